This design comes from an exercise in tuning for small area, a short achievable clock period and few clock cycles on the open sky130 flow, not from production work. At most, simulation tests tie the RTL to the original design; equivalence was not proved. The runs stand in the order in which they began. Some may have run side by side, so a run need not build on the results above it, and the first need not be the original design. Not every run is shown, and edits may drop behaviour that the tests do not exercise. No functional check of the RTL was part of runs 3 to 15, 18, 19, 24, 25 and 33 to 35. Power and IR drop assume default switching activity.

$ cat design/flow/config.mk
export PLATFORM = sky130hd
export DESIGN_NAME = alu_add
export DESIGN_NICKNAME = alu_add
export VERILOG_FILES = /design/flow/design.v
export SDC_FILE = /design/flow/constraint.sdc
export NUM_CORES = 4
export LEC_CHECK = 0
export CAP_MARGIN = 20
export CORE_MARGIN = 2
export CORE_UTILIZATION = 40
export SLEW_MARGIN = 20
$ cat design/flow/constraint.sdc
create_clock -name core_clock -period 10.0 [get_ports {clk_i}]
set_input_delay 2.0000 -clock core_clock [delete_from_list [all_inputs] [get_ports {clk_i}]]
set_output_delay 2.0000 -clock core_clock [all_outputs]
set_load 0.01 [all_outputs]
$ cat design/flow/design.v
package calc_pkg;
    typedef struct packed {
        logic on;
        logic off;
        logic mem_rc;
        logic mem_sub;
        logic mem_add;
        logic op_percent;
        logic op_sqrt;
        logic op_div;
        logic op_mul;
        logic op_sub;
        logic op_add;
        logic op_eq;
        logic dot;
        logic num_1;
        logic num_2;
        logic num_3;
        logic num_4;
        logic num_5;
        logic num_6;
        logic num_7;
        logic num_8;
        logic num_9;
        logic num_0;
    } buttons_t;
    typedef enum logic [4:0] {
        B_NONE,          
        B_ON,            
        B_OFF,           
        B_MEM_RC,        
        B_MEM_SUB,       
        B_MEM_ADD,       
        B_OP_PERCENT,    
        B_OP_SQRT,       
        B_OP_DIV,        
        B_OP_MUL,        
        B_OP_SUB,        
        B_OP_ADD,        
        B_OP_EQ,         
        B_DOT,           
        B_NUM_1,         
        B_NUM_2,         
        B_NUM_3,         
        B_NUM_4,         
        B_NUM_5,         
        B_NUM_6,         
        B_NUM_7,         
        B_NUM_8,         
        B_NUM_9,         
        B_NUM_0,         
        B_UNKNOWN        
    } active_button_t;
    function automatic logic isNumberButton(active_button_t active_button);
        isNumberButton = ((active_button >= calc_pkg::B_NUM_1) && (active_button <= calc_pkg::B_NUM_0));
    endfunction
    function automatic logic isOpButton(active_button_t active_button);
        isOpButton = ((active_button >= calc_pkg::B_OP_DIV) && (active_button <= calc_pkg::B_OP_ADD));
    endfunction
    function automatic logic isEqButton(active_button_t active_button);
        isEqButton = (active_button == calc_pkg::B_OP_EQ);
    endfunction
    function automatic logic isDotButton(active_button_t active_button);
        isDotButton = (active_button == calc_pkg::B_DOT);
    endfunction
    typedef logic [3:0] bcd_t;
    function automatic logic [6:0] bcd2segments(bcd_t bcd);
        unique case (bcd)
            4'd0: bcd2segments = 7'b1111110;
            4'd1: bcd2segments = 7'b0110000;
            4'd2: bcd2segments = 7'b1101101;
            4'd3: bcd2segments = 7'b1111001;
            4'd4: bcd2segments = 7'b0110011;
            4'd5: bcd2segments = 7'b1011011;
            4'd6: bcd2segments = 7'b1011111;
            4'd7: bcd2segments = 7'b1110000;
            4'd8: bcd2segments = 7'b1111111;
            4'd9: bcd2segments = 7'b1111011;
            default: bcd2segments = 7'bxxxxxxx;
        endcase
    endfunction
    typedef enum logic [1:0] {
        OP_NONE,
        OP_ADD,
        OP_MUL,
        OP_DIV
    } op_t;
    function automatic op_t button2op(active_button_t active_button);
        unique case (active_button)
            calc_pkg::B_OP_DIV: button2op = calc_pkg::OP_DIV;
            calc_pkg::B_OP_MUL: button2op = calc_pkg::OP_MUL;
            calc_pkg::B_OP_SUB: button2op = calc_pkg::OP_ADD;
            calc_pkg::B_OP_ADD: button2op = calc_pkg::OP_ADD;
            default: button2op = calc_pkg::OP_NONE;
        endcase
    endfunction
    function automatic bcd_t button2bcd(active_button_t active_button);
        unique case (active_button)
            calc_pkg::B_NUM_1: button2bcd = 1;
            calc_pkg::B_NUM_2: button2bcd = 2;
            calc_pkg::B_NUM_3: button2bcd = 3;
            calc_pkg::B_NUM_4: button2bcd = 4;
            calc_pkg::B_NUM_5: button2bcd = 5;
            calc_pkg::B_NUM_6: button2bcd = 6;
            calc_pkg::B_NUM_7: button2bcd = 7;
            calc_pkg::B_NUM_8: button2bcd = 8;
            calc_pkg::B_NUM_9: button2bcd = 9;
            calc_pkg::B_NUM_0: button2bcd = 0;
            default: button2bcd = 0;
        endcase
    endfunction
    parameter NumDigits = 8;
    typedef logic unsigned [$clog2(NumDigits)-1:0] exponent_t;
    typedef struct packed {
        logic error;
        logic sign;
        exponent_t exponent;
        bcd_t [NumDigits-1:0] significand;
    } num_t;
    function automatic num_t neg(num_t num);
        neg = num;
        neg.sign = !num.sign;
    endfunction
endpackage
module alu_add (
    input   logic           clk_i,
    input   logic           rst_i,
    input   logic [36:0]    left_i,      
    input   logic [36:0]    right_i,     
    output  logic           in_ready_o,
    input   logic           in_valid_i,
    output  logic [36:0]    result_o,    
    input   logic           out_ready_i,
    output  logic           out_valid_o
);
typedef enum logic [1:0] {
    S_IDLE,
    S_NORMALIZE,
    S_ADD,
    S_RENORMALIZE
} state_t;
state_t state_d, state_q;
logic [$clog2(calc_pkg::NumDigits):0] counter_d, counter_q;
logic in_ready_d, in_ready_q;
logic out_valid_d, out_valid_q;
assign out_valid_o = out_valid_q;
assign in_ready_o = in_ready_q;
calc_pkg::num_t left_d, left_q;
calc_pkg::num_t right_d, right_q;
calc_pkg::num_t result_d, result_q;
calc_pkg::bcd_t result_extra_d, result_extra_q;
logic carryborrow_d, carryborrow_q;
assign result_o = out_valid_q ? result_q : '0;
logic [4:0] nibble_sum;
always_comb begin
    nibble_sum = 'x;
    carryborrow_d = carryborrow_q;
    if (state_q != S_ADD) begin
        carryborrow_d = 0;
    end else if (left_q.sign == right_q.sign) begin
        nibble_sum =
            left_q.significand[counter_q]
            + right_q.significand[counter_q]
            + 4'(carryborrow_q);
        if (nibble_sum >= 10) begin
            nibble_sum += 6;
        end
        carryborrow_d = nibble_sum[4];
    end else begin
        if (left_q.significand > right_q.significand) begin
            nibble_sum =
                6'(left_q.significand[counter_q])
                - 6'(right_q.significand[counter_q])
                - 6'(carryborrow_q);
        end else begin
            nibble_sum =
                6'(right_q.significand[counter_q])
                - 6'(left_q.significand[counter_q])
                - 6'(carryborrow_q);
        end
        carryborrow_d = nibble_sum[4];
        if ($signed(nibble_sum) < 0) begin
            nibble_sum += 10;
        end
    end
end
always_comb begin
    state_d = state_q;
    out_valid_d = out_valid_q;
    in_ready_d = in_ready_q;
    counter_d = counter_q;
    left_d = left_q;
    right_d = right_q;
    result_d = result_q;
    result_extra_d = result_extra_q;
    unique case (state_q)
        S_IDLE: begin
            result_d = '0;
            if (in_valid_i) begin
                left_d = left_i;
                right_d = right_i;
                state_d = S_NORMALIZE;
                in_ready_d = 0;
            end
        end
        S_NORMALIZE: begin
            if (left_q.exponent < right_q.exponent) begin
                left_d.significand = (left_q.significand >> 4);
                left_d.exponent++;
            end else if (left_q.exponent > right_q.exponent) begin
                right_d.significand = (right_q.significand >> 4);
                right_d.exponent++;
            end else begin
                state_d = S_ADD;
                counter_d = 0;
            end
        end
        S_ADD: begin
            result_d.exponent = left_q.exponent;
            if (left_q.sign == right_q.sign) begin
                result_extra_d = carryborrow_d;
            end
            if (left_q.significand > right_q.significand) begin
                result_d.sign = left_q.sign;
            end else begin
                result_d.sign = right_q.sign;
            end
            result_d.significand[counter_q] = 4'(nibble_sum);
            counter_d++;
            if (counter_d == calc_pkg::NumDigits) begin
                state_d = S_RENORMALIZE;
            end
        end
        S_RENORMALIZE: begin
            if (result_extra_q != '0) begin  
                result_extra_d = '0;
                result_d.significand = ({result_extra_q, result_q.significand} >> 4);
                result_d.exponent++;
                if (result_d.exponent == 0)
                    result_d.error = 1;
            end else if ((result_q.exponent != 0) && (result_q.significand[calc_pkg::NumDigits-1] == 0)) begin  
                result_d.significand = (result_q.significand << 4);
                result_d.exponent--;
            end else begin  
                out_valid_d = 1;
                if (result_d.significand == 0)
                    result_d.sign = 0;
                if (out_valid_q && out_ready_i) begin
                    state_d = S_IDLE;
                    out_valid_d = 0;
                    in_ready_d = 1;
                    result_d = '0;
                end
            end
        end
    endcase
end
always_ff @(posedge clk_i) begin
    if (rst_i) begin
        state_q <= S_IDLE;
        out_valid_q <= 0;
        in_ready_q <= 1;
        counter_q <= '0;
        left_q <= '0;
        right_q <= '0;
        result_q <= '0;
        result_extra_q <= '0;
        carryborrow_q <= 0;
    end else begin
        state_q <= state_d;
        out_valid_q <= out_valid_d;
        in_ready_q <= in_ready_d;
        counter_q <= counter_d;
        left_q <= left_d;
        right_q <= right_d;
        result_q <= result_d;
        result_extra_q <= result_extra_d;
        carryborrow_q <= carryborrow_d;
    end
end
endmodule
$ cat design/flow/run.sh
#!/bin/bash
# synth_recipe.tcl (not shown) runs the flow's synth.tcl, then flattens the netlist and writes it again
# the make line also repeats each setting of config.mk as NAME=value (left out here)
make -C /OpenROAD-flow-scripts/flow DESIGN_CONFIG=/design/flow/config.mk WORK_HOME=/design/flow/orfs CLKGATE_MAP_FILE= SYNTH_SCRIPT=/design/flow/synth_recipe.tcl finish
==> impl_metrics.tcl, run 1 <==
set metrics [dict create \
    power.internal_mw 1.80 \
    final_area_um2 10400 \
    drt_wl_total_um 24800 \
    syn_to_final_growth_pct 23.3 \
    fin_setup_tns_ns 0 \
    crit_start "counter_q[0]" \
    die_area_um2 22400 \
    synth_seq_area_share 0.281 \
    worstRegToRegCells 15 \
    path_buf_inv 2 \
    layout_min_cycle_time_ns 4.72 \
    critPathLaunchType "register" \
    synth_edf_count 0 \
    cts_max_level 4 \
    place.gp.congestion 0.864 \
    synth_common_cells "dfxtp_1 (119), nor2_1 (97), mux2i_1 (67), a211oi_1 (66)" \
    grt_max_degree 92 \
    path_delay_family "adder cells" \
    synth-seq-cells 119 \
    outcome "complete, no violations" \
    vias 7947 \
    hp-class "reg -> reg" \
    layout-drive-gt1-share 0.0674 \
    grt_antenna_before_repair 0 \
    grt_pass1_wl_um 40300 \
    critPathMaxStageDelay_ns 0.69 \
    timing_hold_violations_final 0 \
    syn_area_um2 8470 \
    ctsResizeCount 0 \
    grt_use_total 0.227 \
    cp_max_fo 19 \
    cts_sinks 119 \
    crit-reg2reg-capture "result_q[19]" \
    total_power_mw 3.32 \
    finalClockSkew_ns 0.0119 \
    overflow 0 \
    maxCapViolations 0 \
    grt_setup_unrepaired "no" \
    synth_top_area_cell "dfxtp_1" \
    power.share.clock 0.197 \
    comb_power_share 0.547 \
    p_leak_nw 3.96 \
    r2r_setup_slack_ns 5.28 \
    cts_tree "built" \
    placement.io_buffers 114 \
    drt-initial-drc-count 525 \
    rows 53 \
    postCtsSetupRepairBufs 0 \
    worstMarginPinSlew_ns 1.10 \
    postRouteAntennaNets 0 \
    cts_buffers 17 \
    dr.pass1.iters 5 \
    insertion_delay_ns 0.42 \
    fp.dieH_um 150 \
    slew_headroom 0.269 \
    drc 0 \
    pwr_density_cell_nw_per_um2 318 \
    clk_pin_slew_ns 0.06 \
    grt_pass1_vias 7493 \
    pwr-share-seq 0.257 \
    p_sw_mw 1.52 \
    ctsHoldBuffers 0 \
    avgViaCountPerCell 5.79 \
    cts_root_buf "clkbuf_16" \
    diodes 0 \
    path_cells "buf_4 > mux4_2 > nand2_1 > nand2_1 > nand2_1 > inv_1 > fa_1 > fa_1 > mux2_2 > ha_1 > o31ai_1 > xor2_1 > a21o_1 > o2111ai_1 > a31oi_1" \
    period_share 0.472 \
    avgSynthCellArea_um2 8.39 \
    fmax_ghz 0.212 \
    async_flop_share 0 \
    place_ws_ns 5.26 \
    min_path_cells 2 \
    die_width_um 150 \
    routedWlPerCell_um 18.0 \
    io_pins 117 \
    synthTopCellsByArea "dfxtp_1 (28%), ha_1 (9.4%), mux2i_1 (7.9%)" \
    dpl_cell_area_um2 9820 \
    start_util 0.406 \
    ys_warn_count 1 \
    p_sw_frac 0.459 \
    cts_buffer_depth 2 \
    yosysMostFrequentCell "dfxtp_1" \
    fin_nets 1234 \
    core_um2 20900 \
    arrival_ns 5.07 \
    endpoint_kind "register" \
    finalWorstSetupSlack_ns 5.28 \
    worstSetupPathType "reg -> reg" \
    hp-start "result_q[35]" \
    worst-path-stages 15 \
    synth_cell_types 59 \
    min_to "result_q[35]" \
    required_ns 10.35 \
    syn-instance-count 1010 \
    drv_slew 0 \
    rr_startpoint "counter_q[0]" \
    hpwlAfterDp_um 17700 \
    yosysTopAreaCellShare 0.281 \
    syn_nets 1158 \
    setup_viol 0 \
    peakVddDrop_mv 0.190 \
    cp_slowest_cell "dfxtp_1" \
    synthFlopType "dfxtp_1" \
    crit_top_cell "nand2_1" \
]
[cells by family (layout without fill, tap and decap cells)]
family                   after synthesis  after routing  share of synthesized area
XOR/XNOR                              19             19                     0.0196
multiplexers                          87             87                      0.128
buffers and inverters                134            222                     0.0611
adder cells (fa/ha/maj)               70             70                      0.109
AO/OA/AOI/OAI                        288            288                      0.235
flip-flops                           119            119                      0.281
AND/OR/NAND/NOR                      293            293                      0.166
[state kept, by name, summed over array words and instances (netlist names)]
name	flops
carryborrow_q	1
right_q	36
in_ready_q	1
counter_q	4
state_q	2
result_extra_q	1
out_valid_q	1
left_q	36
result_q	37
[through the flow]
stage	utilization	std cells	hold slack, ns
3_5_place_dp	0.470	1341	0.475
2_1_floorplan	-	1010	0.427
5_1_grt	0.500	1373	0.500
4_1_cts	0.499	1372	0.481
6_report	0.500	1373	0.473
3_3_place_gp	0.470	1341	0.469
[how the worst max path moves through the flow]
stage / endpoint / slack (ns)
after floorplan: result_q[18] / 5.89
after global placement: result_q[7] / 5.29
after detailed placement: result_q[18] / 5.26
after CTS: result_q[19] / 5.21
after global routing: result_q[17] / 4.81
final: result_q[19] / 5.28
[power by group through the flow]
stage / registers [mW] / logic [mW] / clock network, mW
floorplan: 0.760 / 1.40 / 0
global placement: 0.857 / 1.77 / 0
detailed placement: 0.856 / 1.80 / 0
CTS: 0.847 / 1.82 / 0.657
finish: 0.852 / 1.81 / 0.653
global route: 0.875 / 2.04 / 0.680
[area by class of cell]
type,count,area (um^2)
inverters,65,244
flip-flops and latches,119,2380
fillers,1987,10400
well taps,275,344
repair buffers,126,1230
clock inverters,12,175
multi-input cells,757,5630
clock buffers,19,443
[metal layers]
metal  GRT usage  up-vias  part of all wire
met5           0        -                 0
met4      0.0638        0             0.017
li1            -     3892                 -
met3      0.0409       32             0.050
met1       0.310     3762              0.47
met2       0.366      261              0.46
[worst min-delay path, cell delays in order, from the launching register on]
cell and delay (ns):
dfxtp_1 0.32, nand2_1 0.06, a21oi_1 0.05
[cell usage in the layout, fill, tap and decap left out, types with 24 or more instances in the layout]
cell / count
o21ai_0: 45
ha_1: 63
dfxtp_1: 119
a211oi_1: 66
mux2i_1: 67
clkdlybuf4s50_1: 113
nor2_1: 97
nand2_1: 63
and2_1: 41
nand3_1: 24
a21oi_1: 47
inv_1: 64
Testbench counts, summed over its fixed seeds: cycles 50,936.
==> inputs of run 2 (changes only) <==
==> design/flow/design.v (replaced) <==
package calc_pkg;
    typedef struct packed {
        logic on;
        logic off;
        logic mem_rc;
        logic mem_sub;
        logic mem_add;
        logic op_percent;
        logic op_sqrt;
        logic op_div;
        logic op_mul;
        logic op_sub;
        logic op_add;
        logic op_eq;
        logic dot;
        logic num_1;
        logic num_2;
        logic num_3;
        logic num_4;
        logic num_5;
        logic num_6;
        logic num_7;
        logic num_8;
        logic num_9;
        logic num_0;
    } buttons_t;
    typedef enum logic [4:0] {
        B_NONE,          
        B_ON,            
        B_OFF,           
        B_MEM_RC,        
        B_MEM_SUB,       
        B_MEM_ADD,       
        B_OP_PERCENT,    
        B_OP_SQRT,       
        B_OP_DIV,        
        B_OP_MUL,        
        B_OP_SUB,        
        B_OP_ADD,        
        B_OP_EQ,         
        B_DOT,           
        B_NUM_1,         
        B_NUM_2,         
        B_NUM_3,         
        B_NUM_4,         
        B_NUM_5,         
        B_NUM_6,         
        B_NUM_7,         
        B_NUM_8,         
        B_NUM_9,         
        B_NUM_0,         
        B_UNKNOWN        
    } active_button_t;
    function automatic logic isNumberButton(active_button_t active_button);
        isNumberButton = ((active_button >= calc_pkg::B_NUM_1) && (active_button <= calc_pkg::B_NUM_0));
    endfunction
    function automatic logic isOpButton(active_button_t active_button);
        isOpButton = ((active_button >= calc_pkg::B_OP_DIV) && (active_button <= calc_pkg::B_OP_ADD));
    endfunction
    function automatic logic isEqButton(active_button_t active_button);
        isEqButton = (active_button == calc_pkg::B_OP_EQ);
    endfunction
    function automatic logic isDotButton(active_button_t active_button);
        isDotButton = (active_button == calc_pkg::B_DOT);
    endfunction
    typedef logic [3:0] bcd_t;
    function automatic logic [6:0] bcd2segments(bcd_t bcd);
        unique case (bcd)
            4'd0: bcd2segments = 7'b1111110;
            4'd1: bcd2segments = 7'b0110000;
            4'd2: bcd2segments = 7'b1101101;
            4'd3: bcd2segments = 7'b1111001;
            4'd4: bcd2segments = 7'b0110011;
            4'd5: bcd2segments = 7'b1011011;
            4'd6: bcd2segments = 7'b1011111;
            4'd7: bcd2segments = 7'b1110000;
            4'd8: bcd2segments = 7'b1111111;
            4'd9: bcd2segments = 7'b1111011;
            default: bcd2segments = 7'bxxxxxxx;
        endcase
    endfunction
    typedef enum logic [1:0] {
        OP_NONE,
        OP_ADD,
        OP_MUL,
        OP_DIV
    } op_t;
    function automatic op_t button2op(active_button_t active_button);
        unique case (active_button)
            calc_pkg::B_OP_DIV: button2op = calc_pkg::OP_DIV;
            calc_pkg::B_OP_MUL: button2op = calc_pkg::OP_MUL;
            calc_pkg::B_OP_SUB: button2op = calc_pkg::OP_ADD;
            calc_pkg::B_OP_ADD: button2op = calc_pkg::OP_ADD;
            default: button2op = calc_pkg::OP_NONE;
        endcase
    endfunction
    function automatic bcd_t button2bcd(active_button_t active_button);
        unique case (active_button)
            calc_pkg::B_NUM_1: button2bcd = 1;
            calc_pkg::B_NUM_2: button2bcd = 2;
            calc_pkg::B_NUM_3: button2bcd = 3;
            calc_pkg::B_NUM_4: button2bcd = 4;
            calc_pkg::B_NUM_5: button2bcd = 5;
            calc_pkg::B_NUM_6: button2bcd = 6;
            calc_pkg::B_NUM_7: button2bcd = 7;
            calc_pkg::B_NUM_8: button2bcd = 8;
            calc_pkg::B_NUM_9: button2bcd = 9;
            calc_pkg::B_NUM_0: button2bcd = 0;
            default: button2bcd = 0;
        endcase
    endfunction
    parameter NumDigits = 8;
    typedef logic unsigned [$clog2(NumDigits)-1:0] exponent_t;
    typedef struct packed {
        logic error;
        logic sign;
        exponent_t exponent;
        bcd_t [NumDigits-1:0] significand;
    } num_t;
    function automatic num_t neg(num_t num);
        neg = num;
        neg.sign = !num.sign;
    endfunction
endpackage
module alu_add (
    input   logic           clk_i,
    input   logic           rst_i,
    input   logic [36:0]    left_i,      
    input   logic [36:0]    right_i,     
    output  logic           in_ready_o,
    input   logic           in_valid_i,
    output  logic [36:0]    result_o,    
    input   logic           out_ready_i,
    output  logic           out_valid_o
);
logic [31:0] sa, sb, big, sml, sml_sh;
logic [2:0]  ea, eb, er, d_ab, d_ba, d;
logic        ga, gb, a_ge, g_big, g_small, sub;
assign sa = left_i[31:0];
assign sb = right_i[31:0];
assign ea = left_i[34:32];
assign eb = right_i[34:32];
assign ga = left_i[35];
assign gb = right_i[35];
assign a_ge    = (ea >= eb);
assign d_ab    = ea - eb;
assign d_ba    = eb - ea;
assign d       = a_ge ? d_ab : d_ba;
assign er      = a_ge ? ea : eb;
assign big     = a_ge ? sa : sb;
assign sml   = a_ge ? sb : sa;
assign g_big   = a_ge ? ga : gb;
assign g_small = a_ge ? gb : ga;
assign sub     = ga ^ gb;
assign sml_sh = sml >> {d, 2'b00};
logic [3:0] xd [8];
logic [3:0] yd [8];
logic [4:0] t  [8];
logic [7:0] g, p;
always_comb begin
    for (int i = 0; i < 8; i++) begin
        xd[i] = big[4*i +: 4];
        yd[i] = sub ? (4'd9 - sml_sh[4*i +: 4]) : sml_sh[4*i +: 4];
        t[i]  = 5'(xd[i]) + 5'(yd[i]);
        g[i]  = (t[i] >= 5'd10);
        p[i]  = (t[i] == 5'd9);
    end
end
logic [8:0] c0, c1;
logic [7:0] gg [4];
logic [7:0] pp [4];
always_comb begin
    gg[0] = g; pp[0] = p;
    for (int l = 0; l < 3; l++) begin
        for (int i = 0; i < 8; i++) begin
            if (i >= (1 << l)) begin
                gg[l+1][i] = gg[l][i] | (pp[l][i] & gg[l][i - (1 << l)]);
                pp[l+1][i] = pp[l][i] & pp[l][i - (1 << l)];
            end else begin
                gg[l+1][i] = gg[l][i];
                pp[l+1][i] = pp[l][i];
            end
        end
    end
    c0[0] = 1'b0;
    c1[0] = 1'b1;
    for (int i = 0; i < 8; i++) begin
        c0[i+1] = gg[3][i];
        c1[i+1] = gg[3][i] | pp[3][i];
    end
end
logic [31:0] s0, s1, s0c;
logic [4:0]  u0 [8];
logic [4:0]  u1 [8];
always_comb begin
    for (int i = 0; i < 8; i++) begin
        u0[i] = t[i] + 5'(c0[i]);
        u1[i] = t[i] + 5'(c1[i]);
        s0[4*i +: 4] = (u0[i] >= 5'd10) ? 4'(u0[i] - 5'd10) : u0[i][3:0];
        s1[4*i +: 4] = (u1[i] >= 5'd10) ? 4'(u1[i] - 5'd10) : u1[i][3:0];
        s0c[4*i +: 4] = 4'd9 - s0[4*i +: 4];
    end
end
logic        cy;
logic [31:0] sig1;
logic [2:0]  exp1;
logic        sgn1, err1;
assign cy = c0[8];
always_comb begin
    if (!sub) begin
        sig1 = cy ? {4'd1, s0[31:4]} : s0;
        exp1 = er + 3'(cy);
        err1 = cy & (er == 3'd7);
        sgn1 = ga;
    end else begin
        sig1 = cy ? s1 : s0c;
        exp1 = er;
        err1 = 1'b0;
        sgn1 = cy ? g_big : g_small;
    end
end
logic        valid_q;
logic [31:0] sig_q;
logic [2:0]  exp_q;
logic        sgn_q, err_q;
assign in_ready_o  = !valid_q || out_ready_i;
assign out_valid_o = valid_q;
always_ff @(posedge clk_i) begin
    if (rst_i)
        valid_q <= 1'b0;
    else if (in_ready_o)
        valid_q <= in_valid_i;
end
always_ff @(posedge clk_i) begin
    if (in_ready_o) begin
        sig_q <= sig1;
        exp_q <= exp1;
        sgn_q <= sgn1;
        err_q <= err1;
    end
end
logic [3:0]  lz;
logic [2:0]  k;
logic [31:0] sig2;
always_comb begin
    lz = 4'd8;
    for (int i = 0; i < 8; i++)
        if (sig_q[4*i +: 4] != 4'd0) lz = 4'(7 - i);
    k = ({1'b0, exp_q} < lz) ? exp_q : lz[2:0];
    sig2 = sig_q << {k, 2'b00};
end
assign result_o = {err_q, sgn_q & (sig_q != 32'd0), exp_q - k, sig2};
endmodule
==> run 2 against run 1 <==
Wire length is 1.3% higher. Critical path depth is 23 higher. Fmax is 50% lower. Largest cell class unchanged. Non-clock buffer count is 43 higher. Global-route usage is 2.2 points lower. Register-to-register slack better by 3.6 ns. Still clean.
==> impl_metrics.tcl, run 2 <==
set metrics [dict create \
    endpoint_kind "register" \
    path_buf_inv 8 \
    period_share 0.943 \
    syn_area_um2 9310 \
    fp.dieH_um 157 \
    setup_viol 0 \
    yosysMostFrequentCell "nand2_1" \
    grt_antenna_before_repair 0 \
    top_regs "sig_q x32, exp_q x3" \
    grt_max_degree 40 \
    cp_max_fo 15 \
    timing_hold_violations_final 0 \
    drv_slew 0 \
    synth_cell_types 67 \
    fin_nets 1495 \
    rows 55 \
    drc 0 \
    io_pins 117 \
    largest_reg_flops 32 \
    synth-seq-cells 38 \
    path_delay_family "adder cells" \
    yosysTopAreaCellShare 0.150 \
    die_area_um2 24500 \
    grt_pass1_vias 7962 \
    syn_to_final_growth_pct 22.1 \
    final_area_um2 11400 \
    hpwlAfterDp_um 21000 \
    top_register "sig_q" \
    fin_setup_tns_ns 0 \
    clk_pin_slew_ns 0.06 \
    overflow 0 \
    synth_edf_count 37 \
    fmax_ghz 0.106 \
    worstMarginPinSlew_ns 0.880 \
    vias 8498 \
    slew_headroom 0.408 \
    avgSynthCellArea_um2 7.99 \
    layout-drive-gt1-share 0.123 \
    layout_common_cells "nand2_1 (130), clkdlybuf4s50_1 (114), ha_1 (112), mux2i_1 (99), nor2_1 (91)" \
    core_um2 22800 \
    ys_warn_count 8 \
    die_width_um 157 \
    dr.pass1.iters 5 \
    cts_max_level 2 \
    maxCapViolations 0 \
    synth_common_cells "nand2_1 (130), ha_1 (112), mux2i_1 (103), nor2_1 (91), inv_1 (86)" \
    critPathMaxStageDelay_ns 0.51 \
    cts_buffers 5 \
    layout_min_cycle_time_ns 9.43 \
    synthTopCellsByArea "ha_1 (15%), edfxtp_1 (12%), mux2i_1 (11%)" \
    cts_root_buf "clkbuf_16" \
    cts_sinks 38 \
    async_flop_share 0 \
    finalClockSkew_ns 0.00618 \
    place.gp.congestion 0.883 \
    cts_buffer_depth 2 \
    crit_top_cell "ha_1" \
    outcome "complete, no violations" \
    drt_wl_total_um 25100 \
    hp-class "reg -> reg" \
    synth_top_area_cell "ha_1" \
    postRouteAntennaNets 0 \
    critPathLaunchType "input port" \
    start_util 0.409 \
    synthFlopType "edfxtp_1" \
    required_ns 10.02 \
    grt_use_total 0.205 \
    drt-initial-drc-count 429 \
    dpl_cell_area_um2 11100 \
    cts_tree "built" \
    diodes 0 \
    worstSetupPathType "in -> reg" \
    syn_nets 1367 \
    arrival_ns 9.45 \
    routedWlPerCell_um 15.6 \
    insertion_delay_ns 0.28 \
    syn-instance-count 1166 \
    grt_pass1_wl_um 40600 \
    avgViaCountPerCell 5.28 \
    synth_seq_area_share 0.121 \
    placement.io_buffers 114 \
    cp_slowest_cell "or4b_4" \
    final_common_cell "nand2_1" \
]
## run 2: worst paths after layout
kind | cells after the start | slack [ns] | start | end
worst max-delay path | 38 | 0.57 | left_i[32] | sig_q[26]
worst min register to register | 3 | 0.88 | valid_q | valid_q
worst min-delay path | 3 | 0.88 | valid_q | valid_q
worst max register to register | 2 | 8.85 | valid_q | sig_q[0]
## run 2: kinds of logic after synthesis
family	count (synthesis)	synth area share
simple gates	393	0.204
mux	166	0.205
compound gates	208	0.140
buf+inv	136	0.0582
xor+xnor	102	0.0967
fa+ha+maj	123	0.174
flops	38	0.121
## run 2: tightest hold or removal path, stage by stage, from the launching register on
cell	delay [ns]
dfxtp_1	0.34
nand2b_2	0.05
buf_4	0.26
a21oi_1	0.18
## run 2: final cells by class
type / count / area, um^2
Fill cell: 2224 / 11400
Multi-Input combinational cell: 992 / 7730
Timing Repair Buffer: 169 / 1580
Sequential cell: 38 / 1130
Tap cell: 313 / 392
Inverter: 88 / 333
Clock buffer: 6 / 139
Clock inverter: 2 / 60.1
## run 2: routing by layer
| metal | routed length, um | vias to the layer above | track usage |
|---|---|---|---|
| li1 | - | 4412 | - |
| met2 | 11200 | 220 | 0.338 |
| met5 | 0 | - | 0 |
| met4 | 633 | 0 | 0.0585 |
| met1 | 12300 | 3830 | 0.289 |
| met3 | 904 | 36 | 0.0127 |
## run 2: what timing repair did
item,4_1_cts,5_1_grt
setup endpoints to repair,0,9
setup buffers,0,4
hold buffers,0,0
endpoints found under the hold margin,0,0
resized for setup,0,12
## run 2: stage by stage
step                hold slack [ns]  std cells  setup slack (ns)  utilization
CTS                           0.905       1603             0.264        0.495
floorplan                      1.46       1166             0.506            -
global route                  0.931       1608           -0.0248        0.499
global placement              0.868       1595            0.0887        0.486
finish                        0.877       1608             0.565        0.499
detailed placement            0.891       1595           -0.0191        0.486
Testbench counts for the RTL of run 2, summed over its fixed seeds: cycles 3,208.
Power of run 2 is not shown: the default activity estimate is doubtful for this run.
==> inputs of run 3 (changes only) <==
--- a/design/flow/design.v
+++ b/design/flow/design.v
@@ -134,28 +134,28 @@
     output  logic           out_valid_o
 );
 logic [31:0] sa, sb, big, sml, sml_sh;
-logic [2:0]  ea, eb, er, d_ab, d_ba, d;
-logic        ga, gb, a_ge, g_big, g_small, sub;
+logic [2:0]  ea, eb, er, d;
+logic        ga, gb, a_ge, g_big, g_sml, sub;
 assign sa = left_i[31:0];
 assign sb = right_i[31:0];
 assign ea = left_i[34:32];
 assign eb = right_i[34:32];
 assign ga = left_i[35];
 assign gb = right_i[35];
-assign a_ge    = (ea >= eb);
-assign d_ab    = ea - eb;
-assign d_ba    = eb - ea;
-assign d       = a_ge ? d_ab : d_ba;
-assign er      = a_ge ? ea : eb;
-assign big     = a_ge ? sa : sb;
-assign sml   = a_ge ? sb : sa;
-assign g_big   = a_ge ? ga : gb;
-assign g_small = a_ge ? gb : ga;
-assign sub     = ga ^ gb;
+assign a_ge   = (ea >= eb);
+assign d      = a_ge ? (ea - eb) : (eb - ea);
+assign er     = a_ge ? ea : eb;
+assign big    = a_ge ? sa : sb;
+assign sml    = a_ge ? sb : sa;
+assign g_big  = a_ge ? ga : gb;
+assign g_sml  = a_ge ? gb : ga;
+assign sub    = ga ^ gb;
 assign sml_sh = sml >> {d, 2'b00};
 logic [3:0] xd [8];
 logic [3:0] yd [8];
 logic [4:0] t  [8];
+logic [3:0] r0 [8];
+logic [3:0] r1 [8];
 logic [7:0] g, p;
 always_comb begin
     for (int i = 0; i < 8; i++) begin
@@ -164,6 +164,8 @@
         t[i]  = 5'(xd[i]) + 5'(yd[i]);
         g[i]  = (t[i] >= 5'd10);
         p[i]  = (t[i] == 5'd9);
+        r0[i] = g[i] ? 4'(t[i] - 5'd10) : t[i][3:0];
+        r1[i] = (g[i] || p[i]) ? 4'(t[i] - 5'd9) : 4'(t[i] + 5'd1);
     end
 end
 logic [8:0] c0, c1;
@@ -189,36 +191,26 @@
         c1[i+1] = gg[3][i] | pp[3][i];
     end
 end
-logic [31:0] s0, s1, s0c;
-logic [4:0]  u0 [8];
-logic [4:0]  u1 [8];
+logic        cy, inc, neg;
+logic [31:0] s;
+assign cy  = c0[8];
+assign inc = sub & cy;
+assign neg = sub & ~cy;
 always_comb begin
     for (int i = 0; i < 8; i++) begin
-        u0[i] = t[i] + 5'(c0[i]);
-        u1[i] = t[i] + 5'(c1[i]);
-        s0[4*i +: 4] = (u0[i] >= 5'd10) ? 4'(u0[i] - 5'd10) : u0[i][3:0];
-        s1[4*i +: 4] = (u1[i] >= 5'd10) ? 4'(u1[i] - 5'd10) : u1[i][3:0];
-        s0c[4*i +: 4] = 4'd9 - s0[4*i +: 4];
-    end
-end
-logic        cy;
+        s[4*i +: 4] = (inc ? c1[i] : c0[i]) ? r1[i] : r0[i];
+        if (neg) s[4*i +: 4] = 4'd9 - s[4*i +: 4];
+    end
+end
+logic        shr;
 logic [31:0] sig1;
 logic [2:0]  exp1;
 logic        sgn1, err1;
-assign cy = c0[8];
-always_comb begin
-    if (!sub) begin
-        sig1 = cy ? {4'd1, s0[31:4]} : s0;
-        exp1 = er + 3'(cy);
-        err1 = cy & (er == 3'd7);
-        sgn1 = ga;
-    end else begin
-        sig1 = cy ? s1 : s0c;
-        exp1 = er;
-        err1 = 1'b0;
-        sgn1 = cy ? g_big : g_small;
-    end
-end
+assign shr  = ~sub & cy;
+assign sig1 = shr ? {4'd1, s[31:4]} : s;
+assign exp1 = er + 3'(shr);
+assign err1 = shr & (er == 3'd7);
+assign sgn1 = sub ? (cy ? g_big : g_sml) : ga;
 logic        valid_q;
 logic [31:0] sig_q;
 logic [2:0]  exp_q;
@@ -239,15 +231,24 @@
         err_q <= err1;
     end
 end
-logic [3:0]  lz;
-logic [2:0]  k;
-logic [31:0] sig2;
-always_comb begin
-    lz = 4'd8;
-    for (int i = 0; i < 8; i++)
-        if (sig_q[4*i +: 4] != 4'd0) lz = 4'(7 - i);
-    k = ({1'b0, exp_q} < lz) ? exp_q : lz[2:0];
-    sig2 = sig_q << {k, 2'b00};
-end
-assign result_o = {err_q, sgn_q & (sig_q != 32'd0), exp_q - k, sig2};
+logic [31:0] n4, n2, n1;
+logic [2:0]  e4, e2, e1;
+always_comb begin
+    n4 = sig_q; e4 = exp_q;
+    if (exp_q[2] && sig_q[31:16] == 16'd0) begin
+        n4 = {sig_q[15:0], 16'd0};
+        e4 = {1'b0, exp_q[1:0]};
+    end
+    n2 = n4; e2 = e4;
+    if (e4 >= 3'd2 && n4[31:24] == 8'd0) begin
+        n2 = {n4[23:0], 8'd0};
+        e2 = e4 - 3'd2;
+    end
+    n1 = n2; e1 = e2;
+    if (e2 != 3'd0 && n2[31:28] == 4'd0) begin
+        n1 = {n2[27:0], 4'd0};
+        e1 = e2 - 3'd1;
+    end
+end
+assign result_o = {err_q, sgn_q & (sig_q != 32'd0), e1, n1};
 endmodule
==> run 3 against run 2 <==
Sequential share of layout area increased by 1.2 points. Die area shrank 8.6%. First-iteration DRC count shrank 16%. Clock skew is 0.0021 ns lower. Synthesized cell count fell by 9.8%. Fmax up 0.92%. Cell count fell by 12%. Design area shrank 11%. Still clean on timing, DRC and antenna. Register-to-register slack about the same.
==> impl_metrics.tcl, run 3 <==
set metrics [dict create \
    outcome "complete, no violations" \
    fin_nets 1316 \
    avgViaCountPerCell 5.49 \
    final_common_cell "mux2i_1" \
    drc 0 \
    overflow 0 \
    hpwlAfterDp_um 18700 \
    cts_root_buf "clkbuf_16" \
    cts_max_level 2 \
    grt_pass1_vias 7200 \
    top_register "sig_q" \
    synth_top_area_cell "mux2i_1" \
    yosysTopAreaCellShare 0.135 \
    place.gp.congestion 0.931 \
    die_area_um2 22400 \
    syn-instance-count 1052 \
    yosysMostFrequentCell "mux2i_1" \
    grt_use_total 0.201 \
    routedWlPerCell_um 15.8 \
    placement.io_buffers 114 \
    endpoint_kind "register" \
    syn_to_final_growth_pct 19.5 \
    syn_nets 1230 \
    synth_seq_area_share 0.133 \
    ctsHoldBuffers 0 \
    syn_area_um2 8500 \
    ctsResizeCount 0 \
    postCtsSetupRepairBufs 0 \
    drt_wl_total_um 22300 \
    finalClockSkew_ns 0.00405 \
    worstSetupPathType "in -> reg" \
    timing_hold_violations_final 0 \
    synthTopCellsByArea "mux2i_1 (14%), edfxtp_1 (13%), ha_1 (12%)" \
    cts_buffers 5 \
    setup_viol 0 \
    grt_max_degree 54 \
    cts_buffer_depth 2 \
    multi_input_area_um2 6990 \
    grt_antenna_before_repair 0 \
    drt-initial-drc-count 360 \
    die_width_um 150 \
    seqCellArea_um2 1130 \
    synthFlopType "edfxtp_1" \
    hp-class "reg -> reg" \
    core_um2 21000 \
    avgSynthCellArea_um2 8.08 \
    layout_common_cells "mux2i_1 (115), clkdlybuf4s50_1 (114), a21oi_1 (113), nand2_1 (88), nor2_1 (83)" \
    drv_slew 0 \
    postRouteAntennaNets 0 \
    arrival_ns 9.37 \
    required_ns 10.02 \
    fp.dieH_um 150 \
    largest_reg_flops 32 \
    vias 7769 \
    dr.pass1.iters 5 \
    synth_cell_types 81 \
    crit_top_cell "ha_1" \
    io_pins 117 \
    top_regs "sig_q x32, exp_q x3" \
    period_share 0.935 \
    cts_sinks 38 \
    cp_max_fo 53 \
    fin_setup_tns_ns 0 \
    critPathLaunchType "input port" \
    synth_edf_count 37 \
    cp_slowest_cell "mux4_2" \
    ys_warn_count 8 \
    cts_tree "built" \
    synth_common_cells "mux2i_1 (115), a21oi_1 (114), nand2_1 (88), nor2_1 (84), ha_1 (82)" \
    fin_util 0.484 \
    diodes 0 \
    layout_min_cycle_time_ns 9.35 \
    layout-drive-gt1-share 0.0992 \
    grt_setup_unrepaired "no" \
    fillers 2140 \
    grt_pass1_wl_um 36600 \
    async_flop_share 0 \
    synth-seq-cells 38 \
    worstMarginPinSlew_ns 0.785 \
    slew_headroom 0.476 \
    start_util 0.405 \
    rows 53 \
    maxCapViolations 0 \
    clk_pin_slew_ns 0.06 \
    insertion_delay_ns 0.28 \
    fmax_ghz 0.107 \
    critPathMaxStageDelay_ns 0.50 \
]
==> run 3: per-stage QoR <==
step	setup WS [ns]	area, um^2	cells	hold WS (ns)
floorplan	1.27	8500	1052	1.46
global placement	0.430	9980	1406	0.880
detailed placement	0.378	9980	1406	0.889
CTS	0.675	10100	1414	0.903
global route	0.208	10100	1414	0.944
finish	0.651	10100	1414	0.880
==> run 3: final cells by class <==
cell class,count,area share
Tap cell,275,0.0339
Multi-Input combinational cell,897,0.688
Sequential cell,38,0.111
Clock buffer,5,0.0123
Timing Repair Buffer,130,0.126
Inverter,66,0.0244
Clock inverter,3,0.00395
==> run 3: final timing paths <==
| check | slack [ns] | end | depth (start not counted) | startpoint |
|---|---|---|---|---|
| worst max-delay path | 0.65 | exp_q[2] | 28 | left_i[32] |
| worst max register to register | 8.86 | sig_q[28] | 2 | valid_q |
| worst min register to register | 0.88 | valid_q | 3 | valid_q |
| worst min-delay path | 0.88 | valid_q | 3 | valid_q |
==> run 3: logic make-up (layout without fill, tap and decap cells) <==
group,count (synthesis),after routing,share of synthesized area
flip-flops,38,38,0.133
AND/OR/NAND/NOR,295,295,0.170
adder cells (fa/ha/maj),100,100,0.163
AO/OA/AOI/OAI,274,274,0.209
multiplexers,168,168,0.210
XOR/XNOR,60,60,0.0627
buffers and inverters,117,204,0.0524
==> run 3: worst max-delay path: cells and delay by family <==
kind,cells,cell delay [ns]
adders and majority gates,6,1.72
AOI/OAI and AO/OA,7,1.56
buffers and inverters,5,1.23
muxes,3,1.18
and+or+nand+nor,5,1.14
xor gates and xnor gates,2,0.48
==> run 3: routing by layer <==
layer | up-vias | track usage | share of wire | wire length, um
met4 | 0 | 0.0783 | 0.035 | 777
met5 | - | 0 | 0 | 0
met1 | 3513 | 0.280 | 0.49 | 10800
li1 | 4014 | - | - | -
met2 | 200 | 0.327 | 0.44 | 9890
met3 | 42 | 0.0119 | 0.036 | 794
Power of run 3 is not shown: the default activity estimate is doubtful for this run.
==> inputs of run 4 (changes only) <==
--- a/design/flow/config.mk
+++ b/design/flow/config.mk
@@ -5,7 +5,9 @@
 export SDC_FILE = /design/flow/constraint.sdc
 export NUM_CORES = 4
 export LEC_CHECK = 0
+export ABC_CLOCK_PERIOD_IN_PS = 5000
 export CAP_MARGIN = 20
 export CORE_MARGIN = 2
 export CORE_UTILIZATION = 40
+export SETUP_SLACK_MARGIN = 3
 export SLEW_MARGIN = 20
==> run 4 against run 3 <==
Worst setup slack improved by 1.6 ns. Synthesized cell count did not move. Via count rose by 12%. Non-clock buffer count rose by 159. Highest routed layer unchanged. Sequential share of layout area fell by 2.6 points. Utilization rose by 15 points. Wire length rose by 24%. Hold slack got worse by 0.0022 ns. Register-to-register slack barely moved. Still clean. Clock-buffer cell count did not move. Die area did not move. Fmax rose by 20%.
==> impl_metrics.tcl, run 4 <==
set metrics [dict create \
    crit_start "right_i[32]" \
    start_util 0.405 \
    period_share 0.779 \
    multi_input_area_um2 8490 \
    met3_length_um 1040 \
    cts_buffer_depth 2 \
    synthTopCellsByArea "mux2i_1 (14%), edfxtp_1 (13%), ha_1 (12%)" \
    cts_sinks 38 \
    io_pins 117 \
    endpoint_kind "register" \
    grt_setup_unrepaired "yes" \
    final_area_um2 13200 \
    synth_cell_types 81 \
    vias 8719 \
    cts_max_level 2 \
    placement.io_buffers 114 \
    grt_max_degree 48 \
    ctsHoldBuffers 0 \
    grt_pass1_vias 7839 \
    rows 53 \
    cp_max_fo 7 \
    drc 0 \
    die_width_um 150 \
    clk_pin_slew_ns 0.05 \
    fillers 1727 \
    dpl_cell_area_um2 10300 \
    fin_setup_tns_ns 0 \
    top_regs "sig_q x32, exp_q x3" \
    outcome "complete, no violations" \
    synth_seq_area_share 0.133 \
    dpl.cell_count 1409 \
    synth_edf_count 37 \
    wirelength_met1_um 12000 \
    drt_wl_total_um 27600 \
    critPathLaunchType "input port" \
    ys_warn_count 8 \
    syn-instance-count 1052 \
    insertion_delay_ns 0.28 \
    required_ns 10.04 \
    postRouteAntennaNets 0 \
    fmax_ghz 0.128 \
    syn_nets 1230 \
    met2_wirelength_um 13400 \
    worstMarginPinSlew_ns 0.811 \
    grt_use_total 0.228 \
    yosysMostFrequentCell "mux2i_1" \
    syn_area_um2 8500 \
    die_area_um2 22400 \
    layout_min_cycle_time_ns 7.79 \
    grt_antenna_before_repair 0 \
    highest_layer "met4" \
    largest_reg_flops 32 \
    hp-class "reg -> reg" \
    cp-endpoint "sig_q[27]" \
    cts_buffers 5 \
    final_common_cell "buf_4" \
    r2r_setup_slack_ns 8.86 \
    drt-initial-drc-count 472 \
    hpwlAfterDp_um 19100 \
    slew_headroom 0.459 \
    synth_common_cells "mux2i_1 (115), a21oi_1 (114), nand2_1 (88), nor2_1 (84), ha_1 (82)" \
    crit-reg2reg-capture "sig_q[20]" \
    avgSynthCellArea_um2 8.08 \
    routedWlPerCell_um 17.5 \
    avgViaCountPerCell 5.54 \
    core_um2 21000 \
    worstSetupPathType "in -> reg" \
    fin_util 0.632 \
    fin_nets 1476 \
    seqCellArea_um2 1130 \
    synth-seq-cells 38 \
    cts_root_buf "clkbuf_16" \
    async_flop_share 0 \
    rr_startpoint "valid_q" \
    finalClockSkew_ns 0.00201 \
    cp_slowest_cell "or4b_4" \
    timing_hold_violations_final 0 \
    dr.pass1.iters 5 \
    yosysTopAreaCellShare 0.135 \
    overflow 0 \
    drv_slew 0 \
    critPathMaxStageDelay_ns 0.49 \
    grt_pass1_wl_um 41000 \
    layout-drive-gt1-share 0.363 \
    diodes 0 \
    worstRegToRegCells 2 \
    synth_top_area_cell "mux2i_1" \
    top_register "sig_q" \
    layout_common_cells "buf_4 (136), clkdlybuf4s50_1 (107), a21oi_1 (95), nand2_1 (81), nor2_1 (67)" \
    syn_to_final_growth_pct 55.9 \
    maxCapViolations 0 \
    arrival_ns 7.83 \
    place.gp.congestion 0.900 \
    layoutNonFillerInstCount 1574 \
    synthFlopType "edfxtp_1" \
    fp.dieH_um 150 \
    cts_tree "built" \
    setup_viol 0 \
]
[run 4: worst min-delay path by stage]
stage | start | endpoint | slack, ns | depth (start not counted)
2_1_floorplan | valid_q | valid_q | 1.46 | 2
3_3_place_gp | valid_q | valid_q | 0.88 | 3
3_5_place_dp | valid_q | valid_q | 0.88 | 3
4_1_cts | valid_q | valid_q | 0.90 | 3
5_1_grt | valid_q | sgn_q | 0.96 | 2
6_report | valid_q | valid_q | 0.88 | 3
[run 4: routing by layer]
metal / GRT usage / vias up
li1: - / 4337
met1: 0.306 / 4015
met2: 0.387 / 293
met3: 0.0131 / 74
met4: 0.0821 / 0
met5: 0 / -
[run 4: repair_timing]
item	CTS	global route
pin swaps	53	58
endpoints found under the setup margin	71	69
gates cloned	6	5
buffers inserted	84	62
gates resized for setup	174	140
[run 4: kinds of logic (layout without fill, tap and decap cells)]
group,Yosys count,in the layout,share of synthesized area
buf+inv,117,363,0.0524
compound gates,274,274,0.209
simple gates,295,295,0.170
xor+xnor,60,60,0.0627
fa+ha+maj,100,100,0.163
flops,38,38,0.133
mux,168,169,0.210
[run 4: critical path: cells and delay by family]
kind,cells,cell delay (ns)
buf+inv,4,0.48
mux,4,0.81
simple gates,9,1.93
compound gates,8,1.58
xor+xnor,1,0.18
fa+ha+maj,3,0.83
[run 4: through the flow]
step,setup WS [ns],hold WS [ns]
after floorplan,2.27,1.46
after detailed placement,0.815,0.883
after CTS,2.17,0.897
final,2.21,0.878
after global placement,0.893,0.880
after global routing,2.01,0.956
[run 4: final cells by class]
| cell class | instances | area share |
|---|---|---|
| multi-input combinational | 898 | 0.641 |
| timing repair buffer | 289 | 0.213 |
| sequential | 38 | 0.0854 |
| tap | 275 | 0.0260 |
| inverter | 66 | 0.0202 |
| clock buffer | 5 | 0.00945 |
| clock inverter | 3 | 0.00482 |
Power of run 4 is not shown: the default activity estimate is doubtful for this run.
==> inputs of run 5 (changes only) <==
--- a/design/flow/config.mk
+++ b/design/flow/config.mk
@@ -5,7 +5,7 @@
 export SDC_FILE = /design/flow/constraint.sdc
 export NUM_CORES = 4
 export LEC_CHECK = 0
-export ABC_CLOCK_PERIOD_IN_PS = 5000
+export ABC_AREA = 1
 export CAP_MARGIN = 20
 export CORE_MARGIN = 2
 export CORE_UTILIZATION = 40
==> run 5 against run 4 <==
First-iteration DRC count up 4.0%. Die area rose by 9.0%. Wire length grew 14%. Design area up 5.7%. Fmax increased by 10%. Synthesized cell count up 44%. Non-clock buffer count grew 13. Area after synthesis is 9.2% higher. Global-route usage up 1.0 points. Hold slack got worse by 0.035 ns. Largest cell class unchanged.
==> impl_metrics.tcl, run 5 <==
set metrics [dict create \
    hp-class "reg -> reg" \
    critPathMaxStageDelay_ns 0.41 \
    setup_viol 0 \
    highest_layer "met4" \
    path_buf_inv 13 \
    outcome "complete, no violations" \
    ys_warn_count 8 \
    worstMarginPinSlew_ns 0.900 \
    start_util 0.409 \
    layout-drive-gt1-share 0.311 \
    cts_sinks 38 \
    critPathLaunchType "input port" \
    grt_setup_unrepaired "yes" \
    avgSynthCellArea_um2 6.14 \
    place.gp.congestion 0.959 \
    maxCapViolations 0 \
    postRouteAntennaNets 0 \
    top_regs "sig_q x32, exp_q x3" \
    crit_start "right_i[34]" \
    hp-start "valid_q" \
    layout_min_cycle_time_ns 7.06 \
    drt_wl_total_um 31400 \
    top_register "sig_q" \
    synth_top_area_cell "nand2_1" \
    met3_length_um 928 \
    core_um2 22700 \
    synth_edf_count 37 \
    vias 10600 \
    fin_nets 1941 \
    drv_slew 0 \
    path_delay_family "simple AND/OR/NAND/NOR gates" \
    largest_reg_flops 32 \
    drt-initial-drc-count 491 \
    synthTopCellsByArea "nand2_1 (17%), edfxtp_1 (12%), ha_1 (11%)" \
    cts_buffers 5 \
    syn_to_final_growth_pct 50.8 \
    grt_pass1_wl_um 47500 \
    arrival_ns 7.09 \
    grt_pass1_vias 9853 \
    endpoint_kind "register" \
    async_flop_share 0 \
    finalClockSkew_ns 0.00614 \
    syn_nets 1690 \
    synth_cell_types 56 \
    syn-instance-count 1512 \
    die_area_um2 24400 \
    grt_max_degree 52 \
    cts_buffer_depth 2 \
    final_common_cell "nand2_1" \
    cp_slowest_cell "fa_2" \
    period_share 0.706 \
    placement.io_buffers 114 \
    synth-seq-cells 38 \
    required_ns 10.02 \
    fmax_ghz 0.142 \
    overflow 0 \
    synth_seq_area_share 0.122 \
    cp_max_fo 6 \
    synth_common_cells "nand2_1 (424), inv_1 (219), nand3_1 (155), o21ai_0 (146), nor2_1 (90)" \
    dr.pass1.iters 5 \
    wirelength_met1_um 13000 \
    timing_hold_violations_final 0 \
    yosysTopAreaCellShare 0.172 \
    fin_util 0.616 \
    clk_pin_slew_ns 0.06 \
    io_pins 117 \
    rows 55 \
    rr_startpoint "valid_q" \
    avgViaCountPerCell 5.18 \
    fp.dieH_um 156 \
    hpwlAfterDp_um 21800 \
    met2_wirelength_um 15800 \
    die_width_um 156 \
    routedWlPerCell_um 15.3 \
    drc 0 \
    fin_setup_tns_ns 0 \
    yosysMostFrequentCell "nand2_1" \
    hold_ws_ns 0.843 \
    cts_root_buf "clkbuf_16" \
    grt_use_total 0.238 \
    diodes 0 \
    synthFlopType "edfxtp_1" \
    slew_headroom 0.394 \
    cts_max_level 2 \
    cts_tree "built" \
    syn_area_um2 9280 \
    worstSetupPathType "in -> reg" \
    insertion_delay_ns 0.28 \
    grt_antenna_before_repair 0 \
    layout_common_cells "nand2_1 (356), inv_1 (190), buf_4 (154), nand3_1 (115), clkdlybuf4s50_1 (108)" \
]
run 5: cell types whose count changed after synthesis, moves of 13 or more:
cell	delta
nand2_1	+336
inv_1	+155
nand3_1	+135
mux2i_1	-106
o21ai_0	+98
a21oi_1	-65
mux2_2	-49
xnor2_1	-22
nand2b_1	-17
a21o_1	-16
nand2_2	+16
nand3b_1	+14
a211oi_1	-13
run 5: metrics by stage:
stage               cell area [um^2]  worst slack (ns)  instances
floorplan                       9370              3.01       1512
global placement               10600              1.03       1864
detailed placement             10600             0.941       1864
CTS                            12800              2.98       1998
global route                   14000              2.68       2049
finish                         14000              2.94       2049
run 5: path summary, 6_finish.rpt:
check	end	slack (ns)	cells past startpoint
max reg2reg	sig_q[4]	8.86	2
min	valid_q	0.84	3
max	sig_q[31]	2.94	42
min reg2reg	valid_q	0.84	3
run 5: layout make-up:
cell class | instances | area [um^2]
clock inverter | 2 | 60.1
fill | 2028 | 8710
sequential | 38 | 1130
clock buffer | 6 | 139
tap | 285 | 357
timing repair inverter | 1 | 8.76
multi-input combinational | 1186 | 8540
inverter | 229 | 901
timing repair buffer | 302 | 2860
run 5: logic make-up (layout without fill, tap and decap cells):
group / after synthesis / count (layout) / synth area share
multiplexers: 9 / 9 / 0.00971
flip-flops: 38 / 38 / 0.122
AND/OR/NAND/NOR: 765 / 767 / 0.379
XOR/XNOR: 54 / 54 / 0.0607
buffers and inverters: 290 / 540 / 0.127
adder cells (fa/ha/maj): 100 / 100 / 0.149
AO/OA/AOI/OAI: 256 / 256 / 0.152
run 5: worst reg2reg max path, cell delays in order (launching register included):
cell and delay, ns:
dfxtp_1 0.30, nand2_1 0.06, buf_4 0.40
run 5: timing repair:
item | 4_1_cts | 5_1_grt
pin swaps | 110 | 106
hold buffers | 0 | 0
setup endpoints to repair | 38 | 41
endpoints found under the hold margin | 0 | 0
cloned | 7 | 3
buffers inserted | 119 | 48
gates resized for setup | 279 | 194
run 5: metal layers:
layer / track usage / up-vias
met4: 0.104 / 0
met1: 0.288 / 4857
li1: - / 5383
met3: 0.0127 / 94
met2: 0.434 / 288
met5: 0 / -
Power of run 5 is not shown: default switching activity piles up to over one toggle a cycle in this logic, so the estimate is an artifact.
==> inputs of run 6 (changes only) <==
--- a/design/flow/design.v
+++ b/design/flow/design.v
@@ -151,21 +151,23 @@
 assign g_sml  = a_ge ? gb : ga;
 assign sub    = ga ^ gb;
 assign sml_sh = sml >> {d, 2'b00};
-logic [3:0] xd [8];
-logic [3:0] yd [8];
-logic [4:0] t  [8];
+logic        cy;
+logic [31:0] s;
+function automatic logic [3:0] c9(input logic [3:0] y, input logic en);
+    c9 = {en ? ~(y[3] | y[2] | y[1]) : y[3], y[2] ^ (en & y[1]), y[1], y[0] ^ en};
+endfunction
+function automatic logic [3:0] dinc(input logic [3:0] r, input logic c);
+    dinc = c ? {(r[3] & ~r[0]) | (r[2] & r[1] & r[0]), r[2] ^ (r[1] & r[0]), (r[1] ^ r[0]) & ~r[3], ~r[0]} : r;
+endfunction
 logic [3:0] r0 [8];
-logic [3:0] r1 [8];
+logic [4:0] z  [8];
 logic [7:0] g, p;
 always_comb begin
     for (int i = 0; i < 8; i++) begin
-        xd[i] = big[4*i +: 4];
-        yd[i] = sub ? (4'd9 - sml_sh[4*i +: 4]) : sml_sh[4*i +: 4];
-        t[i]  = 5'(xd[i]) + 5'(yd[i]);
-        g[i]  = (t[i] >= 5'd10);
-        p[i]  = (t[i] == 5'd9);
-        r0[i] = g[i] ? 4'(t[i] - 5'd10) : t[i][3:0];
-        r1[i] = (g[i] || p[i]) ? 4'(t[i] - 5'd9) : 4'(t[i] + 5'd1);
+        z[i] = 5'(big[4*i +: 4]) + 5'(c9(sml_sh[4*i +: 4], sub));
+        g[i] = z[i][4] | (z[i][3] & (z[i][2] | z[i][1]));
+        p[i] = ~z[i][4] & z[i][3] & ~z[i][2] & ~z[i][1] & z[i][0];
+        r0[i] = g[i] ? {z[i][3] ^ (z[i][2] | z[i][1]), ~(z[i][2] ^ z[i][1]), ~z[i][1], z[i][0]} : z[i][3:0];
     end
 end
 logic [8:0] c0, c1;
@@ -191,16 +193,13 @@
         c1[i+1] = gg[3][i] | pp[3][i];
     end
 end
-logic        cy, inc, neg;
-logic [31:0] s;
+logic        inc, neg;
 assign cy  = c0[8];
 assign inc = sub & cy;
 assign neg = sub & ~cy;
 always_comb begin
-    for (int i = 0; i < 8; i++) begin
-        s[4*i +: 4] = (inc ? c1[i] : c0[i]) ? r1[i] : r0[i];
-        if (neg) s[4*i +: 4] = 4'd9 - s[4*i +: 4];
-    end
+    for (int i = 0; i < 8; i++)
+        s[4*i +: 4] = c9(dinc(r0[i], c0[i] | (inc & c1[i])), neg);
 end
 logic        shr;
 logic [31:0] sig1;
==> design/flow/flow/run.sh (new file) <==
#!/bin/bash
# Standard ORFS layout, with two changes: adders are left to abc as plain gates
# (no half/full adder cells), and ports are buffered with buf_1 cells.
set -euo pipefail
bash standard.sh ADDER_MAP_FILE= 'BUFFER_PORTS_ARGS=-buffer_cell sky130_fd_sc_hd__buf_1' finish > standard.log 2>&1
==> design/flow/standard.sh (new file) <==
#!/bin/bash
# synth_recipe.tcl (not shown) runs the flow's synth.tcl, then flattens the netlist and writes it again
# the make line also repeats each setting of config.mk as NAME=value (left out here)
make -C /OpenROAD-flow-scripts/flow DESIGN_CONFIG=/design/flow/config.mk WORK_HOME=/design/flow/orfs CLKGATE_MAP_FILE= SYNTH_SCRIPT=/design/flow/synth_recipe.tcl "${@:-finish}"
--- a/design/flow/config.mk
+++ b/design/flow/config.mk
@@ -5,9 +5,7 @@
 export SDC_FILE = /design/flow/constraint.sdc
 export NUM_CORES = 4
 export LEC_CHECK = 0
-export ABC_AREA = 1
 export CAP_MARGIN = 20
 export CORE_MARGIN = 2
 export CORE_UTILIZATION = 40
-export SETUP_SLACK_MARGIN = 3
 export SLEW_MARGIN = 20
removed: design/flow/run.sh
==> run 6 against run 5 <==
Still clean on timing, DRC and antenna. Critical path depth decreased by 21. Clock-buffer cell count unchanged. Cell count fell by 7.3%. Critical path type unchanged.
==> impl_metrics.tcl, run 6 <==
set metrics [dict create \
    placement.io_buffers 114 \
    top_register "sig_q" \
    final_area_um2 11700 \
    syn-instance-count 1485 \
    fp.dieH_um 168 \
    yosysTopAreaCellShare 0.108 \
    arrival_ns 8.98 \
    avgViaCountPerCell 6.50 \
    postRouteAntennaNets 0 \
    die_width_um 168 \
    syn_to_final_growth_pct 9.02 \
    period_share 0.896 \
    drt-initial-drc-count 1377 \
    hp-class "reg -> reg" \
    layout_common_cells "nand2_1 (185), nor2_1 (135), a21oi_1 (124), mux2i_1 (116), buf_1 (114)" \
    dr.pass1.iters 8 \
    maxCapViolations 0 \
    critPathMaxStageDelay_ns 0.58 \
    required_ns 10.02 \
    finalWorstSetupSlack_ns 1.04 \
    setup_viol 0 \
    ys_warn_count 5 \
    grt_max_degree 55 \
    fin_util 0.446 \
    synth_cell_types 118 \
    dpl.cell_count 1892 \
    syn_area_um2 10700 \
    pwr_density_cell_nw_per_um2 239 \
    insertion_delay_ns 0.27 \
    path_cells "buf_1 > nand2b_1 > a21o_1 > a21oi_4 > buf_4 > o2111ai_1 > o311a_1 > a21o_1 > o221a_1 > nor3_1 > a2bb2oi_1 > a2111oi_4 > nand4_1 > o32ai_4 > a2111oi_4 > nor4_4 > mux2_2 > o31ai_1 > buf_4 > nor4_1 > a211o_1" \
    synth_common_cells "nand2_1 (185), nor2_1 (136), a21oi_1 (124), mux2i_1 (116)" \
    cp_max_fo 24 \
    layoutNonFillerInstCount 1900 \
    r2r_setup_slack_ns 8.64 \
    vias 12300 \
    total_power_mw 2.79 \
    cts_sinks 38 \
    drc 0 \
    timing_hold_violations_final 0 \
    cts_tree "built" \
    core_um2 26200 \
    critPathLaunchType "input port" \
    rows 59 \
    cp_slowest_cell "nor4_4" \
    min_path_cells 2 \
    cts_max_level 2 \
    async_flop_share 0 \
    synth_top_area_cell "mux2i_1" \
    peakVddDrop_mv 0.0940 \
    cts_buffer_depth 2 \
    fmax_ghz 0.112 \
    ctsResizeCount 0 \
    ctsHoldBuffers 0 \
    p_leak_nw 4.29 \
    grt_use_total 0.267 \
    synthFlopType "edfxtp_1" \
    die_area_um2 28100 \
    grt_antenna_before_repair 0 \
    pwr-share-seq 0.142 \
    outcome "complete, no violations" \
    endpoint_kind "register" \
    cts_buffers 5 \
    hpwlAfterDp_um 30800 \
    worstMarginPinSlew_ns 0.922 \
    drt_wl_total_um 38800 \
    hold_ws_ns 1.15 \
    comb_power_share 0.784 \
    worstSetupPathType "in -> reg" \
    final_common_cell "nand2_1" \
    top_regs "sig_q x32, exp_q x3" \
    start_util 0.409 \
    avgSynthCellArea_um2 7.21 \
    drv_slew 0 \
    power.internal_mw 1.29 \
    synth_edf_count 37 \
    min_to "valid_q" \
    synth_seq_area_share 0.106 \
    p_sw_frac 0.536 \
    rr_startpoint "valid_q" \
    worstRegToRegCells 1 \
    finalClockSkew_ns 0.00391 \
    dpl_cell_area_um2 11500 \
    layout_min_cycle_time_ns 8.96 \
    synthTopCellsByArea "mux2i_1 (11%), edfxtp_1 (10%), nand2_1 (6.5%)" \
    cts_root_buf "clkbuf_16" \
    largest_reg_flops 32 \
    fin_setup_tns_ns 0 \
    grt_pass1_wl_um 61400 \
    io_pins 117 \
    yosysMostFrequentCell "nand2_1" \
    fin_nets 1642 \
    path_delay_family "compound AO/OA/AOI/OAI gates" \
    clk_pin_slew_ns 0.05 \
    overflow 0 \
    power.share.clock 0.074 \
    layout-drive-gt1-share 0.0984 \
    synth-seq-cells 38 \
    hp-start "valid_q" \
    place_ws_ns 0.914 \
    syn_nets 1563 \
    p_sw_mw 1.50 \
    place.gp.congestion 0.949 \
    crit-reg2reg-capture "exp_q[0]" \
    grt_setup_unrepaired "no" \
    diodes 0 \
    grt_pass1_vias 11100 \
    path_buf_inv 3 \
    postCtsSetupRepairBufs 0 \
    routedWlPerCell_um 20.4 \
    slew_headroom 0.370 \
]
run 6: changes by cell type in the layout (fill, tap and decap cells not counted), sizes merged, moves of 29 or more:
| cell | change |
|---|---|
| nand2 | -262 |
| inv | -198 |
| nand3 | -138 |
| clkdlybuf4s50 | -108 |
| mux2i | +107 |
| ha | -82 |
| o21ai | -82 |
| a21oi | +73 |
| xnor2 | +60 |
| nor3 | +46 |
| a211oi | +34 |
| nor2 | +32 |
| buf | -29 |
run 6: power by group through the flow:
stage	registers (mW)	logic [mW]	clock network, mW
3_5_place_dp	0.397	2.16	0
3_3_place_gp	0.397	2.13	0
4_1_cts	0.394	2.17	0.210
5_1_grt	0.404	2.41	0.217
2_1_floorplan	0.345	1.65	0
6_report	0.397	2.19	0.207
run 6: kinds of logic (layout without fill, tap and decap cells):
group / count (synthesis) / after routing / share of synthesized area
buf+inv: 116 / 196 / 0.0550
xor+xnor: 93 / 93 / 0.0791
flops: 38 / 38 / 0.106
simple gates: 565 / 565 / 0.257
mux: 143 / 143 / 0.138
fa+ha+maj: 15 / 15 / 0.0141
compound gates: 515 / 515 / 0.352
run 6: cell type report:
type	instances	area [um^2]
Clock buffer	6	139
Timing Repair Buffer	160	773
Multi-Input combinational cell	1331	9050
Sequential cell	38	1130
Fill cell	2744	14500
Inverter	28	105
Tap cell	335	419
Clock inverter	2	60.1
run 6: how the worst max path moves through the flow:
stage	startpoint	end	depth (start not counted)
after floorplan	left_i[32]	sig_q[30]	22
after global placement	right_i[32]	sig_q[30]	21
after detailed placement	right_i[32]	sig_q[30]	21
after CTS	right_i[32]	sig_q[30]	21
after global routing	right_i[32]	sig_q[30]	21
final	right_i[32]	sig_q[30]	21
run 6: layer usage:
metal  routed length [um]  GRT usage  vias to the layer above  part of all wire
met5                    0          0                        -                 0
met4                 1350     0.0775                        0             0.035
met3                 2850     0.0340                       79             0.073
met2                16900      0.420                      520              0.44
met1                17700      0.380                     5880              0.46
li1                     -          -                     5867                 -
run 6: worst min-delay path: cells and delay by family (launching register included):
kind | cells | cell delay, ns
and+or+nand+nor | 1 | 0.65
DFF | 1 | 0.32
AOI/OAI and AO/OA | 1 | 0.14
==> inputs of run 7 (changes only) <==
==> design/flow/run.sh (new file) <==
#!/bin/bash
# synth_recipe.tcl (not shown) runs the flow's synth.tcl, then flattens the netlist and writes it again
# the make line also repeats each setting of config.mk as NAME=value (left out here)
make -C /OpenROAD-flow-scripts/flow DESIGN_CONFIG=/design/flow/config.mk WORK_HOME=/design/flow/orfs CLKGATE_MAP_FILE= SYNTH_SCRIPT=/design/flow/synth_recipe.tcl finish
removed: design/flow/flow/run.sh
removed: design/flow/standard.sh
==> run 7 against run 6 <==
Critical endpoint unchanged. Register-to-register slack about the same. Critical path type unchanged. Largest cell class unchanged. Still clean on timing, DRC and antenna. Wire length is 44% lower. Fmax shrank 4.3%. Sequential share of layout area is 2.4 points higher. Non-clock buffer count down 30. Design area down 20%. Critical path depth rose by 7. Area after synthesis shrank 28%.
==> impl_metrics.tcl, run 7 <==
set metrics [dict create \
    outcome "complete, no violations" \
    final_common_cell "clkdlybuf4s50_1" \
    grt_max_degree 50 \
    overflow 0 \
    cts_buffers 5 \
    drc 0 \
    arrival_ns 9.38 \
    die_width_um 143 \
    endpoint_kind "register" \
    largest_reg_flops 32 \
    worstMarginPinSlew_ns 0.932 \
    synthFlopType "edfxtp_1" \
    core_um2 18800 \
    syn_nets 1111 \
    syn_area_um2 7710 \
    synth_top_area_cell "edfxtp_1" \
    place_ws_ns 0.243 \
    cp_max_fo 48 \
    diodes 0 \
    postCtsSetupRepairBufs 0 \
    cts_tree "built" \
    dpl.cell_count 1298 \
    hpwlAfterDp_um 18100 \
    avgSynthCellArea_um2 8.05 \
    placement.io_buffers 114 \
    grt_antenna_before_repair 0 \
    fin_nets 1199 \
    cts_root_buf "clkbuf_16" \
    seqCellArea_um2 1130 \
    synth_edf_count 37 \
    drt_wl_total_um 21900 \
    timing_hold_violations_final 0 \
    layout_min_cycle_time_ns 9.36 \
    synth_seq_area_share 0.147 \
    cts_sinks 38 \
    rows 50 \
    dpl_cell_area_um2 9150 \
    grt_use_total 0.214 \
    place.gp.congestion 0.925 \
    syn_to_final_growth_pct 21.5 \
    drt-initial-drc-count 547 \
    multi_input_area_um2 6260 \
    clk_pin_slew_ns 0.06 \
    setup_viol 0 \
    insertion_delay_ns 0.28 \
    vias 7326 \
    ctsResizeCount 0 \
    avgViaCountPerCell 5.61 \
    grt_pass1_wl_um 35200 \
    cts_max_level 2 \
    required_ns 10.02 \
    layout_common_cells "clkdlybuf4s50_1 (114), nor2_1 (98), mux2i_1 (92), a21oi_1 (91), nand2_1 (78)" \
    synth_common_cells "nor2_1 (99), mux2i_1 (93), a21oi_1 (92), nand2_1 (78), ha_1 (66)" \
    hp-class "reg -> reg" \
    drv_slew 0 \
    yosysTopAreaCellShare 0.144 \
    io_pins 117 \
    synth-seq-cells 38 \
    grt_setup_unrepaired "no" \
    period_share 0.936 \
    synthTopCellsByArea "edfxtp_1 (14%), mux2i_1 (12%), ha_1 (11%)" \
    layoutNonFillerInstCount 1306 \
    postRouteAntennaNets 0 \
    final_area_um2 9360 \
    yosysMostFrequentCell "nor2_1" \
    fillers 1836 \
    start_util 0.409 \
    syn-instance-count 957 \
    ctsHoldBuffers 0 \
    die_area_um2 20400 \
    top_regs "sig_q x32, exp_q x3" \
    ys_warn_count 5 \
    finalClockSkew_ns 0.00302 \
    fmax_ghz 0.107 \
    top_register "sig_q" \
    synth_cell_types 77 \
    fin_setup_tns_ns 0 \
    fp.dieH_um 143 \
    dr.pass1.iters 6 \
    slew_headroom 0.378 \
    cts_buffer_depth 2 \
    critPathLaunchType "input port" \
    finalWorstSetupSlack_ns 0.640 \
    grt_pass1_vias 6740 \
    worstSetupPathType "in -> reg" \
    async_flop_share 0 \
    layout-drive-gt1-share 0.0956 \
    maxCapViolations 0 \
    routedWlPerCell_um 16.7 \
]
run 7: layout make-up:
type                       instances  share of cell area
tap                              260              0.0348
sequential                        38               0.121
clock inverter                     3             0.00735
inverter                          48              0.0192
clock buffer                       5              0.0134
multi-input combinational        822               0.668
timing repair buffer             130               0.136
run 7: per-layer routing:
layer	vias up	share of wire	track usage
li1	3719	-	-
met1	3427	0.47	0.300
met2	168	0.47	0.359
met3	12	0.056	0.0342
met4	0	0.0052	0.0240
met5	-	0	0
run 7: worst paths after layout:
kind / start / cells after the start / endpoint / slack [ns]
worst max-delay path: left_i[32] / 28 / sig_q[30] / 0.64
worst max register to register: valid_q / 1 / exp_q[0] / 8.63
worst min register to register: valid_q / 2 / valid_q / 1.15
worst min-delay path: valid_q / 2 / valid_q / 1.15
run 7: cell families after synthesis:
family,after synthesis,share of synthesized area
flops,38,0.147
simple gates,294,0.185
fa+ha+maj,76,0.133
compound gates,247,0.208
mux,142,0.205
buf+inv,97,0.0489
xor+xnor,63,0.0735
run 7: worst max-delay path: stages:
cell and delay [ns]:
clkdlybuf4s50_1 0.48, inv_1 0.06, ha_1 0.29, nand2b_1 0.14, a21o_1 0.20, a21oi_4 0.29, buf_12 0.29, mux2i_1 0.44
mux2i_1 0.21, mux2i_1 0.40, nor2_1 0.10, xnor2_1 0.14, ha_1 0.25, fa_1 0.47, xor2_1 0.33, inv_1 0.08
ha_1 0.20, inv_1 0.05, ha_1 0.20, a211oi_4 0.09, o41a_1 0.54, nor4_4 0.41, o2111ai_4 0.26, a31oi_1 0.46
mux2i_1 0.49, a211oi_1 0.14, a31oi_1 0.16, o31ai_1 0.10
run 7: per-stage QoR:
| stage | util | hold WS (ns) |
|---|---|---|
| 5_1_grt | 0.497 | 1.27 |
| 4_1_cts | 0.496 | 1.22 |
| 6_report | 0.497 | 1.15 |
| 3_3_place_gp | 0.486 | 1.18 |
| 2_1_floorplan | - | 1.46 |
| 3_5_place_dp | 0.486 | 1.20 |
Power of run 7 is not shown: the default activity estimate is doubtful for this run.
==> inputs of run 8 (changes only) <==
==> design/flow/flow/run.sh (new file) <==
#!/bin/bash
# Standard ORFS layout, with ports buffered by buf_1 cells instead of clkdlybuf4s50_1.
set -euo pipefail
bash standard.sh 'BUFFER_PORTS_ARGS=-buffer_cell sky130_fd_sc_hd__buf_1' finish > standard.log 2>&1
==> design/flow/standard.sh (new file) <==
#!/bin/bash
# synth_recipe.tcl (not shown) runs the flow's synth.tcl, then flattens the netlist and writes it again
# the make line also repeats each setting of config.mk as NAME=value (left out here)
make -C /OpenROAD-flow-scripts/flow DESIGN_CONFIG=/design/flow/config.mk WORK_HOME=/design/flow/orfs CLKGATE_MAP_FILE= SYNTH_SCRIPT=/design/flow/synth_recipe.tcl "${@:-finish}"
removed: design/flow/run.sh
==> run 8 against run 7 <==
Still clean on timing, DRC and antenna. Fmax increased by 2.9%. Hold slack improved by 0.017 ns. Worst setup slack improved by 0.27 ns.
==> impl_metrics.tcl, run 8 <==
set metrics [dict create \
    outcome "complete, no violations" \
    fin_nets 1197 \
    layout_common_cells "buf_1 (114), nor2_1 (98), mux2i_1 (93), a21oi_1 (91), nand2_1 (78)" \
    postRouteAntennaNets 0 \
    ctsResizeCount 0 \
    worstMarginPinSlew_ns 0.933 \
    syn_to_final_growth_pct 11.3 \
    maxCapViolations 0 \
    insertion_delay_ns 0.28 \
    grt_pass1_wl_um 34900 \
    grt_use_total 0.212 \
    cp_slowest_cell "a211oi_1" \
    cts_max_level 2 \
    vias 7350 \
    avgViaCountPerCell 5.64 \
    grt_pass1_vias 6797 \
    worstRegToRegCells 1 \
    fmax_ghz 0.110 \
    clk_pin_slew_ns 0.06 \
    arrival_ns 9.11 \
    period_share 0.909 \
    cp_max_fo 37 \
    layout_min_cycle_time_ns 9.09 \
    cts_buffers 5 \
    fillers 1958 \
    min_path_cells 2 \
    avgSynthCellArea_um2 8.05 \
    overflow 0 \
    slew_headroom 0.378 \
    synthFlopType "edfxtp_1" \
    synth-seq-cells 38 \
    postCtsSetupRepairBufs 0 \
    async_flop_share 0 \
    core_um2 18800 \
    syn_nets 1111 \
    dr.pass1.iters 5 \
    finalClockSkew_ns 0.00608 \
    drt_wl_total_um 21200 \
    synth_edf_count 37 \
    required_ns 10.01 \
    largest_reg_flops 32 \
    die_width_um 143 \
    cts_root_buf "clkbuf_16" \
    diodes 0 \
    syn-instance-count 957 \
    start_util 0.409 \
    hpwlAfterDp_um 17400 \
    synth_seq_area_share 0.147 \
    fp.dieH_um 143 \
    timing_hold_violations_final 0 \
    ctsHoldBuffers 0 \
    ys_warn_count 5 \
    fin_setup_tns_ns 0 \
    top_regs "sig_q x32, exp_q x3" \
    grt_max_degree 50 \
    yosysTopAreaCellShare 0.144 \
    crit_top_cell "mux2i_1" \
    grt_antenna_before_repair 0 \
    routedWlPerCell_um 16.3 \
    cts_buffer_depth 2 \
    rows 50 \
    synth_common_cells "nor2_1 (99), mux2i_1 (93), a21oi_1 (92), nand2_1 (78), ha_1 (66)" \
    io_pins 117 \
    drc 0 \
    setup_viol 0 \
    drt-initial-drc-count 603 \
    critPathMaxStageDelay_ns 0.64 \
    synth_top_area_cell "edfxtp_1" \
    top_register "sig_q" \
    endpoint_kind "register" \
    drv_slew 0 \
    syn_area_um2 7710 \
    cts_tree "built" \
    cts_sinks 38 \
    die_area_um2 20400 \
    synthTopCellsByArea "edfxtp_1 (14%), mux2i_1 (12%), ha_1 (11%)" \
    place.gp.congestion 0.933 \
    hp-class "reg -> reg" \
    layout-drive-gt1-share 0.0920 \
    grt_setup_unrepaired "no" \
    critPathLaunchType "input port" \
    placement.io_buffers 114 \
    worstSetupPathType "in -> reg" \
    yosysMostFrequentCell "nor2_1" \
    final_common_cell "buf_1" \
    synth_cell_types 77 \
]
==> run 8: cell counts after synthesis <==
Identical to the previous run, type by type.
==> run 8: routing by layer <==
metal  up-vias  global-route usage  part of all wire
met5         -                   0                 0
met4         0              0.0427             0.017
met3        24              0.0161             0.044
met2       169               0.356              0.46
met1      3445               0.299              0.48
li1       3712                   -                 -
==> run 8: cells by family after synthesis <==
kind of cell | count (synthesis) | synth area share
XOR/XNOR | 63 | 0.0735
adder cells (fa/ha/maj) | 76 | 0.133
buffers and inverters | 97 | 0.0489
AND/OR/NAND/NOR | 294 | 0.185
multiplexers | 142 | 0.205
flip-flops | 38 | 0.147
AO/OA/AOI/OAI | 247 | 0.208
==> run 8: final cells by class <==
type,count,area [um^2],area share
Sequential cell,38,1130,0.132
Inverter,48,180,0.0210
Clock buffer,6,139,0.0162
Multi-Input combinational cell,822,6250,0.728
Clock inverter,2,12.5,0.00146
Timing Repair Buffer,128,546,0.0636
Tap cell,260,325,0.0379
==> run 8: critical path: cells and delay by family <==
| kind | cells | cell delay, ns |
|---|---|---|
| AO/OA/AOI/OAI | 12 | 3.04 |
| multiplexers | 4 | 1.64 |
| AND/OR/NAND/NOR | 5 | 0.81 |
| adder cells (fa/ha/maj) | 3 | 0.80 |
| buffers and inverters | 4 | 0.64 |
| XOR/XNOR | 1 | 0.12 |
==> run 8: path summary, 6_finish.rpt <==
| check | end | start | slack [ns] |
|---|---|---|---|
| max | sig_q[30] | left_i[32] | 0.91 |
| min | valid_q | valid_q | 1.17 |
| max reg2reg | exp_q[0] | valid_q | 8.63 |
| min reg2reg | valid_q | valid_q | 1.17 |
==> run 8: per-stage QoR <==
| stage | setup WS (ns) | hold slack (ns) | std cells | util | cell area, um^2 |
|---|---|---|---|---|---|
| 4_1_cts | 0.964 | 1.22 | 1304 | 0.455 | 8570 |
| 6_report | 0.907 | 1.17 | 1304 | 0.456 | 8580 |
| 3_3_place_gp | 0.792 | 1.17 | 1296 | 0.447 | 8420 |
| 2_1_floorplan | 1.26 | 1.46 | 957 | - | 7710 |
| 3_5_place_dp | 0.695 | 1.21 | 1296 | 0.447 | 8420 |
| 5_1_grt | 0.149 | 1.31 | 1304 | 0.456 | 8580 |
Power of run 8 is not shown: the default activity estimate is doubtful for this run.
==> inputs of run 9 (changes only) <==
--- a/design/flow/design.v
+++ b/design/flow/design.v
@@ -133,6 +133,12 @@
     input   logic           out_ready_i,
     output  logic           out_valid_o
 );
+function automatic logic [3:0] c9(input logic [3:0] y, input logic en);
+    c9 = {en ? ~(y[3] | y[2] | y[1]) : y[3], y[2] ^ (en & y[1]), y[1], y[0] ^ en};
+endfunction
+function automatic logic [3:0] dinc(input logic [3:0] r, input logic c);
+    dinc = c ? {(r[3] & ~r[0]) | (r[2] & r[1] & r[0]), r[2] ^ (r[1] & r[0]), (r[1] ^ r[0]) & ~r[3], ~r[0]} : r;
+endfunction
 logic [31:0] sa, sb, big, sml, sml_sh;
 logic [2:0]  ea, eb, er, d;
 logic        ga, gb, a_ge, g_big, g_sml, sub;
@@ -151,14 +157,6 @@
 assign g_sml  = a_ge ? gb : ga;
 assign sub    = ga ^ gb;
 assign sml_sh = sml >> {d, 2'b00};
-logic        cy;
-logic [31:0] s;
-function automatic logic [3:0] c9(input logic [3:0] y, input logic en);
-    c9 = {en ? ~(y[3] | y[2] | y[1]) : y[3], y[2] ^ (en & y[1]), y[1], y[0] ^ en};
-endfunction
-function automatic logic [3:0] dinc(input logic [3:0] r, input logic c);
-    dinc = c ? {(r[3] & ~r[0]) | (r[2] & r[1] & r[0]), r[2] ^ (r[1] & r[0]), (r[1] ^ r[0]) & ~r[3], ~r[0]} : r;
-endfunction
 logic [3:0] r0 [8];
 logic [4:0] z  [8];
 logic [7:0] g, p;
@@ -193,27 +191,17 @@
         c1[i+1] = gg[3][i] | pp[3][i];
     end
 end
-logic        inc, neg;
+logic        cy, inc;
+logic [31:0] s;
 assign cy  = c0[8];
 assign inc = sub & cy;
-assign neg = sub & ~cy;
-always_comb begin
+always_comb
     for (int i = 0; i < 8; i++)
-        s[4*i +: 4] = c9(dinc(r0[i], c0[i] | (inc & c1[i])), neg);
-end
-logic        shr;
-logic [31:0] sig1;
-logic [2:0]  exp1;
-logic        sgn1, err1;
-assign shr  = ~sub & cy;
-assign sig1 = shr ? {4'd1, s[31:4]} : s;
-assign exp1 = er + 3'(shr);
-assign err1 = shr & (er == 3'd7);
-assign sgn1 = sub ? (cy ? g_big : g_sml) : ga;
+        s[4*i +: 4] = dinc(r0[i], c0[i] | (inc & c1[i]));
 logic        valid_q;
-logic [31:0] sig_q;
-logic [2:0]  exp_q;
-logic        sgn_q, err_q;
+logic [31:0] s_q;
+logic [2:0]  er_q;
+logic        sgn_q, cy_q, sub_q;
 assign in_ready_o  = !valid_q || out_ready_i;
 assign out_valid_o = valid_q;
 always_ff @(posedge clk_i) begin
@@ -224,19 +212,27 @@
 end
 always_ff @(posedge clk_i) begin
     if (in_ready_o) begin
-        sig_q <= sig1;
-        exp_q <= exp1;
-        sgn_q <= sgn1;
-        err_q <= err1;
-    end
-end
+        s_q   <= s;
+        er_q  <= er;
+        sgn_q <= sub ? (cy ? g_big : g_sml) : ga;
+        cy_q  <= cy;
+        sub_q <= sub;
+    end
+end
+logic        neg, shr;
+logic [31:0] m;
+assign neg = sub_q & ~cy_q;
+assign shr = ~sub_q & cy_q;
+always_comb
+    for (int i = 0; i < 8; i++)
+        m[4*i +: 4] = c9(s_q[4*i +: 4], neg);
 logic [31:0] n4, n2, n1;
 logic [2:0]  e4, e2, e1;
 always_comb begin
-    n4 = sig_q; e4 = exp_q;
-    if (exp_q[2] && sig_q[31:16] == 16'd0) begin
-        n4 = {sig_q[15:0], 16'd0};
-        e4 = {1'b0, exp_q[1:0]};
+    n4 = m; e4 = er_q;
+    if (er_q[2] && m[31:16] == 16'd0) begin
+        n4 = {m[15:0], 16'd0};
+        e4 = {1'b0, er_q[1:0]};
     end
     n2 = n4; e2 = e4;
     if (e4 >= 3'd2 && n4[31:24] == 8'd0) begin
@@ -249,5 +245,6 @@
         e1 = e2 - 3'd1;
     end
 end
-assign result_o = {err_q, sgn_q & (sig_q != 32'd0), e1, n1};
+assign result_o = shr ? {er_q == 3'd7, sgn_q, er_q + 3'd1, 4'd1, m[31:4]}
+                      : {1'b0, sgn_q & (m != 32'd0), e1, n1};
 endmodule
==> design/flow/run.sh (new file) <==
#!/bin/bash
# synth_recipe.tcl (not shown) runs the flow's synth.tcl, then flattens the netlist and writes it again
# the make line also repeats each setting of config.mk as NAME=value (left out here)
make -C /OpenROAD-flow-scripts/flow DESIGN_CONFIG=/design/flow/config.mk WORK_HOME=/design/flow/orfs CLKGATE_MAP_FILE= SYNTH_SCRIPT=/design/flow/synth_recipe.tcl finish
removed: design/flow/flow/run.sh
removed: design/flow/standard.sh
==> run 9 against run 8 <==
Sequential share of layout area shrank 1.0 points. Worst setup slack improved by 0.14 ns. Fmax grew 1.5%. Global-route usage up 0.26 points. Area after synthesis up 3.7%. Non-clock buffer count increased by 4.
==> impl_metrics.tcl, run 9 <==
set metrics [dict create \
    diodes 0 \
    power.share.clock 0.062 \
    pwr-share-seq 0.155 \
    synth_cell_types 93 \
    maxCapViolations 0 \
    fin_nets 1214 \
    drv_slew 0 \
    top_register "s_q" \
    ctsResizeCount 0 \
    layout_min_cycle_time_ns 8.96 \
    fp.dieH_um 145 \
    cts_sinks 39 \
    grt_max_degree 49 \
    async_flop_share 0 \
    synth-seq-cells 39 \
    layout_common_cells "clkdlybuf4s50_1 (114), nand2_1 (111), mux2i_1 (90), ha_1 (67), nor2_1 (66)" \
    grt_antenna_before_repair 0 \
    setup_viol 0 \
    timing_hold_violations_final 0 \
    vias 7547 \
    cts_max_level 2 \
    core_um2 19500 \
    critPathLaunchType "input port" \
    drt-initial-drc-count 396 \
    synth_edf_count 38 \
    required_ns 10.12 \
    peakVddDrop_mv 0.122 \
    place.gp.congestion 0.941 \
    die_width_um 145 \
    synth_top_area_cell "edfxtp_1" \
    cp_max_fo 19 \
    grt_use_total 0.214 \
    grt_pass1_wl_um 37500 \
    synthFlopType "edfxtp_1" \
    p_sw_frac 0.487 \
    final_common_cell "clkdlybuf4s50_1" \
    fin_util 0.489 \
    layout-drive-gt1-share 0.0981 \
    grt_setup_unrepaired "no" \
    cts_buffer_depth 2 \
    postRouteAntennaNets 0 \
    synth_common_cells "nand2_1 (111), mux2i_1 (90), ha_1 (67), nor2_1 (66), a21oi_1 (59)" \
    place_ws_ns 0.720 \
    die_area_um2 21100 \
    drt_wl_total_um 23200 \
    syn_area_um2 7990 \
    synthTopCellsByArea "edfxtp_1 (14%), mux2i_1 (11%), ha_1 (10%)" \
    period_share 0.896 \
    routedWlPerCell_um 17.5 \
    syn-instance-count 978 \
    drc 0 \
    avgSynthCellArea_um2 8.17 \
    worstMarginPinSlew_ns 0.949 \
    insertion_delay_ns 0.28 \
    fmax_ghz 0.112 \
    arrival_ns 9.07 \
    comb_power_share 0.783 \
    dpl.cell_count 1317 \
    hpwlAfterDp_um 18800 \
    io_pins 117 \
    pwr_density_cell_nw_per_um2 338 \
    grt_pass1_vias 7244 \
    hp-class "reg -> reg" \
    clk_pin_slew_ns 0.06 \
    cts_root_buf "clkbuf_16" \
    finalClockSkew_ns 0.00350 \
    overflow 0 \
    start_util 0.409 \
    postCtsSetupRepairBufs 0 \
    p_sw_mw 1.57 \
    total_power_mw 3.22 \
    fin_setup_tns_ns 0 \
    slew_headroom 0.367 \
    worstSetupPathType "in -> reg" \
    syn_to_final_growth_pct 19.4 \
    dr.pass1.iters 6 \
    endpoint_kind "register" \
    synth_seq_area_share 0.145 \
    placement.io_buffers 114 \
    yosysTopAreaCellShare 0.143 \
    largest_reg_flops 32 \
    ys_warn_count 5 \
    cts_tree "built" \
    fillers 1942 \
    rows 51 \
    p_leak_nw 4.02 \
    avgViaCountPerCell 5.70 \
    ctsHoldBuffers 0 \
    yosysMostFrequentCell "nand2_1" \
    layoutNonFillerInstCount 1325 \
    top_regs "s_q x32, er_q x3" \
    outcome "complete, no violations" \
    power.internal_mw 1.65 \
    syn_nets 1133 \
    cts_buffers 5 \
    finalWorstSetupSlack_ns 1.04 \
]
run 9: logic make-up (layout without fill, tap and decap cells):
kind of cell | Yosys count | in the layout | synth area share
AND/OR/NAND/NOR | 320 | 320 | 0.198
AO/OA/AOI/OAI | 232 | 232 | 0.207
adder cells (fa/ha/maj) | 77 | 77 | 0.130
buffers and inverters | 101 | 183 | 0.0570
multiplexers | 135 | 135 | 0.182
XOR/XNOR | 74 | 74 | 0.0811
flip-flops | 39 | 39 | 0.145
run 9: path summary, 6_finish.rpt:
kind / cells past startpoint / end / startpoint / slack, ns
worst max-delay path: 27 / s_q[29] / left_i[32] / 1.04
worst min-delay path: 2 / valid_q / valid_q / 1.15
worst max register to register: 1 / er_q[2] / valid_q / 8.65
worst min register to register: 2 / valid_q / valid_q / 1.15
run 9: layout make-up:
| class | count | area (um^2) | area share |
|---|---|---|---|
| multi-input combinational | 838 | 6410 | 0.672 |
| timing repair buffer | 132 | 1290 | 0.135 |
| sequential | 39 | 1160 | 0.122 |
| tap | 265 | 332 | 0.0348 |
| inverter | 43 | 161 | 0.0169 |
| clock buffer | 6 | 129 | 0.0135 |
| clock inverter | 2 | 60.1 | 0.00630 |
run 9: power groups by stage:
stage | Clock, mW | Combinational [mW] | Sequential [mW]
2_1_floorplan | 0 | 1.86 | 0.402
3_3_place_gp | 0 | 2.47 | 0.494
3_5_place_dp | 0 | 2.50 | 0.497
4_1_cts | 0.206 | 2.52 | 0.494
5_1_grt | 0.210 | 2.80 | 0.508
6_report | 0.200 | 2.52 | 0.500
run 9: metal layers:
metal	GRT usage	routed length, um
met1	0.289	10800
met4	0.0946	927
met5	0	0
met3	0.0185	1090
met2	0.352	10400
run 9: worst max-delay path, stage by stage:
cell and delay, ns:
clkdlybuf4s50_1 0.48, inv_1 0.06, ha_1 0.30, nand2b_1 0.14
a21o_1 0.21, a21oi_4 0.37, buf_4 0.23, mux2i_1 0.38
xnor2_2 0.29, buf_4 0.33, nand2_1 0.18, nor2_1 0.20
xnor2_1 0.15, ha_1 0.19, inv_1 0.06, fa_1 0.45
xor2_1 0.25, ha_1 0.20, inv_1 0.04, ha_1 0.17
nor3b_1 0.50, a21boi_1 0.49, a21oi_1 0.24, o21ai_1 0.46
nor3_1 0.12, nor3_1 0.30, mux2i_1 0.27
run 9: metrics by stage:
stage	hold WS (ns)	cell area, um^2
2_1_floorplan	1.48	7990
3_3_place_gp	1.14	9350
3_5_place_dp	1.18	9350
4_1_cts	1.18	9540
5_1_grt	1.27	9540
6_report	1.15	9540
==> inputs of run 10 (changes only) <==
==> design/flow/flow/run.sh (new file) <==
#!/bin/bash
# Standard ORFS layout, with ports buffered by buf_1 cells instead of clkdlybuf4s50_1.
set -euo pipefail
bash standard.sh 'BUFFER_PORTS_ARGS=-buffer_cell sky130_fd_sc_hd__buf_1' finish > standard.log 2>&1
==> design/flow/standard.sh (new file) <==
#!/bin/bash
# synth_recipe.tcl (not shown) runs the flow's synth.tcl, then flattens the netlist and writes it again
# the make line also repeats each setting of config.mk as NAME=value (left out here)
make -C /OpenROAD-flow-scripts/flow DESIGN_CONFIG=/design/flow/config.mk WORK_HOME=/design/flow/orfs CLKGATE_MAP_FILE= SYNTH_SCRIPT=/design/flow/synth_recipe.tcl "${@:-finish}"
--- a/design/flow/config.mk
+++ b/design/flow/config.mk
@@ -5,6 +5,7 @@
 export SDC_FILE = /design/flow/constraint.sdc
 export NUM_CORES = 4
 export LEC_CHECK = 0
+export ABC_CLOCK_PERIOD_IN_PS = 6000
 export CAP_MARGIN = 20
 export CORE_MARGIN = 2
 export CORE_UTILIZATION = 40
removed: design/flow/run.sh
==> run 10 against run 9 <==
Power fell by 5.6%. Non-clock buffer count is 1 lower. Cell count hardly changed. Critical path depth stayed put. Still clean. Hold slack worse by 0.018 ns. Area after synthesis is the same. Register-to-register slack about the same.
==> impl_metrics.tcl, run 10 <==
set metrics [dict create \
    diodes 0 \
    overflow 0 \
    cp_max_fo 37 \
    synth_seq_area_share 0.145 \
    die_area_um2 21100 \
    drt-initial-drc-count 522 \
    drc 0 \
    worstMarginPinSlew_ns 0.915 \
    cts_max_level 2 \
    met3_length_um 1410 \
    synthFlopType "edfxtp_1" \
    place.gp.congestion 0.926 \
    fin_setup_tns_ns 0 \
    vias 7560 \
    clk_pin_slew_ns 0.06 \
    cts_buffers 5 \
    yosysMostFrequentCell "nand2_1" \
    cp_slowest_cell "mux2_2" \
    core_um2 19500 \
    timing_hold_violations_final 0 \
    crit_top_cell "ha_1" \
    arrival_ns 8.67 \
    required_ns 10.02 \
    hold_ws_ns 1.13 \
    pwr_density_cell_nw_per_um2 345 \
    outcome "complete, no violations" \
    worstSetupPathType "in -> reg" \
    met2_wirelength_um 9950 \
    placement.io_buffers 114 \
    syn_area_um2 7990 \
    die_width_um 145 \
    grt_max_degree 41 \
    grt_use_total 0.209 \
    top_regs "s_q x32, er_q x3" \
    grt_antenna_before_repair 0 \
    routedWlPerCell_um 17.1 \
    dr.pass1.iters 5 \
    hp-class "reg -> reg" \
    place_ws_ns 1.04 \
    endpoint_kind "register" \
    async_flop_share 0 \
    ys_warn_count 5 \
    critPathMaxStageDelay_ns 0.65 \
    p_leak_nw 3.70 \
    finalClockSkew_ns 0.00543 \
    critPathLaunchType "input port" \
    hpwlAfterDp_um 18100 \
    top_register "s_q" \
    grt_pass1_wl_um 36500 \
    fp.dieH_um 145 \
    synth-seq-cells 39 \
    syn_to_final_growth_pct 10.2 \
    layoutNonFillerInstCount 1324 \
    drt_wl_total_um 22600 \
    yosysTopAreaCellShare 0.143 \
    synth_top_area_cell "edfxtp_1" \
    io_pins 117 \
    syn_nets 1133 \
    avgViaCountPerCell 5.71 \
    synth_common_cells "nand2_1 (111), mux2i_1 (90), ha_1 (67), nor2_1 (66), a21oi_1 (59)" \
    period_share 0.864 \
    grt_pass1_vias 6975 \
    dpl.cell_count 1316 \
    start_util 0.409 \
    layout-drive-gt1-share 0.0973 \
    path_delay_family "compound AO/OA/AOI/OAI gates" \
    rows 51 \
    synthTopCellsByArea "edfxtp_1 (14%), mux2i_1 (11%), ha_1 (10%)" \
    final_area_um2 8810 \
    peakVddDrop_mv 0.130 \
    cts_root_buf "clkbuf_16" \
    maxCapViolations 0 \
    synth_cell_types 93 \
    postCtsSetupRepairBufs 0 \
    layout_common_cells "buf_1 (114), nand2_1 (111), mux2i_1 (90), ha_1 (67), nor2_1 (66)" \
    highest_layer "met4" \
    syn-instance-count 978 \
    postRouteAntennaNets 0 \
    synth_edf_count 38 \
    cts_tree "built" \
    cts_buffer_depth 2 \
    cts_sinks 39 \
    insertion_delay_ns 0.28 \
    ctsResizeCount 0 \
    layout_min_cycle_time_ns 8.64 \
    largest_reg_flops 32 \
    fmax_ghz 0.116 \
    total_power_mw 3.04 \
    path_buf_inv 4 \
    wirelength_met1_um 10500 \
    avgSynthCellArea_um2 8.17 \
    ctsHoldBuffers 0 \
    grt_setup_unrepaired "no" \
    fin_nets 1213 \
    final_common_cell "buf_1" \
    slew_headroom 0.390 \
    finalWorstSetupSlack_ns 1.36 \
    setup_viol 0 \
    drv_slew 0 \
    dpl_cell_area_um2 8620 \
    fin_util 0.451 \
]
run 10: cell counts after synthesis:
Identical to the previous run, type by type.
run 10: kinds of logic after synthesis:
family,share of synthesized area
simple gates,0.198
compound gates,0.207
mux,0.182
buf+inv,0.0570
fa+ha+maj,0.130
xor+xnor,0.0811
flops,0.145
run 10: worst paths after layout:
| path | start | end | slack (ns) | cells after the start |
|---|---|---|---|---|
| setup reg to reg | valid_q | er_q[2] | 8.66 | 1 |
| setup / recovery | left_i[32] | s_q[29] | 1.36 | 27 |
| hold reg to reg | valid_q | valid_q | 1.13 | 2 |
| hold / removal | valid_q | valid_q | 1.13 | 2 |
run 10: where the power goes:
part | switching [mW] | leakage (nW) | internal (mW) | total (mW)
registers | 0.153 | 0.408 | 0.349 | 0.503
clock network | 0.0570 | 0.0911 | 0.143 | 0.200
logic | 1.35 | 3.20 | 0.989 | 2.34
total | 1.56 | 3.70 | 1.48 | 3.04
run 10: routing by layer:
layer	vias to the layer above	global-route usage
li1	3759	-
met1	3463	0.296
met2	286	0.333
met3	52	0.0141
met4	0	0.0809
met5	-	0
run 10: cell type report:
class | instances | area [um^2]
well taps | 265 | 332
flip-flops and latches | 39 | 1160
clock inverters | 2 | 60.1
multi-input cells | 838 | 6410
repair buffers | 131 | 556
inverters | 43 | 161
fillers | 2003 | 10700
clock buffers | 6 | 129
==> inputs of run 11 (changes only) <==
--- a/design/flow/config.mk
+++ b/design/flow/config.mk
@@ -5,8 +5,8 @@
 export SDC_FILE = /design/flow/constraint.sdc
 export NUM_CORES = 4
 export LEC_CHECK = 0
-export ABC_CLOCK_PERIOD_IN_PS = 6000
 export CAP_MARGIN = 20
 export CORE_MARGIN = 2
 export CORE_UTILIZATION = 40
+export SETUP_SLACK_MARGIN = 2
 export SLEW_MARGIN = 20
==> run 11 against run 10 <==
Global-route usage is 0.27 points higher. Utilization is 1.9 points higher. Clock-buffer cell count stayed put. Sequential share of layout area is 0.53 points lower. Sequential power hardly changed. Power is 5.5% higher. Combinational power is 7% higher. Fmax is 13% higher. Wire length is 3.0% higher. Worst setup slack better by 1.0 ns.
==> impl_metrics.tcl, run 11 <==
set metrics [dict create \
    die_area_um2 21100 \
    hpwlAfterDp_um 18100 \
    yosysTopAreaCellShare 0.143 \
    largest_reg_flops 32 \
    dpl.cell_count 1311 \
    synth_common_cells "nand2_1 (111), mux2i_1 (90), ha_1 (67), nor2_1 (66), a21oi_1 (59)" \
    placement.io_buffers 114 \
    synthTopCellsByArea "edfxtp_1 (14%), mux2i_1 (11%), ha_1 (10%)" \
    cts_max_level 2 \
    synth_seq_area_share 0.145 \
    arrival_ns 7.66 \
    finalClockSkew_ns 0.00674 \
    syn-instance-count 978 \
    synth_top_area_cell "edfxtp_1" \
    grt.busiest_layer "met2" \
    fmax_ghz 0.131 \
    io_pins 117 \
    die_width_um 145 \
    vias 7663 \
    required_ns 10.03 \
    rows 51 \
    gr-usage-met3 0.0160 \
    cts_buffers 5 \
    syn_to_final_growth_pct 14.8 \
    slew_headroom 0.386 \
    drt-initial-drc-count 497 \
    dr.pass1.iters 5 \
    diodes 0 \
    p_sw_frac 0.508 \
    cp_slowest_cell "fa_1" \
    grt_max_degree 49 \
    yosysMostFrequentCell "nand2_1" \
    setup_viol 0 \
    ys_warn_count 5 \
    outcome "complete, no violations" \
    avgViaCountPerCell 5.71 \
    grt_setup_unrepaired "no" \
    synthFlopType "edfxtp_1" \
    pwr_density_cell_nw_per_um2 349 \
    cts_sinks 39 \
    insertion_delay_ns 0.28 \
    layout-drive-gt1-share 0.134 \
    synth_cell_types 93 \
    cts_buffer_depth 2 \
    clk_pin_slew_ns 0.06 \
    met2_usage 0.344 \
    syn_nets 1133 \
    top_register "s_q" \
    critPathMaxStageDelay_ns 0.43 \
    power.internal_mw 1.58 \
    timing_hold_violations_final 0 \
    p_sw_mw 1.63 \
    synth-seq-cells 39 \
    grt_pass1_vias 6963 \
    syn_area_um2 7990 \
    fin_setup_tns_ns 0 \
    final_common_cell "buf_1" \
    ctsHoldBuffers 0 \
    grt_antenna_before_repair 0 \
    comb_power_share 0.780 \
    peakVddDrop_mv 0.118 \
    top_regs "s_q x32, er_q x3" \
    avgSynthCellArea_um2 8.17 \
    drc 0 \
    async_flop_share 0 \
    maxCapViolations 0 \
    layoutNonFillerInstCount 1342 \
    cp_max_fo 11 \
    p_leak_nw 3.85 \
    fp.dieH_um 145 \
    power.share.clock 0.063 \
    layout_common_cells "buf_1 (114), nand2_1 (111), mux2i_1 (86), ha_1 (67), nor2_1 (65)" \
    routedWlPerCell_um 17.4 \
    start_util 0.409 \
    worstMarginPinSlew_ns 0.921 \
    hp-class "reg -> reg" \
    pwr-share-seq 0.157 \
    core_um2 19500 \
    grt_use_total 0.212 \
    endpoint_kind "register" \
    period_share 0.763 \
    cts_tree "built" \
    drt_wl_total_um 23300 \
    drv_slew 0 \
    synth_edf_count 38 \
    worstSetupPathType "in -> reg" \
    critPathLaunchType "input port" \
    layout_min_cycle_time_ns 7.63 \
    cts_root_buf "clkbuf_16" \
    overflow 0 \
    place.gp.congestion 0.914 \
    fin_nets 1231 \
    crit_top_cell "ha_1" \
    postRouteAntennaNets 0 \
    grt_pass1_wl_um 36800 \
    use_met1 0.298 \
]
run 11: area by class of cell:
cell class / count / area (um^2)
Tap cell: 265 / 332
Multi-Input combinational cell: 840 / 6600
Timing Repair Buffer: 147 / 733
Clock buffer: 6 / 129
Sequential cell: 39 / 1160
Fill cell: 2006 / 10300
Inverter: 43 / 161
Clock inverter: 2 / 60.1
run 11: per-layer routing:
| metal | up-vias | share of wire | routed length [um] |
|---|---|---|---|
| li1 | 3796 | - | - |
| met2 | 290 | 0.45 | 10400 |
| met5 | - | 0 | 0 |
| met3 | 43 | 0.058 | 1340 |
| met4 | 0 | 0.031 | 727 |
| met1 | 3534 | 0.46 | 10800 |
run 11: final timing paths:
kind              depth (start not counted)  endpoint  slack [ns]        from
setup / recovery                         29   s_q[30]        2.37  left_i[32]
hold / removal                            2   valid_q        1.15     valid_q
setup reg to reg                          1   s_q[25]        8.64     valid_q
hold reg to reg                           2   valid_q        1.15     valid_q
run 11: cell families (layout without fill, tap and decap cells):
| group | Yosys count | in the layout | synth area share |
|---|---|---|---|
| compound gates | 232 | 232 | 0.207 |
| xor+xnor | 74 | 74 | 0.0811 |
| fa+ha+maj | 77 | 77 | 0.130 |
| buf+inv | 101 | 198 | 0.0570 |
| flops | 39 | 39 | 0.145 |
| mux | 135 | 136 | 0.182 |
| simple gates | 320 | 321 | 0.198 |
run 11: worst max-delay path, delay by kind of cell:
family	cells	cell delay, ns
AND/OR/NAND/NOR	3	0.34
buffers and inverters	6	0.68
XOR/XNOR	3	0.48
adder cells (fa/ha/maj)	5	1.34
AO/OA/AOI/OAI	9	2.03
multiplexers	3	0.78
run 11: power groups by stage:
stage / sequential, mW / combinational, mW / clock, mW
after floorplan: 0.402 / 1.89 / 0
after global placement: 0.496 / 2.30 / 0
after detailed placement: 0.498 / 2.33 / 0
after CTS: 0.496 / 2.38 / 0.206
after global routing: 0.512 / 2.79 / 0.213
final: 0.503 / 2.50 / 0.202
run 11: stage by stage:
step	total power, mW	hold slack [ns]	utilization	setup slack, ns	instance area [um^2]
floorplan	2.29	1.48	-	2.01	8040
global placement	2.80	1.14	0.442	0.995	8630
detailed placement	2.83	1.16	0.442	0.930	8630
CTS	3.08	1.17	0.457	2.01	8930
global route	3.51	1.27	0.470	1.96	9180
finish	3.21	1.15	0.470	2.37	9180
run 11: repair_timing:
| action | in CTS | in global routing |
|---|---|---|
| endpoints found under the setup margin | 34 | 53 |
| pin swaps | 4 | 4 |
| gates resized for setup | 6 | 26 |
| setup buffers | 9 | 11 |
| gates cloned | 0 | 3 |
==> inputs of run 12 (changes only) <==
--- a/design/flow/config.mk
+++ b/design/flow/config.mk
@@ -8,5 +8,5 @@
 export CAP_MARGIN = 20
 export CORE_MARGIN = 2
 export CORE_UTILIZATION = 40
-export SETUP_SLACK_MARGIN = 2
+export SETUP_SLACK_MARGIN = 3.5
 export SLEW_MARGIN = 20
==> run 12 against run 11 <==
Utilization increased by 13 points. Worst setup slack better by 0.53 ns. Hold slack better by 0.0053 ns.
==> impl_metrics.tcl, run 12 <==
set metrics [dict create \
    maxCapViolations 0 \
    top_regs "s_q x32, er_q x3" \
    top_register "s_q" \
    avgViaCountPerCell 5.86 \
    layout_common_cells "buf_4 (120), nand2_1 (95), buf_1 (80), mux2i_1 (59), nor2_1 (53)" \
    rows 51 \
    grt.busiest_layer "met2" \
    crit-reg2reg-capture "s_q[29]" \
    synth-compound-area-share 0.207 \
    grt_use_total 0.237 \
    synth_edf_count 38 \
    cts_buffer_depth 2 \
    io_pins 117 \
    drv_slew 0 \
    syn-instance-count 978 \
    worstSetupPathType "in -> reg" \
    synth_mux_area_frac 0.182 \
    layoutNonFillerInstCount 1478 \
    crit_start "left_i[32]" \
    fin_nets 1367 \
    overflow 0 \
    layout_min_cycle_time_ns 7.11 \
    gr-usage-met3 0.0229 \
    clk_pin_slew_ns 0.05 \
    yosysTopAreaCellShare 0.143 \
    synth_fa_ha_area_frac 0.130 \
    fp.dieH_um 145 \
    synth_xor_area_frac 0.0811 \
    cts_tree "built" \
    setup_viol 0 \
    grt_setup_unrepaired "yes" \
    grt_antenna_before_repair 0 \
    dr.pass1.iters 5 \
    yosysMostFrequentCell "nand2_1" \
    grt_pass1_wl_um 41300 \
    cp_max_fo 8 \
    synthFlopType "edfxtp_1" \
    critPathLaunchType "input port" \
    start_util 0.409 \
    min_to "valid_q" \
    min_path_cells 2 \
    ys_warn_count 5 \
    hp-start "valid_q" \
    hpwlAfterDp_um 18100 \
    postRouteAntennaNets 0 \
    cts_max_level 2 \
    r2r_setup_slack_ns 8.65 \
    fin_setup_tns_ns 0 \
    hold_ws_ns 1.15 \
    multi_input_area_um2 7780 \
    outcome "complete, no violations" \
    rr_startpoint "valid_q" \
    dpl.cell_count 1313 \
    synthTopCellsByArea "edfxtp_1 (14%), mux2i_1 (11%), ha_1 (10%)" \
    slew_headroom 0.311 \
    synth_common_cells "nand2_1 (111), mux2i_1 (90), ha_1 (67), nor2_1 (66), a21oi_1 (59)" \
    seqCellArea_um2 1160 \
    drt-initial-drc-count 539 \
    routedWlPerCell_um 19.0 \
    synth-simple-area-share 0.198 \
    cts_sinks 39 \
    hp-class "reg -> reg" \
    fmax_ghz 0.141 \
    finalClockSkew_ns 0.00391 \
    die_width_um 145 \
    core_um2 19500 \
    die_area_um2 21100 \
    arrival_ns 7.13 \
    async_flop_share 0 \
    fin_util 0.604 \
    avgSynthCellArea_um2 8.17 \
    diodes 0 \
    synth_top_family_by_area "compound AO/OA/AOI/OAI gates" \
    drc 0 \
    placement.io_buffers 114 \
    endpoint_kind "register" \
    worstMarginPinSlew_ns 1.03 \
    timing_hold_violations_final 0 \
    syn_area_um2 7990 \
    synth_top_area_cell "edfxtp_1" \
    drt_wl_total_um 28100 \
    insertion_delay_ns 0.28 \
    met2_usage 0.411 \
    period_share 0.711 \
    use_met1 0.304 \
    worstRegToRegCells 1 \
    required_ns 10.03 \
    layout-drive-gt1-share 0.398 \
    synth-seq-cells 39 \
    largest_reg_flops 32 \
    fillers 1646 \
    cts_root_buf "clkbuf_16" \
    syn_nets 1133 \
    final_common_cell "buf_4" \
    place.gp.congestion 0.932 \
    grt_max_degree 41 \
    grt_pass1_vias 8009 \
    synth_cell_types 93 \
    vias 8668 \
    ctsHoldBuffers 0 \
    synth_seq_area_share 0.145 \
    syn_to_final_growth_pct 47.5 \
    cts_buffers 5 \
]
-- run 12: cell counts after synthesis --
No cell type changed its count.
-- run 12: cell families after synthesis --
kind of cell | count (synthesis)
flops | 39
compound gates | 232
buf+inv | 101
mux | 135
xor+xnor | 74
simple gates | 320
fa+ha+maj | 77
-- run 12: per-layer routing --
metal,vias up,share of wire
li1,4070,-
met1,4070,0.41
met2,418,0.48
met3,110,0.061
met4,0,0.051
met5,-,0
-- run 12: final cells by class --
| type | count | area share |
|---|---|---|
| well taps | 265 | 0.0281 |
| multi-input cells | 841 | 0.660 |
| flip-flops and latches | 39 | 0.0985 |
| clock inverters | 2 | 0.00509 |
| repair inverters | 1 | 0.000955 |
| inverters | 43 | 0.0152 |
| clock buffers | 6 | 0.0109 |
| repair buffers | 281 | 0.181 |
-- run 12: timing repair --
item | 4_1_cts | 5_1_grt
endpoints found under the setup margin | 69 | 69
buffers inserted | 83 | 62
pin swaps | 62 | 85
resized for setup | 153 | 204
cloned | 10 | 2
-- run 12: worst max path at each step --
stage,endpoint
CTS,s_q[17]
global route,s_q[23]
floorplan,s_q[9]
finish,s_q[17]
global placement,s_q[17]
detailed placement,s_q[27]
-- run 12: critical path, cell delays in order --
cell and delay (ns):
buf_8 0.10, inv_6 0.05, ha_4 0.19, nand2b_4 0.13, a21o_1 0.20, a21oi_4 0.14
buf_12 0.17, mux2i_4 0.31, buf_6 0.15, xor2_4 0.20, buf_6 0.16, nand2_1 0.07
a31oi_1 0.32, xnor2_1 0.16, ha_1 0.24, fa_2 0.40, a21o_1 0.18, a21o_1 0.26
and4b_2 0.32, and4_1 0.24, o2111ai_4 0.16, a21oi_4 0.28, nor2_4 0.09, o31ai_4 0.27
mux2_4 0.32
-- run 12: through the flow --
stage	instance area [um^2]	setup slack, ns
after global routing	11800	2.74
after CTS	10600	2.95
after floorplan	8280	2.74
after global placement	8800	1.21
final	11800	2.89
after detailed placement	8800	1.15
Power of run 12 is not shown: the default activity estimate is doubtful for this run.
==> inputs of run 13 (changes only) <==
--- a/design/flow/config.mk
+++ b/design/flow/config.mk
@@ -5,8 +5,9 @@
 export SDC_FILE = /design/flow/constraint.sdc
 export NUM_CORES = 4
 export LEC_CHECK = 0
+export ABC_CLOCK_PERIOD_IN_PS = 6000
 export CAP_MARGIN = 20
 export CORE_MARGIN = 2
 export CORE_UTILIZATION = 40
-export SETUP_SLACK_MARGIN = 3.5
+export SETUP_SLACK_MARGIN = 3
 export SLEW_MARGIN = 20
==> run 13 against run 12 <==
Register-to-register slack gained 0.18 ns. Worst setup slack better by 0.14 ns. Still clean. Via count down 5.7%. Hold slack worse by 0.26 ns. Non-clock buffer count shrank 52. Wire length fell by 7.7%. Synthesized cell count stayed put. Critical path depth rose by 1. Cell count down 3.6%. Utilization is 5.5 points lower.
==> impl_metrics.tcl, run 13 <==
set metrics [dict create \
    outcome "complete, no violations" \
    synth_fa_ha_area_frac 0.130 \
    synth-seq-cells 39 \
    grt.busiest_layer "met2" \
    cp_slowest_cell "mux2_4" \
    hp-class "reg -> reg" \
    synth_edf_count 38 \
    synth_cell_types 93 \
    postRouteAntennaNets 0 \
    final_common_cell "nand2_1" \
    crit_start "right_i[32]" \
    top_register "s_q" \
    cts_max_level 2 \
    met2_usage 0.388 \
    vias 8171 \
    syn_nets 1133 \
    ctsHoldBuffers 0 \
    timing_hold_violations_final 0 \
    syn_area_um2 7990 \
    maxCapViolations 0 \
    yosysTopAreaCellShare 0.143 \
    synth-compound-area-share 0.207 \
    syn_to_final_growth_pct 34.1 \
    cp_max_fo 10 \
    cts_root_buf "clkbuf_16" \
    arrival_ns 6.99 \
    peakVddDrop_mv 0.133 \
    fmax_ghz 0.144 \
    async_flop_share 0 \
    ys_warn_count 5 \
    synth_mux_area_frac 0.182 \
    period_share 0.696 \
    grt_use_total 0.233 \
    rows 51 \
    multi_input_area_um2 7310 \
    die_width_um 145 \
    drt_wl_total_um 26000 \
    fin_nets 1314 \
    drv_slew 0 \
    synth_common_cells "nand2_1 (111), mux2i_1 (90), ha_1 (67), nor2_1 (66), a21oi_1 (59)" \
    grt_pass1_vias 7630 \
    hold_ws_ns 0.889 \
    critPathMaxStageDelay_ns 0.32 \
    grt_max_degree 41 \
    slew_headroom 0.395 \
    grt_pass1_wl_um 40300 \
    cts_buffers 5 \
    placement.io_buffers 114 \
    pwr_density_cell_nw_per_um2 345 \
    worstMarginPinSlew_ns 0.908 \
    grt_antenna_before_repair 0 \
    drc 0 \
    synth_xor_area_frac 0.0811 \
    rr_startpoint "valid_q" \
    largest_reg_flops 32 \
    fp.dieH_um 145 \
    cts_buffer_depth 2 \
    insertion_delay_ns 0.28 \
    hp-start "valid_q" \
    synth_seq_area_share 0.145 \
    endpoint_kind "register" \
    synth_top_area_cell "edfxtp_1" \
    avgSynthCellArea_um2 8.17 \
    hpwlAfterDp_um 18300 \
    start_util 0.409 \
    synth-simple-area-share 0.198 \
    gr-usage-met3 0.0219 \
    setup_viol 0 \
    worstSetupPathType "in -> reg" \
    core_um2 19500 \
    io_pins 117 \
    fin_setup_tns_ns 0 \
    avgViaCountPerCell 5.73 \
    synth_top_family_by_area "compound AO/OA/AOI/OAI gates" \
    total_power_mw 3.69 \
    top_regs "s_q x32, er_q x3" \
    path_delay_family "compound AO/OA/AOI/OAI gates" \
    synthTopCellsByArea "edfxtp_1 (14%), mux2i_1 (11%), ha_1 (10%)" \
    yosysMostFrequentCell "nand2_1" \
    fillers 1859 \
    finalClockSkew_ns 0.00536 \
    clk_pin_slew_ns 0.06 \
    syn-instance-count 978 \
    routedWlPerCell_um 18.2 \
    required_ns 10.03 \
    overflow 0 \
    dr.pass1.iters 4 \
    drt-initial-drc-count 522 \
    critPathLaunchType "input port" \
    die_area_um2 21100 \
    p_leak_nw 4.45 \
    seqCellArea_um2 1160 \
    place.gp.congestion 0.933 \
    diodes 0 \
    cts_tree "built" \
    layout_common_cells "nand2_1 (110), buf_1 (108), buf_4 (98), mux2i_1 (66), nor2_1 (59)" \
    path_buf_inv 5 \
    layout_min_cycle_time_ns 6.96 \
    layout-drive-gt1-share 0.289 \
    grt_setup_unrepaired "yes" \
    cts_sinks 39 \
    use_met1 0.306 \
    synthFlopType "edfxtp_1" \
]
[run 13: routing by layer]
layer	routed length [um]	vias to the layer above
li1	-	3964
met1	11000	3792
met2	12300	335
met3	1530	80
met4	1160	0
met5	0	-
[run 13: metrics by stage]
stage,util,std cells,setup slack (ns),instance area (um^2)
floorplan,-,978,2.74,8280
global placement,0.451,1313,1.27,8800
detailed placement,0.451,1313,1.26,8800
CTS,0.517,1380,2.98,10100
global route,0.549,1425,2.79,10700
finish,0.549,1425,3.04,10700
[run 13: worst paths after layout]
path	endpoint	slack, ns	depth (start not counted)
max reg2reg	s_q[20]	8.83	2
min reg2reg	valid_q	0.89	3
max	s_q[17]	3.04	26
min	valid_q	0.89	3
[run 13: cell type report]
cell class	count	share of cell area
Clock inverter	3	0.00409
Clock buffer	5	0.0117
Timing Repair Buffer	229	0.147
Tap cell	265	0.0309
Inverter	43	0.0158
Sequential cell	39	0.108
Multi-Input combinational cell	841	0.682
[run 13: power breakdown]
part | leakage (nW) | internal [mW] | switching (mW)
registers | 0.408 | 0.349 | 0.136
logic | 3.96 | 1.42 | 1.61
clock network | 0.0838 | 0.117 | 0.0575
total | 4.45 | 1.89 | 1.81
[run 13: worst reg2reg max path, delay by kind of cell (launching register included)]
family,cells,cell delay [ns]
simple gates,1,0.06
flops,1,0.32
buf+inv,1,0.40
[run 13: kinds of logic after synthesis]
| logic type | count (synthesis) |
|---|---|
| simple gates | 320 |
| compound gates | 232 |
| mux | 135 |
| buf+inv | 101 |
| fa+ha+maj | 77 |
| xor+xnor | 74 |
| flops | 39 |
[run 13: timing repair]
item / 4_1_cts / 5_1_grt
gates cloned: 8 / 1
endpoints found under the setup margin: 69 / 68
resized for setup: 105 / 67
endpoints found under the hold margin: 0 / 0
setup buffers: 51 / 44
pin swaps: 27 / 42
==> inputs of run 14 (changes only) <==
--- a/design/flow/design.v
+++ b/design/flow/design.v
@@ -159,10 +159,21 @@
 assign sml_sh = sml >> {d, 2'b00};
 logic [3:0] r0 [8];
 logic [4:0] z  [8];
+logic [3:0] xk [8];
+logic [3:0] xh [8];
+logic [4:0] xc [8];
 logic [7:0] g, p;
 always_comb begin
     for (int i = 0; i < 8; i++) begin
-        z[i] = 5'(big[4*i +: 4]) + 5'(c9(sml_sh[4*i +: 4], sub));
+        xk[i] = big[4*i +: 4] & c9(sml_sh[4*i +: 4], sub);
+        xh[i] = big[4*i +: 4] ^ c9(sml_sh[4*i +: 4], sub);
+        xc[i][0] = 1'b0;
+        xc[i][1] = xk[i][0];
+        xc[i][2] = xk[i][1] | (xh[i][1] & xk[i][0]);
+        xc[i][3] = xk[i][2] | (xh[i][2] & xk[i][1]) | (xh[i][2] & xh[i][1] & xk[i][0]);
+        xc[i][4] = xk[i][3] | (xh[i][3] & xk[i][2]) | (xh[i][3] & xh[i][2] & xk[i][1])
+                 | (xh[i][3] & xh[i][2] & xh[i][1] & xk[i][0]);
+        z[i] = {xc[i][4], xh[i] ^ xc[i][3:0]};
         g[i] = z[i][4] | (z[i][3] & (z[i][2] | z[i][1]));
         p[i] = ~z[i][4] & z[i][3] & ~z[i][2] & ~z[i][1] & z[i][0];
         r0[i] = g[i] ? {z[i][3] ^ (z[i][2] | z[i][1]), ~(z[i][2] ^ z[i][1]), ~z[i][1], z[i][0]} : z[i][3:0];
@@ -220,31 +231,33 @@
     end
 end
 logic        neg, shr;
-logic [31:0] m;
-assign neg = sub_q & ~cy_q;
-assign shr = ~sub_q & cy_q;
-always_comb
+logic [7:0]  zd;         
+logic [8:1]  kt;         
+logic [7:0]  lzt;        
+logic [2:0]  k;
+logic [31:0] h4, h2, h1, m;
+logic [3:0]  fill;
+assign neg  = sub_q & ~cy_q;
+assign shr  = ~sub_q & cy_q;
+assign fill = {neg, 2'b00, neg};
+always_comb begin
     for (int i = 0; i < 8; i++)
-        m[4*i +: 4] = c9(s_q[4*i +: 4], neg);
-logic [31:0] n4, n2, n1;
-logic [2:0]  e4, e2, e1;
-always_comb begin
-    n4 = m; e4 = er_q;
-    if (er_q[2] && m[31:16] == 16'd0) begin
-        n4 = {m[15:0], 16'd0};
-        e4 = {1'b0, er_q[1:0]};
-    end
-    n2 = n4; e2 = e4;
-    if (e4 >= 3'd2 && n4[31:24] == 8'd0) begin
-        n2 = {n4[23:0], 8'd0};
-        e2 = e4 - 3'd2;
-    end
-    n1 = n2; e1 = e2;
-    if (e2 != 3'd0 && n2[31:28] == 4'd0) begin
-        n1 = {n2[27:0], 4'd0};
-        e1 = e2 - 3'd1;
-    end
-end
-assign result_o = shr ? {er_q == 3'd7, sgn_q, er_q + 3'd1, 4'd1, m[31:4]}
-                      : {1'b0, sgn_q & (m != 32'd0), e1, n1};
+        zd[i] = (s_q[4*i +: 4] == fill);
+    lzt[0] = 1'b1;
+    for (int j = 1; j <= 7; j++) begin
+        lzt[j] = lzt[j-1] & zd[8-j];
+        kt[j] = lzt[j] && (er_q >= 3'(j));
+    end
+    kt[8] = 1'b0;
+    k[2] = kt[4];
+    k[1] = kt[6] | (kt[2] & ~kt[4]);
+    k[0] = kt[7] | (kt[5] & ~kt[6]) | (kt[3] & ~kt[4]) | (kt[1] & ~kt[2]);
+    h4 = k[2] ? {s_q[15:0], {4{fill}}} : s_q;
+    h2 = k[1] ? {h4[23:0], {2{fill}}} : h4;
+    h1 = k[0] ? {h2[27:0], fill} : h2;
+    for (int i = 0; i < 8; i++)
+        m[4*i +: 4] = c9(h1[4*i +: 4], neg);
+end
+assign result_o = shr ? {er_q == 3'd7, sgn_q, er_q + 3'd1, 4'd1, s_q[31:4]}
+                      : {1'b0, sgn_q & ~(&zd), er_q - k, m};
 endmodule
==> design/flow/config.mk (replaced) <==
export PLATFORM = sky130hd
export DESIGN_NAME = alu_add
export DESIGN_NICKNAME = alu_add
export VERILOG_FILES = /design/flow/design.v
export SDC_FILE = /design/flow/constraint.sdc
export NUM_CORES = 4
export LEC_CHECK = 0
export CAP_MARGIN = 20
export CORE_MARGIN = 2
export CORE_UTILIZATION = 40
export SETUP_SLACK_MARGIN = 2
export SLEW_MARGIN = 20
==> run 14 against run 13 <==
Synthesized cell count grew 2.6%. Wire length shrank 5.1%. Sequential share of layout area grew 1.5 points. Combinational power shrank 21%. Die area grew 3.8%. Fmax shrank 10%. Sequential power is essentially flat. Worst setup slack lost 0.79 ns. Still clean on timing, DRC and antenna. Critical endpoint is now s_q[21]. Design area shrank 12%. Critical path type unchanged. Critical path depth shrank 3. Clock skew grew 0.0029 ns.
==> impl_metrics.tcl, run 14 <==
set metrics [dict create \
    async_flop_share 0 \
    peakVddDrop_mv 0.227 \
    arrival_ns 7.78 \
    synth_cell_types 88 \
    fin_util 0.464 \
    worstRegToRegCells 1 \
    syn_area_um2 8310 \
    cts_buffers 5 \
    final_common_cell "buf_1" \
    syn_nets 1153 \
    cts_tree "built" \
    syn-instance-count 1003 \
    critPathLaunchType "input port" \
    grt_setup_unrepaired "no" \
    final_area_um2 9410 \
    fillers 2057 \
    avgViaCountPerCell 5.83 \
    drt_wl_total_um 24600 \
    postRouteAntennaNets 0 \
    min_path_cells 2 \
    grt_max_degree 46 \
    fin_setup_tns_ns 0 \
    overflow 0 \
    layout-drive-gt1-share 0.144 \
    synth_top_area_cell "edfxtp_1" \
    yosysMostFrequentCell "mux2i_1" \
    fmax_ghz 0.129 \
    synth_common_cells "mux2i_1 (99), nor2_1 (91), nand2_1 (83), a21oi_1 (69), ha_1 (63)" \
    dr.pass1.iters 5 \
    drv_slew 0 \
    clk_pin_slew_ns 0.06 \
    worstSetupPathType "in -> reg" \
    ctsHoldBuffers 0 \
    synthTopCellsByArea "edfxtp_1 (14%), mux2i_1 (12%), ha_1 (9.5%)" \
    diodes 0 \
    cts_root_buf "clkbuf_16" \
    synth_edf_count 38 \
    timing_hold_violations_final 0 \
    crit_start "right_i[34]" \
    seqCellArea_um2 1160 \
    slew_headroom 0.363 \
    grt_use_total 0.221 \
    dpl_cell_area_um2 8960 \
    layoutNonFillerInstCount 1374 \
    routedWlPerCell_um 17.9 \
    pwr_density_cell_nw_per_um2 321 \
    rows 52 \
    grt_antenna_before_repair 0 \
    layout_min_cycle_time_ns 7.75 \
    finalClockSkew_ns 0.00821 \
    synth_seq_area_share 0.140 \
    path_cells "buf_1 > inv_1 > ha_1 > a21o_1 > a31o_4 > buf_4 > mux2i_2 > mux2i_1 > mux2i_1 > nor2_1 > xnor2_1 > ha_1 > inv_1 > fa_1 > xor2_1 > nand3_1 > nor3b_1 > nand3_1 > a311oi_2 > nand4b_1 > a21oi_1 > or2_1 > mux2_1" \
    p_leak_nw 3.90 \
    critPathMaxStageDelay_ns 0.50 \
    yosysTopAreaCellShare 0.137 \
    total_power_mw 3.02 \
    hpwlAfterDp_um 19500 \
    cts_max_level 2 \
    io_pins 117 \
    grt_pass1_wl_um 39000 \
    hp-class "reg -> reg" \
    core_um2 20300 \
    fp.dieH_um 148 \
    largest_reg_flops 32 \
    cp_slowest_cell "a311oi_2" \
    cp-endpoint "s_q[21]" \
    avgSynthCellArea_um2 8.28 \
    insertion_delay_ns 0.28 \
    endpoint_kind "register" \
    fin_nets 1253 \
    rr_startpoint "valid_q" \
    grt_pass1_vias 7520 \
    dpl.cell_count 1352 \
    r2r_setup_slack_ns 8.61 \
    drc 0 \
    vias 8005 \
    top_register "s_q" \
    placement.io_buffers 114 \
    required_ns 10.02 \
    place.gp.congestion 0.942 \
    setup_viol 0 \
    path_buf_inv 4 \
    top_regs "s_q x32, er_q x3" \
    cp_max_fo 9 \
    hold_ws_ns 1.17 \
    outcome "complete, no violations" \
    ys_warn_count 8 \
    path_delay_family "simple AND/OR/NAND/NOR gates" \
    finalWorstSetupSlack_ns 2.25 \
    start_util 0.409 \
    period_share 0.775 \
    syn_to_final_growth_pct 13.3 \
    maxCapViolations 0 \
    layout_common_cells "buf_1 (114), mux2i_1 (91), nor2_1 (89), nand2_1 (83), a21oi_1 (65)" \
    crit-reg2reg-capture "s_q[20]" \
    drt-initial-drc-count 592 \
    worst-path-stages 23 \
    place_ws_ns 1.42 \
    multi_input_area_um2 6920 \
    cts_sinks 39 \
    synth-seq-cells 39 \
    cts_buffer_depth 2 \
    synthFlopType "edfxtp_1" \
    die_area_um2 21900 \
    worstMarginPinSlew_ns 0.948 \
    die_width_um 148 \
]
==> run 14: cell types whose count changed after synthesis, moves of 5 or more <==
cell / before / now
nand2b_1: 17 / 8
a21oi_1: 59 / 69
o21ai_0: 36 / 56
a211oi_2: 7 / 1
a21o_1: 25 / 19
nand2_1: 111 / 83
nor2_1: 66 / 91
mux4_2: 4 / 18
mux2i_1: 90 / 99
inv_1: 42 / 52
buf_2: 11 / 6
==> run 14: repair_timing <==
action,CTS,global route
pin swaps,1,4
endpoints found under the setup margin,19,33
gates cloned,1,2
buffers inserted,4,7
gates resized for setup,6,35
==> run 14: metal layers <==
layer	track usage	share of wire	vias up
met2	0.368	0.46	292
li1	-	-	3922
met3	0.0328	0.069	42
met5	0	0	-
met1	0.307	0.45	3749
met4	0.0424	0.018	0
==> run 14: area by class of cell <==
cell class,instances,share of cell area
clock inverters,3,0.00213
well taps,270,0.0359
inverters,56,0.0223
flip-flops and latches,39,0.123
multi-input cells,861,0.736
clock buffers,5,0.0133
repair buffers,140,0.0670
==> run 14: report_power, final <==
part | leakage (nW) | switching, mW | internal (mW) | total (mW)
Combinational | 3.42 | 1.36 | 1.02 | 2.38
Sequential | 0.409 | 0.143 | 0.343 | 0.486
Clock | 0.0658 | 0.0621 | 0.0917 | 0.154
Total | 3.90 | 1.57 | 1.46 | 3.02
==> run 14: worst min-delay path by stage <==
stage                        from      end  slack, ns
final                     valid_q  valid_q       1.17
after CTS                 valid_q  valid_q       1.22
after floorplan           valid_q  valid_q       1.48
after global placement    valid_q  valid_q       1.18
after detailed placement  valid_q  valid_q       1.22
after global routing      valid_q  valid_q       1.33
==> run 14: cell families (layout without fill, tap and decap cells) <==
| kind of cell | count (synthesis) | count (layout) | share of synthesized area |
|---|---|---|---|
| multiplexers | 158 | 159 | 0.224 |
| XOR/XNOR | 71 | 71 | 0.0749 |
| AO/OA/AOI/OAI | 248 | 250 | 0.205 |
| flip-flops | 39 | 39 | 0.140 |
| adder cells (fa/ha/maj) | 72 | 72 | 0.117 |
| AND/OR/NAND/NOR | 309 | 309 | 0.185 |
| buffers and inverters | 106 | 204 | 0.0542 |
==> run 14: worst min-delay path, delay by kind of cell, from the launching register on <==
family           cells  cell delay (ns)
AND/OR/NAND/NOR      1             0.66
flip-flops           1             0.32
AO/OA/AOI/OAI        1             0.15
==> inputs of run 15 (changes only) <==
--- a/design/flow/design.v
+++ b/design/flow/design.v
@@ -159,21 +159,10 @@
 assign sml_sh = sml >> {d, 2'b00};
 logic [3:0] r0 [8];
 logic [4:0] z  [8];
-logic [3:0] xk [8];
-logic [3:0] xh [8];
-logic [4:0] xc [8];
 logic [7:0] g, p;
 always_comb begin
     for (int i = 0; i < 8; i++) begin
-        xk[i] = big[4*i +: 4] & c9(sml_sh[4*i +: 4], sub);
-        xh[i] = big[4*i +: 4] ^ c9(sml_sh[4*i +: 4], sub);
-        xc[i][0] = 1'b0;
-        xc[i][1] = xk[i][0];
-        xc[i][2] = xk[i][1] | (xh[i][1] & xk[i][0]);
-        xc[i][3] = xk[i][2] | (xh[i][2] & xk[i][1]) | (xh[i][2] & xh[i][1] & xk[i][0]);
-        xc[i][4] = xk[i][3] | (xh[i][3] & xk[i][2]) | (xh[i][3] & xh[i][2] & xk[i][1])
-                 | (xh[i][3] & xh[i][2] & xh[i][1] & xk[i][0]);
-        z[i] = {xc[i][4], xh[i] ^ xc[i][3:0]};
+        z[i] = 5'(big[4*i +: 4]) + 5'(c9(sml_sh[4*i +: 4], sub));
         g[i] = z[i][4] | (z[i][3] & (z[i][2] | z[i][1]));
         p[i] = ~z[i][4] & z[i][3] & ~z[i][2] & ~z[i][1] & z[i][0];
         r0[i] = g[i] ? {z[i][3] ^ (z[i][2] | z[i][1]), ~(z[i][2] ^ z[i][1]), ~z[i][1], z[i][0]} : z[i][3:0];
==> run 15 against run 14 <==
Global-route usage shrank 0.74 points. Via count shrank 1.2%. Non-clock buffer count shrank 2. Synthesized cell count grew 1.3%. Largest power group unchanged.
==> impl_metrics.tcl, run 15 <==
set metrics [dict create \
    dr.pass1.iters 7 \
    cp_max_fo 46 \
    hp-class "reg -> reg" \
    crit-reg2reg-capture "s_q[23]" \
    syn-instance-count 1016 \
    arrival_ns 7.67 \
    vias 7905 \
    layout-drive-gt1-share 0.131 \
    core_um2 20300 \
    slew_headroom 0.439 \
    insertion_delay_ns 0.27 \
    period_share 0.766 \
    syn_area_um2 8280 \
    async_flop_share 0 \
    power.share.clock 0.055 \
    comb_power_share 0.791 \
    pwr-share-seq 0.154 \
    p_leak_nw 3.81 \
    critPathLaunchType "input port" \
    maxCapViolations 0 \
    drv_slew 0 \
    rr_startpoint "valid_q" \
    worstMarginPinSlew_ns 0.841 \
    fmax_ghz 0.131 \
    crit_start "left_i[32]" \
    p_sw_mw 1.61 \
    cp_slowest_cell "fa_1" \
    yosysTopAreaCellShare 0.138 \
    min_path_cells 2 \
    r2r_setup_slack_ns 8.84 \
    cts_buffer_depth 2 \
    io_pins 117 \
    hpwlAfterDp_um 19200 \
    cts_sinks 39 \
    grt_setup_unrepaired "yes" \
    outcome "complete, no violations" \
    synth-seq-cells 39 \
    p_sw_frac 0.511 \
    top_register "s_q" \
    fin_setup_tns_ns 0 \
    avgViaCountPerCell 5.76 \
    routedWlPerCell_um 17.2 \
    critPathMaxStageDelay_ns 0.56 \
    ctsHoldBuffers 0 \
    fin_nets 1254 \
    grt_pass1_vias 7219 \
    fin_util 0.461 \
    drt_wl_total_um 23600 \
    place_ws_ns 1.21 \
    postRouteAntennaNets 0 \
    setup_viol 0 \
    start_util 0.408 \
    avgSynthCellArea_um2 8.15 \
    cts_max_level 2 \
    pwr_density_cell_nw_per_um2 336 \
    timing_hold_violations_final 0 \
    diodes 0 \
    cts_buffers 5 \
    required_ns 10.01 \
    cts_tree "built" \
    hp-start "valid_q" \
    synth_edf_count 38 \
    drc 0 \
    hold_ws_ns 0.885 \
    place.gp.congestion 0.951 \
    finalWorstSetupSlack_ns 2.34 \
    total_power_mw 3.14 \
    synth_cell_types 81 \
    worstRegToRegCells 2 \
    worstSetupPathType "in -> reg" \
    grt_pass1_wl_um 38100 \
    synthFlopType "edfxtp_1" \
    layout_common_cells "buf_1 (114), nand2_1 (112), mux2i_1 (81), nor2_1 (66), ha_1 (62)" \
    finalClockSkew_ns 0.00375 \
    top_regs "s_q x32, er_q x3" \
    fillers 2126 \
    fp.dieH_um 148 \
    endpoint_kind "register" \
    die_width_um 148 \
    largest_reg_flops 32 \
    crit_top_cell "mux2i_1" \
    synth_top_area_cell "edfxtp_1" \
    die_area_um2 21900 \
    synthTopCellsByArea "edfxtp_1 (14%), mux2i_1 (11%), ha_1 (9.5%)" \
    clk_pin_slew_ns 0.06 \
    layout_min_cycle_time_ns 7.66 \
    final_common_cell "buf_1" \
    ys_warn_count 5 \
    syn_to_final_growth_pct 13.2 \
    grt_antenna_before_repair 0 \
    synth_common_cells "nand2_1 (112), mux2i_1 (87), nor2_1 (67), a21oi_1 (64), ha_1 (63)" \
    grt_max_degree 47 \
    grt_use_total 0.213 \
    rows 52 \
    syn_nets 1168 \
    overflow 0 \
    power.internal_mw 1.54 \
    yosysMostFrequentCell "nand2_1" \
    cts_root_buf "clkbuf_16" \
    placement.io_buffers 114 \
    drt-initial-drc-count 459 \
    peakVddDrop_mv 0.153 \
    synth_seq_area_share 0.140 \
    min_to "s_q[2]" \
]
-- run 15: layout make-up --
class	instances	area (um^2)	share of cell area
multi-input combinational	871	6880	0.735
sequential	39	1160	0.124
timing repair buffer	138	646	0.0689
tap	270	338	0.0361
inverter	47	176	0.0188
clock buffer	5	125	0.0134
clock inverter	3	38.8	0.00414
-- run 15: what timing repair did --
item	in CTS	in global routing
resized for setup	2	22
endpoints found under the setup margin	14	23
pin swaps	1	6
setup buffers	5	7
-- run 15: critical path, delay by kind of cell --
kind | cells | cell delay (ns)
compound gates | 8 | 1.84
fa+ha+maj | 5 | 1.43
buf+inv | 8 | 0.98
mux | 4 | 0.83
simple gates | 3 | 0.45
xor+xnor | 1 | 0.15
-- run 15: how the worst max path moves through the flow --
| stage | to | slack, ns |
|---|---|---|
| after floorplan | s_q[28] | 2.06 |
| after global placement | s_q[28] | 1.26 |
| after detailed placement | s_q[28] | 1.21 |
| after CTS | s_q[28] | 2.05 |
| after global routing | s_q[29] | 1.94 |
| final | s_q[27] | 2.34 |
-- run 15: power groups by stage --
stage	combinational, mW	sequential (mW)	clock, mW
after floorplan	1.89	0.399	0
after global placement	2.33	0.485	0
after detailed placement	2.36	0.482	0
after CTS	2.39	0.479	0.177
after global routing	2.79	0.490	0.186
final	2.49	0.484	0.173
-- run 15: per-stage QoR --
| step | area (um^2) | instances |
|---|---|---|
| floorplan | 8310 | 1016 |
| global placement | 8940 | 1353 |
| detailed placement | 8940 | 1353 |
| CTS | 9180 | 1366 |
| global route | 9370 | 1373 |
| finish | 9370 | 1373 |
-- run 15: routing by layer --
metal / wire length [um] / part of all wire / vias up / track usage
met2: 10600 / 0.45 / 253 / 0.350
met4: 574 / 0.024 / 0 / 0.0595
met5: 0 / 0 / - / 0
li1: - / - / 3947 / -
met3: 1200 / 0.051 / 35 / 0.0170
met1: 11200 / 0.47 / 3670 / 0.302
-- run 15: cells by family after synthesis --
family	synth area share
compound gates	0.193
xor+xnor	0.0677
fa+ha+maj	0.122
buf+inv	0.0532
flops	0.140
mux	0.215
simple gates	0.209
==> inputs of run 16 (changes only) <==
--- a/design/flow/design.v
+++ b/design/flow/design.v
@@ -139,6 +139,20 @@
 function automatic logic [3:0] dinc(input logic [3:0] r, input logic c);
     dinc = c ? {(r[3] & ~r[0]) | (r[2] & r[1] & r[0]), r[2] ^ (r[1] & r[0]), (r[1] ^ r[0]) & ~r[3], ~r[0]} : r;
 endfunction
+logic v1_q, v2_q, en1, en2;
+assign en2         = !v2_q || out_ready_i;
+assign en1         = !v1_q || en2;
+assign in_ready_o  = en1;
+assign out_valid_o = v2_q;
+always_ff @(posedge clk_i) begin
+    if (rst_i) begin
+        v1_q <= 1'b0;
+        v2_q <= 1'b0;
+    end else begin
+        if (en1) v1_q <= in_valid_i;
+        if (en2) v2_q <= v1_q;
+    end
+end
 logic [31:0] sa, sb, big, sml, sml_sh;
 logic [2:0]  ea, eb, er, d;
 logic        ga, gb, a_ge, g_big, g_sml, sub;
@@ -157,15 +171,43 @@
 assign g_sml  = a_ge ? gb : ga;
 assign sub    = ga ^ gb;
 assign sml_sh = sml >> {d, 2'b00};
+logic [4:0] z  [8];
+logic [3:0] xk [8];
+logic [3:0] xh [8];
+logic [4:0] xc [8];
+always_comb begin
+    for (int i = 0; i < 8; i++) begin
+        xk[i] = big[4*i +: 4] & c9(sml_sh[4*i +: 4], sub);
+        xh[i] = big[4*i +: 4] ^ c9(sml_sh[4*i +: 4], sub);
+        xc[i][0] = 1'b0;
+        xc[i][1] = xk[i][0];
+        xc[i][2] = xk[i][1] | (xh[i][1] & xk[i][0]);
+        xc[i][3] = xk[i][2] | (xh[i][2] & xk[i][1]) | (xh[i][2] & xh[i][1] & xk[i][0]);
+        xc[i][4] = xk[i][3] | (xh[i][3] & xk[i][2]) | (xh[i][3] & xh[i][2] & xk[i][1])
+                 | (xh[i][3] & xh[i][2] & xh[i][1] & xk[i][0]);
+        z[i] = {xc[i][4], xh[i] ^ xc[i][3:0]};
+    end
+end
+logic [4:0] z_q [8];
+logic [2:0] er_q;
+logic       sub_q, gbig_q, gsml_q;
+always_ff @(posedge clk_i) begin
+    if (en1) begin
+        for (int i = 0; i < 8; i++) z_q[i] <= z[i];
+        er_q   <= er;
+        sub_q  <= sub;
+        gbig_q <= g_big;
+        gsml_q <= g_sml;
+    end
+end
 logic [3:0] r0 [8];
-logic [4:0] z  [8];
 logic [7:0] g, p;
 always_comb begin
     for (int i = 0; i < 8; i++) begin
-        z[i] = 5'(big[4*i +: 4]) + 5'(c9(sml_sh[4*i +: 4], sub));
-        g[i] = z[i][4] | (z[i][3] & (z[i][2] | z[i][1]));
-        p[i] = ~z[i][4] & z[i][3] & ~z[i][2] & ~z[i][1] & z[i][0];
-        r0[i] = g[i] ? {z[i][3] ^ (z[i][2] | z[i][1]), ~(z[i][2] ^ z[i][1]), ~z[i][1], z[i][0]} : z[i][3:0];
+        g[i] = z_q[i][4] | (z_q[i][3] & (z_q[i][2] | z_q[i][1]));
+        p[i] = ~z_q[i][4] & z_q[i][3] & ~z_q[i][2] & ~z_q[i][1] & z_q[i][0];
+        r0[i] = g[i] ? {z_q[i][3] ^ (z_q[i][2] | z_q[i][1]), ~(z_q[i][2] ^ z_q[i][1]), ~z_q[i][1], z_q[i][0]}
+                     : z_q[i][3:0];
     end
 end
 logic [8:0] c0, c1;
@@ -191,47 +233,25 @@
         c1[i+1] = gg[3][i] | pp[3][i];
     end
 end
-logic        cy, inc;
+logic        cy, inc, neg, shr;
 logic [31:0] s;
 assign cy  = c0[8];
-assign inc = sub & cy;
+assign inc = sub_q & cy;
+assign neg = sub_q & ~cy;
+assign shr = ~sub_q & cy;
 always_comb
     for (int i = 0; i < 8; i++)
         s[4*i +: 4] = dinc(r0[i], c0[i] | (inc & c1[i]));
-logic        valid_q;
-logic [31:0] s_q;
-logic [2:0]  er_q;
-logic        sgn_q, cy_q, sub_q;
-assign in_ready_o  = !valid_q || out_ready_i;
-assign out_valid_o = valid_q;
-always_ff @(posedge clk_i) begin
-    if (rst_i)
-        valid_q <= 1'b0;
-    else if (in_ready_o)
-        valid_q <= in_valid_i;
-end
-always_ff @(posedge clk_i) begin
-    if (in_ready_o) begin
-        s_q   <= s;
-        er_q  <= er;
-        sgn_q <= sub ? (cy ? g_big : g_sml) : ga;
-        cy_q  <= cy;
-        sub_q <= sub;
-    end
-end
-logic        neg, shr;
 logic [7:0]  zd;         
+logic [7:0]  lzt;        
 logic [8:1]  kt;         
-logic [7:0]  lzt;        
 logic [2:0]  k;
 logic [31:0] h4, h2, h1, m;
 logic [3:0]  fill;
-assign neg  = sub_q & ~cy_q;
-assign shr  = ~sub_q & cy_q;
 assign fill = {neg, 2'b00, neg};
 always_comb begin
     for (int i = 0; i < 8; i++)
-        zd[i] = (s_q[4*i +: 4] == fill);
+        zd[i] = (s[4*i +: 4] == fill);
     lzt[0] = 1'b1;
     for (int j = 1; j <= 7; j++) begin
         lzt[j] = lzt[j-1] & zd[8-j];
@@ -241,12 +261,17 @@
     k[2] = kt[4];
     k[1] = kt[6] | (kt[2] & ~kt[4]);
     k[0] = kt[7] | (kt[5] & ~kt[6]) | (kt[3] & ~kt[4]) | (kt[1] & ~kt[2]);
-    h4 = k[2] ? {s_q[15:0], {4{fill}}} : s_q;
+    h4 = k[2] ? {s[15:0], {4{fill}}} : s;
     h2 = k[1] ? {h4[23:0], {2{fill}}} : h4;
     h1 = k[0] ? {h2[27:0], fill} : h2;
     for (int i = 0; i < 8; i++)
         m[4*i +: 4] = c9(h1[4*i +: 4], neg);
 end
-assign result_o = shr ? {er_q == 3'd7, sgn_q, er_q + 3'd1, 4'd1, s_q[31:4]}
-                      : {1'b0, sgn_q & ~(&zd), er_q - k, m};
+logic [36:0] res;
+assign res = shr ? {er_q == 3'd7, gbig_q, er_q + 3'd1, 4'd1, s[31:4]}
+                 : {1'b0, (neg ? gsml_q : gbig_q) & ~(&zd), er_q - k, m};
+logic [36:0] r2_q;
+always_ff @(posedge clk_i)
+    if (en2) r2_q <= res;
+assign result_o = r2_q;
 endmodule
--- a/design/flow/config.mk
+++ b/design/flow/config.mk
@@ -8,5 +8,5 @@
 export CAP_MARGIN = 20
 export CORE_MARGIN = 2
 export CORE_UTILIZATION = 40
-export SETUP_SLACK_MARGIN = 2
+export SETUP_SLACK_MARGIN = 3
 export SLEW_MARGIN = 20
==> run 16 against run 15 <==
Sequential share of layout area up 11 points. Global-route usage down 0.27 points. Still clean. Critical endpoint is now z_q[1][3]. Critical path depth down 11. Synthesized cell count up 9.7%. Worst setup slack better by 1.1 ns.
==> impl_metrics.tcl, run 16 <==
set metrics [dict create \
    cts_buffers 9 \
    cts_root_buf "clkbuf_16" \
    cp_max_fo 60 \
    fmax_ghz 0.152 \
    cts_sinks 85 \
    cts_max_level 3 \
    yosysMostFrequentCell "mux2i_1" \
    fin_setup_tns_ns 0 \
    cts_tree "built" \
    layout_min_cycle_time_ns 6.60 \
    synth_seq_area_share 0.256 \
    synth_top_area_cell "edfxtp_1" \
    top_regs "z_q x40, r2_q x37, er_q x3" \
    core_um2 24300 \
    synth_common_cells "mux2i_1 (120), nand2_1 (104), edfxtp_1 (83), nor2_1 (77), inv_1 (71)" \
    drv_slew 0 \
    synth_cell_types 87 \
    routedWlPerCell_um 17.7 \
    place_ws_ns 2.99 \
    syn_to_final_growth_pct 10.9 \
    setup_viol 0 \
    largest_reg_flops 40 \
    insertion_delay_ns 0.36 \
    grt_antenna_before_repair 0 \
    finalClockSkew_ns 0.0107 \
    die_width_um 161 \
    postCtsSetupRepairBufs 0 \
    critPathLaunchType "input port" \
    diodes 0 \
    multi_input_area_um2 6910 \
    drt-initial-drc-count 424 \
    ys_warn_count 9 \
    avgSynthCellArea_um2 8.88 \
    yosysTopAreaCellShare 0.252 \
    vias 8564 \
    synthTopCellsByArea "edfxtp_1 (25%), mux2i_1 (12%), ha_1 (8.0%)" \
    place.gp.congestion 0.946 \
    fillers 2443 \
    arrival_ns 6.70 \
    hpwlAfterDp_um 21200 \
    drc 0 \
    async_flop_share 0 \
    grt_use_total 0.211 \
    postRouteAntennaNets 0 \
    crit-reg2reg-capture "r2_q[14]" \
    synth_edf_count 83 \
    synth-seq-cells 85 \
    fin_util 0.452 \
    slew_headroom 0.274 \
    outcome "complete, no violations" \
    die_area_um2 26000 \
    timing_hold_violations_final 0 \
    avgViaCountPerCell 5.60 \
    grt_max_degree 61 \
    syn_area_um2 9900 \
    rows 57 \
    finalWorstSetupSlack_ns 3.40 \
    fp.dieH_um 161 \
    worstRegToRegCells 19 \
    endpoint_kind "register" \
    top_register "z_q" \
    layout-drive-gt1-share 0.105 \
    syn_nets 1267 \
    hold_ws_ns 0.521 \
    drt_wl_total_um 27100 \
    min_path_cells 2 \
    overflow 0 \
    cts_buffer_depth 2 \
    r2r_setup_slack_ns 3.44 \
    period_share 0.660 \
    grt_pass1_vias 8021 \
    clk_pin_slew_ns 0.06 \
    dr.pass1.iters 5 \
    grt_pass1_wl_um 43500 \
    hp-start "v1_q" \
    synthFlopType "edfxtp_1" \
    maxCapViolations 0 \
    placement.io_buffers 114 \
    seqCellArea_um2 2530 \
    fin_nets 1351 \
    rr_startpoint "z_q[0][1]" \
    layout_common_cells "mux2i_1 (118), buf_1 (114), nand2_1 (103), edfxtp_1 (83), nor2_1 (75)" \
    io_pins 117 \
    start_util 0.407 \
    min_to "v2_q" \
    final_common_cell "mux2i_1" \
    hp-class "reg -> reg" \
    syn-instance-count 1115 \
    grt_setup_unrepaired "no" \
    worstMarginPinSlew_ns 1.09 \
    required_ns 10.10 \
    worstSetupPathType "in -> reg" \
]
## run 16: critical path, cell delays in order
cell and delay, ns:
buf_1 0.09, inv_1 0.06, ha_1 0.28, buf_4 0.28, o21ai_0 0.22, nand2b_1 0.11, a21oi_4 0.44, buf_4 0.71
mux2i_2 0.28, buf_4 0.35, nor2_1 0.09, a22o_1 0.28, o21ai_0 0.56, nor2_1 0.11, xnor2_1 0.17, ha_1 0.31
a21oi_1 0.21, xnor2_1 0.09
## run 16: area by class of cell
class | count | area share
multi-input combinational | 901 | 0.629
clock inverter | 7 | 0.00889
sequential | 85 | 0.231
timing repair buffer | 128 | 0.0485
inverter | 74 | 0.0255
tap | 324 | 0.0369
clock buffer | 9 | 0.0205
## run 16: cells by family (layout without fill, tap and decap cells)
logic type	count (synthesis)	after routing	share of synthesized area
adders and majority gates	75	75	0.103
DFF	85	85	0.256
muxes	180	180	0.190
xor gates and xnor gates	71	71	0.0628
buffers and inverters	129	218	0.0514
AOI/OAI and AO/OA	255	255	0.179
and+or+nand+nor	320	320	0.158
## run 16: metrics by stage
step                      area [um^2]  std cells
final                           11000       1528
after CTS                       11000       1528
after global routing            11000       1528
after detailed placement        10600       1512
after global placement          10600       1512
after floorplan                  9900       1115
## run 16: worst max-delay path by stage
stage                    start        end  slack [ns]  cells after the start
floorplan           left_i[32]  z_q[4][3]        3.87                     15
global placement    left_i[32]  z_q[1][4]        3.14                     18
detailed placement  left_i[32]  z_q[1][3]        2.99                     18
CTS                  z_q[6][1]   r2_q[14]        3.37                     19
global route        left_i[32]  z_q[1][3]        3.03                     18
finish              left_i[32]  z_q[1][3]        3.40                     18
## run 16: what timing repair did
action	4_1_cts	5_1_grt
setup endpoints to repair	0	9
resized for setup	0	4
hold buffers	0	0
## run 16: routing by layer
| layer | vias up | wire [um] | track usage |
|---|---|---|---|
| met1 | 3931 | 12600 | 0.289 |
| met2 | 264 | 12300 | 0.340 |
| li1 | 4316 | - | - |
| met4 | 0 | 922 | 0.0950 |
| met3 | 53 | 1210 | 0.0159 |
| met5 | - | 0 | 0 |
Testbench counts for the RTL of run 16, summed over its fixed seeds: cycles 3,216.
Power of run 16 is not shown: the default activity estimate is doubtful for this run.
==> inputs of run 17 (changes only) <==
--- a/design/flow/config.mk
+++ b/design/flow/config.mk
@@ -8,5 +8,5 @@
 export CAP_MARGIN = 20
 export CORE_MARGIN = 2
 export CORE_UTILIZATION = 40
-export SETUP_SLACK_MARGIN = 3
+export SETUP_SLACK_MARGIN = 4.5
 export SLEW_MARGIN = 20
==> run 17 against run 16 <==
Sequential share of layout area is 1.7 points lower. Via count rose by 4.9%. Die area unchanged. Critical path depth is 2 higher. Clock skew is 0.00058 ns higher. Wire length grew 4.9%.
==> impl_metrics.tcl, run 17 <==
set metrics [dict create \
    outcome "complete, no violations" \
    layout_min_cycle_time_ns 5.37 \
    arrival_ns 5.48 \
    avgSynthCellArea_um2 8.88 \
    fin_setup_tns_ns 0 \
    drt_wl_total_um 28500 \
    hp-class "reg -> reg" \
    cp_slowest_cell "or4_4" \
    synth_seq_area_share 0.256 \
    layout-drive-gt1-share 0.185 \
    drt-initial-drc-count 608 \
    yosysMostFrequentCell "mux2i_1" \
    largest_reg_flops 40 \
    fillers 2326 \
    syn_area_um2 9900 \
    worstMarginPinSlew_ns 1.03 \
    critPathLaunchType "register" \
    crit-reg2reg-capture "r2_q[14]" \
    final_common_cell "buf_1" \
    die_width_um 161 \
    fmax_ghz 0.186 \
    worst-path-stages 20 \
    clk_pin_slew_ns 0.07 \
    synth_cell_types 87 \
    diodes 0 \
    worstRegToRegCells 20 \
    top_regs "z_q x40, r2_q x37, er_q x3" \
    drc 0 \
    rows 57 \
    seqCellArea_um2 2530 \
    finalClockSkew_ns 0.0112 \
    insertion_delay_ns 0.36 \
    cts_tree "built" \
    maxCapViolations 0 \
    drv_slew 0 \
    top_register "z_q" \
    highest_layer "met4" \
    dr.pass1.iters 5 \
    grt_pass1_vias 8205 \
    ctsHoldBuffers 0 \
    met2_wirelength_um 13300 \
    rr_startpoint "z_q[5][1]" \
    r2r_setup_slack_ns 4.63 \
    path_buf_inv 4 \
    ys_warn_count 9 \
    cts_max_level 3 \
    cts_sinks 85 \
    grt_antenna_before_repair 0 \
    syn_nets 1267 \
    die_area_um2 26000 \
    cp-endpoint "r2_q[14]" \
    syn-instance-count 1115 \
    timing_hold_violations_final 0 \
    syn_to_final_growth_pct 19.7 \
    yosysTopAreaCellShare 0.252 \
    critPathMaxStageDelay_ns 0.56 \
    path_cells "inv_1 > ha_1 > inv_1 > ha_1 > nor2_4 > o21a_4 > o31ai_4 > buf_6 > a21o_4 > buf_6 > a21oi_4 > mux2i_2 > o311ai_4 > or4_4 > a2111oi_4 > a211o_4 > mux2i_4 > mux2i_2 > o311a_1 > a211o_1" \
    postRouteAntennaNets 0 \
    cp_max_fo 22 \
    cts_root_buf "clkbuf_16" \
    layoutNonFillerInstCount 1576 \
    multi_input_area_um2 7350 \
    core_um2 24300 \
    cts_buffer_depth 2 \
    synth-seq-cells 85 \
    grt_max_degree 48 \
    period_share 0.537 \
    crit_start "z_q[5][1]" \
    io_pins 117 \
    synthTopCellsByArea "edfxtp_1 (25%), mux2i_1 (12%), ha_1 (8.0%)" \
    dpl.cell_count 1513 \
    cts_buffers 9 \
    worstSetupPathType "reg -> reg" \
    setup_viol 0 \
    synth_edf_count 83 \
    grt_pass1_wl_um 44500 \
    placement.io_buffers 114 \
    overflow 0 \
    layout_common_cells "buf_1 (114), nand2_1 (102), mux2i_1 (98), edfxtp_1 (83), inv_1 (71)" \
    synth_common_cells "mux2i_1 (120), nand2_1 (104), edfxtp_1 (83), nor2_1 (77), inv_1 (71)" \
    fin_nets 1399 \
    slew_headroom 0.311 \
    fp.dieH_um 161 \
    required_ns 10.10 \
    synth_top_area_cell "edfxtp_1" \
    place.gp.congestion 0.946 \
    avgViaCountPerCell 5.70 \
    hpwlAfterDp_um 21100 \
    grt_use_total 0.215 \
    path_delay_family "compound AO/OA/AOI/OAI gates" \
    endpoint_kind "register" \
    vias 8985 \
    async_flop_share 0 \
    met3_length_um 1500 \
    wirelength_met1_um 12700 \
    routedWlPerCell_um 18.1 \
    synthFlopType "edfxtp_1" \
    grt_setup_unrepaired "no" \
    start_util 0.407 \
]
==> run 17: cell counts after synthesis <==
No cell type changed its count.
==> run 17: cell families (layout without fill, tap and decap cells) <==
kind of cell,count (synthesis),count (layout),share of synthesized area
and+or+nand+nor,320,320,0.158
AOI/OAI and AO/OA,255,256,0.179
muxes,180,180,0.190
buffers and inverters,129,265,0.0514
DFF,85,85,0.256
adders and majority gates,75,75,0.103
xor gates and xnor gates,71,71,0.0628
==> run 17: cell type report <==
| type | count | share of cell area |
|---|---|---|
| Clock buffer | 9 | 0.0190 |
| Clock inverter | 7 | 0.00623 |
| Inverter | 74 | 0.0241 |
| Multi-Input combinational cell | 902 | 0.620 |
| Sequential cell | 85 | 0.214 |
| Tap cell | 324 | 0.0342 |
| Timing Repair Buffer | 175 | 0.0826 |
==> run 17: timing repair <==
item,CTS,global route
setup buffers,11,33
endpoints found under the hold margin,0,0
resized for setup,53,60
endpoints found under the setup margin,69,55
pin swaps,6,15
gates cloned,2,1
==> run 17: how the worst min path moves through the flow <==
| stage | from | to | slack [ns] | depth (start not counted) |
|---|---|---|---|---|
| finish | v1_q | v2_q | 0.52 | 2 |
| global route | v1_q | v2_q | 0.55 | 2 |
| CTS | v1_q | v2_q | 0.53 | 2 |
| detailed placement | v1_q | v2_q | 0.52 | 2 |
| global placement | v1_q | v2_q | 0.49 | 2 |
| floorplan | v1_q | v2_q | 0.46 | 2 |
==> run 17: worst register-to-register path, stage by stage, from the launching register on <==
cell	delay, ns
edfxtp_1	0.47
inv_1	0.12
ha_1	0.15
inv_1	0.05
ha_1	0.20
nor2_4	0.22
o21a_4	0.21
o31ai_4	0.08
buf_6	0.14
a21o_4	0.24
buf_6	0.19
a21oi_4	0.23
mux2i_2	0.32
o311ai_4	0.18
or4_4	0.56
a2111oi_4	0.42
a211o_4	0.28
mux2i_4	0.33
mux2i_2	0.14
o311a_1	0.31
a211o_1	0.29
==> run 17: per-stage QoR <==
step	util	hold slack [ns]	setup slack (ns)	instance area, um^2
6_report	0.487	0.523	4.63	11800
5_1_grt	0.487	0.553	4.45	11800
4_1_cts	0.465	0.529	4.47	11300
3_5_place_dp	0.438	0.517	3.06	10600
3_3_place_gp	0.438	0.494	3.16	10600
2_1_floorplan	-	0.463	4.51	9900
==> run 17: layer usage <==
layer / up-vias / global-route usage
met5: - / 0
met1: 4190 / 0.289
met2: 323 / 0.353
met4: 0 / 0.0869
met3: 55 / 0.0226
li1: 4417 / -
Power of run 17 is not shown: the default activity estimate is doubtful for this run.
==> inputs of run 18 (changes only) <==
==> design/flow/design.v: back to that of run 9 <==
--- a/design/flow/config.mk
+++ b/design/flow/config.mk
@@ -5,8 +5,9 @@
 export SDC_FILE = /design/flow/constraint.sdc
 export NUM_CORES = 4
 export LEC_CHECK = 0
+export ABC_AREA = 1
 export CAP_MARGIN = 20
 export CORE_MARGIN = 2
 export CORE_UTILIZATION = 40
-export SETUP_SLACK_MARGIN = 4.5
+export SETUP_SLACK_MARGIN = 2
 export SLEW_MARGIN = 20
==> run 18 against run 17 <==
Non-clock buffer count down 37. Utilization down 3.3 points. Clock skew down 0.0029 ns. Critical path depth up 13. Via count down 5.7%. Register-to-register slack better by 4.2 ns. Synthesized cell count up 18%. Fmax down 28%. Design area down 25%.
==> impl_metrics.tcl, run 18 <==
set metrics [dict create \
    syn_area_um2 7950 \
    finalClockSkew_ns 0.00835 \
    yosysMostFrequentCell "nand2_1" \
    vias 8477 \
    yosysTopAreaCellShare 0.187 \
    postRouteAntennaNets 0 \
    synth_seq_area_share 0.146 \
    seqCellArea_um2 1160 \
    cp-endpoint "s_q[24]" \
    arrival_ns 7.52 \
    multi_input_area_um2 5910 \
    place.gp.congestion 0.965 \
    ys_warn_count 5 \
    grt_max_degree 54 \
    crit_start "left_i[33]" \
    setup_viol 0 \
    synth_top_area_cell "nand2_1" \
    synth_edf_count 38 \
    drt-initial-drc-count 452 \
    synth_common_cells "nand2_1 (396), inv_1 (174), o21ai_0 (154), nand3_1 (113), nor2_1 (71)" \
    cts_max_level 2 \
    fillers 2141 \
    synth-seq-cells 39 \
    largest_reg_flops 32 \
    worst-path-stages 33 \
    syn-instance-count 1312 \
    top_regs "s_q x32, er_q x3" \
    synthTopCellsByArea "nand2_1 (19%), edfxtp_1 (14%), ha_1 (11%)" \
    r2r_setup_slack_ns 8.84 \
    dr.pass1.iters 7 \
    grt_use_total 0.219 \
    fin_setup_tns_ns 0 \
    drt_wl_total_um 23700 \
    path_buf_inv 9 \
    cts_root_buf "clkbuf_16" \
    rr_startpoint "valid_q" \
    top_register "s_q" \
    die_area_um2 21000 \
    worstSetupPathType "in -> reg" \
    slew_headroom 0.346 \
    grt_pass1_vias 7732 \
    hpwlAfterDp_um 19300 \
    overflow 0 \
    required_ns 10.03 \
    final_common_cell "nand2_1" \
    fmax_ghz 0.134 \
    avgSynthCellArea_um2 6.06 \
    rows 51 \
    syn_to_final_growth_pct 11.4 \
    timing_hold_violations_final 0 \
    synthFlopType "edfxtp_1" \
    io_pins 117 \
    endpoint_kind "register" \
    cts_tree "built" \
    drv_slew 0 \
    cts_buffers 5 \
    insertion_delay_ns 0.28 \
    worstMarginPinSlew_ns 0.981 \
    fp.dieH_um 145 \
    synth_cell_types 48 \
    grt_pass1_wl_um 38200 \
    cts_sinks 39 \
    cts_buffer_depth 2 \
    async_flop_share 0 \
    cp_slowest_cell "nor2_1" \
    grt_antenna_before_repair 2 \
    cp_max_fo 23 \
    critPathMaxStageDelay_ns 0.37 \
    routedWlPerCell_um 14.2 \
    path_delay_family "simple AND/OR/NAND/NOR gates" \
    start_util 0.408 \
    crit_top_cell "nand2_1" \
    layout_min_cycle_time_ns 7.49 \
    avgViaCountPerCell 5.08 \
    placement.io_buffers 114 \
    crit-reg2reg-capture "s_q[7]" \
    outcome "complete, no violations" \
    worstRegToRegCells 2 \
    die_width_um 145 \
    layout_common_cells "nand2_1 (394), inv_1 (172), o21ai_0 (149), buf_1 (114), nand3_1 (111)" \
    grt_setup_unrepaired "no" \
    layout-drive-gt1-share 0.0570 \
    clk_pin_slew_ns 0.06 \
    core_um2 19500 \
    fin_nets 1557 \
    critPathLaunchType "input port" \
    syn_nets 1467 \
    drc 0 \
    ctsHoldBuffers 0 \
    maxCapViolations 0 \
    period_share 0.749 \
    hp-class "reg -> reg" \
]
run 18: changes by cell type after synthesis, sizes merged, moves of 59 or more:
cell and change:
mux2 -59, nand3 +86, mux2i -116, nand2 +303, o21ai +121, inv +105
run 18: repair_timing:
item                                    CTS  global route
setup buffers                             0            11
gates cloned                              0             1
pin swaps                                 0             2
endpoints found under the setup margin   17            32
gates resized for setup                   4            13
run 18: layout make-up:
class | instances | share of cell area
Multi-Input combinational cell | 1039 | 0.668
Sequential cell | 39 | 0.131
Inverter | 179 | 0.0771
Timing Repair Buffer | 138 | 0.0696
Tap cell | 265 | 0.0375
Clock buffer | 5 | 0.0141
Clock inverter | 3 | 0.00226
Antenna cell | 1 | 0.000283
run 18: layer usage:
metal / share of wire / GRT usage / vias to the layer above
met5: 0.00055 / 0 / -
met3: 0.044 / 0.0148 / 27
met4: 0.017 / 0.0550 / 2
met1: 0.46 / 0.288 / 3755
li1: - / - / 4480
met2: 0.48 / 0.391 / 213
run 18: cell families (layout without fill, tap and decap cells):
group	after synthesis	in the layout	synth area share
AO/OA/AOI/OAI	243	243	0.168
XOR/XNOR	66	66	0.0728
adder cells (fa/ha/maj)	77	77	0.131
buffers and inverters	235	325	0.118
flip-flops	39	39	0.146
multiplexers	5	5	0.00646
other	0	1	0
AND/OR/NAND/NOR	647	648	0.358
run 18: worst min path at each step:
stage / slack [ns] / startpoint / cells after the start / end
2_1_floorplan: 1.40 / valid_q / 2 / valid_q
3_3_place_gp: 0.85 / valid_q / 3 / valid_q
3_5_place_dp: 0.87 / valid_q / 3 / valid_q
4_1_cts: 0.88 / valid_q / 3 / valid_q
5_1_grt: 0.95 / valid_q / 2 / s_q[30]
6_report: 0.86 / valid_q / 3 / valid_q
run 18: worst reg2reg max path, delay by kind of cell, from the launching register on:
kind                   cells  cell delay, ns
buffers and inverters      1            0.40
DFF                        1            0.31
and+or+nand+nor            1            0.06
run 18: through the flow:
step | util | area, um^2 | hold WS, ns | setup slack [ns] | cells
floorplan | - | 7950 | 1.40 | 2.92 | 1312
global placement | 0.439 | 8550 | 0.850 | 1.49 | 1648
detailed placement | 0.439 | 8550 | 0.865 | 1.42 | 1648
CTS | 0.448 | 8710 | 0.882 | 2.20 | 1656
global route | 0.455 | 8850 | 0.945 | 2.00 | 1668
finish | 0.455 | 8850 | 0.861 | 2.51 | 1669
Power of run 18 is not shown: the default activity estimate is doubtful for this run.
==> inputs of run 19 (changes only) <==
--- a/design/flow/config.mk
+++ b/design/flow/config.mk
@@ -5,7 +5,7 @@
 export SDC_FILE = /design/flow/constraint.sdc
 export NUM_CORES = 4
 export LEC_CHECK = 0
-export ABC_AREA = 1
+export ABC_CLOCK_PERIOD_IN_PS = 7000
 export CAP_MARGIN = 20
 export CORE_MARGIN = 2
 export CORE_UTILIZATION = 40
==> run 19 against run 18 <==
Global-route usage decreased by 0.77 points. Cell count down 20%. Non-clock buffer count increased by 9. Area after synthesis grew 0.58%. Clock skew fell by 0.0016 ns. First-iteration DRC count increased by 10%. Sequential share of layout area shrank 0.47 points. Still clean on timing, DRC and antenna. Hold slack better by 0.28 ns.
==> impl_metrics.tcl, run 19 <==
set metrics [dict create \
    outcome "complete, no violations" \
    drt-initial-drc-count 497 \
    synth_cell_types 93 \
    timing_hold_violations_final 0 \
    rows 51 \
    final_common_cell "buf_1" \
    synthFlopType "edfxtp_1" \
    grt_max_degree 49 \
    worstRegToRegCells 1 \
    postRouteAntennaNets 0 \
    fp.dieH_um 145 \
    critPathMaxStageDelay_ns 0.43 \
    syn_to_final_growth_pct 14.8 \
    routedWlPerCell_um 17.4 \
    cts_buffers 5 \
    cts_root_buf "clkbuf_16" \
    die_width_um 145 \
    synth_edf_count 38 \
    grt_setup_unrepaired "no" \
    avgSynthCellArea_um2 8.17 \
    fin_setup_tns_ns 0 \
    min_path_cells 2 \
    seqCellArea_um2 1160 \
    crit-reg2reg-capture "s_q[25]" \
    largest_reg_flops 32 \
    grt_antenna_before_repair 0 \
    avgViaCountPerCell 5.71 \
    yosysTopAreaCellShare 0.143 \
    min_to "valid_q" \
    hp-class "reg -> reg" \
    synthTopCellsByArea "edfxtp_1 (14%), mux2i_1 (11%), ha_1 (10%)" \
    cp_slowest_cell "fa_1" \
    drt_wl_total_um 23300 \
    p_leak_nw 3.85 \
    cts_buffer_depth 2 \
    setup_viol 0 \
    cp_max_fo 11 \
    layout_min_cycle_time_ns 7.63 \
    diodes 0 \
    finalClockSkew_ns 0.00674 \
    synth_top_area_cell "edfxtp_1" \
    place.gp.congestion 0.914 \
    drv_slew 0 \
    path_delay_family "compound AO/OA/AOI/OAI gates" \
    hp-start "valid_q" \
    hpwlAfterDp_um 18100 \
    start_util 0.409 \
    maxCapViolations 0 \
    placement.io_buffers 114 \
    top_regs "s_q x32, er_q x3" \
    fmax_ghz 0.131 \
    critPathLaunchType "input port" \
    peakVddDrop_mv 0.118 \
    dr.pass1.iters 5 \
    async_flop_share 0 \
    layout_common_cells "buf_1 (114), nand2_1 (111), mux2i_1 (86), ha_1 (67), nor2_1 (65)" \
    insertion_delay_ns 0.28 \
    path_buf_inv 6 \
    rr_startpoint "valid_q" \
    fin_nets 1231 \
    syn_nets 1133 \
    fin_util 0.470 \
    overflow 0 \
    layout-drive-gt1-share 0.134 \
    grt_pass1_vias 6963 \
    cts_tree "built" \
    yosysMostFrequentCell "nand2_1" \
    endpoint_kind "register" \
    die_area_um2 21100 \
    core_um2 19500 \
    grt_use_total 0.212 \
    cts_sinks 39 \
    ctsHoldBuffers 0 \
    cts_max_level 2 \
    fillers 2006 \
    synth_seq_area_share 0.145 \
    worstSetupPathType "in -> reg" \
    io_pins 117 \
    synth-seq-cells 39 \
    syn_area_um2 7990 \
    clk_pin_slew_ns 0.06 \
    ys_warn_count 5 \
    pwr_density_cell_nw_per_um2 349 \
    synth_common_cells "nand2_1 (111), mux2i_1 (90), ha_1 (67), nor2_1 (66), a21oi_1 (59)" \
    multi_input_area_um2 6600 \
    grt_pass1_wl_um 36800 \
    worstMarginPinSlew_ns 0.921 \
    r2r_setup_slack_ns 8.64 \
    crit_top_cell "ha_1" \
    slew_headroom 0.386 \
    top_register "s_q" \
    required_ns 10.03 \
    drc 0 \
    syn-instance-count 978 \
    arrival_ns 7.66 \
    period_share 0.763 \
    vias 7663 \
]
[run 19: cell count changes in the layout (fill, tap and decap cells not counted), moves of 19 or more]
cell,delta
a21oi_1,+22
o21ai_0,-114
xor2_1,-23
mux2_2,+38
xnor2_1,+26
inv_1,-130
mux2i_1,+82
nand3_1,-90
a21o_1,+24
nor3_1,+19
nand2_1,-283
[run 19: worst min-delay path, delay by kind of cell, from the launching register on]
| family | cells | cell delay (ns) |
|---|---|---|
| flip-flops | 1 | 0.31 |
| AND/OR/NAND/NOR | 1 | 0.64 |
| AO/OA/AOI/OAI | 1 | 0.15 |
[run 19: worst max-delay path by stage]
| stage | from | to | slack (ns) | depth (start not counted) |
|---|---|---|---|---|
| after floorplan | left_i[32] | s_q[9] | 2.01 | 26 |
| final | left_i[32] | s_q[30] | 2.37 | 29 |
| after detailed placement | left_i[32] | s_q[29] | 0.93 | 26 |
| after global routing | left_i[32] | s_q[30] | 1.96 | 29 |
| after CTS | left_i[32] | s_q[17] | 2.01 | 27 |
| after global placement | left_i[32] | s_q[29] | 1.0 | 26 |
[run 19: report_power, final]
group          switching (mW)  internal (mW)  total, mW
clock                  0.0589          0.143      0.202
sequential              0.154          0.349      0.503
combinational            1.42           1.08       2.50
[run 19: timing repair]
action | CTS | global route
cloned | 0 | 3
resized for setup | 6 | 26
pin swaps | 4 | 4
setup buffers | 9 | 11
setup endpoints to repair | 34 | 53
[run 19: through the flow]
step | power (mW) | hold slack (ns) | area, um^2 | setup slack, ns | cells
floorplan | 2.29 | 1.48 | 8040 | 2.01 | 978
global placement | 2.80 | 1.14 | 8630 | 0.995 | 1311
detailed placement | 2.83 | 1.16 | 8630 | 0.930 | 1311
CTS | 3.08 | 1.17 | 8930 | 2.01 | 1328
global route | 3.51 | 1.27 | 9180 | 1.96 | 1342
finish | 3.21 | 1.15 | 9180 | 2.37 | 1342
[run 19: layout make-up]
| cell class | instances | share of cell area |
|---|---|---|
| Inverter | 43 | 0.0176 |
| Multi-Input combinational cell | 840 | 0.719 |
| Timing Repair Buffer | 147 | 0.0799 |
| Clock buffer | 6 | 0.0140 |
| Sequential cell | 39 | 0.127 |
| Clock inverter | 2 | 0.00654 |
| Tap cell | 265 | 0.0361 |
[run 19: kinds of logic (layout without fill, tap and decap cells)]
| group | after synthesis | in the layout | share of synthesized area |
|---|---|---|---|
| compound gates | 232 | 232 | 0.207 |
| xor+xnor | 74 | 74 | 0.0811 |
| fa+ha+maj | 77 | 77 | 0.130 |
| buf+inv | 101 | 198 | 0.0570 |
| flops | 39 | 39 | 0.145 |
| mux | 135 | 136 | 0.182 |
| simple gates | 320 | 321 | 0.198 |
[run 19: per-layer routing]
layer / up-vias / part of all wire / track usage
li1: 3796 / - / -
met1: 3534 / 0.46 / 0.298
met2: 290 / 0.45 / 0.344
met3: 43 / 0.058 / 0.0160
met4: 0 / 0.031 / 0.0706
met5: - / 0 / 0
==> inputs of run 20 (changes only) <==
==> design/flow/design.v: back to that of run 16 <==
==> design/flow/config.mk (replaced) <==
export PLATFORM = sky130hd
export DESIGN_NAME = alu_add
export DESIGN_NICKNAME = alu_add
export VERILOG_FILES = /design/flow/design.v
export SDC_FILE = /design/flow/constraint.sdc
export NUM_CORES = 4
export LEC_CHECK = 0
export CAP_MARGIN = 20
export CORE_MARGIN = 2
export CORE_UTILIZATION = 40
export SETUP_SLACK_MARGIN = 5
export SLEW_MARGIN = 20
==> run 20 against run 19 <==
Critical endpoint is now r2_q[10]. Register-to-register slack worse by 3.8 ns. Critical path type is now reg -> reg. Die area is 23% higher. Via count is 27% higher. Utilization is 8.3 points higher. First-iteration DRC count is 32% higher. Fmax is 49% higher.
==> impl_metrics.tcl, run 20 <==
set metrics [dict create \
    top_regs "z_q x40, r2_q x37, er_q x3" \
    avgSynthCellArea_um2 8.88 \
    yosysMostFrequentCell "mux2i_1" \
    layout-drive-gt1-share 0.308 \
    period_share 0.512 \
    hpwlAfterDp_um 20600 \
    layout_common_cells "buf_1 (110), nand2_1 (98), buf_4 (95), edfxtp_1 (83), mux2i_1 (82)" \
    critPathLaunchType "register" \
    finalClockSkew_ns 0.00579 \
    routedWlPerCell_um 19.1 \
    place.gp.congestion 0.933 \
    drc 0 \
    worstSetupPathType "reg -> reg" \
    arrival_ns 5.20 \
    layout_min_cycle_time_ns 5.12 \
    die_area_um2 26000 \
    fin_setup_tns_ns 0 \
    yosysTopAreaCellShare 0.252 \
    worstMarginPinSlew_ns 1.17 \
    hold_ws_ns 0.514 \
    hp-class "reg -> reg" \
    diodes 0 \
    cp-endpoint "r2_q[10]" \
    die_width_um 161 \
    synth_common_cells "mux2i_1 (120), nand2_1 (104), edfxtp_1 (83), nor2_1 (77), inv_1 (71)" \
    clk_pin_slew_ns 0.07 \
    path_cells "buf_4 > nor4_1 > and3_4 > a21oi_4 > o31ai_4 > mux2i_2 > o31ai_4 > or4_4 > a2111oi_4 > a211o_4 > buf_12 > clkinv_16 > buf_12 > or4_4 > nand3_2 > xnor2_1 > o22ai_1" \
    largest_reg_flops 40 \
    syn_nets 1267 \
    path_buf_inv 4 \
    grt_pass1_vias 8766 \
    synthFlopType "edfxtp_1" \
    endpoint_kind "register" \
    critPathMaxStageDelay_ns 0.60 \
    fillers 2099 \
    vias 9699 \
    grt_setup_unrepaired "yes" \
    fmax_ghz 0.195 \
    slew_headroom 0.213 \
    synth-seq-cells 85 \
    synthTopCellsByArea "edfxtp_1 (25%), mux2i_1 (12%), ha_1 (8.0%)" \
    fin_util 0.553 \
    syn_area_um2 9900 \
    crit_start "z_q[6][1]" \
    required_ns 10.09 \
    cts_buffers 9 \
    core_um2 24300 \
    ys_warn_count 9 \
    cts_buffer_depth 2 \
    timing_hold_violations_final 0 \
    synth_top_area_cell "edfxtp_1" \
    drt-initial-drc-count 655 \
    dr.pass1.iters 5 \
    crit-reg2reg-capture "r2_q[10]" \
    fin_nets 1477 \
    postRouteAntennaNets 0 \
    avgViaCountPerCell 5.86 \
    drt_wl_total_um 31600 \
    fp.dieH_um 161 \
    cts_sinks 85 \
    worst-path-stages 17 \
    final_area_um2 13500 \
    cp_max_fo 7 \
    start_util 0.407 \
    grt_antenna_before_repair 0 \
    grt_use_total 0.224 \
    overflow 0 \
    hp-start "v1_q" \
    syn-instance-count 1115 \
    cts_tree "built" \
    cp_slowest_cell "or4_4" \
    syn_to_final_growth_pct 36.0 \
    placement.io_buffers 114 \
    async_flop_share 0 \
    setup_viol 0 \
    grt_max_degree 48 \
    r2r_setup_slack_ns 4.88 \
    rows 57 \
    insertion_delay_ns 0.36 \
    synth_edf_count 83 \
    final_common_cell "buf_1" \
    outcome "complete, no violations" \
    cts_root_buf "clkbuf_16" \
    grt_pass1_wl_um 46300 \
    maxCapViolations 0 \
    worstRegToRegCells 17 \
    io_pins 117 \
    drv_slew 0 \
    rr_startpoint "z_q[6][1]" \
    synth_seq_area_share 0.256 \
    dpl_cell_area_um2 10700 \
    cts_max_level 3 \
    synth_cell_types 87 \
    top_register "z_q" \
    path_delay_family "simple AND/OR/NAND/NOR gates" \
]
run 20: cell types whose count changed after synthesis, moves of 6 or more:
cell      delta
nand2_1      -7
a21o_1      -10
inv_1       +29
nand3_1      +9
edfxtp_1    +45
o21bai_1     +8
mux2_2      +21
nor2_1      +11
mux2i_1     +30
nand4_1      +8
nand2b_1     -9
and2_1       -6
a211oi_2     -6
a31oi_1     +15
run 20: stage by stage:
stage / setup slack (ns) / instances
after CTS: 5.00 / 1600
final: 4.88 / 1654
after global placement: 3.03 / 1512
after detailed placement: 2.91 / 1512
after global routing: 4.75 / 1654
after floorplan: 5.00 / 1115
run 20: routing by layer:
metal  global-route usage  wire length, um  vias up
met4                0.106             1560        0
met1                0.292            13200     4510
met3               0.0342             2350      125
li1                     -                -     4584
met2                0.367            14500      480
met5                    0                0        -
run 20: cell type report:
class	instances	area [um^2]	area share
Multi-Input combinational cell	905	8020	0.596
Sequential cell	85	2530	0.188
Timing Repair Buffer	249	1880	0.139
Tap cell	324	405	0.0301
Inverter	74	318	0.0236
Clock buffer	9	225	0.0167
Clock inverter	7	72.6	0.00539
Timing Repair inverter	1	11.3	0.000837
run 20: worst reg2reg max path, delay by kind of cell (launching register included):
kind                   cells  cell delay (ns)
AND/OR/NAND/NOR            5             2.07
AO/OA/AOI/OAI              6             1.35
buffers and inverters      4             0.54
flip-flops                 1             0.43
multiplexers               1             0.32
XOR/XNOR                   1             0.12
run 20: logic make-up after synthesis:
group	after synthesis	share of synthesized area
muxes	180	0.190
and+or+nand+nor	320	0.158
AOI/OAI and AO/OA	255	0.179
buffers and inverters	129	0.0514
xor gates and xnor gates	71	0.0628
adders and majority gates	75	0.103
DFF	85	0.256
run 20: worst min-delay path by stage:
stage	end	cells past startpoint
6_report	v2_q	2
5_1_grt	v2_q	2
4_1_cts	v2_q	2
3_5_place_dp	v2_q	2
3_3_place_gp	v2_q	2
2_1_floorplan	v2_q	2
run 20: what timing repair did:
item,in CTS,in global routing
setup buffers,61,51
setup endpoints to repair,72,56
cloned,11,3
gates resized for setup,117,152
pin swaps,25,52
hold buffers,0,0
Testbench counts for the RTL of run 20, summed over its fixed seeds: cycles 3,216.
Power of run 20 is not shown: the default activity estimate is doubtful for this run.
==> inputs of run 21 (changes only) <==
--- a/design/flow/config.mk
+++ b/design/flow/config.mk
@@ -5,8 +5,9 @@
 export SDC_FILE = /design/flow/constraint.sdc
 export NUM_CORES = 4
 export LEC_CHECK = 0
+export ABC_AREA = 1
 export CAP_MARGIN = 20
 export CORE_MARGIN = 2
 export CORE_UTILIZATION = 40
-export SETUP_SLACK_MARGIN = 5
+export SETUP_SLACK_MARGIN = 4
 export SLEW_MARGIN = 20
==> run 21 against run 20 <==
Still clean. Synthesized cell count rose by 44%. Register-to-register slack got worse by 0.40 ns. Clock skew rose by 0.0072 ns. Flip-flop and latch count did not move. Cell count rose by 22%. Area after synthesis rose by 3.2%. Via count rose by 4.4%. Non-clock buffer count fell by 117. Design area fell by 16%. Worst setup slack got worse by 0.53 ns. Global-route usage fell by 1.4 points. Largest cell class unchanged.
==> impl_metrics.tcl, run 21 <==
set metrics [dict create \
    synth_common_cells "nand2_1 (574), inv_1 (209), o21ai_0 (170), nand3_1 (143), edfxtp_1 (83)" \
    hpwlAfterDp_um 22600 \
    postRouteAntennaNets 0 \
    cts_sinks 85 \
    hp-class "reg -> reg" \
    syn_to_final_growth_pct 10.8 \
    cp_slowest_cell "fa_1" \
    r2r_setup_slack_ns 4.48 \
    avgSynthCellArea_um2 6.36 \
    finalClockSkew_ns 0.0130 \
    grt_max_degree 88 \
    start_util 0.407 \
    crit_top_cell "nand2_1" \
    synth_seq_area_share 0.248 \
    dpl.cell_count 1996 \
    worstSetupPathType "in -> reg" \
    worstRegToRegCells 28 \
    cp_max_fo 45 \
    synthTopCellsByArea "edfxtp_1 (24%), nand2_1 (21%), o21ai_0 (8.3%)" \
    cts_buffer_depth 2 \
    syn_nets 1758 \
    vias 10100 \
    slew_headroom 0.261 \
    largest_reg_flops 40 \
    grt_pass1_vias 9035 \
    routedWlPerCell_um 14.1 \
    worstMarginPinSlew_ns 1.11 \
    synth-seq-cells 85 \
    synth_cell_types 51 \
    drt_wl_total_um 28400 \
    grt_setup_unrepaired "no" \
    syn-instance-count 1606 \
    hp-start "v1_q" \
    grt_antenna_before_repair 0 \
    rr_startpoint "z_q[0][1]" \
    syn_area_um2 10200 \
    ctsHoldBuffers 0 \
    top_regs "z_q x40, r2_q x37, er_q x3" \
    cts_tree "built" \
    synth_edf_count 83 \
    io_pins 117 \
    drv_slew 0 \
    drt-initial-drc-count 616 \
    synth_top_area_cell "edfxtp_1" \
    overflow 0 \
    dr.pass1.iters 5 \
    clk_pin_slew_ns 0.06 \
    rows 58 \
    fillers 2762 \
    fmax_ghz 0.177 \
    layout_common_cells "nand2_1 (574), inv_1 (207), o21ai_0 (167), nand3_1 (141), buf_1 (114)" \
    maxCapViolations 0 \
    top_register "z_q" \
    synthFlopType "edfxtp_1" \
    fp.dieH_um 164 \
    yosysMostFrequentCell "nand2_1" \
    crit-reg2reg-capture "r2_q[34]" \
    placement.io_buffers 114 \
    diodes 0 \
    fin_nets 1839 \
    required_ns 10.10 \
    fin_setup_tns_ns 0 \
    seqCellArea_um2 2530 \
    drc 0 \
    place.gp.congestion 0.927 \
    cts_max_level 3 \
    multi_input_area_um2 6630 \
    die_area_um2 26800 \
    die_width_um 164 \
    ys_warn_count 9 \
    grt_pass1_wl_um 44900 \
    grt_use_total 0.211 \
    endpoint_kind "register" \
    insertion_delay_ns 0.36 \
    min_path_cells 2 \
    yosysTopAreaCellShare 0.244 \
    final_common_cell "nand2_1" \
    period_share 0.565 \
    layout-drive-gt1-share 0.0573 \
    avgViaCountPerCell 5.01 \
    layoutNonFillerInstCount 2022 \
    critPathLaunchType "input port" \
    outcome "complete, no violations" \
    cts_buffers 9 \
    min_to "v2_q" \
    async_flop_share 0 \
    arrival_ns 5.75 \
    path_cells "buf_1 > inv_1 > ha_1 > buf_4 > nand3_1 > nand3_2 > clkinv_1 > buf_6 > nand2_1 > nand2_1 > xor2_2 > buf_4 > clkinvlp_2 > buf_4 > nand2_1 > nand2_1 > xor2_1 > ha_1 > inv_1 > fa_1 > xnor2_1" \
    timing_hold_violations_final 0 \
    layout_min_cycle_time_ns 5.65 \
    setup_viol 0 \
    core_um2 25100 \
    critPathMaxStageDelay_ns 0.37 \
    cts_root_buf "clkbuf_16" \
]
-- run 21: cell families (layout without fill, tap and decap cells) --
| group | Yosys count | in the layout | synth area share |
|---|---|---|---|
| AO/OA/AOI/OAI | 262 | 262 | 0.140 |
| XOR/XNOR | 52 | 52 | 0.0446 |
| flip-flops | 85 | 85 | 0.248 |
| multiplexers | 4 | 4 | 0.00404 |
| adder cells (fa/ha/maj) | 74 | 74 | 0.0987 |
| buffers and inverters | 287 | 371 | 0.112 |
| AND/OR/NAND/NOR | 842 | 844 | 0.353 |
-- run 21: area by class of cell --
| class | count | area share |
|---|---|---|
| clock buffers | 9 | 0.0199 |
| repair buffers | 132 | 0.0512 |
| well taps | 330 | 0.0365 |
| repair inverters | 2 | 0.000884 |
| clock inverters | 7 | 0.00851 |
| multi-input cells | 1236 | 0.585 |
| inverters | 221 | 0.0739 |
| flip-flops and latches | 85 | 0.224 |
-- run 21: through the flow --
step                      hold WS (ns)  setup WS (ns)  cell area, um^2   util
after floorplan                  0.425           4.71            10200      -
after global placement           0.449           3.58            10900  0.432
after detailed placement         0.455           3.43            10900  0.432
after CTS                        0.464           4.12            11200  0.446
after global routing             0.482           4.03            11300  0.451
final                            0.460           4.35            11300  0.451
-- run 21: routing by layer --
metal | up-vias | share of wire | global-route usage
li1 | 5350 | - | -
met1 | 4437 | 0.45 | 0.280
met2 | 273 | 0.46 | 0.345
met3 | 61 | 0.044 | 0.0199
met4 | 0 | 0.042 | 0.102
met5 | - | 0 | 0
-- run 21: worst max-delay path: cells and delay by family --
family	cells	cell delay, ns
adder cells (fa/ha/maj)	3	0.84
buffers and inverters	9	1.79
XOR/XNOR	3	0.42
AND/OR/NAND/NOR	6	0.69
-- run 21: worst max path at each step --
stage | startpoint | end | slack, ns | cells after the start
floorplan | left_i[32] | z_q[2][2] | 4.71 | 18
global placement | z_q[7][1] | r2_q[34] | 3.58 | 24
detailed placement | left_i[32] | z_q[2][4] | 3.43 | 19
CTS | z_q[7][1] | r2_q[34] | 4.12 | 24
global route | z_q[0][1] | r2_q[34] | 4.03 | 29
finish | left_i[32] | z_q[2][2] | 4.35 | 21
-- run 21: repair_timing --
action / 4_1_cts / 5_1_grt
endpoints found under the hold margin: 0 / 0
setup buffers: 0 / 6
pin swaps: 0 / 2
gates resized for setup: 6 / 9
setup endpoints to repair: 4 / 18
cloned: 0 / 4
Power of run 21 is not shown: the default activity estimate is doubtful for this run.
==> inputs of run 22 (changes only) <==
--- a/design/flow/design.v
+++ b/design/flow/design.v
@@ -153,32 +153,32 @@
         if (en2) v2_q <= v1_q;
     end
 end
-logic [31:0] sa, sb, big, sml, sml_sh;
-logic [2:0]  ea, eb, er, d;
-logic        ga, gb, a_ge, g_big, g_sml, sub;
+logic [31:0] sa, sb, xa, xb;
+logic [2:0]  ea, eb, er, dab, dba, sha, shb;
+logic        ga, gb, a_lt, sub;
 assign sa = left_i[31:0];
 assign sb = right_i[31:0];
 assign ea = left_i[34:32];
 assign eb = right_i[34:32];
 assign ga = left_i[35];
 assign gb = right_i[35];
-assign a_ge   = (ea >= eb);
-assign d      = a_ge ? (ea - eb) : (eb - ea);
-assign er     = a_ge ? ea : eb;
-assign big    = a_ge ? sa : sb;
-assign sml    = a_ge ? sb : sa;
-assign g_big  = a_ge ? ga : gb;
-assign g_sml  = a_ge ? gb : ga;
-assign sub    = ga ^ gb;
-assign sml_sh = sml >> {d, 2'b00};
+assign a_lt = (ea < eb);
+assign dab  = ea - eb;
+assign dba  = eb - ea;
+assign sha  = a_lt ? dba : 3'd0;
+assign shb  = a_lt ? 3'd0 : dab;
+assign er   = a_lt ? eb : ea;
+assign sub  = ga ^ gb;
+assign xa   = sa >> {sha, 2'b00};
+assign xb   = sb >> {shb, 2'b00};
 logic [4:0] z  [8];
 logic [3:0] xk [8];
 logic [3:0] xh [8];
 logic [4:0] xc [8];
 always_comb begin
     for (int i = 0; i < 8; i++) begin
-        xk[i] = big[4*i +: 4] & c9(sml_sh[4*i +: 4], sub);
-        xh[i] = big[4*i +: 4] ^ c9(sml_sh[4*i +: 4], sub);
+        xk[i] = xa[4*i +: 4] & c9(xb[4*i +: 4], sub);
+        xh[i] = xa[4*i +: 4] ^ c9(xb[4*i +: 4], sub);
         xc[i][0] = 1'b0;
         xc[i][1] = xk[i][0];
         xc[i][2] = xk[i][1] | (xh[i][1] & xk[i][0]);
@@ -190,14 +190,14 @@
 end
 logic [4:0] z_q [8];
 logic [2:0] er_q;
-logic       sub_q, gbig_q, gsml_q;
+logic       sub_q, ga_q, gb_q;
 always_ff @(posedge clk_i) begin
     if (en1) begin
         for (int i = 0; i < 8; i++) z_q[i] <= z[i];
         er_q   <= er;
         sub_q  <= sub;
-        gbig_q <= g_big;
-        gsml_q <= g_sml;
+        ga_q   <= ga;
+        gb_q   <= gb;
     end
 end
 logic [3:0] r0 [8];
@@ -268,8 +268,8 @@
         m[4*i +: 4] = c9(h1[4*i +: 4], neg);
 end
 logic [36:0] res;
-assign res = shr ? {er_q == 3'd7, gbig_q, er_q + 3'd1, 4'd1, s[31:4]}
-                 : {1'b0, (neg ? gsml_q : gbig_q) & ~(&zd), er_q - k, m};
+assign res = shr ? {er_q == 3'd7, ga_q, er_q + 3'd1, 4'd1, s[31:4]}
+                 : {1'b0, (neg ? gb_q : ga_q) & ~(&zd), er_q - k, m};
 logic [36:0] r2_q;
 always_ff @(posedge clk_i)
     if (en2) r2_q <= res;
--- a/design/flow/config.mk
+++ b/design/flow/config.mk
@@ -9,5 +9,5 @@
 export CAP_MARGIN = 20
 export CORE_MARGIN = 2
 export CORE_UTILIZATION = 40
-export SETUP_SLACK_MARGIN = 4
+export SETUP_SLACK_MARGIN = 4.5
 export SLEW_MARGIN = 20
==> run 22 against run 21 <==
Cell count is 0.59% lower. Area after synthesis increased by 0.51%. Global-route usage rose by 0.31 points. Design area rose by 0.66%. Wire length increased by 0.33%. Utilization increased by 0.17 points. Register-to-register slack gained 0.48 ns. Highest routed layer unchanged. Fmax grew 6.6%. Flip-flop and latch count stayed put. Worst setup slack better by 0.35 ns. Die area rose by 0.50%. Sequential share of layout area decreased by 0.15 points.
==> impl_metrics.tcl, run 22 <==
set metrics [dict create \
    outcome "complete, no violations" \
    grt_antenna_before_repair 0 \
    final_common_cell "nand2_1" \
    layout-drive-gt1-share 0.0798 \
    layout_common_cells "nand2_1 (473), inv_1 (212), o21ai_0 (150), nand3_1 (142), buf_1 (114)" \
    setup_viol 0 \
    cp_max_fo 27 \
    dpl_cell_area_um2 10900 \
    ys_warn_count 9 \
    drt-initial-drc-count 661 \
    place.gp.congestion 0.962 \
    period_share 0.529 \
    routedWlPerCell_um 14.2 \
    fin_setup_tns_ns 0 \
    final_area_um2 11400 \
    synth-seq-cells 85 \
    diodes 0 \
    drt_wl_total_um 28500 \
    synth_common_cells "nand2_1 (476), inv_1 (218), o21ai_0 (160), nand3_1 (143), nor2_1 (108)" \
    die_area_um2 27000 \
    yosysTopAreaCellShare 0.243 \
    clk_pin_slew_ns 0.06 \
    avgSynthCellArea_um2 6.49 \
    cts_tree "built" \
    met3_length_um 1310 \
    grt_max_degree 49 \
    syn_nets 1736 \
    core_um2 25200 \
    timing_hold_violations_final 0 \
    grt_use_total 0.214 \
    cp_slowest_cell "fa_1" \
    top_register "z_q" \
    fin_util 0.453 \
    placement.io_buffers 114 \
    fp.dieH_um 164 \
    critPathMaxStageDelay_ns 0.49 \
    cts_max_level 3 \
    grt_pass1_vias 8971 \
    yosysMostFrequentCell "nand2_1" \
    fmax_ghz 0.189 \
    die_width_um 164 \
    start_util 0.408 \
    fin_nets 1827 \
    avgViaCountPerCell 4.99 \
    met2_wirelength_um 13100 \
    grt_setup_unrepaired "yes" \
    ctsHoldBuffers 0 \
    rr_startpoint "z_q[0][1]" \
    slew_headroom 0.358 \
    highest_layer "met4" \
    syn_to_final_growth_pct 10.9 \
    hold_ws_ns 0.467 \
    drc 0 \
    cts_buffer_depth 2 \
    dr.pass1.iters 5 \
    async_flop_share 0 \
    path_cells "buf_1 > inv_1 > ha_1 > a21oi_1 > and2_2 > inv_1 > nand2_4 > clkinvlp_4 > buf_4 > nor2_1 > a31oi_1 > o21ai_0 > xor2_1 > ha_1 > inv_1 > fa_1 > inv_1" \
    critPathLaunchType "input port" \
    layout_min_cycle_time_ns 5.29 \
    drv_slew 0 \
    crit_start "right_i[33]" \
    endpoint_kind "register" \
    multi_input_area_um2 6620 \
    largest_reg_flops 40 \
    hpwlAfterDp_um 22600 \
    worstSetupPathType "in -> reg" \
    rows 58 \
    overflow 0 \
    insertion_delay_ns 0.36 \
    synth_seq_area_share 0.247 \
    synthTopCellsByArea "edfxtp_1 (24%), nand2_1 (17%), inv_1 (8.0%)" \
    cts_buffers 9 \
    hp-start "v1_q" \
    synth_edf_count 83 \
    required_ns 10.12 \
    worstMarginPinSlew_ns 0.957 \
    syn_area_um2 10300 \
    wirelength_met1_um 12700 \
    crit_top_cell "inv_1" \
    finalClockSkew_ns 0.00670 \
    arrival_ns 5.41 \
    postRouteAntennaNets 0 \
    io_pins 117 \
    syn-instance-count 1584 \
    synthFlopType "edfxtp_1" \
    grt_pass1_wl_um 45800 \
    cts_sinks 85 \
    seqCellArea_um2 2530 \
    fillers 2679 \
    hp-class "reg -> reg" \
    maxCapViolations 0 \
    synth_cell_types 50 \
    synth_top_area_cell "edfxtp_1" \
    top_regs "z_q x40, r2_q x37, er_q x3" \
    cts_root_buf "clkbuf_16" \
    vias 10000 \
]
run 22: logic make-up after synthesis:
logic type                 Yosys count  share of synthesized area
and+or+nand+nor                    810                      0.352
buffers and inverters              298                      0.115
AOI/OAI and AO/OA                  260                      0.138
DFF                                 85                      0.247
adders and majority gates           74                     0.0982
xor gates and xnor gates            52                     0.0443
muxes                                5                    0.00487
run 22: per-stage QoR:
stage | setup WS [ns] | std cells
CTS | 4.51 | 1996
floorplan | 4.82 | 1584
finish | 4.71 | 2010
detailed placement | 3.50 | 1977
global placement | 3.55 | 1977
global route | 4.49 | 2010
run 22: final timing paths:
kind	depth (start not counted)	slack [ns]	endpoint
hold reg to reg	2	0.47	v2_q
hold / removal	2	0.47	v2_q
setup / recovery	17	4.71	z_q[1][1]
setup reg to reg	27	4.96	r2_q[34]
run 22: repair_timing:
item,4_1_cts,5_1_grt
pin swaps,0,0
buffers inserted,0,6
resized for setup,9,33
gates cloned,3,8
setup endpoints to repair,28,31
run 22: routing by layer:
layer	GRT usage	up-vias
met1	0.272	4364
met4	0.111	0
met3	0.0245	61
met5	0	-
li1	-	5315
met2	0.357	296
run 22: cell type report:
class,count,area share
clock inverter,7,0.00637
inverter,238,0.0806
timing repair buffer,129,0.0481
tap,330,0.0362
sequential,85,0.222
multi-input combinational,1202,0.581
clock buffer,9,0.0198
timing repair inverter,10,0.00593
run 22: worst max-delay path: cells and delay by family:
kind	cells	cell delay (ns)
buf+inv	7	0.92
xor+xnor	1	0.38
simple gates	3	0.64
fa+ha+maj	3	0.94
compound gates	3	0.51
Testbench counts for the RTL of run 22, summed over its fixed seeds: cycles 3,216.
Power of run 22 is not shown: the default activity estimate is doubtful for this run.
==> inputs of run 23 (changes only) <==
--- a/design/flow/design.v
+++ b/design/flow/design.v
@@ -153,32 +153,32 @@
         if (en2) v2_q <= v1_q;
     end
 end
-logic [31:0] sa, sb, xa, xb;
-logic [2:0]  ea, eb, er, dab, dba, sha, shb;
-logic        ga, gb, a_lt, sub;
+logic [31:0] sa, sb, big, sml, sml_sh;
+logic [2:0]  ea, eb, er, d;
+logic        ga, gb, a_ge, g_big, g_sml, sub;
 assign sa = left_i[31:0];
 assign sb = right_i[31:0];
 assign ea = left_i[34:32];
 assign eb = right_i[34:32];
 assign ga = left_i[35];
 assign gb = right_i[35];
-assign a_lt = (ea < eb);
-assign dab  = ea - eb;
-assign dba  = eb - ea;
-assign sha  = a_lt ? dba : 3'd0;
-assign shb  = a_lt ? 3'd0 : dab;
-assign er   = a_lt ? eb : ea;
-assign sub  = ga ^ gb;
-assign xa   = sa >> {sha, 2'b00};
-assign xb   = sb >> {shb, 2'b00};
+assign a_ge   = (ea >= eb);
+assign d      = a_ge ? (ea - eb) : (eb - ea);
+assign er     = a_ge ? ea : eb;
+assign big    = a_ge ? sa : sb;
+assign sml    = a_ge ? sb : sa;
+assign g_big  = a_ge ? ga : gb;
+assign g_sml  = a_ge ? gb : ga;
+assign sub    = ga ^ gb;
+assign sml_sh = sml >> {d, 2'b00};
 logic [4:0] z  [8];
 logic [3:0] xk [8];
 logic [3:0] xh [8];
 logic [4:0] xc [8];
 always_comb begin
     for (int i = 0; i < 8; i++) begin
-        xk[i] = xa[4*i +: 4] & c9(xb[4*i +: 4], sub);
-        xh[i] = xa[4*i +: 4] ^ c9(xb[4*i +: 4], sub);
+        xk[i] = big[4*i +: 4] & c9(sml_sh[4*i +: 4], sub);
+        xh[i] = big[4*i +: 4] ^ c9(sml_sh[4*i +: 4], sub);
         xc[i][0] = 1'b0;
         xc[i][1] = xk[i][0];
         xc[i][2] = xk[i][1] | (xh[i][1] & xk[i][0]);
@@ -190,14 +190,14 @@
 end
 logic [4:0] z_q [8];
 logic [2:0] er_q;
-logic       sub_q, ga_q, gb_q;
+logic       sub_q, gbig_q, gsml_q;
 always_ff @(posedge clk_i) begin
     if (en1) begin
         for (int i = 0; i < 8; i++) z_q[i] <= z[i];
         er_q   <= er;
         sub_q  <= sub;
-        ga_q   <= ga;
-        gb_q   <= gb;
+        gbig_q <= g_big;
+        gsml_q <= g_sml;
     end
 end
 logic [3:0] r0 [8];
@@ -268,8 +268,8 @@
         m[4*i +: 4] = c9(h1[4*i +: 4], neg);
 end
 logic [36:0] res;
-assign res = shr ? {er_q == 3'd7, ga_q, er_q + 3'd1, 4'd1, s[31:4]}
-                 : {1'b0, (neg ? gb_q : ga_q) & ~(&zd), er_q - k, m};
+assign res = shr ? {er_q == 3'd7, gbig_q, er_q + 3'd1, 4'd1, s[31:4]}
+                 : {1'b0, (neg ? gsml_q : gbig_q) & ~(&zd), er_q - k, m};
 logic [36:0] r2_q;
 always_ff @(posedge clk_i)
     if (en2) r2_q <= res;
==> run 23 against run 22 <==
Still clean. Worst setup slack improved by 0.0019 ns. Area after synthesis decreased by 0.51%. Utilization increased by 0.60 points. Flip-flop and latch count unchanged. Sequential share of layout area decreased by 0.23 points. Wire length increased by 3.5%. Design area increased by 1.0%. Clock-buffer cell count unchanged.
==> impl_metrics.tcl, run 23 <==
set metrics [dict create \
    outcome "complete, no violations" \
    endpoint_kind "register" \
    layout-drive-gt1-share 0.0653 \
    syn-instance-count 1606 \
    arrival_ns 5.40 \
    vias 10300 \
    met3_length_um 1570 \
    synth_common_cells "nand2_1 (574), inv_1 (209), o21ai_0 (170), nand3_1 (143), edfxtp_1 (83)" \
    cts_buffer_depth 2 \
    syn_area_um2 10200 \
    postRouteAntennaNets 0 \
    largest_reg_flops 40 \
    avgSynthCellArea_um2 6.36 \
    synth_seq_area_share 0.248 \
    maxCapViolations 0 \
    dr.pass1.iters 8 \
    fin_nets 1848 \
    synthFlopType "edfxtp_1" \
    met2_wirelength_um 13600 \
    insertion_delay_ns 0.35 \
    critPathLaunchType "input port" \
    worstRegToRegCells 28 \
    worstSetupPathType "in -> reg" \
    wirelength_met1_um 12900 \
    hp-class "reg -> reg" \
    required_ns 10.11 \
    layout_min_cycle_time_ns 5.29 \
    worstMarginPinSlew_ns 1.08 \
    crit-reg2reg-capture "r2_q[34]" \
    timing_hold_violations_final 0 \
    synth_cell_types 51 \
    ys_warn_count 9 \
    syn_nets 1758 \
    grt_pass1_wl_um 45300 \
    die_area_um2 26800 \
    die_width_um 164 \
    grt_pass1_vias 9097 \
    synth-seq-cells 85 \
    cts_max_level 3 \
    cts_buffers 9 \
    grt_use_total 0.213 \
    grt_antenna_before_repair 0 \
    diodes 0 \
    io_pins 117 \
    place.gp.congestion 0.927 \
    fin_setup_tns_ns 0 \
    r2r_setup_slack_ns 4.82 \
    highest_layer "met4" \
    avgViaCountPerCell 5.09 \
    fp.dieH_um 164 \
    clk_pin_slew_ns 0.06 \
    core_um2 25100 \
    hpwlAfterDp_um 22600 \
    synth_top_area_cell "edfxtp_1" \
    top_register "z_q" \
    placement.io_buffers 114 \
    setup_viol 0 \
    cp-endpoint "z_q[5][4]" \
    routedWlPerCell_um 14.5 \
    drt_wl_total_um 29500 \
    rows 58 \
    slew_headroom 0.276 \
    grt_setup_unrepaired "yes" \
    yosysMostFrequentCell "nand2_1" \
    syn_to_final_growth_pct 12.7 \
    final_common_cell "nand2_1" \
    start_util 0.407 \
    overflow 0 \
    cp_max_fo 45 \
    synthTopCellsByArea "edfxtp_1 (24%), nand2_1 (21%), o21ai_0 (8.3%)" \
    drc 0 \
    synth_edf_count 83 \
    async_flop_share 0 \
    period_share 0.529 \
    cts_tree "built" \
    yosysTopAreaCellShare 0.244 \
    rr_startpoint "z_q[0][1]" \
    top_regs "z_q x40, r2_q x37, er_q x3" \
    crit_start "left_i[32]" \
    ctsHoldBuffers 0 \
    drv_slew 0 \
    cts_sinks 85 \
    cts_root_buf "clkbuf_16" \
    drt-initial-drc-count 691 \
    grt_max_degree 88 \
    layout_common_cells "nand2_1 (574), inv_1 (206), o21ai_0 (163), nand3_1 (141), buf_1 (114)" \
    fmax_ghz 0.189 \
    finalClockSkew_ns 0.00983 \
]
-- run 23: changes by cell type in the layout (fill, tap and decap cells not counted), moves of 6 or more --
| cell | before | now |
|---|---|---|
| nand2_1 | 473 | 574 |
| or2_2 | 9 | 1 |
| nor2_1 | 105 | 67 |
| o21ai_1 | 36 | 21 |
| clkinvlp_4 | 14 | 3 |
| o21ai_0 | 150 | 163 |
| inv_1 | 212 | 206 |
-- run 23: what timing repair did --
| item | CTS | global route |
|---|---|---|
| gates cloned | 1 | 7 |
| buffers inserted | 2 | 9 |
| endpoints found under the setup margin | 59 | 33 |
| gates resized for setup | 18 | 21 |
| pin swaps | 0 | 7 |
-- run 23: worst min-delay path by stage --
stage / startpoint / to / slack, ns / cells past startpoint
floorplan: v1_q / v2_q / 0.42 / 2
global placement: v1_q / v2_q / 0.45 / 2
detailed placement: v1_q / v2_q / 0.46 / 2
CTS: v1_q / v2_q / 0.46 / 2
global route: v1_q / v2_q / 0.48 / 2
finish: v1_q / v2_q / 0.46 / 2
-- run 23: per-stage QoR --
step	setup WS, ns	utilization	hold WS, ns	cells	area [um^2]
2_1_floorplan	4.71	-	0.425	1606	10200
3_3_place_gp	3.58	0.432	0.449	1996	10900
3_5_place_dp	3.43	0.432	0.455	1996	10900
4_1_cts	4.47	0.449	0.464	2015	11300
5_1_grt	4.44	0.459	0.482	2031	11500
6_report	4.71	0.459	0.460	2031	11500
-- run 23: layout make-up --
class,instances,area [um^2]
Clock buffer,9,225
Clock inverter,7,96.3
Fill cell,2742,13600
Inverter,221,837
Multi-Input combinational cell,1240,6720
Sequential cell,85,2530
Tap cell,330,413
Timing Repair Buffer,138,687
Timing Repair inverter,1,7.51
-- run 23: per-layer routing --
metal	up-vias	global-route usage
met1	4532	0.279
met4	0	0.108
met2	341	0.347
met5	-	0
met3	83	0.0225
li1	5381	-
-- run 23: cells by family (layout without fill, tap and decap cells) --
family          count (synthesis)  after routing  synth area share
fa+ha+maj                      74             74            0.0987
buf+inv                       287            376             0.112
simple gates                  842            848             0.353
mux                             4              4           0.00404
flops                          85             85             0.248
xor+xnor                       52             52            0.0446
compound gates                262            262             0.140
-- run 23: critical path, cell delays in order --
cell and delay (ns):
buf_1 0.13, inv_1 0.06, ha_1 0.32, buf_12 0.18, nand3_1 0.14, nand3_4 0.17, clkinv_1 0.12, buf_12 0.19
nand2_1 0.07, nand2_1 0.10, xor2_2 0.19, buf_12 0.20, clkinvlp_4 0.10, buf_4 0.19, nor2_1 0.26, nand2_1 0.11
xnor2_1 0.14, ha_1 0.32, a21oi_1 0.14, nand2_1 0.09, a21o_1 0.16
Testbench counts for the RTL of run 23, summed over its fixed seeds: cycles 3,216.
Power of run 23 is not shown: the default activity estimate is doubtful for this run.
==> inputs of run 24 (changes only) <==
--- a/design/flow/design.v
+++ b/design/flow/design.v
@@ -139,46 +139,64 @@
 function automatic logic [3:0] dinc(input logic [3:0] r, input logic c);
     dinc = c ? {(r[3] & ~r[0]) | (r[2] & r[1] & r[0]), r[2] ^ (r[1] & r[0]), (r[1] ^ r[0]) & ~r[3], ~r[0]} : r;
 endfunction
-logic v1_q, v2_q, en1, en2;
-assign en2         = !v2_q || out_ready_i;
+logic v1_q, v2_q, v3_q, en1, en2, en3;
+assign en3         = !v3_q || out_ready_i;
+assign en2         = !v2_q || en3;
 assign en1         = !v1_q || en2;
 assign in_ready_o  = en1;
-assign out_valid_o = v2_q;
+assign out_valid_o = v3_q;
 always_ff @(posedge clk_i) begin
     if (rst_i) begin
         v1_q <= 1'b0;
         v2_q <= 1'b0;
+        v3_q <= 1'b0;
     end else begin
         if (en1) v1_q <= in_valid_i;
         if (en2) v2_q <= v1_q;
-    end
-end
-logic [31:0] sa, sb, big, sml, sml_sh;
-logic [2:0]  ea, eb, er, d;
-logic        ga, gb, a_ge, g_big, g_sml, sub;
+        if (en3) v3_q <= v2_q;
+    end
+end
+logic [31:0] sa, sb, xa, xb;
+logic [2:0]  ea, eb, er, dab, dba, sha, shb;
+logic        ga, gb, a_lt;
 assign sa = left_i[31:0];
 assign sb = right_i[31:0];
 assign ea = left_i[34:32];
 assign eb = right_i[34:32];
 assign ga = left_i[35];
 assign gb = right_i[35];
-assign a_ge   = (ea >= eb);
-assign d      = a_ge ? (ea - eb) : (eb - ea);
-assign er     = a_ge ? ea : eb;
-assign big    = a_ge ? sa : sb;
-assign sml    = a_ge ? sb : sa;
-assign g_big  = a_ge ? ga : gb;
-assign g_sml  = a_ge ? gb : ga;
-assign sub    = ga ^ gb;
-assign sml_sh = sml >> {d, 2'b00};
+assign a_lt = (ea < eb);
+assign dab  = ea - eb;
+assign dba  = eb - ea;
+assign sha  = a_lt ? dba : 3'd0;
+assign shb  = a_lt ? 3'd0 : dab;
+assign er   = a_lt ? eb : ea;
+assign xa   = sa >> {sha, 2'b00};
+assign xb   = sb >> {shb, 2'b00};
+logic [31:0] xa_q, xb_q;
+logic [2:0]  er1_q;
+logic        ga1_q, gb1_q;
+always_ff @(posedge clk_i) begin
+    if (en1) begin
+        xa_q  <= xa;
+        xb_q  <= xb;
+        er1_q <= er;
+        ga1_q <= ga;
+        gb1_q <= gb;
+    end
+end
+logic       sub;
 logic [4:0] z  [8];
 logic [3:0] xk [8];
 logic [3:0] xh [8];
 logic [4:0] xc [8];
+logic [3:0] r0 [8];
+logic [7:0] g, p;
+assign sub = ga1_q ^ gb1_q;
 always_comb begin
     for (int i = 0; i < 8; i++) begin
-        xk[i] = big[4*i +: 4] & c9(sml_sh[4*i +: 4], sub);
-        xh[i] = big[4*i +: 4] ^ c9(sml_sh[4*i +: 4], sub);
+        xk[i] = xa_q[4*i +: 4] & c9(xb_q[4*i +: 4], sub);
+        xh[i] = xa_q[4*i +: 4] ^ c9(xb_q[4*i +: 4], sub);
         xc[i][0] = 1'b0;
         xc[i][1] = xk[i][0];
         xc[i][2] = xk[i][1] | (xh[i][1] & xk[i][0]);
@@ -186,28 +204,9 @@
         xc[i][4] = xk[i][3] | (xh[i][3] & xk[i][2]) | (xh[i][3] & xh[i][2] & xk[i][1])
                  | (xh[i][3] & xh[i][2] & xh[i][1] & xk[i][0]);
         z[i] = {xc[i][4], xh[i] ^ xc[i][3:0]};
-    end
-end
-logic [4:0] z_q [8];
-logic [2:0] er_q;
-logic       sub_q, gbig_q, gsml_q;
-always_ff @(posedge clk_i) begin
-    if (en1) begin
-        for (int i = 0; i < 8; i++) z_q[i] <= z[i];
-        er_q   <= er;
-        sub_q  <= sub;
-        gbig_q <= g_big;
-        gsml_q <= g_sml;
-    end
-end
-logic [3:0] r0 [8];
-logic [7:0] g, p;
-always_comb begin
-    for (int i = 0; i < 8; i++) begin
-        g[i] = z_q[i][4] | (z_q[i][3] & (z_q[i][2] | z_q[i][1]));
-        p[i] = ~z_q[i][4] & z_q[i][3] & ~z_q[i][2] & ~z_q[i][1] & z_q[i][0];
-        r0[i] = g[i] ? {z_q[i][3] ^ (z_q[i][2] | z_q[i][1]), ~(z_q[i][2] ^ z_q[i][1]), ~z_q[i][1], z_q[i][0]}
-                     : z_q[i][3:0];
+        g[i] = z[i][4] | (z[i][3] & (z[i][2] | z[i][1]));
+        p[i] = ~z[i][4] & z[i][3] & ~z[i][2] & ~z[i][1] & z[i][0];
+        r0[i] = g[i] ? {z[i][3] ^ (z[i][2] | z[i][1]), ~(z[i][2] ^ z[i][1]), ~z[i][1], z[i][0]} : z[i][3:0];
     end
 end
 logic [8:0] c0, c1;
@@ -233,45 +232,59 @@
         c1[i+1] = gg[3][i] | pp[3][i];
     end
 end
-logic        cy, inc, neg, shr;
+logic        cy, inc;
 logic [31:0] s;
 assign cy  = c0[8];
-assign inc = sub_q & cy;
-assign neg = sub_q & ~cy;
-assign shr = ~sub_q & cy;
+assign inc = sub & cy;
 always_comb
     for (int i = 0; i < 8; i++)
         s[4*i +: 4] = dinc(r0[i], c0[i] | (inc & c1[i]));
+logic [31:0] s_q;
+logic [2:0]  er2_q;
+logic        sub_q, cy_q, ga2_q, gb2_q;
+always_ff @(posedge clk_i) begin
+    if (en2) begin
+        s_q   <= s;
+        er2_q <= er1_q;
+        sub_q <= sub;
+        cy_q  <= cy;
+        ga2_q <= ga1_q;
+        gb2_q <= gb1_q;
+    end
+end
+logic        neg, shr;
 logic [7:0]  zd;         
 logic [7:0]  lzt;        
 logic [8:1]  kt;         
 logic [2:0]  k;
 logic [31:0] h4, h2, h1, m;
 logic [3:0]  fill;
+assign neg  = sub_q & ~cy_q;
+assign shr  = ~sub_q & cy_q;
 assign fill = {neg, 2'b00, neg};
 always_comb begin
     for (int i = 0; i < 8; i++)
-        zd[i] = (s[4*i +: 4] == fill);
+        zd[i] = (s_q[4*i +: 4] == fill);
     lzt[0] = 1'b1;
     for (int j = 1; j <= 7; j++) begin
         lzt[j] = lzt[j-1] & zd[8-j];
-        kt[j] = lzt[j] && (er_q >= 3'(j));
+        kt[j] = lzt[j] && (er2_q >= 3'(j));
     end
     kt[8] = 1'b0;
     k[2] = kt[4];
     k[1] = kt[6] | (kt[2] & ~kt[4]);
     k[0] = kt[7] | (kt[5] & ~kt[6]) | (kt[3] & ~kt[4]) | (kt[1] & ~kt[2]);
-    h4 = k[2] ? {s[15:0], {4{fill}}} : s;
+    h4 = k[2] ? {s_q[15:0], {4{fill}}} : s_q;
     h2 = k[1] ? {h4[23:0], {2{fill}}} : h4;
     h1 = k[0] ? {h2[27:0], fill} : h2;
     for (int i = 0; i < 8; i++)
         m[4*i +: 4] = c9(h1[4*i +: 4], neg);
 end
 logic [36:0] res;
-assign res = shr ? {er_q == 3'd7, gbig_q, er_q + 3'd1, 4'd1, s[31:4]}
-                 : {1'b0, (neg ? gsml_q : gbig_q) & ~(&zd), er_q - k, m};
-logic [36:0] r2_q;
+assign res = shr ? {er2_q == 3'd7, ga2_q, er2_q + 3'd1, 4'd1, s_q[31:4]}
+                 : {1'b0, (neg ? gb2_q : ga2_q) & ~(&zd), er2_q - k, m};
+logic [36:0] r3_q;
 always_ff @(posedge clk_i)
-    if (en2) r2_q <= res;
-assign result_o = r2_q;
+    if (en3) r3_q <= res;
+assign result_o = r3_q;
 endmodule
--- a/design/flow/config.mk
+++ b/design/flow/config.mk
@@ -9,5 +9,5 @@
 export CAP_MARGIN = 20
 export CORE_MARGIN = 2
 export CORE_UTILIZATION = 40
-export SETUP_SLACK_MARGIN = 4.5
+export SETUP_SLACK_MARGIN = 5
 export SLEW_MARGIN = 20
==> run 24 against run 23 <==
Die area increased by 15%. Design area increased by 16%. Register-to-register slack improved by 0.60 ns. Cell count increased by 2.4%. Flip-flop and latch count increased by 63. Global-route usage decreased by 0.62 points. Via count increased by 1.0%. Still clean. Wire length increased by 6.2%. Synthesized cell count decreased by 0.87%. Clock skew about the same. Critical path depth decreased by 15.
==> impl_metrics.tcl, run 24 <==
set metrics [dict create \
    outcome "complete, no violations" \
    dr.pass1.iters 7 \
    finalWorstSetupSlack_ns 5.08 \
    syn_nets 1744 \
    fin_nets 1834 \
    synthTopCellsByArea "edfxtp_1 (37%), nand2_1 (16%), ha_1 (6.7%)" \
    cts_max_level 4 \
    dpl.cell_count 2041 \
    synth_top_area_cell "edfxtp_1" \
    required_ns 8.00 \
    fp.dieH_um 176 \
    routedWlPerCell_um 15.1 \
    insertion_delay_ns 0.42 \
    fmax_ghz 0.203 \
    synth_seq_area_share 0.374 \
    largest_reg_flops 37 \
    postRouteAntennaNets 0 \
    synth_cell_types 45 \
    vias 10400 \
    maxCapViolations 0 \
    slew_headroom 0.433 \
    ys_warn_count 8 \
    drc 0 \
    cts_root_buf "clkbuf_16" \
    crit-reg2reg-capture "s_q[29]" \
    layout_min_cycle_time_ns 4.92 \
    die_area_um2 30900 \
    total_power_mw 4.47 \
    setup_viol 0 \
    final_common_cell "nand2_1" \
    start_util 0.409 \
    peakVddDrop_mv 0.135 \
    dpl_cell_area_um2 12600 \
    worstSetupPathType "in -> out" \
    timing_hold_violations_final 0 \
    pwr_density_cell_nw_per_um2 336 \
    layout_common_cells "nand2_1 (492), inv_1 (204), o21ai_0 (150), edfxtp_1 (145), nand3_1 (121)" \
    final_area_um2 13300 \
    top_register "r3_q" \
    period_share 0.492 \
    hp-class "reg -> reg" \
    async_flop_share 0 \
    finalClockSkew_ns 0.00996 \
    avgViaCountPerCell 5.02 \
    worstMarginPinSlew_ns 0.849 \
    fin_setup_tns_ns 0 \
    diodes 0 \
    die_width_um 176 \
    cts_tree "built" \
    grt_pass1_vias 9643 \
    placement.io_buffers 114 \
    drt_wl_total_um 31300 \
    overflow 0 \
    syn_to_final_growth_pct 12.8 \
    grt_use_total 0.206 \
    drv_slew 0 \
    rows 62 \
    multi_input_area_um2 6480 \
    place_ws_ns 4.02 \
    cts_sinks 148 \
    grt_pass1_wl_um 50200 \
    endpoint_kind "output port" \
    arrival_ns 2.92 \
    drt-initial-drc-count 627 \
    avgSynthCellArea_um2 7.42 \
    r2r_setup_slack_ns 5.42 \
    hp-start "er1_q[1]" \
    seqCellArea_um2 4410 \
    rr_startpoint "gb1_q" \
    yosysTopAreaCellShare 0.369 \
    crit_start "out_ready_i" \
    synthFlopType "edfxtp_1" \
    core_um2 28900 \
    worstRegToRegCells 20 \
    place.gp.congestion 0.890 \
    fillers 2947 \
    grt_setup_unrepaired "no" \
    grt_max_degree 42 \
    synth_edf_count 145 \
    p_leak_nw 6.26 \
    cp_max_fo 20 \
    min_path_cells 0 \
    layout-drive-gt1-share 0.0596 \
    syn_area_um2 11800 \
    syn-instance-count 1592 \
    clk_pin_slew_ns 0.06 \
    io_pins 117 \
    layoutNonFillerInstCount 2079 \
    cts_buffer_depth 2 \
    synth-seq-cells 148 \
    synth_common_cells "nand2_1 (496), inv_1 (205), o21ai_0 (150), edfxtp_1 (145), nand3_1 (121)" \
    critPathLaunchType "input port" \
    yosysMostFrequentCell "nand2_1" \
    cts_buffers 17 \
    min_to "er2_q[1]" \
    grt_antenna_before_repair 0 \
    hpwlAfterDp_um 23300 \
]
-- run 24: power breakdown --
group	switching [mW]	leakage, nW	internal (mW)	total [mW]
registers	0.167	1.61	1.04	1.21
clock network	0.268	0.297	0.423	0.691
logic	1.66	4.36	0.911	2.57
-- run 24: how the worst max path moves through the flow --
stage,to,slack (ns),cells past startpoint
floorplan,in_ready_o,5.12,4
global placement,xa_q[11],4.06,12
detailed placement,xa_q[2],4.02,12
CTS,in_ready_o,5.05,6
global route,in_ready_o,5.00,6
finish,in_ready_o,5.08,6
-- run 24: per-layer routing --
layer | global-route usage | wire length [um]
met5 | 0 | 0
met4 | 0.0716 | 881
met3 | 0.0277 | 1310
met2 | 0.369 | 15300
met1 | 0.255 | 13800
-- run 24: per-stage QoR --
stage                      util  hold WS (ns)
after floorplan               -         0.400
after global placement    0.436         0.410
after detailed placement  0.436         0.405
after CTS                 0.460         0.417
after global routing      0.461         0.444
final                     0.461         0.416
-- run 24: kinds of logic after synthesis --
group	synth area share
compound gates	0.107
flops	0.374
mux	0.0308
xor+xnor	0.0312
simple gates	0.283
fa+ha+maj	0.0854
buf+inv	0.0887
-- run 24: repair_timing --
item,4_1_cts,5_1_grt
pin swaps,3,0
setup buffers,3,0
endpoints found under the setup margin,42,40
gates cloned,3,0
resized for setup,8,6
hold buffers,0,0
-- run 24: cell type report --
type	instances	area share
repair buffers	126	0.0393
clock inverters	13	0.0148
clock buffers	19	0.0325
multi-input cells	1179	0.486
well taps	384	0.0361
flip-flops and latches	148	0.331
inverters	210	0.0595
-- run 24: critical path, stage by stage --
cell	delay, ns
buf_1	0.08
inv_2	0.09
nand2_8	0.13
nor2_4	0.23
nand2_8	0.16
buf_2	0.22
==> inputs of run 25 (changes only) <==
==> design/flow/flow/run.sh (replaced) <==
#!/bin/bash
# Standard ORFS layout, with ports buffered by buf_1 cells instead of clkdlybuf4s50_1,
# and timing repair aimed at 6 ns of setup slack.
set -euo pipefail
bash standard.sh 'BUFFER_PORTS_ARGS=-buffer_cell sky130_fd_sc_hd__buf_1' SETUP_SLACK_MARGIN=6 finish > standard.log 2>&1
--- a/design/flow/config.mk
+++ b/design/flow/config.mk
@@ -9,5 +9,4 @@
 export CAP_MARGIN = 20
 export CORE_MARGIN = 2
 export CORE_UTILIZATION = 40
-export SETUP_SLACK_MARGIN = 5
 export SLEW_MARGIN = 20
==> run 25 against run 24 <==
Register-to-register slack improved by 0.73 ns. Clock skew is essentially flat. Combinational power grew 12%. Hold slack gained 0.011 ns. Highest routed layer unchanged. Die area did not move. Largest cell class unchanged. Non-clock buffer count rose by 41. Flip-flop and latch count unchanged. Clock-buffer cell count is 2 lower. Sequential share of layout area down 1.9 points.
==> impl_metrics.tcl, run 25 <==
set metrics [dict create \
    layout-drive-gt1-share 0.118 \
    postRouteAntennaNets 0 \
    cts_root_buf "clkbuf_16" \
    ys_warn_count 8 \
    cts_tree "built" \
    worstRegToRegCells 20 \
    slew_headroom 0.457 \
    cp_slowest_cell "nor2_4" \
    clk_pin_slew_ns 0.06 \
    vias 10800 \
    fin_nets 1885 \
    worstMarginPinSlew_ns 0.814 \
    place_ws_ns 4.62 \
    fin_setup_tns_ns 0 \
    grt_antenna_before_repair 0 \
    top_register "r3_q" \
    die_area_um2 30900 \
    finalWorstSetupSlack_ns 5.34 \
    largest_reg_flops 37 \
    worstSetupPathType "in -> out" \
    path_buf_inv 3 \
    core_um2 28900 \
    grt_max_degree 41 \
    diodes 0 \
    arrival_ns 2.66 \
    syn_to_final_growth_pct 19.7 \
    avgSynthCellArea_um2 7.42 \
    timing_hold_violations_final 0 \
    dpl_cell_area_um2 12600 \
    cts_buffer_depth 2 \
    fmax_ghz 0.215 \
    yosysTopAreaCellShare 0.369 \
    synth_edf_count 145 \
    fillers 2847 \
    cp-endpoint "in_ready_o" \
    crit-reg2reg-capture "s_q[29]" \
    overflow 0 \
    outcome "complete, no violations" \
    worst-path-stages 6 \
    place.gp.congestion 0.892 \
    synth-seq-cells 148 \
    drt_wl_total_um 33800 \
    dr.pass1.iters 6 \
    synthTopCellsByArea "edfxtp_1 (37%), nand2_1 (16%), ha_1 (6.7%)" \
    critPathLaunchType "input port" \
    synth_seq_area_share 0.374 \
    critPathMaxStageDelay_ns 0.17 \
    hold_ws_ns 0.427 \
    drc 0 \
    synthFlopType "edfxtp_1" \
    path_delay_family "buffers and inverters" \
    hp-class "reg -> reg" \
    start_util 0.409 \
    p_leak_nw 6.58 \
    rr_startpoint "gb1_q" \
    grt_setup_unrepaired "yes" \
    io_pins 117 \
    insertion_delay_ns 0.43 \
    rows 62 \
    final_area_um2 14100 \
    grt_use_total 0.217 \
    path_cells "buf_6 > clkinvlp_4 > nand2_8 > nor2_4 > nand2_8 > buf_6" \
    hpwlAfterDp_um 23300 \
    syn_nets 1744 \
    final_common_cell "nand2_1" \
    layout_common_cells "nand2_1 (484), inv_1 (198), edfxtp_1 (145), o21ai_0 (140), nand3_1 (113)" \
    async_flop_share 0 \
    synth_top_area_cell "edfxtp_1" \
    grt_pass1_wl_um 52400 \
    drt-initial-drc-count 625 \
    die_width_um 176 \
    endpoint_kind "output port" \
    cts_sinks 148 \
    finalClockSkew_ns 0.00991 \
    maxCapViolations 0 \
    synth_cell_types 45 \
    fp.dieH_um 176 \
    required_ns 8.00 \
    cp_max_fo 2 \
    placement.io_buffers 114 \
    grt_pass1_vias 9940 \
    crit_start "out_ready_i" \
    total_power_mw 4.71 \
    syn_area_um2 11800 \
    cts_max_level 4 \
    synth_common_cells "nand2_1 (496), inv_1 (205), o21ai_0 (150), edfxtp_1 (145), nand3_1 (121)" \
    peakVddDrop_mv 0.167 \
    cts_buffers 17 \
    r2r_setup_slack_ns 6.15 \
    syn-instance-count 1592 \
    yosysMostFrequentCell "nand2_1" \
    setup_viol 0 \
    period_share 0.466 \
    avgViaCountPerCell 5.05 \
    pwr_density_cell_nw_per_um2 333 \
    routedWlPerCell_um 15.8 \
    drv_slew 0 \
    layout_min_cycle_time_ns 4.66 \
]
==> run 25: cell types whose count changed in the layout (fill, tap and decap cells not counted), moves of 8 or more <==
cell / change
buf_4: +32
nand2_1: -8
nand3_1: -8
o21ai_0: -10
o21ai_1: +8
==> run 25: through the flow <==
step / util / instances
2_1_floorplan: - / 1592
3_3_place_gp: 0.437 / 2040
3_5_place_dp: 0.437 / 2040
4_1_cts: 0.472 / 2098
5_1_grt: 0.490 / 2130
6_report: 0.490 / 2130
==> run 25: metal layers <==
layer  up-vias  track usage  routed length, um
li1       5539            -                  -
met1      4801        0.269              14200
met2       327        0.382              16500
met3        90       0.0271               1520
met4         0       0.0909               1540
met5         -            0                  0
==> run 25: kinds of logic after synthesis <==
family                     share of synthesized area
AOI/OAI and AO/OA                              0.107
xor gates and xnor gates                      0.0312
adders and majority gates                     0.0854
buffers and inverters                         0.0887
DFF                                            0.374
muxes                                         0.0308
and+or+nand+nor                                0.283
==> run 25: worst min path at each step <==
stage             start  endpoint  slack [ns]  cells past startpoint
2_1_floorplan  er1_q[0]  er2_q[0]        0.40                      0
3_3_place_gp   er1_q[1]  er2_q[1]        0.41                      0
3_5_place_dp   er1_q[1]  er2_q[1]        0.41                      0
4_1_cts        er1_q[1]  er2_q[1]        0.43                      0
5_1_grt        er1_q[0]  er2_q[0]        0.45                      0
6_report       er1_q[2]  er2_q[2]        0.43                      0
==> run 25: timing repair <==
item | CTS | global route
cloned | 11 | 5
resized for setup | 53 | 56
hold buffers | 0 | 0
hold endpoints to repair | 0 | 0
buffers inserted | 15 | 27
pin swaps | 7 | 22
endpoints found under the setup margin | 118 | 99
==> run 25: power breakdown <==
group | switching, mW | total (mW) | internal [mW] | leakage (nW)
combinational | 1.79 | 2.87 | 1.09 | 4.70
clock | 0.278 | 0.627 | 0.349 | 0.282
sequential | 0.168 | 1.21 | 1.04 | 1.61
total | 2.23 | 4.71 | 2.48 | 6.58
==> run 25: layout make-up <==
type | instances | area, um^2 | share of cell area
Clock inverter | 15 | 143 | 0.0101
Sequential cell | 148 | 4410 | 0.312
Inverter | 210 | 817 | 0.0578
Clock buffer | 17 | 425 | 0.0301
Tap cell | 384 | 480 | 0.0340
Timing Repair Buffer | 167 | 963 | 0.0682
Multi-Input combinational cell | 1186 | 6870 | 0.486
Timing Repair inverter | 3 | 20.0 | 0.00142
==> inputs of run 26 (changes only) <==
==> design/flow/design.v: back to that of run 22 <==
==> design/flow/flow/run.sh (replaced) <==
#!/bin/bash
# Standard ORFS layout, with two changes: abc maps the logic with flow/area.abc (an
# area-oriented script), and ports are buffered by buf_1 cells instead of clkdlybuf4s50_1.
set -euo pipefail
export FLOW_SYNTH_TCL=$PWD/synth_recipe.tcl
export ABC_SCRIPT_OVERRIDE=$PWD/flow/area.abc
bash standard.sh SYNTH_SCRIPT=$PWD/flow/synth.tcl 'BUFFER_PORTS_ARGS=-buffer_cell sky130_fd_sc_hd__buf_1' finish > standard.log 2>&1
==> design/flow/flow/area.abc (new file) <==
strash
&get -n
&dch -f
&nf -a
&put
topo
stime -c
==> design/flow/flow/synth.tcl (new file) <==
# The standard synthesis (synth_recipe.tcl), with abc's technology mapping run with
# the script in $ABC_SCRIPT_OVERRIDE instead of ORFS's abc_speed/abc_area script.
proc abc {args} {
  set i [lsearch -exact $args -script]
  if { $i >= 0 } {
    lset args [expr { $i + 1 }] $::env(ABC_SCRIPT_OVERRIDE)
  }
  yosys abc {*}$args
}
source $::env(FLOW_SYNTH_TCL)
--- a/design/flow/config.mk
+++ b/design/flow/config.mk
@@ -5,8 +5,8 @@
 export SDC_FILE = /design/flow/constraint.sdc
 export NUM_CORES = 4
 export LEC_CHECK = 0
-export ABC_AREA = 1
 export CAP_MARGIN = 20
 export CORE_MARGIN = 2
 export CORE_UTILIZATION = 40
+export SETUP_SLACK_MARGIN = 4.5
 export SLEW_MARGIN = 20
==> run 26 against run 25 <==
Die area shrank 24%. Non-clock buffer count grew 35. Highest routed layer unchanged. Worst setup slack lost 1.0 ns. Still clean on timing, DRC and antenna.
==> impl_metrics.tcl, run 26 <==
set metrics [dict create \
    synthFlopType "edfxtp_1" \
    place_ws_ns 3.19 \
    dr.pass1.iters 5 \
    fmax_ghz 0.175 \
    cts_max_level 3 \
    path_cells "or4b_4 > o31a_1 > nor3_2 > a311oi_4 > buf_12 > buf_8 > or4_4 > a21boi_4 > o22ai_1 > a2111o_1 > or4b_4 > or3_4 > o221a_4 > nand2_8 > buf_4 > buf_16 > buf_8 > mux2i_4 > buf_4 > nand4_1 > o221ai_2" \
    path_buf_inv 6 \
    drv_slew 0 \
    rows 54 \
    arrival_ns 5.88 \
    fp.dieH_um 153 \
    die_width_um 153 \
    synth_seq_area_share 0.285 \
    layout_common_cells "buf_1 (114), nor2_1 (111), nand2_1 (105), edfxtp_1 (83), clkinv_1 (78)" \
    cts_buffers 9 \
    worstMarginPinSlew_ns 0.938 \
    dpl_cell_area_um2 9970 \
    slew_headroom 0.374 \
    top_regs "z_q x40, r2_q x37, er_q x3" \
    synth-seq-cells 85 \
    maxCapViolations 0 \
    cts_sinks 85 \
    async_flop_share 0 \
    drc 0 \
    fin_setup_tns_ns 0 \
    syn_to_final_growth_pct 33.8 \
    syn-instance-count 1050 \
    timing_hold_violations_final 0 \
    start_util 0.408 \
    syn_area_um2 8900 \
    final_area_um2 11900 \
    avgSynthCellArea_um2 8.47 \
    synth_edf_count 83 \
    cts_tree "built" \
    finalClockSkew_ns 0.00544 \
    cp_slowest_cell "or4b_4" \
    grt_max_degree 48 \
    postRouteAntennaNets 0 \
    synthTopCellsByArea "edfxtp_1 (28%), mux2i_1 (11%), ha_1 (8.9%)" \
    overflow 0 \
    cp_max_fo 7 \
    setup_viol 0 \
    cts_root_buf "clkbuf_16" \
    die_area_um2 23400 \
    io_pins 117 \
    hp-class "reg -> reg" \
    placement.io_buffers 114 \
    outcome "complete, no violations" \
    insertion_delay_ns 0.35 \
    top_register "z_q" \
    drt_wl_total_um 28400 \
    grt_pass1_vias 8309 \
    core_um2 21800 \
    synth_common_cells "nor2_1 (120), nand2_1 (114), mux2i_1 (100), o21ai_0 (89), clkinv_1 (84)" \
    avgViaCountPerCell 5.78 \
    vias 8975 \
    path_delay_family "simple AND/OR/NAND/NOR gates" \
    synth_cell_types 56 \
    drt-initial-drc-count 595 \
    largest_reg_flops 40 \
    layout_min_cycle_time_ns 5.71 \
    fin_nets 1421 \
    endpoint_kind "register" \
    grt_antenna_before_repair 0 \
    ys_warn_count 9 \
    routedWlPerCell_um 18.3 \
    grt_setup_unrepaired "yes" \
    critPathLaunchType "register" \
    required_ns 10.18 \
    grt_pass1_wl_um 43300 \
    critPathMaxStageDelay_ns 0.61 \
    finalWorstSetupSlack_ns 4.29 \
    syn_nets 1202 \
    final_common_cell "buf_1" \
    grt_use_total 0.228 \
    yosysTopAreaCellShare 0.280 \
    yosysMostFrequentCell "nor2_1" \
    worstSetupPathType "reg -> reg" \
    diodes 0 \
    place.gp.congestion 0.908 \
    cts_buffer_depth 2 \
    layout-drive-gt1-share 0.193 \
    clk_pin_slew_ns 0.06 \
    synth_top_area_cell "edfxtp_1" \
    period_share 0.571 \
    hpwlAfterDp_um 19600 \
]
run 26: final cells by class:
type / count / area (um^2)
inverter: 84 / 338
timing repair inverter: 2 / 25.0
timing repair buffer: 202 / 1250
multi-input combinational: 885 / 7140
clock inverter: 3 / 38.8
fill: 1932 / 9920
sequential: 85 / 2530
clock buffer: 11 / 233
tap: 280 / 350
run 26: stage by stage:
| stage | cells | util | hold WS, ns |
|---|---|---|---|
| 2_1_floorplan | 1050 | - | 0.463 |
| 3_3_place_gp | 1455 | 0.457 | 0.497 |
| 3_5_place_dp | 1455 | 0.457 | 0.503 |
| 4_1_cts | 1520 | 0.507 | 0.512 |
| 5_1_grt | 1552 | 0.546 | 0.567 |
| 6_report | 1552 | 0.546 | 0.511 |
run 26: logic make-up after synthesis:
family | synth area share
xor gates and xnor gates | 0.0620
and+or+nand+nor | 0.183
adders and majority gates | 0.113
buffers and inverters | 0.0354
DFF | 0.285
muxes | 0.124
AOI/OAI and AO/OA | 0.197
run 26: worst min-delay path, delay by kind of cell, from the launching register on:
family	cells	cell delay (ns)
flip-flops	1	0.33
AND/OR/NAND/NOR	2	0.14
run 26: path summary, 6_finish.rpt:
check                 start  endpoint  slack (ns)  cells after the start
setup / recovery  z_q[5][1]  r2_q[15]        4.29                     21
hold / removal         v1_q      v2_q        0.51                      2
hold reg to reg        v1_q      v2_q        0.51                      2
setup reg to reg  z_q[5][1]  r2_q[15]        4.29                     21
run 26: what timing repair did:
action	CTS	global route
cloned	6	1
setup endpoints to repair	62	52
hold endpoints to repair	0	0
hold buffers	0	0
resized for setup	90	126
pin swaps	31	27
buffers inserted	45	31
run 26: routing by layer:
layer  share of wire  global-route usage
met1            0.42               0.292
met2            0.46               0.371
met3           0.065              0.0340
met4           0.052               0.119
met5               0                   0
Testbench counts for the RTL of run 26, summed over its fixed seeds: cycles 3,216.
Power of run 26 is not shown: the default activity estimate is doubtful for this run.
==> inputs of run 27 (changes only) <==
==> design/flow/flow/run.sh (replaced) <==
#!/bin/bash
# Standard ORFS layout, with ports buffered by buf_1 cells instead of clkdlybuf4s50_1,
# and timing repair aimed at 6 ns of setup slack.
set -euo pipefail
bash standard.sh 'BUFFER_PORTS_ARGS=-buffer_cell sky130_fd_sc_hd__buf_1' SETUP_SLACK_MARGIN=6 finish > standard.log 2>&1
--- a/design/flow/config.mk
+++ b/design/flow/config.mk
@@ -5,8 +5,8 @@
 export SDC_FILE = /design/flow/constraint.sdc
 export NUM_CORES = 4
 export LEC_CHECK = 0
+export ABC_AREA = 1
 export CAP_MARGIN = 20
 export CORE_MARGIN = 2
 export CORE_UTILIZATION = 40
-export SETUP_SLACK_MARGIN = 4.5
 export SLEW_MARGIN = 20
removed: design/flow/flow/area.abc
removed: design/flow/flow/synth.tcl
==> run 27 against run 26 <==
Still clean. Synthesized cell count up 51%. Cell count grew 44%. Clock skew rose by 0.0011 ns. First-iteration DRC count grew 40%. Critical path depth fell by 3. Register-to-register slack improved by 1.3 ns. Clock-buffer cell count unchanged. Via count grew 34%. Critical path type is now in -> reg. Largest cell class unchanged. Highest routed layer unchanged.
==> impl_metrics.tcl, run 27 <==
set metrics [dict create \
    cts_buffer_depth 2 \
    cts_sinks 85 \
    vias 12000 \
    fp.dieH_um 164 \
    cts_buffers 9 \
    endpoint_kind "register" \
    maxCapViolations 0 \
    syn-instance-count 1584 \
    placement.io_buffers 114 \
    drt-initial-drc-count 834 \
    ys_warn_count 9 \
    final_common_cell "nand2_1" \
    grt_use_total 0.262 \
    cp_max_fo 7 \
    diodes 0 \
    gr-usage-met3 0.0303 \
    synth_edf_count 83 \
    ctsHoldBuffers 0 \
    avgViaCountPerCell 5.39 \
    fmax_ghz 0.216 \
    top_register "z_q" \
    met2_usage 0.446 \
    place.gp.congestion 0.924 \
    grt.busiest_layer "met2" \
    routedWlPerCell_um 17.4 \
    layout-drive-gt1-share 0.412 \
    drc 0 \
    dpl_cell_area_um2 11100 \
    grt_max_degree 39 \
    rows 58 \
    grt_antenna_before_repair 0 \
    setup_viol 0 \
    synth_seq_area_share 0.247 \
    start_util 0.408 \
    syn_area_um2 10300 \
    cts_tree "built" \
    hp-class "reg -> reg" \
    synth_common_cells "nand2_1 (476), inv_1 (218), o21ai_0 (160), nand3_1 (143), nor2_1 (108)" \
    grt_setup_unrepaired "yes" \
    yosysMostFrequentCell "nand2_1" \
    finalWorstSetupSlack_ns 5.37 \
    required_ns 10.11 \
    final_area_um2 16100 \
    layout_min_cycle_time_ns 4.63 \
    finalClockSkew_ns 0.00650 \
    fin_nets 2048 \
    place_ws_ns 3.85 \
    cts_max_level 3 \
    insertion_delay_ns 0.36 \
    die_area_um2 27000 \
    grt_pass1_vias 10600 \
    yosysTopAreaCellShare 0.243 \
    die_width_um 164 \
    arrival_ns 4.75 \
    critPathLaunchType "input port" \
    top_regs "z_q x40, r2_q x37, er_q x3" \
    drt_wl_total_um 38800 \
    use_met1 0.299 \
    clk_pin_slew_ns 0.06 \
    postRouteAntennaNets 0 \
    slew_headroom 0.465 \
    syn_nets 1736 \
    synth_cell_types 50 \
    grt_pass1_wl_um 55000 \
    worstSetupPathType "in -> reg" \
    dr.pass1.iters 6 \
    fin_setup_tns_ns 0 \
    worstMarginPinSlew_ns 0.794 \
    period_share 0.463 \
    largest_reg_flops 40 \
    cts_root_buf "clkbuf_16" \
    outcome "complete, no violations" \
    synthFlopType "edfxtp_1" \
    async_flop_share 0 \
    synth_top_area_cell "edfxtp_1" \
    timing_hold_violations_final 0 \
    hpwlAfterDp_um 22800 \
    synthTopCellsByArea "edfxtp_1 (24%), nand2_1 (17%), inv_1 (8.0%)" \
    io_pins 117 \
    avgSynthCellArea_um2 6.49 \
    synth-seq-cells 85 \
    drv_slew 0 \
    overflow 0 \
    layout_common_cells "nand2_1 (342), inv_1 (173), buf_4 (153), buf_1 (106), nand2_2 (100)" \
    fillers 2059 \
    syn_to_final_growth_pct 56.3 \
    core_um2 25200 \
]
==> run 27: changes by cell type after synthesis, moves of 40 or more <==
cell	previous run	this run
clkbuf_1	0	40
clkinv_1	84	4
inv_1	0	218
mux2i_1	100	5
nand2_1	114	476
nand3_1	17	143
o21ai_0	89	160
==> run 27: repair_timing <==
action                                  4_1_cts  5_1_grt
resized for setup                           346      418
gates cloned                                 25        5
endpoints found under the setup margin       77       77
hold endpoints to repair                      0        0
buffers inserted                            135       77
pin swaps                                   131      168
==> run 27: per-stage QoR <==
step / utilization / hold slack [ns] / instances
floorplan: - / 0.459 / 1584
global route: 0.638 / 0.711 / 2230
global placement: 0.439 / 0.472 / 1973
detailed placement: 0.439 / 0.486 / 1973
finish: 0.638 / 0.679 / 2230
CTS: 0.551 / 0.673 / 2148
==> run 27: path summary, 6_finish.rpt <==
kind                                 start   endpoint  slack, ns  depth (start not counted)
worst min register to register        ga_q   r2_q[35]       0.68                          2
worst max register to register   z_q[0][2]   r2_q[34]       5.63                         31
worst min-delay path                  ga_q   r2_q[35]       0.68                          2
worst max-delay path            left_i[34]  z_q[1][4]       5.37                         18
==> run 27: area by class of cell <==
cell class | instances | area [um^2] | area share
clock buffer | 11 | 233 | 0.0145
clock inverter | 4 | 50.0 | 0.00312
inverter | 238 | 1020 | 0.0637
multi-input combinational | 1213 | 9030 | 0.562
sequential | 85 | 2530 | 0.158
tap | 330 | 413 | 0.0257
timing repair buffer | 336 | 2640 | 0.164
timing repair inverter | 13 | 136 | 0.00849
==> run 27: critical path, stage by stage <==
cell and delay [ns]:
buf_8 0.11, ha_4 0.25, a21oi_4 0.17, and2_4 0.20, buf_8 0.13, inv_12 0.05
nand2_8 0.13, buf_12 0.15, inv_12 0.05, buf_12 0.12, o311ai_4 0.22, nand2_2 0.14
nor2_2 0.11, xnor2_1 0.08, ha_1 0.38, a21oi_2 0.17, nand2_2 0.08, a21o_1 0.19
==> run 27: cell families (layout without fill, tap and decap cells) <==
logic type / Yosys count / count (layout) / share of synthesized area
buffers and inverters: 298 / 602 / 0.115
XOR/XNOR: 52 / 52 / 0.0443
multiplexers: 5 / 5 / 0.00487
AND/OR/NAND/NOR: 810 / 822 / 0.352
flip-flops: 85 / 85 / 0.247
AO/OA/AOI/OAI: 260 / 260 / 0.138
adder cells (fa/ha/maj): 74 / 74 / 0.0982
==> run 27: metal layers <==
layer / vias up / part of all wire
li1: 5796 / -
met1: 5461 / 0.38
met2: 566 / 0.48
met3: 201 / 0.053
met4: 0 / 0.088
met5: - / 0
Power of run 27 is not shown: the default activity estimate is doubtful for this run.
==> inputs of run 28 (changes only) <==
==> design/flow/flow/run.sh (replaced) <==
#!/bin/bash
# Standard ORFS layout, with ports buffered by buf_1 cells instead of clkdlybuf4s50_1,
# and timing repair aimed at 5.5 ns of setup slack.
set -euo pipefail
bash standard.sh 'BUFFER_PORTS_ARGS=-buffer_cell sky130_fd_sc_hd__buf_1' SETUP_SLACK_MARGIN=5.5 finish > standard.log 2>&1
==> run 28 against run 27 <==
Still clean. First-iteration DRC count down 22%. Flip-flop and latch count unchanged. Fmax down 0.31%. Register-to-register slack worse by 0.04 ns. Utilization down 11 points. Sequential share of layout area up 3.4 points.
==> impl_metrics.tcl, run 28 <==
set metrics [dict create \
    grt_use_total 0.242 \
    hpwlAfterDp_um 22600 \
    drt-initial-drc-count 654 \
    yosysTopAreaCellShare 0.243 \
    cts_root_buf "clkbuf_16" \
    avgSynthCellArea_um2 6.49 \
    place.gp.congestion 0.913 \
    syn_nets 1736 \
    finalWorstSetupSlack_ns 5.35 \
    avgViaCountPerCell 5.14 \
    hold_ws_ns 0.615 \
    synthTopCellsByArea "edfxtp_1 (24%), nand2_1 (17%), inv_1 (8.0%)" \
    synth_top_area_cell "edfxtp_1" \
    critPathLaunchType "input port" \
    fp.dieH_um 164 \
    cts_max_level 3 \
    hp-start "v1_q" \
    grt_pass1_vias 9971 \
    drc 0 \
    hp-class "reg -> reg" \
    cts_buffer_depth 2 \
    endpoint_kind "register" \
    routedWlPerCell_um 15.6 \
    postRouteAntennaNets 0 \
    placement.io_buffers 114 \
    arrival_ns 4.75 \
    synth-seq-cells 85 \
    drt_wl_total_um 32800 \
    async_flop_share 0 \
    die_area_um2 27000 \
    fillers 2525 \
    cts_buffers 9 \
    synth_edf_count 83 \
    grt_max_degree 42 \
    largest_reg_flops 40 \
    cts_tree "built" \
    worstRegToRegCells 31 \
    synth_cell_types 50 \
    io_pins 117 \
    rows 58 \
    drv_slew 0 \
    grt_antenna_before_repair 0 \
    required_ns 10.11 \
    synth_seq_area_share 0.247 \
    cts_sinks 85 \
    ys_warn_count 9 \
    crit-reg2reg-capture "r2_q[34]" \
    min_path_cells 2 \
    final_common_cell "nand2_1" \
    fin_setup_tns_ns 0 \
    fin_nets 1915 \
    clk_pin_slew_ns 0.06 \
    fmax_ghz 0.215 \
    core_um2 25200 \
    layout_min_cycle_time_ns 4.65 \
    cp_max_fo 5 \
    worstMarginPinSlew_ns 0.697 \
    layout-drive-gt1-share 0.214 \
    overflow 0 \
    min_to "v2_q" \
    r2r_setup_slack_ns 5.59 \
    top_register "z_q" \
    top_regs "z_q x40, r2_q x37, er_q x3" \
    vias 10800 \
    maxCapViolations 0 \
    place_ws_ns 3.89 \
    slew_headroom 0.535 \
    diodes 0 \
    setup_viol 0 \
    die_width_um 164 \
    finalClockSkew_ns 0.00750 \
    syn-instance-count 1584 \
    insertion_delay_ns 0.35 \
    syn_area_um2 10300 \
    syn_to_final_growth_pct 28.3 \
    dr.pass1.iters 7 \
    synthFlopType "edfxtp_1" \
    layoutNonFillerInstCount 2098 \
    yosysMostFrequentCell "nand2_1" \
    rr_startpoint "z_q[0][2]" \
    dpl.cell_count 1975 \
    worstSetupPathType "in -> reg" \
    timing_hold_violations_final 0 \
    layout_common_cells "nand2_1 (456), inv_1 (191), nand3_1 (136), o21ai_0 (111), buf_1 (108)" \
    outcome "complete, no violations" \
    period_share 0.465 \
    synth_common_cells "nand2_1 (476), inv_1 (218), o21ai_0 (160), nand3_1 (143), nor2_1 (108)" \
    grt_setup_unrepaired "yes" \
    grt_pass1_wl_um 51200 \
    start_util 0.408 \
]
run 28: cell counts after synthesis:
Identical to the previous run, type by type.
run 28: cells by family after synthesis:
group | synth area share
AND/OR/NAND/NOR | 0.352
buffers and inverters | 0.115
AO/OA/AOI/OAI | 0.138
flip-flops | 0.247
adder cells (fa/ha/maj) | 0.0982
XOR/XNOR | 0.0443
multiplexers | 0.00487
run 28: area by class of cell:
type,count,area [um^2],area share
Clock buffer,14,264,0.0200
Tap cell,330,413,0.0313
Multi-Input combinational cell,1213,7490,0.568
Timing Repair inverter,7,62.6,0.00475
Inverter,238,1010,0.0770
Timing Repair Buffer,209,1370,0.104
Sequential cell,85,2530,0.192
Clock inverter,2,35.0,0.00266
run 28: worst max-delay path by stage:
stage	start	endpoint	slack, ns	cells after the start
4_1_cts	right_i[34]	z_q[1][1]	5.37	17
3_5_place_dp	left_i[32]	z_q[3][4]	3.89	13
5_1_grt	right_i[34]	z_q[1][1]	5.30	18
3_3_place_gp	left_i[32]	z_q[3][4]	3.88	13
2_1_floorplan	left_i[34]	z_q[0][1]	5.32	16
6_report	right_i[34]	z_q[0][1]	5.35	17
run 28: stage by stage:
step / utilization / area [um^2]
after floorplan: - / 10600
after global placement: 0.439 / 11100
after detailed placement: 0.439 / 11100
after CTS: 0.498 / 12500
after global routing: 0.523 / 13200
final: 0.523 / 13200
run 28: metal layers:
metal | wire length (um) | global-route usage
met5 | 0 | 0
met4 | 2310 | 0.154
met3 | 1580 | 0.0301
met2 | 15400 | 0.411
met1 | 13500 | 0.288
run 28: timing repair:
item | in CTS | in global routing
hold buffers | 0 | 0
pin swaps | 47 | 53
buffers inserted | 54 | 33
gates cloned | 16 | 4
gates resized for setup | 158 | 111
endpoints found under the setup margin | 75 | 53
run 28: critical path: stages:
cell and delay, ns:
buf_8 0.09, inv_12 0.03, ha_4 0.27, a21oi_4 0.05, and2_4 0.18, nor2_4 0.10
buf_12 0.15, buf_8 0.13, buf_12 0.10, mux2i_4 0.23, o21ai_2 0.08, o21ai_2 0.17
xor2_2 0.27, ha_2 0.25, inv_2 0.04, fa_2 0.55, inv_1 0.03
Power of run 28 is not shown: the default activity estimate is doubtful for this run.
==> inputs of run 29 (changes only) <==
==> design/flow/flow/run.sh (replaced) <==
#!/bin/bash
# Standard ORFS layout, with ports buffered by buf_1 cells instead of clkdlybuf4s50_1.
set -euo pipefail
bash standard.sh 'BUFFER_PORTS_ARGS=-buffer_cell sky130_fd_sc_hd__buf_1' finish > standard.log 2>&1
--- a/design/flow/config.mk
+++ b/design/flow/config.mk
@@ -9,4 +9,5 @@
 export CAP_MARGIN = 20
 export CORE_MARGIN = 2
 export CORE_UTILIZATION = 40
+export SETUP_SLACK_MARGIN = 5
 export SLEW_MARGIN = 20
==> run 29 against run 28 <==
Register-to-register slack got worse by 0.28 ns. Cell count fell by 1.7%. Fmax fell by 4.3%. Critical endpoint is now z_q[1][4]. Worst setup slack got worse by 0.21 ns.
==> impl_metrics.tcl, run 29 <==
set metrics [dict create \
    critPathLaunchType "input port" \
    cp_max_fo 14 \
    top_regs "z_q x40, r2_q x37, er_q x3" \
    worstRegToRegCells 28 \
    maxCapViolations 0 \
    drv_slew 0 \
    synth-seq-cells 85 \
    synthTopCellsByArea "edfxtp_1 (24%), nand2_1 (17%), inv_1 (8.0%)" \
    hp-class "reg -> reg" \
    fp.dieH_um 164 \
    grt_pass1_wl_um 47400 \
    avgSynthCellArea_um2 6.49 \
    timing_hold_violations_final 0 \
    drc 0 \
    die_area_um2 27000 \
    synth_top_area_cell "edfxtp_1" \
    diodes 0 \
    core_um2 25200 \
    async_flop_share 0 \
    period_share 0.486 \
    postRouteAntennaNets 0 \
    seqCellArea_um2 2530 \
    overflow 0 \
    grt_max_degree 49 \
    grt_use_total 0.222 \
    syn_nets 1736 \
    slew_headroom 0.483 \
    syn_area_um2 10300 \
    cp_slowest_cell "ha_1" \
    die_width_um 164 \
    clk_pin_slew_ns 0.06 \
    layout_common_cells "nand2_1 (471), inv_1 (210), nand3_1 (142), o21ai_0 (130), buf_1 (112)" \
    worstSetupPathType "in -> reg" \
    synth_common_cells "nand2_1 (476), inv_1 (218), o21ai_0 (160), nand3_1 (143), nor2_1 (108)" \
    syn-instance-count 1584 \
    largest_reg_flops 40 \
    ys_warn_count 9 \
    top_register "z_q" \
    fin_nets 1879 \
    syn_to_final_growth_pct 16.8 \
    cts_buffers 9 \
    hpwlAfterDp_um 22600 \
    path_cells "clkbuf_2 > inv_1 > ha_1 > nand3_1 > and2_4 > nor2_4 > buf_12 > clkinvlp_2 > nand2_1 > o21ai_0 > o21ai_1 > nand2_1 > o21ai_1 > nand4_1 > o21ai_0 > ha_1 > a21o_1" \
    cts_max_level 3 \
    grt_pass1_vias 9336 \
    grt_antenna_before_repair 0 \
    multi_input_area_um2 6850 \
    cts_buffer_depth 2 \
    fillers 2637 \
    routedWlPerCell_um 14.7 \
    start_util 0.408 \
    drt_wl_total_um 30300 \
    yosysTopAreaCellShare 0.243 \
    arrival_ns 4.97 \
    layout_min_cycle_time_ns 4.86 \
    insertion_delay_ns 0.35 \
    io_pins 117 \
    synth_seq_area_share 0.247 \
    grt_setup_unrepaired "yes" \
    cts_tree "built" \
    placement.io_buffers 114 \
    drt-initial-drc-count 678 \
    fmax_ghz 0.206 \
    synthFlopType "edfxtp_1" \
    endpoint_kind "register" \
    worstMarginPinSlew_ns 0.771 \
    ctsHoldBuffers 0 \
    cts_root_buf "clkbuf_16" \
    finalClockSkew_ns 0.00848 \
    synth_cell_types 50 \
    dr.pass1.iters 6 \
    place.gp.congestion 0.930 \
    synth_edf_count 83 \
    avgViaCountPerCell 5.07 \
    rows 58 \
    final_common_cell "nand2_1" \
    outcome "complete, no violations" \
    fin_setup_tns_ns 0 \
    min_path_cells 2 \
    vias 10500 \
    required_ns 10.11 \
    setup_viol 0 \
    critPathMaxStageDelay_ns 0.35 \
    yosysMostFrequentCell "nand2_1" \
    cts_sinks 85 \
    layout-drive-gt1-share 0.124 \
]
[run 29: cell count changes in the layout (fill, tap and decap cells not counted), sizes merged, moves of 2 or more]
cell,delta
buf,-38
clkbuf,-2
clkinvlp,+18
inv,-7
nand3,-2
nor2,-2
[run 29: cells by family (layout without fill, tap and decap cells)]
kind of cell    after synthesis  count (layout)  synth area share
buf+inv                     298             440             0.115
flops                        85              85             0.247
compound gates              260             260             0.138
fa+ha+maj                    74              74            0.0982
xor+xnor                     52              52            0.0443
simple gates                810             816             0.352
mux                           5               5           0.00487
[run 29: worst paths after layout]
| path | endpoint | slack (ns) | startpoint |
|---|---|---|---|
| max reg2reg | r2_q[34] | 5.31 | z_q[0][1] |
| max | z_q[1][4] | 5.14 | left_i[33] |
| min | v2_q | 0.46 | v1_q |
| min reg2reg | v2_q | 0.46 | v1_q |
[run 29: stage by stage]
| step | setup WS [ns] | util | cells | cell area (um^2) | hold slack, ns |
|---|---|---|---|---|---|
| after floorplan | 5.02 | - | 1584 | 10300 | 0.437 |
| after global placement | 3.54 | 0.433 | 1978 | 10900 | 0.451 |
| after detailed placement | 3.53 | 0.433 | 1978 | 10900 | 0.455 |
| after CTS | 4.94 | 0.458 | 2026 | 11500 | 0.465 |
| after global routing | 4.96 | 0.476 | 2062 | 12000 | 0.490 |
| final | 5.14 | 0.476 | 2062 | 12000 | 0.462 |
[run 29: area by class of cell]
class | count | area share
multi-input combinational | 1207 | 0.571
timing repair buffer | 172 | 0.0753
tap | 330 | 0.0344
timing repair inverter | 14 | 0.00793
clock inverter | 6 | 0.00334
clock buffer | 10 | 0.0191
inverter | 238 | 0.0775
sequential | 85 | 0.211
[run 29: repair_timing]
| item | in CTS | in global routing |
|---|---|---|
| setup buffers | 15 | 31 |
| cloned | 17 | 5 |
| resized for setup | 55 | 60 |
| pin swaps | 7 | 17 |
| setup endpoints to repair | 40 | 33 |
[run 29: metal layers]
metal,vias up,GRT usage,share of wire
met5,-,0,0
met4,0,0.131,0.061
met3,84,0.0210,0.045
met2,348,0.375,0.46
met1,4606,0.274,0.43
li1,5424,-,-
[run 29: critical path, delay by kind of cell]
kind | cells | cell delay (ns)
adder cells (fa/ha/maj) | 2 | 0.63
buffers and inverters | 4 | 0.58
AND/OR/NAND/NOR | 6 | 0.72
AO/OA/AOI/OAI | 5 | 1.02
Power of run 29 is not shown: the default activity estimate is doubtful for this run.
==> inputs of run 30 (changes only) <==
--- a/design/flow/config.mk
+++ b/design/flow/config.mk
@@ -8,6 +8,6 @@
 export ABC_AREA = 1
 export CAP_MARGIN = 20
 export CORE_MARGIN = 2
-export CORE_UTILIZATION = 40
+export CORE_UTILIZATION = 60
 export SETUP_SLACK_MARGIN = 5
 export SLEW_MARGIN = 20
==> run 30 against run 29 <==
Die area decreased by 33%. Largest cell class unchanged. Cell count decreased by 4.9%. Register-to-register slack got worse by 0.10 ns. Worst setup slack got worse by 0.11 ns. Hold slack got worse by 0.0013 ns. Design area about the same. Fmax decreased by 2.2%. Critical endpoint is now z_q[3][2]. Critical path type unchanged. Sequential share of layout area about the same. Area after synthesis unchanged. Wire length decreased by 0.99%. Clock skew decreased by 0.0010 ns. Via count increased by 5.2%.
==> impl_metrics.tcl, run 30 <==
set metrics [dict create \
    drv_slew 0 \
    yosysMostFrequentCell "nand2_1" \
    layout_common_cells "nand2_1 (472), inv_1 (210), nand3_1 (142), o21ai_0 (136), buf_1 (112)" \
    cts_buffer_depth 2 \
    diodes 0 \
    synth_common_cells "nand2_1 (476), inv_1 (218), o21ai_0 (160), nand3_1 (143), nor2_1 (108)" \
    synth_cell_types 50 \
    grt_antenna_before_repair 0 \
    avgSynthCellArea_um2 6.49 \
    worstMarginPinSlew_ns 0.952 \
    maxCapViolations 0 \
    synth_xor_area_frac 0.0443 \
    io_pins 117 \
    path_cells "clkbuf_2 > inv_1 > ha_1 > nand3_1 > and2_4 > nor2_4 > buf_12 > clkinvlp_4 > o21ai_0 > nand2_1 > nand3_1 > o21ai_1 > xor2_1 > ha_2 > inv_1 > fa_1 > xnor2_1" \
    largest_reg_flops 40 \
    cts_tree "built" \
    cp_slowest_cell "fa_1" \
    layout-drive-gt1-share 0.132 \
    async_flop_share 0 \
    drt_wl_total_um 30000 \
    dpl.cell_count 1868 \
    start_util 0.617 \
    critPathLaunchType "input port" \
    vias 11000 \
    routedWlPerCell_um 15.3 \
    die_width_um 135 \
    overflow 0 \
    fp.dieH_um 135 \
    top_register "z_q" \
    cts_buffers 9 \
    synth_mux_area_frac 0.00487 \
    synth-simple-area-share 0.352 \
    layout_min_cycle_time_ns 4.96 \
    synth_top_family_by_area "simple AND/OR/NAND/NOR gates" \
    syn_area_um2 10300 \
    cp_max_fo 14 \
    placement.io_buffers 114 \
    syn_to_final_growth_pct 16.7 \
    clk_pin_slew_ns 0.06 \
    period_share 0.496 \
    critPathMaxStageDelay_ns 0.38 \
    path_delay_family "adder cells" \
    fin_nets 1890 \
    path_buf_inv 5 \
    fin_setup_tns_ns 0 \
    drt-initial-drc-count 775 \
    postRouteAntennaNets 0 \
    synth-compound-area-share 0.138 \
    place.gp.congestion 0.970 \
    hpwlAfterDp_um 21300 \
    insertion_delay_ns 0.34 \
    timing_hold_violations_final 0 \
    final_common_cell "nand2_1" \
    worstSetupPathType "in -> reg" \
    ys_warn_count 9 \
    grt_pass1_vias 9574 \
    slew_headroom 0.364 \
    cts_max_level 3 \
    synth_fa_ha_area_frac 0.0982 \
    synth_seq_area_share 0.247 \
    synth_edf_count 83 \
    layoutNonFillerInstCount 1961 \
    hp-class "reg -> reg" \
    grt_pass1_wl_um 46000 \
    yosysTopAreaCellShare 0.243 \
    synthFlopType "edfxtp_1" \
    synth-seq-cells 85 \
    dr.pass1.iters 8 \
    fmax_ghz 0.202 \
    rows 47 \
    arrival_ns 5.05 \
    outcome "complete, no violations" \
    die_area_um2 18200 \
    grt_max_degree 49 \
    setup_viol 0 \
    core_um2 16600 \
    ctsHoldBuffers 0 \
    grt_use_total 0.319 \
    syn-instance-count 1584 \
    syn_nets 1736 \
    synthTopCellsByArea "edfxtp_1 (24%), nand2_1 (17%), inv_1 (8.0%)" \
    cts_sinks 85 \
    grt_setup_unrepaired "yes" \
    endpoint_kind "register" \
    finalClockSkew_ns 0.00745 \
    top_regs "z_q x40, r2_q x37, er_q x3" \
    avgViaCountPerCell 5.61 \
    cts_root_buf "clkbuf_16" \
    required_ns 10.09 \
    synth_top_area_cell "edfxtp_1" \
    drc 0 \
]
run 30: worst min-delay path, cell delays in order (launching register included):
cell and delay, ns:
dfxtp_1 0.32, inv_1 0.05, a21oi_1 0.05
run 30: layout make-up:
type                    count  area [um^2]
clock buffers               9          225
flip-flops and latches     85         2530
fillers                  1427         4660
repair buffers            183         1010
inverters                 238          920
multi-input cells        1205         6830
repair inverters           16          113
well taps                 220          275
clock inverters             5         77.6
run 30: logic make-up (layout without fill, tap and decap cells):
group / Yosys count / count (layout)
muxes: 5 / 5
buffers and inverters: 298 / 451
AOI/OAI and AO/OA: 260 / 260
DFF: 85 / 85
xor gates and xnor gates: 52 / 52
and+or+nand+nor: 810 / 814
adders and majority gates: 74 / 74
run 30: worst paths after layout:
| kind | start | end | slack (ns) | cells past startpoint |
|---|---|---|---|---|
| worst min-delay path | v1_q | v2_q | 0.46 | 2 |
| worst max-delay path | left_i[33] | z_q[3][2] | 5.04 | 17 |
| worst min register to register | v1_q | v2_q | 0.46 | 2 |
| worst max register to register | z_q[4][2] | r2_q[34] | 5.21 | 26 |
run 30: metrics by stage:
stage / setup slack, ns / utilization / instance area, um^2 / hold slack, ns
after floorplan: 5.02 / - / 10300 / 0.437
after global placement: 3.80 / 0.647 / 10800 / 0.450
after detailed placement: 3.70 / 0.647 / 10800 / 0.455
after CTS: 5.00 / 0.683 / 11400 / 0.464
after global routing: 4.89 / 0.720 / 12000 / 0.485
final: 5.04 / 0.720 / 12000 / 0.461
run 30: metal layers:
layer,GRT usage,part of all wire,up-vias
li1,-,-,5449
met1,0.370,0.38,4835
met2,0.547,0.47,541
met3,0.0338,0.060,178
met4,0.230,0.086,0
met5,0,0,-
run 30: timing repair:
item | 4_1_cts | 5_1_grt
cloned | 16 | 8
resized for setup | 54 | 59
setup buffers | 8 | 47
pin swaps | 4 | 17
setup endpoints to repair | 71 | 30
Power of run 30 is not shown: the default activity estimate is doubtful for this run.
==> inputs of run 31 (changes only) <==
--- a/design/flow/config.mk
+++ b/design/flow/config.mk
@@ -6,8 +6,9 @@
 export NUM_CORES = 4
 export LEC_CHECK = 0
 export ABC_AREA = 1
+export ABC_CLOCK_PERIOD_IN_PS = 4500
 export CAP_MARGIN = 20
 export CORE_MARGIN = 2
-export CORE_UTILIZATION = 60
+export CORE_UTILIZATION = 40
 export SETUP_SLACK_MARGIN = 5
 export SLEW_MARGIN = 20
==> run 31 against run 30 <==
Still clean. Register-to-register slack better by 0.10 ns. Flip-flop and latch count did not move. Critical path depth unchanged. Utilization fell by 24 points. Worst setup slack better by 0.11 ns. Clock-buffer cell count increased by 1. Fmax rose by 2.2%. Highest routed layer unchanged.
==> impl_metrics.tcl, run 31 <==
set metrics [dict create \
    start_util 0.408 \
    io_pins 117 \
    cp_max_fo 14 \
    grt_setup_unrepaired "yes" \
    yosysTopAreaCellShare 0.243 \
    synthFlopType "edfxtp_1" \
    synth_top_area_cell "edfxtp_1" \
    grt_max_degree 49 \
    synthTopCellsByArea "edfxtp_1 (24%), nand2_1 (17%), inv_1 (8.0%)" \
    cts_buffers 9 \
    arrival_ns 4.97 \
    synth_cell_types 50 \
    setup_viol 0 \
    layout-drive-gt1-share 0.124 \
    die_area_um2 27000 \
    fin_setup_tns_ns 0 \
    placement.io_buffers 114 \
    critPathLaunchType "input port" \
    hp-class "reg -> reg" \
    hpwlAfterDp_um 22600 \
    fin_nets 1879 \
    drt_wl_total_um 30300 \
    finalClockSkew_ns 0.00848 \
    routedWlPerCell_um 14.7 \
    grt_pass1_wl_um 47400 \
    cts_buffer_depth 2 \
    vias 10500 \
    synth_edf_count 83 \
    die_width_um 164 \
    rr_startpoint "z_q[0][1]" \
    rows 58 \
    dr.pass1.iters 6 \
    drv_slew 0 \
    grt_pass1_vias 9336 \
    place.gp.congestion 0.930 \
    syn_area_um2 10300 \
    cts_root_buf "clkbuf_16" \
    clk_pin_slew_ns 0.06 \
    avgViaCountPerCell 5.07 \
    top_register "z_q" \
    cts_tree "built" \
    crit_start "left_i[33]" \
    required_ns 10.11 \
    worstSetupPathType "in -> reg" \
    yosysMostFrequentCell "nand2_1" \
    core_um2 25200 \
    largest_reg_flops 40 \
    overflow 0 \
    hp-start "v1_q" \
    outcome "complete, no violations" \
    fp.dieH_um 164 \
    synth-seq-cells 85 \
    top_regs "z_q x40, r2_q x37, er_q x3" \
    async_flop_share 0 \
    layout_common_cells "nand2_1 (471), inv_1 (210), nand3_1 (142), o21ai_0 (130), buf_1 (112)" \
    grt_use_total 0.222 \
    cts_sinks 85 \
    fmax_ghz 0.206 \
    layout_min_cycle_time_ns 4.86 \
    syn_nets 1736 \
    slew_headroom 0.483 \
    worstMarginPinSlew_ns 0.771 \
    endpoint_kind "register" \
    insertion_delay_ns 0.35 \
    postRouteAntennaNets 0 \
    syn_to_final_growth_pct 16.8 \
    drt-initial-drc-count 678 \
    diodes 0 \
    synth_common_cells "nand2_1 (476), inv_1 (218), o21ai_0 (160), nand3_1 (143), nor2_1 (108)" \
    timing_hold_violations_final 0 \
    syn-instance-count 1584 \
    period_share 0.486 \
    drc 0 \
    final_common_cell "nand2_1" \
    maxCapViolations 0 \
    cts_max_level 3 \
    grt_antenna_before_repair 0 \
    ys_warn_count 9 \
    avgSynthCellArea_um2 6.49 \
    synth_seq_area_share 0.247 \
]
## run 31: changes by cell type in the layout (fill, tap and decap cells not counted), moves of 2 or more
cell / previous run / this run
o311ai_1: 0 / 2
inv_2: 18 / 15
buf_6: 2 / 0
buf_4: 59 / 51
clkinv_4: 0 / 2
bufinv_16: 2 / 0
clkinv_2: 2 / 0
clkinv_1: 3 / 5
o21ai_1: 42 / 48
o21ai_0: 136 / 130
o311ai_2: 2 / 0
## run 31: layer usage
| metal | share of wire | track usage | wire, um |
|---|---|---|---|
| met4 | 0.061 | 0.131 | 1840 |
| met1 | 0.43 | 0.274 | 13100 |
| met2 | 0.46 | 0.375 | 14000 |
| met5 | 0 | 0 | 0 |
| met3 | 0.045 | 0.0210 | 1370 |
## run 31: cells by family after synthesis
kind of cell	share of synthesized area
compound gates	0.138
fa+ha+maj	0.0982
simple gates	0.352
xor+xnor	0.0443
mux	0.00487
flops	0.247
buf+inv	0.115
## run 31: per-stage QoR
step | instance area (um^2) | hold WS [ns] | cells | utilization | setup WS, ns
4_1_cts | 11500 | 0.465 | 2026 | 0.458 | 4.94
3_3_place_gp | 10900 | 0.451 | 1978 | 0.433 | 3.54
6_report | 12000 | 0.462 | 2062 | 0.476 | 5.14
3_5_place_dp | 10900 | 0.455 | 1978 | 0.433 | 3.53
5_1_grt | 12000 | 0.490 | 2062 | 0.476 | 4.96
2_1_floorplan | 10300 | 0.437 | 1584 | - | 5.02
## run 31: final timing paths
path / end / slack [ns] / cells past startpoint
setup reg to reg: r2_q[34] / 5.31 / 28
hold reg to reg: v2_q / 0.46 / 2
hold / removal: v2_q / 0.46 / 2
setup / recovery: z_q[1][4] / 5.14 / 17
## run 31: cell type report
type	count	area (um^2)
Fill cell	2637	13200
Multi-Input combinational cell	1207	6850
Sequential cell	85	2530
Inverter	238	930
Timing Repair Buffer	172	903
Tap cell	330	413
Clock buffer	10	229
Timing Repair inverter	14	95.1
Clock inverter	6	40.0
## run 31: what timing repair did
item,4_1_cts,5_1_grt
resized for setup,55,60
buffers inserted,15,31
pin swaps,7,17
hold buffers,0,0
endpoints found under the setup margin,40,33
gates cloned,17,5
## run 31: worst max-delay path, cell delays in order
cell        delay, ns
clkbuf_2         0.12
inv_1            0.09
ha_1             0.28
nand3_1          0.08
and2_4           0.18
nor2_4           0.14
buf_12           0.18
clkinvlp_2       0.19
nand2_1          0.09
o21ai_0          0.11
o21ai_1          0.28
nand2_1          0.08
o21ai_1          0.23
nand4_1          0.15
o21ai_0          0.22
ha_1             0.35
a21o_1           0.18
Power of run 31 is not shown: the default activity estimate is doubtful for this run.
==> inputs of run 32 (changes only) <==
--- a/design/flow/config.mk
+++ b/design/flow/config.mk
@@ -5,7 +5,6 @@
 export SDC_FILE = /design/flow/constraint.sdc
 export NUM_CORES = 4
 export LEC_CHECK = 0
-export ABC_AREA = 1
 export ABC_CLOCK_PERIOD_IN_PS = 4500
 export CAP_MARGIN = 20
 export CORE_MARGIN = 2
==> run 32 against run 31 <==
Still clean. Die area up 1.2%. Cell count fell by 13%. Clock-buffer cell count grew 1. Sequential share of layout area is 1.1 points lower. Via count shrank 0.46%. Non-clock buffer count is 40 higher. Critical path depth is 2 higher. First-iteration DRC count is 18% higher. Fmax decreased by 3.4%. Register-to-register slack worse by 0.14 ns. Critical endpoint is now z_q[3][3]. Highest routed layer unchanged.
==> impl_metrics.tcl, run 32 <==
set metrics [dict create \
    start_util 0.404 \
    required_ns 10.10 \
    cts_sinks 85 \
    io_pins 117 \
    synthTopCellsByArea "edfxtp_1 (24%), mux2i_1 (8.2%), ha_1 (7.6%)" \
    cts_buffer_depth 2 \
    fin_setup_tns_ns 0 \
    syn_to_final_growth_pct 21.4 \
    path_buf_inv 6 \
    layout_common_cells "nand2_1 (177), buf_1 (113), nor2_1 (97), buf_4 (86), inv_1 (84)" \
    layout_min_cycle_time_ns 5.02 \
    hpwlAfterDp_um 23600 \
    syn_area_um2 10400 \
    clk_pin_slew_ns 0.06 \
    grt_use_total 0.232 \
    drv_slew 0 \
    setup_viol 0 \
    vias 10400 \
    grt_max_degree 48 \
    yosysMostFrequentCell "nand2_1" \
    top_register "z_q" \
    slew_headroom 0.455 \
    routedWlPerCell_um 18.4 \
    cp_slowest_cell "ha_1" \
    r2r_setup_slack_ns 5.17 \
    die_area_um2 27300 \
    outcome "complete, no violations" \
    top_regs "z_q x40, r2_q x37, er_q x3" \
    drc 0 \
    fmax_ghz 0.199 \
    layout-drive-gt1-share 0.169 \
    placement.io_buffers 114 \
    avgViaCountPerCell 5.80 \
    rows 59 \
    final_common_cell "nand2_1" \
    drt-initial-drc-count 799 \
    dr.pass1.iters 5 \
    cts_max_level 3 \
    avgSynthCellArea_um2 8.00 \
    critPathMaxStageDelay_ns 0.27 \
    diodes 0 \
    cts_root_buf "clkbuf_16" \
    critPathLaunchType "input port" \
    grt_setup_unrepaired "yes" \
    synth_seq_area_share 0.244 \
    hp-class "reg -> reg" \
    arrival_ns 5.13 \
    period_share 0.502 \
    postRouteAntennaNets 0 \
    drt_wl_total_um 33100 \
    synth_top_area_cell "edfxtp_1" \
    worstMarginPinSlew_ns 0.814 \
    worstSetupPathType "in -> reg" \
    grt_antenna_before_repair 0 \
    fillers 2462 \
    yosysTopAreaCellShare 0.240 \
    async_flop_share 0 \
    synth_edf_count 83 \
    timing_hold_violations_final 0 \
    grt_pass1_vias 9344 \
    endpoint_kind "register" \
    ctsHoldBuffers 0 \
    syn-instance-count 1300 \
    largest_reg_flops 40 \
    cp_max_fo 11 \
    cts_buffers 9 \
    fp.dieH_um 165 \
    synth_common_cells "nand2_1 (183), nor2_1 (102), inv_1 (85), mux2i_1 (85)" \
    die_width_um 165 \
    grt_pass1_wl_um 49800 \
    synth-seq-cells 85 \
    maxCapViolations 0 \
    path_cells "clkbuf_2 > inv_2 > ha_1 > nor2b_1 > o21ai_1 > nand2b_1 > buf_6 > buf_4 > and2_1 > buf_6 > nand2_1 > a21oi_1 > a21oi_1 > o22ai_2 > buf_4 > ha_1 > a21o_1 > a21oi_2 > xnor2_1" \
    core_um2 25800 \
    syn_nets 1452 \
    fin_nets 1609 \
    cts_tree "built" \
    ys_warn_count 9 \
    synthFlopType "edfxtp_1" \
    synth_cell_types 95 \
    path_delay_family "buffers and inverters" \
    overflow 0 \
    place.gp.congestion 0.926 \
    finalClockSkew_ns 0.00487 \
    insertion_delay_ns 0.35 \
]
-- run 32: changes by cell type in the layout (fill, tap and decap cells not counted), moves of 21 or more --
cell | previous run | this run
nand2_1 | 471 | 177
inv_1 | 210 | 84
o21ai_0 | 130 | 48
nand3_1 | 142 | 63
mux2i_1 | 5 | 76
a21oi_1 | 29 | 77
xnor2_1 | 16 | 55
o21ai_1 | 48 | 10
buf_4 | 51 | 86
xor2_1 | 35 | 13
a31oi_1 | 3 | 24
-- run 32: through the flow --
step / instance area (um^2) / cells / util / setup WS, ns / hold slack (ns)
2_1_floorplan: 10400 / 1300 / - / 5.03 / 0.484
3_3_place_gp: 11100 / 1694 / 0.429 / 3.60 / 0.491
3_5_place_dp: 11100 / 1694 / 0.429 / 3.57 / 0.513
4_1_cts: 11800 / 1731 / 0.458 / 4.99 / 0.568
6_report: 12600 / 1796 / 0.490 / 4.98 / 0.551
5_1_grt: 12600 / 1796 / 0.490 / 4.82 / 0.605
-- run 32: repair_timing --
action                     CTS  global route
gates resized for setup     57            57
buffers inserted            20            58
pin swaps                   10            23
setup endpoints to repair   68            57
cloned                       2             7
-- run 32: path summary, 6_finish.rpt --
check	start	endpoint	cells after the start
hold / removal	ga_q	r2_q[35]	1
setup reg to reg	z_q[2][1]	r2_q[22]	20
setup / recovery	left_i[33]	z_q[3][3]	19
hold reg to reg	ga_q	r2_q[35]	1
-- run 32: kinds of logic (layout without fill, tap and decap cells) --
family          after synthesis  after routing  synth area share
simple gates                500            504             0.236
compound gates              306            308             0.196
buf+inv                     159            314            0.0633
mux                         103            103             0.102
flops                        85             85             0.244
fa+ha+maj                    75             75            0.0981
xor+xnor                     72             72            0.0607
-- run 32: routing by layer --
| layer | routed length, um | up-vias | track usage |
|---|---|---|---|
| met1 | 13700 | 4832 | 0.292 |
| met2 | 15500 | 445 | 0.383 |
| met4 | 1750 | 0 | 0.125 |
| met5 | 0 | - | 0 |
| li1 | - | 5030 | - |
| met3 | 2110 | 107 | 0.0352 |
-- run 32: cell type report --
type | instances | area, um^2 | share of cell area
well taps | 335 | 419 | 0.0332
flip-flops and latches | 85 | 2530 | 0.201
repair buffers | 212 | 1270 | 0.101
clock buffers | 11 | 233 | 0.0184
clock inverters | 4 | 50.0 | 0.00396
multi-input cells | 1062 | 7770 | 0.616
inverters | 87 | 339 | 0.0269
Power of run 32 is not shown: the default activity estimate is doubtful for this run.
==> inputs of run 33 (changes only) <==
--- a/design/flow/design.v
+++ b/design/flow/design.v
@@ -239,9 +239,12 @@
 assign inc = sub_q & cy;
 assign neg = sub_q & ~cy;
 assign shr = ~sub_q & cy;
+logic [4:0] u [8];
 always_comb
-    for (int i = 0; i < 8; i++)
-        s[4*i +: 4] = dinc(r0[i], c0[i] | (inc & c1[i]));
+    for (int i = 0; i < 8; i++) begin
+        u[i] = z_q[i] + 5'(c0[i] | (inc & c1[i]));
+        s[4*i +: 4] = (u[i] >= 5'd10) ? 4'(u[i] - 5'd10) : u[i][3:0];
+    end
 logic [7:0]  zd;         
 logic [7:0]  lzt;        
 logic [8:1]  kt;         
--- a/design/flow/config.mk
+++ b/design/flow/config.mk
@@ -5,7 +5,7 @@
 export SDC_FILE = /design/flow/constraint.sdc
 export NUM_CORES = 4
 export LEC_CHECK = 0
-export ABC_CLOCK_PERIOD_IN_PS = 4500
+export ABC_AREA = 1
 export CAP_MARGIN = 20
 export CORE_MARGIN = 2
 export CORE_UTILIZATION = 40
==> run 33 against run 32 <==
Synthesized cell count grew 17%. Sequential share of layout area shrank 1.3 points. Worst setup slack lost 0.67 ns. Wire length grew 5.5%. Utilization grew 6.5 points. Via count grew 7.3%. Global-route usage grew 1.7 points. Flip-flop and latch count is the same. Clock skew grew 0.0032 ns. First-iteration DRC count grew 16%.
==> impl_metrics.tcl, run 33 <==
set metrics [dict create \
    outcome "complete, no violations" \
    cp_slowest_cell "edfxtp_1" \
    cts_max_level 3 \
    postRouteAntennaNets 0 \
    top_register "z_q" \
    top_regs "z_q x40, r2_q x37, er_q x3" \
    fillers 2264 \
    fin_nets 1907 \
    async_flop_share 0 \
    diodes 0 \
    start_util 0.408 \
    synth_edf_count 83 \
    ys_warn_count 10 \
    largest_reg_flops 40 \
    synthTopCellsByArea "edfxtp_1 (25%), nand2_1 (18%), o21ai_0 (7.9%)" \
    insertion_delay_ns 0.36 \
    critPathMaxStageDelay_ns 0.41 \
    critPathLaunchType "register" \
    io_pins 117 \
    syn_area_um2 9960 \
    syn_nets 1679 \
    grt_antenna_before_repair 0 \
    synth_top_area_cell "edfxtp_1" \
    synth_top_family_by_area "simple AND/OR/NAND/NOR gates" \
    cts_sinks 85 \
    fmax_ghz 0.175 \
    hp-class "reg -> reg" \
    synth-seq-cells 85 \
    grt_use_total 0.249 \
    cts_tree "built" \
    layoutNonFillerInstCount 2084 \
    endpoint_kind "register" \
    drc 0 \
    dr.pass1.iters 7 \
    synth_common_cells "nand2_1 (479), inv_1 (205), o21ai_0 (158), nand3_1 (119), nor2_1 (95)" \
    die_width_um 162 \
    grt_setup_unrepaired "yes" \
    cp_max_fo 6 \
    core_um2 24400 \
    grt.busiest_layer "met2" \
    layout_min_cycle_time_ns 5.70 \
    grt_pass1_wl_um 52000 \
    cts_buffer_depth 2 \
    rows 57 \
    avgSynthCellArea_um2 6.52 \
    yosysMostFrequentCell "nand2_1" \
    dpl.cell_count 1911 \
    final_common_cell "nand2_1" \
    place.gp.congestion 0.904 \
    layout-drive-gt1-share 0.250 \
    drt-initial-drc-count 925 \
    grt_pass1_vias 9954 \
    clk_pin_slew_ns 0.06 \
    arrival_ns 5.92 \
    syn_to_final_growth_pct 35.9 \
    vias 11200 \
    overflow 0 \
    syn-instance-count 1527 \
    fin_setup_tns_ns 0 \
    synth_mux_area_frac 0.00301 \
    yosysTopAreaCellShare 0.250 \
    synth_fa_ha_area_frac 0.101 \
    layout_common_cells "nand2_1 (399), inv_1 (188), buf_1 (112), o21ai_0 (107), buf_4 (107)" \
    synth_xor_area_frac 0.0528 \
    met2_usage 0.406 \
    synth-compound-area-share 0.145 \
    synth_cell_types 53 \
    multi_input_area_um2 7630 \
    setup_viol 0 \
    gr-usage-met3 0.0424 \
    grt_max_degree 49 \
    use_met1 0.313 \
    fp.dieH_um 162 \
    routedWlPerCell_um 16.7 \
    seqCellArea_um2 2530 \
    timing_hold_violations_final 0 \
    finalClockSkew_ns 0.00802 \
    placement.io_buffers 114 \
    synthFlopType "edfxtp_1" \
    synth-simple-area-share 0.330 \
    die_area_um2 26200 \
    avgViaCountPerCell 5.36 \
    drv_slew 0 \
    worstSetupPathType "reg -> reg" \
    slew_headroom 0.363 \
    fin_util 0.555 \
    maxCapViolations 0 \
    worstMarginPinSlew_ns 0.945 \
    crit_top_cell "nand2_4" \
    drt_wl_total_um 34900 \
    period_share 0.570 \
    cts_root_buf "clkbuf_16" \
    cts_buffers 9 \
    required_ns 10.23 \
    hpwlAfterDp_um 21200 \
    synth_seq_area_share 0.254 \
]
-- run 33: cell count changes in the layout (fill, tap and decap cells not counted), sizes merged, moves of 50 or more --
cell	change
a21oi	-50
inv	+126
mux2i	-82
nand2	+307
nand3	+66
o21ai	+121
-- run 33: critical path, delay by kind of cell, from the launching register on --
kind / cells / cell delay (ns)
buf+inv: 9 / 0.92
compound gates: 6 / 1.15
flops: 1 / 0.41
fa+ha+maj: 3 / 0.56
simple gates: 23 / 2.37
xor+xnor: 1 / 0.15
-- run 33: area by class of cell --
class                   count  area share
clock buffers               9      0.0166
clock inverters             7     0.00481
inverters                 220      0.0644
multi-input cells        1172       0.564
flip-flops and latches     85       0.187
well taps                 324      0.0300
repair buffers            256       0.127
repair inverters           11     0.00555
-- run 33: path summary, 6_finish.rpt --
path	to	slack (ns)	depth (start not counted)	from
setup / recovery	r2_q[22]	4.30	42	z_q[3][1]
hold / removal	v2_q	0.46	2	v1_q
setup reg to reg	r2_q[22]	4.30	42	z_q[3][1]
hold reg to reg	v2_q	0.46	2	v1_q
-- run 33: kinds of logic (layout without fill, tap and decap cells) --
kind of cell	count (synthesis)	in the layout
adder cells (fa/ha/maj)	74	74
flip-flops	85	85
multiplexers	3	3
AND/OR/NAND/NOR	763	776
buffers and inverters	283	503
AO/OA/AOI/OAI	259	259
XOR/XNOR	60	60
-- run 33: metrics by stage --
| stage | worst slack [ns] | area, um^2 | hold WS (ns) |
|---|---|---|---|
| 6_report | 4.30 | 13500 | 0.465 |
| 5_1_grt | 3.95 | 13500 | 0.508 |
| 4_1_cts | 4.53 | 12600 | 0.469 |
| 3_5_place_dp | 2.91 | 10600 | 0.455 |
| 3_3_place_gp | 2.94 | 10600 | 0.447 |
| 2_1_floorplan | 4.57 | 10000 | 0.437 |
-- run 33: timing repair --
item | CTS | global route
hold buffers | 0 | 0
pin swaps | 106 | 93
setup buffers | 87 | 44
gates cloned | 20 | 6
resized for setup | 251 | 145
endpoints found under the setup margin | 74 | 68
-- run 33: layer usage --
metal  part of all wire  vias to the layer above
met5                  0                        -
li1                   -                     5441
met4              0.067                        0
met1               0.40                     4980
met2               0.46                      570
met3              0.074                      181
Power of run 33 is not shown: the default activity estimate is doubtful for this run.
==> inputs of run 34 (changes only) <==
--- a/design/flow/design.v
+++ b/design/flow/design.v
@@ -144,6 +144,9 @@
 assign en1         = !v1_q || en2;
 assign in_ready_o  = en1;
 assign out_valid_o = v2_q;
+logic ld1, ld2;
+assign ld1 = en1 && in_valid_i;
+assign ld2 = en2 && v1_q;
 always_ff @(posedge clk_i) begin
     if (rst_i) begin
         v1_q <= 1'b0;
@@ -192,7 +195,7 @@
 logic [2:0] er_q;
 logic       sub_q, ga_q, gb_q;
 always_ff @(posedge clk_i) begin
-    if (en1) begin
+    if (ld1) begin
         for (int i = 0; i < 8; i++) z_q[i] <= z[i];
         er_q   <= er;
         sub_q  <= sub;
@@ -239,22 +242,19 @@
 assign inc = sub_q & cy;
 assign neg = sub_q & ~cy;
 assign shr = ~sub_q & cy;
-logic [4:0] u [8];
 always_comb
-    for (int i = 0; i < 8; i++) begin
-        u[i] = z_q[i] + 5'(c0[i] | (inc & c1[i]));
-        s[4*i +: 4] = (u[i] >= 5'd10) ? 4'(u[i] - 5'd10) : u[i][3:0];
-    end
+    for (int i = 0; i < 8; i++)
+        s[4*i +: 4] = dinc(r0[i], c0[i] | (inc & c1[i]));
 logic [7:0]  zd;         
 logic [7:0]  lzt;        
 logic [8:1]  kt;         
 logic [2:0]  k;
-logic [31:0] h4, h2, h1, m;
-logic [3:0]  fill;
-assign fill = {neg, 2'b00, neg};
-always_comb begin
-    for (int i = 0; i < 8; i++)
-        zd[i] = (s[4*i +: 4] == fill);
+logic [31:0] m, h4, h2, h1;
+always_comb begin
+    for (int i = 0; i < 8; i++) begin
+        m[4*i +: 4] = c9(s[4*i +: 4], neg);
+        zd[i] = (s[4*i +: 4] == {neg, 2'b00, neg});
+    end
     lzt[0] = 1'b1;
     for (int j = 1; j <= 7; j++) begin
         lzt[j] = lzt[j-1] & zd[8-j];
@@ -264,17 +264,15 @@
     k[2] = kt[4];
     k[1] = kt[6] | (kt[2] & ~kt[4]);
     k[0] = kt[7] | (kt[5] & ~kt[6]) | (kt[3] & ~kt[4]) | (kt[1] & ~kt[2]);
-    h4 = k[2] ? {s[15:0], {4{fill}}} : s;
-    h2 = k[1] ? {h4[23:0], {2{fill}}} : h4;
-    h1 = k[0] ? {h2[27:0], fill} : h2;
-    for (int i = 0; i < 8; i++)
-        m[4*i +: 4] = c9(h1[4*i +: 4], neg);
+    h4 = k[2] ? {m[15:0], 16'd0} : m;
+    h2 = k[1] ? {h4[23:0], 8'd0} : h4;
+    h1 = k[0] ? {h2[27:0], 4'd0} : h2;
 end
 logic [36:0] res;
 assign res = shr ? {er_q == 3'd7, ga_q, er_q + 3'd1, 4'd1, s[31:4]}
-                 : {1'b0, (neg ? gb_q : ga_q) & ~(&zd), er_q - k, m};
+                 : {1'b0, (neg ? gb_q : ga_q) & ~(&zd), er_q - k, h1};
 logic [36:0] r2_q;
 always_ff @(posedge clk_i)
-    if (en2) r2_q <= res;
+    if (ld2) r2_q <= res;
 assign result_o = r2_q;
 endmodule
--- a/design/flow/config.mk
+++ b/design/flow/config.mk
@@ -6,8 +6,8 @@
 export NUM_CORES = 4
 export LEC_CHECK = 0
 export ABC_AREA = 1
-export CAP_MARGIN = 20
+export CAP_MARGIN = 0
 export CORE_MARGIN = 2
 export CORE_UTILIZATION = 40
 export SETUP_SLACK_MARGIN = 5
-export SLEW_MARGIN = 20
+export SLEW_MARGIN = 0
==> run 34 against run 33 <==
Still clean on timing, DRC and antenna. Cell count shrank 5.9%. Flip-flop and latch count is the same. Die area grew 0.24%. Critical path depth shrank 26. Clock-buffer cell count grew 5. Design area shrank 15%. Worst setup slack gained 0.87 ns. Synthesized cell count shrank 1.6%. First-iteration DRC count shrank 40%. Wire length shrank 19%. Clock skew is essentially flat. Sequential share of layout area grew 3.2 points.
==> impl_metrics.tcl, run 34 <==
set metrics [dict create \
    hpwlAfterDp_um 20800 \
    overflow 0 \
    layoutNonFillerInstCount 1962 \
    clk_pin_slew_ns 0.06 \
    critPathLaunchType "input port" \
    finalClockSkew_ns 0.00763 \
    drv_slew 0 \
    timing_hold_violations_final 0 \
    layout-drive-gt1-share 0.114 \
    drt-initial-drc-count 553 \
    synth_top_area_cell "edfxtp_1" \
    diodes 0 \
    cts_max_level 3 \
    grt_pass1_wl_um 44700 \
    cts_tree "built" \
    largest_reg_flops 40 \
    routedWlPerCell_um 14.4 \
    outcome "complete, no violations" \
    cts_buffers 9 \
    fp.dieH_um 162 \
    start_util 0.409 \
    fin_nets 1785 \
    place.gp.congestion 0.917 \
    cts_sinks 85 \
    layout_min_cycle_time_ns 4.83 \
    period_share 0.483 \
    endpoint_kind "register" \
    cts_buffer_depth 2 \
    grt_max_degree 47 \
    dr.pass1.iters 5 \
    final_common_cell "nand2_1" \
    cts_root_buf "clkbuf_16" \
    required_ns 10.10 \
    finalWorstSetupSlack_ns 5.17 \
    synth-seq-cells 85 \
    die_area_um2 26200 \
    fmax_ghz 0.207 \
    syn_nets 1655 \
    worstSetupPathType "in -> reg" \
    synthFlopType "edfxtp_1" \
    synth_seq_area_share 0.254 \
    fin_setup_tns_ns 0 \
    synth_common_cells "nand2_1 (468), inv_1 (180), nand3_1 (155), o21ai_0 (135), nor2_1 (96)" \
    grt_use_total 0.212 \
    maxCapViolations 0 \
    slew_headroom 0.269 \
    vias 9996 \
    postRouteAntennaNets 0 \
    total_power_mw 3.38 \
    grt_setup_unrepaired "yes" \
    layout_common_cells "nand2_1 (463), inv_1 (174), nand3_1 (154), buf_1 (112), o21ai_0 (106)" \
    place_ws_ns 3.28 \
    p_leak_nw 5.45 \
    insertion_delay_ns 0.35 \
    synthTopCellsByArea "edfxtp_1 (25%), nand2_1 (18%), ha_1 (7.9%)" \
    drt_wl_total_um 28200 \
    pwr_density_cell_nw_per_um2 293 \
    syn_to_final_growth_pct 15.8 \
    yosysTopAreaCellShare 0.250 \
    drc 0 \
    fin_util 0.474 \
    dpl.cell_count 1889 \
    arrival_ns 4.93 \
    ys_warn_count 9 \
    yosysMostFrequentCell "nand2_1" \
    core_um2 24400 \
    top_regs "z_q x40, r2_q x37, er_q x3" \
    synth_edf_count 83 \
    syn_area_um2 9990 \
    io_pins 117 \
    worstMarginPinSlew_ns 1.09 \
    avgSynthCellArea_um2 6.64 \
    synth_cell_types 54 \
    grt_pass1_vias 8830 \
    avgViaCountPerCell 5.09 \
    hp-class "reg -> reg" \
    cp_max_fo 8 \
    grt_antenna_before_repair 0 \
    rows 57 \
    async_flop_share 0 \
    peakVddDrop_mv 0.117 \
    top_register "z_q" \
    placement.io_buffers 114 \
    syn-instance-count 1503 \
    die_width_um 162 \
    setup_viol 0 \
]
## run 34: worst paths after layout
path | start | endpoint | slack, ns | cells past startpoint
max reg2reg | z_q[4][1] | r2_q[34] | 5.36 | 27
max | left_i[32] | z_q[2][4] | 5.17 | 16
min reg2reg | v1_q | v2_q | 0.53 | 2
min | v1_q | v2_q | 0.53 | 2
## run 34: cell families (layout without fill, tap and decap cells)
| group | after synthesis | in the layout | share of synthesized area |
|---|---|---|---|
| flip-flops | 85 | 85 | 0.254 |
| AND/OR/NAND/NOR | 802 | 808 | 0.362 |
| multiplexers | 6 | 6 | 0.00601 |
| buffers and inverters | 256 | 384 | 0.101 |
| XOR/XNOR | 59 | 59 | 0.0517 |
| AO/OA/AOI/OAI | 221 | 222 | 0.124 |
| adder cells (fa/ha/maj) | 74 | 74 | 0.101 |
## run 34: metal layers
metal  vias up  routed length [um]  global-route usage
li1       5197                   -                   -
met1      4373               12300               0.270
met2       339               12800               0.350
met3        87                1420              0.0268
met4         0                1670               0.120
met5         -                   0                   0
## run 34: cell type report
class                           instances  area (um^2)
Inverter                              198          788
Clock inverter                          2         10.0
Timing Repair Buffer                  162          813
Sequential cell                        85         2530
Multi-Input combinational cell       1169         6690
Timing Repair inverter                  8         57.6
Tap cell                              324          405
Clock buffer                           14          264
Fill cell                            2572        12800
## run 34: report_power, final
part / switching [mW] / internal [mW] / total (mW)
Sequential: 0.0651 / 0.591 / 0.656
Combinational: 1.59 / 0.836 / 2.42
Clock: 0.125 / 0.181 / 0.306
## run 34: per-stage QoR
stage | hold WS (ns) | area (um^2)
final | 0.532 | 11600
after global routing | 0.550 | 11600
after CTS | 0.533 | 11200
after detailed placement | 0.524 | 10600
after global placement | 0.511 | 10600
after floorplan | 0.445 | 10000
## run 34: what timing repair did
action | CTS | global route
endpoints found under the setup margin | 70 | 34
cloned | 13 | 4
resized for setup | 56 | 41
endpoints found under the hold margin | 0 | 0
buffers inserted | 12 | 28
hold buffers | 0 | 0
pin swaps | 6 | 10
## run 34: critical path, cell delays in order
cell	delay, ns
buf_1	0.08
inv_1	0.07
ha_1	0.14
inv_1	0.06
fa_1	0.37
or2_2	0.37
a21oi_4	0.20
clkinvlp_4	0.10
buf_4	0.17
o21ai_1	0.34
nor2_1	0.09
xor2_1	0.19
ha_1	0.32
a21oi_1	0.16
nand2_1	0.09
a21o_1	0.17
==> inputs of run 35 (changes only) <==
==> design/flow/flow/run.sh (replaced) <==
#!/bin/bash
# Standard ORFS layout, with ports buffered by buf_1 cells instead of clkdlybuf4s50_1,
# and timing repair aimed at 5.4 ns of setup slack.
set -euo pipefail
bash standard.sh 'BUFFER_PORTS_ARGS=-buffer_cell sky130_fd_sc_hd__buf_1' SETUP_SLACK_MARGIN=5.4 finish > standard.log 2>&1
--- a/design/flow/config.mk
+++ b/design/flow/config.mk
@@ -9,5 +9,4 @@
 export CAP_MARGIN = 0
 export CORE_MARGIN = 2
 export CORE_UTILIZATION = 40
-export SETUP_SLACK_MARGIN = 5
 export SLEW_MARGIN = 0
==> run 35 against run 34 <==
Cell count up 1.4%. Worst setup slack better by 0.20 ns. First-iteration DRC count up 8.1%. Area after synthesis unchanged. Power up 5.6%. Flip-flop and latch count unchanged. Via count up 1.3%. Synthesized cell count unchanged. Clock-buffer cell count down 4. Largest cell class unchanged. Critical path depth unchanged. Die area unchanged.
==> impl_metrics.tcl, run 35 <==
set metrics [dict create \
    crit-reg2reg-capture "r2_q[34]" \
    grt_max_degree 47 \
    grt_antenna_before_repair 0 \
    grt_use_total 0.222 \
    vias 10100 \
    cts_root_buf "clkbuf_16" \
    syn_nets 1655 \
    fp.dieH_um 162 \
    outcome "complete, no violations" \
    layout_min_cycle_time_ns 4.63 \
    slew_headroom 0.262 \
    final_common_cell "nand2_1" \
    drc 0 \
    p_leak_nw 5.69 \
    synthFlopType "edfxtp_1" \
    pwr_density_cell_nw_per_um2 291 \
    synth_seq_area_share 0.254 \
    min_path_cells 2 \
    synthTopCellsByArea "edfxtp_1 (25%), nand2_1 (18%), ha_1 (7.9%)" \
    endpoint_kind "register" \
    cts_buffer_depth 2 \
    layout_common_cells "nand2_1 (449), inv_1 (164), nand3_1 (152), buf_1 (110), o21ai_0 (94)" \
    setup_viol 0 \
    r2r_setup_slack_ns 5.52 \
    synth-seq-cells 85 \
    grt_pass1_wl_um 46900 \
    fmax_ghz 0.216 \
    die_area_um2 26200 \
    syn_area_um2 9990 \
    drt-initial-drc-count 598 \
    place.gp.congestion 0.938 \
    critPathLaunchType "input port" \
    ys_warn_count 9 \
    die_width_um 162 \
    grt_pass1_vias 9217 \
    diodes 0 \
    layout-drive-gt1-share 0.175 \
    arrival_ns 4.74 \
    avgViaCountPerCell 5.09 \
    hpwlAfterDp_um 21100 \
    min_to "v2_q" \
    cts_max_level 3 \
    yosysMostFrequentCell "nand2_1" \
    timing_hold_violations_final 0 \
    clk_pin_slew_ns 0.06 \
    worstMarginPinSlew_ns 1.10 \
    drt_wl_total_um 29600 \
    cp_max_fo 5 \
    routedWlPerCell_um 14.9 \
    postRouteAntennaNets 0 \
    maxCapViolations 0 \
    period_share 0.463 \
    synth_cell_types 54 \
    grt_setup_unrepaired "yes" \
    worstSetupPathType "in -> reg" \
    syn-instance-count 1503 \
    fin_nets 1813 \
    start_util 0.409 \
    syn_to_final_growth_pct 23.0 \
    overflow 0 \
    ctsHoldBuffers 0 \
    insertion_delay_ns 0.35 \
    cts_sinks 85 \
    synth_top_area_cell "edfxtp_1" \
    yosysTopAreaCellShare 0.250 \
    rr_startpoint "z_q[1][1]" \
    synth_edf_count 83 \
    worstRegToRegCells 25 \
    fin_setup_tns_ns 0 \
    dpl.cell_count 1887 \
    hp-class "reg -> reg" \
    largest_reg_flops 40 \
    rows 57 \
    core_um2 24400 \
    placement.io_buffers 114 \
    avgSynthCellArea_um2 6.64 \
    top_regs "z_q x40, r2_q x37, er_q x3" \
    top_register "z_q" \
    finalClockSkew_ns 0.00780 \
    synth_common_cells "nand2_1 (468), inv_1 (180), nand3_1 (155), o21ai_0 (135), nor2_1 (96)" \
    io_pins 117 \
    dr.pass1.iters 5 \
    required_ns 10.11 \
    cts_buffers 9 \
    cts_tree "built" \
    hp-start "v1_q" \
    async_flop_share 0 \
    drv_slew 0 \
    peakVddDrop_mv 0.123 \
    layoutNonFillerInstCount 1990 \
]
-- run 35: area by class of cell --
class                   count  area [um^2]
fillers                  2473        12100
flip-flops and latches     85         2530
repair buffers            189         1080
repair inverters            7         57.6
well taps                 324          405
multi-input cells        1171         7090
clock buffers              10          229
inverters                 198          850
clock inverters             6         40.0
-- run 35: worst max-delay path by stage --
stage          cells after the start  slack [ns]   endpoint   startpoint
6_report                          16        5.37  z_q[1][1]  right_i[34]
3_3_place_gp                      26        3.88   r2_q[34]    z_q[0][1]
2_1_floorplan                     15        5.35  z_q[3][1]   left_i[32]
4_1_cts                           28        5.36   r2_q[34]    z_q[4][1]
3_5_place_dp                      26        3.78   r2_q[34]    z_q[0][1]
5_1_grt                           25        5.28   r2_q[34]    z_q[1][2]
-- run 35: power breakdown --
| part | leakage [nW] | internal (mW) | switching (mW) | total (mW) |
|---|---|---|---|---|
| logic | 4.75 | 0.928 | 1.68 | 2.61 |
| registers | 0.821 | 0.591 | 0.0700 | 0.661 |
| clock network | 0.122 | 0.167 | 0.138 | 0.306 |
| total | 5.69 | 1.69 | 1.89 | 3.58 |
-- run 35: critical path: stages --
cell     delay, ns
buf_1         0.08
inv_2         0.05
ha_4          0.27
a21oi_2       0.05
and2_4        0.20
nor2_4        0.18
buf_6         0.17
mux2i_4       0.26
nor2_4        0.06
a31oi_2       0.18
o21ai_2       0.09
xor2_2        0.26
ha_2          0.27
inv_2         0.04
fa_2          0.51
inv_1         0.04
-- run 35: kinds of logic (layout without fill, tap and decap cells) --
| family | count (synthesis) | after routing | share of synthesized area |
|---|---|---|---|
| xor+xnor | 59 | 59 | 0.0517 |
| compound gates | 221 | 221 | 0.124 |
| buf+inv | 256 | 410 | 0.101 |
| mux | 6 | 6 | 0.00601 |
| fa+ha+maj | 74 | 74 | 0.101 |
| flops | 85 | 85 | 0.254 |
| simple gates | 802 | 811 | 0.362 |
-- run 35: per-layer routing --
metal	track usage	wire, um
met5	0	0
met4	0.128	1650
met3	0.0220	1330
met2	0.367	13900
met1	0.285	12700
-- run 35: timing repair --
action	CTS	global route
cloned	13	4
gates resized for setup	86	113
setup buffers	31	39
pin swaps	24	38
setup endpoints to repair	74	49
-- run 35: per-stage QoR --
stage	area, um^2	utilization	total power, mW	hold slack [ns]	setup WS, ns
finish	12300	0.504	3.58	0.531	5.37
detailed placement	10700	0.439	2.96	0.521	3.78
global route	12300	0.504	3.94	0.545	5.28
global placement	10700	0.439	2.92	0.511	3.88
floorplan	10200	-	2.43	0.445	5.35
CTS	11600	0.474	3.39	0.531	5.36
==> inputs of run 36 (changes only) <==
--- a/design/flow/design.v
+++ b/design/flow/design.v
@@ -156,7 +156,7 @@
         if (en2) v2_q <= v1_q;
     end
 end
-logic [31:0] sa, sb, xa, xb;
+logic [31:0] sa, sb, xa, yb, xb;
 logic [2:0]  ea, eb, er, dab, dba, sha, shb;
 logic        ga, gb, a_lt, sub;
 assign sa = left_i[31:0];
@@ -173,15 +173,25 @@
 assign er   = a_lt ? eb : ea;
 assign sub  = ga ^ gb;
 assign xa   = sa >> {sha, 2'b00};
-assign xb   = sb >> {shb, 2'b00};
+always_comb
+    for (int i = 0; i < 8; i++)
+        yb[4*i +: 4] = c9(sb[4*i +: 4], sub);
+always_comb begin
+    logic [31:0] t4, t2;
+    logic [3:0]  f;
+    f  = {sub, 2'b00, sub};
+    t4 = shb[2] ? {{4{f}}, yb[31:16]} : yb;
+    t2 = shb[1] ? {{2{f}}, t4[31:8]} : t4;
+    xb = shb[0] ? {f, t2[31:4]} : t2;
+end
 logic [4:0] z  [8];
 logic [3:0] xk [8];
 logic [3:0] xh [8];
 logic [4:0] xc [8];
 always_comb begin
     for (int i = 0; i < 8; i++) begin
-        xk[i] = xa[4*i +: 4] & c9(xb[4*i +: 4], sub);
-        xh[i] = xa[4*i +: 4] ^ c9(xb[4*i +: 4], sub);
+        xk[i] = xa[4*i +: 4] & xb[4*i +: 4];
+        xh[i] = xa[4*i +: 4] ^ xb[4*i +: 4];
         xc[i][0] = 1'b0;
         xc[i][1] = xk[i][0];
         xc[i][2] = xk[i][1] | (xh[i][1] & xk[i][0]);
==> design/flow/flow/run.sh (replaced) <==
#!/bin/bash
# Standard ORFS layout, with ports buffered by buf_1 cells instead of clkdlybuf4s50_1.
set -euo pipefail
bash standard.sh 'BUFFER_PORTS_ARGS=-buffer_cell sky130_fd_sc_hd__buf_1' finish > standard.log 2>&1
--- a/design/flow/config.mk
+++ b/design/flow/config.mk
@@ -9,4 +9,5 @@
 export CAP_MARGIN = 0
 export CORE_MARGIN = 2
 export CORE_UTILIZATION = 40
+export SETUP_SLACK_MARGIN = 5
 export SLEW_MARGIN = 0
==> run 36 against run 35 <==
Area after synthesis grew 0.73%. Still clean on timing, DRC and antenna. Clock power rose by 8.8%. Sequential power down 1%. Die area rose by 0.71%. Via count fell by 2.3%. Cell count shrank 1.8%. Fmax fell by 3.4%. Flip-flop and latch count stayed put. Sequential share of layout area increased by 1.3 points.
==> impl_metrics.tcl, run 36 <==
set metrics [dict create \
    vias 9890 \
    cts_max_level 3 \
    slew_headroom 0.256 \
    pwr-share-seq 0.194 \
    p_sw_mw 1.75 \
    insertion_delay_ns 0.35 \
    cts_buffer_depth 2 \
    avgViaCountPerCell 5.06 \
    clk_pin_slew_ns 0.06 \
    placement.io_buffers 114 \
    grt_pass1_vias 9056 \
    top_register "z_q" \
    crit_top_cell "inv_1" \
    hpwlAfterDp_um 21100 \
    path_buf_inv 7 \
    outcome "complete, no violations" \
    synth_cell_types 50 \
    required_ns 10.10 \
    place_ws_ns 3.34 \
    drc 0 \
    fin_setup_tns_ns 0 \
    avgSynthCellArea_um2 6.67 \
    diodes 0 \
    final_common_cell "nand2_1" \
    p_sw_frac 0.518 \
    syn-instance-count 1507 \
    ys_warn_count 9 \
    timing_hold_violations_final 0 \
    period_share 0.479 \
    drt_wl_total_um 28500 \
    path_cells "buf_1 > inv_1 > ha_2 > a21oi_4 > and2_4 > inv_2 > nand2_1 > buf_6 > clkinv_4 > o21ai_0 > inv_1 > o21ai_1 > ha_1 > inv_1 > fa_1 > xnor2_1" \
    synthTopCellsByArea "edfxtp_1 (25%), nand2_1 (18%), ha_1 (7.8%)" \
    arrival_ns 4.89 \
    fp.dieH_um 163 \
    fin_nets 1772 \
    path_delay_family "adder cells" \
    rows 58 \
    grt_max_degree 47 \
    cts_root_buf "clkbuf_16" \
    pwr_density_cell_nw_per_um2 292 \
    peakVddDrop_mv 0.110 \
    synth_seq_area_share 0.252 \
    yosysTopAreaCellShare 0.248 \
    die_area_um2 26400 \
    top_regs "z_q x40, r2_q x37, er_q x3" \
    critPathMaxStageDelay_ns 0.37 \
    critPathLaunchType "input port" \
    layout-drive-gt1-share 0.103 \
    maxCapViolations 0 \
    setup_viol 0 \
    drt-initial-drc-count 590 \
    syn_to_final_growth_pct 14.7 \
    io_pins 117 \
    cts_sinks 85 \
    cts_tree "built" \
    finalClockSkew_ns 0.00810 \
    layout_common_cells "nand2_1 (464), inv_1 (181), nand3_1 (150), o21ai_0 (122), buf_1 (112)" \
    async_flop_share 0 \
    dr.pass1.iters 8 \
    cp_slowest_cell "fa_1" \
    cp_max_fo 31 \
    worstMarginPinSlew_ns 1.11 \
    worstSetupPathType "in -> reg" \
    power.internal_mw 1.63 \
    routedWlPerCell_um 14.6 \
    ctsHoldBuffers 0 \
    syn_area_um2 10100 \
    layout_min_cycle_time_ns 4.79 \
    cts_buffers 9 \
    overflow 0 \
    largest_reg_flops 40 \
    postRouteAntennaNets 0 \
    grt_setup_unrepaired "yes" \
    synthFlopType "edfxtp_1" \
    grt_use_total 0.215 \
    synth_top_area_cell "edfxtp_1" \
    grt_pass1_wl_um 45400 \
    power.share.clock 0.099 \
    finalWorstSetupSlack_ns 5.21 \
    p_leak_nw 5.52 \
    synth_common_cells "nand2_1 (469), inv_1 (185), nand3_1 (150), o21ai_0 (139), edfxtp_1 (83)" \
    place.gp.congestion 0.981 \
    drv_slew 0 \
    endpoint_kind "register" \
    synth_edf_count 83 \
    syn_nets 1659 \
    fmax_ghz 0.209 \
    comb_power_share 0.707 \
    synth-seq-cells 85 \
    start_util 0.403 \
    core_um2 25000 \
    hp-class "reg -> reg" \
    yosysMostFrequentCell "nand2_1" \
    die_width_um 163 \
    grt_antenna_before_repair 0 \
]
run 36: changes by cell type after synthesis, sizes merged, moves of 3 or more:
cell and change:
nand4 -5, mux2i +3, xor2 +5, o21ai -5, a21oi +11, buf +7
xnor2 -4, nor3 +5, o211ai -3, o31ai +3, nor2 -11, nor4 +7
o22ai -7
run 36: per-stage QoR:
stage | power, mW | utilization | area [um^2] | std cells | hold slack, ns
final | 3.37 | 0.462 | 11500 | 1955 | 0.526
after CTS | 3.28 | 0.447 | 11200 | 1924 | 0.530
after floorplan | 2.39 | - | 10100 | 1507 | 0.445
after global routing | 3.75 | 0.462 | 11500 | 1955 | 0.568
after global placement | 2.85 | 0.427 | 10700 | 1894 | 0.512
after detailed placement | 2.89 | 0.427 | 10700 | 1894 | 0.521
run 36: layer usage:
| layer | part of all wire | wire length [um] | track usage | up-vias |
|---|---|---|---|---|
| met2 | 0.46 | 13000 | 0.358 | 337 |
| met4 | 0.058 | 1650 | 0.120 | 0 |
| met1 | 0.44 | 12400 | 0.270 | 4311 |
| met3 | 0.048 | 1370 | 0.0272 | 85 |
| met5 | 0 | 0 | 0 | - |
| li1 | - | - | - | 5157 |
run 36: logic make-up (layout without fill, tap and decap cells):
group | Yosys count | after routing | synth area share
AND/OR/NAND/NOR | 798 | 807 | 0.361
buffers and inverters | 264 | 373 | 0.106
AO/OA/AOI/OAI | 216 | 216 | 0.118
flip-flops | 85 | 85 | 0.252
adder cells (fa/ha/maj) | 74 | 74 | 0.100
XOR/XNOR | 60 | 60 | 0.0522
multiplexers | 10 | 10 | 0.0101
run 36: final timing paths:
check,cells after the start,from,to,slack [ns]
max,16,right_i[34],z_q[2][2],5.21
max reg2reg,28,z_q[0][1],r2_q[34],5.29
min reg2reg,2,v1_q,v2_q,0.53
min,2,v1_q,v2_q,0.53
run 36: timing repair:
item / 4_1_cts / 5_1_grt
setup endpoints to repair: 67 / 34
pin swaps: 6 / 13
buffers inserted: 6 / 28
gates resized for setup: 31 / 36
cloned: 8 / 3
run 36: area by class of cell:
cell class / count / area, um^2
fill: 2642 / 13400
multi-input combinational: 1167 / 6720
timing repair inverter: 2 / 12.5
inverter: 201 / 778
tap: 330 / 413
clock inverter: 1 / 30.0
timing repair buffer: 154 / 779
sequential: 85 / 2530
clock buffer: 15 / 268
run 36: power groups by stage:
| stage | clock network (mW) | registers [mW] | logic (mW) |
|---|---|---|---|
| after detailed placement | 0 | 0.662 | 2.23 |
| final | 0.333 | 0.654 | 2.39 |
| after global routing | 0.355 | 0.668 | 2.72 |
| after global placement | 0 | 0.658 | 2.19 |
| after CTS | 0.342 | 0.654 | 2.28 |
| after floorplan | 0 | 0.670 | 1.72 |
run 36: tightest hold or removal path: cells and delay by family (launching register included):
| family | cells | cell delay, ns |
|---|---|---|
| compound gates | 1 | 0.07 |
| buf+inv | 1 | 0.10 |
| flops | 1 | 0.31 |
Testbench counts for the RTL of run 36, summed over its fixed seeds: cycles 3,216.
==> inputs of run 37 (changes only) <==
--- a/design/flow/config.mk
+++ b/design/flow/config.mk
@@ -8,6 +8,6 @@
 export ABC_AREA = 1
 export CAP_MARGIN = 0
 export CORE_MARGIN = 2
-export CORE_UTILIZATION = 40
+export CORE_UTILIZATION = 50
 export SETUP_SLACK_MARGIN = 5
 export SLEW_MARGIN = 0
==> run 37 against run 36 <==
Utilization rose by 12 points. Fmax down 2.7%. Combinational power fell by 2%. Clock power rose by 14%. Clock-buffer cell count decreased by 4. Still clean. Sequential power about the same. Largest power group unchanged. Clock skew down 0.0016 ns. Die area is 20% lower. Non-clock buffer count shrank 7. Wire length down 0.41%. Synthesized cell count is the same. Cell count fell by 3.8%.
==> impl_metrics.tcl, run 37 <==
set metrics [dict create \
    postRouteAntennaNets 0 \
    fmax_ghz 0.203 \
    cp_slowest_cell "fa_1" \
    hp-class "reg -> reg" \
    synth_edf_count 83 \
    p_sw_frac 0.513 \
    insertion_delay_ns 0.34 \
    cts_root_buf "clkbuf_16" \
    clk_pin_slew_ns 0.06 \
    io_pins 117 \
    grt_pass1_wl_um 46100 \
    place_ws_ns 3.61 \
    layout-drive-gt1-share 0.101 \
    synth_top_area_cell "edfxtp_1" \
    routedWlPerCell_um 15.1 \
    avgSynthCellArea_um2 6.67 \
    worstRegToRegCells 28 \
    rows 51 \
    layout_common_cells "nand2_1 (465), inv_1 (181), nand3_1 (149), o21ai_0 (124), buf_1 (112)" \
    syn_area_um2 10100 \
    drv_slew 0 \
    critPathLaunchType "register" \
    syn_to_final_growth_pct 13.2 \
    arrival_ns 5.03 \
    fin_setup_tns_ns 0 \
    min_path_cells 2 \
    finalClockSkew_ns 0.00651 \
    synth_common_cells "nand2_1 (469), inv_1 (185), nand3_1 (150), o21ai_0 (139), edfxtp_1 (83)" \
    grt_pass1_vias 9238 \
    largest_reg_flops 40 \
    yosysTopAreaCellShare 0.248 \
    fillers 1992 \
    drt_wl_total_um 28400 \
    setup_viol 0 \
    synth_seq_area_share 0.252 \
    synth_cell_types 50 \
    syn-instance-count 1507 \
    async_flop_share 0 \
    cts_max_level 3 \
    placement.io_buffers 114 \
    finalWorstSetupSlack_ns 5.07 \
    p_sw_mw 1.73 \
    worstMarginPinSlew_ns 1.14 \
    cts_buffers 9 \
    layout_min_cycle_time_ns 4.93 \
    top_register "z_q" \
    outcome "complete, no violations" \
    dr.pass1.iters 7 \
    total_power_mw 3.37 \
    slew_headroom 0.237 \
    period_share 0.493 \
    drt-initial-drc-count 567 \
    synthFlopType "edfxtp_1" \
    pwr_density_cell_nw_per_um2 296 \
    grt_setup_unrepaired "yes" \
    start_util 0.513 \
    required_ns 10.10 \
    core_um2 19600 \
    cts_sinks 85 \
    comb_power_share 0.695 \
    ys_warn_count 9 \
    pwr-share-seq 0.193 \
    timing_hold_violations_final 0 \
    cp_max_fo 14 \
    worstSetupPathType "reg -> reg" \
    hpwlAfterDp_um 21200 \
    endpoint_kind "register" \
    fp.dieH_um 146 \
    p_leak_nw 5.49 \
    peakVddDrop_mv 0.112 \
    rr_startpoint "z_q[0][1]" \
    final_common_cell "nand2_1" \
    r2r_setup_slack_ns 5.07 \
    avgViaCountPerCell 5.30 \
    fin_nets 1764 \
    grt_max_degree 47 \
    synth-seq-cells 85 \
    synthTopCellsByArea "edfxtp_1 (25%), nand2_1 (18%), ha_1 (7.8%)" \
    hp-start "v2_q" \
    crit_top_cell "nand2_1" \
    grt_antenna_before_repair 0 \
    min_to "v2_q" \
    power.internal_mw 1.64 \
    diodes 0 \
    cts_buffer_depth 2 \
    crit-reg2reg-capture "r2_q[34]" \
    die_width_um 146 \
    maxCapViolations 0 \
    grt_use_total 0.266 \
    overflow 0 \
    syn_nets 1659 \
    critPathMaxStageDelay_ns 0.40 \
    top_regs "z_q x40, r2_q x37, er_q x3" \
    yosysMostFrequentCell "nand2_1" \
    drc 0 \
    die_area_um2 21300 \
    cts_tree "built" \
    vias 9969 \
    power.share.clock 0.112 \
    place.gp.congestion 0.907 \
]
==> run 37: cell counts after synthesis <==
No cell type changed its count.
==> run 37: critical path, delay by kind of cell (launching register included) <==
kind / cells / cell delay [ns]
adders and majority gates: 4 / 0.99
buffers and inverters: 5 / 0.60
DFF: 1 / 0.35
xor gates and xnor gates: 2 / 0.33
and+or+nand+nor: 15 / 1.92
AOI/OAI and AO/OA: 2 / 0.47
==> run 37: cells by family (layout without fill, tap and decap cells) <==
| family | after synthesis | count (layout) | synth area share |
|---|---|---|---|
| fa+ha+maj | 74 | 74 | 0.100 |
| simple gates | 798 | 806 | 0.361 |
| xor+xnor | 60 | 60 | 0.0522 |
| flops | 85 | 85 | 0.252 |
| compound gates | 216 | 216 | 0.118 |
| mux | 10 | 10 | 0.0101 |
| buf+inv | 264 | 365 | 0.106 |
==> run 37: cell type report <==
type                            count  area, um^2  share of cell area
Clock inverter                      4        97.6             0.00857
Tap cell                          265         332              0.0291
Inverter                          201         782              0.0687
Sequential cell                    85        2530               0.222
Multi-Input combinational cell   1166        6680               0.586
Timing Repair inverter              2        12.5             0.00110
Timing Repair Buffer              147         724              0.0636
Clock buffer                       11         233              0.0204
==> run 37: metrics by stage <==
step | util | hold WS, ns | instance area (um^2) | cells
CTS | 0.570 | 0.531 | 11200 | 1862
floorplan | - | 0.445 | 10100 | 1507
global route | 0.581 | 0.563 | 11400 | 1881
global placement | 0.540 | 0.515 | 10600 | 1830
detailed placement | 0.540 | 0.519 | 10600 | 1830
finish | 0.581 | 0.526 | 11400 | 1881
==> run 37: worst max-delay path by stage <==
stage                     cells after the start        end         from
after CTS                                    28   r2_q[34]    z_q[0][1]
after global routing                         28   r2_q[34]    z_q[0][1]
after global placement                       27   r2_q[34]    z_q[0][1]
final                                        28   r2_q[34]    z_q[0][1]
after detailed placement                     27   r2_q[34]    z_q[0][1]
after floorplan                              17  z_q[1][2]  right_i[34]
==> run 37: per-layer routing <==
metal  part of all wire  vias up  GRT usage
met4              0.071        0      0.178
met2               0.46      333      0.448
li1                   -     5148          -
met3              0.042      102     0.0288
met5                  0        -          0
met1               0.42     4386      0.319
==> run 37: power groups by stage <==
stage | combinational, mW | clock (mW) | sequential (mW)
after floorplan | 1.72 | 0 | 0.670
after global placement | 2.19 | 0 | 0.657
after detailed placement | 2.23 | 0 | 0.660
after CTS | 2.29 | 0.385 | 0.653
after global routing | 2.68 | 0.398 | 0.666
final | 2.34 | 0.378 | 0.652
==> run 37: timing repair <==
item | CTS | global route
hold buffers | 0 | 0
gates resized for setup | 37 | 21
gates cloned | 8 | 3
setup endpoints to repair | 70 | 61
pin swaps | 8 | 7
buffers inserted | 9 | 16
==> inputs of run 38 (changes only) <==
==> design/flow/flow/run.sh (replaced) <==
#!/bin/bash
# Standard ORFS layout, with ports buffered by buf_1 cells instead of clkdlybuf4s50_1,
# and timing repair aimed at 5.25 ns of setup slack.
set -euo pipefail
bash standard.sh 'BUFFER_PORTS_ARGS=-buffer_cell sky130_fd_sc_hd__buf_1' SETUP_SLACK_MARGIN=5.25 finish > standard.log 2>&1
--- a/design/flow/config.mk
+++ b/design/flow/config.mk
@@ -8,6 +8,5 @@
 export ABC_AREA = 1
 export CAP_MARGIN = 0
 export CORE_MARGIN = 2
-export CORE_UTILIZATION = 50
-export SETUP_SLACK_MARGIN = 5
+export CORE_UTILIZATION = 40
 export SLEW_MARGIN = 0
==> run 38 against run 37 <==
Critical endpoint is now z_q[0][4]. Combinational power is 4% higher. Die area is 24% higher. Fmax is 6.4% higher. Critical path type is now in -> reg. Largest cell class unchanged. Clock power is 7.7% lower. Global-route usage is 4.5 points lower.
==> impl_metrics.tcl, run 38 <==
set metrics [dict create \
    comb_power_share 0.708 \
    slew_headroom 0.260 \
    vias 9953 \
    die_width_um 163 \
    outcome "complete, no violations" \
    arrival_ns 4.74 \
    ctsHoldBuffers 0 \
    timing_hold_violations_final 0 \
    syn_nets 1659 \
    postRouteAntennaNets 0 \
    crit-reg2reg-capture "r2_q[34]" \
    synthFlopType "edfxtp_1" \
    cts_tree "built" \
    required_ns 10.11 \
    synthTopCellsByArea "edfxtp_1 (25%), nand2_1 (18%), ha_1 (7.8%)" \
    grt_use_total 0.220 \
    multi_input_area_um2 6860 \
    synth_edf_count 83 \
    dpl.cell_count 1896 \
    drt-initial-drc-count 582 \
    fin_setup_tns_ns 0 \
    fmax_ghz 0.216 \
    fillers 2629 \
    layout_min_cycle_time_ns 4.63 \
    grt_max_degree 47 \
    grt_pass1_wl_um 46400 \
    syn_area_um2 10100 \
    start_util 0.403 \
    cts_max_level 3 \
    hpwlAfterDp_um 21100 \
    power.internal_mw 1.66 \
    ys_warn_count 9 \
    avgViaCountPerCell 5.06 \
    routedWlPerCell_um 14.5 \
    grt_pass1_vias 9109 \
    synth_seq_area_share 0.252 \
    min_path_cells 2 \
    synth_cell_types 50 \
    p_sw_frac 0.515 \
    finalClockSkew_ns 0.00621 \
    pwr-share-seq 0.190 \
    p_leak_nw 5.64 \
    diodes 0 \
    setup_viol 0 \
    pwr_density_cell_nw_per_um2 290 \
    synth_top_area_cell "edfxtp_1" \
    avgSynthCellArea_um2 6.67 \
    period_share 0.463 \
    endpoint_kind "register" \
    layoutNonFillerInstCount 1967 \
    cp_max_fo 8 \
    top_register "z_q" \
    grt_setup_unrepaired "yes" \
    rows 58 \
    drt_wl_total_um 28500 \
    synth-seq-cells 85 \
    final_common_cell "nand2_1" \
    die_area_um2 26400 \
    fp.dieH_um 163 \
    hp-start "v1_q" \
    worstMarginPinSlew_ns 1.11 \
    cts_sinks 85 \
    clk_pin_slew_ns 0.06 \
    maxCapViolations 0 \
    critPathLaunchType "input port" \
    min_to "v2_q" \
    synth_common_cells "nand2_1 (469), inv_1 (185), nand3_1 (150), o21ai_0 (139), edfxtp_1 (83)" \
    worstRegToRegCells 28 \
    worstSetupPathType "in -> reg" \
    rr_startpoint "z_q[0][2]" \
    top_regs "z_q x40, r2_q x37, er_q x3" \
    syn_to_final_growth_pct 17.8 \
    fin_nets 1784 \
    insertion_delay_ns 0.35 \
    drc 0 \
    syn-instance-count 1507 \
    io_pins 117 \
    layout-drive-gt1-share 0.137 \
    r2r_setup_slack_ns 5.44 \
    power.share.clock 0.102 \
    place_ws_ns 3.74 \
    largest_reg_flops 40 \
    placement.io_buffers 114 \
    yosysMostFrequentCell "nand2_1" \
    finalWorstSetupSlack_ns 5.37 \
    async_flop_share 0 \
    yosysTopAreaCellShare 0.248 \
    hp-class "reg -> reg" \
    overflow 0 \
    drv_slew 0 \
    dr.pass1.iters 5 \
    cts_buffers 9 \
    core_um2 25000 \
    cts_buffer_depth 2 \
    cts_root_buf "clkbuf_16" \
    p_sw_mw 1.77 \
    peakVddDrop_mv 0.110 \
    layout_common_cells "nand2_1 (458), inv_1 (174), nand3_1 (149), buf_1 (109), o21ai_0 (102)" \
    grt_antenna_before_repair 0 \
    place.gp.congestion 0.962 \
    seqCellArea_um2 2530 \
    hold_ws_ns 0.527 \
]
[run 38: cell count changes in the layout (fill, tap and decap cells not counted), moves of 10 or more]
cell and delta:
o21ai_0 -22, buf_4 +12, o21ai_2 +11, o21ai_1 +10
[run 38: how the worst max path moves through the flow]
stage	startpoint	end	depth (start not counted)
after floorplan	right_i[34]	z_q[3][4]	18
after global placement	z_q[0][1]	r2_q[34]	27
after detailed placement	z_q[0][1]	r2_q[34]	27
after CTS	z_q[0][1]	r2_q[34]	28
after global routing	z_q[0][1]	r2_q[34]	28
final	right_i[33]	z_q[0][4]	19
[run 38: logic make-up (layout without fill, tap and decap cells)]
logic type / Yosys count / after routing / share of synthesized area
AO/OA/AOI/OAI: 216 / 216 / 0.118
XOR/XNOR: 60 / 60 / 0.0522
adder cells (fa/ha/maj): 74 / 74 / 0.100
buffers and inverters: 264 / 386 / 0.106
flip-flops: 85 / 85 / 0.252
multiplexers: 10 / 10 / 0.0101
AND/OR/NAND/NOR: 798 / 806 / 0.361
[run 38: power groups by stage]
stage / Combinational [mW] / Sequential (mW) / Clock (mW)
floorplan: 1.73 / 0.670 / 0
global placement: 2.20 / 0.659 / 0
detailed placement: 2.24 / 0.662 / 0
CTS: 2.32 / 0.655 / 0.356
global route: 2.78 / 0.669 / 0.370
finish: 2.43 / 0.654 / 0.349
[run 38: repair_timing]
action,CTS,global route
setup endpoints to repair,75,34
setup buffers,15,27
gates cloned,10,3
pin swaps,12,31
gates resized for setup,57,85
[run 38: metrics by stage]
stage	cell area [um^2]	util	power, mW
after floorplan	10100	-	2.40
after global placement	10700	0.428	2.86
after detailed placement	10700	0.428	2.90
after CTS	11400	0.456	3.33
after global routing	11800	0.475	3.82
final	11800	0.475	3.43
[run 38: cell type report]
type / count / share of cell area
clock buffers: 11 / 0.0196
repair inverters: 4 / 0.00232
well taps: 330 / 0.0349
repair buffers: 165 / 0.0774
inverters: 201 / 0.0666
clock inverters: 5 / 0.00634
multi-input cells: 1166 / 0.579
flip-flops and latches: 85 / 0.214
[run 38: routing by layer]
metal / vias up / track usage / part of all wire
met2: 321 / 0.364 / 0.46
met4: 0 / 0.124 / 0.052
met5: - / 0 / 0
met1: 4378 / 0.283 / 0.44
met3: 75 / 0.0214 / 0.047
li1: 5179 / - / -
[run 38: critical path, stage by stage]
cell        delay [ns]
clkbuf_4          0.14
inv_2             0.05
ha_1              0.19
a21oi_2           0.18
and2_4            0.22
inv_4             0.07
nand2_4           0.10
buf_12            0.13
clkinvlp_4        0.11
buf_6             0.16
a21oi_4           0.11
o21ai_2           0.07
o21ai_2           0.10
o21ai_2           0.11
mux2i_1           0.24
ha_1              0.31
a21oi_1           0.16
nand2_1           0.10
a21o_1            0.18
==> inputs of run 39 (changes only) <==
==> design/flow/flow/run.sh (replaced) <==
#!/bin/bash
# Standard ORFS layout, with ports buffered by buf_1 cells instead of clkdlybuf4s50_1.
set -euo pipefail
bash standard.sh 'BUFFER_PORTS_ARGS=-buffer_cell sky130_fd_sc_hd__buf_1' finish > standard.log 2>&1
--- a/design/flow/config.mk
+++ b/design/flow/config.mk
@@ -9,4 +9,7 @@
 export CAP_MARGIN = 0
 export CORE_MARGIN = 2
 export CORE_UTILIZATION = 40
+export CTS_CLUSTER_DIAMETER = 100
+export CTS_CLUSTER_SIZE = 30
+export SETUP_SLACK_MARGIN = 5
 export SLEW_MARGIN = 0
==> run 39 against run 38 <==
Still clean on timing, DRC and antenna. Clock power down 5%. Critical path depth down 3. Synthesized cell count is the same. Worst setup slack lost 0.16 ns. Via count is 0.63% lower. Sequential share of layout area grew 0.58 points. Cell count fell by 0.61%. Power is 1.8% lower. Wire length fell by 0.23%. Clock skew up 0.0019 ns. Area after synthesis unchanged. Non-clock buffer count down 11.
==> impl_metrics.tcl, run 39 <==
set metrics [dict create \
    outcome "complete, no violations" \
    synth_cell_types 50 \
    synthTopCellsByArea "edfxtp_1 (25%), nand2_1 (18%), ha_1 (7.8%)" \
    routedWlPerCell_um 14.6 \
    largest_reg_flops 40 \
    r2r_setup_slack_ns 5.29 \
    cts_max_level 3 \
    cts_buffers 9 \
    insertion_delay_ns 0.35 \
    p_leak_nw 5.52 \
    layout-drive-gt1-share 0.103 \
    die_area_um2 26400 \
    cts_buffer_depth 2 \
    final_common_cell "nand2_1" \
    grt_antenna_before_repair 0 \
    drc 0 \
    synth_seq_area_share 0.252 \
    rows 58 \
    drt-initial-drc-count 590 \
    arrival_ns 4.89 \
    slew_headroom 0.256 \
    drt_wl_total_um 28500 \
    required_ns 10.10 \
    top_register "z_q" \
    synth_top_area_cell "edfxtp_1" \
    grt_setup_unrepaired "yes" \
    yosysTopAreaCellShare 0.248 \
    setup_viol 0 \
    layout_min_cycle_time_ns 4.79 \
    syn_to_final_growth_pct 14.7 \
    endpoint_kind "register" \
    synth_common_cells "nand2_1 (469), inv_1 (185), nand3_1 (150), o21ai_0 (139), edfxtp_1 (83)" \
    hpwlAfterDp_um 21100 \
    hp-start "v1_q" \
    postRouteAntennaNets 0 \
    placement.io_buffers 114 \
    timing_hold_violations_final 0 \
    die_width_um 163 \
    dr.pass1.iters 8 \
    grt_pass1_wl_um 45400 \
    pwr_density_cell_nw_per_um2 292 \
    synth-seq-cells 85 \
    rr_startpoint "z_q[0][1]" \
    hp-class "reg -> reg" \
    place.gp.congestion 0.981 \
    grt_use_total 0.215 \
    worstSetupPathType "in -> reg" \
    drv_slew 0 \
    crit-reg2reg-capture "r2_q[34]" \
    cp_max_fo 31 \
    synth_edf_count 83 \
    core_um2 25000 \
    min_to "v2_q" \
    synthFlopType "edfxtp_1" \
    min_path_cells 2 \
    async_flop_share 0 \
    ys_warn_count 9 \
    syn-instance-count 1507 \
    fp.dieH_um 163 \
    total_power_mw 3.37 \
    worstMarginPinSlew_ns 1.11 \
    layout_common_cells "nand2_1 (464), inv_1 (181), nand3_1 (150), o21ai_0 (122), buf_1 (112)" \
    grt_pass1_vias 9056 \
    diodes 0 \
    grt_max_degree 47 \
    fin_util 0.462 \
    avgSynthCellArea_um2 6.67 \
    avgViaCountPerCell 5.06 \
    maxCapViolations 0 \
    cts_sinks 85 \
    fmax_ghz 0.209 \
    overflow 0 \
    cts_root_buf "clkbuf_16" \
    fin_nets 1772 \
    top_regs "z_q x40, r2_q x37, er_q x3" \
    finalClockSkew_ns 0.00810 \
    start_util 0.403 \
    clk_pin_slew_ns 0.06 \
    syn_area_um2 10100 \
    syn_nets 1659 \
    cts_tree "built" \
    yosysMostFrequentCell "nand2_1" \
    peakVddDrop_mv 0.110 \
    io_pins 117 \
    fin_setup_tns_ns 0 \
    vias 9890 \
    critPathLaunchType "input port" \
    period_share 0.479 \
    worstRegToRegCells 28 \
]
[run 39: cell types whose count changed in the layout (fill, tap and decap cells not counted), moves of 6 or more]
cell / before / now
buf_4: 41 / 35
inv_1: 174 / 181
inv_2: 17 / 11
nand2_1: 458 / 464
o21ai_0: 102 / 122
o21ai_2: 18 / 4
[run 39: report_power, final]
part	leakage, nW	internal (mW)	switching [mW]	total [mW]
Sequential	0.820	0.590	0.0640	0.654
Clock	0.144	0.207	0.126	0.333
Combinational	4.56	0.829	1.56	2.39
Total	5.52	1.63	1.75	3.37
[run 39: final cells by class]
class | instances | area [um^2]
inverter | 201 | 778
timing repair inverter | 2 | 12.5
clock inverter | 1 | 30.0
clock buffer | 15 | 268
sequential | 85 | 2530
fill | 2642 | 13400
tap | 330 | 413
multi-input combinational | 1167 | 6720
timing repair buffer | 154 | 779
[run 39: timing repair]
item | in CTS | in global routing
buffers inserted | 6 | 28
setup endpoints to repair | 67 | 34
hold endpoints to repair | 0 | 0
hold buffers | 0 | 0
gates cloned | 8 | 3
pin swaps | 6 | 13
resized for setup | 31 | 36
[run 39: worst max path at each step]
| stage | start | end | cells past startpoint |
|---|---|---|---|
| after global routing | z_q[0][2] | r2_q[34] | 28 |
| after CTS | z_q[1][1] | r2_q[34] | 25 |
| final | right_i[34] | z_q[2][2] | 16 |
| after global placement | right_i[33] | z_q[1][1] | 19 |
| after floorplan | right_i[34] | z_q[1][2] | 17 |
| after detailed placement | right_i[33] | z_q[1][2] | 19 |
[run 39: cells by family (layout without fill, tap and decap cells)]
family / after synthesis / after routing / synth area share
compound gates: 216 / 216 / 0.118
xor+xnor: 60 / 60 / 0.0522
fa+ha+maj: 74 / 74 / 0.100
buf+inv: 264 / 373 / 0.106
flops: 85 / 85 / 0.252
mux: 10 / 10 / 0.0101
simple gates: 798 / 807 / 0.361
[run 39: per-stage QoR]
| stage | cells | setup WS, ns | cell area, um^2 | hold slack [ns] |
|---|---|---|---|---|
| final | 1955 | 5.21 | 11500 | 0.526 |
| after global routing | 1955 | 4.94 | 11500 | 0.568 |
| after CTS | 1924 | 4.92 | 11200 | 0.530 |
| after detailed placement | 1894 | 3.34 | 10700 | 0.521 |
| after global placement | 1894 | 3.39 | 10700 | 0.512 |
| after floorplan | 1507 | 5.03 | 10100 | 0.445 |
[run 39: routing by layer]
metal / wire length (um) / part of all wire / global-route usage
met2: 13000 / 0.46 / 0.358
met4: 1650 / 0.058 / 0.120
met5: 0 / 0 / 0
met3: 1370 / 0.048 / 0.0272
met1: 12400 / 0.44 / 0.270
[run 39: critical path: stages]
cell and delay, ns:
buf_1 0.07, inv_1 0.06, ha_2 0.33, a21oi_4 0.16, and2_4 0.21, inv_2 0.14
nand2_1 0.11, buf_6 0.23, clkinv_4 0.20, o21ai_0 0.20, inv_1 0.09, o21ai_1 0.26
ha_1 0.23, inv_1 0.06, fa_1 0.37, xnor2_1 0.14
==> inputs of run 40 (changes only) <==
==> design/flow/flow/run.sh (replaced) <==
#!/bin/bash
# Standard ORFS layout, with three changes: adders are left to abc as plain gates (no
# half/full adder cells), ports are buffered by buf_1 cells instead of clkdlybuf4s50_1,
# and timing repair aims at 5 ns of setup slack.
set -euo pipefail
bash standard.sh ADDER_MAP_FILE= 'BUFFER_PORTS_ARGS=-buffer_cell sky130_fd_sc_hd__buf_1' SETUP_SLACK_MARGIN=5 finish > standard.log 2>&1
--- a/design/flow/config.mk
+++ b/design/flow/config.mk
@@ -9,7 +9,4 @@
 export CAP_MARGIN = 0
 export CORE_MARGIN = 2
 export CORE_UTILIZATION = 40
-export CTS_CLUSTER_DIAMETER = 100
-export CTS_CLUSTER_SIZE = 30
-export SETUP_SLACK_MARGIN = 5
 export SLEW_MARGIN = 0
==> run 40 against run 39 <==
Synthesized cell count down 4.0%. Area after synthesis decreased by 9.1%. Register-to-register slack better by 0.13 ns. Power decreased by 28%. Fmax fell by 0.65%. Worst setup slack worse by 0.031 ns. Global-route usage fell by 0.36 points. Die area decreased by 8.9%. Via count is 6.6% lower. Highest routed layer unchanged.
==> impl_metrics.tcl, run 40 <==
set metrics [dict create \
    outcome "complete, no violations" \
    layout_min_cycle_time_ns 4.82 \
    core_um2 22500 \
    cp_max_fo 19 \
    r2r_setup_slack_ns 5.42 \
    top_regs "z_q x40, r2_q x37, er_q x3" \
    async_flop_share 0 \
    drv_slew 0 \
    syn-instance-count 1446 \
    synthTopCellsByArea "edfxtp_1 (27%), nand2_1 (19%), o21ai_0 (7.9%)" \
    critPathMaxStageDelay_ns 0.33 \
    syn_area_um2 9140 \
    routedWlPerCell_um 13.8 \
    finalWorstSetupSlack_ns 5.18 \
    timing_hold_violations_final 0 \
    grt_max_degree 47 \
    hpwlAfterDp_um 20200 \
    seqCellArea_um2 2530 \
    min_to "v2_q" \
    overflow 0 \
    rr_startpoint "z_q[0][1]" \
    power.internal_mw 1.24 \
    synth_common_cells "nand2_1 (465), inv_1 (151), o21ai_0 (144), nor2_1 (131), nand3_1 (89)" \
    layout-drive-gt1-share 0.0960 \
    placement.io_buffers 114 \
    critPathLaunchType "input port" \
    arrival_ns 4.92 \
    cts_sinks 85 \
    rows 55 \
    cts_buffer_depth 2 \
    fillers 2419 \
    dr.pass1.iters 5 \
    drt_wl_total_um 25600 \
    dpl.cell_count 1801 \
    synth-seq-cells 85 \
    diodes 0 \
    grt_antenna_before_repair 0 \
    worstRegToRegCells 22 \
    avgSynthCellArea_um2 6.32 \
    crit_start "left_i[33]" \
    min_path_cells 2 \
    place_ws_ns 4.08 \
    p_sw_mw 1.18 \
    grt_use_total 0.211 \
    grt_pass1_vias 8331 \
    synth_top_area_cell "edfxtp_1" \
    cts_buffers 9 \
    path_cells "buf_1 > inv_1 > nor2_1 > inv_2 > nand2_1 > nor2_4 > inv_2 > nand3_1 > nand2_4 > inv_1 > nor2_4 > buf_12 > clkinvlp_4 > o21ai_2 > nor2_1 > nand2_1 > inv_2 > nand2_1 > inv_2 > maj3_2 > maj3_2 > maj3_1" \
    top_register "z_q" \
    period_share 0.482 \
    endpoint_kind "register" \
    place.gp.congestion 0.929 \
    drt-initial-drc-count 473 \
    fin_nets 1636 \
    grt_pass1_wl_um 41200 \
    cts_root_buf "clkbuf_16" \
    worstMarginPinSlew_ns 1.07 \
    vias 9237 \
    die_area_um2 24100 \
    power.share.clock 0.150 \
    synthFlopType "edfxtp_1" \
    synth_edf_count 83 \
    slew_headroom 0.283 \
    pwr-share-seq 0.242 \
    cts_max_level 3 \
    hp-start "v1_q" \
    finalClockSkew_ns 0.00952 \
    p_leak_nw 4.59 \
    fin_setup_tns_ns 0 \
    start_util 0.406 \
    io_pins 117 \
    cts_tree "built" \
    peakVddDrop_mv 0.106 \
    layout_common_cells "nand2_1 (463), inv_1 (147), o21ai_0 (135), nor2_1 (129), buf_1 (114)" \
    hp-class "reg -> reg" \
    required_ns 10.09 \
    worstSetupPathType "in -> reg" \
    yosysTopAreaCellShare 0.273 \
    crit-reg2reg-capture "r2_q[11]" \
    insertion_delay_ns 0.36 \
    multi_input_area_um2 5810 \
    synth_cell_types 59 \
    syn_nets 1524 \
    final_common_cell "nand2_1" \
    crit_top_cell "inv_2" \
    fp.dieH_um 155 \
    avgViaCountPerCell 5.00 \
    syn_to_final_growth_pct 14.3 \
    postRouteAntennaNets 0 \
    p_sw_frac 0.487 \
    die_width_um 155 \
    grt_setup_unrepaired "yes" \
    pwr_density_cell_nw_per_um2 232 \
    yosysMostFrequentCell "nand2_1" \
    comb_power_share 0.607 \
    layoutNonFillerInstCount 1848 \
    clk_pin_slew_ns 0.06 \
    ys_warn_count 9 \
    total_power_mw 2.42 \
    synth_seq_area_share 0.277 \
    drc 0 \
    maxCapViolations 0 \
    ctsHoldBuffers 0 \
    fmax_ghz 0.207 \
    setup_viol 0 \
    largest_reg_flops 40 \
    cp_slowest_cell "maj3_1" \
]
-- run 40: cell count changes after synthesis, moves of 9 or more --
cell      previous run  this run
inv_2               10        20
nand3_1            150        89
o211ai_1            10        26
nor2_1              78       131
inv_1              185       151
fa_1                11         0
a31oi_1              1        10
xnor2_1             15        33
ha_1                63         0
-- run 40: cell type report --
| type | count | area share |
|---|---|---|
| Clock inverter | 7 | 0.00958 |
| Inverter | 173 | 0.0644 |
| Timing Repair inverter | 6 | 0.00311 |
| Multi-Input combinational cell | 1136 | 0.556 |
| Timing Repair Buffer | 147 | 0.0691 |
| Tap cell | 285 | 0.0341 |
| Sequential cell | 85 | 0.242 |
| Clock buffer | 9 | 0.0216 |
-- run 40: routing by layer --
layer | global-route usage | share of wire | vias to the layer above | routed length, um
met1 | 0.270 | 0.45 | 3990 | 11600
met4 | 0.0751 | 0.032 | 0 | 808
met5 | 0 | 0 | - | 0
met2 | 0.371 | 0.48 | 222 | 12300
met3 | 0.0220 | 0.035 | 38 | 897
li1 | - | - | 4987 | -
-- run 40: power by group through the flow --
| stage | clock network (mW) | registers [mW] | logic, mW |
|---|---|---|---|
| after detailed placement | 0 | 0.593 | 1.43 |
| after CTS | 0.369 | 0.586 | 1.44 |
| after global routing | 0.384 | 0.598 | 1.67 |
| final | 0.364 | 0.587 | 1.47 |
| after global placement | 0 | 0.592 | 1.41 |
| after floorplan | 0 | 0.598 | 1.07 |
-- run 40: worst max-delay path by stage --
stage	to	slack (ns)	cells after the start
CTS	z_q[6][4]	5.03	22
global route	z_q[5][4]	4.90	24
finish	z_q[6][4]	5.18	22
global placement	z_q[0][3]	4.14	18
detailed placement	z_q[0][3]	4.08	18
floorplan	z_q[6][4]	5.24	19
-- run 40: logic make-up (layout without fill, tap and decap cells) --
kind of cell,Yosys count,count (layout),synth area share
muxes,2,2,0.00219
AOI/OAI and AO/OA,265,265,0.169
adders and majority gates,10,10,0.0112
buffers and inverters,225,342,0.0959
and+or+nand+nor,786,786,0.375
DFF,85,85,0.277
xor gates and xnor gates,73,73,0.0699
-- run 40: through the flow --
step,area (um^2),utilization,hold WS (ns)
after global routing,10400,0.464,0.557
after CTS,10200,0.453,0.539
after floorplan,9140,-,0.445
after detailed placement,9770,0.434,0.527
after global placement,9770,0.434,0.515
final,10400,0.464,0.535
-- run 40: repair_timing --
action | 4_1_cts | 5_1_grt
setup buffers | 6 | 17
cloned | 4 | 4
pin swaps | 0 | 2
resized for setup | 12 | 29
endpoints found under the setup margin | 21 | 25
-- run 40: critical path, delay by kind of cell --
family	cells	cell delay, ns
simple gates	9	1.00
fa+ha+maj	3	0.96
buf+inv	9	0.75
compound gates	1	0.18
==> inputs of run 41 (changes only) <==
==> design/flow/flow/run.sh (replaced) <==
#!/bin/bash
# Standard ORFS layout, with three changes: adders are left to abc as plain gates (no
# half/full adder cells), ports are buffered by buf_1 cells instead of clkdlybuf4s50_1,
# and timing repair aims at 5.6 ns of setup slack.
set -euo pipefail
bash standard.sh ADDER_MAP_FILE= 'BUFFER_PORTS_ARGS=-buffer_cell sky130_fd_sc_hd__buf_1' SETUP_SLACK_MARGIN=5.6 finish > standard.log 2>&1
==> run 41 against run 40 <==
Still clean. Die area unchanged. Critical path depth up 2. Non-clock buffer count up 63. Utilization up 5.1 points. Wire length up 12%. Sequential share of layout area down 2.4 points. Register-to-register slack better by 0.55 ns. Sequential power about the same. Clock skew up 0.0026 ns. Design area up 11%. Largest cell class unchanged. Largest power group unchanged. Highest routed layer unchanged.
==> impl_metrics.tcl, run 41 <==
set metrics [dict create \
    outcome "complete, no violations" \
    drt_wl_total_um 28500 \
    critPathMaxStageDelay_ns 0.29 \
    top_regs "z_q x40, r2_q x37, er_q x3" \
    required_ns 10.10 \
    syn_nets 1524 \
    slew_headroom 0.235 \
    dpl.cell_count 1800 \
    cts_sinks 85 \
    comb_power_share 0.622 \
    synth-seq-cells 85 \
    async_flop_share 0 \
    endpoint_kind "register" \
    overflow 0 \
    grt_pass1_vias 8311 \
    layout-drive-gt1-share 0.186 \
    hold_ws_ns 0.533 \
    pwr-share-seq 0.227 \
    final_area_um2 11600 \
    grt_pass1_wl_um 42200 \
    yosysTopAreaCellShare 0.273 \
    setup_viol 0 \
    hpwlAfterDp_um 20200 \
    routedWlPerCell_um 14.9 \
    p_leak_nw 5.07 \
    clk_pin_slew_ns 0.06 \
    worstSetupPathType "in -> reg" \
    cts_buffers 9 \
    grt_antenna_before_repair 0 \
    synthTopCellsByArea "edfxtp_1 (27%), nand2_1 (19%), o21ai_0 (7.9%)" \
    grt_use_total 0.219 \
    critPathLaunchType "input port" \
    finalWorstSetupSlack_ns 5.38 \
    fin_util 0.515 \
    vias 9821 \
    multi_input_area_um2 6240 \
    synth_cell_types 59 \
    layout_common_cells "nand2_1 (440), inv_1 (142), nor2_1 (118), buf_1 (110), o21ai_0 (98)" \
    cp_max_fo 6 \
    core_um2 22500 \
    cts_buffer_depth 2 \
    peakVddDrop_mv 0.103 \
    pwr_density_cell_nw_per_um2 223 \
    fin_setup_tns_ns 0 \
    period_share 0.462 \
    layout_min_cycle_time_ns 4.62 \
    fmax_ghz 0.217 \
    largest_reg_flops 40 \
    cts_root_buf "clkbuf_16" \
    syn_area_um2 9140 \
    synth_edf_count 83 \
    total_power_mw 2.59 \
    arrival_ns 4.72 \
    drv_slew 0 \
    grt_max_degree 47 \
    synth_seq_area_share 0.277 \
    cp_slowest_cell "maj3_2" \
    finalClockSkew_ns 0.0121 \
    drt-initial-drc-count 650 \
    syn_to_final_growth_pct 26.8 \
    diodes 0 \
    postRouteAntennaNets 0 \
    die_width_um 155 \
    insertion_delay_ns 0.35 \
    place_ws_ns 3.96 \
    fp.dieH_um 155 \
    avgSynthCellArea_um2 6.32 \
    power.share.clock 0.151 \
    power.internal_mw 1.34 \
    layoutNonFillerInstCount 1915 \
    syn-instance-count 1446 \
    top_register "z_q" \
    fin_nets 1703 \
    placement.io_buffers 114 \
    avgViaCountPerCell 5.13 \
    io_pins 117 \
    dr.pass1.iters 8 \
    synth_common_cells "nand2_1 (465), inv_1 (151), o21ai_0 (144), nor2_1 (131), nand3_1 (89)" \
    start_util 0.406 \
    yosysMostFrequentCell "nand2_1" \
    final_common_cell "nand2_1" \
    seqCellArea_um2 2530 \
    path_cells "buf_8 > nor2_4 > inv_4 > nand2_4 > nor2_4 > inv_2 > nand3_2 > nand2_4 > clkinvlp_4 > nor2_4 > buf_6 > buf_6 > buf_6 > nand2_1 > o21ai_2 > nor2_1 > nor3_1 > a31oi_1 > or2_4 > nand2_4 > o31ai_4 > nand2_1 > nand2_2 > maj3_2" \
    hp-class "reg -> reg" \
    grt_setup_unrepaired "yes" \
    p_sw_mw 1.24 \
    dpl_cell_area_um2 9830 \
    maxCapViolations 0 \
    rows 55 \
    worstMarginPinSlew_ns 1.15 \
    fillers 2255 \
    die_area_um2 24100 \
    synth_top_area_cell "edfxtp_1" \
    synthFlopType "edfxtp_1" \
    cts_tree "built" \
    drc 0 \
    timing_hold_violations_final 0 \
    ys_warn_count 9 \
    place.gp.congestion 0.921 \
    cts_max_level 3 \
    p_sw_frac 0.480 \
]
## run 41: cell counts after synthesis
No cell type changed its count.
## run 41: cell type report
cell class,instances,area share
multi-input cells,1140,0.539
flip-flops and latches,85,0.219
repair buffers,210,0.116
inverters,173,0.0622
well taps,285,0.0308
clock buffers,9,0.0194
clock inverters,7,0.0106
repair inverters,6,0.00345
## run 41: power by group through the flow
stage | clock network [mW] | logic (mW) | registers [mW]
after floorplan | 0 | 1.07 | 0.598
after global placement | 0 | 1.41 | 0.592
after detailed placement | 0 | 1.43 | 0.594
after CTS | 0.397 | 1.49 | 0.587
after global routing | 0.409 | 1.80 | 0.597
final | 0.391 | 1.61 | 0.586
## run 41: cell families (layout without fill, tap and decap cells)
family	count (synthesis)	count (layout)	synth area share
DFF	85	85	0.277
xor gates and xnor gates	73	73	0.0699
AOI/OAI and AO/OA	265	265	0.169
and+or+nand+nor	786	790	0.375
adders and majority gates	10	10	0.0112
buffers and inverters	225	405	0.0959
muxes	2	2	0.00219
## run 41: repair_timing
action | in CTS | in global routing
hold buffers | 0 | 0
buffers inserted | 41 | 44
cloned | 6 | 8
setup endpoints to repair | 76 | 58
pin swaps | 24 | 42
gates resized for setup | 94 | 110
## run 41: metal layers
metal	up-vias	wire length, um	GRT usage	share of wire
met5	-	0	0	0
met3	72	1120	0.0214	0.039
li1	5147	-	-	-
met4	0	1610	0.137	0.056
met2	281	13700	0.366	0.48
met1	4321	12100	0.274	0.43
## run 41: worst paths after layout
kind | start | end | slack, ns | cells after the start
max | right_i[33] | z_q[2][4] | 5.38 | 24
min | v1_q | v1_q | 0.53 | 2
max reg2reg | z_q[3][1] | r2_q[34] | 5.97 | 27
min reg2reg | v1_q | v1_q | 0.53 | 2
## run 41: critical path: cells and delay by family
kind	cells	cell delay (ns)
AND/OR/NAND/NOR	13	1.53
buffers and inverters	7	0.66
AO/OA/AOI/OAI	3	0.23
adder cells (fa/ha/maj)	1	0.29
==> inputs of run 42 (changes only) <==
==> design/flow/flow/run.sh (replaced) <==
#!/bin/bash
# Standard ORFS layout, with three changes: adders are left to abc as plain gates (no
# half/full adder cells), ports are buffered by buf_1 cells instead of clkdlybuf4s50_1,
# and timing repair aims at 5.25 ns of setup slack.
set -euo pipefail
bash standard.sh ADDER_MAP_FILE= 'BUFFER_PORTS_ARGS=-buffer_cell sky130_fd_sc_hd__buf_1' SETUP_SLACK_MARGIN=5.25 finish > standard.log 2>&1
==> run 42 against run 41 <==
Sequential share of layout area rose by 2.1 points. Power fell by 5.6%. Worst setup slack got worse by 0.010 ns. Hold slack got worse by 0.00093 ns. Critical path depth fell by 1. Synthesized cell count did not move. Combinational power fell by 7%. Wire length fell by 8.0%. Cell count fell by 3.6%. Utilization fell by 4.5 points. Via count fell by 4.4%. Die area did not move.
==> impl_metrics.tcl, run 42 <==
set metrics [dict create \
    outcome "complete, no violations" \
    layoutNonFillerInstCount 1846 \
    avgSynthCellArea_um2 6.32 \
    cp_max_fo 8 \
    critPathMaxStageDelay_ns 0.33 \
    grt_setup_unrepaired "yes" \
    drt_wl_total_um 26200 \
    grt_pass1_wl_um 41900 \
    cts_buffers 9 \
    power.share.clock 0.149 \
    grt_use_total 0.217 \
    critPathLaunchType "input port" \
    io_pins 117 \
    min_path_cells 2 \
    routedWlPerCell_um 14.2 \
    hp-class "reg -> reg" \
    arrival_ns 4.72 \
    drc 0 \
    place.gp.congestion 0.933 \
    path_cells "buf_1 > inv_2 > nor2_2 > inv_2 > nand2_4 > nor2_4 > inv_2 > nand3_2 > nand2_4 > inv_2 > nor2_4 > buf_12 > buf_6 > or2_2 > o21ai_2 > nor2_2 > nand2_2 > inv_2 > nand2_2 > inv_2 > maj3_2 > maj3_2 > maj3_1" \
    finalClockSkew_ns 0.00991 \
    cts_tree "built" \
    pwr-share-seq 0.241 \
    worstRegToRegCells 26 \
    power.internal_mw 1.25 \
    syn-instance-count 1446 \
    period_share 0.463 \
    maxCapViolations 0 \
    peakVddDrop_mv 0.0953 \
    drv_slew 0 \
    fmax_ghz 0.216 \
    synth-seq-cells 85 \
    overflow 0 \
    syn_to_final_growth_pct 15.8 \
    hold_ws_ns 0.532 \
    p_sw_mw 1.19 \
    finalWorstSetupSlack_ns 5.37 \
    rows 55 \
    endpoint_kind "register" \
    ctsHoldBuffers 0 \
    avgViaCountPerCell 5.09 \
    comb_power_share 0.611 \
    p_leak_nw 4.63 \
    synthTopCellsByArea "edfxtp_1 (27%), nand2_1 (19%), o21ai_0 (7.9%)" \
    grt_pass1_vias 8405 \
    layout_common_cells "nand2_1 (457), inv_1 (144), nor2_1 (126), o21ai_0 (121), buf_1 (113)" \
    required_ns 10.10 \
    ys_warn_count 9 \
    insertion_delay_ns 0.35 \
    yosysMostFrequentCell "nand2_1" \
    start_util 0.406 \
    p_sw_frac 0.488 \
    hpwlAfterDp_um 20200 \
    syn_area_um2 9140 \
    cts_buffer_depth 2 \
    grt_max_degree 47 \
    worstSetupPathType "in -> reg" \
    yosysTopAreaCellShare 0.273 \
    synth_common_cells "nand2_1 (465), inv_1 (151), o21ai_0 (144), nor2_1 (131), nand3_1 (89)" \
    fin_nets 1634 \
    fin_setup_tns_ns 0 \
    async_flop_share 0 \
    setup_viol 0 \
    dr.pass1.iters 5 \
    syn_nets 1524 \
    worstMarginPinSlew_ns 1.09 \
    multi_input_area_um2 5900 \
    timing_hold_violations_final 0 \
    place_ws_ns 4.11 \
    layout-drive-gt1-share 0.108 \
    cp_slowest_cell "maj3_2" \
    pwr_density_cell_nw_per_um2 231 \
    clk_pin_slew_ns 0.06 \
    seqCellArea_um2 2530 \
    grt_antenna_before_repair 0 \
    path_buf_inv 9 \
    synth_seq_area_share 0.277 \
    cts_sinks 85 \
    drt-initial-drc-count 412 \
    vias 9388 \
    crit_top_cell "inv_2" \
    placement.io_buffers 114 \
    final_common_cell "nand2_1" \
    fin_util 0.470 \
    core_um2 22500 \
    cts_max_level 3 \
    die_width_um 155 \
    fillers 2396 \
    worst-path-stages 23 \
    path_delay_family "adder cells" \
    top_regs "z_q x40, r2_q x37, er_q x3" \
    top_register "z_q" \
    slew_headroom 0.271 \
    synthFlopType "edfxtp_1" \
    cts_root_buf "clkbuf_16" \
    synth_top_area_cell "edfxtp_1" \
    synth_cell_types 59 \
    postRouteAntennaNets 0 \
    largest_reg_flops 40 \
    layout_min_cycle_time_ns 4.63 \
    fp.dieH_um 155 \
    diodes 0 \
    die_area_um2 24100 \
    dpl.cell_count 1800 \
    synth_edf_count 83 \
]
-- run 42: cell counts after synthesis --
No cell type changed its count.
-- run 42: cell type report --
cell class                      instances  share of cell area
Timing Repair inverter                  5             0.00284
Tap cell                              285              0.0337
Inverter                              173              0.0647
Timing Repair Buffer                  145              0.0716
Sequential cell                        85               0.239
Clock inverter                          7             0.00934
Multi-Input combinational cell       1137               0.557
Clock buffer                            9              0.0213
-- run 42: metal layers --
metal | track usage | wire [um]
met4 | 0.102 | 1190
met2 | 0.377 | 12500
met5 | 0 | 0
met1 | 0.274 | 11600
met3 | 0.0150 | 880
-- run 42: power groups by stage --
stage / Combinational, mW / Sequential, mW / Clock [mW]
5_1_grt: 1.68 / 0.599 / 0.383
4_1_cts: 1.46 / 0.587 / 0.372
3_3_place_gp: 1.41 / 0.592 / 0
2_1_floorplan: 1.07 / 0.598 / 0
3_5_place_dp: 1.42 / 0.595 / 0
6_report: 1.49 / 0.587 / 0.363
-- run 42: tightest hold or removal path: cells and delay by family, from the launching register on --
family / cells / cell delay [ns]
compound gates: 1 / 0.05
simple gates: 1 / 0.08
flops: 1 / 0.35
-- run 42: worst paths after layout --
check	from	end	slack [ns]
max	left_i[33]	z_q[6][4]	5.37
min	v2_q	v2_q	0.53
max reg2reg	z_q[2][1]	r2_q[34]	5.72
min reg2reg	v2_q	v2_q	0.53
-- run 42: per-stage QoR --
| stage | area (um^2) | total power, mW |
|---|---|---|
| 6_report | 10600 | 2.44 |
| 5_1_grt | 10600 | 2.66 |
| 4_1_cts | 10400 | 2.42 |
| 3_5_place_dp | 9770 | 2.02 |
| 3_3_place_gp | 9770 | 2.00 |
| 2_1_floorplan | 9150 | 1.67 |
-- run 42: cell families (layout without fill, tap and decap cells) --
group,count (synthesis),in the layout,share of synthesized area
AO/OA/AOI/OAI,265,265,0.169
XOR/XNOR,73,73,0.0699
adder cells (fa/ha/maj),10,10,0.0112
buffers and inverters,225,339,0.0959
flip-flops,85,85,0.277
multiplexers,2,2,0.00219
AND/OR/NAND/NOR,786,787,0.375
-- run 42: repair_timing --
| action | CTS | global route |
|---|---|---|
| buffers inserted | 17 | 5 |
| pin swaps | 5 | 8 |
| gates resized for setup | 30 | 57 |
| gates cloned | 7 | 1 |
| setup endpoints to repair | 61 | 46 |
==> inputs of run 43 (changes only) <==
==> design/flow/flow/run.sh (replaced) <==
#!/bin/bash
# Standard ORFS layout, with three changes: adders are left to abc as plain gates (no
# half/full adder cells), ports are buffered by buf_1 cells instead of clkdlybuf4s50_1,
# and timing repair aims at 5.4 ns of setup slack.
set -euo pipefail
bash standard.sh ADDER_MAP_FILE= 'BUFFER_PORTS_ARGS=-buffer_cell sky130_fd_sc_hd__buf_1' SETUP_SLACK_MARGIN=5.4 finish > standard.log 2>&1
==> run 43 against run 42 <==
Clock-buffer cell count unchanged. Largest cell class unchanged. Sequential power about the same. Cell count up 2.2%. Fmax up 2.9%. Power up 1.5%. Synthesized cell count unchanged. Critical path depth down 3. Highest routed layer unchanged.
==> impl_metrics.tcl, run 43 <==
set metrics [dict create \
    met3_length_um 981 \
    wirelength_met1_um 11900 \
    cts_buffers 9 \
    synth_top_family_by_area "simple AND/OR/NAND/NOR gates" \
    worstMarginPinSlew_ns 1.11 \
    layoutNonFillerInstCount 1887 \
    rr_startpoint "z_q[2][1]" \
    syn_nets 1524 \
    vias 9632 \
    hpwlAfterDp_um 20300 \
    met2_wirelength_um 13000 \
    grt_antenna_before_repair 0 \
    layout_min_cycle_time_ns 4.50 \
    period_share 0.450 \
    yosysTopAreaCellShare 0.273 \
    critPathLaunchType "input port" \
    top_register "z_q" \
    highest_layer "met4" \
    hp-class "reg -> reg" \
    die_width_um 155 \
    placement.io_buffers 114 \
    drc 0 \
    timing_hold_violations_final 0 \
    die_area_um2 24100 \
    synth_mux_area_frac 0.00219 \
    synth_edf_count 83 \
    synth_xor_area_frac 0.0699 \
    synthFlopType "edfxtp_1" \
    place.gp.congestion 0.908 \
    syn-instance-count 1446 \
    drt-initial-drc-count 607 \
    synth_cell_types 59 \
    fin_util 0.492 \
    p_leak_nw 4.83 \
    cp_max_fo 6 \
    avgViaCountPerCell 5.10 \
    cts_root_buf "clkbuf_16" \
    synth-seq-cells 85 \
    synth_top_area_cell "edfxtp_1" \
    synth-compound-area-share 0.169 \
    synth_common_cells "nand2_1 (465), inv_1 (151), o21ai_0 (144), nor2_1 (131), nand3_1 (89)" \
    insertion_delay_ns 0.36 \
    overflow 0 \
    required_ns 10.10 \
    slew_headroom 0.257 \
    grt_use_total 0.221 \
    synth-simple-area-share 0.375 \
    critPathMaxStageDelay_ns 0.32 \
    setup_viol 0 \
    layout-drive-gt1-share 0.156 \
    syn_area_um2 9140 \
    grt_pass1_vias 8433 \
    hp-start "v1_q" \
    final_common_cell "nand2_1" \
    yosysMostFrequentCell "nand2_1" \
    synthTopCellsByArea "edfxtp_1 (27%), nand2_1 (19%), o21ai_0 (7.9%)" \
    endpoint_kind "register" \
    largest_reg_flops 40 \
    pwr_density_cell_nw_per_um2 224 \
    peakVddDrop_mv 0.105 \
    synth_fa_ha_area_frac 0.0112 \
    dpl.cell_count 1800 \
    io_pins 117 \
    rows 55 \
    async_flop_share 0 \
    syn_to_final_growth_pct 21.2 \
    cts_buffer_depth 2 \
    cts_tree "built" \
    postRouteAntennaNets 0 \
    fin_nets 1675 \
    fmax_ghz 0.222 \
    grt_setup_unrepaired "yes" \
    layout_common_cells "nand2_1 (450), inv_1 (140), nor2_1 (122), buf_1 (111), o21ai_0 (100)" \
    outcome "complete, no violations" \
    fillers 2346 \
    path_cells "buf_8 > nor2_4 > inv_4 > nand2_4 > nor2_4 > inv_2 > nand3_2 > nand2_4 > clkinvlp_4 > nor2_4 > clkinvlp_4 > o21ai_2 > nor2_2 > nand2_2 > inv_2 > nand2_2 > inv_2 > maj3_2 > maj3_2 > maj3_2" \
    start_util 0.406 \
    fin_setup_tns_ns 0 \
    crit_start "right_i[33]" \
    dr.pass1.iters 5 \
    arrival_ns 4.60 \
    maxCapViolations 0 \
    cp_slowest_cell "maj3_2" \
    cts_sinks 85 \
    diodes 0 \
    grt_pass1_wl_um 42500 \
    routedWlPerCell_um 14.4 \
    fp.dieH_um 155 \
    top_regs "z_q x40, r2_q x37, er_q x3" \
    drv_slew 0 \
    worstSetupPathType "in -> reg" \
    grt_max_degree 47 \
    ys_warn_count 9 \
    drt_wl_total_um 27200 \
    synth_seq_area_share 0.277 \
    cts_max_level 3 \
    core_um2 22500 \
    finalClockSkew_ns 0.00927 \
    avgSynthCellArea_um2 6.32 \
    clk_pin_slew_ns 0.06 \
]
-- run 43: cell counts after synthesis --
No cell type changed its count.
-- run 43: cell type report --
| class | count | area, um^2 | share of cell area |
|---|---|---|---|
| well taps | 285 | 357 | 0.0322 |
| inverters | 173 | 718 | 0.0648 |
| flip-flops and latches | 85 | 2530 | 0.229 |
| clock inverters | 7 | 73.8 | 0.00667 |
| clock buffers | 9 | 225 | 0.0203 |
| repair buffers | 184 | 1070 | 0.0964 |
| repair inverters | 6 | 40.0 | 0.00362 |
| multi-input cells | 1138 | 6060 | 0.547 |
-- run 43: worst paths after layout --
check	end	slack (ns)	depth (start not counted)
max reg2reg	r2_q[8]	5.76	18
min	v1_q	0.53	2
min reg2reg	v1_q	0.53	2
max	z_q[6][4]	5.50	20
-- run 43: worst max-delay path, delay by kind of cell --
family                     cells  cell delay, ns
buffers and inverters          7            0.64
adders and majority gates      3            0.92
and+or+nand+nor                9            0.85
AOI/OAI and AO/OA              1            0.20
-- run 43: report_power, final --
group          total [mW]  internal, mW  leakage [nW]  switching (mW)
combinational        1.55         0.530          3.88            1.02
clock               0.341         0.194         0.134           0.148
sequential          0.587         0.534         0.818          0.0527
total                2.48          1.26          4.83            1.22
-- run 43: kinds of logic (layout without fill, tap and decap cells) --
family,Yosys count,after routing
flops,85,85
buf+inv,225,379
xor+xnor,73,73
compound gates,265,265
fa+ha+maj,10,10
simple gates,786,788
mux,2,2
-- run 43: timing repair --
| action | CTS | global route |
|---|---|---|
| gates cloned | 8 | 1 |
| gates resized for setup | 56 | 101 |
| setup endpoints to repair | 72 | 56 |
| hold buffers | 0 | 0 |
| pin swaps | 14 | 41 |
| buffers inserted | 34 | 28 |
-- run 43: metal layers --
metal,track usage,vias up
met3,0.0178,59
met1,0.276,4234
li1,-,5073
met5,0,-
met2,0.391,266
met4,0.0965,0
-- run 43: metrics by stage --
stage | area [um^2] | setup slack [ns] | hold WS (ns) | power, mW
6_report | 11100 | 5.50 | 0.528 | 2.48
5_1_grt | 11100 | 5.23 | 0.554 | 2.70
4_1_cts | 10600 | 5.36 | 0.533 | 2.41
3_5_place_dp | 9830 | 3.94 | 0.523 | 2.02
3_3_place_gp | 9830 | 3.97 | 0.514 | 2.00
2_1_floorplan | 9200 | 5.37 | 0.445 | 1.67
==> inputs of run 44 (changes only) <==
==> design/flow/flow/run.sh (replaced) <==
#!/bin/bash
# Standard ORFS layout, with three changes: adders are left to abc as plain gates (no
# half/full adder cells), ports are buffered by buf_1 cells instead of clkdlybuf4s50_1,
# and timing repair aims at 5.25 ns of setup slack.
set -euo pipefail
bash standard.sh ADDER_MAP_FILE= 'BUFFER_PORTS_ARGS=-buffer_cell sky130_fd_sc_hd__buf_1' SETUP_SLACK_MARGIN=5.25 finish > standard.log 2>&1
--- a/design/flow/config.mk
+++ b/design/flow/config.mk
@@ -9,4 +9,5 @@
 export CAP_MARGIN = 0
 export CORE_MARGIN = 2
 export CORE_UTILIZATION = 40
+export CTS_BUF_LIST = sky130_fd_sc_hd__clkbuf_8
 export SLEW_MARGIN = 0
==> run 44 against run 43 <==
Synthesized cell count unchanged. Global-route usage decreased by 0.72 points. Fmax decreased by 2.9%. Utilization decreased by 2.6 points. Via count shrank 2.1%. Sequential share of layout area rose by 1.3 points. Design area shrank 5.3%. Worst setup slack got worse by 0.13 ns. Clock power down about 20%. Critical path type unchanged. Largest power group unchanged.
==> impl_metrics.tcl, run 44 <==
set metrics [dict create \
    peakVddDrop_mv 0.0767 \
    syn_nets 1524 \
    p_leak_nw 4.59 \
    fin_nets 1642 \
    insertion_delay_ns 0.38 \
    layout-drive-gt1-share 0.108 \
    avgSynthCellArea_um2 6.32 \
    grt_antenna_before_repair 0 \
    clk_pin_slew_ns 0.08 \
    synth_cell_types 59 \
    io_pins 117 \
    postRouteAntennaNets 0 \
    cts_tree "built" \
    cts_max_level 3 \
    grt_setup_unrepaired "yes" \
    yosysTopAreaCellShare 0.273 \
    grt_use_total 0.214 \
    drc 0 \
    yosysMostFrequentCell "nand2_1" \
    outcome "complete, no violations" \
    synth_common_cells "nand2_1 (465), inv_1 (151), o21ai_0 (144), nor2_1 (131), nand3_1 (89)" \
    layout_common_cells "nand2_1 (460), inv_1 (144), nor2_1 (127), o21ai_0 (127), buf_1 (113)" \
    synthTopCellsByArea "edfxtp_1 (27%), nand2_1 (19%), o21ai_0 (7.9%)" \
    synth_top_area_cell "edfxtp_1" \
    overflow 0 \
    avgViaCountPerCell 5.08 \
    dr.pass1.iters 5 \
    placement.io_buffers 114 \
    synthFlopType "edfxtp_1" \
    cts_buffers 9 \
    required_ns 10.12 \
    syn_to_final_growth_pct 14.7 \
    top_regs "z_q x40, r2_q x37, er_q x3" \
    pwr_density_cell_nw_per_um2 224 \
    synth_edf_count 83 \
    worstMarginPinSlew_ns 1.08 \
    slew_headroom 0.277 \
    largest_reg_flops 40 \
    syn-instance-count 1446 \
    fp.dieH_um 155 \
    hpwlAfterDp_um 20200 \
    critPathLaunchType "input port" \
    start_util 0.406 \
    layout_min_cycle_time_ns 4.63 \
    fmax_ghz 0.216 \
    cts_root_buf "clkbuf_8" \
    maxCapViolations 0 \
    timing_hold_violations_final 0 \
    arrival_ns 4.75 \
    top_register "z_q" \
    grt_pass1_vias 8313 \
    synth-seq-cells 85 \
    cp_max_fo 9 \
    ys_warn_count 9 \
    period_share 0.463 \
    die_area_um2 24100 \
    hp-class "reg -> reg" \
    core_um2 22500 \
    setup_viol 0 \
    worstSetupPathType "in -> reg" \
    drv_slew 0 \
    diodes 0 \
    cts_sinks 85 \
    cts_buffer_depth 2 \
    die_width_um 155 \
    total_power_mw 2.34 \
    drt-initial-drc-count 443 \
    async_flop_share 0 \
    grt_pass1_wl_um 41300 \
    rows 55 \
    routedWlPerCell_um 14.0 \
    fin_util 0.466 \
    fin_setup_tns_ns 0 \
    grt_max_degree 47 \
    final_common_cell "nand2_1" \
    vias 9427 \
    syn_area_um2 9140 \
    finalClockSkew_ns 0.0185 \
    synth_seq_area_share 0.277 \
    drt_wl_total_um 26000 \
    endpoint_kind "register" \
    place.gp.congestion 0.933 \
]
==> run 44: layer usage <==
metal	GRT usage	wire, um
met2	0.368	12300
met5	0	0
met3	0.0164	916
met4	0.106	1190
met1	0.271	11500
==> run 44: layout make-up <==
cell class | instances | area [um^2]
clock buffer | 9 | 124
clock inverter | 7 | 98.8
fill | 2415 | 12000
inverter | 173 | 684
multi-input combinational | 1137 | 5870
sequential | 85 | 2530
tap | 285 | 357
timing repair buffer | 152 | 781
timing repair inverter | 6 | 35.0
==> run 44: power breakdown <==
part / internal [mW] / switching [mW]
clock network: 0.142 / 0.132
logic: 0.495 / 0.990
registers: 0.534 / 0.0522
total: 1.17 / 1.17
==> run 44: cells by family (layout without fill, tap and decap cells) <==
logic type	after synthesis	count (layout)	synth area share
xor gates and xnor gates	73	73	0.0699
and+or+nand+nor	786	787	0.375
buffers and inverters	225	347	0.0959
DFF	85	85	0.277
AOI/OAI and AO/OA	265	265	0.169
muxes	2	2	0.00219
adders and majority gates	10	10	0.0112
==> run 44: repair_timing <==
| item | 4_1_cts | 5_1_grt |
|---|---|---|
| gates resized for setup | 31 | 41 |
| pin swaps | 3 | 7 |
| gates cloned | 7 | 1 |
| hold buffers | 0 | 0 |
| setup buffers | 11 | 19 |
| endpoints found under the setup margin | 58 | 47 |
==> run 44: stage by stage <==
stage          cells  setup slack [ns]  hold WS [ns]  area (um^2)
2_1_floorplan   1446              5.28         0.445         9150
3_3_place_gp    1800              4.13         0.516         9770
3_5_place_dp    1800              4.11         0.522         9770
4_1_cts         1834              5.25         0.537        10200
5_1_grt         1854              5.20         0.568        10500
6_report        1854              5.37         0.535        10500
==> run 44: worst paths after layout <==
check | startpoint | endpoint | slack (ns) | cells past startpoint
worst max-delay path | left_i[33] | z_q[6][4] | 5.37 | 23
worst min-delay path | v2_q | v2_q | 0.54 | 2
worst max register to register | z_q[2][1] | r2_q[34] | 5.72 | 26
worst min register to register | v2_q | v2_q | 0.54 | 2
==> run 44: worst max-delay path: stages <==
cell and delay (ns):
buf_1 0.08, inv_2 0.06, nor2_1 0.04, inv_2 0.09, nand2_4 0.07, nor2_4 0.12, inv_2 0.06, nand3_2 0.08
nand2_4 0.07, inv_2 0.07, nor2_4 0.04, buf_12 0.15, buf_6 0.14, or2_2 0.28, o21ai_2 0.08, nor2_2 0.06
nand2_1 0.13, inv_2 0.06, nand2_2 0.08, inv_2 0.04, maj3_2 0.31, maj3_2 0.33, maj3_1 0.32
==> inputs of run 45 (changes only) <==
==> design/flow/flow/run.sh (replaced) <==
#!/bin/bash
# Standard ORFS layout, with three changes: adders are left to abc as plain gates (no
# half/full adder cells), ports are buffered by buf_1 cells instead of clkdlybuf4s50_1,
# and timing repair aims at 5.1 ns of setup slack.
set -euo pipefail
bash standard.sh ADDER_MAP_FILE= 'BUFFER_PORTS_ARGS=-buffer_cell sky130_fd_sc_hd__buf_1' SETUP_SLACK_MARGIN=5.1 finish > standard.log 2>&1
==> run 45 against run 44 <==
Fmax fell by 2.6%. Critical path depth down 2. Non-clock buffer count down 10. Sequential power hardly changed. Register-to-register slack worse by 0.02 ns. Hold slack better by 0.0045 ns. Wire length fell by 1.5%. Cell count decreased by 0.65%. First-iteration DRC count rose by 9.7%. Worst setup slack worse by 0.12 ns. Utilization shrank 0.75 points. Critical endpoint unchanged. Largest cell class unchanged. Highest routed layer unchanged.
==> impl_metrics.tcl, run 45 <==
set metrics [dict create \
    maxCapViolations 0 \
    synth-compound-area-share 0.169 \
    yosysMostFrequentCell "nand2_1" \
    fmax_ghz 0.210 \
    dpl.cell_count 1801 \
    grt_pass1_wl_um 41200 \
    layout-drive-gt1-share 0.0938 \
    cts_tree "built" \
    insertion_delay_ns 0.38 \
    layout_min_cycle_time_ns 4.75 \
    start_util 0.406 \
    place.gp.congestion 0.929 \
    overflow 0 \
    peakVddDrop_mv 0.0921 \
    top_register "z_q" \
    top_regs "z_q x40, r2_q x37, er_q x3" \
    worstMarginPinSlew_ns 1.09 \
    grt_setup_unrepaired "yes" \
    placement.io_buffers 114 \
    fin_util 0.458 \
    period_share 0.475 \
    die_area_um2 24100 \
    async_flop_share 0 \
    min_path_cells 2 \
    drv_slew 0 \
    layout_common_cells "nand2_1 (462), inv_1 (147), o21ai_0 (133), nor2_1 (128), buf_1 (114)" \
    grt_use_total 0.211 \
    grt_pass1_vias 8330 \
    synth_seq_area_share 0.277 \
    cp_max_fo 19 \
    ctsHoldBuffers 0 \
    worstSetupPathType "in -> reg" \
    grt_antenna_before_repair 0 \
    worstRegToRegCells 24 \
    endpoint_kind "register" \
    grt.busiest_layer "met2" \
    die_width_um 155 \
    layoutNonFillerInstCount 1842 \
    io_pins 117 \
    vias 9302 \
    synth_common_cells "nand2_1 (465), inv_1 (151), o21ai_0 (144), nor2_1 (131), nand3_1 (89)" \
    rows 55 \
    drt_wl_total_um 25600 \
    drt-initial-drc-count 486 \
    setup_viol 0 \
    finalClockSkew_ns 0.0135 \
    core_um2 22500 \
    postRouteAntennaNets 0 \
    cts_buffers 9 \
    routedWlPerCell_um 13.9 \
    path_cells "buf_1 > nor2_1 > inv_2 > nand2_2 > nor2_4 > inv_2 > nand3_1 > nand2_4 > inv_1 > nor2_4 > buf_12 > clkinvlp_4 > o21ai_2 > nor2_1 > nand2_1 > inv_2 > nand2_1 > inv_2 > maj3_2 > maj3_2 > maj3_1" \
    hp-class "reg -> reg" \
    met2_usage 0.371 \
    drc 0 \
    synth_xor_area_frac 0.0699 \
    diodes 0 \
    critPathLaunchType "input port" \
    path_delay_family "simple AND/OR/NAND/NOR gates" \
    largest_reg_flops 40 \
    fin_setup_tns_ns 0 \
    outcome "complete, no violations" \
    gr-usage-met3 0.0167 \
    worst-path-stages 21 \
    cts_sinks 85 \
    synth_fa_ha_area_frac 0.0112 \
    use_met1 0.268 \
    dr.pass1.iters 5 \
    cts_root_buf "clkbuf_8" \
    clk_pin_slew_ns 0.09 \
    synth_top_area_cell "edfxtp_1" \
    synth_cell_types 59 \
    synth-seq-cells 85 \
    cts_max_level 3 \
    cp_slowest_cell "maj3_1" \
    p_leak_nw 4.51 \
    syn_to_final_growth_pct 12.8 \
    crit_top_cell "inv_2" \
    synthTopCellsByArea "edfxtp_1 (27%), nand2_1 (19%), o21ai_0 (7.9%)" \
    fin_nets 1630 \
    hpwlAfterDp_um 20200 \
    syn_area_um2 9140 \
    syn_nets 1524 \
    syn-instance-count 1446 \
    avgSynthCellArea_um2 6.32 \
    timing_hold_violations_final 0 \
    required_ns 10.11 \
    path_buf_inv 8 \
    fp.dieH_um 155 \
    grt_max_degree 47 \
    critPathMaxStageDelay_ns 0.33 \
    slew_headroom 0.275 \
    cts_buffer_depth 2 \
    ys_warn_count 9 \
    total_power_mw 2.33 \
    yosysTopAreaCellShare 0.273 \
    pwr_density_cell_nw_per_um2 226 \
    synthFlopType "edfxtp_1" \
    avgViaCountPerCell 5.05 \
    final_common_cell "nand2_1" \
    arrival_ns 4.87 \
    synth_edf_count 83 \
    synth_mux_area_frac 0.00219 \
    synth-simple-area-share 0.375 \
    synth_top_family_by_area "simple AND/OR/NAND/NOR gates" \
]
==> run 45: kinds of logic after synthesis <==
family | Yosys count
AND/OR/NAND/NOR | 786
XOR/XNOR | 73
AO/OA/AOI/OAI | 265
multiplexers | 2
flip-flops | 85
buffers and inverters | 225
adder cells (fa/ha/maj) | 10
==> run 45: worst register-to-register path: stages, from the launching register on <==
cell	delay, ns
edfxtp_1	0.46
nor2_4	0.18
nand3_2	0.14
nor2_2	0.19
nand2_1	0.08
nand2_2	0.11
nand2_2	0.10
nand2_4	0.15
nand3_2	0.14
nand2_2	0.13
nand2_1	0.07
nand2_1	0.10
nand2_1	0.06
nand2_1	0.12
nand2_1	0.06
nor2_1	0.16
nand2_1	0.12
nor2_4	0.14
nand2_4	0.16
inv_1	0.59
nor2_1	0.13
o21ai_0	0.37
nand2_1	0.10
nand3_1	0.07
o21ai_0	0.10
==> run 45: per-stage QoR <==
stage | instance area (um^2) | hold slack [ns] | setup slack, ns
detailed placement | 9770 | 0.527 | 4.08
finish | 10300 | 0.540 | 5.25
global placement | 9770 | 0.515 | 4.14
floorplan | 9140 | 0.445 | 5.24
CTS | 10100 | 0.543 | 5.00
global route | 10300 | 0.561 | 5.00
==> run 45: worst paths after layout <==
kind	from	to	slack, ns
min reg2reg	v2_q	v2_q	0.54
min	v2_q	v2_q	0.54
max reg2reg	z_q[2][1]	r2_q[11]	5.70
max	right_i[33]	z_q[6][4]	5.25
==> run 45: repair_timing <==
item / CTS / global route
pin swaps: 0 / 1
endpoints found under the setup margin: 37 / 43
hold endpoints to repair: 0 / 0
setup buffers: 6 / 12
gates cloned: 5 / 2
resized for setup: 11 / 36
==> run 45: layout make-up <==
cell class,count,area [um^2]
clock buffers,9,124
clock inverters,7,100
fillers,2423,12200
inverters,173,676
multi-input cells,1136,5820
flip-flops and latches,85,2530
well taps,285,357
repair buffers,142,681
repair inverters,5,27.5
==> run 45: routing by layer <==
metal / part of all wire / wire length [um]
met5: 0 / 0
met4: 0.038 / 978
met3: 0.033 / 836
met2: 0.47 / 12100
met1: 0.46 / 11700
==> run 45: power by group <==
group | switching, mW | internal (mW) | leakage, nW
Clock | 0.132 | 0.141 | 0.102
Sequential | 0.0522 | 0.534 | 0.818
Combinational | 0.985 | 0.485 | 3.59
Total | 1.17 | 1.16 | 4.51

[re-timing with driven ports]
Ports are ideal in the flow. The routed layouts listed here were re-timed in OpenROAD. Step 1, drivers: a clkbuf_16 drives clk_i and a buf_2 each remaining input, both assumed. Step 2 adds t to the input delays and takes it off the output delays; t is the mean of the earliest and latest rising clock arrival at the registers after step 1. Input paths then give back, and output paths get back, about the clock's delay inside the block. Three values: no drivers, after step 1, after step 2; two values: the first two.
run	shift t [ns]	slack for setup (ns)	slew at the worst register clock pin (ns)
run 1	0.462	5.277 / 5.277 / 5.277	0.06 / 0.06
run 2	0.315	0.565 / 0.579 / 0.264	0.06 / 0.06
run 3	0.315	0.651 / 0.666 / 0.351	0.06 / 0.06
run 4	0.322	2.210 / 2.204 / 1.882	0.05 / 0.05
run 5	0.316	2.935 / 2.931 / 2.615	0.06 / 0.06
run 6	0.305	1.043 / 1.051 / 0.745	0.06 / 0.06
run 7	0.316	0.640 / 0.654 / 0.338	0.06 / 0.06
run 8	0.311	0.907 / 0.920 / 0.609	0.06 / 0.06
run 9	0.312	1.042 / 1.050 / 0.738	0.06 / 0.06
run 10	0.320	1.356 / 1.372 / 1.052	0.06 / 0.06
run 11	0.317	2.368 / 2.380 / 2.064	0.06 / 0.06
run 12	0.309	2.894 / 2.884 / 2.575	0.05 / 0.05
run 13	0.314	3.039 / 3.031 / 2.717	0.06 / 0.06
run 14	0.315	2.245 / 2.259 / 1.945	0.06 / 0.06
run 15	0.308	2.342 / 2.355 / 2.047	0.06 / 0.06
run 16	0.400	3.401 / 3.418 / 3.018	0.07 / 0.07
run 17	0.402	4.627 / 4.627 / 4.333	0.07 / 0.07
run 18	0.315	2.510 / 2.475 / 2.160	0.06 / 0.06
run 19	0.317	2.368 / 2.380 / 2.064	0.06 / 0.06
run 20	0.402	4.883 / 4.883 / 4.588	0.07 / 0.07
run 21	0.395	4.354 / 4.372 / 3.977	0.07 / 0.07
run 22	0.398	4.705 / 4.729 / 4.331	0.07 / 0.07
run 23	0.396	4.707 / 4.728 / 4.332	0.07 / 0.07
run 24	0.467	5.076 / 5.055 / 5.055	0.07 / 0.07
run 25	0.480	5.342 / 5.311 / 5.311	0.07 / 0.07
run 26	0.390	4.295 / 4.295 / 4.295	0.06 / 0.06
run 27	0.399	5.366 / 5.346 / 4.948	0.06 / 0.06
run 28	0.393	5.352 / 5.348 / 4.955	0.06 / 0.06
run 29	0.390	5.145 / 5.141 / 4.772	0.07 / 0.07
run 30	0.382	5.038 / 5.053 / 4.671	0.06 / 0.06
run 31	0.390	5.145 / 5.141 / 4.772	0.07 / 0.07
run 32	0.397	4.976 / 4.998 / 4.602	0.06 / 0.06
run 33	0.400	4.302 / 4.302 / 4.302	0.06 / 0.06
run 34	0.394	5.173 / 5.199 / 4.805	0.06 / 0.06
run 35	0.392	5.370 / 5.389 / 4.997	0.07 / 0.07
run 36	0.392	5.207 / 5.235 / 4.843	0.06 / 0.06
run 37	0.379	5.072 / 5.072 / 4.775	0.06 / 0.06
run 38	0.387	5.371 / 5.390 / 5.003	0.06 / 0.06
run 39	0.392	5.207 / 5.235 / 4.843	0.06 / 0.06
run 40	0.397	5.176 / 5.197 / 4.801	0.07 / 0.07
run 41	0.393	5.382 / 5.379 / 4.986	0.07 / 0.07
run 42	0.391	5.371 / 5.393 / 5.002	0.07 / 0.07
run 43	0.395	5.502 / 5.490 / 5.096	0.07 / 0.07
run 44	0.413	5.368 / 5.387 / 4.973	0.10 / 0.10
run 45	0.407	5.247 / 5.261 / 4.853	0.09 / 0.09
After both steps every run listed still meets setup and hold. The setup slack of run 27, which loses most, moves by -0.020 ns with the drivers and by -0.418 ns with both steps.
